This design comes from an exercise in tuning for small area, a short achievable clock period and few clock cycles on the open sky130 flow, not from production work.
Where RTL was checked, it was by simulation tests only, not by an equivalence proof against the original.
Runs are listed by start time; runs that overlapped did not see each other's results, and the first one shown may already differ from the original design.
The series may have gaps, and a smaller design here may also do less where the tests do not look.
No functional check of the RTL was part of runs 12, 22, 23, 28, 31, 34 and 36.
No activity file was given, so power comes from the tool's default toggle rates.

**flow/run.sh**
```bash
#!/bin/bash
# synth_recipe.tcl (not shown) runs the flow's synth.tcl, then flattens the netlist and writes it again
# the make line also repeats each setting of config.mk as NAME=value (left out here)
make -C /OpenROAD-flow-scripts/flow DESIGN_CONFIG=/design/flow/config.mk WORK_HOME=/design/flow/orfs CLKGATE_MAP_FILE= SYNTH_SCRIPT=/design/flow/synth_recipe.tcl finish
```
**flow/config.mk**
```make
export PLATFORM = sky130hd
export DESIGN_NAME = alu
export DESIGN_NICKNAME = alu
export VERILOG_FILES = /design/flow/design.v
export SDC_FILE = /design/flow/constraint.sdc
export NUM_CORES = 4
export LEC_CHECK = 0
export CAP_MARGIN = 20
export CORE_MARGIN = 2
export CORE_UTILIZATION = 40
export PLACE_DENSITY = 0.6
export SLEW_MARGIN = 20
```
**flow/constraint.sdc**
```tcl
create_clock -name core_clock -period 11.0 [get_ports {clk}]
set_input_delay 2.2000 -clock core_clock [delete_from_list [all_inputs] [get_ports {clk}]]
set_output_delay 2.2000 -clock core_clock [all_outputs]
set_load 0.01 [all_outputs]
```
**flow/design.v**
```verilog
module alu(
    input logic clk,
    input logic rst,
    input logic in_alu,
    input logic[31:0] operand1,
    input logic[31:0] operand2,
    input logic [5:0]operation,
    input logic[5:0]op,
    input logic [4:0]shamt,
    output logic[31:0] result,
    output logic out_alu
);
logic [31:0]ii;
logic flag_shift;
logic flag_shift2;
logic [31:0]operand1_use;
logic signed [31:0]D;
always_ff @(posedge clk)
begin
if(rst==1'b1)
begin
    flag_shift <= 1'b0;
    flag_shift2 <= 1'b0;
    ii <= 32'd0;
    out_alu <= 1'b0;
end
else
begin
out_alu <= 1'b0;
if(in_alu==1'b1)
begin
    case(operation)
        6'b001101:
        begin
            result <= operand1+operand2;
            out_alu <= 1'b1;
        end
        6'b000001:
        begin
            result <= operand1-operand2;
            out_alu <= 1'b1;
        end
        6'b000010:
        begin
            if(flag_shift==1'b0)
            begin
                ii<=shamt;
            end
            flag_shift<=1'b1;
            operand1_use<=operand1;
            if(flag_shift==1'b1)
            begin
                operand1_use<={operand1_use[30:0],1'b0};
                ii<=ii-1;
                if(ii==0)
                begin
                    result<=operand1_use;
                    out_alu <= 1'b1;
                    flag_shift<=1'b0;
                end
            end
        end
        6'b000011:
        begin
            if(flag_shift==1'b0)
            begin
                ii<=shamt;
            end
            flag_shift<=1'b1;
            operand1_use<=operand1;
            if(flag_shift==1'b1)
            begin
                operand1_use<={1'b0,operand1_use[31:1]};
                ii<=ii-1;
                if(ii==0)
                begin
                    result<=operand1_use;
                    out_alu <= 1'b1;
                    flag_shift<=1'b0;
                end
            end
        end
        6'b000100:
        begin
            result<=operand1<operand2; 
            out_alu<=1'b1;
        end
        6'b000101:
        begin
            result<=operand1>operand2; 
            out_alu<=1'b1;
        end
        6'b000110:
        begin
            result<=(operand1==operand2); 
            out_alu<=1'b1;
        end
        6'b000111: 
        begin
            if(flag_shift==1'b0)
            begin
                ii<=shamt;
            end
            flag_shift<=1'b1;
            operand1_use<=operand1;
            if(flag_shift==1'b1)
            begin
                operand1_use<={operand1_use[31],operand1_use[31:1]};
                ii<=ii-1;
                if(ii==0)
                begin
                    result<=operand1_use;
                    out_alu <= 1'b1;
                    flag_shift<=1'b0;
                end
            end
        end
        6'b001000: 
        begin
            if(flag_shift==1'b0)
            begin
                ii<=shamt;
            end
            flag_shift<=1'b1;
            operand1_use<=operand1;
            if(flag_shift==1'b1)
            begin
                operand1_use<={operand1_use[30:0],operand1_use[31]};
                ii<=ii-1;
                if(ii==0)
                begin
                    result<=operand1_use;
                    out_alu <= 1'b1;
                    flag_shift<=1'b0;
                end
            end
        end
        6'b001001: 
        begin
            if(flag_shift==1'b0)
            begin
                ii<=shamt;
            end
            flag_shift<=1'b1;
            operand1_use<=operand1;
            if(flag_shift==1'b1)
            begin
                operand1_use<={operand1_use[0],operand1_use[31:1]};
                ii<=ii-1;
                if(ii==0)
                begin
                    result<=operand1_use;
                    out_alu <= 1'b1;
                    flag_shift<=1'b0;
                end
            end
        end
        6'b001010: 
        begin
            if(flag_shift==1'b0)
            begin
                ii<=shamt;
            end
            flag_shift<=1'b1;
            operand1_use<=operand1;
            if(flag_shift==1'b1)
            begin
                operand1_use<={operand1_use[30:0],operand1_use[31]};
                ii<=ii-1;
                if(ii==0)
                begin
                    result<=operand1_use;
                    out_alu <= 1'b1;
                    flag_shift<=1'b0;
                end
            end
        end
        6'b001011: 
        begin
            result<=operand1*operand2;
            out_alu<=1'b1;
        end
        6'b001100: 
        begin
            if(flag_shift2==1'b0)
            begin
                D<=(operand1-operand2);
                flag_shift2<=1'b1;
                ii<=0;
            end
            if(flag_shift2==1'b1)
            begin
                if(D>=0)
                begin
                    ii<=ii+1;
                    D<=D-operand2;
                end
                if(D<0)
                begin
                    result<=ii;
                    flag_shift2<=1'b0;
                    out_alu<=1'b1;
                end 
            end
        end
        default: ;
    endcase
end
end
end
endmodule
```
==> key figures, run 1 <==
Run status
  • Result of the run: no timing/DRC/antenna violations

Synth
  • Ys flop type: edfxtp_1
  • Mean Syn Cell Area: 8.51 um2
  • Mapped Area: 0.0282 mm2
  • Syn_nets: 4,028
  • Asr flop ratio synth: 0
  • Seq/Total Area, Yosys: 0.127
  • Ys Warns: 1
  • Number of flops mapped to enable cells by yosys: 96
  • Cell variety after synth: 94
  • #FFs+latches synth: 131
  • Cells after Synth: 3,313

CTS
  • Clk buf depth: 2
  • H-tree levels: 4
  • Post-cts sizing count: 0
  • Root buf cell: clkbuf_16
  • CTS Hold Bufs: 0
  • Post-CTS Setup Inserts: 0
  • Worst-Skew Late Latency: 460 ps
  • Worst-path clk slew: 60 ps
  • CTS tree: yes
  • Cts bufs inserted: 17
  • CTS Sinks: 131

Job
  • Max Cap Viol: 0

STA
  • Slew Viols, Final: 0
  • Post-Route Skew: 10.8 ps
  • Setup violators final: 0
  • Setup TNS: 0 ps
  • Fin. Hold Viols: 0
  • Highest Clock Rate: 100 MHz
  • Worst-Margin Slew: 1100 ps
  • Tcrit/Tclk final: 0.909
  • Slew HR: 0.264
  • Unrepaired setup endpoints after global routing: no
  • Fin crit period: 10,000 ps

Die
  • Top Ports: 117
  • Total die area: 0.0726 mm2
  • CORE AREA: 0.0699 mm2
  • Initial Utilization: 0.403
  • FP Rows: 97
  • Die Span X: 270 um
  • Die Ht: 270 um

Critical path
  • Required time of the critical path: 11,170 ps
  • Crit path DAT: 10,170 ps
  • Worst-case reg-to-reg path depth: 13
  • Critical Path Sink Type: flop
  • R2R setup slack: 7260 ps
  • Crit Path Max Fanout: 12
  • Startpoint class of the critical path: input pin
  • R2R Path Start: D[31]
  • Reg2Reg Capture Point: ii[31]
  • Setup CP Type: input pin to flop

Detailed routing
  • DR vias/cell: 5.62
  • Drt first pass iters: 8
  • DRC: 0
  • DR WL/cell: 22.7 um
  • Total Wirelength: 97,400 um
  • Initial DRC count: 2,426
  • Antenna-violating nets left: 0
  • Via count: 24,100

Cells and area
  • Proportion of layout cells with a drive suffix above 1: 0.0510
  • Fin nets: 4,054
  • N_diodes: 0
  • Post-route insts no fill: 4,292
  • P&R area growth vs syn: 10.5%

GRT
  • Initial antenna violation count: 11
  • Via count of the first global-routing pass: 24,000
  • First-pass GRT wire length: 149,000 um
  • Layer with the highest usage: met2
  • Met2 Use GR: 0.418
  • Remaining global-route overflow: 0
  • GRT Total Usage: 0.269
  • Met3 Use GR: 0.0477
  • Met1 Usage GRT: 0.387
  • Largest net degree at the start of global routing: 76

Place
  • Port bufs: 110
  • DP Cell Count: 4,259
  • Hpwl dp: 78,400 um
  • GP Congestion: 0.980

Worst hold path
  • Worst hold path type: flop to flop
  • Hold path start: D[20]
  • Hold EP: D[20]
  • Hold path cells: 2
## placed cells by master (no fill, tap or decap), types with 33 or more instances in the layout
master,instances
inv_1,466
fa_1,411
nand2_1,339
and2_1,260
nor2_1,227
ha_1,220
a21oi_1,210
o21ai_0,118
xnor2_1,113
clkdlybuf4s50_1,108
edfxtp_1,96
buf_4,91
nor3_1,47
xor2_1,44
mux2i_1,43
a21o_1,42
nand3_1,42
dfxtp_1,33
## Yosys cell counts, types with 10 or more instances
library cell    n  area (um2)
dfxtp_1        35         701
a21o_1         42         315
nor2b_1        14        87.6
a22oi_1        17         128
and2_1        260        1630
nand4_1        17         106
ha_1          220        2750
o21a_1         19         143
a211oi_1       23         173
edfxtp_1       96        2880
a21oi_1       210        1050
o21ai_0       118         591
nor3_1         47         235
xnor2_1       113         990
a221oi_1       24         210
or3_1          10        62.6
nand2b_1       23         144
xor2_1         44         385
nor2_1        231         867
clkbuf_1      185         694
o21bai_1       23         173
nand2_1       339        1270
a221o_1        15         150
mux2i_1        43         430
a31oi_1        15        93.8
fa_1          411        8230
and3_1         15        93.8
nand3_1        43         215
nor4_1         11        68.8
o31ai_1        10        75.1
inv_1         466        1750
o22ai_1        23         144
## through the flow
step	cell area, um2	util	hold WS, ps	setup WS, ps
2_1_floorplan	28200	-	517	2030
3_3_place_gp	30500	0.436	593	688
3_5_place_dp	30500	0.436	593	552
4_1_cts	31100	0.445	610	998
5_1_grt	31200	0.446	660	709
6_report	31200	0.446	615	997
## worst max path at each step
stage	from	to	slack, ps	cells after the start
2_1_floorplan	operand2[3]	result[27]	2030	25
3_3_place_gp	operand1[2]	result[27]	690	25
3_5_place_dp	operand1[2]	result[27]	550	25
4_1_cts	operand1[2]	result[27]	1000	25
5_1_grt	operand1[10]	result[27]	710	26
6_report	operand1[10]	result[27]	1000	26
## routing by layer
layer | share of wire | up-vias
met3 | 0.092 | 125
met4 | 0.027 | 16
met1 | 0.44 | 12000
li1 | - | 10900
met5 | 0.00097 | -
met2 | 0.44 | 1103
## final cells by class
type | count | area [um2]
well taps | 940 | 1180
multi-input cells | 2517 | 22200
repair buffers | 204 | 1840
flip-flops and latches | 131 | 3590
clock inverters | 9 | 113
clock buffers | 23 | 532
fillers | 6994 | 38700
inverters | 468 | 1760
## state kept, by name, summed over array words and instances, names as in the netlist
register and flops:
D 32, flag_shift 1, flag_shift2 1, ii 32, operand1_use 32, out_alu 1, result 32
## cells by family (layout without fill, tap and decap cells)
logic type / Yosys count / count (layout) / synth area share
buf+inv: 665 / 704 / 0.0890
flops: 131 / 131 / 0.127
simple gates: 1038 / 1038 / 0.178
fa+ha+maj: 631 / 631 / 0.389
compound gates: 644 / 644 / 0.151
xor+xnor: 157 / 157 / 0.0488
mux: 47 / 47 / 0.0169
## worst max-delay path, stage by stage
cell and delay (ps):
clkdlybuf4s50_1 840, buf_4 390, and2_1 170, fa_1 530
inv_1 50, fa_1 520, fa_1 450, fa_1 540
inv_1 40, ha_1 260, ha_1 300, fa_1 500
fa_1 410, ha_1 370, nand3_1 150, o21bai_1 190
a32oi_1 200, o41ai_1 100, buf_4 170, or3_1 340
a311oi_1 380, xnor2_1 280, a222oi_1 390, nand2_1 100
a221oi_1 210, a31oi_1 90
Testbench counts, summed over its fixed seeds: cycles 20,255.
Power of run 1 is left out: the tool's default activity adds up to more than one toggle a clock period on the data nets, which glitch-free logic cannot reach.
==> run 2: changes to the inputs <==
==> flow/design.v (replaced) <==
module alu(
    input logic clk,
    input logic rst,
    input logic in_alu,
    input logic[31:0] operand1,
    input logic[31:0] operand2,
    input logic [5:0]operation,
    input logic[5:0]op,
    input logic [4:0]shamt,
    output logic[31:0] result,
    output logic out_alu
);
localparam logic [1:0] ST_IDLE = 2'd0, ST_MUL = 2'd1, ST_DINIT = 2'd2, ST_DIV = 2'd3;
logic [1:0]  st;
logic [4:0]  cnt;
logic [30:0] rem;
wire [31:0] A = operand1;
wire [31:0] B = operand2;
wire op_add = (operation == 6'd13);
wire op_sub = (operation == 6'd1);
wire op_lt  = (operation == 6'd4);
wire op_gt  = (operation == 6'd5);
wire op_eq  = (operation == 6'd6);
wire op_sll = (operation == 6'd2);
wire op_srl = (operation == 6'd3);
wire op_sra = (operation == 6'd7);
wire op_rol = (operation == 6'd8) | (operation == 6'd10);
wire op_ror = (operation == 6'd9);
wire op_mul = (operation == 6'd11);
wire op_div = (operation == 6'd12);
wire op_cmp = op_lt | op_gt | op_eq;
wire op_shf = op_sll | op_srl | op_sra | op_rol | op_ror;
wire idle = (st == ST_IDLE);
wire [2:0] grp = idle ? 3'd7 : cnt[2:0];
wire [32:0] bext = {B, 1'b0};
wire [4:0] bd = bext[{grp, 2'b00} +: 5];    
function automatic [32:0] booth_pp(input [2:0] d, input [31:0] a);
    logic one, two, neg;
    logic [31:0] m;
    one = d[1] ^ d[0];
    two = (d[2] & ~d[1] & ~d[0]) | (~d[2] & d[1] & d[0]);
    neg = d[2];
    m = one ? a : (two ? {a[30:0], 1'b0} : 32'd0);
    booth_pp = {neg, m ^ {32{neg}}};
endfunction
wire [32:0] pplo = booth_pp(bd[2:0], A);
wire [32:0] pphi = booth_pp(bd[4:2], A);
wire [31:0] acc  = idle ? 32'd0 : result;
wire [31:0] mx = {acc[27:0], 1'b0, pphi[32], 1'b0, pplo[32]};
wire [31:0] my = pplo[31:0];
wire [31:0] mz = {pphi[29:0], 2'b00};
wire [31:0] csa_s = mx ^ my ^ mz;
wire [31:0] csa_c = {(mx[30:0] & my[30:0]) | (mx[30:0] & mz[30:0]) | (my[30:0] & mz[30:0]), 1'b0};
wire in_mul = (st == ST_MUL) | (idle & op_mul);
wire in_div = (st == ST_DIV);
wire do_sub = ~in_mul & (in_div | ~op_add);
wire [31:0] ax = in_mul ? csa_s : (in_div ? {rem, result[31]} : A);
wire [31:0] ay = in_mul ? csa_c : (B ^ {32{do_sub}});
wire [32:0] asum = {1'b0, ax} + {1'b0, ay} + {32'd0, do_sub};
wire borrow = ~asum[32];             
wire eq = (A == B);
wire lt = borrow;
wire gt = ~borrow & ~eq;
wire dinit = (st == ST_DINIT);
wire left = dinit | op_sll | op_rol;
wire [4:0] samt = dinit ? cnt : shamt;
wire [4:0] t = (left & ~dinit) ? ~samt : samt;
wire [62:0] fv = left ? {A, ((op_rol | dinit) ? A[31:1] : 31'd0)}
                      : {(op_ror ? A[30:0] : (op_sra ? {31{A[31]}} : 31'd0)), A};
wire [62:0] fsh = fv >> t;
wire [31:0] shv = fsh[31:0];
logic [31:0] dmask;
genvar gj;
generate for (gj = 0; gj < 32; gj++) begin : g_dmask
    assign dmask[gj] = (6'(gj) + {1'b0, cnt}) >= 6'd31;
end endgenerate
function automatic [5:0] bitlen(input [31:0] x);
    bitlen = 6'd0;
    for (int j = 0; j < 32; j++) if (x[j]) bitlen = j[5:0] + 6'd1;
endfunction
wire [5:0] sdiff = bitlen(A) - bitlen(B);
always_ff @(posedge clk)
begin
if (rst | ~in_alu) begin
    st <= ST_IDLE;
    out_alu <= 1'b0;
end else begin
    out_alu <= 1'b0;
    case (st)
    ST_IDLE: begin
        if (op_add | op_sub) begin
            result <= asum[31:0];
            out_alu <= 1'b1;
        end else if (op_cmp) begin
            result <= {31'd0, (op_lt & lt) | (op_gt & gt) | (op_eq & eq)};
            out_alu <= 1'b1;
        end else if (op_shf) begin
            result <= shv;
            out_alu <= 1'b1;
        end else if (op_mul) begin
            result <= asum[31:0];
            cnt <= 5'd6;
            st <= ST_MUL;
        end else if (op_div) begin
            if (lt) begin
                result <= 32'd0;
                out_alu <= 1'b1;
            end else begin
                cnt <= sdiff[4:0];
                st <= ST_DINIT;
            end
        end
    end
    ST_MUL: begin
        result <= asum[31:0];
        cnt <= cnt - 5'd1;
        if (cnt[2:0] == 3'd0) begin
            out_alu <= 1'b1;
            st <= ST_IDLE;
        end
    end
    ST_DINIT: begin
        result <= shv & dmask;
        rem <= shv[30:0] & ~dmask[30:0];
        st <= ST_DIV;
    end
    ST_DIV: begin
        result <= {result[30:0], ~borrow};
        rem <= borrow ? {rem[29:0], result[31]} : asum[30:0];
        cnt <= cnt - 5'd1;
        if (cnt == 5'd0) begin
            out_alu <= 1'b1;
            st <= ST_IDLE;
        end
    end
    endcase
end
end
endmodule
==> key figures, run 2 <==
Die
  • Total die area: 0.0432 mm2
  • Initial Utilization: 0.406
  • CORE AREA: 0.0409 mm2
  • Die Span X: 208 um
  • FP Rows: 74
  • Top Ports: 117
  • Die Ht: 208 um

Synth
  • Mux cell area share after synthesis: 0.151
  • Post-synth top area cell: edfxtp_1
  • Ys Warns: 1
  • Synth Area in XOR/XNOR: 0.0600
  • Top-count cell post-synth: nand2_1
  • Cells after Synth: 2,295
  • Post-synth top area share: 0.123
  • Seq/Total Area, Yosys: 0.126
  • Mapped Area: 0.0166 mm2
  • Asr flop ratio synth: 0
  • Post-synthesis compound-gate area fraction: 0.307
  • Mean Syn Cell Area: 7.25 um2
  • Syn_nets: 2,468
  • Cell variety after synth: 92
  • Ys flop type: edfxtp_1
  • Ranking of synthesized cells by area: edfxtp_1 (12%), mux2i_1 (9.4%), nand2_1 (6.7%)
  • Adder-cell share of the synthesized area: 0.0805
  • Post-Synth Simple-Gate Area: 0.205
  • Number of flops mapped to enable cells by yosys: 68
  • #FFs+latches synth: 71
  • Largest family of logic cells by synthesized area: compound AO/OA/AOI/OAI gates
  • Commonest cells in the netlist: nand2_1 (299), nor2_1 (284), clkbuf_1 (164)

Run status
  • Result of the run: no timing/DRC/antenna violations

Place
  • Port bufs: 110
  • GP Congestion: 1.00
  • Hpwl dp: 57,400 um

Critical path
  • Crit path DAT: 9150 ps
  • Required time of the critical path: 10,970 ps
  • Reg2Reg Capture Point: result[18]
  • Crit Path Max Fanout: 32
  • CP max stage delay: 760 ps
  • Top cell by count, worst path: nand2_1
  • R2R Path Start: st[0]
  • Startpoint class of the critical path: input pin
  • Critical Path Sink Type: flop
  • R2R setup slack: 2940 ps
  • Crit-path cells: clkdlybuf4s50_1 > mux4_2 > mux2_2 > nand2_1 > buf_4 > nor2_1 > a211oi_1 > nor2_1 > a221oi_1 > fa_1 > nand2_1 > o21ai_0 > ha_1 > or2_2 > a21o_1 > nor2b_1 > a21o_1 > a21oi_1 > o21a_1 > nand2_1 > a31oi_4 > buf_4
  • Setup CP Type: input pin to flop
  • Worst-case reg-to-reg path depth: 24
  • Worst path slowest cell: nand2_1

Worst hold path
  • Hold EP: st[1]
  • Worst hold path type: flop to flop
  • Hold path cells: 2
  • Hold path start: st[1]

GRT
  • GRT Total Usage: 0.339
  • Initial antenna violation count: 1
  • Largest net degree at the start of global routing: 69
  • First-pass GRT wire length: 112,000 um
  • Remaining global-route overflow: 0
  • Via count of the first global-routing pass: 16,800

Pwr
  • Cell Pwr Density: 91.3 mW/mm2
  • Peak VDD IR: 0.0786 mV
  • Clock share of power: 0.177
  • Comb power frac: 0.637
  • Net load switching power: 0.808 mW
  • Leak pwr: 6.77 nW
  • Internal Power: 0.869 mW
  • Sequential group share of total power: 0.186
  • Switching share of power: 0.482

Cells and area
  • P&R area growth vs syn: 10.4%
  • Final Core Density: 0.449
  • Commonest non-fill, non-tap cells in the layout: nand2_1 (299), nor2_1 (279), mux2i_1 (155)
  • Largest Register: result
  • Fin nets: 2,431
  • Proportion of layout cells with a drive suffix above 1: 0.0946
  • Commonest non-fill, non-tap cell in the layout: nand2_1
  • Max reg flops: 32
  • N_diodes: 0
  • Largest regs: result: 32 flops, rem: 31 flops, cnt: 5 flops

CTS
  • CTS Sinks: 71
  • Post-CTS Setup Inserts: 0
  • Clk buf depth: 2
  • H-tree levels: 3
  • CTS tree: yes
  • Worst-Skew Late Latency: 340 ps
  • Root buf cell: clkbuf_16
  • Post-cts sizing count: 0
  • Worst-path clk slew: 60 ps
  • CTS Hold Bufs: 0
  • Cts bufs inserted: 9

STA
  • Post-Route Skew: 9.79 ps
  • Slew Viols, Final: 0
  • Fin. Hold Viols: 0
  • Highest Clock Rate: 109 MHz
  • Setup violators final: 0
  • Tcrit/Tclk final: 0.834
  • Setup TNS: 0 ps
  • Worst-Margin Slew: 1140 ps
  • Fin crit period: 9180 ps
  • Slew HR: 0.237
  • Unrepaired setup endpoints after global routing: no

Detailed routing
  • DR vias/cell: 6.67
  • Met3 Wirelength: 9790 um
  • Total Wirelength: 76,600 um
  • Antenna-violating nets left: 0
  • Via count: 18,600
  • Initial DRC count: 2,996
  • M1 wire length: 32,300 um
  • DR WL/cell: 27.4 um
  • WL met2: 31,700 um
  • Drt first pass iters: 10
  • DRC: 0
  • Top Metal Used: met5

Job
  • Max Cap Viol: 0
==> run 2: cell count changes in the layout (fill, tap and decap cells not counted), sizes merged, moves of 32 or more <==
cell and delta:
fa -381, nor2 +54, and2 -250, ha -161
a21oi -58, nand2 -40, inv -427, dfxtp -32
a221oi +44, mux2i +114, mux2 +63, xnor2 -38
==> run 2: how the worst max path moves through the flow <==
stage                            start         end  slack, ps  depth (start not counted)
after detailed placement  operand2[17]  result[28]       1610                         22
after CTS                 operand2[17]  result[18]       1930                         22
after global placement    operand2[17]  result[23]       1660                         22
after global routing      operand2[17]  result[18]       1460                         21
after floorplan           operand2[25]   result[0]       1710                         23
final                     operand2[17]  result[18]       1820                         22
==> run 2: logic make-up after synthesis <==
| group | Yosys count |
|---|---|
| xor+xnor | 114 |
| mux | 232 |
| fa+ha+maj | 89 |
| buf+inv | 276 |
| compound gates | 732 |
| simple gates | 781 |
| flops | 71 |
==> run 2: per-layer routing <==
metal | GRT usage | vias up
li1 | - | 8386
met1 | 0.492 | 8912
met2 | 0.492 | 1227
met3 | 0.0755 | 116
met4 | 0.116 | 2
met5 | 0 | -
==> run 2: layout make-up <==
cell class / count / area (um2)
clock buffer: 10 / 229
clock inverter: 6 / 61.3
fill: 4181 / 22600
inverter: 44 / 165
multi-input combinational: 1948 / 13500
sequential: 71 / 2100
tap: 532 / 666
timing repair buffer: 184 / 1660
==> run 2: critical path, delay by kind of cell <==
family | cells | cell delay (ps)
AO/OA/AOI/OAI | 8 | 2070
AND/OR/NAND/NOR | 7 | 1560
buffers and inverters | 3 | 1360
multiplexers | 2 | 1020
adder cells (fa/ha/maj) | 2 | 860
==> run 2: power groups by stage <==
stage	clock, mW	sequential, mW	combinational (mW)
3_3_place_gp	0	0.318	1.02
6_report	0.297	0.312	1.07
5_1_grt	0.304	0.312	1.14
4_1_cts	0.295	0.312	1.03
3_5_place_dp	0	0.318	1.03
2_1_floorplan	0	0.317	0.702
==> run 2: through the flow <==
| step | instance area, um2 | hold slack (ps) | power [mW] | cells | setup slack (ps) |
|---|---|---|---|---|---|
| 3_3_place_gp | 18100 | 551 | 1.33 | 2779 | 1660 |
| 2_1_floorplan | 16600 | 487 | 1.02 | 2295 | 1710 |
| 6_report | 18400 | 570 | 1.68 | 2795 | 1820 |
| 5_1_grt | 18400 | 626 | 1.75 | 2795 | 1460 |
| 3_5_place_dp | 18100 | 570 | 1.34 | 2779 | 1610 |
| 4_1_cts | 18400 | 579 | 1.64 | 2795 | 1930 |
Testbench counts for the RTL of run 2, summed over its fixed seeds: cycles 5,792.
==> run 3: changes to the inputs <==
--- a/flow/config.mk
+++ b/flow/config.mk
@@ -5,8 +5,10 @@
 export SDC_FILE = /design/flow/constraint.sdc
 export NUM_CORES = 4
 export LEC_CHECK = 0
+export ABC_CLOCK_PERIOD_IN_PS = 4000
 export CAP_MARGIN = 20
 export CORE_MARGIN = 2
 export CORE_UTILIZATION = 40
 export PLACE_DENSITY = 0.6
+export SETUP_SLACK_MARGIN = 5
 export SLEW_MARGIN = 20
==> key figures, run 3 <==
Run status
  • Result of the run: no timing/DRC/antenna violations

Critical path
  • Crit path DAT: 7190 ps
  • Critical Path Sink Type: flop
  • Setup crit start: operand2[23]
  • R2R Path Start: cnt[0]
  • Crit Path Max Fanout: 7
  • Startpoint class of the critical path: input pin
  • Setup CP Type: input pin to flop
  • CP max stage delay: 450 ps
  • Worst path slowest cell: fa_1
  • Required time of the critical path: 11,070 ps

STA
  • Setup TNS: 0 ps
  • Slew Viols, Final: 0
  • Highest Clock Rate: 140 MHz
  • Unrepaired setup endpoints after global routing: yes
  • Tcrit/Tclk final: 0.647
  • Fin crit period: 7120 ps
  • Fin. Hold Viols: 0
  • Post-Route Skew: 9.32 ps
  • Worst-Margin Slew: 1210 ps
  • Setup violators final: 0
  • Slew HR: 0.196
  • Worst Hold Slack: 567 ps

Cells and area
  • Commonest non-fill, non-tap cell in the layout: nand2_1
  • Max reg flops: 32
  • Post-route insts no fill: 2,991
  • Proportion of layout cells with a drive suffix above 1: 0.274
  • Fillers: 3,769
  • Fin nets: 2,625
  • Largest regs: result: 32 flops, rem: 31 flops, cnt: 5 flops
  • Commonest non-fill, non-tap cells in the layout: nand2_1 (279), nor2_1 (266), buf_4 (186)
  • P&R area growth vs syn: 33.4%
  • Largest Register: result

GRT
  • Remaining global-route overflow: 0
  • GRT Total Usage: 0.382
  • First-pass GRT wire length: 125,000 um
  • Initial antenna violation count: 3
  • Largest net degree at the start of global routing: 61
  • Via count of the first global-routing pass: 18,400

Die
  • CORE AREA: 0.0409 mm2
  • Top Ports: 117
  • FP Rows: 74
  • Initial Utilization: 0.406
  • Die Span X: 208 um
  • Total die area: 0.0432 mm2
  • Die Ht: 208 um

Pwr
  • Internal Power: 1.14 mW
  • Peak VDD IR: 0.0658 mV
  • Cell Pwr Density: 95.8 mW/mm2
  • Leak pwr: 8.39 nW
  • Clock share of power: 0.162
  • Comb power frac: 0.691
  • Total power: 2.13 mW
  • Sequential group share of total power: 0.147
  • Net load switching power: 0.986 mW
  • Switching share of power: 0.464

Synth
  • Post-synth top area share: 0.123
  • Mean Syn Cell Area: 7.25 um2
  • Asr flop ratio synth: 0
  • Number of flops mapped to enable cells by yosys: 68
  • #FFs+latches synth: 71
  • Cells after Synth: 2,295
  • Cell variety after synth: 92
  • Commonest cells in the netlist: nand2_1 (299), nor2_1 (284), clkbuf_1 (164)
  • Mapped Area: 0.0166 mm2
  • Ys flop type: edfxtp_1
  • Ys Warns: 1
  • Top-count cell post-synth: nand2_1
  • Seq/Total Area, Yosys: 0.126
  • Post-synth top area cell: edfxtp_1
  • Syn_nets: 2,468
  • Ranking of synthesized cells by area: edfxtp_1 (12%), mux2i_1 (9.4%), nand2_1 (6.7%)

Worst hold path
  • Hold path start: st[1]
  • Worst hold path type: flop to flop

Detailed routing
  • DR vias/cell: 6.84
  • Initial DRC count: 2,938
  • Via count: 20,500
  • DRC: 0
  • Drt first pass iters: 6
  • Total Wirelength: 88,300 um
  • DR WL/cell: 29.5 um
  • Antenna-violating nets left: 0

CTS
  • CTS Hold Bufs: 0
  • Cts bufs inserted: 9
  • Clk buf depth: 2
  • H-tree levels: 3
  • Root buf cell: clkbuf_16
  • Worst-Skew Late Latency: 350 ps
  • Worst-path clk slew: 60 ps
  • CTS Sinks: 71
  • CTS tree: yes

Place
  • GP Congestion: 1.03
  • Hpwl dp: 59,500 um
  • DP Cell Count: 2,775
  • Port bufs: 110

Job
  • Max Cap Viol: 0
==> run 3: path summary, 6_finish.rpt <==
kind	cells after the start	slack, ps	end
setup / recovery	28	3880	result[0]
hold reg to reg	2	570	st[1]
setup reg to reg	25	4430	result[31]
hold / removal	2	570	st[1]
==> run 3: kinds of logic (layout without fill, tap and decap cells) <==
kind of cell | Yosys count | in the layout | synth area share
other | 0 | 2 | 0
XOR/XNOR | 114 | 114 | 0.0600
AO/OA/AOI/OAI | 732 | 732 | 0.307
flip-flops | 71 | 71 | 0.126
AND/OR/NAND/NOR | 781 | 791 | 0.205
multiplexers | 232 | 235 | 0.151
buffers and inverters | 276 | 425 | 0.0698
adder cells (fa/ha/maj) | 89 | 89 | 0.0805
==> run 3: final cells by class <==
cell class,instances,area [um2],area share
multi-input cells,1961,15200,0.685
repair buffers,365,3700,0.167
flip-flops and latches,71,2100,0.0947
well taps,532,666,0.0300
clock buffers,9,225,0.0102
inverters,44,176,0.00795
clock inverters,7,121,0.00547
diodes,2,5.00,0.000226
==> run 3: metrics by stage <==
stage          utilization  area [um2]  setup WS (ps)
4_1_cts              0.512       21000           4060
5_1_grt              0.542       22200           3760
6_report             0.542       22200           3880
3_3_place_gp         0.451       18500           1610
2_1_floorplan            -       17300           3710
3_5_place_dp         0.451       18500           1540
==> run 3: worst max-delay path: cells and delay by family <==
kind	cells	cell delay (ps)
AO/OA/AOI/OAI	10	2100
adder cells (fa/ha/maj)	2	780
AND/OR/NAND/NOR	9	1140
buffers and inverters	7	960
==> run 3: repair_timing <==
item | in CTS | in global routing
gates cloned | 18 | 4
buffers inserted | 118 | 58
pin swaps | 97 | 94
gates resized for setup | 398 | 165
endpoints found under the setup margin | 104 | 104
==> run 3: per-layer routing <==
metal  GRT usage  up-vias  wire length [um]
met5           0        -                43
met1       0.531     9825             35400
met2       0.548     1522             35800
met4       0.180        6              5500
met3       0.101      296             11600
li1            -     8821                 -
==> run 3: power groups by stage <==
stage	combinational, mW	clock [mW]	sequential (mW)
finish	1.47	0.344	0.313
global route	1.53	0.352	0.313
CTS	1.29	0.341	0.313
detailed placement	1.07	0	0.318
global placement	1.07	0	0.318
floorplan	0.765	0	0.316
==> run 4: changes to the inputs <==
==> flow/design.v (replaced) <==
module alu(
    input logic clk,
    input logic rst,
    input logic in_alu,
    input logic[31:0] operand1,
    input logic[31:0] operand2,
    input logic [5:0]operation,
    input logic[5:0]op,
    input logic [4:0]shamt,
    output logic[31:0] result,
    output logic out_alu
);
localparam logic [1:0] ST_IDLE = 2'd0, ST_MUL = 2'd1, ST_DINIT = 2'd2, ST_DIV = 2'd3;
logic [1:0]  st;
logic [4:0]  cnt;
logic [30:0] rem;
logic [4:0]  bdr;      
logic        swp;      
wire [31:0] A = operand1;
wire [31:0] B = operand2;
wire [3:0]  oc = operation[3:0];
wire op_add = (oc == 4'd13);
wire op_sub = (oc == 4'd1);
wire op_lt  = (oc == 4'd4);
wire op_gt  = (oc == 4'd5);
wire op_eq  = (oc == 4'd6);
wire op_sll = (oc == 4'd2);
wire op_srl = (oc == 4'd3);
wire op_sra = (oc == 4'd7);
wire op_rol = (oc == 4'd8) | (oc == 4'd10);
wire op_ror = (oc == 4'd9);
wire op_mul = (oc == 4'd11);
wire op_div = (oc == 4'd12);
wire op_cmp = op_lt | op_gt | op_eq;
wire idle    = (st == ST_IDLE);
wire s_mul   = (st == ST_MUL);
wire s_dinit = (st == ST_DINIT);
wire s_div   = (st == ST_DIV);
function automatic [2:0] tstar(input [31:0] x);
    logic [2:0] t;
    logic [31:0] d;
    d = x ^ {32{x[31]}};
    t = 3'd7;
    for (int g = 6; g >= 0; g--)
        if ((d >> (4*g+3)) == 32'd0) t = g[2:0];
    tstar = t;
endfunction
function automatic [4:0] group_bits(input [31:0] x, input [2:0] g);
    logic [32:0] xe;
    xe = {x, 1'b0};
    group_bits = xe[{g, 2'b00} +: 5];
endfunction
wire [2:0] ta = tstar(A);
wire [2:0] tb = tstar(B);
wire       swp_n = (ta < tb);
wire [2:0] t0 = swp_n ? ta : tb;
wire [31:0] dsrc0 = swp_n ? A : B;
wire [31:0] dsrc  = swp ? A : B;
wire [31:0] mcand = swp ? B : A;
function automatic [32:0] booth_pp(input [2:0] d, input [31:0] a);
    logic one, two, neg;
    logic [31:0] m;
    one = d[1] ^ d[0];
    two = (d[2] & ~d[1] & ~d[0]) | (~d[2] & d[1] & d[0]);
    neg = d[2];
    m = one ? a : (two ? {a[30:0], 1'b0} : 32'd0);
    booth_pp = {neg, m ^ {32{neg}}};
endfunction
wire [32:0] pplo = booth_pp(bdr[2:0], mcand);
wire [32:0] pphi = booth_pp(bdr[4:2], mcand);
wire [31:0] mx = {result[27:0], 1'b0, pphi[32], 1'b0, pplo[32]};
wire [31:0] my = pplo[31:0];
wire [31:0] mz = {pphi[29:0], 2'b00};
wire [31:0] csa_s = mx ^ my ^ mz;
wire [31:0] csa_c = {(mx[30:0] & my[30:0]) | (mx[30:0] & mz[30:0]) | (my[30:0] & mz[30:0]), 1'b0};
wire do_sub = ~s_mul & (s_div | ~op_add);
wire [31:0] ax = s_mul ? csa_s : (s_div ? {rem, result[31]} : A);
wire [31:0] ay = s_mul ? csa_c : (B ^ {32{do_sub}});
wire [32:0] asum = {1'b0, ax} + {1'b0, ay} + {32'd0, do_sub};
wire borrow = ~asum[32];             
wire eq = (A == B);
wire lt = borrow;
wire gt = ~borrow & ~eq;
wire cmp_bit = (op_lt & lt) | (op_gt & gt) | (op_eq & eq);
wire left = s_dinit | op_sll | op_rol;
wire [4:0] samt = s_dinit ? ~cnt : shamt;
wire [4:0] n = left ? (~samt + 5'd1) : samt;
wire [63:0] rr = {A, A} >> n;
wire [31:0] rot = rr[31:0];
logic [31:0] m;
genvar gj;
generate for (gj = 0; gj < 32; gj++) begin : g_mask
    assign m[gj] = left ? (5'(gj) >= samt) : ((6'(gj) + {1'b0, samt}) <= 6'd31);
end endgenerate
wire is_rot = op_rol | op_ror;
wire [31:0] shv = is_rot ? rot : ((rot & m) | (~m & {32{op_sra & A[31]}}));
function automatic [5:0] bitlen(input [31:0] x);
    bitlen = 6'd0;
    for (int j = 0; j < 32; j++) if (x[j]) bitlen = j[5:0] + 6'd1;
endfunction
wire [5:0] sdiff = bitlen(A) - bitlen(B);
logic [31:0] res_n;
logic        out_n;
logic [1:0]  st_n;
logic [4:0]  cnt_n;
always_comb begin
    res_n = asum[31:0];
    out_n = 1'b0;
    st_n  = st;
    cnt_n = cnt - 5'd1;
    case (st)
    ST_IDLE: begin
        out_n = 1'b1;
        if (op_cmp) res_n = {31'd0, cmp_bit};
        else if (op_mul) begin
            res_n = 32'd0;
            out_n = 1'b0;
            st_n = ST_MUL;
            cnt_n = {2'b00, t0};
        end else if (op_div) begin
            res_n = 32'd0;
            out_n = lt;
            st_n = lt ? ST_IDLE : ST_DINIT;
            cnt_n = sdiff[4:0];
        end else if (!(op_add | op_sub)) res_n = shv;
    end
    ST_MUL: begin
        if (cnt[2:0] == 3'd0) begin
            out_n = 1'b1;
            st_n = ST_IDLE;
        end
    end
    ST_DINIT: begin
        res_n = rot & m;
        cnt_n = cnt;
        st_n = ST_DIV;
    end
    default: begin
        res_n = {result[30:0], ~borrow};
        if (cnt == 5'd0) begin
            out_n = 1'b1;
            st_n = ST_IDLE;
        end
    end
    endcase
end
always_ff @(posedge clk) begin
    result <= res_n;
    cnt <= cnt_n;
    rem <= s_dinit ? (rot[30:0] & ~m[30:0]) : (borrow ? {rem[29:0], result[31]} : asum[30:0]);
    bdr <= idle ? group_bits(dsrc0, t0) : group_bits(dsrc, cnt[2:0] - 3'd1);
    swp <= idle ? swp_n : swp;
    if (rst | ~in_alu) begin
        st <= ST_IDLE;
        out_alu <= 1'b0;
    end else begin
        st <= st_n;
        out_alu <= out_n;
    end
end
endmodule
==> flow/config.mk (replaced) <==
export PLATFORM = sky130hd
export DESIGN_NAME = alu
export DESIGN_NICKNAME = alu
export VERILOG_FILES = /design/flow/design.v
export SDC_FILE = /design/flow/constraint.sdc
export NUM_CORES = 4
export LEC_CHECK = 0
export CAP_MARGIN = 20
export CORE_MARGIN = 2
export CORE_UTILIZATION = 40
export PLACE_DENSITY = 0.6
export SLEW_MARGIN = 20
==> key figures, run 4 <==
Pwr
  • Clock share of power: 0.135
  • Leak pwr: 7.21 nW
  • Comb power frac: 0.633
  • Switching share of power: 0.511
  • Sequential group share of total power: 0.232
  • Net load switching power: 1.24 mW
  • Cell Pwr Density: 130 mW/mm2
  • Peak VDD IR: 0.0947 mV
  • Internal Power: 1.19 mW

STA
  • Slew HR: 0.270
  • Tcrit/Tclk final: 0.746
  • Post-Route Skew: 17.0 ps
  • Setup TNS: 0 ps
  • Fin. Hold Viols: 0
  • Worst-Margin Slew: 1090 ps
  • Setup violators final: 0
  • Highest Clock Rate: 122 MHz
  • Setup slack after layout: 2800 ps
  • Unrepaired setup endpoints after global routing: no
  • Fin crit period: 8200 ps
  • Slew Viols, Final: 0

Synth
  • Cell variety after synth: 83
  • Mapped Area: 0.0170 mm2
  • Mean Syn Cell Area: 6.93 um2
  • Ys flop type: dfxtp_1
  • Asr flop ratio synth: 0
  • Commonest cells in the netlist: a21oi_1 (330), nand2_1 (277), mux2i_1 (238)
  • Cells after Synth: 2,455
  • Number of flops mapped to enable cells by yosys: 6
  • Post-Synth Simple-Gate Area: 0.173
  • #FFs+latches synth: 77
  • Synth Area in XOR/XNOR: 0.0375
  • Largest family of logic cells by synthesized area: compound AO/OA/AOI/OAI gates
  • Ys Warns: 1
  • Post-synth top area cell: mux2i_1
  • Post-synth top area share: 0.140
  • Adder-cell share of the synthesized area: 0.0903
  • Syn_nets: 2,619
  • Ranking of synthesized cells by area: mux2i_1 (14%), a21oi_1 (9.7%), dfxtp_1 (8.3%)
  • Seq/Total Area, Yosys: 0.0941
  • Top-count cell post-synth: a21oi_1
  • Mux cell area share after synthesis: 0.220
  • Post-synthesis compound-gate area fraction: 0.318

Cells and area
  • Largest regs: result: 32 flops, rem: 31 flops
  • Commonest non-fill, non-tap cells in the layout: a21oi_1 (327), nand2_1 (277), mux2i_1 (238)
  • Post-route insts no fill: 2,937
  • Largest Register: result
  • Max reg flops: 32
  • Final Core Density: 0.447
  • P&R area growth vs syn: 10.0%
  • Fin nets: 2,556
  • Commonest non-fill, non-tap cell in the layout: a21oi_1
  • Proportion of layout cells with a drive suffix above 1: 0.0872

Worst hold path
  • Worst hold path type: flop to flop

Detailed routing
  • Via count: 19,800
  • Antenna-violating nets left: 0
  • DR WL/cell: 26.7 um
  • DRC: 0
  • Drt first pass iters: 8
  • Total Wirelength: 78,400 um
  • Initial DRC count: 2,711
  • DR vias/cell: 6.74

CTS
  • CTS Hold Bufs: 0
  • Root buf cell: clkbuf_16
  • Post-cts sizing count: 0
  • Clk buf depth: 2
  • Worst-path clk slew: 70 ps
  • Worst-Skew Late Latency: 380 ps
  • CTS Sinks: 77
  • Cts bufs inserted: 9
  • Post-CTS Setup Inserts: 0
  • H-tree levels: 3
  • CTS tree: yes

Critical path
  • Top cell by count, worst path: buf_4
  • Required time of the critical path: 11,290 ps
  • Crit-path cells: clkdlybuf4s50_1 > nand2b_1 > or3_1 > buf_4 > and2_0 > buf_4 > inv_1 > mux2_2 > fa_1 > fa_1 > nor2b_1 > o31a_1 > o2bb2ai_1 > o21ai_0 > nand4_1 > a21oi_1 > o21ai_0 > o2bb2ai_4 > buf_4 > or4_1 > a21oi_1
  • Startpoint class of the critical path: input pin
  • Worst path slowest cell: o21ai_0
  • Setup CP Type: input pin to flop
  • Critical Path Sink Type: flop
  • Crit Path Max Fanout: 37
  • CP max stage delay: 730 ps
  • Crit path DAT: 8490 ps

Die
  • Total die area: 0.0442 mm2
  • Initial Utilization: 0.406
  • Die Span X: 210 um
  • CORE AREA: 0.0419 mm2
  • FP Rows: 75
  • Top Ports: 117
  • Die Ht: 210 um

Place
  • Port bufs: 108
  • Hpwl dp: 56,500 um
  • DP Cell Count: 2,920
  • GP Congestion: 1.03
  • Post-placement setup slack: 2510 ps

GRT
  • Largest net degree at the start of global routing: 109
  • Initial antenna violation count: 2
  • First-pass GRT wire length: 115,000 um
  • Remaining global-route overflow: 0
  • Via count of the first global-routing pass: 18,100
  • GRT Total Usage: 0.345

Job
  • Max Cap Viol: 0

Run status
  • Result of the run: no timing/DRC/antenna violations
==> run 4: cell count changes after synthesis, moves of 31 or more <==
cell / change
o21ai_0: +67
maj3_1: +31
mux2i_1: +82
edfxtp_1: -62
dfxtp_1: +68
nor2_1: -60
a21oi_1: +178
o22ai_1: +105
a221oi_1: -58
==> run 4: path summary, 6_finish.rpt <==
path / cells past startpoint / endpoint / slack (ps) / startpoint
setup reg to reg: 22 / st[1] / 3740 / swp
hold reg to reg: 2 / rem[6] / 520 / rem[5]
hold / removal: 2 / rem[6] / 520 / rem[5]
setup / recovery: 21 / st[1] / 2800 / operation[1]
==> run 4: logic make-up (layout without fill, tap and decap cells) <==
logic type / after synthesis / count (layout)
AO/OA/AOI/OAI: 903 / 903
XOR/XNOR: 72 / 72
adder cells (fa/ha/maj): 111 / 111
buffers and inverters: 295 / 237
flip-flops: 77 / 77
multiplexers: 321 / 321
other: 0 / 1
AND/OR/NAND/NOR: 676 / 676
==> run 4: critical path: cells and delay by family <==
family / cells / cell delay [ps]
and+or+nand+nor: 6 / 1420
adders and majority gates: 2 / 840
buffers and inverters: 5 / 1850
AOI/OAI and AO/OA: 7 / 1830
muxes: 1 / 290
==> run 4: cell type report <==
| type | count | area [um2] |
|---|---|---|
| diodes | 1 | 2.50 |
| well taps | 539 | 674 |
| fillers | 4264 | 23200 |
| clock buffers | 10 | 229 |
| multi-input cells | 2083 | 14400 |
| repair buffers | 180 | 1620 |
| clock inverters | 6 | 68.8 |
| flip-flops and latches | 77 | 1620 |
| inverters | 41 | 154 |
==> run 4: power by group through the flow <==
stage                     combinational (mW)  sequential [mW]  clock [mW]
after global routing                    1.66            0.566       0.338
after CTS                               1.49            0.551       0.328
after detailed placement                1.48            0.557           0
after global placement                  1.46            0.557           0
final                                   1.54            0.565       0.329
after floorplan                         1.05            0.456           0
==> run 4: metrics by stage <==
step | power (mW) | hold WS (ps) | instance area (um2)
after floorplan | 1.50 | 452 | 17000
after global routing | 2.56 | 545 | 18700
final | 2.44 | 524 | 18700
after CTS | 2.37 | 517 | 18700
after global placement | 2.02 | 510 | 18400
after detailed placement | 2.04 | 507 | 18400
==> run 4: metal layers <==
layer,track usage,up-vias,share of wire
li1,-,8918,-
met1,0.478,9342,0.41
met2,0.509,1310,0.41
met3,0.0743,234,0.12
met4,0.163,0,0.054
met5,0,-,0
Testbench counts for the RTL of run 4, summed over its fixed seeds: cycles 4,604.
==> run 5: changes to the inputs <==
--- a/flow/config.mk
+++ b/flow/config.mk
@@ -5,8 +5,10 @@
 export SDC_FILE = /design/flow/constraint.sdc
 export NUM_CORES = 4
 export LEC_CHECK = 0
+export ABC_CLOCK_PERIOD_IN_PS = 4000
 export CAP_MARGIN = 20
 export CORE_MARGIN = 2
 export CORE_UTILIZATION = 40
 export PLACE_DENSITY = 0.6
+export SETUP_SLACK_MARGIN = 5
 export SLEW_MARGIN = 20
==> key figures, run 5 <==
Pwr
  • Peak VDD IR: 0.0953 mV
  • Leak pwr: 8.65 nW
  • Cell Pwr Density: 126 mW/mm2

CTS
  • Clk buf depth: 2
  • Cts bufs inserted: 9
  • CTS tree: yes
  • Worst-Skew Late Latency: 370 ps
  • CTS Sinks: 77
  • H-tree levels: 3
  • Worst-path clk slew: 70 ps
  • Root buf cell: clkbuf_16
  • CTS Hold Bufs: 0

STA
  • Unrepaired setup endpoints after global routing: yes
  • Highest Clock Rate: 155 MHz
  • Setup TNS: 0 ps
  • Tcrit/Tclk final: 0.585
  • Slew Viols, Final: 0
  • Worst-Margin Slew: 1080 ps
  • Setup violators final: 0
  • Post-Route Skew: 15.1 ps
  • Fin crit period: 6440 ps
  • Slew HR: 0.279
  • Fin. Hold Viols: 0

Cells and area
  • Commonest non-fill, non-tap cell in the layout: a21oi_1
  • Proportion of layout cells with a drive suffix above 1: 0.249
  • Largest regs: result: 32 flops, rem: 31 flops
  • N_diodes: 0
  • FF+latch area: 0.00162 mm2
  • Commonest non-fill, non-tap cells in the layout: a21oi_1 (263), nand2_1 (257), mux2i_1 (229)
  • Multi-input gate area: 0.0155 mm2
  • Fillers: 4,021
  • Fin nets: 2,747
  • Post-route insts no fill: 3,126
  • Largest Register: result
  • P&R area growth vs syn: 27.6%
  • Max reg flops: 32

Detailed routing
  • DR WL/cell: 27.9 um
  • Initial DRC count: 2,811
  • Drt first pass iters: 6
  • Total Wirelength: 87,200 um
  • DRC: 0
  • DR vias/cell: 6.76
  • Via count: 21,100
  • Antenna-violating nets left: 0

Critical path
  • Startpoint class of the critical path: input pin
  • R2R Path Start: bdr[2]
  • Setup CP Type: input pin to flop
  • Worst path top cell family by delay: compound AO/OA/AOI/OAI gates
  • Worst path slowest cell: fa_1
  • Critical Path Sink Type: flop
  • Setup crit start: operand1[6]
  • WP buf/inv: 7
  • Crit path DAT: 6640 ps
  • Required time of the critical path: 11,210 ps
  • Reg2Reg Capture Point: st[1]
  • CP max stage delay: 490 ps
  • R2R setup slack: 4740 ps
  • Worst-case reg-to-reg path depth: 20
  • Crit Path Max Fanout: 5

GRT
  • Initial antenna violation count: 3
  • GRT Total Usage: 0.382
  • First-pass GRT wire length: 126,000 um
  • Largest net degree at the start of global routing: 148
  • Remaining global-route overflow: 0
  • Via count of the first global-routing pass: 19,200

Synth
  • Cells after Synth: 2,455
  • Number of flops mapped to enable cells by yosys: 6
  • Post-synth top area cell: mux2i_1
  • Ys Warns: 1
  • Mapped Area: 0.0170 mm2
  • Seq/Total Area, Yosys: 0.0941
  • Cell variety after synth: 83
  • #FFs+latches synth: 77
  • Mean Syn Cell Area: 6.93 um2
  • Post-synth top area share: 0.140
  • Commonest cells in the netlist: a21oi_1 (330), nand2_1 (277), mux2i_1 (238)
  • Top-count cell post-synth: a21oi_1
  • Ranking of synthesized cells by area: mux2i_1 (14%), a21oi_1 (9.7%), dfxtp_1 (8.3%)
  • Ys flop type: dfxtp_1
  • Syn_nets: 2,619
  • Asr flop ratio synth: 0

Die
  • CORE AREA: 0.0419 mm2
  • Top Ports: 117
  • Die Ht: 210 um
  • Total die area: 0.0442 mm2
  • FP Rows: 75
  • Die Span X: 210 um
  • Initial Utilization: 0.406

Place
  • DP Cell Count: 2,933
  • Port bufs: 108
  • GP Congestion: 1.03
  • Hpwl dp: 56,300 um

Run status
  • Result of the run: no timing/DRC/antenna violations

Worst hold path
  • Worst hold path type: flop to flop
  • Hold EP: result[30]
  • Hold path start: result[29]
  • Hold path cells: 2

Job
  • Max Cap Viol: 0
==> run 5: cell families (layout without fill, tap and decap cells) <==
logic type,after synthesis,in the layout,share of synthesized area
compound gates,903,903,0.318
simple gates,676,676,0.173
xor+xnor,72,72,0.0375
buf+inv,295,427,0.0680
flops,77,77,0.0941
fa+ha+maj,111,111,0.0903
mux,321,321,0.220
==> run 5: layout make-up <==
class                           count  share of cell area
Multi-Input combinational cell   2083               0.716
Timing Repair Buffer              371               0.158
Sequential cell                    77              0.0746
Tap cell                          539              0.0310
Clock buffer                       11              0.0112
Inverter                           41             0.00737
Clock inverter                      4             0.00225
==> run 5: worst max-delay path by stage <==
stage,end,slack (ps),cells past startpoint
3_3_place_gp,rem[9],3280,23
3_5_place_dp,rem[8],3140,23
5_1_grt,result[29],4410,23
4_1_cts,rem[21],4710,23
2_1_floorplan,result[22],4920,19
6_report,rem[8],4560,26
==> run 5: metrics by stage <==
| stage | cell area, um2 | hold slack [ps] | setup slack [ps] | util | power [mW] |
|---|---|---|---|---|---|
| after global placement | 18600 | 506 | 3280 | 0.444 | 2.01 |
| after global routing | 21700 | 551 | 4410 | 0.518 | 2.87 |
| after floorplan | 17200 | 452 | 4920 | - | 1.52 |
| after detailed placement | 18600 | 502 | 3140 | 0.444 | 2.03 |
| after CTS | 21200 | 513 | 4710 | 0.505 | 2.59 |
| final | 21700 | 509 | 4560 | 0.518 | 2.74 |
==> run 5: worst register-to-register path, delay by kind of cell (launching register included) <==
kind	cells	cell delay, ps
simple gates	4	1300
buf+inv	3	1220
flops	1	1030
compound gates	12	2280
fa+ha+maj	1	320
==> run 5: layer usage <==
| layer | global-route usage | up-vias | routed length (um) |
|---|---|---|---|
| li1 | - | 9322 | - |
| met1 | 0.485 | 9978 | 33200 |
| met2 | 0.551 | 1504 | 35300 |
| met3 | 0.109 | 326 | 11000 |
| met4 | 0.278 | 6 | 7700 |
| met5 | 0 | - | 39 |
==> run 5: timing repair <==
action	in CTS	in global routing
setup buffers	149	23
cloned	5	1
resized for setup	461	91
setup endpoints to repair	70	64
pin swaps	93	70
==> run 5: where the power goes <==
| group | internal, mW | switching (mW) | leakage [nW] |
|---|---|---|---|
| logic | 0.814 | 1.06 | 7.85 |
| registers | 0.385 | 0.165 | 0.662 |
| clock network | 0.181 | 0.136 | 0.145 |
| total | 1.38 | 1.36 | 8.65 |
==> run 6: changes to the inputs <==
--- a/flow/design.v
+++ b/flow/design.v
@@ -13,7 +13,7 @@
 localparam logic [1:0] ST_IDLE = 2'd0, ST_MUL = 2'd1, ST_DINIT = 2'd2, ST_DIV = 2'd3;
 logic [1:0]  st;
 logic [4:0]  cnt;
-logic [30:0] rem;
+logic [31:0] rem;      
 logic [4:0]  bdr;      
 logic        swp;      
 wire [31:0] A = operand1;
@@ -56,7 +56,7 @@
 wire [2:0] t0 = swp_n ? ta : tb;
 wire [31:0] dsrc0 = swp_n ? A : B;
 wire [31:0] dsrc  = swp ? A : B;
-wire [31:0] mcand = swp ? B : A;
+wire [31:0] mcand = rem;
 function automatic [32:0] booth_pp(input [2:0] d, input [31:0] a);
     logic one, two, neg;
     logic [31:0] m;
@@ -73,8 +73,8 @@
 wire [31:0] mz = {pphi[29:0], 2'b00};
 wire [31:0] csa_s = mx ^ my ^ mz;
 wire [31:0] csa_c = {(mx[30:0] & my[30:0]) | (mx[30:0] & mz[30:0]) | (my[30:0] & mz[30:0]), 1'b0};
-wire do_sub = ~s_mul & (s_div | ~op_add);
-wire [31:0] ax = s_mul ? csa_s : (s_div ? {rem, result[31]} : A);
+wire do_sub = s_div ? ~rem[31] : (~s_mul & ~op_add);
+wire [31:0] ax = s_mul ? csa_s : (s_div ? {rem[30:0], result[31]} : A);
 wire [31:0] ay = s_mul ? csa_c : (B ^ {32{do_sub}});
 wire [32:0] asum = {1'b0, ax} + {1'b0, ay} + {32'd0, do_sub};
 wire borrow = ~asum[32];             
@@ -136,7 +136,7 @@
         st_n = ST_DIV;
     end
     default: begin
-        res_n = {result[30:0], ~borrow};
+        res_n = {result[30:0], ~asum[31]};
         if (cnt == 5'd0) begin
             out_n = 1'b1;
             st_n = ST_IDLE;
@@ -147,7 +147,9 @@
 always_ff @(posedge clk) begin
     result <= res_n;
     cnt <= cnt_n;
-    rem <= s_dinit ? (rot[30:0] & ~m[30:0]) : (borrow ? {rem[29:0], result[31]} : asum[30:0]);
+    if (idle)         rem <= swp_n ? B : A;
+    else if (s_dinit) rem <= rot & ~m;
+    else if (s_div)   rem <= asum[31:0];
     bdr <= idle ? group_bits(dsrc0, t0) : group_bits(dsrc, cnt[2:0] - 3'd1);
     swp <= idle ? swp_n : swp;
     if (rst | ~in_alu) begin
==> key figures, run 6 <==
Critical path
  • Required time of the critical path: 11,110 ps
  • Critical Path Sink Type: flop
  • Startpoint class of the critical path: input pin
  • Worst path slowest cell: or4_1
  • Crit path DAT: 6040 ps
  • Crit Path Max Fanout: 15
  • Setup CP Type: input pin to flop
  • Worst path top cell family by delay: simple AND/OR/NAND/NOR gates
  • Crit-path cells: dlygate4sd2_1 > or4_1 > o22ai_1 > and2_1 > nand2_1 > ha_1 > a21oi_2 > inv_1 > a31oi_4 > buf_4 > buf_12 > mux2_1 > a221o_1
  • WP buf/inv: 4
  • R2R setup slack: 5220 ps
  • CP max stage delay: 720 ps

Cells and area
  • Commonest non-fill, non-tap cell in the layout: a21oi_1
  • N_diodes: 0
  • P&R area growth vs syn: 12.1%
  • Final instance area: 0.0196 mm2
  • Largest regs: rem: 32 flops, result: 32 flops
  • Proportion of layout cells with a drive suffix above 1: 0.105
  • Commonest non-fill, non-tap cells in the layout: a21oi_1 (275), nor2_1 (250), nand2_1 (244)
  • Fillers: 4,424
  • Fin nets: 2,562

Detailed routing
  • Antenna-violating nets left: 0
  • Drt first pass iters: 6
  • Via count: 19,600
  • Total Wirelength: 79,000 um
  • DR WL/cell: 26.4 um
  • Initial DRC count: 2,253
  • DR vias/cell: 6.55
  • DRC: 0

Place
  • Port bufs: 108
  • Post-placement cell area: 0.0188 mm2
  • Hpwl dp: 57,300 um
  • GP Congestion: 0.992

Synth
  • Mean Syn Cell Area: 7.11 um2
  • Mapped Area: 0.0175 mm2
  • Top-count cell post-synth: a21oi_1
  • #FFs+latches synth: 78
  • Cell variety after synth: 87
  • Asr flop ratio synth: 0
  • Syn_nets: 2,626
  • Seq/Total Area, Yosys: 0.111
  • Ys Warns: 1
  • Cells after Synth: 2,462
  • Commonest cells in the netlist: a21oi_1 (278), nor2_1 (252), nand2_1 (246)
  • Ranking of synthesized cells by area: mux2i_1 (12%), a21oi_1 (7.9%), edfxtp_1 (6.5%)
  • Number of flops mapped to enable cells by yosys: 38
  • Post-synth top area share: 0.119
  • Ys flop type: dfxtp_1
  • Post-synth top area cell: mux2i_1

GRT
  • GRT Total Usage: 0.338
  • Initial antenna violation count: 1
  • First-pass GRT wire length: 114,000 um
  • Via count of the first global-routing pass: 17,800
  • Largest net degree at the start of global routing: 86
  • Remaining global-route overflow: 0

Die
  • Die Span X: 213 um
  • FP Rows: 76
  • Total die area: 0.0455 mm2
  • Initial Utilization: 0.406
  • Top Ports: 117
  • Die Ht: 213 um
  • CORE AREA: 0.0432 mm2

STA
  • Worst-Margin Slew: 1130 ps
  • Slew HR: 0.244
  • Fin. Hold Viols: 0
  • Tcrit/Tclk final: 0.540
  • Unrepaired setup endpoints after global routing: yes
  • Setup TNS: 0 ps
  • Fin crit period: 5940 ps
  • Highest Clock Rate: 168 MHz
  • Setup violators final: 0
  • Post-Route Skew: 14.7 ps
  • Slew Viols, Final: 0

Pwr
  • Peak VDD IR: 0.0667 mV
  • Leak pwr: 7.37 nW
  • Cell Pwr Density: 144 mW/mm2

CTS
  • Cts bufs inserted: 9
  • H-tree levels: 3
  • CTS Sinks: 78
  • Clk buf depth: 2
  • Worst-Skew Late Latency: 370 ps
  • CTS tree: yes
  • Worst-path clk slew: 70 ps
  • Root buf cell: clkbuf_16

Job
  • Max Cap Viol: 0

Worst hold path
  • Worst hold path type: flop to flop

Run status
  • Result of the run: no timing/DRC/antenna violations
-- run 6: per-layer routing --
layer / track usage / wire (um) / up-vias
met2: 0.518 / 34100 / 1130
met1: 0.438 / 31800 / 9345
met3: 0.0525 / 7050 / 294
met5: 0 / 0 / -
li1: - / - / 8803
met4: 0.229 / 6000 / 0
-- run 6: final cells by class --
class	instances	area, um2	area share
clock inverters	7	51.3	0.00261
clock buffers	9	225	0.0115
flip-flops and latches	78	1960	0.100
inverters	50	195	0.00994
well taps	585	732	0.0373
repair buffers	204	1910	0.0974
multi-input cells	2055	14600	0.741
-- run 6: kinds of logic (layout without fill, tap and decap cells) --
group,after synthesis,count (layout),share of synthesized area
AO/OA/AOI/OAI,810,810,0.283
AND/OR/NAND/NOR,729,729,0.189
buffers and inverters,329,270,0.0762
multiplexers,272,272,0.185
adder cells (fa/ha/maj),136,136,0.102
XOR/XNOR,108,108,0.0544
flip-flops,78,78,0.111
-- run 6: path summary, 6_finish.rpt --
kind / to / depth (start not counted) / startpoint
min: result[30] / 2 / result[29]
max: rem[10] / 13 / operand1[15]
min reg2reg: result[30] / 2 / result[29]
max reg2reg: result[30] / 17 / st[1]
-- run 6: tightest hold or removal path, stage by stage (launching register included) --
cell and delay, ps:
dfxtp_1 320, inv_1 50, a311oi_1 70
-- run 6: stage by stage --
step | hold WS [ps] | util | power, mW | std cells | setup slack (ps)
2_1_floorplan | 506 | - | 1.80 | 2462 | 5010
3_3_place_gp | 483 | 0.435 | 2.39 | 2949 | 3140
3_5_place_dp | 482 | 0.435 | 2.42 | 2949 | 3100
4_1_cts | 495 | 0.448 | 2.77 | 2972 | 5000
5_1_grt | 510 | 0.455 | 3.01 | 2988 | 4940
6_report | 491 | 0.455 | 2.83 | 2988 | 5060
-- run 6: where the power goes --
part | internal, mW | switching [mW]
Clock | 0.156 | 0.154
Combinational | 0.804 | 1.14
Sequential | 0.382 | 0.191
Total | 1.34 | 1.49
-- run 6: repair_timing --
| item | CTS | global route |
|---|---|---|
| gates resized for setup | 61 | 43 |
| hold buffers | 0 | 0 |
| setup endpoints to repair | 70 | 53 |
| buffers inserted | 6 | 12 |
| cloned | 1 | 3 |
| pin swaps | 12 | 19 |
| hold endpoints to repair | 0 | 0 |
Testbench counts for the RTL of run 6, summed over its fixed seeds: cycles 4,604.
==> run 7: changes to the inputs <==
==> flow/config.mk (replaced) <==
export PLATFORM = sky130hd
export DESIGN_NAME = alu
export DESIGN_NICKNAME = alu
export VERILOG_FILES = /design/flow/design.v
export SDC_FILE = /design/flow/constraint.sdc
export NUM_CORES = 4
export LEC_CHECK = 0
export ABC_AREA = 1
export CAP_MARGIN = 20
export CORE_MARGIN = 2
export CORE_UTILIZATION = 60
export PLACE_DENSITY = 0.75
export SETUP_SLACK_MARGIN = 5
export SLEW_MARGIN = 20
==> key figures, run 7 <==
CTS
  • CTS Sinks: 78
  • Worst-Skew Late Latency: 380 ps
  • H-tree levels: 3
  • Clk buf depth: 2
  • Cts bufs inserted: 9
  • Worst-path clk slew: 70 ps
  • CTS tree: yes
  • Root buf cell: clkbuf_16

GRT
  • Initial antenna violation count: 2
  • Remaining global-route overflow: 0
  • Largest net degree at the start of global routing: 91
  • First-pass GRT wire length: 105,000 um
  • GRT Total Usage: 0.524
  • Via count of the first global-routing pass: 17,900

Synth
  • #FFs+latches synth: 78
  • Ys Warns: 1
  • Top-count cell post-synth: nand2_1
  • Ranking of synthesized cells by area: nand2_1 (16%), o21ai_0 (8.6%), inv_1 (7.6%)
  • Syn_nets: 2,742
  • Seq/Total Area, Yosys: 0.129
  • Cell variety after synth: 64
  • Commonest cells in the netlist: nand2_1 (657), inv_1 (305), o21ai_0 (258)
  • Mean Syn Cell Area: 5.84 um2
  • Post-synth top area share: 0.164
  • Mapped Area: 0.0151 mm2
  • Cells after Synth: 2,578
  • Asr flop ratio synth: 0
  • Number of flops mapped to enable cells by yosys: 38
  • Ys flop type: dfxtp_1
  • Post-synth top area cell: nand2_1

Cells and area
  • Commonest non-fill, non-tap cells in the layout: nand2_1 (652), inv_1 (297), o21ai_0 (248)
  • Fin nets: 2,770
  • Post-route insts no fill: 2,936
  • Proportion of layout cells with a drive suffix above 1: 0.0823
  • Commonest non-fill, non-tap cell in the layout: nand2_1
  • Largest regs: rem: 32 flops, result: 32 flops
  • P&R area growth vs syn: 13.7%

Critical path
  • Setup crit start: operation[0]
  • Reg2Reg Capture Point: rem[29]
  • Crit Path Max Fanout: 11
  • Setup CP Type: input pin to flop
  • Worst-case reg-to-reg path depth: 23
  • Crit path DAT: 6090 ps
  • CP max stage delay: 330 ps
  • Worst Setup EP: rem[29]
  • Required time of the critical path: 11,080 ps
  • Critical Path Sink Type: flop
  • Worst path slowest cell: a32oi_2
  • Startpoint class of the critical path: input pin
  • R2R setup slack: 5170 ps
  • R2R Path Start: bdr[2]

STA
  • Worst-Margin Slew: 1160 ps
  • Unrepaired setup endpoints after global routing: no
  • Setup TNS: 0 ps
  • Setup violators final: 0
  • Slew Viols, Final: 0
  • Post-Route Skew: 25.7 ps
  • Slew HR: 0.216
  • Fin. Hold Viols: 0
  • Highest Clock Rate: 166 MHz
  • Fin crit period: 6010 ps
  • Tcrit/Tclk final: 0.547

Die
  • Top Ports: 117
  • Total die area: 0.0264 mm2
  • CORE AREA: 0.0245 mm2
  • FP Rows: 57
  • Initial Utilization: 0.616
  • Die Ht: 162 um
  • Die Span X: 162 um

Pwr
  • Cell Pwr Density: 161 mW/mm2
  • Peak VDD IR: 0.159 mV
  • Leak pwr: 7.84 nW

Place
  • GP Congestion: 1.13
  • DP Cell Count: 2,876
  • Port bufs: 108
  • Hpwl dp: 52,500 um

Detailed routing
  • DR vias/cell: 6.78
  • Antenna-violating nets left: 0
  • Total Wirelength: 72,000 um
  • Drt first pass iters: 9
  • Via count: 19,900
  • DRC: 0
  • DR WL/cell: 24.5 um
  • Initial DRC count: 3,840

Job
  • Max Cap Viol: 0

Run status
  • Result of the run: no timing/DRC/antenna violations

Worst hold path
  • Worst hold path type: flop to flop
-- run 7: changes by cell type after synthesis, moves of 47 or more --
cell	previous run	this run
o21ai_0	181	258
o21ai_1	7	101
a21oi_1	278	162
nand2b_1	47	0
mux2i_1	208	5
nand3_1	23	119
inv_1	47	305
nand2_1	246	657
clkbuf_1	192	104
nor2_1	252	161
nor2b_1	58	0
maj3_1	56	0
-- run 7: cell families after synthesis --
logic type | after synthesis | share of synthesized area
buffers and inverters | 487 | 0.130
XOR/XNOR | 114 | 0.0668
AND/OR/NAND/NOR | 1013 | 0.276
adder cells (fa/ha/maj) | 80 | 0.0814
flip-flops | 78 | 0.129
multiplexers | 5 | 0.00332
AO/OA/AOI/OAI | 801 | 0.313
-- run 7: per-layer routing --
metal / GRT usage / wire (um) / up-vias
met2: 0.748 / 28000 / 1869
met4: 0.396 / 7220 / 4
li1: - / - / 8789
met5: 0 / 31 / -
met3: 0.193 / 12000 / 471
met1: 0.641 / 24700 / 8781
-- run 7: worst max-delay path, delay by kind of cell --
family	cells	cell delay (ps)
xor gates and xnor gates	1	210
AOI/OAI and AO/OA	12	2220
and+or+nand+nor	4	350
buffers and inverters	7	810
adders and majority gates	1	270
-- run 7: area by class of cell --
type                       instances  area (um2)
antenna                            1        2.50
clock buffer                       9         225
clock inverter                     7        61.3
fill                            2203        7340
inverter                         328        1260
multi-input combinational       2014       11500
sequential                        78        1950
tap                              324         405
timing repair buffer             174        1680
timing repair inverter             1        7.51
-- run 7: repair_timing --
item                       4_1_cts  5_1_grt
gates cloned                     2        2
hold buffers                     0        0
gates resized for setup         66       79
setup endpoints to repair       71       60
buffers inserted                16       23
pin swaps                       13       28
-- run 7: power by group --
| part | internal (mW) | switching, mW | leakage, nW | total, mW |
|---|---|---|---|---|
| clock | 0.158 | 0.157 | 0.135 | 0.315 |
| combinational | 0.681 | 1.26 | 6.96 | 1.95 |
| sequential | 0.385 | 0.111 | 0.738 | 0.496 |
-- run 7: worst min-delay path by stage --
stage	from	end	slack [ps]	depth (start not counted)
after detailed placement	result[28]	result[29]	480	2
after CTS	result[28]	result[29]	500	2
final	result[28]	result[29]	500	2
after global routing	result[28]	result[29]	530	2
after global placement	result[28]	result[29]	470	2
after floorplan	result[29]	result[30]	510	2
-- run 7: through the flow --
stage	cell area, um2	utilization	total power, mW	setup slack, ps	hold slack [ps]
final	17100	0.700	2.76	4990	504
after global routing	17100	0.700	2.90	4830	530
after CTS	16700	0.682	2.59	5010	501
after detailed placement	16100	0.656	2.24	2960	484
after global placement	16100	0.656	2.19	3210	470
after floorplan	15100	-	1.68	5040	506
==> run 8: changes to the inputs <==
--- a/flow/config.mk
+++ b/flow/config.mk
@@ -8,7 +8,7 @@
 export ABC_AREA = 1
 export CAP_MARGIN = 20
 export CORE_MARGIN = 2
-export CORE_UTILIZATION = 60
-export PLACE_DENSITY = 0.75
+export CORE_UTILIZATION = 40
+export PLACE_DENSITY = 0.6
 export SETUP_SLACK_MARGIN = 5
 export SLEW_MARGIN = 20
==> key figures, run 8 <==
Run status
  • Result of the run: no timing/DRC/antenna violations

GRT
  • Largest net degree at the start of global routing: 82
  • Remaining global-route overflow: 0
  • Via count of the first global-routing pass: 17,400
  • First-pass GRT wire length: 118,000 um
  • Initial antenna violation count: 2
  • GRT Total Usage: 0.414

STA
  • Post-Route Skew: 17.9 ps
  • Fin. Hold Viols: 0
  • Setup slack after layout: 5110 ps
  • Unrepaired setup endpoints after global routing: no
  • Worst-Margin Slew: 1150 ps
  • Highest Clock Rate: 170 MHz
  • Worst Hold Slack: 489 ps
  • Setup violators final: 0
  • Setup TNS: 0 ps
  • Slew HR: 0.234
  • Tcrit/Tclk final: 0.535
  • Fin crit period: 5890 ps
  • Slew Viols, Final: 0

Synth
  • Cell variety after synth: 64
  • #FFs+latches synth: 78
  • Post-synth top area share: 0.164
  • Cells after Synth: 2,578
  • Ys Warns: 1
  • Commonest cells in the netlist: nand2_1 (657), inv_1 (305), o21ai_0 (258)
  • Number of flops mapped to enable cells by yosys: 38
  • Post-synth top area cell: nand2_1
  • Syn_nets: 2,742
  • Seq/Total Area, Yosys: 0.129
  • Ys flop type: dfxtp_1
  • Ranking of synthesized cells by area: nand2_1 (16%), o21ai_0 (8.6%), inv_1 (7.6%)
  • Mean Syn Cell Area: 5.84 um2
  • Asr flop ratio synth: 0
  • Mapped Area: 0.0151 mm2
  • Top-count cell post-synth: nand2_1

CTS
  • H-tree levels: 3
  • CTS Hold Bufs: 0
  • Worst-Skew Late Latency: 390 ps
  • Cts bufs inserted: 9
  • CTS tree: yes
  • Root buf cell: clkbuf_16
  • Worst-path clk slew: 80 ps
  • Clk buf depth: 2
  • CTS Sinks: 78

Pwr
  • Cell Pwr Density: 163 mW/mm2
  • Leak pwr: 7.87 nW
  • Peak VDD IR: 0.0910 mV

Die
  • Die Span X: 198 um
  • CORE AREA: 0.0374 mm2
  • FP Rows: 71
  • Top Ports: 117
  • Die Ht: 198 um
  • Total die area: 0.0392 mm2
  • Initial Utilization: 0.403

Cells and area
  • Commonest non-fill, non-tap cells in the layout: nand2_1 (649), inv_1 (290), o21ai_0 (244)
  • Post-route insts no fill: 3,133
  • Commonest non-fill, non-tap cell in the layout: nand2_1
  • N_diodes: 0
  • Proportion of layout cells with a drive suffix above 1: 0.0908
  • Fin nets: 2,782
  • Multi-input gate area: 0.0116 mm2
  • FF+latch area: 0.00194 mm2
  • Fillers: 4,029
  • P&R area growth vs syn: 16.7%
  • Largest regs: rem: 32 flops, result: 32 flops
  • Final instance area: 0.0176 mm2

Place
  • DP Cell Count: 3,071
  • GP Congestion: 1.03
  • Post-placement cell area: 0.0164 mm2
  • Hpwl dp: 61,500 um
  • Post-placement setup slack: 3250 ps
  • Port bufs: 108

Critical path
  • R2R Path Start: bdr[2]
  • R2R setup slack: 5230 ps
  • Setup crit start: operand1[31]
  • Critical Path Sink Type: flop
  • Crit Path Max Fanout: 23
  • Crit path DAT: 6080 ps
  • Reg2Reg Capture Point: rem[31]
  • Worst-case reg-to-reg path depth: 24
  • Required time of the critical path: 11,200 ps
  • Setup CP Type: input pin to flop
  • Startpoint class of the critical path: input pin
  • Worst Setup EP: bdr[0]

Detailed routing
  • DR vias/cell: 6.24
  • Total Wirelength: 83,800 um
  • Via count: 19,600
  • Drt first pass iters: 6
  • DR WL/cell: 26.8 um
  • Initial DRC count: 2,817
  • DRC: 0
  • Antenna-violating nets left: 0

Worst hold path
  • Hold path cells: 2
  • Worst hold path type: flop to flop

Job
  • Max Cap Viol: 0
## run 8: worst min path at each step
stage                           from    endpoint
after floorplan           result[29]  result[30]
after CTS                 result[29]  result[30]
final                     result[29]  result[30]
after global routing      result[28]  result[29]
after global placement    result[29]  result[30]
after detailed placement  result[29]  result[30]
## run 8: critical path, stage by stage
cell	delay [ps]
clkdlybuf4s50_1	490
buf_8	240
nand2_1	130
o41ai_4	490
nand4_4	250
inv_2	140
nand3_2	80
inv_1	110
a31oi_4	70
ha_1	380
nand3_4	180
nand2_8	110
clkinv_1	70
buf_6	220
nand2_1	120
nand2_4	210
nand2_1	90
nand3_1	70
nand3_1	70
nand3_1	110
nand2_1	220
## run 8: metal layers
layer	GRT usage	wire length, um	share of wire
met2	0.585	33100	0.40
met4	0.256	6350	0.076
met5	0.00255	13	0.00016
met3	0.0949	10500	0.13
met1	0.567	33800	0.40
## run 8: through the flow
step | total power, mW | util
after floorplan | 1.68 | -
after global placement | 2.31 | 0.437
after detailed placement | 2.33 | 0.438
after CTS | 2.73 | 0.458
after global routing | 3.04 | 0.470
final | 2.86 | 0.470
## run 8: cell families (layout without fill, tap and decap cells)
kind of cell               after synthesis  after routing  synth area share
muxes                                    5              5           0.00332
adders and majority gates               80             80            0.0814
and+or+nand+nor                       1013           1016             0.276
buffers and inverters                  487            526             0.130
xor gates and xnor gates               114            114            0.0668
DFF                                     78             78             0.129
AOI/OAI and AO/OA                      801            803             0.313
## run 8: power breakdown
part / switching, mW / internal, mW / total [mW]
clock: 0.154 / 0.175 / 0.330
combinational: 1.35 / 0.696 / 2.04
sequential: 0.101 / 0.385 / 0.486
total: 1.60 / 1.26 / 2.86
## run 8: timing repair
| item | CTS | global route |
|---|---|---|
| resized for setup | 103 | 72 |
| cloned | 2 | 5 |
| pin swaps | 26 | 31 |
| setup buffers | 17 | 22 |
| setup endpoints to repair | 66 | 58 |
## run 8: layout make-up
class / instances / area share
Timing Repair Buffer: 183 / 0.102
Tap cell: 511 / 0.0364
Sequential cell: 78 / 0.111
Multi-Input combinational cell: 2018 / 0.663
Clock inverter: 5 / 0.00335
Clock buffer: 10 / 0.0130
Inverter: 328 / 0.0721
==> run 9: changes to the inputs <==
--- a/flow/design.v
+++ b/flow/design.v
@@ -36,25 +36,38 @@
 wire s_mul   = (st == ST_MUL);
 wire s_dinit = (st == ST_DINIT);
 wire s_div   = (st == ST_DIV);
-function automatic [2:0] tstar(input [31:0] x);
-    logic [2:0] t;
+function automatic [7:0] sign_groups(input [31:0] x);
     logic [31:0] d;
     d = x ^ {32{x[31]}};
-    t = 3'd7;
-    for (int g = 6; g >= 0; g--)
-        if ((d >> (4*g+3)) == 32'd0) t = g[2:0];
-    tstar = t;
+    for (int g = 0; g < 7; g++) sign_groups[g] = ((d >> (4*g+3)) == 32'd0);
+    sign_groups[7] = 1'b1;
 endfunction
 function automatic [4:0] group_bits(input [31:0] x, input [2:0] g);
     logic [32:0] xe;
     xe = {x, 1'b0};
     group_bits = xe[{g, 2'b00} +: 5];
 endfunction
-wire [2:0] ta = tstar(A);
-wire [2:0] tb = tstar(B);
-wire       swp_n = (ta < tb);
-wire [2:0] t0 = swp_n ? ta : tb;
-wire [31:0] dsrc0 = swp_n ? A : B;
+function automatic [7:0] top_group(input [31:0] x, input [7:0] sgn);
+    logic [32:0] xe;
+    logic [4:0] b;
+    logic [2:0] t;
+    xe = {x, 1'b0};
+    b = 5'd0;
+    t = 3'd0;
+    for (int g = 0; g < 8; g++)
+        if (sgn[g] & ((g == 0) | ~sgn[(g == 0) ? 0 : g-1])) begin
+            b = b | xe[4*g +: 5];
+            t = t | g[2:0];
+        end
+    top_group = {t, b};
+endfunction
+wire [7:0] sga = sign_groups(A);
+wire [7:0] sgb = sign_groups(B);
+wire [7:0] tga = top_group(A, sga);
+wire [7:0] tgb = top_group(B, sgb);
+wire       swp_n = |(sga & ~sgb);     
+wire [2:0] t0 = swp_n ? tga[7:5] : tgb[7:5];
+wire [4:0] bd0 = swp_n ? tga[4:0] : tgb[4:0];
 wire [31:0] dsrc  = swp ? A : B;
 wire [31:0] mcand = rem;
 function automatic [32:0] booth_pp(input [2:0] d, input [31:0] a);
@@ -76,9 +89,28 @@
 wire do_sub = s_div ? ~rem[31] : (~s_mul & ~op_add);
 wire [31:0] ax = s_mul ? csa_s : (s_div ? {rem[30:0], result[31]} : A);
 wire [31:0] ay = s_mul ? csa_c : (B ^ {32{do_sub}});
-wire [32:0] asum = {1'b0, ax} + {1'b0, ay} + {32'd0, do_sub};
+wire [31:0] pp = ax ^ ay;
+wire [31:0] gg = ax & ay;
+logic [31:0] pg [0:5];
+logic [31:0] gl [0:5];
+assign gl[0] = {gg[31:1], gg[0] | (pp[0] & do_sub)};
+assign pg[0] = {pp[31:1], 1'b0};
+genvar lv, bi;
+generate for (lv = 0; lv < 5; lv++) begin : g_lv
+    for (bi = 0; bi < 32; bi++) begin : g_bi
+        if (((bi >> lv) & 1) == 1) begin : g_op
+            localparam integer J = ((bi >> lv) << lv) - 1;
+            assign gl[lv+1][bi] = gl[lv][bi] | (pg[lv][bi] & gl[lv][J]);
+            assign pg[lv+1][bi] = pg[lv][bi] & pg[lv][J];
+        end else begin : g_pass
+            assign gl[lv+1][bi] = gl[lv][bi];
+            assign pg[lv+1][bi] = pg[lv][bi];
+        end
+    end
+end endgenerate
+wire [32:0] asum = {gl[5][31], pp ^ {gl[5][30:0], do_sub}};
 wire borrow = ~asum[32];             
-wire eq = (A == B);
+wire eq = &pp;                       
 wire lt = borrow;
 wire gt = ~borrow & ~eq;
 wire cmp_bit = (op_lt & lt) | (op_gt & gt) | (op_eq & eq);
@@ -131,7 +163,7 @@
         end
     end
     ST_DINIT: begin
-        res_n = rot & m;
+        res_n = shv;           
         cnt_n = cnt;
         st_n = ST_DIV;
     end
@@ -150,7 +182,7 @@
     if (idle)         rem <= swp_n ? B : A;
     else if (s_dinit) rem <= rot & ~m;
     else if (s_div)   rem <= asum[31:0];
-    bdr <= idle ? group_bits(dsrc0, t0) : group_bits(dsrc, cnt[2:0] - 3'd1);
+    bdr <= idle ? bd0 : group_bits(dsrc, cnt[2:0] - 3'd1);
     swp <= idle ? swp_n : swp;
     if (rst | ~in_alu) begin
         st <= ST_IDLE;
--- a/flow/config.mk
+++ b/flow/config.mk
@@ -8,7 +8,7 @@
 export ABC_AREA = 1
 export CAP_MARGIN = 20
 export CORE_MARGIN = 2
-export CORE_UTILIZATION = 40
-export PLACE_DENSITY = 0.6
+export CORE_UTILIZATION = 60
+export PLACE_DENSITY = 0.75
 export SETUP_SLACK_MARGIN = 5
 export SLEW_MARGIN = 20
==> key figures, run 9 <==
GRT
  • GRT Total Usage: 0.523
  • Largest net degree at the start of global routing: 68
  • First-pass GRT wire length: 96,400 um
  • Initial antenna violation count: 7
  • Remaining global-route overflow: 0
  • Via count of the first global-routing pass: 16,000

STA
  • Fin crit period: 6050 ps
  • Post-Route Skew: 19.4 ps
  • Slew Viols, Final: 0
  • Tcrit/Tclk final: 0.550
  • Fin. Hold Viols: 0
  • Setup TNS: 0 ps
  • Worst-Margin Slew: 1130 ps
  • Unrepaired setup endpoints after global routing: yes
  • Setup violators final: 0
  • Highest Clock Rate: 165 MHz
  • Slew HR: 0.242

Synth
  • Post-synth top area cell: nand2_1
  • Syn_nets: 2,604
  • Seq/Total Area, Yosys: 0.138
  • Mean Syn Cell Area: 5.79 um2
  • Ys Warns: 3
  • Mapped Area: 0.0141 mm2
  • #FFs+latches synth: 78
  • Commonest cells in the netlist: nand2_1 (518), inv_1 (356), o21ai_0 (240)
  • Asr flop ratio synth: 0
  • Top-count cell post-synth: nand2_1
  • Number of flops mapped to enable cells by yosys: 38
  • Post-synth top area share: 0.138
  • Cell variety after synth: 59
  • Ys flop type: dfxtp_1
  • Cells after Synth: 2,438
  • Ranking of synthesized cells by area: nand2_1 (14%), inv_1 (9.5%), o21ai_0 (8.5%)

Place
  • Hpwl dp: 50,900 um
  • Port bufs: 108
  • Post-placement cell area: 0.0153 mm2
  • GP Congestion: 1.14

CTS
  • Clk buf depth: 2
  • CTS tree: yes
  • Worst-Skew Late Latency: 370 ps
  • Cts bufs inserted: 9
  • H-tree levels: 3
  • CTS Hold Bufs: 0
  • Worst-path clk slew: 70 ps
  • CTS Sinks: 78
  • Root buf cell: clkbuf_16

Cells and area
  • Commonest non-fill, non-tap cell in the layout: nand2_1
  • P&R area growth vs syn: 14.7%
  • Final instance area: 0.0162 mm2
  • Largest regs: rem: 32 flops, result: 32 flops
  • Proportion of layout cells with a drive suffix above 1: 0.0697
  • Commonest non-fill, non-tap cells in the layout: nand2_1 (511), inv_1 (341), o21ai_0 (218)
  • Fin nets: 2,644

Critical path
  • Critical Path Sink Type: flop
  • Setup crit start: operation[1]
  • Crit Path Max Fanout: 9
  • Top cell by count, worst path: nand2_2
  • Crit path DAT: 6290 ps
  • CP max stage delay: 380 ps
  • Worst path slowest cell: fa_1
  • Startpoint class of the critical path: input pin
  • R2R Path Start: bdr[2]
  • Required time of the critical path: 11,240 ps
  • Setup CP Type: input pin to flop

Run status
  • Result of the run: no timing/DRC/antenna violations

Detailed routing
  • DR vias/cell: 6.74
  • Drt first pass iters: 13
  • Via count: 18,900
  • DRC: 0
  • Antenna-violating nets left: 0
  • Initial DRC count: 3,667
  • DR WL/cell: 24.3 um
  • Total Wirelength: 68,100 um

Die
  • Top Ports: 117
  • Total die area: 0.0248 mm2
  • Die Ht: 157 um
  • CORE AREA: 0.0233 mm2
  • FP Rows: 56
  • Initial Utilization: 0.607
  • Die Span X: 157 um

Pwr
  • Cell Pwr Density: 136 mW/mm2
  • Leak pwr: 7.42 nW
  • Peak VDD IR: 0.0922 mV

Worst hold path
  • Hold path start: result[28]
  • Worst hold path type: flop to flop

Job
  • Max Cap Viol: 0
run 9: path summary, 6_finish.rpt:
check,endpoint,cells after the start,slack [ps]
min reg2reg,result[29],2,500
max,result[17],30,4950
max reg2reg,result[17],28,5060
min,result[29],2,500
run 9: critical path, delay by kind of cell:
family	cells	cell delay (ps)
adders and majority gates	2	680
xor gates and xnor gates	1	170
AOI/OAI and AO/OA	10	1500
and+or+nand+nor	11	970
buffers and inverters	6	730
run 9: kinds of logic after synthesis:
group,after synthesis,share of synthesized area
AO/OA/AOI/OAI,754,0.301
flip-flops,78,0.138
multiplexers,1,0.000709
AND/OR/NAND/NOR,937,0.280
buffers and inverters,506,0.139
adder cells (fa/ha/maj),82,0.0908
XOR/XNOR,80,0.0502
run 9: final cells by class:
class                           instances  area, um2
Timing Repair inverter                  3       26.3
Clock inverter                          5       37.5
Tap cell                              319        399
Antenna cell                            5       12.5
Inverter                              376       1480
Sequential cell                        78       1940
Clock buffer                           11        233
Timing Repair Buffer                  155       1520
Multi-Input combinational cell       1855      10500
Fill cell                            2081       7080
run 9: timing repair:
action                                  in CTS  in global routing
cloned                                       3                  2
setup buffers                                9                 16
endpoints found under the setup margin      68                 67
gates resized for setup                     48                 85
pin swaps                                    6                 22
run 9: per-layer routing:
metal  global-route usage  wire length, um
met1                0.667            23400
met2                0.734            27000
met3                0.210            12100
met4                0.317             5620
met5                    0               16
run 9: metrics by stage:
| step | util | power [mW] | instances | setup slack, ps | hold WS, ps |
|---|---|---|---|---|---|
| final | 0.695 | 2.20 | 2807 | 4950 | 498 |
| after global routing | 0.695 | 2.30 | 2803 | 4890 | 545 |
| after CTS | 0.677 | 2.05 | 2783 | 5010 | 502 |
| after detailed placement | 0.656 | 1.73 | 2755 | 2950 | 485 |
| after global placement | 0.656 | 1.70 | 2755 | 3100 | 456 |
| after floorplan | - | 1.29 | 2438 | 4900 | 492 |
run 9: power by group:
group          internal, mW  switching, mW  leakage (nW)
combinational         0.510          0.955          6.56
clock                 0.154          0.147         0.126
sequential            0.366         0.0678         0.736
Testbench counts for the RTL of run 9, summed over its fixed seeds: cycles 4,604.
==> run 10: changes to the inputs <==
==> flow/flow/run.sh (new file) <==
#!/bin/bash
export SETUP_SLACK_MARGIN=6
bash standard.sh > standard.log 2>&1
==> flow/standard.sh (new file) <==
#!/bin/bash
# synth_recipe.tcl (not shown) runs the flow's synth.tcl, then flattens the netlist and writes it again
# the make line also repeats each setting of config.mk as NAME=value (left out here)
make -C /OpenROAD-flow-scripts/flow DESIGN_CONFIG=/design/flow/config.mk WORK_HOME=/design/flow/orfs CLKGATE_MAP_FILE= SYNTH_SCRIPT=/design/flow/synth_recipe.tcl "${@:-finish}"
--- a/flow/config.mk
+++ b/flow/config.mk
@@ -10,5 +10,4 @@
 export CORE_MARGIN = 2
 export CORE_UTILIZATION = 60
 export PLACE_DENSITY = 0.75
-export SETUP_SLACK_MARGIN = 5
 export SLEW_MARGIN = 20
removed: flow/run.sh
==> key figures, run 10 <==
Synth
  • Seq/Total Area, Yosys: 0.138
  • Cell variety after synth: 59
  • Post-synth top area cell: nand2_1
  • Asr flop ratio synth: 0
  • Ys Warns: 3
  • Post-synth top area share: 0.138
  • Commonest cells in the netlist: nand2_1 (518), inv_1 (356), o21ai_0 (240)
  • #FFs+latches synth: 78
  • Mean Syn Cell Area: 5.79 um2
  • Top-count cell post-synth: nand2_1
  • Syn_nets: 2,604
  • Number of flops mapped to enable cells by yosys: 38
  • Mapped Area: 0.0141 mm2
  • Ranking of synthesized cells by area: nand2_1 (14%), inv_1 (9.5%), o21ai_0 (8.5%)
  • Cells after Synth: 2,438
  • Ys flop type: dfxtp_1

CTS
  • Root buf cell: clkbuf_16
  • CTS Hold Bufs: 0
  • H-tree levels: 3
  • CTS Sinks: 78
  • Clk buf depth: 2
  • Cts bufs inserted: 9

STA
  • GRT worst endpoint: rem[12]$_DFFE_PP_/D
  • WEP type: register data pin

GRT
  • GRT Total Usage: 0.774
  • Largest net degree at the start of global routing: 89
  • Remaining global-route overflow: 6

Run status
  • Stopped at: global routing
  • Result of the run: did not finish
  • Err: [ERROR GRT-0232] Routing congestion too high. Check the congestion heatmap in the GUI.

Place
  • Post-placement setup slack: 3000 ps
  • Hpwl dp: 50,800 um
  • Port bufs: 108
  • GP Congestion: 1.10

Die
  • Die Ht: 157 um
  • FP Rows: 56
  • Initial Utilization: 0.607
  • Top Ports: 117
  • Die Span X: 157 um
-- run 10: cell families after synthesis --
group           Yosys count  synth area share
compound gates          754             0.301
simple gates            937             0.280
buf+inv                 506             0.139
mux                       1          0.000709
flops                    78             0.138
xor+xnor                 80            0.0502
fa+ha+maj                82            0.0908
-- run 10: timing repair --
action / CTS
setup endpoints to repair: 77
buffers inserted: 94
gates cloned: 17
resized for setup: 371
pin swaps: 54
-- run 10: per-stage QoR --
| step | hold slack [ps] | util | area [um2] | std cells |
|---|---|---|---|---|
| 3_3_place_gp | 450 | 0.656 | 15300 | 2755 |
| 3_5_place_dp | 474 | 0.656 | 15300 | 2755 |
| 2_1_floorplan | 492 | - | 14200 | 2438 |
| 4_1_cts | 492 | 0.748 | 17400 | 2882 |
-- run 10: worst max path at each step --
| stage | to | slack (ps) | cells past startpoint |
|---|---|---|---|
| 3_5_place_dp | result[16] | 3000 | 30 |
| 2_1_floorplan | result[16] | 4900 | 30 |
| 4_1_cts | rem[18] | 5300 | 29 |
| 3_3_place_gp | result[16] | 3120 | 30 |
-- run 10: per-layer routing --
layer,global-route usage,overflow
met1,0.784,0
met2,0.906,6
met3,0.655,0
met4,0.703,0
met5,0.559,0
==> run 11: changes to the inputs <==
==> flow/run.sh (new file) <==
#!/bin/bash
# synth_recipe.tcl (not shown) runs the flow's synth.tcl, then flattens the netlist and writes it again
# the make line also repeats each setting of config.mk as NAME=value (left out here)
make -C /OpenROAD-flow-scripts/flow DESIGN_CONFIG=/design/flow/config.mk WORK_HOME=/design/flow/orfs CLKGATE_MAP_FILE= SYNTH_SCRIPT=/design/flow/synth_recipe.tcl finish
--- a/flow/config.mk
+++ b/flow/config.mk
@@ -8,6 +8,7 @@
 export ABC_AREA = 1
 export CAP_MARGIN = 20
 export CORE_MARGIN = 2
-export CORE_UTILIZATION = 60
-export PLACE_DENSITY = 0.75
+export CORE_UTILIZATION = 40
+export PLACE_DENSITY = 0.6
+export SETUP_SLACK_MARGIN = 5
 export SLEW_MARGIN = 20
removed: flow/flow/run.sh
removed: flow/standard.sh
==> key figures, run 11 <==
Run status
  • Result of the run: no timing/DRC/antenna violations

Cells and area
  • Commonest non-fill, non-tap cell in the layout: nand2_1
  • Final Core Density: 0.475
  • Largest regs: rem: 32 flops, result: 32 flops
  • Proportion of layout cells with a drive suffix above 1: 0.0758
  • Post-route insts no fill: 2,951
  • Final instance area: 0.0165 mm2
  • Commonest non-fill, non-tap cells in the layout: nand2_1 (512), inv_1 (340), o21ai_0 (221)
  • Fillers: 3,746
  • Fin nets: 2,656
  • P&R area growth vs syn: 16.7%

Place
  • GP Congestion: 1.10
  • Port bufs: 108
  • Post-placement setup slack: 2930 ps
  • Post-placement cell area: 0.0155 mm2
  • Hpwl dp: 56,700 um
  • DP Cell Count: 2,904

Critical path
  • Crit Path Max Fanout: 50
  • Critical Path Sink Type: flop
  • Setup CP Type: input pin to flop
  • Crit path DAT: 6260 ps
  • Startpoint class of the critical path: input pin
  • Required time of the critical path: 11,100 ps
  • Worst-case reg-to-reg path depth: 26

GRT
  • Initial antenna violation count: 5
  • First-pass GRT wire length: 106,000 um
  • GRT Total Usage: 0.394
  • Largest net degree at the start of global routing: 71
  • Remaining global-route overflow: 0
  • Via count of the first global-routing pass: 16,200

CTS
  • CTS Sinks: 78
  • Clk buf depth: 2
  • Worst-Skew Late Latency: 390 ps
  • H-tree levels: 3
  • Cts bufs inserted: 9
  • CTS tree: yes
  • Root buf cell: clkbuf_16
  • Worst-path clk slew: 70 ps

STA
  • Post-Route Skew: 19.1 ps
  • Slew Viols, Final: 0
  • Setup violators final: 0
  • Setup TNS: 0 ps
  • Tcrit/Tclk final: 0.559
  • Highest Clock Rate: 162 MHz
  • Worst Hold Slack: 463 ps
  • Unrepaired setup endpoints after global routing: yes
  • Fin crit period: 6150 ps
  • Worst-Margin Slew: 1090 ps
  • Slew HR: 0.274
  • Setup slack after layout: 4850 ps
  • Fin. Hold Viols: 0

Die
  • Total die area: 0.0368 mm2
  • Die Ht: 192 um
  • CORE AREA: 0.0346 mm2
  • Die Span X: 192 um
  • Top Ports: 117
  • FP Rows: 68
  • Initial Utilization: 0.407

Synth
  • Seq/Total Area, Yosys: 0.138
  • Mean Syn Cell Area: 5.79 um2
  • Post-Synth Simple-Gate Area: 0.280
  • Commonest cells in the netlist: nand2_1 (518), inv_1 (356), o21ai_0 (240)
  • Largest family of logic cells by synthesized area: compound AO/OA/AOI/OAI gates
  • Syn_nets: 2,604
  • Cells after Synth: 2,438
  • Synth Area in XOR/XNOR: 0.0502
  • Ranking of synthesized cells by area: nand2_1 (14%), inv_1 (9.5%), o21ai_0 (8.5%)
  • Top-count cell post-synth: nand2_1
  • Post-synth top area cell: nand2_1
  • Asr flop ratio synth: 0
  • Ys Warns: 3
  • Post-synthesis compound-gate area fraction: 0.301
  • Post-synth top area share: 0.138
  • Mapped Area: 0.0141 mm2
  • Adder-cell share of the synthesized area: 0.0908
  • Mux cell area share after synthesis: 0.000709
  • Number of flops mapped to enable cells by yosys: 38
  • #FFs+latches synth: 78
  • Cell variety after synth: 59
  • Ys flop type: dfxtp_1

Detailed routing
  • Initial DRC count: 2,294
  • DR vias/cell: 6.11
  • DR WL/cell: 24.8 um
  • Drt first pass iters: 6
  • Via count: 18,000
  • Antenna-violating nets left: 0
  • DRC: 0
  • Total Wirelength: 73,200 um

Pwr
  • Switching share of power: 0.520
  • Leak pwr: 7.61 nW
  • Cell Pwr Density: 132 mW/mm2
  • Internal Power: 1.05 mW
  • Net load switching power: 1.13 mW
  • Peak VDD IR: 0.0951 mV
  • Total power: 2.18 mW
  • Clock share of power: 0.157
  • Comb power frac: 0.641
  • Sequential group share of total power: 0.202

Worst hold path
  • Worst hold path type: flop to flop
  • Hold path cells: 2

Job
  • Max Cap Viol: 0
-- run 11: critical path: stages --
cell,delay (ps)
clkdlybuf4s50_1,570
inv_1,440
nand4_1,360
o21ai_0,730
inv_1,90
nor2_1,160
nand2_1,170
o221ai_4,370
nand2_4,200
buf_12,250
o21ai_0,510
nand3b_1,170
-- run 11: what timing repair did --
item | in CTS | in global routing
setup endpoints to repair | 69 | 54
setup buffers | 14 | 12
gates cloned | 3 | 0
gates resized for setup | 36 | 101
hold buffers | 0 | 0
pin swaps | 8 | 22
-- run 11: cell type report --
| class | count | area [um2] | share of cell area |
|---|---|---|---|
| timing repair inverter | 1 | 8.76 | 0.000532 |
| inverter | 376 | 1450 | 0.0879 |
| clock buffer | 11 | 243 | 0.0147 |
| timing repair buffer | 169 | 1670 | 0.101 |
| tap | 455 | 569 | 0.0346 |
| sequential | 78 | 1940 | 0.118 |
| clock inverter | 5 | 57.6 | 0.00350 |
| antenna | 1 | 2.50 | 0.000152 |
| multi-input combinational | 1855 | 10500 | 0.639 |
-- run 11: power by group through the flow --
stage / clock network (mW) / logic, mW / registers [mW]
2_1_floorplan: 0 / 0.863 / 0.423
3_3_place_gp: 0 / 1.30 / 0.445
3_5_place_dp: 0 / 1.30 / 0.446
4_1_cts: 0.342 / 1.33 / 0.439
5_1_grt: 0.354 / 1.53 / 0.447
6_report: 0.342 / 1.40 / 0.440
-- run 11: cells by family (layout without fill, tap and decap cells) --
| kind of cell | Yosys count | after routing |
|---|---|---|
| XOR/XNOR | 80 | 80 |
| other | 0 | 1 |
| flip-flops | 78 | 78 |
| multiplexers | 1 | 1 |
| AND/OR/NAND/NOR | 937 | 938 |
| AO/OA/AOI/OAI | 754 | 754 |
| buffers and inverters | 506 | 562 |
| adder cells (fa/ha/maj) | 82 | 82 |
-- run 11: worst paths after layout --
check                             startpoint    endpoint  slack [ps]
worst max-delay path            operand1[10]      rem[8]        4850
worst max register to register         st[0]  result[31]        5290
worst min register to register    result[30]  result[31]         460
worst min-delay path              result[30]  result[31]         460
-- run 11: layer usage --
layer,global-route usage,vias up,wire length [um]
li1,-,8315,-
met2,0.611,1093,31600
met5,0,-,13
met4,0.195,2,4180
met1,0.526,8440,29100
met3,0.0700,176,8270
==> run 12: changes to the inputs <==
--- a/flow/design.v
+++ b/flow/design.v
@@ -10,7 +10,7 @@
     output logic[31:0] result,
     output logic out_alu
 );
-localparam logic [1:0] ST_IDLE = 2'd0, ST_MUL = 2'd1, ST_DINIT = 2'd2, ST_DIV = 2'd3;
+localparam logic [1:0] ST_IDLE = 2'd0, ST_MUL = 2'd1, ST_DIV1 = 2'd2, ST_DIV = 2'd3;
 logic [1:0]  st;
 logic [4:0]  cnt;
 logic [31:0] rem;      
@@ -34,13 +34,18 @@
 wire op_cmp = op_lt | op_gt | op_eq;
 wire idle    = (st == ST_IDLE);
 wire s_mul   = (st == ST_MUL);
-wire s_dinit = (st == ST_DINIT);
+wire s_div1  = (st == ST_DIV1);
 wire s_div   = (st == ST_DIV);
 function automatic [7:0] sign_groups(input [31:0] x);
-    logic [31:0] d;
-    d = x ^ {32{x[31]}};
-    for (int g = 0; g < 7; g++) sign_groups[g] = ((d >> (4*g+3)) == 32'd0);
+    logic z, o;
+    z = ~x[31];
+    o = x[31];
     sign_groups[7] = 1'b1;
+    for (int g = 6; g >= 0; g--) begin
+        z = z & ~(|x[4*g+3 +: 4]);
+        o = o & (&x[4*g+3 +: 4]);
+        sign_groups[g] = z | o;
+    end
 endfunction
 function automatic [4:0] group_bits(input [31:0] x, input [2:0] g);
     logic [32:0] xe;
@@ -87,7 +92,7 @@
 wire [31:0] csa_s = mx ^ my ^ mz;
 wire [31:0] csa_c = {(mx[30:0] & my[30:0]) | (mx[30:0] & mz[30:0]) | (my[30:0] & mz[30:0]), 1'b0};
 wire do_sub = s_div ? ~rem[31] : (~s_mul & ~op_add);
-wire [31:0] ax = s_mul ? csa_s : (s_div ? {rem[30:0], result[31]} : A);
+wire [31:0] ax = s_mul ? csa_s : (s_div ? {rem[30:0], result[31]} : (s_div1 ? shv : A));
 wire [31:0] ay = s_mul ? csa_c : (B ^ {32{do_sub}});
 wire [31:0] pp = ax ^ ay;
 wire [31:0] gg = ax & ay;
@@ -114,10 +119,11 @@
 wire lt = borrow;
 wire gt = ~borrow & ~eq;
 wire cmp_bit = (op_lt & lt) | (op_gt & gt) | (op_eq & eq);
-wire left = s_dinit | op_sll | op_rol;
-wire [4:0] samt = s_dinit ? ~cnt : shamt;
+wire [31:0] sa = s_div1 ? rem : A;
+wire left = op_sll | op_rol;
+wire [4:0] samt = s_div1 ? cnt : shamt;
 wire [4:0] n = left ? (~samt + 5'd1) : samt;
-wire [63:0] rr = {A, A} >> n;
+wire [63:0] rr = {sa, sa} >> n;
 wire [31:0] rot = rr[31:0];
 logic [31:0] m;
 genvar gj;
@@ -152,7 +158,7 @@
         end else if (op_div) begin
             res_n = 32'd0;
             out_n = lt;
-            st_n = lt ? ST_IDLE : ST_DINIT;
+            st_n = lt ? ST_IDLE : ST_DIV1;
             cnt_n = sdiff[4:0];
         end else if (!(op_add | op_sub)) res_n = shv;
     end
@@ -162,10 +168,12 @@
             st_n = ST_IDLE;
         end
     end
-    ST_DINIT: begin
-        res_n = shv;           
-        cnt_n = cnt;
-        st_n = ST_DIV;
+    ST_DIV1: begin
+        res_n = (rot & ~m) | {31'd0, ~asum[31]};
+        if (cnt == 5'd0) begin
+            out_n = 1'b1;
+            st_n = ST_IDLE;
+        end else st_n = ST_DIV;
     end
     default: begin
         res_n = {result[30:0], ~asum[31]};
@@ -179,9 +187,8 @@
 always_ff @(posedge clk) begin
     result <= res_n;
     cnt <= cnt_n;
-    if (idle)         rem <= swp_n ? B : A;
-    else if (s_dinit) rem <= rot & ~m;
-    else if (s_div)   rem <= asum[31:0];
+    if (idle)         rem <= (swp_n & op_mul) ? B : A;
+    else if (~s_mul)  rem <= asum[31:0];
     bdr <= idle ? bd0 : group_bits(dsrc, cnt[2:0] - 3'd1);
     swp <= idle ? swp_n : swp;
     if (rst | ~in_alu) begin
==> key figures, run 12 <==
Critical path
  • CP max stage delay: 370 ps
  • Setup CP Type: input pin to flop
  • Worst path slowest cell: fa_2
  • Critical Path Sink Type: flop
  • Startpoint class of the critical path: input pin
  • Top cell by count, worst path: o21ai_4
  • Crit path DAT: 7050 ps
  • Crit Path Max Fanout: 5
  • Required time of the critical path: 11,100 ps

Detailed routing
  • Top Metal Used: met4
  • WL met2: 31,000 um
  • M1 wire length: 29,200 um
  • Initial DRC count: 2,075
  • Antenna-violating nets left: 0
  • Via count: 18,600
  • DR vias/cell: 6.05
  • Total Wirelength: 71,700 um
  • DR WL/cell: 23.4 um
  • DRC: 0
  • Met3 Wirelength: 7490 um
  • Drt first pass iters: 8

Pwr
  • Internal Power: 1.19 mW
  • Comb power frac: 0.681
  • Sequential group share of total power: 0.182
  • Switching share of power: 0.507
  • Leak pwr: 8.44 nW
  • Peak VDD IR: 0.0765 mV
  • Cell Pwr Density: 129 mW/mm2
  • Net load switching power: 1.22 mW
  • Clock share of power: 0.137

Cells and area
  • P&R area growth vs syn: 30.4%
  • Largest regs: rem: 32 flops, result: 32 flops
  • Commonest non-fill, non-tap cell in the layout: nand2_1
  • N_diodes: 0
  • Fin nets: 2,769
  • Commonest non-fill, non-tap cells in the layout: nand2_1 (601), inv_1 (246), o21ai_0 (159)
  • Final instance area: 0.0187 mm2
  • Proportion of layout cells with a drive suffix above 1: 0.197

GRT
  • Largest net degree at the start of global routing: 118
  • Via count of the first global-routing pass: 16,700
  • First-pass GRT wire length: 104,000 um
  • Remaining global-route overflow: 0
  • Initial antenna violation count: 0
  • GRT Total Usage: 0.364

Synth
  • Cells after Synth: 2,438
  • Post-synth top area share: 0.167
  • Number of flops mapped to enable cells by yosys: 33
  • #FFs+latches synth: 78
  • Syn_nets: 2,604
  • Top-count cell post-synth: nand2_1
  • Ranking of synthesized cells by area: nand2_1 (17%), o21ai_0 (7.6%), inv_1 (7.4%)
  • Mapped Area: 0.0144 mm2
  • Mean Syn Cell Area: 5.89 um2
  • Ys Warns: 3
  • Cell variety after synth: 59
  • Asr flop ratio synth: 0
  • Post-synth top area cell: nand2_1
  • Ys flop type: dfxtp_1
  • Commonest cells in the netlist: nand2_1 (639), inv_1 (282), o21ai_0 (219)
  • Seq/Total Area, Yosys: 0.132

STA
  • Slew Viols, Final: 0
  • Fin crit period: 6950 ps
  • Tcrit/Tclk final: 0.632
  • Setup violators final: 0
  • Fin. Hold Viols: 0
  • Worst-Margin Slew: 1090 ps
  • Unrepaired setup endpoints after global routing: yes
  • Slew HR: 0.274
  • Post-Route Skew: 17.6 ps
  • Highest Clock Rate: 144 MHz
  • Setup slack after layout: 4050 ps
  • Setup TNS: 0 ps

Die
  • Die Ht: 194 um
  • FP Rows: 69
  • Total die area: 0.0374 mm2
  • Top Ports: 117
  • CORE AREA: 0.0355 mm2
  • Die Span X: 194 um
  • Initial Utilization: 0.405

Run status
  • Result of the run: no timing/DRC/antenna violations

CTS
  • CTS Hold Bufs: 0
  • H-tree levels: 3
  • CTS tree: yes
  • Worst-Skew Late Latency: 380 ps
  • Cts bufs inserted: 9
  • Clk buf depth: 2
  • Root buf cell: clkbuf_16
  • Worst-path clk slew: 70 ps
  • CTS Sinks: 78

Place
  • GP Congestion: 1.02
  • Port bufs: 108
  • Hpwl dp: 54,300 um
  • Post-placement setup slack: 1750 ps
  • Post-placement cell area: 0.0158 mm2

Job
  • Max Cap Viol: 0

Worst hold path
  • Worst hold path type: flop to flop
run 12: cells by family (layout without fill, tap and decap cells):
kind of cell,after synthesis,after routing,share of synthesized area
and+or+nand+nor,966,966,0.275
AOI/OAI and AO/OA,758,759,0.309
buffers and inverters,441,610,0.123
xor gates and xnor gates,88,88,0.0542
adders and majority gates,82,82,0.0892
DFF,78,78,0.132
muxes,25,25,0.0174
run 12: path summary, 6_finish.rpt:
| kind | from | to | slack [ps] | cells after the start |
|---|---|---|---|---|
| worst max-delay path | shamt[1] | rem[27] | 4050 | 38 |
| worst min-delay path | result[30] | result[31] | 490 | 2 |
| worst max register to register | st[1] | rem[27] | 4120 | 39 |
| worst min register to register | result[30] | result[31] | 490 | 2 |
run 12: cell type report:
class / count / area, um2
fillers: 3675 / 16800
multi-input cells: 1920 / 12000
repair buffers: 286 / 2660
flip-flops and latches: 78 / 1890
inverters: 306 / 1240
well taps: 461 / 577
clock buffers: 13 / 270
clock inverters: 3 / 42.5
repair inverters: 2 / 21.3
run 12: through the flow:
step           std cells  hold WS [ps]  total power, mW  utilization
3_3_place_gp        2904           468             1.71        0.446
3_5_place_dp        2904           480             1.72        0.446
6_report            3069           489             2.42        0.528
4_1_cts             3012           492             2.23        0.498
5_1_grt             3069           519             2.55        0.528
2_1_floorplan       2438           506             1.26            -
run 12: timing repair:
item,4_1_cts,5_1_grt
setup endpoints to repair,66,65
pin swaps,74,77
gates resized for setup,279,167
gates cloned,6,0
buffers inserted,86,57
run 12: layer usage:
metal | vias to the layer above | track usage
li1 | 8648 | -
met1 | 8701 | 0.489
met2 | 1052 | 0.563
met3 | 180 | 0.0659
met4 | 0 | 0.178
met5 | - | 0
run 12: critical path: cells and delay by family:
kind / cells / cell delay [ps]
AOI/OAI and AO/OA: 13 / 1700
and+or+nand+nor: 13 / 1110
adders and majority gates: 3 / 1080
buffers and inverters: 9 / 950
run 12: power groups by stage:
stage / combinational, mW / clock, mW / sequential (mW)
global placement: 1.27 / 0 / 0.439
detailed placement: 1.28 / 0 / 0.439
CTS: 1.46 / 0.332 / 0.435
global route: 1.77 / 0.340 / 0.443
finish: 1.65 / 0.331 / 0.439
floorplan: 0.852 / 0 / 0.413
==> run 13: changes to the inputs <==
--- a/flow/design.v
+++ b/flow/design.v
@@ -10,7 +10,7 @@
     output logic[31:0] result,
     output logic out_alu
 );
-localparam logic [1:0] ST_IDLE = 2'd0, ST_MUL = 2'd1, ST_DIV1 = 2'd2, ST_DIV = 2'd3;
+localparam logic [1:0] ST_IDLE = 2'd0, ST_MUL = 2'd1, ST_DINIT = 2'd2, ST_DIV = 2'd3;
 logic [1:0]  st;
 logic [4:0]  cnt;
 logic [31:0] rem;      
@@ -34,7 +34,7 @@
 wire op_cmp = op_lt | op_gt | op_eq;
 wire idle    = (st == ST_IDLE);
 wire s_mul   = (st == ST_MUL);
-wire s_div1  = (st == ST_DIV1);
+wire s_dinit = (st == ST_DINIT);
 wire s_div   = (st == ST_DIV);
 function automatic [7:0] sign_groups(input [31:0] x);
     logic z, o;
@@ -92,7 +92,7 @@
 wire [31:0] csa_s = mx ^ my ^ mz;
 wire [31:0] csa_c = {(mx[30:0] & my[30:0]) | (mx[30:0] & mz[30:0]) | (my[30:0] & mz[30:0]), 1'b0};
 wire do_sub = s_div ? ~rem[31] : (~s_mul & ~op_add);
-wire [31:0] ax = s_mul ? csa_s : (s_div ? {rem[30:0], result[31]} : (s_div1 ? shv : A));
+wire [31:0] ax = s_mul ? csa_s : (s_div ? {rem[30:0], result[31]} : A);
 wire [31:0] ay = s_mul ? csa_c : (B ^ {32{do_sub}});
 wire [31:0] pp = ax ^ ay;
 wire [31:0] gg = ax & ay;
@@ -119,11 +119,10 @@
 wire lt = borrow;
 wire gt = ~borrow & ~eq;
 wire cmp_bit = (op_lt & lt) | (op_gt & gt) | (op_eq & eq);
-wire [31:0] sa = s_div1 ? rem : A;
-wire left = op_sll | op_rol;
-wire [4:0] samt = s_div1 ? cnt : shamt;
+wire left = s_dinit | op_sll | op_rol;
+wire [4:0] samt = s_dinit ? ~cnt : shamt;
 wire [4:0] n = left ? (~samt + 5'd1) : samt;
-wire [63:0] rr = {sa, sa} >> n;
+wire [63:0] rr = {A, A} >> n;
 wire [31:0] rot = rr[31:0];
 logic [31:0] m;
 genvar gj;
@@ -158,7 +157,7 @@
         end else if (op_div) begin
             res_n = 32'd0;
             out_n = lt;
-            st_n = lt ? ST_IDLE : ST_DIV1;
+            st_n = lt ? ST_IDLE : ST_DINIT;
             cnt_n = sdiff[4:0];
         end else if (!(op_add | op_sub)) res_n = shv;
     end
@@ -168,12 +167,10 @@
             st_n = ST_IDLE;
         end
     end
-    ST_DIV1: begin
-        res_n = (rot & ~m) | {31'd0, ~asum[31]};
-        if (cnt == 5'd0) begin
-            out_n = 1'b1;
-            st_n = ST_IDLE;
-        end else st_n = ST_DIV;
+    ST_DINIT: begin
+        res_n = shv;           
+        cnt_n = cnt;
+        st_n = ST_DIV;
     end
     default: begin
         res_n = {result[30:0], ~asum[31]};
@@ -187,8 +184,9 @@
 always_ff @(posedge clk) begin
     result <= res_n;
     cnt <= cnt_n;
-    if (idle)         rem <= (swp_n & op_mul) ? B : A;
-    else if (~s_mul)  rem <= asum[31:0];
+    if (idle)         rem <= swp_n ? B : A;
+    else if (s_dinit) rem <= rot & ~m;
+    else if (s_div)   rem <= asum[31:0];
     bdr <= idle ? bd0 : group_bits(dsrc, cnt[2:0] - 3'd1);
     swp <= idle ? swp_n : swp;
     if (rst | ~in_alu) begin
--- a/flow/config.mk
+++ b/flow/config.mk
@@ -6,6 +6,7 @@
 export NUM_CORES = 4
 export LEC_CHECK = 0
 export ABC_AREA = 1
+export ABC_CLOCK_PERIOD_IN_PS = 6000
 export CAP_MARGIN = 20
 export CORE_MARGIN = 2
 export CORE_UTILIZATION = 40
==> key figures, run 13 <==
STA
  • Worst-Margin Slew: 1100 ps
  • Highest Clock Rate: 169 MHz
  • Slew Viols, Final: 0
  • Post-Route Skew: 10.4 ps
  • Slew HR: 0.266
  • Tcrit/Tclk final: 0.536
  • Fin crit period: 5900 ps
  • Worst Hold Slack: 498 ps
  • Unrepaired setup endpoints after global routing: yes
  • Setup TNS: 0 ps
  • Setup violators final: 0
  • Fin. Hold Viols: 0

Pwr
  • Peak VDD IR: 0.0910 mV
  • Cell Pwr Density: 135 mW/mm2
  • Leak pwr: 7.40 nW

Worst hold path
  • Hold path start: result[29]
  • Hold EP: result[30]
  • Worst hold path type: flop to flop
  • Hold path cells: 2

Critical path
  • R2R setup slack: 5190 ps
  • Required time of the critical path: 11,200 ps
  • Crit path DAT: 6100 ps
  • Reg2Reg Capture Point: rem[20]
  • Setup CP Type: input pin to flop
  • Crit Path Max Fanout: 52
  • R2R Path Start: st[0]
  • CP Depth: 18
  • Startpoint class of the critical path: input pin
  • Worst path slowest cell: clkdlybuf4s50_1
  • Worst path top cell family by delay: compound AO/OA/AOI/OAI gates
  • WP buf/inv: 5
  • Critical Path Sink Type: flop
  • Top cell by count, worst path: nand2_1
  • CP max stage delay: 450 ps
  • Crit-path cells: clkdlybuf4s50_1 > nand2_1 > o21ai_1 > inv_1 > ha_1 > inv_1 > nand2_1 > xor2_4 > inv_4 > o21ai_2 > nand2_1 > o21ai_2 > inv_2 > o21ai_1 > nand3_1 > o21ai_0 > nand2_1 > o21ai_1
  • Worst-case reg-to-reg path depth: 23

GRT
  • Via count of the first global-routing pass: 15,800
  • First-pass GRT wire length: 101,000 um
  • Largest net degree at the start of global routing: 74
  • Remaining global-route overflow: 0
  • Initial antenna violation count: 2
  • GRT Total Usage: 0.376

Detailed routing
  • DR vias/cell: 6.07
  • Initial DRC count: 2,370
  • Via count: 17,500
  • M1 wire length: 28,900 um
  • DR WL/cell: 24.3 um
  • Top Metal Used: met5
  • WL met2: 29,200 um
  • Met3 Wirelength: 7250 um
  • Total Wirelength: 69,900 um
  • Antenna-violating nets left: 0
  • Drt first pass iters: 6
  • DRC: 0

Synth
  • #FFs+latches synth: 78
  • Ranking of synthesized cells by area: nand2_1 (13%), inv_1 (8.9%), edfxtp_1 (8.2%)
  • Seq/Total Area, Yosys: 0.139
  • Mean Syn Cell Area: 5.89 um2
  • Syn_nets: 2,542
  • Cell variety after synth: 63
  • Post-synth top area share: 0.135
  • Ys Warns: 3
  • Ys flop type: dfxtp_1
  • Post-synth top area cell: nand2_1
  • Commonest cells in the netlist: nand2_1 (503), inv_1 (332), nor2_1 (183)
  • Asr flop ratio synth: 0
  • Top-count cell post-synth: nand2_1
  • Number of flops mapped to enable cells by yosys: 38
  • Mapped Area: 0.0140 mm2
  • Cells after Synth: 2,376

CTS
  • Worst-Skew Late Latency: 370 ps
  • Cts bufs inserted: 9
  • CTS Sinks: 78
  • Clk buf depth: 2
  • CTS Hold Bufs: 0
  • Worst-path clk slew: 70 ps
  • Root buf cell: clkbuf_16
  • CTS tree: yes
  • H-tree levels: 3

Cells and area
  • N_diodes: 0
  • Commonest non-fill, non-tap cells in the layout: nand2_1 (499), inv_1 (320), nor2_1 (178)
  • Largest regs: rem: 32 flops, result: 32 flops
  • Fin nets: 2,584
  • Commonest non-fill, non-tap cell in the layout: nand2_1
  • Proportion of layout cells with a drive suffix above 1: 0.0739
  • P&R area growth vs syn: 15.5%

Run status
  • Result of the run: no timing/DRC/antenna violations

Die
  • Die Span X: 191 um
  • Total die area: 0.0365 mm2
  • CORE AREA: 0.0345 mm2
  • Top Ports: 117
  • FP Rows: 68
  • Die Ht: 191 um
  • Initial Utilization: 0.406

Place
  • GP Congestion: 1.03
  • Port bufs: 108
  • Hpwl dp: 54,200 um

Job
  • Max Cap Viol: 0
## run 13: cell types whose count changed in the layout (fill, tap and decap cells not counted), sizes merged, moves of 19 or more
cell / delta
nand2: -137
buf: -132
o21ai: -81
a21oi: +66
inv: +52
nor2: +44
mux2i: -24
o2111ai: -24
nand3: +19
## run 13: cell type report
cell class	instances	area (um2)
fillers	3731	18300
multi-input cells	1813	10400
flip-flops and latches	78	1940
repair buffers	160	1570
inverters	355	1360
well taps	455	569
clock buffers	12	236
clock inverters	4	71.3
repair inverters	1	7.51
## run 13: metrics by stage
| step | worst slack, ps | std cells | util | area, um2 | total power, mW |
|---|---|---|---|---|---|
| detailed placement | 3440 | 2834 | 0.443 | 15300 | 1.73 |
| finish | 5100 | 2878 | 0.469 | 16200 | 2.18 |
| floorplan | 5180 | 2376 | - | 14000 | 1.28 |
| CTS | 4860 | 2867 | 0.462 | 15900 | 2.11 |
| global route | 4980 | 2878 | 0.469 | 16200 | 2.32 |
| global placement | 3480 | 2834 | 0.443 | 15300 | 1.72 |
## run 13: tightest hold or removal path, stage by stage, from the launching register on
cell	delay, ps
dfxtp_1	310
nor2_1	90
a21oi_1	50
## run 13: cell families after synthesis
group / Yosys count / share of synthesized area
xor+xnor: 90 / 0.0569
flops: 78 / 0.139
simple gates: 896 / 0.267
buf+inv: 485 / 0.137
fa+ha+maj: 82 / 0.0916
compound gates: 744 / 0.308
mux: 1 / 0.000715
## run 13: worst max-delay path by stage
stage,end,slack [ps],from
after floorplan,rem[22],5180,operation[0]
after global placement,result[0],3480,operation[0]
after detailed placement,result[0],3440,operation[0]
after CTS,rem[13],4860,operand2[15]
after global routing,result[17],4980,shamt[1]
final,rem[20],5100,shamt[1]
## run 13: timing repair
action                                  CTS  global route
endpoints found under the setup margin   63            67
pin swaps                                12            25
buffers inserted                         14            11
resized for setup                        57            89
cloned                                    3             0
## run 13: routing by layer
metal	global-route usage	vias up
met2	0.566	1079
met5	0	-
met4	0.201	4
met1	0.507	8113
met3	0.0690	184
li1	-	8082
## run 13: power breakdown
group | internal [mW] | total [mW] | leakage [nW] | switching (mW)
sequential | 0.366 | 0.445 | 0.736 | 0.0782
combinational | 0.497 | 1.39 | 6.52 | 0.896
clock | 0.199 | 0.340 | 0.144 | 0.142
Testbench counts for the RTL of run 13, summed over its fixed seeds: cycles 4,604.
==> run 14: changes to the inputs <==
--- a/flow/config.mk
+++ b/flow/config.mk
@@ -6,10 +6,9 @@
 export NUM_CORES = 4
 export LEC_CHECK = 0
 export ABC_AREA = 1
-export ABC_CLOCK_PERIOD_IN_PS = 6000
-export CAP_MARGIN = 20
+export CAP_MARGIN = 10
 export CORE_MARGIN = 2
 export CORE_UTILIZATION = 40
 export PLACE_DENSITY = 0.6
 export SETUP_SLACK_MARGIN = 5
-export SLEW_MARGIN = 20
+export SLEW_MARGIN = 10
==> key figures, run 14 <==
Run status
  • Result of the run: no timing/DRC/antenna violations

STA
  • Post-Route Skew: 10.4 ps
  • Fin crit period: 5900 ps
  • Fin. Hold Viols: 0
  • Tcrit/Tclk final: 0.536
  • Unrepaired setup endpoints after global routing: yes
  • Setup TNS: 0 ps
  • Highest Clock Rate: 169 MHz
  • Setup violators final: 0
  • Slew HR: 0.266
  • Slew Viols, Final: 0
  • Worst-Margin Slew: 1100 ps

Synth
  • #FFs+latches synth: 78
  • Post-synthesis compound-gate area fraction: 0.308
  • Largest family of logic cells by synthesized area: compound AO/OA/AOI/OAI gates
  • Ys Warns: 3
  • Asr flop ratio synth: 0
  • Top-count cell post-synth: nand2_1
  • Commonest cells in the netlist: nand2_1 (503), inv_1 (332), nor2_1 (183)
  • Ranking of synthesized cells by area: nand2_1 (13%), inv_1 (8.9%), edfxtp_1 (8.2%)
  • Number of flops mapped to enable cells by yosys: 38
  • Cell variety after synth: 63
  • Cells after Synth: 2,376
  • Synth Area in XOR/XNOR: 0.0569
  • Post-synth top area share: 0.135
  • Mapped Area: 0.0140 mm2
  • Mean Syn Cell Area: 5.89 um2
  • Seq/Total Area, Yosys: 0.139
  • Syn_nets: 2,542
  • Ys flop type: dfxtp_1
  • Post-synth top area cell: nand2_1
  • Post-Synth Simple-Gate Area: 0.267
  • Adder-cell share of the synthesized area: 0.0916
  • Mux cell area share after synthesis: 0.000715

Critical path
  • Crit path DAT: 6100 ps
  • Critical Path Sink Type: flop
  • Setup CP Type: input pin to flop
  • Required time of the critical path: 11,200 ps
  • Startpoint class of the critical path: input pin
  • Worst-case reg-to-reg path depth: 23
  • Crit Path Max Fanout: 52

Place
  • Hpwl dp: 54,200 um
  • Port bufs: 108
  • GP Congestion: 1.03

CTS
  • H-tree levels: 3
  • Cts bufs inserted: 9
  • CTS tree: yes
  • CTS Hold Bufs: 0
  • Worst-Skew Late Latency: 370 ps
  • CTS Sinks: 78
  • Clk buf depth: 2
  • Root buf cell: clkbuf_16
  • Worst-path clk slew: 70 ps

Die
  • FP Rows: 68
  • Total die area: 0.0365 mm2
  • Die Span X: 191 um
  • CORE AREA: 0.0345 mm2
  • Initial Utilization: 0.406
  • Top Ports: 117
  • Die Ht: 191 um

GRT
  • Met3 Use GR: 0.0690
  • GRT Total Usage: 0.376
  • Via count of the first global-routing pass: 15,800
  • Remaining global-route overflow: 0
  • Initial antenna violation count: 2
  • First-pass GRT wire length: 101,000 um
  • Met1 Usage GRT: 0.507
  • Largest net degree at the start of global routing: 74
  • Met2 Use GR: 0.566
  • Layer with the highest usage: met2

Detailed routing
  • Drt first pass iters: 6
  • DR WL/cell: 24.3 um
  • Antenna-violating nets left: 0
  • DR vias/cell: 6.07
  • Via count: 17,500
  • Total Wirelength: 69,900 um
  • DRC: 0
  • Initial DRC count: 2,370

Pwr
  • Sequential group share of total power: 0.204
  • Peak VDD IR: 0.0910 mV
  • Cell Pwr Density: 135 mW/mm2
  • Comb power frac: 0.639
  • Net load switching power: 1.12 mW
  • Leak pwr: 7.40 nW
  • Switching share of power: 0.512
  • Internal Power: 1.06 mW
  • Clock share of power: 0.156

Cells and area
  • P&R area growth vs syn: 15.5%
  • Final Core Density: 0.469
  • Commonest non-fill, non-tap cells in the layout: nand2_1 (499), inv_1 (320), nor2_1 (178)
  • N_diodes: 0
  • Proportion of layout cells with a drive suffix above 1: 0.0739
  • Fin nets: 2,584
  • Commonest non-fill, non-tap cell in the layout: nand2_1
  • Largest regs: rem: 32 flops, result: 32 flops

Job
  • Max Cap Viol: 0

Worst hold path
  • Hold path cells: 2
  • Worst hold path type: flop to flop
run 14: power by group through the flow:
stage | Sequential [mW] | Clock, mW | Combinational, mW
final | 0.445 | 0.340 | 1.39
after global routing | 0.450 | 0.350 | 1.52
after CTS | 0.443 | 0.339 | 1.33
after detailed placement | 0.449 | 0 | 1.29
after global placement | 0.448 | 0 | 1.28
after floorplan | 0.423 | 0 | 0.852
run 14: critical path, cell delays in order:
cell             delay (ps)
clkdlybuf4s50_1         450
nand2_1                  50
o21ai_1                 290
inv_1                   170
ha_1                    250
inv_1                   180
nand2_1                 180
xor2_4                  400
inv_4                   270
o21ai_2                 280
nand2_1                  90
o21ai_2                  80
inv_2                    50
o21ai_1                 410
nand3_1                 320
o21ai_0                 220
nand2_1                  90
o21ai_1                 120
run 14: metal layers:
| metal | up-vias | routed length, um |
|---|---|---|
| li1 | 8082 | - |
| met2 | 1079 | 29200 |
| met5 | - | 20 |
| met1 | 8113 | 28900 |
| met3 | 184 | 7250 |
| met4 | 4 | 4540 |
run 14: final cells by class:
class	count	area [um2]
well taps	455	569
repair buffers	160	1570
multi-input cells	1813	10400
clock inverters	4	71.3
fillers	3731	18300
flip-flops and latches	78	1940
repair inverters	1	7.51
inverters	355	1360
clock buffers	12	236
run 14: what timing repair did:
item                       in CTS  in global routing
pin swaps                      12                 25
cloned                          3                  0
setup endpoints to repair      63                 67
gates resized for setup        57                 89
setup buffers                  14                 11
run 14: worst paths after layout:
kind	start	end	slack [ps]
worst max-delay path	shamt[1]	rem[20]	5100
worst min-delay path	result[29]	result[30]	500
worst max register to register	st[0]	rem[20]	5190
worst min register to register	result[29]	result[30]	500
run 14: stage by stage:
stage	setup slack, ps	cell area, um2	hold slack, ps	cells	power [mW]
2_1_floorplan	5180	14000	508	2376	1.28
3_3_place_gp	3480	15300	490	2834	1.72
3_5_place_dp	3440	15300	491	2834	1.73
4_1_cts	4860	15900	503	2867	2.11
5_1_grt	4980	16200	540	2878	2.32
6_report	5100	16200	498	2878	2.18
run 14: cells by family (layout without fill, tap and decap cells):
kind of cell,Yosys count,in the layout
compound gates,744,744
xor+xnor,90,90
mux,1,1
buf+inv,485,532
simple gates,896,896
fa+ha+maj,82,82
flops,78,78
==> run 15: changes to the inputs <==
--- a/flow/config.mk
+++ b/flow/config.mk
@@ -6,9 +6,9 @@
 export NUM_CORES = 4
 export LEC_CHECK = 0
 export ABC_AREA = 1
-export CAP_MARGIN = 10
+export CAP_MARGIN = 20
 export CORE_MARGIN = 2
 export CORE_UTILIZATION = 40
 export PLACE_DENSITY = 0.6
 export SETUP_SLACK_MARGIN = 5
-export SLEW_MARGIN = 10
+export SLEW_MARGIN = 20
==> key figures, run 15 <==
Run status
  • Result of the run: no timing/DRC/antenna violations

CTS
  • CTS tree: yes
  • Clk buf depth: 2
  • Cts bufs inserted: 9
  • Worst-path clk slew: 70 ps
  • CTS Hold Bufs: 0
  • Worst-Skew Late Latency: 370 ps
  • H-tree levels: 3
  • CTS Sinks: 78
  • Root buf cell: clkbuf_16

STA
  • Slew HR: 0.266
  • Tcrit/Tclk final: 0.536
  • Fin crit period: 5900 ps
  • Unrepaired setup endpoints after global routing: yes
  • Post-Route Skew: 10.4 ps
  • Slew Viols, Final: 0
  • Worst Hold Slack: 498 ps
  • Setup violators final: 0
  • Worst-Margin Slew: 1100 ps
  • Setup TNS: 0 ps
  • Highest Clock Rate: 169 MHz
  • Fin. Hold Viols: 0

Synth
  • Post-synthesis compound-gate area fraction: 0.308
  • Top-count cell post-synth: nand2_1
  • Post-synth top area share: 0.135
  • Synth Area in XOR/XNOR: 0.0569
  • Number of flops mapped to enable cells by yosys: 38
  • Post-synth top area cell: nand2_1
  • Ranking of synthesized cells by area: nand2_1 (13%), inv_1 (8.9%), edfxtp_1 (8.2%)
  • Ys flop type: dfxtp_1
  • Syn_nets: 2,542
  • Cell variety after synth: 63
  • Mux cell area share after synthesis: 0.000715
  • Largest family of logic cells by synthesized area: compound AO/OA/AOI/OAI gates
  • Cells after Synth: 2,376
  • Post-Synth Simple-Gate Area: 0.267
  • Mean Syn Cell Area: 5.89 um2
  • Adder-cell share of the synthesized area: 0.0916
  • Seq/Total Area, Yosys: 0.139
  • Ys Warns: 3
  • #FFs+latches synth: 78
  • Asr flop ratio synth: 0
  • Commonest cells in the netlist: nand2_1 (503), inv_1 (332), nor2_1 (183)
  • Mapped Area: 0.0140 mm2

Die
  • Initial Utilization: 0.406
  • Top Ports: 117
  • CORE AREA: 0.0345 mm2
  • Total die area: 0.0365 mm2
  • FP Rows: 68
  • Die Span X: 191 um
  • Die Ht: 191 um

Cells and area
  • Fin nets: 2,584
  • Commonest non-fill, non-tap cell in the layout: nand2_1
  • Largest regs: rem: 32 flops, result: 32 flops
  • Commonest non-fill, non-tap cells in the layout: nand2_1 (499), inv_1 (320), nor2_1 (178)
  • Final instance area: 0.0162 mm2
  • FF+latch area: 0.00194 mm2
  • N_diodes: 0
  • Multi-input gate area: 0.0104 mm2
  • Proportion of layout cells with a drive suffix above 1: 0.0739
  • Fillers: 3,731
  • P&R area growth vs syn: 15.5%

Critical path
  • Critical Path Sink Type: flop
  • R2R setup slack: 5190 ps
  • R2R Path Start: st[0]
  • Crit Path Max Fanout: 52
  • Reg2Reg Capture Point: rem[20]
  • Top cell by count, worst path: nand2_1
  • Setup CP Type: input pin to flop
  • Required time of the critical path: 11,200 ps
  • Worst path slowest cell: clkdlybuf4s50_1
  • Setup crit start: shamt[1]
  • Crit-path cells: clkdlybuf4s50_1 > nand2_1 > o21ai_1 > inv_1 > ha_1 > inv_1 > nand2_1 > xor2_4 > inv_4 > o21ai_2 > nand2_1 > o21ai_2 > inv_2 > o21ai_1 > nand3_1 > o21ai_0 > nand2_1 > o21ai_1
  • Worst Setup EP: rem[20]
  • Crit path DAT: 6100 ps
  • CP max stage delay: 450 ps
  • Startpoint class of the critical path: input pin
  • Worst-case reg-to-reg path depth: 23

Detailed routing
  • DR vias/cell: 6.07
  • DRC: 0
  • Via count: 17,500
  • DR WL/cell: 24.3 um
  • Total Wirelength: 69,900 um
  • Initial DRC count: 2,370
  • Drt first pass iters: 6
  • Antenna-violating nets left: 0

Job
  • Max Cap Viol: 0

Worst hold path
  • Worst hold path type: flop to flop

GRT
  • Largest net degree at the start of global routing: 74
  • GRT Total Usage: 0.376
  • First-pass GRT wire length: 101,000 um
  • Via count of the first global-routing pass: 15,800
  • Initial antenna violation count: 2
  • Remaining global-route overflow: 0

Pwr
  • Cell Pwr Density: 135 mW/mm2
  • Total power: 2.18 mW
  • Leak pwr: 7.40 nW
  • Peak VDD IR: 0.0910 mV

Place
  • Port bufs: 108
  • Post-placement cell area: 0.0153 mm2
  • GP Congestion: 1.03
  • Hpwl dp: 54,200 um
[run 15: cell counts in the layout (fill, tap and decap cells not counted)]
Identical to the previous run, type by type.
[run 15: final cells by class]
type	instances	share of cell area
clock buffers	12	0.0146
well taps	455	0.0352
clock inverters	4	0.00441
inverters	355	0.0844
flip-flops and latches	78	0.120
repair inverters	1	0.000464
repair buffers	160	0.0969
multi-input cells	1813	0.644
[run 15: critical path: cells and delay by family]
| kind | cells | cell delay [ps] |
|---|---|---|
| AO/OA/AOI/OAI | 6 | 1400 |
| AND/OR/NAND/NOR | 5 | 730 |
| buffers and inverters | 5 | 1120 |
| XOR/XNOR | 1 | 400 |
| adder cells (fa/ha/maj) | 1 | 250 |
[run 15: logic make-up (layout without fill, tap and decap cells)]
kind of cell	after synthesis	in the layout
simple gates	896	896
buf+inv	485	532
mux	1	1
fa+ha+maj	82	82
compound gates	744	744
flops	78	78
xor+xnor	90	90
[run 15: worst min path at each step]
stage / from / endpoint / slack (ps) / depth (start not counted)
floorplan: result[28] / result[29] / 510 / 2
detailed placement: result[29] / result[30] / 490 / 2
finish: result[29] / result[30] / 500 / 2
CTS: result[29] / result[30] / 500 / 2
global placement: result[30] / result[31] / 490 / 2
global route: result[30] / result[31] / 540 / 2
[run 15: metrics by stage]
step            util  instances  worst slack (ps)
6_report       0.469       2878              5100
5_1_grt        0.469       2878              4980
4_1_cts        0.462       2867              4860
3_5_place_dp   0.443       2834              3440
3_3_place_gp   0.443       2834              3480
2_1_floorplan      -       2376              5180
[run 15: routing by layer]
| layer | vias up | routed length (um) | GRT usage |
|---|---|---|---|
| met5 | - | 20 | 0 |
| met4 | 4 | 4540 | 0.201 |
| met3 | 184 | 7250 | 0.0690 |
| met2 | 1079 | 29200 | 0.566 |
| met1 | 8113 | 28900 | 0.507 |
| li1 | 8082 | - | - |
[run 15: timing repair]
item                                   CTS  global route
cloned                                   3             0
endpoints found under the hold margin    0             0
setup endpoints to repair               63            67
pin swaps                               12            25
buffers inserted                        14            11
gates resized for setup                 57            89
[run 15: where the power goes]
part | switching [mW] | total (mW) | internal [mW]
clock | 0.142 | 0.340 | 0.199
combinational | 0.896 | 1.39 | 0.497
sequential | 0.0782 | 0.445 | 0.366
total | 1.12 | 2.18 | 1.06
==> run 16: changes to the inputs <==
--- a/flow/config.mk
+++ b/flow/config.mk
@@ -12,3 +12,4 @@
 export PLACE_DENSITY = 0.6
 export SETUP_SLACK_MARGIN = 5
 export SLEW_MARGIN = 20
+export TNS_END_PERCENT = 0
==> key figures, run 16 <==
Run status
  • Result of the run: no timing/DRC/antenna violations

GRT
  • GRT Total Usage: 0.375
  • Largest net degree at the start of global routing: 74
  • First-pass GRT wire length: 101,000 um
  • Remaining global-route overflow: 0
  • Via count of the first global-routing pass: 15,700
  • Initial antenna violation count: 1

Die
  • Initial Utilization: 0.406
  • Die Ht: 191 um
  • CORE AREA: 0.0345 mm2
  • FP Rows: 68
  • Total die area: 0.0365 mm2
  • Die Span X: 191 um
  • Top Ports: 117

Critical path
  • Required time of the critical path: 11,070 ps
  • Crit Path Max Fanout: 64
  • Startpoint class of the critical path: input pin
  • Critical Path Sink Type: flop
  • Setup CP Type: input pin to flop
  • Crit path DAT: 6280 ps

Detailed routing
  • Drt first pass iters: 6
  • Total Wirelength: 69,700 um
  • DR WL/cell: 24.3 um
  • Initial DRC count: 2,268
  • DR vias/cell: 6.07
  • Via count: 17,400
  • DRC: 0
  • Antenna-violating nets left: 0

STA
  • Slew Viols, Final: 0
  • Setup TNS: 0 ps
  • Slew HR: 0.261
  • Fin crit period: 6210 ps
  • Fin. Hold Viols: 0
  • Unrepaired setup endpoints after global routing: yes
  • Post-Route Skew: 10.6 ps
  • Worst Hold Slack: 497 ps
  • Setup violators final: 0
  • Setup slack after layout: 4790 ps
  • Worst-Margin Slew: 1110 ps
  • Tcrit/Tclk final: 0.565
  • Highest Clock Rate: 161 MHz

Synth
  • Cells after Synth: 2,376
  • Ys flop type: dfxtp_1
  • #FFs+latches synth: 78
  • Syn_nets: 2,542
  • Mapped Area: 0.0140 mm2
  • Ranking of synthesized cells by area: nand2_1 (13%), inv_1 (8.9%), edfxtp_1 (8.2%)
  • Asr flop ratio synth: 0
  • Ys Warns: 3
  • Top-count cell post-synth: nand2_1
  • Post-synth top area share: 0.135
  • Commonest cells in the netlist: nand2_1 (503), inv_1 (332), nor2_1 (183)
  • Mean Syn Cell Area: 5.89 um2
  • Post-synth top area cell: nand2_1
  • Number of flops mapped to enable cells by yosys: 38
  • Seq/Total Area, Yosys: 0.139
  • Cell variety after synth: 63

CTS
  • Worst-Skew Late Latency: 370 ps
  • Cts bufs inserted: 9
  • H-tree levels: 3
  • Root buf cell: clkbuf_16
  • CTS tree: yes
  • CTS Sinks: 78
  • Worst-path clk slew: 60 ps
  • Clk buf depth: 2
  • CTS Hold Bufs: 0

Cells and area
  • Largest regs: rem: 32 flops, result: 32 flops
  • Post-route insts no fill: 2,869
  • Commonest non-fill, non-tap cell in the layout: nand2_1
  • Final Core Density: 0.466
  • N_diodes: 0
  • Fin nets: 2,575
  • Proportion of layout cells with a drive suffix above 1: 0.0609
  • FF+latch area: 0.00194 mm2
  • Multi-input gate area: 0.0104 mm2
  • P&R area growth vs syn: 14.9%
  • Commonest non-fill, non-tap cells in the layout: nand2_1 (500), inv_1 (324), nor2_1 (180)
  • Fillers: 3,725
  • Final instance area: 0.0161 mm2

Pwr
  • Net load switching power: 1.11 mW
  • Internal Power: 1.06 mW
  • Clock share of power: 0.156
  • Cell Pwr Density: 135 mW/mm2
  • Peak VDD IR: 0.0905 mV
  • Leak pwr: 7.34 nW
  • Switching share of power: 0.513
  • Sequential group share of total power: 0.206
  • Total power: 2.17 mW
  • Comb power frac: 0.638

Place
  • Post-placement cell area: 0.0153 mm2
  • GP Congestion: 1.03
  • DP Cell Count: 2,834
  • Post-placement setup slack: 3440 ps
  • Port bufs: 108
  • Hpwl dp: 54,200 um

Worst hold path
  • Worst hold path type: flop to flop

Job
  • Max Cap Viol: 0
[run 16: layout make-up]
cell class,instances,area share
multi-input cells,1813,0.644
flip-flops and latches,78,0.121
repair buffers,151,0.0948
inverters,355,0.0850
well taps,455,0.0354
clock buffers,12,0.0147
clock inverters,4,0.00444
repair inverters,1,0.000467
[run 16: logic make-up after synthesis]
| kind of cell | Yosys count | share of synthesized area |
|---|---|---|
| AND/OR/NAND/NOR | 896 | 0.267 |
| AO/OA/AOI/OAI | 744 | 0.308 |
| buffers and inverters | 485 | 0.137 |
| XOR/XNOR | 90 | 0.0569 |
| adder cells (fa/ha/maj) | 82 | 0.0916 |
| flip-flops | 78 | 0.139 |
| multiplexers | 1 | 0.000715 |
[run 16: worst paths after layout]
| check | depth (start not counted) | slack (ps) | start | end |
|---|---|---|---|---|
| max | 13 | 4790 | operand2[15] | rem[13] |
| min | 2 | 500 | result[29] | result[30] |
| max reg2reg | 22 | 5100 | st[0] | result[17] |
| min reg2reg | 2 | 500 | result[29] | result[30] |
[run 16: power groups by stage]
| stage | Clock (mW) | Sequential, mW | Combinational, mW |
|---|---|---|---|
| 2_1_floorplan | 0 | 0.423 | 0.852 |
| 3_3_place_gp | 0 | 0.448 | 1.28 |
| 3_5_place_dp | 0 | 0.449 | 1.29 |
| 4_1_cts | 0.339 | 0.443 | 1.32 |
| 5_1_grt | 0.350 | 0.450 | 1.51 |
| 6_report | 0.339 | 0.445 | 1.38 |
[run 16: metal layers]
metal  share of wire  global-route usage  vias to the layer above
met4           0.069               0.213                        2
met5         0.00019                   0                        -
met1            0.42               0.501                     8121
met2            0.41               0.557                     1037
li1                -                   -                     8063
met3            0.10              0.0762                      184
[run 16: critical path, cell delays in order]
cell and delay [ps]:
clkdlybuf4s50_1 720, inv_1 220, nor4_1 520, nand3_1 180, nand3b_1 190, inv_1 110
nor2_1 70, a221oi_1 310, nand2_1 140, nor2_4 520, inv_8 240, o21ai_0 620
o211ai_1 190
[run 16: timing repair]
item / 4_1_cts / 5_1_grt
endpoints found under the setup margin: 63 / 71
buffers inserted: 6 / 10
pin swaps: 11 / 15
hold endpoints to repair: 0 / 0
gates resized for setup: 34 / 60
cloned: 2 / 1
==> run 17: changes to the inputs <==
==> flow/flow/run.sh (new file) <==
#!/bin/bash
export SETUP_SLACK_MARGIN=5.5
bash standard.sh > standard.log 2>&1
==> flow/standard.sh (new file) <==
#!/bin/bash
# synth_recipe.tcl (not shown) runs the flow's synth.tcl, then flattens the netlist and writes it again
# the make line also repeats each setting of config.mk as NAME=value (left out here)
make -C /OpenROAD-flow-scripts/flow DESIGN_CONFIG=/design/flow/config.mk WORK_HOME=/design/flow/orfs CLKGATE_MAP_FILE= SYNTH_SCRIPT=/design/flow/synth_recipe.tcl "${@:-finish}"
--- a/flow/config.mk
+++ b/flow/config.mk
@@ -10,6 +10,4 @@
 export CORE_MARGIN = 2
 export CORE_UTILIZATION = 40
 export PLACE_DENSITY = 0.6
-export SETUP_SLACK_MARGIN = 5
 export SLEW_MARGIN = 20
-export TNS_END_PERCENT = 0
removed: flow/run.sh
==> key figures, run 17 <==
Detailed routing
  • Initial DRC count: 2,208
  • Antenna-violating nets left: 0
  • Total Wirelength: 74,300 um
  • DRC: 0
  • Drt first pass iters: 8
  • DR WL/cell: 25.5 um
  • Via count: 17,800
  • DR vias/cell: 6.11

Die
  • Total die area: 0.0365 mm2
  • Die Span X: 191 um
  • CORE AREA: 0.0345 mm2
  • Die Ht: 191 um
  • FP Rows: 68
  • Top Ports: 117
  • Initial Utilization: 0.406

Pwr
  • Peak VDD IR: 0.101 mV
  • Switching share of power: 0.526
  • Leak pwr: 7.65 nW
  • Internal Power: 1.10 mW
  • Cell Pwr Density: 135 mW/mm2
  • Net load switching power: 1.21 mW
  • Clock share of power: 0.143
  • Sequential group share of total power: 0.193
  • Comb power frac: 0.664

Synth
  • Ys Warns: 3
  • Top-count cell post-synth: nand2_1
  • Post-synth top area cell: nand2_1
  • Ys flop type: dfxtp_1
  • #FFs+latches synth: 78
  • Number of flops mapped to enable cells by yosys: 38
  • Syn_nets: 2,542
  • Mean Syn Cell Area: 5.89 um2
  • Ranking of synthesized cells by area: nand2_1 (13%), inv_1 (8.9%), edfxtp_1 (8.2%)
  • Seq/Total Area, Yosys: 0.139
  • Commonest cells in the netlist: nand2_1 (503), inv_1 (332), nor2_1 (183)
  • Post-synth top area share: 0.135
  • Mapped Area: 0.0140 mm2
  • Cells after Synth: 2,376
  • Asr flop ratio synth: 0
  • Cell variety after synth: 63

Cells and area
  • Fin nets: 2,614
  • Largest regs: rem: 32 flops, result: 32 flops
  • N_diodes: 0
  • Commonest non-fill, non-tap cell in the layout: nand2_1
  • Fillers: 3,662
  • Multi-input gate area: 0.0110 mm2
  • Proportion of layout cells with a drive suffix above 1: 0.131
  • P&R area growth vs syn: 21.9%
  • FF+latch area: 0.00195 mm2
  • Final Core Density: 0.495
  • Commonest non-fill, non-tap cells in the layout: nand2_1 (488), inv_1 (304), nor2_1 (174)

Critical path
  • Required time of the critical path: 11,090 ps
  • WP buf/inv: 2
  • Setup CP Type: input pin to flop
  • Worst path slowest cell: clkdlybuf4s50_1
  • Worst path top cell family by delay: simple AND/OR/NAND/NOR gates
  • Crit Path Max Fanout: 6
  • Startpoint class of the critical path: input pin
  • CP max stage delay: 770 ps
  • Crit path DAT: 5610 ps
  • Critical Path Sink Type: flop
  • Top cell by count, worst path: nand2_1

CTS
  • CTS tree: yes
  • Root buf cell: clkbuf_16
  • CTS Sinks: 78
  • Clk buf depth: 2
  • Worst-Skew Late Latency: 390 ps
  • Cts bufs inserted: 9
  • H-tree levels: 3
  • CTS Hold Bufs: 0
  • Worst-path clk slew: 70 ps

GRT
  • First-pass GRT wire length: 104,000 um
  • GRT Total Usage: 0.394
  • Largest net degree at the start of global routing: 70
  • Via count of the first global-routing pass: 15,600
  • Initial antenna violation count: 1
  • Remaining global-route overflow: 0

Worst hold path
  • Worst hold path type: flop to flop

STA
  • Fin. Hold Viols: 0
  • Setup violators final: 0
  • Unrepaired setup endpoints after global routing: yes
  • Worst-Margin Slew: 1240 ps
  • Highest Clock Rate: 181 MHz
  • Setup TNS: 0 ps
  • Tcrit/Tclk final: 0.502
  • Post-Route Skew: 27.2 ps
  • Slew Viols, Final: 0
  • Fin crit period: 5520 ps
  • Slew HR: 0.168

Place
  • GP Congestion: 1.05
  • Hpwl dp: 56,200 um
  • Port bufs: 108

Job
  • Max Cap Viol: 0

Run status
  • Result of the run: no timing/DRC/antenna violations
## run 17: per-stage QoR
stage / setup slack (ps) / instances / hold slack [ps] / power [mW] / instance area (um2)
after floorplan: 5460 / 2376 / 508 / 1.28 / 14000
after global placement: 3530 / 2836 / 492 / 1.77 / 15300
after detailed placement: 3530 / 2836 / 484 / 1.78 / 15300
after CTS: 5470 / 2872 / 501 / 2.17 / 16200
after global routing: 5400 / 2908 / 554 / 2.44 / 17100
final: 5480 / 2908 / 500 / 2.31 / 17100
## run 17: what timing repair did
item / 4_1_cts / 5_1_grt
setup buffers: 17 / 31
pin swaps: 17 / 46
resized for setup: 189 / 205
cloned: 3 / 4
hold endpoints to repair: 0 / 0
endpoints found under the setup margin: 75 / 70
## run 17: final cells by class
type	count	area share
clock buffer	11	0.0136
clock inverter	5	0.00345
inverter	355	0.0846
multi-input combinational	1814	0.643
sequential	78	0.114
tap	455	0.0334
timing repair buffer	187	0.106
timing repair inverter	3	0.00161
## run 17: cell families after synthesis
family | share of synthesized area
AO/OA/AOI/OAI | 0.308
XOR/XNOR | 0.0569
adder cells (fa/ha/maj) | 0.0916
buffers and inverters | 0.137
flip-flops | 0.139
multiplexers | 0.000715
AND/OR/NAND/NOR | 0.267
## run 17: metal layers
layer | wire length, um | part of all wire | GRT usage | up-vias
li1 | - | - | - | 8144
met1 | 29500 | 0.40 | 0.525 | 8294
met2 | 31300 | 0.42 | 0.599 | 1106
met3 | 8470 | 0.11 | 0.0758 | 211
met4 | 5050 | 0.068 | 0.208 | 2
met5 | 16 | 0.00022 | 0 | -
## run 17: power by group through the flow
stage | registers, mW | clock network [mW] | logic [mW]
3_3_place_gp | 0.450 | 0 | 1.32
3_5_place_dp | 0.449 | 0 | 1.33
2_1_floorplan | 0.423 | 0 | 0.856
6_report | 0.445 | 0.330 | 1.53
5_1_grt | 0.450 | 0.338 | 1.65
4_1_cts | 0.443 | 0.328 | 1.40
## run 17: worst paths after layout
kind | start | depth (start not counted) | end | slack, ps
min | result[29] | 2 | result[30] | 500
min reg2reg | result[29] | 2 | result[30] | 500
max | operand1[15] | 27 | cnt[4] | 5480
max reg2reg | st[1] | 19 | result[0] | 5620
## run 17: worst min-delay path: cells and delay by family (launching register included)
kind / cells / cell delay [ps]
AO/OA/AOI/OAI: 1 / 50
flip-flops: 1 / 320
AND/OR/NAND/NOR: 1 / 90
==> run 18: changes to the inputs <==
==> flow/flow/run.sh (replaced) <==
#!/bin/bash
# The standard layout (standard.sh: unchanged synthesis, steps and
# constraints); only the cell used to buffer each input and output port is
# chosen here (a plain buffer instead of the default delay buffer).
export BUFFER_PORTS_ARGS="-buffer_cell sky130_fd_sc_hd__buf_1"
bash standard.sh > standard.log 2>&1
--- a/flow/config.mk
+++ b/flow/config.mk
@@ -10,4 +10,5 @@
 export CORE_MARGIN = 2
 export CORE_UTILIZATION = 40
 export PLACE_DENSITY = 0.6
+export SETUP_SLACK_MARGIN = 5
 export SLEW_MARGIN = 20
==> key figures, run 18 <==
Run status
  • Result of the run: no timing/DRC/antenna violations

Cells and area
  • Multi-input gate area: 0.0104 mm2
  • P&R area growth vs syn: 10.4%
  • N_diodes: 0
  • Proportion of layout cells with a drive suffix above 1: 0.0696
  • Final Core Density: 0.448
  • Largest regs: rem: 32 flops, result: 32 flops
  • Fin nets: 2,589
  • Commonest non-fill, non-tap cell in the layout: nand2_1
  • Commonest non-fill, non-tap cells in the layout: nand2_1 (501), inv_1 (325), nor2_1 (180)
  • Fillers: 3,752
  • FF+latch area: 0.00194 mm2

Critical path
  • CP max stage delay: 360 ps
  • Startpoint class of the critical path: input pin
  • Crit Path Max Fanout: 11
  • Setup crit start: operation[0]
  • CP Depth: 26
  • Top cell by count, worst path: inv_2
  • Worst-case reg-to-reg path depth: 20
  • Worst path top cell family by delay: compound AO/OA/AOI/OAI gates
  • R2R Path Start: st[0]
  • Crit path DAT: 6080 ps
  • Worst path slowest cell: nor2_2
  • Required time of the critical path: 11,240 ps
  • Setup CP Type: input pin to flop
  • WP buf/inv: 8
  • Critical Path Sink Type: flop

Synth
  • Syn_nets: 2,542
  • Commonest cells in the netlist: nand2_1 (503), inv_1 (332), nor2_1 (183)
  • Post-synth top area cell: nand2_1
  • Ys flop type: dfxtp_1
  • Mapped Area: 0.0140 mm2
  • Cells after Synth: 2,376
  • #FFs+latches synth: 78
  • Seq/Total Area, Yosys: 0.139
  • Mean Syn Cell Area: 5.89 um2
  • Asr flop ratio synth: 0
  • Number of flops mapped to enable cells by yosys: 38
  • Top-count cell post-synth: nand2_1
  • Post-synth top area share: 0.135
  • Ys Warns: 3
  • Cell variety after synth: 63
  • Ranking of synthesized cells by area: nand2_1 (13%), inv_1 (8.9%), edfxtp_1 (8.2%)

STA
  • Setup slack after layout: 5160 ps
  • Unrepaired setup endpoints after global routing: yes
  • Post-Route Skew: 9.78 ps
  • Worst-Margin Slew: 1140 ps
  • Slew Viols, Final: 0
  • Fin crit period: 5840 ps
  • Tcrit/Tclk final: 0.531
  • Setup TNS: 0 ps
  • Highest Clock Rate: 171 MHz
  • Setup violators final: 0
  • Slew HR: 0.240
  • Fin. Hold Viols: 0

Pwr
  • Total power: 2.12 mW
  • Leak pwr: 6.97 nW
  • Peak VDD IR: 0.0903 mV
  • Cell Pwr Density: 137 mW/mm2

Detailed routing
  • Total Wirelength: 70,100 um
  • Initial DRC count: 2,565
  • DR vias/cell: 6.11
  • Antenna-violating nets left: 0
  • DRC: 0
  • Drt first pass iters: 6
  • DR WL/cell: 24.3 um
  • Via count: 17,600

CTS
  • Worst-path clk slew: 70 ps
  • Root buf cell: clkbuf_16
  • Clk buf depth: 2
  • Cts bufs inserted: 9
  • Worst-Skew Late Latency: 360 ps
  • H-tree levels: 3
  • CTS tree: yes
  • CTS Sinks: 78

Die
  • Initial Utilization: 0.406
  • Die Ht: 191 um
  • FP Rows: 68
  • CORE AREA: 0.0345 mm2
  • Top Ports: 117
  • Die Span X: 191 um
  • Total die area: 0.0365 mm2

Worst hold path
  • Hold path cells: 2
  • Hold path start: result[30]
  • Worst hold path type: flop to flop

Place
  • Post-placement setup slack: 3430 ps
  • GP Congestion: 1.03
  • Port bufs: 108
  • Hpwl dp: 54,500 um

GRT
  • GRT Total Usage: 0.374
  • Initial antenna violation count: 1
  • Largest net degree at the start of global routing: 82
  • Remaining global-route overflow: 0
  • First-pass GRT wire length: 100,000 um
  • Via count of the first global-routing pass: 15,600

Job
  • Max Cap Viol: 0
==> run 18: cell type report <==
cell class                 count  share of cell area
timing repair inverter         2            0.000972
clock buffer                  11              0.0151
tap                          455              0.0369
multi-input combinational   1814               0.671
timing repair buffer         163              0.0573
inverter                     355              0.0876
clock inverter                 5             0.00478
sequential                    78               0.126
==> run 18: cells by family (layout without fill, tap and decap cells) <==
kind of cell    after synthesis  after routing  share of synthesized area
simple gates                896            896                      0.267
compound gates              744            745                      0.308
buf+inv                     485            536                      0.137
xor+xnor                     90             90                     0.0569
fa+ha+maj                    82             82                     0.0916
flops                        78             78                      0.139
mux                           1              1                   0.000715
==> run 18: timing repair <==
action                                  in CTS  in global routing
pin swaps                                    4                 14
endpoints found under the setup margin      61                 67
hold buffers                                 0                  0
buffers inserted                             5                 18
cloned                                       1                  3
resized for setup                           21                 61
==> run 18: per-stage QoR <==
| stage | hold WS, ps | std cells | instance area, um2 |
|---|---|---|---|
| after global placement | 486 | 2840 | 14600 |
| final | 505 | 2883 | 15400 |
| after CTS | 511 | 2862 | 15100 |
| after global routing | 543 | 2883 | 15400 |
| after floorplan | 508 | 2376 | 14000 |
| after detailed placement | 496 | 2840 | 14600 |
==> run 18: power by group <==
part / internal [mW] / switching [mW]
Clock: 0.198 / 0.137
Sequential: 0.367 / 0.0785
Combinational: 0.440 / 0.903
==> run 18: per-layer routing <==
layer | part of all wire | GRT usage | up-vias
met5 | 0.00019 | 0 | -
met4 | 0.062 | 0.207 | 2
met3 | 0.11 | 0.0830 | 189
met2 | 0.42 | 0.555 | 1070
met1 | 0.41 | 0.500 | 8245
li1 | - | - | 8102
==> run 18: worst min-delay path, stage by stage (launching register included) <==
cell     delay, ps
dfxtp_1        310
nor2_1         100
a21oi_1         50
==> run 18: final timing paths <==
kind              slack (ps)          to
hold reg to reg          510  result[31]
setup reg to reg        5190     rem[23]
hold / removal           510  result[31]
setup / recovery        5160   result[0]
==> run 19: changes to the inputs <==
==> flow/flow/run.sh (replaced) <==
#!/bin/bash
# The standard layout (standard.sh: unchanged synthesis, steps and
# constraints); only the cell used to buffer each input and output port is
# chosen here (a plain buffer instead of the default delay buffer).
export BUFFER_PORTS_ARGS="-buffer_cell sky130_fd_sc_hd__buf_2"
bash standard.sh > standard.log 2>&1
==> key figures, run 19 <==
STA
  • Tcrit/Tclk final: 0.537
  • Highest Clock Rate: 169 MHz
  • Setup TNS: 0 ps
  • Fin. Hold Viols: 0
  • Slew Viols, Final: 0
  • Fin crit period: 5910 ps
  • Setup slack after layout: 5090 ps
  • Unrepaired setup endpoints after global routing: yes
  • Setup violators final: 0
  • Worst Hold Slack: 502 ps
  • Worst-Margin Slew: 1160 ps
  • Post-Route Skew: 15.5 ps
  • Slew HR: 0.227

Place
  • Hpwl dp: 55,500 um
  • Port bufs: 108
  • GP Congestion: 1.01
  • Post-placement setup slack: 3400 ps

Synth
  • Ranking of synthesized cells by area: nand2_1 (13%), inv_1 (8.9%), edfxtp_1 (8.2%)
  • Cell variety after synth: 63
  • Post-synth top area cell: nand2_1
  • Ys flop type: dfxtp_1
  • Mean Syn Cell Area: 5.89 um2
  • Cells after Synth: 2,376
  • Asr flop ratio synth: 0
  • Mapped Area: 0.0140 mm2
  • Ys Warns: 3
  • Commonest cells in the netlist: nand2_1 (503), inv_1 (332), nor2_1 (183)
  • Top-count cell post-synth: nand2_1
  • Post-synth top area share: 0.135
  • Number of flops mapped to enable cells by yosys: 38
  • #FFs+latches synth: 78
  • Seq/Total Area, Yosys: 0.139
  • Syn_nets: 2,542

Pwr
  • Clock share of power: 0.144
  • Peak VDD IR: 0.0864 mV
  • Cell Pwr Density: 135 mW/mm2
  • Sequential group share of total power: 0.212
  • Leak pwr: 7.19 nW
  • Net load switching power: 1.12 mW
  • Comb power frac: 0.644
  • Total power: 2.09 mW
  • Switching share of power: 0.533
  • Internal Power: 0.978 mW

GRT
  • Via count of the first global-routing pass: 16,100
  • First-pass GRT wire length: 104,000 um
  • Largest net degree at the start of global routing: 74
  • Remaining global-route overflow: 0
  • Initial antenna violation count: 0
  • GRT Total Usage: 0.385

Die
  • Top Ports: 117
  • FP Rows: 68
  • Die Span X: 191 um
  • Initial Utilization: 0.406
  • Die Ht: 191 um
  • CORE AREA: 0.0345 mm2
  • Total die area: 0.0365 mm2

Cells and area
  • Proportion of layout cells with a drive suffix above 1: 0.108
  • P&R area growth vs syn: 10.4%
  • Fin nets: 2,578
  • Commonest non-fill, non-tap cells in the layout: nand2_1 (500), inv_1 (325), nor2_1 (179)
  • Largest regs: rem: 32 flops, result: 32 flops
  • Commonest non-fill, non-tap cell in the layout: nand2_1
  • N_diodes: 0

CTS
  • CTS Sinks: 78
  • H-tree levels: 3
  • Worst-path clk slew: 60 ps
  • Clk buf depth: 2
  • CTS tree: yes
  • Root buf cell: clkbuf_16
  • Cts bufs inserted: 9
  • Worst-Skew Late Latency: 370 ps

Detailed routing
  • Antenna-violating nets left: 0
  • DRC: 0
  • DR vias/cell: 6.09
  • Total Wirelength: 71,400 um
  • Via count: 17,500
  • Initial DRC count: 2,374
  • Drt first pass iters: 6
  • DR WL/cell: 24.9 um

Critical path
  • Setup CP Type: input pin to flop
  • Critical Path Sink Type: flop
  • Crit Path Max Fanout: 32
  • Required time of the critical path: 11,190 ps
  • Crit path DAT: 6100 ps
  • Startpoint class of the critical path: input pin

Worst hold path
  • Worst hold path type: flop to flop

Job
  • Max Cap Viol: 0

Run status
  • Result of the run: no timing/DRC/antenna violations
run 19: cell count changes in the layout (fill, tap and decap cells not counted), sizes merged:
cell,change
buf,-5
bufinv,-2
clkbuf,-1
clkinv,-2
clkinvlp,+2
inv,-2
o21ai,-1
run 19: cells by family after synthesis:
| group | Yosys count | synth area share |
|---|---|---|
| AND/OR/NAND/NOR | 896 | 0.267 |
| AO/OA/AOI/OAI | 744 | 0.308 |
| buffers and inverters | 485 | 0.137 |
| XOR/XNOR | 90 | 0.0569 |
| adder cells (fa/ha/maj) | 82 | 0.0916 |
| flip-flops | 78 | 0.139 |
| multiplexers | 1 | 0.000715 |
run 19: layer usage:
metal | GRT usage | routed length [um] | vias up
met2 | 0.578 | 30100 | 1038
met5 | 0 | 0 | -
met4 | 0.223 | 4530 | 0
met1 | 0.515 | 29400 | 8220
met3 | 0.0692 | 7340 | 173
li1 | - | - | 8063
run 19: power by group through the flow:
stage | clock network [mW] | logic [mW] | registers [mW]
after floorplan | 0 | 0.852 | 0.423
final | 0.301 | 1.35 | 0.445
after detailed placement | 0 | 1.26 | 0.447
after global placement | 0 | 1.25 | 0.447
after global routing | 0.311 | 1.47 | 0.448
after CTS | 0.301 | 1.28 | 0.441
run 19: layout make-up:
cell class | count | area, um2
multi-input cells | 1813 | 10300
fillers | 3816 | 19000
inverters | 355 | 1360
clock buffers | 15 | 268
well taps | 455 | 569
flip-flops and latches | 78 | 1940
clock inverters | 1 | 5.00
repair buffers | 153 | 938
repair inverters | 2 | 12.5
run 19: per-stage QoR:
stage	instances	utilization	area (um2)
after global routing	2872	0.448	15400
after floorplan	2376	-	14000
after detailed placement	2832	0.427	14700
after global placement	2832	0.427	14700
final	2872	0.448	15400
after CTS	2852	0.438	15100
run 19: worst paths after layout:
| kind | startpoint | endpoint | slack [ps] | depth (start not counted) |
|---|---|---|---|---|
| worst max register to register | bdr[2] | result[31] | 5260 | 22 |
| worst min-delay path | result[29] | result[30] | 500 | 2 |
| worst min register to register | result[29] | result[30] | 500 | 2 |
| worst max-delay path | shamt[3] | rem[12] | 5090 | 14 |
run 19: repair_timing:
| item | CTS | global route |
|---|---|---|
| hold buffers | 0 | 0 |
| setup endpoints to repair | 60 | 50 |
| resized for setup | 19 | 46 |
| buffers inserted | 3 | 17 |
| pin swaps | 3 | 13 |
| cloned | 1 | 3 |
run 19: critical path, stage by stage:
cell and delay, ps:
buf_2 120, or2_1 230, o21ai_2 210, inv_2 260, nor2_1 340, inv_1 110
nor2_1 300, ha_1 310, o21ai_2 180, buf_4 340, clkinvlp_2 560, o21ai_1 590
nand3_1 180, o211ai_1 150
==> run 20: changes to the inputs <==
==> flow/flow/run.sh (replaced) <==
#!/bin/bash
export BUFFER_PORTS_ARGS="-buffer_cell sky130_fd_sc_hd__buf_1"
export SETUP_SLACK_MARGIN=6
bash standard.sh > standard.log 2>&1
--- a/flow/config.mk
+++ b/flow/config.mk
@@ -10,5 +10,4 @@
 export CORE_MARGIN = 2
 export CORE_UTILIZATION = 40
 export PLACE_DENSITY = 0.6
-export SETUP_SLACK_MARGIN = 5
 export SLEW_MARGIN = 20
==> key figures, run 20 <==
Worst hold path
  • Worst hold path type: flop to flop

STA
  • Worst-Margin Slew: 991 ps
  • Post-Route Skew: 12.9 ps
  • Setup violators final: 0
  • Setup TNS: 0 ps
  • Slew Viols, Final: 0
  • Tcrit/Tclk final: 0.513
  • Fin. Hold Viols: 0
  • Unrepaired setup endpoints after global routing: yes
  • Fin crit period: 5650 ps
  • Slew HR: 0.339
  • Highest Clock Rate: 177 MHz
  • Setup slack after layout: 5350 ps

Cells and area
  • Fin nets: 2,652
  • Commonest non-fill, non-tap cell in the layout: nand2_1
  • Largest regs: rem: 32 flops, result: 32 flops
  • Proportion of layout cells with a drive suffix above 1: 0.174
  • Commonest non-fill, non-tap cells in the layout: nand2_1 (476), inv_1 (305), nor2_1 (165)
  • P&R area growth vs syn: 23.3%
  • Final Core Density: 0.501
  • Final instance area: 0.0173 mm2
  • N_diodes: 0

Place
  • Hpwl dp: 54,200 um
  • GP Congestion: 1.03
  • Post-placement cell area: 0.0147 mm2
  • Post-placement setup slack: 3800 ps
  • Port bufs: 108

Critical path
  • Critical Path Sink Type: flop
  • Startpoint class of the critical path: input pin
  • Crit Path Max Fanout: 6
  • Setup CP Type: input pin to flop
  • Required time of the critical path: 11,280 ps
  • Crit path DAT: 5930 ps

Die
  • Die Ht: 191 um
  • Initial Utilization: 0.406
  • Total die area: 0.0365 mm2
  • FP Rows: 68
  • Top Ports: 117
  • CORE AREA: 0.0345 mm2
  • Die Span X: 191 um

Detailed routing
  • Via count: 18,100
  • Antenna-violating nets left: 0
  • Initial DRC count: 2,828
  • DR vias/cell: 6.14
  • DRC: 0
  • Total Wirelength: 72,500 um
  • DR WL/cell: 24.6 um
  • Drt first pass iters: 5

Pwr
  • Internal Power: 1.17 mW
  • Sequential group share of total power: 0.188
  • Cell Pwr Density: 138 mW/mm2
  • Clock share of power: 0.161
  • Peak VDD IR: 0.0904 mV
  • Net load switching power: 1.21 mW
  • Switching share of power: 0.508
  • Comb power frac: 0.651
  • Leak pwr: 7.67 nW

CTS
  • CTS Sinks: 78
  • Root buf cell: clkbuf_16
  • Worst-Skew Late Latency: 360 ps
  • Cts bufs inserted: 9
  • H-tree levels: 3
  • Clk buf depth: 2
  • CTS tree: yes
  • Worst-path clk slew: 70 ps

Synth
  • Ys Warns: 3
  • Ys flop type: dfxtp_1
  • Top-count cell post-synth: nand2_1
  • Post-synth top area share: 0.135
  • Number of flops mapped to enable cells by yosys: 38
  • Seq/Total Area, Yosys: 0.139
  • Commonest cells in the netlist: nand2_1 (503), inv_1 (332), nor2_1 (183)
  • Syn_nets: 2,542
  • #FFs+latches synth: 78
  • Mapped Area: 0.0140 mm2
  • Asr flop ratio synth: 0
  • Post-synth top area cell: nand2_1
  • Cell variety after synth: 63
  • Ranking of synthesized cells by area: nand2_1 (13%), inv_1 (8.9%), edfxtp_1 (8.2%)
  • Cells after Synth: 2,376
  • Mean Syn Cell Area: 5.89 um2

GRT
  • Initial antenna violation count: 3
  • Via count of the first global-routing pass: 16,200
  • Largest net degree at the start of global routing: 74
  • Remaining global-route overflow: 0
  • GRT Total Usage: 0.382
  • First-pass GRT wire length: 103,000 um

Job
  • Max Cap Viol: 0

Run status
  • Result of the run: no timing/DRC/antenna violations
## run 20: cell counts after synthesis
Identical to the previous run, type by type.
## run 20: what timing repair did
action	4_1_cts	5_1_grt
hold buffers	0	0
setup buffers	41	41
pin swaps	51	86
gates cloned	5	2
resized for setup	221	179
setup endpoints to repair	77	72
## run 20: final timing paths
check | startpoint | end | slack [ps] | cells past startpoint
min | result[29] | result[30] | 520 | 2
max | operation[1] | result[17] | 5350 | 24
min reg2reg | result[29] | result[30] | 520 | 2
max reg2reg | bdr[2] | result[17] | 5410 | 22
## run 20: per-layer routing
layer / wire length (um) / global-route usage / up-vias
li1: - / - / 8222
met4: 5090 / 0.220 / 4
met2: 30600 / 0.581 / 1165
met3: 8390 / 0.0876 / 227
met1: 28400 / 0.495 / 8470
met5: 21 / 0 / -
## run 20: stage by stage
stage / cells / hold slack, ps / power, mW
floorplan: 2376 / 508 / 1.28
global placement: 2841 / 492 / 1.69
detailed placement: 2841 / 490 / 1.70
CTS: 2903 / 505 / 2.18
global route: 2946 / 549 / 2.51
finish: 2946 / 522 / 2.37
## run 20: area by class of cell
class | instances | area [um2]
Sequential cell | 78 | 1940
Inverter | 355 | 1440
Timing Repair inverter | 5 | 48.8
Timing Repair Buffer | 224 | 1560
Multi-Input combinational cell | 1813 | 11300
Clock buffer | 10 | 229
Tap cell | 455 | 569
Clock inverter | 6 | 134
Fill cell | 3580 | 17200
## run 20: critical path, stage by stage
cell and delay [ps]:
buf_8 100, nor2_4 110, inv_2 60, o21ai_4 200, o21ai_4 120, buf_12 140
buf_16 140, nor2_2 140, nor3_4 70, inv_2 60, fa_2 200, fa_2 200
inv_2 50, nand2_2 80, nand2_4 70, a211oi_4 330, o21a_4 240, inv_4 60
fa_2 350, xnor2_2 160, nor2_2 200, nor2_1 60, a311o_1 410, a21oi_1 180
## run 20: power groups by stage
stage,logic [mW],clock network (mW),registers [mW]
2_1_floorplan,0.860,0,0.424
3_3_place_gp,1.24,0,0.447
3_5_place_dp,1.25,0,0.448
4_1_cts,1.36,0.382,0.441
5_1_grt,1.67,0.390,0.448
6_report,1.55,0.382,0.445
## run 20: cells by family after synthesis
| group | after synthesis | synth area share |
|---|---|---|
| adder cells (fa/ha/maj) | 82 | 0.0916 |
| flip-flops | 78 | 0.139 |
| AND/OR/NAND/NOR | 896 | 0.267 |
| XOR/XNOR | 90 | 0.0569 |
| multiplexers | 1 | 0.000715 |
| AO/OA/AOI/OAI | 744 | 0.308 |
| buffers and inverters | 485 | 0.137 |
==> run 21: changes to the inputs <==
==> flow/flow/run.sh (replaced) <==
#!/bin/bash
export BUFFER_PORTS_ARGS="-buffer_cell sky130_fd_sc_hd__buf_1"
export SETUP_SLACK_MARGIN=5.5
bash standard.sh > standard.log 2>&1
==> key figures, run 21 <==
STA
  • Fin. Hold Viols: 0
  • Setup TNS: 0 ps
  • Fin crit period: 5510 ps
  • Unrepaired setup endpoints after global routing: yes
  • Post-Route Skew: 9.85 ps
  • Setup slack after layout: 5490 ps
  • Setup violators final: 0
  • Worst Hold Slack: 532 ps
  • Slew HR: 0.259
  • Tcrit/Tclk final: 0.501
  • Slew Viols, Final: 0
  • Worst-Margin Slew: 1110 ps
  • Highest Clock Rate: 181 MHz

Cells and area
  • Commonest non-fill, non-tap cells in the layout: nand2_1 (486), inv_1 (313), nor2_1 (176)
  • N_diodes: 0
  • Fin nets: 2,600
  • Final Core Density: 0.468
  • Proportion of layout cells with a drive suffix above 1: 0.112
  • Commonest non-fill, non-tap cell in the layout: nand2_1
  • P&R area growth vs syn: 15.2%
  • FF+latch area: 0.00194 mm2
  • Fillers: 3,703
  • Multi-input gate area: 0.0108 mm2
  • Largest regs: rem: 32 flops, result: 32 flops

Critical path
  • Crit Path Max Fanout: 5
  • R2R Path Start: bdr[4]
  • R2R setup slack: 5640 ps
  • Reg2Reg Capture Point: rem[27]
  • Critical Path Sink Type: flop
  • Setup CP Type: input pin to flop
  • Required time of the critical path: 11,080 ps
  • Crit path DAT: 5590 ps
  • Startpoint class of the critical path: input pin
  • Worst-case reg-to-reg path depth: 24
  • Top cell by count, worst path: nand2_1
  • Worst path slowest cell: buf_1
  • CP max stage delay: 340 ps

Synth
  • Ranking of synthesized cells by area: nand2_1 (13%), inv_1 (8.9%), edfxtp_1 (8.2%)
  • Ys flop type: dfxtp_1
  • Mapped Area: 0.0140 mm2
  • Number of flops mapped to enable cells by yosys: 38
  • Commonest cells in the netlist: nand2_1 (503), inv_1 (332), nor2_1 (183)
  • Post-synth top area cell: nand2_1
  • Top-count cell post-synth: nand2_1
  • #FFs+latches synth: 78
  • Cell variety after synth: 63
  • Mean Syn Cell Area: 5.89 um2
  • Ys Warns: 3
  • Seq/Total Area, Yosys: 0.139
  • Syn_nets: 2,542
  • Asr flop ratio synth: 0
  • Post-synth top area share: 0.135
  • Cells after Synth: 2,376

Detailed routing
  • DR vias/cell: 6.08
  • Drt first pass iters: 7
  • WL met2: 29,900 um
  • Antenna-violating nets left: 0
  • Via count: 17,600
  • Met3 Wirelength: 7520 um
  • Total Wirelength: 71,900 um
  • DR WL/cell: 24.8 um
  • DRC: 0
  • M1 wire length: 29,100 um
  • Initial DRC count: 2,249
  • Top Metal Used: met5

GRT
  • Largest net degree at the start of global routing: 92
  • Initial antenna violation count: 3
  • First-pass GRT wire length: 103,000 um
  • Via count of the first global-routing pass: 15,900
  • Remaining global-route overflow: 0
  • GRT Total Usage: 0.387

Place
  • Port bufs: 108
  • Post-placement setup slack: 3850 ps
  • Hpwl dp: 55,500 um
  • GP Congestion: 1.02

CTS
  • Clk buf depth: 2
  • CTS Sinks: 78
  • H-tree levels: 3
  • Cts bufs inserted: 9
  • Worst-path clk slew: 60 ps
  • Worst-Skew Late Latency: 360 ps
  • CTS tree: yes
  • Root buf cell: clkbuf_16

Pwr
  • Total power: 2.19 mW
  • Peak VDD IR: 0.0759 mV
  • Leak pwr: 7.22 nW
  • Cell Pwr Density: 136 mW/mm2

Die
  • FP Rows: 68
  • Total die area: 0.0365 mm2
  • Die Span X: 191 um
  • Die Ht: 191 um
  • CORE AREA: 0.0345 mm2
  • Top Ports: 117
  • Initial Utilization: 0.406

Worst hold path
  • Worst hold path type: flop to flop
  • Hold path start: result[29]
  • Hold EP: result[30]
  • Hold path cells: 2

Run status
  • Result of the run: no timing/DRC/antenna violations

Job
  • Max Cap Viol: 0
==> run 21: changes by cell type in the layout (fill, tap and decap cells not counted), sizes merged <==
cell	before	now
buf	221	168
bufinv	4	1
clkbuf	12	16
clkinv	8	5
clkinvlp	5	4
inv	349	352
o21ai	316	317
==> run 21: final cells by class <==
type                            count  share of cell area
Clock buffer                       12              0.0153
Clock inverter                      4             0.00341
Inverter                          355              0.0878
Multi-Input combinational cell   1814               0.669
Sequential cell                    78               0.121
Tap cell                          455              0.0353
Timing Repair Buffer              173              0.0664
Timing Repair inverter              3             0.00241
==> run 21: worst max-delay path by stage <==
stage	slack, ps	end	depth (start not counted)	start
floorplan	5460	rem[22]	22	operation[0]
global placement	3890	result[0]	27	operation[0]
detailed placement	3850	result[0]	27	operation[0]
CTS	5460	result[0]	23	operation[0]
global route	5230	cnt[4]	39	operand2[2]
finish	5490	cnt[4]	33	operand2[8]
==> run 21: kinds of logic after synthesis <==
| logic type | Yosys count | share of synthesized area |
|---|---|---|
| AND/OR/NAND/NOR | 896 | 0.267 |
| AO/OA/AOI/OAI | 744 | 0.308 |
| buffers and inverters | 485 | 0.137 |
| XOR/XNOR | 90 | 0.0569 |
| adder cells (fa/ha/maj) | 82 | 0.0916 |
| flip-flops | 78 | 0.139 |
| multiplexers | 1 | 0.000715 |
==> run 21: per-layer routing <==
metal | global-route usage | up-vias
li1 | - | 8120
met1 | 0.502 | 8249
met2 | 0.579 | 1005
met3 | 0.0837 | 207
met4 | 0.248 | 6
met5 | 0 | -
==> run 21: what timing repair did <==
| action | in CTS | in global routing |
|---|---|---|
| hold buffers | 0 | 0 |
| endpoints found under the setup margin | 71 | 67 |
| cloned | 5 | 1 |
| setup buffers | 8 | 24 |
| gates resized for setup | 96 | 147 |
| pin swaps | 15 | 56 |
==> run 21: critical path, delay by kind of cell <==
family | cells | cell delay, ps
AOI/OAI and AO/OA | 3 | 560
xor gates and xnor gates | 1 | 310
adders and majority gates | 2 | 420
buffers and inverters | 2 | 600
and+or+nand+nor | 25 | 1510
==> run 21: report_power, final <==
group / switching [mW] / internal (mW) / leakage (nW)
Clock: 0.143 / 0.184 / 0.143
Combinational: 0.932 / 0.478 / 6.34
Sequential: 0.0877 / 0.366 / 0.736
==> run 21: through the flow <==
| step | cells | cell area [um2] |
|---|---|---|
| final | 2894 | 16100 |
| after global routing | 2894 | 16100 |
| after CTS | 2869 | 15400 |
| after detailed placement | 2840 | 14700 |
| after global placement | 2840 | 14700 |
| after floorplan | 2376 | 14000 |
==> run 22: changes to the inputs <==
--- a/flow/design.v
+++ b/flow/design.v
@@ -91,7 +91,7 @@
 wire [31:0] mz = {pphi[29:0], 2'b00};
 wire [31:0] csa_s = mx ^ my ^ mz;
 wire [31:0] csa_c = {(mx[30:0] & my[30:0]) | (mx[30:0] & mz[30:0]) | (my[30:0] & mz[30:0]), 1'b0};
-wire do_sub = s_div ? ~rem[31] : (~s_mul & ~op_add);
+wire do_sub = s_div ? ~rem[31] : (~s_mul & ~(oc[3] & oc[0]));
 wire [31:0] ax = s_mul ? csa_s : (s_div ? {rem[30:0], result[31]} : A);
 wire [31:0] ay = s_mul ? csa_c : (B ^ {32{do_sub}});
 wire [31:0] pp = ax ^ ay;
==> key figures, run 22 <==
Run status
  • Result of the run: no timing/DRC/antenna violations

Synth
  • Post-Synth Simple-Gate Area: 0.264
  • Cell variety after synth: 58
  • Syn_nets: 2,530
  • Post-synthesis compound-gate area fraction: 0.306
  • Number of flops mapped to enable cells by yosys: 38
  • Seq/Total Area, Yosys: 0.139
  • Synth Area in XOR/XNOR: 0.0569
  • Mux cell area share after synthesis: 0.00143
  • Largest family of logic cells by synthesized area: compound AO/OA/AOI/OAI gates
  • Asr flop ratio synth: 0
  • Commonest cells in the netlist: nand2_1 (503), inv_1 (339), a21oi_1 (173)
  • Top-count cell post-synth: nand2_1
  • Cells after Synth: 2,364
  • Post-synth top area cell: nand2_1
  • Mean Syn Cell Area: 5.93 um2
  • Ys Warns: 3
  • #FFs+latches synth: 78
  • Adder-cell share of the synthesized area: 0.0915
  • Post-synth top area share: 0.135
  • Ys flop type: dfxtp_1
  • Ranking of synthesized cells by area: nand2_1 (13%), inv_1 (9.1%), edfxtp_1 (8.1%)
  • Mapped Area: 0.0140 mm2

STA
  • Worst-Margin Slew: 1040 ps
  • Fin. Hold Viols: 0
  • Highest Clock Rate: 181 MHz
  • Slew Viols, Final: 0
  • Setup violators final: 0
  • Tcrit/Tclk final: 0.504
  • Worst Hold Slack: 547 ps
  • Fin crit period: 5540 ps
  • Setup TNS: 0 ps
  • Unrepaired setup endpoints after global routing: yes
  • Post-Route Skew: 15.6 ps
  • Setup slack after layout: 5460 ps
  • Slew HR: 0.302

Die
  • Total die area: 0.0365 mm2
  • FP Rows: 68
  • Die Span X: 191 um
  • Top Ports: 117
  • CORE AREA: 0.0345 mm2
  • Initial Utilization: 0.406
  • Die Ht: 191 um

Critical path
  • R2R setup slack: 5520 ps
  • Worst path slowest cell: fa_2
  • WP buf/inv: 6
  • Required time of the critical path: 11,090 ps
  • Startpoint class of the critical path: input pin
  • Crit-path cells: buf_12 > inv_12 > o21ai_4 > nand2_8 > inv_16 > nor2_4 > nor3_2 > inv_1 > fa_2 > fa_2 > inv_2 > nand3_2 > nand2_2 > nand2_2 > o211ai_1 > a21boi_2 > o21ai_2 > inv_2 > o21bai_4 > a21oi_4 > o21ai_4 > a21oi_2 > xor2_2 > o21ai_1
  • Setup CP Type: input pin to flop
  • CP max stage delay: 360 ps
  • Critical Path Sink Type: flop
  • Crit path DAT: 5630 ps
  • Crit Path Max Fanout: 6
  • Worst path top cell family by delay: compound AO/OA/AOI/OAI gates

CTS
  • H-tree levels: 3
  • CTS tree: yes
  • Clk buf depth: 2
  • Worst-path clk slew: 70 ps
  • Worst-Skew Late Latency: 360 ps
  • Root buf cell: clkbuf_16
  • CTS Sinks: 78
  • Cts bufs inserted: 9

Detailed routing
  • Via count: 17,900
  • Drt first pass iters: 6
  • DR WL/cell: 25.9 um
  • DR vias/cell: 6.18
  • Antenna-violating nets left: 0
  • DRC: 0
  • Initial DRC count: 2,621
  • Total Wirelength: 75,200 um

Cells and area
  • Fin nets: 2,604
  • Proportion of layout cells with a drive suffix above 1: 0.107
  • P&R area growth vs syn: 14.6%
  • Largest regs: rem: 32 flops, result: 32 flops
  • Commonest non-fill, non-tap cells in the layout: nand2_1 (491), inv_1 (323), a21oi_1 (164)
  • Fillers: 3,807
  • Commonest non-fill, non-tap cell in the layout: nand2_1
  • Post-route insts no fill: 2,902

GRT
  • First-pass GRT wire length: 107,000 um
  • GRT Total Usage: 0.400
  • Initial antenna violation count: 3
  • Remaining global-route overflow: 0
  • Via count of the first global-routing pass: 15,600
  • Largest net degree at the start of global routing: 77

Place
  • Hpwl dp: 56,600 um
  • Port bufs: 108
  • DP Cell Count: 2,834
  • Post-placement setup slack: 3500 ps
  • GP Congestion: 1.04

Job
  • Max Cap Viol: 0

Pwr
  • Peak VDD IR: 0.125 mV
  • Cell Pwr Density: 140 mW/mm2
  • Leak pwr: 7.26 nW
  • Total power: 2.25 mW

Worst hold path
  • Worst hold path type: flop to flop
[run 22: per-layer routing]
layer	global-route usage	share of wire	up-vias
li1	-	-	8128
met1	0.565	0.41	8479
met2	0.586	0.42	1167
met3	0.0729	0.12	171
met4	0.189	0.054	0
met5	0	0	-
[run 22: through the flow]
stage	util	area [um2]
global placement	0.427	14700
floorplan	-	14100
finish	0.465	16100
global route	0.465	16100
CTS	0.449	15500
detailed placement	0.427	14700
[run 22: layout make-up]
class,instances,area [um2],share of cell area
diodes,4,10.0,0.000623
clock buffers,9,225,0.0140
clock inverters,7,97.6,0.00608
inverters,365,1440,0.0897
multi-input cells,1796,10600,0.658
flip-flops and latches,78,1940,0.121
well taps,455,569,0.0354
repair buffers,186,1190,0.0740
repair inverters,2,16.3,0.00101
[run 22: cell families (layout without fill, tap and decap cells)]
| logic type | after synthesis | count (layout) |
|---|---|---|
| adder cells (fa/ha/maj) | 82 | 82 |
| buffers and inverters | 492 | 569 |
| multiplexers | 2 | 2 |
| XOR/XNOR | 91 | 91 |
| AO/OA/AOI/OAI | 735 | 736 |
| flip-flops | 78 | 78 |
| other | 0 | 4 |
| AND/OR/NAND/NOR | 884 | 885 |
[run 22: where the power goes]
| group | switching, mW | leakage, nW | total (mW) | internal [mW] |
|---|---|---|---|---|
| Sequential | 0.0768 | 0.736 | 0.444 | 0.367 |
| Clock | 0.148 | 0.157 | 0.348 | 0.201 |
| Combinational | 0.970 | 6.37 | 1.46 | 0.492 |
[run 22: worst min-delay path: stages, from the launching register on]
cell     delay, ps
dfxtp_1        390
o21ai_1         90
inv_1           50
[run 22: path summary, 6_finish.rpt]
check               startpoint          to  depth (start not counted)
setup / recovery  operation[0]     rem[31]                         24
hold / removal      result[13]  result[14]                          2
setup reg to reg         st[0]     rem[31]                         26
hold reg to reg     result[13]  result[14]                          2
[run 22: repair_timing]
| action | in CTS | in global routing |
|---|---|---|
| pin swaps | 15 | 20 |
| gates cloned | 5 | 2 |
| hold buffers | 0 | 0 |
| setup endpoints to repair | 71 | 71 |
| buffers inserted | 22 | 19 |
| gates resized for setup | 64 | 104 |
| hold endpoints to repair | 0 | 0 |
==> run 23: changes to the inputs <==
--- a/flow/design.v
+++ b/flow/design.v
@@ -91,7 +91,7 @@
 wire [31:0] mz = {pphi[29:0], 2'b00};
 wire [31:0] csa_s = mx ^ my ^ mz;
 wire [31:0] csa_c = {(mx[30:0] & my[30:0]) | (mx[30:0] & mz[30:0]) | (my[30:0] & mz[30:0]), 1'b0};
-wire do_sub = s_div ? ~rem[31] : (~s_mul & ~(oc[3] & oc[0]));
+wire do_sub = s_div ? ~rem[31] : (~s_mul & ~op_add);
 wire [31:0] ax = s_mul ? csa_s : (s_div ? {rem[30:0], result[31]} : A);
 wire [31:0] ay = s_mul ? csa_c : (B ^ {32{do_sub}});
 wire [31:0] pp = ax ^ ay;
@@ -131,11 +131,30 @@
 end endgenerate
 wire is_rot = op_rol | op_ror;
 wire [31:0] shv = is_rot ? rot : ((rot & m) | (~m & {32{op_sra & A[31]}}));
-function automatic [5:0] bitlen(input [31:0] x);
-    bitlen = 6'd0;
-    for (int j = 0; j < 32; j++) if (x[j]) bitlen = j[5:0] + 6'd1;
-endfunction
-wire [5:0] sdiff = bitlen(A) - bitlen(B);
+function automatic [4:0] lead_pos(input [31:0] x);
+    logic [15:0] v1; logic [15:0] p1;
+    logic [7:0]  v2; logic [15:0] p2;
+    logic [3:0]  v3; logic [11:0] p3;
+    logic [1:0]  v4; logic [7:0]  p4;
+    for (int i = 0; i < 16; i++) begin
+        v1[i] = x[2*i+1] | x[2*i];
+        p1[i] = x[2*i+1];
+    end
+    for (int i = 0; i < 8; i++) begin
+        v2[i] = v1[2*i+1] | v1[2*i];
+        p2[2*i +: 2] = v1[2*i+1] ? {1'b1, p1[2*i+1]} : {1'b0, p1[2*i]};
+    end
+    for (int i = 0; i < 4; i++) begin
+        v3[i] = v2[2*i+1] | v2[2*i];
+        p3[3*i +: 3] = v2[2*i+1] ? {1'b1, p2[2*(2*i+1) +: 2]} : {1'b0, p2[2*(2*i) +: 2]};
+    end
+    for (int i = 0; i < 2; i++) begin
+        v4[i] = v3[2*i+1] | v3[2*i];
+        p4[4*i +: 4] = v3[2*i+1] ? {1'b1, p3[3*(2*i+1) +: 3]} : {1'b0, p3[3*(2*i) +: 3]};
+    end
+    lead_pos = v4[1] ? {1'b1, p4[7:4]} : {1'b0, p4[3:0]};
+endfunction
+wire [4:0] sdiff = lead_pos(A) - lead_pos(B);
 logic [31:0] res_n;
 logic        out_n;
 logic [1:0]  st_n;
==> key figures, run 23 <==
STA
  • Slew HR: 0.307
  • Highest Clock Rate: 181 MHz
  • Fin crit period: 5520 ps
  • Fin. Hold Viols: 0
  • Unrepaired setup endpoints after global routing: yes
  • Tcrit/Tclk final: 0.501
  • Setup slack after layout: 5480 ps
  • Slew Viols, Final: 0
  • Post-Route Skew: 16.8 ps
  • Worst-Margin Slew: 1040 ps
  • Setup TNS: 0 ps
  • Setup violators final: 0
  • Worst Hold Slack: 476 ps

Synth
  • Ys Warns: 3
  • Ranking of synthesized cells by area: nand2_1 (18%), nand3_1 (16%), edfxtp_1 (7.8%)
  • #FFs+latches synth: 78
  • Asr flop ratio synth: 0
  • Post-synth top area share: 0.176
  • Post-synth top area cell: nand2_1
  • Seq/Total Area, Yosys: 0.132
  • Mean Syn Cell Area: 5.70 um2
  • Ys flop type: dfxtp_1
  • Mapped Area: 0.0147 mm2
  • Cells after Synth: 2,581
  • Commonest cells in the netlist: nand2_1 (689), nand3_1 (473), inv_1 (279)
  • Top-count cell post-synth: nand2_1
  • Number of flops mapped to enable cells by yosys: 38
  • Syn_nets: 2,747
  • Cell variety after synth: 53

Critical path
  • Top cell by count, worst path: nor2_1
  • Setup crit start: operand1[26]
  • Crit-path cells: buf_1 > inv_1 > nor2_1 > nand3_1 > nor2_1 > nand4_1 > nand2_2 > nand3_2 > nand2_4 > a21oi_1 > o21ai_1 > nand2_1
  • CP max stage delay: 750 ps
  • Required time of the critical path: 11,110 ps
  • Crit path DAT: 5630 ps
  • Worst path slowest cell: buf_1
  • Startpoint class of the critical path: input pin
  • Setup CP Type: input pin to flop
  • R2R Path Start: st[0]
  • Crit Path Max Fanout: 45
  • Critical Path Sink Type: flop

GRT
  • Initial antenna violation count: 4
  • GRT Total Usage: 0.419
  • First-pass GRT wire length: 117,000 um
  • Remaining global-route overflow: 0
  • Largest net degree at the start of global routing: 76
  • Via count of the first global-routing pass: 17,100

Cells and area
  • Post-route insts no fill: 3,086
  • Final instance area: 0.0161 mm2
  • Commonest non-fill, non-tap cell in the layout: nand2_1
  • N_diodes: 0
  • Final Core Density: 0.442
  • Proportion of layout cells with a drive suffix above 1: 0.0665
  • Fin nets: 2,779
  • Fillers: 4,083
  • P&R area growth vs syn: 9.42%
  • Largest regs: rem: 32 flops, result: 32 flops
  • Commonest non-fill, non-tap cells in the layout: nand2_1 (680), nand3_1 (465), inv_1 (272)

Place
  • Post-placement setup slack: 4030 ps
  • Port bufs: 108
  • Post-placement cell area: 0.0152 mm2
  • DP Cell Count: 3,042
  • GP Congestion: 1.03
  • Hpwl dp: 63,400 um

CTS
  • Worst-Skew Late Latency: 380 ps
  • H-tree levels: 3
  • CTS Sinks: 78
  • CTS tree: yes
  • Clk buf depth: 2
  • Cts bufs inserted: 9
  • Root buf cell: clkbuf_16
  • CTS Hold Bufs: 0
  • Worst-path clk slew: 70 ps

Pwr
  • Peak VDD IR: 0.120 mV
  • Leak pwr: 7.73 nW
  • Total power: 2.62 mW
  • Cell Pwr Density: 163 mW/mm2

Run status
  • Result of the run: no timing/DRC/antenna violations

Detailed routing
  • Drt first pass iters: 8
  • Initial DRC count: 2,632
  • DR WL/cell: 26.5 um
  • WL met2: 33,900 um
  • Met3 Wirelength: 9350 um
  • Total Wirelength: 81,900 um
  • Top Metal Used: met5
  • DR vias/cell: 6.24
  • M1 wire length: 33,400 um
  • Antenna-violating nets left: 0
  • DRC: 0
  • Via count: 19,300

Die
  • FP Rows: 70
  • Initial Utilization: 0.404
  • CORE AREA: 0.0364 mm2
  • Die Ht: 196 um
  • Die Span X: 196 um
  • Top Ports: 117
  • Total die area: 0.0383 mm2

Worst hold path
  • Hold path start: result[28]
  • Worst hold path type: flop to flop

Job
  • Max Cap Viol: 0
[run 23: kinds of logic (layout without fill, tap and decap cells)]
family,count (synthesis),after routing,synth area share
AND/OR/NAND/NOR,1419,1419,0.421
AO/OA/AOI/OAI,491,491,0.191
XOR/XNOR,78,78,0.0465
flip-flops,78,78,0.132
buffers and inverters,433,470,0.122
adder cells (fa/ha/maj),82,82,0.0871
[run 23: cell type report]
type | instances | area [um2] | area share
clock buffer | 12 | 246 | 0.0153
sequential | 78 | 1940 | 0.121
multi-input combinational | 2070 | 11200 | 0.698
inverter | 296 | 1150 | 0.0712
timing repair inverter | 1 | 8.76 | 0.000544
timing repair buffer | 157 | 882 | 0.0548
tap | 468 | 586 | 0.0364
clock inverter | 4 | 53.8 | 0.00334
[run 23: power by group]
| part | leakage [nW] | switching, mW | internal [mW] |
|---|---|---|---|
| sequential | 0.739 | 0.100 | 0.385 |
| clock | 0.148 | 0.155 | 0.184 |
| combinational | 6.84 | 1.23 | 0.562 |
| total | 7.73 | 1.49 | 1.13 |
[run 23: final timing paths]
check | endpoint | slack (ps) | cells after the start
worst min register to register | result[29] | 480 | 2
worst min-delay path | result[29] | 480 | 2
worst max register to register | result[9] | 5630 | 20
worst max-delay path | rem[29] | 5480 | 12
[run 23: worst max-delay path, delay by kind of cell]
| family | cells | cell delay (ps) |
|---|---|---|
| AOI/OAI and AO/OA | 2 | 570 |
| buffers and inverters | 2 | 1060 |
| and+or+nand+nor | 8 | 1770 |
[run 23: layer usage]
metal	global-route usage	up-vias
li1	-	8728
met1	0.569	9036
met2	0.620	1272
met3	0.0830	213
met4	0.236	4
met5	0	-
[run 23: what timing repair did]
action,CTS,global route
gates resized for setup,20,50
endpoints found under the hold margin,0,0
pin swaps,4,15
gates cloned,1,2
buffers inserted,3,22
setup endpoints to repair,63,49
==> run 24: changes to the inputs <==
--- a/flow/design.v
+++ b/flow/design.v
@@ -131,30 +131,11 @@
 end endgenerate
 wire is_rot = op_rol | op_ror;
 wire [31:0] shv = is_rot ? rot : ((rot & m) | (~m & {32{op_sra & A[31]}}));
-function automatic [4:0] lead_pos(input [31:0] x);
-    logic [15:0] v1; logic [15:0] p1;
-    logic [7:0]  v2; logic [15:0] p2;
-    logic [3:0]  v3; logic [11:0] p3;
-    logic [1:0]  v4; logic [7:0]  p4;
-    for (int i = 0; i < 16; i++) begin
-        v1[i] = x[2*i+1] | x[2*i];
-        p1[i] = x[2*i+1];
-    end
-    for (int i = 0; i < 8; i++) begin
-        v2[i] = v1[2*i+1] | v1[2*i];
-        p2[2*i +: 2] = v1[2*i+1] ? {1'b1, p1[2*i+1]} : {1'b0, p1[2*i]};
-    end
-    for (int i = 0; i < 4; i++) begin
-        v3[i] = v2[2*i+1] | v2[2*i];
-        p3[3*i +: 3] = v2[2*i+1] ? {1'b1, p2[2*(2*i+1) +: 2]} : {1'b0, p2[2*(2*i) +: 2]};
-    end
-    for (int i = 0; i < 2; i++) begin
-        v4[i] = v3[2*i+1] | v3[2*i];
-        p4[4*i +: 4] = v3[2*i+1] ? {1'b1, p3[3*(2*i+1) +: 3]} : {1'b0, p3[3*(2*i) +: 3]};
-    end
-    lead_pos = v4[1] ? {1'b1, p4[7:4]} : {1'b0, p4[3:0]};
-endfunction
-wire [4:0] sdiff = lead_pos(A) - lead_pos(B);
+function automatic [5:0] bitlen(input [31:0] x);
+    bitlen = 6'd0;
+    for (int j = 0; j < 32; j++) if (x[j]) bitlen = j[5:0] + 6'd1;
+endfunction
+wire [5:0] sdiff = bitlen(A) - bitlen(B);
 logic [31:0] res_n;
 logic        out_n;
 logic [1:0]  st_n;
--- a/flow/config.mk
+++ b/flow/config.mk
@@ -9,5 +9,5 @@
 export CAP_MARGIN = 20
 export CORE_MARGIN = 2
 export CORE_UTILIZATION = 40
-export PLACE_DENSITY = 0.6
+export PLACE_DENSITY = 0.5
 export SLEW_MARGIN = 20
==> key figures, run 24 <==
Pwr
  • Net load switching power: 1.17 mW
  • Clock share of power: 0.157
  • Sequential group share of total power: 0.201
  • Switching share of power: 0.526
  • Internal Power: 1.05 mW
  • Total power: 2.22 mW
  • Leak pwr: 7.27 nW
  • Comb power frac: 0.642
  • Peak VDD IR: 0.0833 mV
  • Cell Pwr Density: 137 mW/mm2

Die
  • FP Rows: 68
  • Die Span X: 191 um
  • Top Ports: 117
  • Initial Utilization: 0.406
  • Die Ht: 191 um
  • CORE AREA: 0.0345 mm2
  • Total die area: 0.0365 mm2

Critical path
  • Crit Path Max Fanout: 6
  • Worst path slowest cell: xor2_2
  • Required time of the critical path: 11,080 ps
  • Startpoint class of the critical path: input pin
  • Crit path DAT: 5690 ps
  • Critical Path Sink Type: flop
  • Top cell by count, worst path: nand2_1
  • Setup CP Type: input pin to flop
  • CP max stage delay: 340 ps

Synth
  • Cell variety after synth: 63
  • #FFs+latches synth: 78
  • Number of flops mapped to enable cells by yosys: 38
  • Seq/Total Area, Yosys: 0.139
  • Mapped Area: 0.0140 mm2
  • Ranking of synthesized cells by area: nand2_1 (13%), inv_1 (8.9%), edfxtp_1 (8.2%)
  • Ys flop type: dfxtp_1
  • Asr flop ratio synth: 0
  • Syn_nets: 2,542
  • Post-synth top area share: 0.135
  • Cells after Synth: 2,376
  • Top-count cell post-synth: nand2_1
  • Mean Syn Cell Area: 5.89 um2
  • Post-synth top area cell: nand2_1
  • Commonest cells in the netlist: nand2_1 (503), inv_1 (332), nor2_1 (183)
  • Ys Warns: 3

Detailed routing
  • DR vias/cell: 6.05
  • Via count: 17,500
  • Drt first pass iters: 8
  • Initial DRC count: 2,111
  • DRC: 0
  • Antenna-violating nets left: 0
  • Total Wirelength: 73,700 um
  • DR WL/cell: 25.4 um

STA
  • Fin. Hold Viols: 0
  • Worst Hold Slack: 492 ps
  • Highest Clock Rate: 178 MHz
  • Unrepaired setup endpoints after global routing: yes
  • Slew Viols, Final: 0
  • Setup TNS: 0 ps
  • Tcrit/Tclk final: 0.510
  • Slew HR: 0.219
  • Post-Route Skew: 17.6 ps
  • Setup violators final: 0
  • Worst-Margin Slew: 1170 ps
  • Fin crit period: 5610 ps

Cells and area
  • N_diodes: 0
  • Proportion of layout cells with a drive suffix above 1: 0.116
  • Commonest non-fill, non-tap cell in the layout: nand2_1
  • Commonest non-fill, non-tap cells in the layout: nand2_1 (488), inv_1 (312), nor2_1 (173)
  • P&R area growth vs syn: 16.1%
  • Fin nets: 2,604
  • Largest regs: rem: 32 flops, result: 32 flops

GRT
  • Initial antenna violation count: 1
  • First-pass GRT wire length: 105,000 um
  • Remaining global-route overflow: 0
  • Largest net degree at the start of global routing: 73
  • Via count of the first global-routing pass: 15,600
  • GRT Total Usage: 0.394

Job
  • Max Cap Viol: 0

CTS
  • H-tree levels: 3
  • Worst-path clk slew: 70 ps
  • Root buf cell: clkbuf_16
  • CTS tree: yes
  • Worst-Skew Late Latency: 370 ps
  • CTS Sinks: 78
  • CTS Hold Bufs: 0
  • Cts bufs inserted: 9
  • Clk buf depth: 2

Worst hold path
  • Worst hold path type: flop to flop

Place
  • Hpwl dp: 56,700 um
  • Port bufs: 108
  • GP Congestion: 1.01

Run status
  • Result of the run: no timing/DRC/antenna violations
## run 24: cell count changes in the layout (fill, tap and decap cells not counted), sizes merged, moves of 13 or more
cell,delta
nand3,-345
nand2,-196
o21ai,+116
inv,+53
a21oi,+40
o211ai,+23
o22ai,+21
o21a,+19
buf,+14
a31oi,+13
## run 24: cell type report
class                   instances  area [um2]
clock buffers                  10         239
clock inverters                 6        85.1
fillers                      3786       18200
inverters                     355        1450
multi-input cells            1813       10700
flip-flops and latches         78        1940
well taps                     455         569
repair buffers                177        1170
repair inverters                4        36.3
## run 24: logic make-up (layout without fill, tap and decap cells)
logic type,Yosys count,in the layout,share of synthesized area
compound gates,744,744,0.308
xor+xnor,90,90,0.0569
fa+ha+maj,82,82,0.0916
buf+inv,485,552,0.137
flops,78,78,0.139
mux,1,1,0.000715
simple gates,896,896,0.267
## run 24: power by group through the flow
stage	clock, mW	combinational [mW]	sequential (mW)
2_1_floorplan	0	0.856	0.423
3_3_place_gp	0	1.27	0.449
3_5_place_dp	0	1.27	0.450
4_1_cts	0.349	1.32	0.444
5_1_grt	0.360	1.55	0.450
6_report	0.349	1.43	0.447
## run 24: worst max-delay path: cells and delay by family
kind                     cells  cell delay (ps)
adder cells (fa/ha/maj)      2              380
buffers and inverters        2              560
AO/OA/AOI/OAI                2              350
XOR/XNOR                     1              340
AND/OR/NAND/NOR             28             1860
## run 24: path summary, 6_finish.rpt
check | startpoint | end | slack (ps) | cells past startpoint
max | operand1[7] | cnt[4] | 5390 | 35
max reg2reg | bdr[2] | result[0] | 5560 | 25
min | result[29] | result[30] | 490 | 2
min reg2reg | result[29] | result[30] | 490 | 2
## run 24: through the flow
| step | instance area (um2) | worst slack (ps) | std cells | util |
|---|---|---|---|---|
| finish | 16200 | 5390 | 2898 | 0.471 |
| floorplan | 14000 | 5460 | 2376 | - |
| global placement | 14700 | 3970 | 2838 | 0.426 |
| detailed placement | 14700 | 3930 | 2838 | 0.426 |
| global route | 16200 | 5180 | 2898 | 0.471 |
| CTS | 15400 | 5470 | 2866 | 0.447 |
## run 24: metal layers
layer  part of all wire  vias up  GRT usage
met3               0.11      193     0.0936
met5            0.00020        -          0
met2               0.42     1039      0.599
met1               0.41     8180      0.520
met4              0.065        2      0.193
li1                   -     8131          -
## run 24: timing repair
action,4_1_cts,5_1_grt
gates resized for setup,92,168
setup endpoints to repair,69,70
buffers inserted,9,29
endpoints found under the hold margin,0,0
gates cloned,3,3
pin swaps,16,37
Testbench counts for the RTL of run 24, summed over its fixed seeds: cycles 4,604.
==> run 25: changes to the inputs <==
--- a/flow/config.mk
+++ b/flow/config.mk
@@ -9,5 +9,5 @@
 export CAP_MARGIN = 20
 export CORE_MARGIN = 2
 export CORE_UTILIZATION = 40
-export PLACE_DENSITY = 0.5
+export PLACE_DENSITY = 0.7
 export SLEW_MARGIN = 20
==> key figures, run 25 <==
Synth
  • Cell variety after synth: 63
  • Commonest cells in the netlist: nand2_1 (503), inv_1 (332), nor2_1 (183)
  • Seq/Total Area, Yosys: 0.139
  • Cells after Synth: 2,376
  • Post-synth top area cell: nand2_1
  • Top-count cell post-synth: nand2_1
  • Mapped Area: 0.0140 mm2
  • Mean Syn Cell Area: 5.89 um2
  • Ranking of synthesized cells by area: nand2_1 (13%), inv_1 (8.9%), edfxtp_1 (8.2%)
  • Ys flop type: dfxtp_1
  • #FFs+latches synth: 78
  • Number of flops mapped to enable cells by yosys: 38
  • Asr flop ratio synth: 0
  • Ys Warns: 3
  • Syn_nets: 2,542
  • Post-synth top area share: 0.135

GRT
  • GRT Total Usage: 0.368
  • Largest net degree at the start of global routing: 75
  • First-pass GRT wire length: 100,000 um
  • Via count of the first global-routing pass: 16,000
  • Remaining global-route overflow: 0
  • Initial antenna violation count: 2

Detailed routing
  • Via count: 18,100
  • Drt first pass iters: 6
  • DRC: 0
  • Antenna-violating nets left: 0
  • Total Wirelength: 69,400 um
  • DR vias/cell: 6.21
  • DR WL/cell: 23.8 um
  • Initial DRC count: 2,738

Cells and area
  • Proportion of layout cells with a drive suffix above 1: 0.126
  • Fin nets: 2,615
  • Final instance area: 0.0164 mm2
  • FF+latch area: 0.00194 mm2
  • Commonest non-fill, non-tap cell in the layout: nand2_1
  • P&R area growth vs syn: 17.3%
  • Multi-input gate area: 0.0109 mm2
  • Largest regs: rem: 32 flops, result: 32 flops
  • Fillers: 3,569
  • Commonest non-fill, non-tap cells in the layout: nand2_1 (485), inv_1 (312), nor2_1 (172)
  • Post-route insts no fill: 2,911

Worst hold path
  • Hold path cells: 2
  • Worst hold path type: flop to flop

Critical path
  • Crit path DAT: 5870 ps
  • Startpoint class of the critical path: input pin
  • WP buf/inv: 6
  • Worst-case reg-to-reg path depth: 21
  • Worst path slowest cell: a311o_1
  • CP Depth: 24
  • Worst path top cell family by delay: compound AO/OA/AOI/OAI gates
  • Crit-path cells: buf_12 > nor2_4 > inv_2 > o21ai_4 > o21ai_4 > buf_12 > inv_12 > nand2_1 > nand3_2 > o21ai_2 > inv_1 > ha_4 > a21o_1 > a21oi_2 > o21bai_1 > a21oi_2 > o21a_4 > inv_4 > fa_2 > xnor2_2 > nor2_2 > nor2_1 > a311o_1 > a21oi_1
  • Required time of the critical path: 11,310 ps
  • Critical Path Sink Type: flop
  • Crit Path Max Fanout: 7
  • Setup CP Type: input pin to flop
  • CP max stage delay: 400 ps

Job
  • Max Cap Viol: 0

CTS
  • Worst-path clk slew: 80 ps
  • Clk buf depth: 2
  • Cts bufs inserted: 9
  • CTS Hold Bufs: 0
  • Root buf cell: clkbuf_16
  • CTS tree: yes
  • Worst-Skew Late Latency: 370 ps
  • CTS Sinks: 78
  • H-tree levels: 3

Die
  • Top Ports: 117
  • Initial Utilization: 0.406
  • FP Rows: 68
  • Die Ht: 191 um
  • CORE AREA: 0.0345 mm2
  • Die Span X: 191 um
  • Total die area: 0.0365 mm2

Place
  • GP Congestion: 1.06
  • DP Cell Count: 2,835
  • Port bufs: 108
  • Hpwl dp: 52,500 um
  • Post-placement cell area: 0.0146 mm2

STA
  • Fin crit period: 5560 ps
  • Setup TNS: 0 ps
  • Post-Route Skew: 17.2 ps
  • Unrepaired setup endpoints after global routing: yes
  • Worst-Margin Slew: 1100 ps
  • Fin. Hold Viols: 0
  • Worst Hold Slack: 533 ps
  • Setup violators final: 0
  • Highest Clock Rate: 180 MHz
  • Tcrit/Tclk final: 0.506
  • Slew HR: 0.263
  • Slew Viols, Final: 0

Run status
  • Result of the run: no timing/DRC/antenna violations

Pwr
  • Switching share of power: 0.524
  • Total power: 2.23 mW
  • Net load switching power: 1.17 mW
  • Leak pwr: 7.35 nW
  • Clock share of power: 0.159
  • Peak VDD IR: 0.0864 mV
  • Sequential group share of total power: 0.204
  • Comb power frac: 0.637
  • Cell Pwr Density: 136 mW/mm2
  • Internal Power: 1.06 mW
==> run 25: power by group through the flow <==
stage / clock network (mW) / logic (mW) / registers [mW]
floorplan: 0 / 0.856 / 0.423
global placement: 0 / 1.21 / 0.457
detailed placement: 0 / 1.23 / 0.457
CTS: 0.352 / 1.28 / 0.451
global route: 0.361 / 1.53 / 0.458
finish: 0.356 / 1.42 / 0.455
==> run 25: tightest hold or removal path, stage by stage (launching register included) <==
cell and delay (ps):
dfxtp_1 350, nor2_1 60, a21oi_2 90
==> run 25: kinds of logic (layout without fill, tap and decap cells) <==
| kind of cell | Yosys count | in the layout | share of synthesized area |
|---|---|---|---|
| and+or+nand+nor | 896 | 896 | 0.267 |
| AOI/OAI and AO/OA | 744 | 745 | 0.308 |
| other | 0 | 2 | 0 |
| DFF | 78 | 78 | 0.139 |
| muxes | 1 | 1 | 0.000715 |
| buffers and inverters | 485 | 562 | 0.137 |
| adders and majority gates | 82 | 82 | 0.0916 |
| xor gates and xnor gates | 90 | 90 | 0.0569 |
==> run 25: timing repair <==
action	in CTS	in global routing
cloned	4	2
pin swaps	22	66
setup endpoints to repair	71	66
hold endpoints to repair	0	0
resized for setup	96	183
buffers inserted	15	37
==> run 25: stage by stage <==
stage,setup slack (ps),utilization
after floorplan,5460,-
after global placement,3910,0.425
after detailed placement,3830,0.425
after CTS,5500,0.449
after global routing,5310,0.476
final,5440,0.476
==> run 25: final timing paths <==
path | from | endpoint | slack (ps)
worst min-delay path | result[30] | result[31] | 530
worst max register to register | bdr[4] | result[17] | 5590
worst min register to register | result[30] | result[31] | 530
worst max-delay path | operation[1] | result[17] | 5440
==> run 25: final cells by class <==
| class | instances | share of cell area |
|---|---|---|
| Sequential cell | 78 | 0.118 |
| Clock buffer | 9 | 0.0137 |
| Inverter | 355 | 0.0872 |
| Multi-Input combinational cell | 1814 | 0.663 |
| Antenna cell | 2 | 0.000305 |
| Timing Repair inverter | 3 | 0.00198 |
| Tap cell | 455 | 0.0347 |
| Clock inverter | 7 | 0.00625 |
| Timing Repair Buffer | 188 | 0.0746 |
==> run 25: per-layer routing <==
layer | wire (um) | track usage
met4 | 5140 | 0.225
met3 | 9030 | 0.0918
met5 | 23 | 0
met2 | 29000 | 0.551
met1 | 26200 | 0.473
==> run 26: changes to the inputs <==
==> flow/flow/run.sh (replaced) <==
#!/bin/bash
export BUFFER_PORTS_ARGS="-buffer_cell sky130_fd_sc_hd__buf_1"
export SETUP_SLACK_MARGIN=5.25
bash standard.sh > standard.log 2>&1
--- a/flow/config.mk
+++ b/flow/config.mk
@@ -9,5 +9,5 @@
 export CAP_MARGIN = 20
 export CORE_MARGIN = 2
 export CORE_UTILIZATION = 40
-export PLACE_DENSITY = 0.7
+export PLACE_DENSITY = 0.6
 export SLEW_MARGIN = 20
==> key figures, run 26 <==
Run status
  • Result of the run: no timing/DRC/antenna violations

Synth
  • #FFs+latches synth: 78
  • Post-synth top area share: 0.135
  • Mean Syn Cell Area: 5.89 um2
  • Ys Warns: 3
  • Cell variety after synth: 63
  • Ys flop type: dfxtp_1
  • Syn_nets: 2,542
  • Number of flops mapped to enable cells by yosys: 38
  • Cells after Synth: 2,376
  • Mapped Area: 0.0140 mm2
  • Commonest cells in the netlist: nand2_1 (503), inv_1 (332), nor2_1 (183)
  • Top-count cell post-synth: nand2_1
  • Ranking of synthesized cells by area: nand2_1 (13%), inv_1 (8.9%), edfxtp_1 (8.2%)
  • Post-synth top area cell: nand2_1
  • Seq/Total Area, Yosys: 0.139
  • Asr flop ratio synth: 0

Pwr
  • Leak pwr: 7.23 nW
  • Cell Pwr Density: 135 mW/mm2
  • Peak VDD IR: 0.0873 mV

STA
  • Fin. Hold Viols: 0
  • Post-Route Skew: 15.0 ps
  • Setup violators final: 0
  • Slew Viols, Final: 0
  • Tcrit/Tclk final: 0.524
  • Fin crit period: 5760 ps
  • Highest Clock Rate: 174 MHz
  • Setup TNS: 0 ps
  • Unrepaired setup endpoints after global routing: yes
  • Worst-Margin Slew: 961 ps
  • Slew HR: 0.358

Cells and area
  • P&R area growth vs syn: 14.7%
  • Final instance area: 0.0161 mm2
  • Largest regs: rem: 32 flops, result: 32 flops
  • Commonest non-fill, non-tap cell in the layout: nand2_1
  • Final Core Density: 0.466
  • Fin nets: 2,618
  • Proportion of layout cells with a drive suffix above 1: 0.107
  • Fillers: 3,712
  • Commonest non-fill, non-tap cells in the layout: nand2_1 (494), inv_1 (314), nor2_1 (174)

CTS
  • Worst-path clk slew: 60 ps
  • H-tree levels: 3
  • Clk buf depth: 2
  • CTS tree: yes
  • Root buf cell: clkbuf_16
  • Worst-Skew Late Latency: 360 ps
  • CTS Sinks: 78
  • Cts bufs inserted: 9
  • CTS Hold Bufs: 0

GRT
  • Via count of the first global-routing pass: 15,800
  • Met2 Use GR: 0.567
  • Met1 Usage GRT: 0.488
  • Largest net degree at the start of global routing: 74
  • Met3 Use GR: 0.103
  • GRT Total Usage: 0.374
  • First-pass GRT wire length: 101,000 um
  • Layer with the highest usage: met2
  • Remaining global-route overflow: 0
  • Initial antenna violation count: 1

Place
  • Post-placement cell area: 0.0146 mm2
  • GP Congestion: 1.04
  • Hpwl dp: 53,900 um
  • Port bufs: 108

Detailed routing
  • Antenna-violating nets left: 0
  • Initial DRC count: 2,389
  • DR vias/cell: 6.07
  • DRC: 0
  • Via count: 17,700
  • Total Wirelength: 70,100 um
  • Drt first pass iters: 6
  • DR WL/cell: 24.1 um

Job
  • Max Cap Viol: 0

Die
  • Die Ht: 191 um
  • CORE AREA: 0.0345 mm2
  • Die Span X: 191 um
  • Initial Utilization: 0.406
  • Total die area: 0.0365 mm2
  • FP Rows: 68
  • Top Ports: 117

Critical path
  • WP buf/inv: 8
  • CP max stage delay: 420 ps
  • Required time of the critical path: 11,290 ps
  • Setup CP Type: input pin to flop
  • Crit path DAT: 6050 ps
  • Startpoint class of the critical path: input pin
  • Worst path top cell family by delay: compound AO/OA/AOI/OAI gates
  • Worst path slowest cell: a311o_1
  • Top cell by count, worst path: a21oi_2
  • Crit Path Max Fanout: 6
  • Critical Path Sink Type: flop

Worst hold path
  • Worst hold path type: flop to flop
run 26: cell counts after synthesis:
Identical to the previous run, type by type.
run 26: per-layer routing:
layer  vias up  wire [um]
met2      1096      29500
met4         0       3880
li1       8156          -
met5         -          0
met1      8261      28200
met3       175       8430
run 26: cells by family (layout without fill, tap and decap cells):
group / Yosys count / in the layout / share of synthesized area
flops: 78 / 78 / 0.139
mux: 1 / 1 / 0.000715
compound gates: 744 / 745 / 0.308
simple gates: 896 / 896 / 0.267
other cells: 0 / 1 / 0
fa+ha+maj: 82 / 82 / 0.0916
xor+xnor: 90 / 90 / 0.0569
buf+inv: 485 / 565 / 0.137
run 26: cell type report:
| type | count | area [um2] | share of cell area |
|---|---|---|---|
| multi-input combinational | 1814 | 10600 | 0.662 |
| sequential | 78 | 1940 | 0.121 |
| inverter | 355 | 1400 | 0.0870 |
| timing repair buffer | 191 | 1190 | 0.0744 |
| tap | 455 | 569 | 0.0355 |
| clock buffer | 13 | 260 | 0.0162 |
| clock inverter | 3 | 42.5 | 0.00265 |
| timing repair inverter | 3 | 22.5 | 0.00140 |
| antenna | 1 | 2.50 | 0.000156 |
run 26: power breakdown:
group	total, mW	internal (mW)	switching (mW)
Clock	0.324	0.189	0.135
Combinational	1.39	0.473	0.919
Sequential	0.447	0.367	0.0802
run 26: final timing paths:
kind	start	to	slack, ps	cells past startpoint
min	result[30]	result[31]	500	2
min reg2reg	result[30]	result[31]	500	2
max	operation[0]	result[17]	5240	26
max reg2reg	st[0]	result[17]	5290	20
run 26: what timing repair did:
action                                  4_1_cts  5_1_grt
pin swaps                                    12       47
gates resized for setup                      55      135
endpoints found under the setup margin       67       64
gates cloned                                  5        1
setup buffers                                11       41
run 26: worst min-delay path: stages, from the launching register on:
cell     delay (ps)
dfxtp_1         320
nor2_1          100
a21oi_1          40
run 26: per-stage QoR:
stage	worst slack (ps)	hold slack, ps	std cells	power [mW]
after global placement	3420	489	2838	1.68
after CTS	5260	495	2870	2.04
after global routing	5110	569	2912	2.29
after floorplan	5280	508	2376	1.28
after detailed placement	3430	485	2838	1.69
final	5240	499	2913	2.16
==> run 27: changes to the inputs <==
==> flow/flow/run.sh (replaced) <==
#!/bin/bash
export BUFFER_PORTS_ARGS="-buffer_cell sky130_fd_sc_hd__buf_1"
export SETUP_SLACK_MARGIN=5.75
bash standard.sh > standard.log 2>&1
==> key figures, run 27 <==
Critical path
  • Worst Setup EP: result[17]
  • Worst-case reg-to-reg path depth: 24
  • Required time of the critical path: 11,300 ps
  • Reg2Reg Capture Point: result[17]
  • Crit path DAT: 5930 ps
  • Setup CP Type: input pin to flop
  • R2R Path Start: bdr[2]
  • Critical Path Sink Type: flop
  • Setup crit start: operation[1]
  • Startpoint class of the critical path: input pin
  • Crit Path Max Fanout: 7
  • R2R setup slack: 5530 ps

Synth
  • Cells after Synth: 2,376
  • Ranking of synthesized cells by area: nand2_1 (13%), inv_1 (8.9%), edfxtp_1 (8.2%)
  • Mean Syn Cell Area: 5.89 um2
  • Commonest cells in the netlist: nand2_1 (503), inv_1 (332), nor2_1 (183)
  • Ys Warns: 3
  • Mapped Area: 0.0140 mm2
  • Post-synth top area share: 0.135
  • Ys flop type: dfxtp_1
  • Post-synth top area cell: nand2_1
  • #FFs+latches synth: 78
  • Number of flops mapped to enable cells by yosys: 38
  • Cell variety after synth: 63
  • Seq/Total Area, Yosys: 0.139
  • Top-count cell post-synth: nand2_1
  • Syn_nets: 2,542
  • Asr flop ratio synth: 0

Place
  • GP Congestion: 1.00
  • Hpwl dp: 56,300 um
  • DP Cell Count: 2,838
  • Post-placement cell area: 0.0147 mm2
  • Port bufs: 108
  • Post-placement setup slack: 3700 ps

STA
  • Setup TNS: 0 ps
  • Fin crit period: 5630 ps
  • Worst Hold Slack: 520 ps
  • Fin. Hold Viols: 0
  • Slew HR: 0.240
  • Worst-Margin Slew: 1140 ps
  • Highest Clock Rate: 178 MHz
  • Slew Viols, Final: 0
  • Unrepaired setup endpoints after global routing: yes
  • Post-Route Skew: 13.1 ps
  • Setup slack after layout: 5370 ps
  • Tcrit/Tclk final: 0.512
  • Setup violators final: 0

Cells and area
  • FF+latch area: 0.00195 mm2
  • N_diodes: 0
  • Commonest non-fill, non-tap cells in the layout: nand2_1 (478), inv_1 (307), nor2_1 (170)
  • Final instance area: 0.0169 mm2
  • Proportion of layout cells with a drive suffix above 1: 0.153
  • Largest regs: rem: 32 flops, result: 32 flops
  • Fillers: 3,632
  • P&R area growth vs syn: 20.8%
  • Final Core Density: 0.490
  • Post-route insts no fill: 2,918
  • Fin nets: 2,624
  • Commonest non-fill, non-tap cell in the layout: nand2_1
  • Multi-input gate area: 0.0113 mm2

Die
  • Initial Utilization: 0.406
  • CORE AREA: 0.0345 mm2
  • Total die area: 0.0365 mm2
  • Die Ht: 191 um
  • Die Span X: 191 um
  • Top Ports: 117
  • FP Rows: 68

Worst hold path
  • Worst hold path type: flop to flop

GRT
  • GRT Total Usage: 0.401
  • First-pass GRT wire length: 107,000 um
  • Remaining global-route overflow: 0
  • Largest net degree at the start of global routing: 84
  • Via count of the first global-routing pass: 16,200
  • Initial antenna violation count: 1

Pwr
  • Leak pwr: 7.48 nW
  • Total power: 2.34 mW
  • Peak VDD IR: 0.0871 mV
  • Cell Pwr Density: 138 mW/mm2

CTS
  • CTS Hold Bufs: 0
  • CTS Sinks: 78
  • Cts bufs inserted: 9
  • Worst-path clk slew: 70 ps
  • Worst-Skew Late Latency: 370 ps
  • Root buf cell: clkbuf_16
  • Clk buf depth: 2
  • CTS tree: yes
  • H-tree levels: 3

Detailed routing
  • Total Wirelength: 74,200 um
  • DR WL/cell: 25.4 um
  • Antenna-violating nets left: 0
  • Initial DRC count: 2,187
  • Via count: 17,800
  • DRC: 0
  • DR vias/cell: 6.11
  • Drt first pass iters: 6

Run status
  • Result of the run: no timing/DRC/antenna violations

Job
  • Max Cap Viol: 0
[run 27: changes by cell type in the layout (fill, tap and decap cells not counted), sizes merged]
| cell | before | now |
|---|---|---|
| buf | 179 | 194 |
| bufinv | 2 | 3 |
| clkbuf | 24 | 15 |
| clkinvlp | 8 | 5 |
| o21ai | 317 | 316 |
| clkinv | 3 | 7 |
| bufbuf | 1 | 0 |
| diode | 1 | 0 |
[run 27: logic make-up (layout without fill, tap and decap cells)]
logic type,Yosys count,after routing,synth area share
mux,1,1,0.000715
compound gates,744,744,0.308
simple gates,896,896,0.267
fa+ha+maj,82,82,0.0916
xor+xnor,90,90,0.0569
flops,78,78,0.139
buf+inv,485,572,0.137
[run 27: worst max-delay path, cell delays in order]
cell and delay, ps:
buf_8 100, nor2_4 100, inv_2 60, o21ai_4 180, o21ai_4 120, buf_12 170
inv_16 90, nand2_1 80, a32oi_2 360, ha_4 270, a21oi_2 170, nand2_4 80
a211oi_4 290, o21a_4 230, inv_4 60, fa_2 350, xnor2_2 160, nor2_2 190
nor2_1 60, a311o_1 410, a21oi_2 170
[run 27: power breakdown]
part / leakage, nW / total (mW) / internal (mW) / switching (mW)
clock network: 0.161 / 0.368 / 0.222 / 0.146
registers: 0.737 / 0.452 / 0.367 / 0.0855
logic: 6.58 / 1.52 / 0.536 / 0.980
[run 27: repair_timing]
action | 4_1_cts | 5_1_grt
buffers inserted | 36 | 21
setup endpoints to repair | 74 | 70
pin swaps | 58 | 51
resized for setup | 232 | 132
cloned | 6 | 0
[run 27: how the worst min path moves through the flow]
stage	start	endpoint	slack, ps	depth (start not counted)
6_report	result[29]	result[30]	520	2
5_1_grt	result[29]	result[30]	540	2
4_1_cts	result[30]	result[31]	500	2
3_5_place_dp	result[30]	result[31]	480	2
3_3_place_gp	result[30]	result[31]	490	2
2_1_floorplan	result[28]	result[29]	510	2
[run 27: layer usage]
layer,routed length (um),vias up,track usage
met5,0,-,0
met4,4320,0,0.203
met3,7790,181,0.0824
met2,31600,1050,0.609
met1,30500,8427,0.536
li1,-,8181,-
[run 27: cell type report]
type / instances / share of cell area
Tap cell: 455 / 0.0337
Timing Repair Buffer: 197 / 0.0785
Inverter: 355 / 0.0850
Clock inverter: 4 / 0.00563
Clock buffer: 12 / 0.0140
Sequential cell: 78 / 0.115
Timing Repair inverter: 4 / 0.00200
Multi-Input combinational cell: 1813 / 0.666
==> run 28: changes to the inputs <==
--- a/flow/design.v
+++ b/flow/design.v
@@ -91,7 +91,7 @@
 wire [31:0] mz = {pphi[29:0], 2'b00};
 wire [31:0] csa_s = mx ^ my ^ mz;
 wire [31:0] csa_c = {(mx[30:0] & my[30:0]) | (mx[30:0] & mz[30:0]) | (my[30:0] & mz[30:0]), 1'b0};
-wire do_sub = s_div ? ~rem[31] : (~s_mul & ~op_add);
+wire do_sub = s_div ? ~rem[31] : (~s_mul & ~(oc[3] & oc[0]));
 wire [31:0] ax = s_mul ? csa_s : (s_div ? {rem[30:0], result[31]} : A);
 wire [31:0] ay = s_mul ? csa_c : (B ^ {32{do_sub}});
 wire [31:0] pp = ax ^ ay;
@@ -131,11 +131,30 @@
 end endgenerate
 wire is_rot = op_rol | op_ror;
 wire [31:0] shv = is_rot ? rot : ((rot & m) | (~m & {32{op_sra & A[31]}}));
-function automatic [5:0] bitlen(input [31:0] x);
-    bitlen = 6'd0;
-    for (int j = 0; j < 32; j++) if (x[j]) bitlen = j[5:0] + 6'd1;
-endfunction
-wire [5:0] sdiff = bitlen(A) - bitlen(B);
+function automatic [4:0] lead_pos(input [31:0] x);
+    logic [15:0] v1; logic [15:0] p1;
+    logic [7:0]  v2; logic [15:0] p2;
+    logic [3:0]  v3; logic [11:0] p3;
+    logic [1:0]  v4; logic [7:0]  p4;
+    for (int i = 0; i < 16; i++) begin
+        v1[i] = x[2*i+1] | x[2*i];
+        p1[i] = x[2*i+1];
+    end
+    for (int i = 0; i < 8; i++) begin
+        v2[i] = v1[2*i+1] | v1[2*i];
+        p2[2*i +: 2] = v1[2*i+1] ? {1'b1, p1[2*i+1]} : {1'b0, p1[2*i]};
+    end
+    for (int i = 0; i < 4; i++) begin
+        v3[i] = v2[2*i+1] | v2[2*i];
+        p3[3*i +: 3] = v2[2*i+1] ? {1'b1, p2[2*(2*i+1) +: 2]} : {1'b0, p2[2*(2*i) +: 2]};
+    end
+    for (int i = 0; i < 2; i++) begin
+        v4[i] = v3[2*i+1] | v3[2*i];
+        p4[4*i +: 4] = v3[2*i+1] ? {1'b1, p3[3*(2*i+1) +: 3]} : {1'b0, p3[3*(2*i) +: 3]};
+    end
+    lead_pos = v4[1] ? {1'b1, p4[7:4]} : {1'b0, p4[3:0]};
+endfunction
+wire [4:0] sdiff = lead_pos(A) - lead_pos(B);
 logic [31:0] res_n;
 logic        out_n;
 logic [1:0]  st_n;
==> flow/flow/run.sh (replaced) <==
#!/bin/bash
export BUFFER_PORTS_ARGS="-buffer_cell sky130_fd_sc_hd__buf_1"
export SETUP_SLACK_MARGIN=5.5
bash standard.sh > standard.log 2>&1
==> key figures, run 28 <==
Run status
  • Result of the run: no timing/DRC/antenna violations

Detailed routing
  • Total Wirelength: 82,200 um
  • Antenna-violating nets left: 0
  • DRC: 0
  • DR WL/cell: 26.2 um
  • Drt first pass iters: 6
  • Initial DRC count: 3,035
  • Via count: 19,500
  • DR vias/cell: 6.23

Synth
  • Cells after Synth: 2,626
  • Ranking of synthesized cells by area: nand2_1 (18%), nand3_1 (17%), edfxtp_1 (7.7%)
  • Ys Warns: 3
  • Top-count cell post-synth: nand2_1
  • Mean Syn Cell Area: 5.66 um2
  • Seq/Total Area, Yosys: 0.131
  • Number of flops mapped to enable cells by yosys: 38
  • Cell variety after synth: 59
  • Post-synth top area cell: nand2_1
  • Largest family of logic cells by synthesized area: simple AND/OR/NAND/NOR gates
  • #FFs+latches synth: 78
  • Post-Synth Simple-Gate Area: 0.435
  • Mapped Area: 0.0149 mm2
  • Mux cell area share after synthesis: 0
  • Asr flop ratio synth: 0
  • Ys flop type: dfxtp_1
  • Post-synthesis compound-gate area fraction: 0.180
  • Commonest cells in the netlist: nand2_1 (700), nand3_1 (506), inv_1 (283)
  • Synth Area in XOR/XNOR: 0.0477
  • Post-synth top area share: 0.177
  • Adder-cell share of the synthesized area: 0.0863
  • Syn_nets: 2,792

Worst hold path
  • Worst hold path type: flop to flop

Critical path
  • Worst path slowest cell: buf_1
  • Crit-path cells: buf_1 > inv_1 > a221oi_1 > ha_1 > nand2_1 > inv_1 > nand3_1 > nor3_2 > nand2_1 > nor3b_2 > nor2_1 > nand2_1 > nand3_1 > a21oi_1 > a21oi_1
  • Setup CP Type: input pin to flop
  • Required time of the critical path: 11,240 ps
  • Crit Path Max Fanout: 6
  • CP max stage delay: 580 ps
  • Crit path DAT: 5820 ps
  • Worst path top cell family by delay: simple AND/OR/NAND/NOR gates
  • Startpoint class of the critical path: input pin
  • WP buf/inv: 3
  • Top cell by count, worst path: nand2_1
  • Critical Path Sink Type: flop

CTS
  • CTS Sinks: 78
  • CTS tree: yes
  • Worst-path clk slew: 60 ps
  • Worst-Skew Late Latency: 380 ps
  • H-tree levels: 3
  • Clk buf depth: 2
  • Cts bufs inserted: 9
  • Root buf cell: clkbuf_16

STA
  • Fin. Hold Viols: 0
  • Tcrit/Tclk final: 0.507
  • Fin crit period: 5580 ps
  • Highest Clock Rate: 179 MHz
  • Slew HR: 0.351
  • Setup TNS: 0 ps
  • Unrepaired setup endpoints after global routing: yes
  • Slew Viols, Final: 0
  • Post-Route Skew: 20.5 ps
  • Worst-Margin Slew: 973 ps
  • Setup violators final: 0
  • Worst Hold Slack: 496 ps

Cells and area
  • P&R area growth vs syn: 8.80%
  • Commonest non-fill, non-tap cell in the layout: nand2_1
  • Proportion of layout cells with a drive suffix above 1: 0.0634
  • Post-route insts no fill: 3,135
  • Fillers: 4,104
  • Fin nets: 2,828
  • Largest regs: rem: 32 flops, result: 32 flops
  • N_diodes: 0
  • Commonest non-fill, non-tap cells in the layout: nand2_1 (692), nand3_1 (506), inv_1 (279)

Place
  • Hpwl dp: 62,600 um
  • Port bufs: 108
  • DP Cell Count: 3,094
  • GP Congestion: 1.02

Die
  • Die Ht: 197 um
  • Top Ports: 117
  • CORE AREA: 0.0366 mm2
  • FP Rows: 70
  • Initial Utilization: 0.406
  • Die Span X: 197 um
  • Total die area: 0.0387 mm2

Pwr
  • Peak VDD IR: 0.0927 mV
  • Cell Pwr Density: 144 mW/mm2
  • Leak pwr: 7.88 nW

GRT
  • Initial antenna violation count: 5
  • Remaining global-route overflow: 0
  • GRT Total Usage: 0.417
  • Via count of the first global-routing pass: 17,500
  • First-pass GRT wire length: 117,000 um
  • Largest net degree at the start of global routing: 62

Job
  • Max Cap Viol: 0
-- run 28: cell count changes in the layout (fill, tap and decap cells not counted), moves of 16 or more --
cell / before / now
o21ai_1: 149 / 22
nand3_1: 116 / 506
a21oi_2: 24 / 0
ha_1: 32 / 48
nand2_1: 478 / 692
o211ai_1: 37 / 8
o22ai_1: 99 / 83
o21ai_0: 125 / 153
o21a_1: 17 / 1
buf_1: 86 / 104
buf_6: 20 / 3
o21ai_2: 31 / 4
inv_1: 307 / 279
-- run 28: worst min-delay path: stages, from the launching register on --
cell     delay [ps]
dfxtp_1         310
nor2_1          100
a21oi_1          40
-- run 28: worst paths after layout --
| kind | startpoint | to | slack, ps | cells past startpoint |
|---|---|---|---|---|
| worst max register to register | st[0] | result[0] | 5560 | 21 |
| worst min register to register | result[29] | result[30] | 500 | 2 |
| worst min-delay path | result[29] | result[30] | 500 | 2 |
| worst max-delay path | operand1[25] | result[0] | 5420 | 15 |
-- run 28: logic make-up (layout without fill, tap and decap cells) --
kind of cell	after synthesis	after routing
buffers and inverters	436	475
xor gates and xnor gates	80	80
DFF	78	78
AOI/OAI and AO/OA	475	476
adders and majority gates	82	82
and+or+nand+nor	1475	1476
-- run 28: final cells by class --
class / instances / area [um2] / share of cell area
Clock buffer: 9 / 225 / 0.0139
Clock inverter: 7 / 88.8 / 0.00550
Inverter: 298 / 1150 / 0.0709
Multi-Input combinational cell: 2114 / 11300 / 0.702
Sequential cell: 78 / 1940 / 0.120
Tap cell: 468 / 586 / 0.0362
Timing Repair Buffer: 160 / 825 / 0.0510
Timing Repair inverter: 1 / 8.76 / 0.000542
-- run 28: where the power goes --
group | internal, mW | switching, mW | total (mW)
clock network | 0.182 | 0.162 | 0.344
logic | 0.478 | 1.05 | 1.52
registers | 0.373 | 0.0926 | 0.466
total | 1.03 | 1.30 | 2.33
-- run 28: timing repair --
action                     in CTS  in global routing
pin swaps                       4                  9
setup endpoints to repair      67                 43
hold buffers                    0                  0
cloned                          3                  0
resized for setup              21                 28
buffers inserted                8                 14
-- run 28: routing by layer --
layer	global-route usage	up-vias	routed length, um
met4	0.232	8	5570
met2	0.629	1296	34600
met3	0.0780	252	9750
met5	0	-	48
li1	-	8870	-
met1	0.560	9096	32300
-- run 28: stage by stage --
step	util	power (mW)	setup WS, ps	cell area, um2
floorplan	-	1.42	5510	14900
global placement	0.422	1.89	3850	15500
detailed placement	0.422	1.90	3800	15500
CTS	0.436	2.26	5470	16000
global route	0.441	2.48	5300	16200
finish	0.441	2.33	5420	16200
==> run 29: changes to the inputs <==
--- a/flow/design.v
+++ b/flow/design.v
@@ -91,7 +91,7 @@
 wire [31:0] mz = {pphi[29:0], 2'b00};
 wire [31:0] csa_s = mx ^ my ^ mz;
 wire [31:0] csa_c = {(mx[30:0] & my[30:0]) | (mx[30:0] & mz[30:0]) | (my[30:0] & mz[30:0]), 1'b0};
-wire do_sub = s_div ? ~rem[31] : (~s_mul & ~(oc[3] & oc[0]));
+wire do_sub = s_div ? ~rem[31] : (~s_mul & ~op_add);
 wire [31:0] ax = s_mul ? csa_s : (s_div ? {rem[30:0], result[31]} : A);
 wire [31:0] ay = s_mul ? csa_c : (B ^ {32{do_sub}});
 wire [31:0] pp = ax ^ ay;
@@ -131,30 +131,11 @@
 end endgenerate
 wire is_rot = op_rol | op_ror;
 wire [31:0] shv = is_rot ? rot : ((rot & m) | (~m & {32{op_sra & A[31]}}));
-function automatic [4:0] lead_pos(input [31:0] x);
-    logic [15:0] v1; logic [15:0] p1;
-    logic [7:0]  v2; logic [15:0] p2;
-    logic [3:0]  v3; logic [11:0] p3;
-    logic [1:0]  v4; logic [7:0]  p4;
-    for (int i = 0; i < 16; i++) begin
-        v1[i] = x[2*i+1] | x[2*i];
-        p1[i] = x[2*i+1];
-    end
-    for (int i = 0; i < 8; i++) begin
-        v2[i] = v1[2*i+1] | v1[2*i];
-        p2[2*i +: 2] = v1[2*i+1] ? {1'b1, p1[2*i+1]} : {1'b0, p1[2*i]};
-    end
-    for (int i = 0; i < 4; i++) begin
-        v3[i] = v2[2*i+1] | v2[2*i];
-        p3[3*i +: 3] = v2[2*i+1] ? {1'b1, p2[2*(2*i+1) +: 2]} : {1'b0, p2[2*(2*i) +: 2]};
-    end
-    for (int i = 0; i < 2; i++) begin
-        v4[i] = v3[2*i+1] | v3[2*i];
-        p4[4*i +: 4] = v3[2*i+1] ? {1'b1, p3[3*(2*i+1) +: 3]} : {1'b0, p3[3*(2*i) +: 3]};
-    end
-    lead_pos = v4[1] ? {1'b1, p4[7:4]} : {1'b0, p4[3:0]};
-endfunction
-wire [4:0] sdiff = lead_pos(A) - lead_pos(B);
+function automatic [5:0] bitlen(input [31:0] x);
+    bitlen = 6'd0;
+    for (int j = 0; j < 32; j++) if (x[j]) bitlen = j[5:0] + 6'd1;
+endfunction
+wire [5:0] sdiff = bitlen(A) - bitlen(B);
 logic [31:0] res_n;
 logic        out_n;
 logic [1:0]  st_n;
--- a/flow/config.mk
+++ b/flow/config.mk
@@ -9,5 +9,7 @@
 export CAP_MARGIN = 20
 export CORE_MARGIN = 2
 export CORE_UTILIZATION = 40
+export CTS_CLUSTER_DIAMETER = 100
+export CTS_CLUSTER_SIZE = 40
 export PLACE_DENSITY = 0.6
 export SLEW_MARGIN = 20
==> key figures, run 29 <==
STA
  • Highest Clock Rate: 181 MHz
  • Slew Viols, Final: 0
  • Tcrit/Tclk final: 0.501
  • Unrepaired setup endpoints after global routing: yes
  • Setup slack after layout: 5490 ps
  • Worst-Margin Slew: 1110 ps
  • Post-Route Skew: 9.85 ps
  • Fin crit period: 5510 ps
  • Fin. Hold Viols: 0
  • Setup TNS: 0 ps
  • Slew HR: 0.259
  • Setup violators final: 0

GRT
  • GRT Total Usage: 0.387
  • Largest net degree at the start of global routing: 92
  • Remaining global-route overflow: 0
  • Via count of the first global-routing pass: 15,900
  • First-pass GRT wire length: 103,000 um
  • Initial antenna violation count: 3

Critical path
  • Critical Path Sink Type: flop
  • Startpoint class of the critical path: input pin
  • Required time of the critical path: 11,080 ps
  • CP max stage delay: 340 ps
  • Top cell by count, worst path: nand2_1
  • R2R Path Start: bdr[4]
  • Setup crit start: operand2[8]
  • Crit path DAT: 5590 ps
  • Setup CP Type: input pin to flop
  • Worst path slowest cell: buf_1
  • Crit Path Max Fanout: 5

Die
  • Top Ports: 117
  • FP Rows: 68
  • Die Ht: 191 um
  • Initial Utilization: 0.406
  • Total die area: 0.0365 mm2
  • CORE AREA: 0.0345 mm2
  • Die Span X: 191 um

Pwr
  • Peak VDD IR: 0.0759 mV
  • Leak pwr: 7.22 nW
  • Total power: 2.19 mW
  • Cell Pwr Density: 136 mW/mm2

Place
  • DP Cell Count: 2,840
  • Post-placement setup slack: 3850 ps
  • Hpwl dp: 55,500 um
  • GP Congestion: 1.02
  • Port bufs: 108

Detailed routing
  • Via count: 17,600
  • Drt first pass iters: 7
  • DRC: 0
  • Initial DRC count: 2,249
  • Total Wirelength: 71,900 um
  • Antenna-violating nets left: 0
  • DR vias/cell: 6.08
  • DR WL/cell: 24.8 um

CTS
  • Cts bufs inserted: 9
  • Worst-path clk slew: 60 ps
  • H-tree levels: 3
  • CTS tree: yes
  • Root buf cell: clkbuf_16
  • Clk buf depth: 2
  • CTS Sinks: 78
  • Worst-Skew Late Latency: 360 ps

Cells and area
  • P&R area growth vs syn: 15.2%
  • Commonest non-fill, non-tap cells in the layout: nand2_1 (486), inv_1 (313), nor2_1 (176)
  • Fin nets: 2,600
  • Commonest non-fill, non-tap cell in the layout: nand2_1
  • Post-route insts no fill: 2,894
  • Proportion of layout cells with a drive suffix above 1: 0.112
  • Final Core Density: 0.468
  • N_diodes: 0
  • Largest regs: rem: 32 flops, result: 32 flops

Synth
  • Cells after Synth: 2,376
  • Syn_nets: 2,542
  • Number of flops mapped to enable cells by yosys: 38
  • #FFs+latches synth: 78
  • Asr flop ratio synth: 0
  • Ys flop type: dfxtp_1
  • Cell variety after synth: 63
  • Mean Syn Cell Area: 5.89 um2
  • Ranking of synthesized cells by area: nand2_1 (13%), inv_1 (8.9%), edfxtp_1 (8.2%)
  • Top-count cell post-synth: nand2_1
  • Mapped Area: 0.0140 mm2
  • Post-synth top area cell: nand2_1
  • Ys Warns: 3
  • Commonest cells in the netlist: nand2_1 (503), inv_1 (332), nor2_1 (183)
  • Post-synth top area share: 0.135
  • Seq/Total Area, Yosys: 0.139

Worst hold path
  • Worst hold path type: flop to flop
  • Hold path start: result[29]

Run status
  • Result of the run: no timing/DRC/antenna violations

Job
  • Max Cap Viol: 0
[run 29: changes by cell type in the layout (fill, tap and decap cells not counted), sizes merged, moves of 19 or more]
cell	before	now
nand3	511	132
nand2	712	506
o21ai	184	317
inv	301	352
o211ai	8	37
a21oi	153	176
o21a	1	20
[run 29: routing by layer]
metal / share of wire / wire length [um] / vias to the layer above / track usage
met3: 0.10 / 7520 / 207 / 0.0837
met4: 0.074 / 5290 / 6 / 0.248
met1: 0.41 / 29100 / 8249 / 0.502
met2: 0.42 / 29900 / 1005 / 0.579
li1: - / - / 8120 / -
met5: 0.00049 / 35 / - / 0
[run 29: final cells by class]
class | instances | area [um2]
Timing Repair Buffer | 173 | 1070
Multi-Input combinational cell | 1814 | 10800
Timing Repair inverter | 3 | 38.8
Tap cell | 455 | 569
Clock inverter | 4 | 55.1
Sequential cell | 78 | 1940
Clock buffer | 12 | 246
Fill cell | 3703 | 18300
Inverter | 355 | 1420
[run 29: report_power, final]
part	switching, mW	internal (mW)	leakage, nW
registers	0.0877	0.366	0.736
logic	0.932	0.478	6.34
clock network	0.143	0.184	0.143
[run 29: path summary, 6_finish.rpt]
kind	endpoint	slack (ps)	depth (start not counted)
worst max-delay path	cnt[4]	5490	33
worst min-delay path	result[30]	530	2
worst max register to register	rem[27]	5640	24
worst min register to register	result[30]	530	2
[run 29: cell families after synthesis]
| logic type | count (synthesis) | synth area share |
|---|---|---|
| buffers and inverters | 485 | 0.137 |
| multiplexers | 1 | 0.000715 |
| AO/OA/AOI/OAI | 744 | 0.308 |
| AND/OR/NAND/NOR | 896 | 0.267 |
| adder cells (fa/ha/maj) | 82 | 0.0916 |
| flip-flops | 78 | 0.139 |
| XOR/XNOR | 90 | 0.0569 |
[run 29: through the flow]
step	cell area, um2	hold WS [ps]
3_5_place_dp	14700	508
6_report	16100	532
5_1_grt	16100	551
3_3_place_gp	14700	514
2_1_floorplan	14000	508
4_1_cts	15400	523
[run 29: repair_timing]
action | in CTS | in global routing
buffers inserted | 8 | 24
hold buffers | 0 | 0
setup endpoints to repair | 71 | 67
gates cloned | 5 | 1
gates resized for setup | 96 | 147
pin swaps | 15 | 56
[run 29: critical path, delay by kind of cell]
family	cells	cell delay [ps]
AOI/OAI and AO/OA	3	560
xor gates and xnor gates	1	310
buffers and inverters	2	600
adders and majority gates	2	420
and+or+nand+nor	25	1510
Testbench counts for the RTL of run 29, summed over its fixed seeds: cycles 4,604.
==> run 30: changes to the inputs <==
--- a/flow/config.mk
+++ b/flow/config.mk
@@ -8,8 +8,7 @@
 export ABC_AREA = 1
 export CAP_MARGIN = 20
 export CORE_MARGIN = 2
-export CORE_UTILIZATION = 40
-export CTS_CLUSTER_DIAMETER = 100
-export CTS_CLUSTER_SIZE = 40
+export CORE_UTILIZATION = 45
+export GPL_ROUTABILITY_DRIVEN = 0
 export PLACE_DENSITY = 0.6
 export SLEW_MARGIN = 20
==> key figures, run 30 <==
Pwr
  • Comb power frac: 0.640
  • Switching share of power: 0.523
  • Net load switching power: 1.15 mW
  • Peak VDD IR: 0.0962 mV
  • Cell Pwr Density: 137 mW/mm2
  • Sequential group share of total power: 0.203
  • Total power: 2.19 mW
  • Clock share of power: 0.157
  • Internal Power: 1.05 mW
  • Leak pwr: 7.22 nW

Synth
  • Synth Area in XOR/XNOR: 0.0569
  • Number of flops mapped to enable cells by yosys: 38
  • Adder-cell share of the synthesized area: 0.0916
  • Seq/Total Area, Yosys: 0.139
  • Mean Syn Cell Area: 5.89 um2
  • Top-count cell post-synth: nand2_1
  • Cells after Synth: 2,376
  • Mapped Area: 0.0140 mm2
  • Post-synthesis compound-gate area fraction: 0.308
  • Mux cell area share after synthesis: 0.000715
  • Ys flop type: dfxtp_1
  • Post-synth top area share: 0.135
  • Cell variety after synth: 63
  • Post-synth top area cell: nand2_1
  • Commonest cells in the netlist: nand2_1 (503), inv_1 (332), nor2_1 (183)
  • #FFs+latches synth: 78
  • Asr flop ratio synth: 0
  • Ys Warns: 3
  • Syn_nets: 2,542
  • Largest family of logic cells by synthesized area: compound AO/OA/AOI/OAI gates
  • Ranking of synthesized cells by area: nand2_1 (13%), inv_1 (8.9%), edfxtp_1 (8.2%)
  • Post-Synth Simple-Gate Area: 0.267

GRT
  • Via count of the first global-routing pass: 15,900
  • GRT Total Usage: 0.392
  • First-pass GRT wire length: 97,600 um
  • Remaining global-route overflow: 0
  • Initial antenna violation count: 0
  • Largest net degree at the start of global routing: 74

Detailed routing
  • Total Wirelength: 66,800 um
  • DR WL/cell: 23.5 um
  • DR vias/cell: 6.30
  • Drt first pass iters: 9
  • Initial DRC count: 3,030
  • DRC: 0
  • Via count: 17,900
  • Antenna-violating nets left: 0

Cells and area
  • Commonest non-fill, non-tap cells in the layout: nand2_1 (488), inv_1 (312), nor2_1 (175)
  • Final Core Density: 0.525
  • Commonest non-fill, non-tap cell in the layout: nand2_1
  • N_diodes: 0
  • Largest regs: rem: 32 flops, result: 32 flops
  • Fillers: 3,234
  • P&R area growth vs syn: 14.7%
  • Proportion of layout cells with a drive suffix above 1: 0.114
  • Multi-input gate area: 0.0107 mm2
  • FF+latch area: 0.00194 mm2
  • Fin nets: 2,602

CTS
  • Root buf cell: clkbuf_16
  • CTS tree: yes
  • Worst-Skew Late Latency: 360 ps
  • Clk buf depth: 2
  • H-tree levels: 3
  • CTS Hold Bufs: 0
  • Cts bufs inserted: 9
  • Worst-path clk slew: 70 ps
  • CTS Sinks: 78

Critical path
  • Worst path top cell family by delay: compound AO/OA/AOI/OAI gates
  • Worst path slowest cell: or2_2
  • WP buf/inv: 6
  • Setup CP Type: input pin to flop
  • Critical Path Sink Type: flop
  • Startpoint class of the critical path: input pin
  • CP max stage delay: 290 ps
  • Crit Path Max Fanout: 7
  • Crit path DAT: 5790 ps
  • Required time of the critical path: 11,300 ps
  • Crit-path cells: buf_12 > nor2_4 > inv_2 > o21ai_4 > o21ai_4 > buf_12 > buf_4 > inv_6 > nand2_1 > nand3_1 > o21ai_2 > inv_1 > ha_1 > a21oi_2 > o21bai_1 > a21oi_2 > o21ai_4 > a211oi_2 > o21ai_2 > a21o_1 > or2_2 > nand2_2 > o21ai_2 > a21oi_2

Job
  • Max Cap Viol: 0

Die
  • FP Rows: 64
  • Die Ht: 180 um
  • Top Ports: 117
  • Die Span X: 180 um
  • Initial Utilization: 0.457
  • Total die area: 0.0325 mm2
  • CORE AREA: 0.0306 mm2

STA
  • Unrepaired setup endpoints after global routing: yes
  • Highest Clock Rate: 182 MHz
  • Slew HR: 0.285
  • Fin. Hold Viols: 0
  • Tcrit/Tclk final: 0.499
  • Fin crit period: 5490 ps
  • Setup violators final: 0
  • Worst-Margin Slew: 1070 ps
  • Post-Route Skew: 8.78 ps
  • Setup TNS: 0 ps
  • Setup slack after layout: 5510 ps
  • Slew Viols, Final: 0

Worst hold path
  • Worst hold path type: flop to flop

Run status
  • Result of the run: no timing/DRC/antenna violations

Place
  • Post-placement setup slack: 4000 ps
  • Port bufs: 108
  • Hpwl dp: 50,700 um
run 30: through the flow:
| step | cell area, um2 | instances | hold slack (ps) |
|---|---|---|---|
| 6_report | 16000 | 2837 | 499 |
| 4_1_cts | 15200 | 2800 | 502 |
| 2_1_floorplan | 14000 | 2376 | 508 |
| 3_3_place_gp | 14500 | 2773 | 490 |
| 3_5_place_dp | 14500 | 2773 | 487 |
| 5_1_grt | 16000 | 2837 | 539 |
run 30: cells by family (layout without fill, tap and decap cells):
logic type               Yosys count  count (layout)
XOR/XNOR                          90              90
flip-flops                        78              78
adder cells (fa/ha/maj)           82              82
AND/OR/NAND/NOR                  896             896
AO/OA/AOI/OAI                    744             744
multiplexers                       1               1
buffers and inverters            485             550
run 30: power groups by stage:
stage          combinational (mW)  sequential, mW  clock, mW
6_report                     1.40           0.446      0.343
5_1_grt                      1.52           0.450      0.351
4_1_cts                      1.27           0.441      0.339
3_5_place_dp                 1.23           0.447          0
3_3_place_gp                 1.22           0.445          0
2_1_floorplan               0.856           0.423          0
run 30: layout make-up:
cell class | instances | area share
multi-input combinational | 1813 | 0.667
sequential | 78 | 0.121
inverter | 355 | 0.0890
timing repair buffer | 176 | 0.0697
tap | 396 | 0.0309
clock buffer | 11 | 0.0172
clock inverter | 5 | 0.00327
timing repair inverter | 3 | 0.00203
run 30: worst paths after layout:
| check | start | endpoint | slack (ps) | cells after the start |
|---|---|---|---|---|
| hold reg to reg | result[29] | result[30] | 500 | 2 |
| hold / removal | result[29] | result[30] | 500 | 2 |
| setup / recovery | operation[1] | result[31] | 5510 | 24 |
| setup reg to reg | bdr[2] | rem[27] | 5720 | 27 |
run 30: per-layer routing:
layer | track usage | vias to the layer above | wire (um)
met3 | 0.106 | 269 | 8980
met5 | 0.0133 | - | 0
met4 | 0.223 | 0 | 5030
met1 | 0.515 | 8208 | 25600
li1 | - | 8132 | -
met2 | 0.575 | 1272 | 27200
run 30: what timing repair did:
item | in CTS | in global routing
hold endpoints to repair | 0 | 0
resized for setup | 67 | 173
pin swaps | 13 | 52
cloned | 4 | 1
setup endpoints to repair | 69 | 67
buffers inserted | 7 | 36
run 30: worst reg2reg max path, cell delays in order, from the launching register on:
cell and delay (ps):
dfxtp_2 320, buf_6 380, nand2_1 150, inv_1 70
nor2_1 40, inv_1 340, buf_4 370, o22ai_1 140
xor2_1 180, fa_1 540, o22ai_1 90, a21oi_1 260
ha_4 260, a21o_1 190, a21oi_1 130, nor2_1 90
a211oi_4 210, o21a_4 260, inv_4 70, a21oi_4 210
nor2_4 60, o21ai_2 180, nand2_1 90, nand2_2 80
nand2_2 60, xor2_2 150, nand2_1 60, nand3_1 60
==> run 31: changes to the inputs <==
--- a/flow/design.v
+++ b/flow/design.v
@@ -73,6 +73,7 @@
 wire       swp_n = |(sga & ~sgb);     
 wire [2:0] t0 = swp_n ? tga[7:5] : tgb[7:5];
 wire [4:0] bd0 = swp_n ? tga[4:0] : tgb[4:0];
+wire       mul_zero = ~(|A) | ~(|B);
 wire [31:0] dsrc  = swp ? A : B;
 wire [31:0] mcand = rem;
 function automatic [32:0] booth_pp(input [2:0] d, input [31:0] a);
@@ -151,8 +152,8 @@
         if (op_cmp) res_n = {31'd0, cmp_bit};
         else if (op_mul) begin
             res_n = 32'd0;
-            out_n = 1'b0;
-            st_n = ST_MUL;
+            out_n = mul_zero;
+            st_n = mul_zero ? ST_IDLE : ST_MUL;
             cnt_n = {2'b00, t0};
         end else if (op_div) begin
             res_n = 32'd0;
--- a/flow/config.mk
+++ b/flow/config.mk
@@ -8,7 +8,6 @@
 export ABC_AREA = 1
 export CAP_MARGIN = 20
 export CORE_MARGIN = 2
-export CORE_UTILIZATION = 45
-export GPL_ROUTABILITY_DRIVEN = 0
+export CORE_UTILIZATION = 40
 export PLACE_DENSITY = 0.6
 export SLEW_MARGIN = 20
==> key figures, run 31 <==
Run status
  • Result of the run: no timing/DRC/antenna violations

Detailed routing
  • Drt first pass iters: 6
  • DRC: 0
  • DR vias/cell: 6.15
  • Antenna-violating nets left: 0
  • Via count: 18,100
  • DR WL/cell: 25.2 um
  • Total Wirelength: 74,200 um
  • Initial DRC count: 2,802

GRT
  • Via count of the first global-routing pass: 16,200
  • Largest net degree at the start of global routing: 71
  • Remaining global-route overflow: 0
  • GRT Total Usage: 0.399
  • Initial antenna violation count: 2
  • First-pass GRT wire length: 107,000 um

CTS
  • Cts bufs inserted: 9
  • CTS Sinks: 78
  • Worst-Skew Late Latency: 390 ps
  • H-tree levels: 3
  • CTS tree: yes
  • Worst-path clk slew: 70 ps
  • Root buf cell: clkbuf_16
  • CTS Hold Bufs: 0
  • Clk buf depth: 2

Die
  • Total die area: 0.0365 mm2
  • FP Rows: 68
  • Die Ht: 191 um
  • CORE AREA: 0.0345 mm2
  • Initial Utilization: 0.405
  • Top Ports: 117
  • Die Span X: 191 um

Critical path
  • CP max stage delay: 400 ps
  • Startpoint class of the critical path: input pin
  • Reg2Reg Capture Point: result[17]
  • Crit Path Max Fanout: 17
  • Crit-path cells: buf_8 > nor2_4 > inv_2 > o21ai_4 > o21ai_4 > buf_4 > bufbuf_16 > nand2_1 > a32oi_1 > ha_1 > a21oi_2 > nand2_2 > nand2_2 > o211ai_1 > a21boi_4 > o21ai_4 > buf_4 > fa_2 > xnor2_2 > nor2_1 > nor2_1 > a311o_1 > a21oi_2
  • Crit path DAT: 6020 ps
  • Critical Path Sink Type: flop
  • Required time of the critical path: 11,300 ps
  • Setup crit start: operation[1]
  • Setup CP Type: input pin to flop
  • Top cell by count, worst path: o21ai_4
  • R2R Path Start: bdr[2]
  • Worst path slowest cell: ha_1
  • Worst Setup EP: result[17]
  • R2R setup slack: 5380 ps
  • Worst-case reg-to-reg path depth: 23

Synth
  • #FFs+latches synth: 78
  • Asr flop ratio synth: 0
  • Post-synth top area cell: nand2_1
  • Mean Syn Cell Area: 5.84 um2
  • Seq/Total Area, Yosys: 0.139
  • Cells after Synth: 2,399
  • Cell variety after synth: 63
  • Ys flop type: dfxtp_1
  • Number of flops mapped to enable cells by yosys: 38
  • Mapped Area: 0.0140 mm2
  • Top-count cell post-synth: nand2_1
  • Post-synth top area share: 0.146
  • Commonest cells in the netlist: nand2_1 (546), inv_1 (331), nor2_1 (173)
  • Ranking of synthesized cells by area: nand2_1 (15%), inv_1 (8.9%), edfxtp_1 (8.2%)
  • Syn_nets: 2,565
  • Ys Warns: 3

Cells and area
  • P&R area growth vs syn: 16.0%
  • Post-route insts no fill: 2,947
  • Largest regs: rem: 32 flops, result: 32 flops
  • Fillers: 3,795
  • Commonest non-fill, non-tap cell in the layout: nand2_1
  • FF+latch area: 0.00194 mm2
  • Fin nets: 2,651
  • Commonest non-fill, non-tap cells in the layout: nand2_1 (524), inv_1 (315), o21ai_1 (183)
  • Proportion of layout cells with a drive suffix above 1: 0.127
  • Multi-input gate area: 0.0107 mm2

STA
  • Highest Clock Rate: 175 MHz
  • Worst-Margin Slew: 1090 ps
  • Unrepaired setup endpoints after global routing: yes
  • Fin. Hold Viols: 0
  • Tcrit/Tclk final: 0.520
  • Setup violators final: 0
  • Slew HR: 0.267
  • Fin crit period: 5720 ps
  • Worst Hold Slack: 485 ps
  • Slew Viols, Final: 0
  • Post-Route Skew: 16.0 ps
  • Setup slack after layout: 5280 ps
  • Setup TNS: 0 ps

Pwr
  • Internal Power: 0.940 mW
  • Comb power frac: 0.627
  • Net load switching power: 1.07 mW
  • Switching share of power: 0.532
  • Clock share of power: 0.158
  • Leak pwr: 7.34 nW
  • Total power: 2.01 mW
  • Sequential group share of total power: 0.215
  • Peak VDD IR: 0.126 mV
  • Cell Pwr Density: 124 mW/mm2

Place
  • Hpwl dp: 55,900 um
  • Post-placement setup slack: 3500 ps
  • GP Congestion: 1.05
  • DP Cell Count: 2,865
  • Port bufs: 108

Worst hold path
  • Hold path cells: 2
  • Worst hold path type: flop to flop

Job
  • Max Cap Viol: 0
-- run 31: changes by cell type after synthesis, moves of 5 or more --
cell / before / now
o31ai_1: 10 / 5
nor2_1: 183 / 173
o22ai_1: 99 / 94
a21oi_1: 176 / 168
nand3b_1: 16 / 11
o21ai_0: 180 / 147
or2_1: 8 / 1
o21a_1: 18 / 10
nand2_1: 503 / 546
inv_2: 17 / 45
o21ai_1: 129 / 172
-- run 31: worst min-delay path by stage --
stage / from / slack [ps] / end
after floorplan: result[28] / 510 / result[29]
after global placement: result[29] / 470 / result[30]
after detailed placement: result[29] / 480 / result[30]
after CTS: result[28] / 490 / result[29]
after global routing: result[28] / 530 / result[29]
final: result[28] / 480 / result[29]
-- run 31: area by class of cell --
class	count	area share
Tap cell	455	0.0351
Multi-Input combinational cell	1817	0.658
Inverter	379	0.0912
Sequential cell	78	0.120
Antenna cell	2	0.000308
Clock inverter	6	0.00285
Timing Repair Buffer	198	0.0767
Timing Repair inverter	2	0.00100
Clock buffer	10	0.0147
-- run 31: power groups by stage --
stage	sequential, mW	clock (mW)	combinational (mW)
2_1_floorplan	0.409	0	0.748
3_3_place_gp	0.435	0	1.11
3_5_place_dp	0.435	0	1.11
4_1_cts	0.428	0.314	1.16
5_1_grt	0.434	0.321	1.36
6_report	0.432	0.317	1.26
-- run 31: cells by family (layout without fill, tap and decap cells) --
| family | Yosys count | count (layout) | synth area share |
|---|---|---|---|
| AOI/OAI and AO/OA | 724 | 725 | 0.298 |
| xor gates and xnor gates | 87 | 87 | 0.0544 |
| adders and majority gates | 82 | 82 | 0.0915 |
| buffers and inverters | 507 | 595 | 0.143 |
| DFF | 78 | 78 | 0.139 |
| muxes | 1 | 1 | 0.000715 |
| other | 0 | 2 | 0 |
| and+or+nand+nor | 920 | 922 | 0.274 |
-- run 31: per-layer routing --
metal	global-route usage	wire length [um]
met1	0.547	30100
met2	0.590	30900
met3	0.0681	8340
met4	0.225	4920
met5	0	0
-- run 31: critical path: cells and delay by family --
kind / cells / cell delay (ps)
xor gates and xnor gates: 1 / 150
buffers and inverters: 5 / 760
and+or+nand+nor: 6 / 570
adders and majority gates: 2 / 750
AOI/OAI and AO/OA: 9 / 1590
-- run 31: stage by stage --
stage          utilization  cell area [um2]
2_1_floorplan            -            14100
4_1_cts              0.451            15600
3_5_place_dp         0.426            14700
6_report             0.470            16200
3_3_place_gp         0.426            14700
5_1_grt              0.470            16200
-- run 31: repair_timing --
item | in CTS | in global routing
setup buffers | 33 | 25
gates resized for setup | 72 | 120
pin swaps | 26 | 29
cloned | 3 | 3
setup endpoints to repair | 66 | 65
==> run 32: changes to the inputs <==
--- a/flow/design.v
+++ b/flow/design.v
@@ -132,11 +132,30 @@
 end endgenerate
 wire is_rot = op_rol | op_ror;
 wire [31:0] shv = is_rot ? rot : ((rot & m) | (~m & {32{op_sra & A[31]}}));
-function automatic [5:0] bitlen(input [31:0] x);
-    bitlen = 6'd0;
-    for (int j = 0; j < 32; j++) if (x[j]) bitlen = j[5:0] + 6'd1;
-endfunction
-wire [5:0] sdiff = bitlen(A) - bitlen(B);
+function automatic [4:0] lead_pos(input [31:0] x);
+    logic [15:0] v1; logic [15:0] p1;
+    logic [7:0]  v2; logic [15:0] p2;
+    logic [3:0]  v3; logic [11:0] p3;
+    logic [1:0]  v4; logic [7:0]  p4;
+    for (int i = 0; i < 16; i++) begin
+        v1[i] = x[2*i+1] | x[2*i];
+        p1[i] = x[2*i+1];
+    end
+    for (int i = 0; i < 8; i++) begin
+        v2[i] = v1[2*i+1] | v1[2*i];
+        p2[2*i +: 2] = v1[2*i+1] ? {1'b1, p1[2*i+1]} : {1'b0, p1[2*i]};
+    end
+    for (int i = 0; i < 4; i++) begin
+        v3[i] = v2[2*i+1] | v2[2*i];
+        p3[3*i +: 3] = v2[2*i+1] ? {1'b1, p2[2*(2*i+1) +: 2]} : {1'b0, p2[2*(2*i) +: 2]};
+    end
+    for (int i = 0; i < 2; i++) begin
+        v4[i] = v3[2*i+1] | v3[2*i];
+        p4[4*i +: 4] = v3[2*i+1] ? {1'b1, p3[3*(2*i+1) +: 3]} : {1'b0, p3[3*(2*i) +: 3]};
+    end
+    lead_pos = v4[1] ? {1'b1, p4[7:4]} : {1'b0, p4[3:0]};
+endfunction
+wire [4:0] sdiff = lead_pos(A) - lead_pos(B);
 logic [31:0] res_n;
 logic        out_n;
 logic [1:0]  st_n;
@@ -156,9 +175,9 @@
             st_n = mul_zero ? ST_IDLE : ST_MUL;
             cnt_n = {2'b00, t0};
         end else if (op_div) begin
-            res_n = 32'd0;
-            out_n = lt;
-            st_n = lt ? ST_IDLE : ST_DINIT;
+            res_n = {31'd0, ~lt};
+            out_n = lt | (sdiff == 5'd0);
+            st_n = out_n ? ST_IDLE : ST_DINIT;
             cnt_n = sdiff[4:0];
         end else if (!(op_add | op_sub)) res_n = shv;
     end
==> key figures, run 32 <==
Die
  • Total die area: 0.0382 mm2
  • Die Ht: 195 um
  • FP Rows: 70
  • CORE AREA: 0.0363 mm2
  • Top Ports: 117
  • Initial Utilization: 0.404
  • Die Span X: 195 um

Critical path
  • Crit path DAT: 5810 ps
  • Setup crit start: operation[1]
  • Required time of the critical path: 11,210 ps
  • Critical Path Sink Type: flop
  • Setup CP Type: input pin to flop
  • Crit Path Max Fanout: 17
  • R2R Path Start: st[0]
  • Startpoint class of the critical path: input pin

Pwr
  • Leak pwr: 7.76 nW
  • Total power: 2.29 mW
  • Peak VDD IR: 0.0805 mV
  • Cell Pwr Density: 141 mW/mm2

Job
  • Max Cap Viol: 0

Synth
  • Ranking of synthesized cells by area: nand2_1 (19%), nand3_1 (13%), edfxtp_1 (7.8%)
  • Top-count cell post-synth: nand2_1
  • Cells after Synth: 2,587
  • #FFs+latches synth: 78
  • Post-synth top area share: 0.186
  • Ys Warns: 3
  • Post-synth top area cell: nand2_1
  • Asr flop ratio synth: 0
  • Number of flops mapped to enable cells by yosys: 38
  • Syn_nets: 2,753
  • Mapped Area: 0.0147 mm2
  • Ys flop type: dfxtp_1
  • Commonest cells in the netlist: nand2_1 (728), nand3_1 (394), inv_1 (272)
  • Seq/Total Area, Yosys: 0.132
  • Mean Syn Cell Area: 5.67 um2
  • Cell variety after synth: 55

STA
  • Setup TNS: 0 ps
  • Unrepaired setup endpoints after global routing: yes
  • Highest Clock Rate: 179 MHz
  • Tcrit/Tclk final: 0.509
  • Setup violators final: 0
  • Fin. Hold Viols: 0
  • Worst Hold Slack: 530 ps
  • Fin crit period: 5600 ps
  • Worst-Margin Slew: 986 ps
  • Slew HR: 0.339
  • Post-Route Skew: 14.9 ps
  • Slew Viols, Final: 0

Detailed routing
  • Total Wirelength: 82,000 um
  • DR WL/cell: 26.4 um
  • Via count: 19,100
  • Initial DRC count: 2,622
  • Antenna-violating nets left: 0
  • Drt first pass iters: 6
  • DR vias/cell: 6.16
  • DRC: 0

GRT
  • First-pass GRT wire length: 117,000 um
  • GRT Total Usage: 0.421
  • Via count of the first global-routing pass: 17,300
  • Largest net degree at the start of global routing: 83
  • Remaining global-route overflow: 0
  • Initial antenna violation count: 2

CTS
  • Root buf cell: clkbuf_16
  • CTS tree: yes
  • Worst-path clk slew: 70 ps
  • Worst-Skew Late Latency: 370 ps
  • CTS Hold Bufs: 0
  • H-tree levels: 3
  • Clk buf depth: 2
  • Cts bufs inserted: 9
  • CTS Sinks: 78

Place
  • Post-placement cell area: 0.0153 mm2
  • Port bufs: 108
  • Hpwl dp: 64,300 um
  • GP Congestion: 1.04

Cells and area
  • Fin nets: 2,797
  • Final instance area: 0.0162 mm2
  • Final Core Density: 0.446
  • Commonest non-fill, non-tap cells in the layout: nand2_1 (715), nand3_1 (382), inv_1 (262)
  • Proportion of layout cells with a drive suffix above 1: 0.0770
  • P&R area growth vs syn: 10.6%
  • Largest regs: rem: 32 flops, result: 32 flops
  • Commonest non-fill, non-tap cell in the layout: nand2_1
  • Fillers: 4,042

Worst hold path
  • Worst hold path type: flop to flop
  • Hold path start: result[9]

Run status
  • Result of the run: no timing/DRC/antenna violations
-- run 32: metal layers --
layer | global-route usage | wire, um | up-vias
met4 | 0.268 | 6410 | 4
met5 | 0 | 26 | -
met2 | 0.618 | 33700 | 1252
li1 | - | - | 8752
met3 | 0.0843 | 9270 | 202
met1 | 0.562 | 32600 | 8913
-- run 32: path summary, 6_finish.rpt --
path	endpoint	slack (ps)	cells past startpoint
worst max-delay path	result[0]	5400	24
worst min-delay path	result[10]	530	2
worst max register to register	result[0]	5700	22
worst min register to register	result[10]	530	2
-- run 32: stage by stage --
step | setup slack (ps) | instances
after floorplan | 5490 | 2587
after global placement | 4130 | 3060
after detailed placement | 4050 | 3060
after CTS | 5520 | 3087
after global routing | 5330 | 3104
final | 5400 | 3105
-- run 32: final cells by class --
class                   count  area (um2)  share of cell area
well taps                 468         586              0.0361
flip-flops and latches     78        1940               0.120
multi-input cells        2089       11300               0.698
repair inverters            1        6.26            0.000386
clock buffers               9         225              0.0139
diodes                      1        2.50            0.000154
clock inverters             7        72.6             0.00447
inverters                 289        1120              0.0693
repair buffers            163         940              0.0579
-- run 32: critical path, cell delays in order --
cell and delay [ps]:
buf_8 110, nor2_4 110, inv_2 60, o21ai_4 280
o21ai_4 180, bufbuf_16 340, nand2_1 60, nand3_1 140
o21ai_0 150, inv_1 70, ha_1 340, a21o_1 220
nand3_1 120, nand3_4 130, nand2_2 100, nand2_4 90
buf_12 160, buf_4 130, nand3_1 70, nand2_1 60
nand2_1 130, nand2_1 70, nor2_1 340, a21oi_1 150
-- run 32: where the power goes --
part           internal, mW  switching, mW  leakage [nW]
logic                 0.478           1.02          6.88
clock network         0.177          0.157         0.143
registers             0.372         0.0861         0.738
total                  1.03           1.26          7.76
-- run 32: cell families after synthesis --
family,share of synthesized area
flip-flops,0.132
buffers and inverters,0.118
AO/OA/AOI/OAI,0.199
adder cells (fa/ha/maj),0.0874
AND/OR/NAND/NOR,0.413
XOR/XNOR,0.0508
-- run 32: timing repair --
action | in CTS | in global routing
gates cloned | 2 | 1
gates resized for setup | 33 | 57
setup buffers | 9 | 15
pin swaps | 6 | 18
setup endpoints to repair | 60 | 65
Testbench counts for the RTL of run 32, summed over its fixed seeds: cycles 4,436.
==> run 33: changes to the inputs <==
==> flow/flow/run.sh (replaced) <==
#!/bin/bash
# The standard layout (standard.sh: unchanged synthesis, steps and
# constraints); only the cell used to buffer each input and output port is
# chosen here (a plain buffer instead of the default delay buffer).
export BUFFER_PORTS_ARGS="-buffer_cell sky130_fd_sc_hd__buf_1"
bash standard.sh > standard.log 2>&1
--- a/flow/config.mk
+++ b/flow/config.mk
@@ -10,4 +10,5 @@
 export CORE_MARGIN = 2
 export CORE_UTILIZATION = 40
 export PLACE_DENSITY = 0.6
+export SETUP_SLACK_MARGIN = 5
 export SLEW_MARGIN = 20
==> key figures, run 33 <==
Pwr
  • Cell Pwr Density: 141 mW/mm2
  • Leak pwr: 7.61 nW
  • Peak VDD IR: 0.0849 mV
  • Clock share of power: 0.142
  • Switching share of power: 0.558
  • Internal Power: 0.988 mW
  • Comb power frac: 0.655
  • Sequential group share of total power: 0.203
  • Total power: 2.24 mW
  • Net load switching power: 1.25 mW

Die
  • Total die area: 0.0382 mm2
  • Initial Utilization: 0.404
  • Top Ports: 117
  • CORE AREA: 0.0363 mm2
  • Die Ht: 195 um
  • FP Rows: 70
  • Die Span X: 195 um

Synth
  • Mean Syn Cell Area: 5.67 um2
  • Ys Warns: 3
  • Cell variety after synth: 55
  • #FFs+latches synth: 78
  • Post-synth top area cell: nand2_1
  • Post-synthesis compound-gate area fraction: 0.199
  • Largest family of logic cells by synthesized area: simple AND/OR/NAND/NOR gates
  • Mux cell area share after synthesis: 0
  • Post-synth top area share: 0.186
  • Asr flop ratio synth: 0
  • Mapped Area: 0.0147 mm2
  • Top-count cell post-synth: nand2_1
  • Ys flop type: dfxtp_1
  • Synth Area in XOR/XNOR: 0.0508
  • Syn_nets: 2,753
  • Adder-cell share of the synthesized area: 0.0874
  • Seq/Total Area, Yosys: 0.132
  • Post-Synth Simple-Gate Area: 0.413
  • Ranking of synthesized cells by area: nand2_1 (19%), nand3_1 (13%), edfxtp_1 (7.8%)
  • Number of flops mapped to enable cells by yosys: 38
  • Cells after Synth: 2,587
  • Commonest cells in the netlist: nand2_1 (728), nand3_1 (394), inv_1 (272)

Critical path
  • WP buf/inv: 10
  • Critical Path Sink Type: flop
  • Crit Path Max Fanout: 16
  • Crit path DAT: 6110 ps
  • Top cell by count, worst path: inv_1
  • CP max stage delay: 380 ps
  • Worst path slowest cell: fa_2
  • Required time of the critical path: 11,260 ps
  • Worst path top cell family by delay: adder cells
  • Startpoint class of the critical path: input pin
  • Setup CP Type: input pin to flop

Place
  • DP Cell Count: 3,062
  • GP Congestion: 1.07
  • Post-placement setup slack: 3520 ps
  • Hpwl dp: 60,700 um
  • Port bufs: 108

Detailed routing
  • DRC: 0
  • DR vias/cell: 6.23
  • DR WL/cell: 25.3 um
  • Total Wirelength: 78,200 um
  • Via count: 19,300
  • Drt first pass iters: 6
  • Initial DRC count: 2,923
  • Antenna-violating nets left: 0

GRT
  • First-pass GRT wire length: 112,000 um
  • Remaining global-route overflow: 0
  • GRT Total Usage: 0.399
  • Initial antenna violation count: 9
  • Largest net degree at the start of global routing: 83
  • Via count of the first global-routing pass: 17,000

CTS
  • H-tree levels: 3
  • Worst-Skew Late Latency: 380 ps
  • CTS Hold Bufs: 0
  • CTS Sinks: 78
  • Root buf cell: clkbuf_16
  • Worst-path clk slew: 70 ps
  • CTS tree: yes
  • Cts bufs inserted: 9
  • Clk buf depth: 2

Cells and area
  • P&R area growth vs syn: 8.01%
  • Post-route insts no fill: 3,094
  • Fin nets: 2,786
  • Commonest non-fill, non-tap cell in the layout: nand2_1
  • Fillers: 4,061
  • Proportion of layout cells with a drive suffix above 1: 0.0541
  • Largest regs: rem: 32 flops, result: 32 flops
  • Commonest non-fill, non-tap cells in the layout: nand2_1 (723), nand3_1 (393), inv_1 (269)

Run status
  • Result of the run: no timing/DRC/antenna violations

STA
  • Worst-Margin Slew: 1210 ps
  • Tcrit/Tclk final: 0.532
  • Fin crit period: 5850 ps
  • Setup violators final: 0
  • Unrepaired setup endpoints after global routing: no
  • Slew HR: 0.187
  • Fin. Hold Viols: 0
  • Slew Viols, Final: 0
  • Setup TNS: 0 ps
  • Highest Clock Rate: 171 MHz
  • Setup slack after layout: 5150 ps
  • Post-Route Skew: 13.1 ps

Worst hold path
  • Worst hold path type: flop to flop

Job
  • Max Cap Viol: 0
[run 33: path summary, 6_finish.rpt]
path	start	end	slack [ps]	cells after the start
max	operation[0]	result[17]	5150	29
min	result[10]	result[11]	520	2
max reg2reg	st[0]	rem[9]	5400	21
min reg2reg	result[10]	result[11]	520	2
[run 33: worst register-to-register path, cell delays in order, from the launching register on]
cell and delay (ps):
dfxtp_2 480, buf_4 530, inv_4 110, buf_4 320, nand2_4 420, nand2_1 150, nand2_2 80, buf_4 570
ha_1 260, inv_1 100, nand2_1 100, nand2_1 70, nand2_2 530, inv_2 410, o21ai_0 540, nand2_1 150
nand3_1 140, nand2_1 70, nand2_1 70, nand2_1 50, nand2_1 110, nand2_1 80
[run 33: logic make-up after synthesis]
group                    Yosys count
AND/OR/NAND/NOR                 1407
AO/OA/AOI/OAI                    516
buffers and inverters            421
XOR/XNOR                          83
adder cells (fa/ha/maj)           82
flip-flops                        78
[run 33: through the flow]
step	utilization	hold WS (ps)	cell area [um2]
2_1_floorplan	-	508	14700
3_3_place_gp	0.420	500	15300
3_5_place_dp	0.420	507	15300
4_1_cts	0.431	520	15700
5_1_grt	0.436	541	15800
6_report	0.436	523	15800
[run 33: cell type report]
class	count	area, um2	share of cell area
well taps	468	586	0.0370
inverters	289	1090	0.0690
clock buffers	9	225	0.0142
flip-flops and latches	78	1940	0.123
diodes	1	2.50	0.000158
multi-input cells	2088	11100	0.700
repair buffers	154	841	0.0531
clock inverters	7	62.6	0.00395
[run 33: routing by layer]
layer  vias up  share of wire  GRT usage  routed length [um]
met3       245           0.13     0.0846                9940
met4        16          0.070      0.244                5490
met2      1397           0.41      0.584               32100
met5         -         0.0019     0.0115                 147
li1       8724              -          -                   -
met1      8885           0.39      0.535               30600
[run 33: power by group through the flow]
stage	clock, mW	combinational, mW	sequential [mW]
2_1_floorplan	0	0.943	0.430
3_3_place_gp	0	1.37	0.456
3_5_place_dp	0	1.38	0.456
4_1_cts	0.315	1.40	0.450
5_1_grt	0.323	1.59	0.456
6_report	0.318	1.47	0.453
[run 33: repair_timing]
| item | 4_1_cts | 5_1_grt |
|---|---|---|
| resized for setup | 16 | 12 |
| pin swaps | 3 | 4 |
| endpoints found under the setup margin | 54 | 34 |
| buffers inserted | 4 | 8 |
| cloned | 1 | 2 |
==> run 34: changes to the inputs <==
--- a/flow/design.v
+++ b/flow/design.v
@@ -97,24 +97,26 @@
 wire [31:0] ay = s_mul ? csa_c : (B ^ {32{do_sub}});
 wire [31:0] pp = ax ^ ay;
 wire [31:0] gg = ax & ay;
-logic [31:0] pg [0:5];
-logic [31:0] gl [0:5];
+logic [31:0] pg [0:9];
+logic [31:0] gl [0:9];
 assign gl[0] = {gg[31:1], gg[0] | (pp[0] & do_sub)};
 assign pg[0] = {pp[31:1], 1'b0};
 genvar lv, bi;
-generate for (lv = 0; lv < 5; lv++) begin : g_lv
+generate for (lv = 0; lv < 9; lv++) begin : g_lv
+    localparam integer D = (lv < 5) ? (1 << lv) : (1 << (8 - lv));
     for (bi = 0; bi < 32; bi++) begin : g_bi
-        if (((bi >> lv) & 1) == 1) begin : g_op
-            localparam integer J = ((bi >> lv) << lv) - 1;
-            assign gl[lv+1][bi] = gl[lv][bi] | (pg[lv][bi] & gl[lv][J]);
-            assign pg[lv+1][bi] = pg[lv][bi] & pg[lv][J];
+        localparam bit UP = (lv < 5) && (((bi + 1) % (2 * D)) == 0);
+        localparam bit DN = (lv >= 5) && (((bi + 1) % (2 * D)) == D) && (bi >= 2 * D);
+        if (UP || DN) begin : g_op
+            assign gl[lv+1][bi] = gl[lv][bi] | (pg[lv][bi] & gl[lv][bi-D]);
+            assign pg[lv+1][bi] = pg[lv][bi] & pg[lv][bi-D];
         end else begin : g_pass
             assign gl[lv+1][bi] = gl[lv][bi];
             assign pg[lv+1][bi] = pg[lv][bi];
         end
     end
 end endgenerate
-wire [32:0] asum = {gl[5][31], pp ^ {gl[5][30:0], do_sub}};
+wire [32:0] asum = {gl[9][31], pp ^ {gl[9][30:0], do_sub}};
 wire borrow = ~asum[32];             
 wire eq = &pp;                       
 wire lt = borrow;
==> flow/flow/run.sh (replaced) <==
#!/bin/bash
export BUFFER_PORTS_ARGS="-buffer_cell sky130_fd_sc_hd__buf_1"
export SETUP_SLACK_MARGIN=5.5
bash standard.sh > standard.log 2>&1
--- a/flow/config.mk
+++ b/flow/config.mk
@@ -10,5 +10,4 @@
 export CORE_MARGIN = 2
 export CORE_UTILIZATION = 40
 export PLACE_DENSITY = 0.6
-export SETUP_SLACK_MARGIN = 5
 export SLEW_MARGIN = 20
==> key figures, run 34 <==
Run status
  • Result of the run: no timing/DRC/antenna violations

STA
  • Worst Hold Slack: 471 ps
  • Highest Clock Rate: 164 MHz
  • Slew Viols, Final: 0
  • Fin crit period: 6090 ps
  • Setup slack after layout: 4910 ps
  • Fin. Hold Viols: 0
  • Setup TNS: 0 ps
  • Slew HR: 0.247
  • Setup violators final: 0
  • Post-Route Skew: 20.0 ps
  • Worst-Margin Slew: 1130 ps
  • Unrepaired setup endpoints after global routing: yes
  • Tcrit/Tclk final: 0.554

GRT
  • GRT Total Usage: 0.423
  • Remaining global-route overflow: 0
  • Initial antenna violation count: 1
  • Via count of the first global-routing pass: 18,700
  • First-pass GRT wire length: 123,000 um
  • Largest net degree at the start of global routing: 72

Pwr
  • Total power: 2.47 mW
  • Peak VDD IR: 0.0863 mV
  • Cell Pwr Density: 141 mW/mm2
  • Leak pwr: 8.56 nW

Worst hold path
  • Hold path start: result[29]
  • Worst hold path type: flop to flop

Critical path
  • Setup crit start: operation[0]
  • Worst path top cell family by delay: adder cells
  • Startpoint class of the critical path: input pin
  • R2R setup slack: 5280 ps
  • CP max stage delay: 440 ps
  • Top cell by count, worst path: inv_2
  • Crit Path Max Fanout: 5
  • Required time of the critical path: 11,250 ps
  • Worst path slowest cell: fa_2
  • Setup CP Type: input pin to flop
  • WP buf/inv: 11
  • Critical Path Sink Type: flop
  • R2R Path Start: bdr[4]
  • Crit path DAT: 6350 ps

Synth
  • Post-synth top area cell: nand3_1
  • Post-Synth Simple-Gate Area: 0.449
  • Ys Warns: 3
  • Synth Area in XOR/XNOR: 0.0474
  • Adder-cell share of the synthesized area: 0.0980
  • Largest family of logic cells by synthesized area: simple AND/OR/NAND/NOR gates
  • Number of flops mapped to enable cells by yosys: 38
  • Mean Syn Cell Area: 5.66 um2
  • #FFs+latches synth: 78
  • Cells after Synth: 2,707
  • Cell variety after synth: 54
  • Seq/Total Area, Yosys: 0.127
  • Top-count cell post-synth: nand2_1
  • Post-synth top area share: 0.200
  • Syn_nets: 2,884
  • Mux cell area share after synthesis: 0
  • Asr flop ratio synth: 0
  • Ys flop type: dfxtp_1
  • Commonest cells in the netlist: nand2_1 (706), nand3_1 (614), inv_1 (313)
  • Mapped Area: 0.0153 mm2
  • Ranking of synthesized cells by area: nand3_1 (20%), nand2_1 (17%), inv_1 (7.7%)
  • Post-synthesis compound-gate area fraction: 0.157

Die
  • Die Ht: 200 um
  • Die Span X: 200 um
  • Initial Utilization: 0.407
  • CORE AREA: 0.0377 mm2
  • Top Ports: 117
  • FP Rows: 71
  • Total die area: 0.0399 mm2

CTS
  • Cts bufs inserted: 9
  • Clk buf depth: 2
  • CTS tree: yes
  • Worst-path clk slew: 70 ps
  • CTS Sinks: 78
  • Worst-Skew Late Latency: 380 ps
  • Root buf cell: clkbuf_16
  • H-tree levels: 3

Job
  • Max Cap Viol: 0

Cells and area
  • Final Core Density: 0.463
  • N_diodes: 0
  • Largest regs: rem: 32 flops, result: 32 flops
  • P&R area growth vs syn: 13.8%
  • Commonest non-fill, non-tap cell in the layout: nand2_1
  • Proportion of layout cells with a drive suffix above 1: 0.104
  • Post-route insts no fill: 3,280
  • Fin nets: 2,941
  • Final instance area: 0.0174 mm2
  • Commonest non-fill, non-tap cells in the layout: nand2_1 (676), nand3_1 (594), inv_1 (289)

Detailed routing
  • Initial DRC count: 3,052
  • DR vias/cell: 6.27
  • Via count: 20,600
  • Total Wirelength: 85,300 um
  • DRC: 0
  • DR WL/cell: 26.0 um
  • Antenna-violating nets left: 0
  • Drt first pass iters: 7

Place
  • Post-placement setup slack: 3270 ps
  • Hpwl dp: 64,500 um
  • Post-placement cell area: 0.0161 mm2
  • GP Congestion: 1.04
  • Port bufs: 108
  • DP Cell Count: 3,214
[run 34: changes by cell type in the layout (fill, tap and decap cells not counted), sizes merged, moves of 8 or more]
cell    previous run  this run
nand2            743       717
a21oi            138       112
buf              151       186
o21ai            230       145
inv              290       327
fa                34        45
nand3b            12         1
nor2             190       178
o221ai            13         5
nand3            395       615
[run 34: logic make-up after synthesis]
group                      after synthesis
and+or+nand+nor                       1569
buffers and inverters                  470
AOI/OAI and AO/OA                      414
adders and majority gates               93
xor gates and xnor gates                83
DFF                                     78
[run 34: path summary, 6_finish.rpt]
check / endpoint / depth (start not counted)
setup / recovery: result[23] / 33
hold / removal: result[30] / 2
setup reg to reg: result[23] / 28
hold reg to reg: result[30] / 2
[run 34: report_power, final]
| group | switching, mW | internal, mW |
|---|---|---|
| Combinational | 1.12 | 0.552 |
| Clock | 0.163 | 0.158 |
| Sequential | 0.0972 | 0.371 |
[run 34: timing repair]
item,4_1_cts,5_1_grt
pin swaps,36,48
hold buffers,0,0
resized for setup,114,66
cloned,3,0
setup endpoints to repair,63,63
setup buffers,34,13
[run 34: worst reg2reg max path, delay by kind of cell, from the launching register on]
kind / cells / cell delay [ps]
AOI/OAI and AO/OA: 6 / 1330
DFF: 1 / 310
buffers and inverters: 7 / 1030
adders and majority gates: 3 / 1120
and+or+nand+nor: 10 / 1380
xor gates and xnor gates: 2 / 460
[run 34: metal layers]
layer	share of wire	wire, um	up-vias	track usage
met5	0.00013	11	-	0
met4	0.077	6550	2	0.266
met3	0.14	11800	314	0.132
met2	0.40	34100	1544	0.608
met1	0.38	32800	9546	0.550
li1	-	-	9172	-
[run 34: layout make-up]
class,count,area (um2)
fill,4167,20200
multi-input combinational,2159,12200
sequential,78,1940
inverter,324,1250
timing repair buffer,190,1140
tap,511,639
clock buffer,9,225
clock inverter,7,62.6
timing repair inverter,2,16.3
==> run 35: changes to the inputs <==
--- a/flow/design.v
+++ b/flow/design.v
@@ -97,26 +97,24 @@
 wire [31:0] ay = s_mul ? csa_c : (B ^ {32{do_sub}});
 wire [31:0] pp = ax ^ ay;
 wire [31:0] gg = ax & ay;
-logic [31:0] pg [0:9];
-logic [31:0] gl [0:9];
+logic [31:0] pg [0:5];
+logic [31:0] gl [0:5];
 assign gl[0] = {gg[31:1], gg[0] | (pp[0] & do_sub)};
 assign pg[0] = {pp[31:1], 1'b0};
 genvar lv, bi;
-generate for (lv = 0; lv < 9; lv++) begin : g_lv
-    localparam integer D = (lv < 5) ? (1 << lv) : (1 << (8 - lv));
+generate for (lv = 0; lv < 5; lv++) begin : g_lv
     for (bi = 0; bi < 32; bi++) begin : g_bi
-        localparam bit UP = (lv < 5) && (((bi + 1) % (2 * D)) == 0);
-        localparam bit DN = (lv >= 5) && (((bi + 1) % (2 * D)) == D) && (bi >= 2 * D);
-        if (UP || DN) begin : g_op
-            assign gl[lv+1][bi] = gl[lv][bi] | (pg[lv][bi] & gl[lv][bi-D]);
-            assign pg[lv+1][bi] = pg[lv][bi] & pg[lv][bi-D];
+        if (((bi >> lv) & 1) == 1) begin : g_op
+            localparam integer J = ((bi >> lv) << lv) - 1;
+            assign gl[lv+1][bi] = gl[lv][bi] | (pg[lv][bi] & gl[lv][J]);
+            assign pg[lv+1][bi] = pg[lv][bi] & pg[lv][J];
         end else begin : g_pass
             assign gl[lv+1][bi] = gl[lv][bi];
             assign pg[lv+1][bi] = pg[lv][bi];
         end
     end
 end endgenerate
-wire [32:0] asum = {gl[9][31], pp ^ {gl[9][30:0], do_sub}};
+wire [32:0] asum = {gl[5][31], pp ^ {gl[5][30:0], do_sub}};
 wire borrow = ~asum[32];             
 wire eq = &pp;                       
 wire lt = borrow;
--- a/flow/config.mk
+++ b/flow/config.mk
@@ -8,6 +8,7 @@
 export ABC_AREA = 1
 export CAP_MARGIN = 20
 export CORE_MARGIN = 2
-export CORE_UTILIZATION = 40
+export CORE_UTILIZATION = 45
+export GPL_ROUTABILITY_DRIVEN = 0
 export PLACE_DENSITY = 0.6
 export SLEW_MARGIN = 20
==> key figures, run 35 <==
Run status
  • Result of the run: no timing/DRC/antenna violations

CTS
  • H-tree levels: 3
  • Cts bufs inserted: 9
  • CTS Hold Bufs: 0
  • CTS tree: yes
  • CTS Sinks: 78
  • Clk buf depth: 2
  • Worst-Skew Late Latency: 390 ps
  • Worst-path clk slew: 80 ps
  • Root buf cell: clkbuf_16

Critical path
  • Required time of the critical path: 11,320 ps
  • Reg2Reg Capture Point: result[17]
  • Setup CP Type: input pin to flop
  • R2R setup slack: 5750 ps
  • Startpoint class of the critical path: input pin
  • Critical Path Sink Type: flop
  • R2R Path Start: st[0]
  • Crit path DAT: 5810 ps
  • Crit Path Max Fanout: 5
  • Worst-case reg-to-reg path depth: 25

Synth
  • Mean Syn Cell Area: 5.67 um2
  • Mapped Area: 0.0147 mm2
  • Post-synth top area cell: nand2_1
  • Post-synth top area share: 0.186
  • Ys flop type: dfxtp_1
  • Ranking of synthesized cells by area: nand2_1 (19%), nand3_1 (13%), edfxtp_1 (7.8%)
  • Syn_nets: 2,753
  • Seq/Total Area, Yosys: 0.132
  • Asr flop ratio synth: 0
  • Cell variety after synth: 55
  • Top-count cell post-synth: nand2_1
  • #FFs+latches synth: 78
  • Ys Warns: 3
  • Cells after Synth: 2,587
  • Number of flops mapped to enable cells by yosys: 38
  • Commonest cells in the netlist: nand2_1 (728), nand3_1 (394), inv_1 (272)

Cells and area
  • Fillers: 3,474
  • Multi-input gate area: 0.0112 mm2
  • Largest regs: rem: 32 flops, result: 32 flops
  • N_diodes: 0
  • Final instance area: 0.0160 mm2
  • Proportion of layout cells with a drive suffix above 1: 0.0651
  • Commonest non-fill, non-tap cell in the layout: nand2_1
  • FF+latch area: 0.00194 mm2
  • Fin nets: 2,786
  • Final Core Density: 0.494
  • Post-route insts no fill: 3,067
  • P&R area growth vs syn: 8.86%
  • Commonest non-fill, non-tap cells in the layout: nand2_1 (720), nand3_1 (390), inv_1 (263)

Place
  • DP Cell Count: 3,026
  • Port bufs: 108
  • Hpwl dp: 57,200 um
  • Post-placement cell area: 0.0152 mm2
  • Post-placement setup slack: 3900 ps

Die
  • Initial Utilization: 0.454
  • Die Ht: 185 um
  • Die Span X: 185 um
  • Total die area: 0.0341 mm2
  • FP Rows: 66
  • CORE AREA: 0.0323 mm2
  • Top Ports: 117

STA
  • Setup TNS: 0 ps
  • Worst-Margin Slew: 1020 ps
  • Tcrit/Tclk final: 0.500
  • Fin. Hold Viols: 0
  • Slew HR: 0.317
  • Setup slack after layout: 5500 ps
  • Setup violators final: 0
  • Fin crit period: 5500 ps
  • Slew Viols, Final: 0
  • Unrepaired setup endpoints after global routing: yes
  • Highest Clock Rate: 182 MHz
  • Post-Route Skew: 12.0 ps

Detailed routing
  • Via count: 19,600
  • DR WL/cell: 24.6 um
  • Total Wirelength: 75,500 um
  • DR vias/cell: 6.39
  • Antenna-violating nets left: 0
  • DRC: 0
  • Drt first pass iters: 8
  • Initial DRC count: 3,443

GRT
  • GRT Total Usage: 0.432
  • Remaining global-route overflow: 0
  • Largest net degree at the start of global routing: 98
  • First-pass GRT wire length: 108,000 um
  • Initial antenna violation count: 1
  • Via count of the first global-routing pass: 17,200

Pwr
  • Cell Pwr Density: 143 mW/mm2
  • Leak pwr: 7.65 nW
  • Peak VDD IR: 0.0880 mV

Worst hold path
  • Hold path cells: 2
  • Hold path start: result[22]
  • Hold EP: result[23]
  • Worst hold path type: flop to flop

Job
  • Max Cap Viol: 0
run 35: metal layers:
layer	up-vias	GRT usage	part of all wire
met3	343	0.166	0.17
met2	1647	0.598	0.39
met4	2	0.284	0.078
met1	8894	0.551	0.36
met5	-	0	0.00017
li1	8713	-	-
run 35: cell families after synthesis:
group	Yosys count	synth area share
adders and majority gates	82	0.0874
xor gates and xnor gates	83	0.0508
buffers and inverters	421	0.118
AOI/OAI and AO/OA	516	0.199
DFF	78	0.132
and+or+nand+nor	1407	0.413
run 35: final cells by class:
cell class                 count  area share
multi-input combinational   2089       0.702
sequential                    78       0.122
inverter                     289      0.0704
timing repair buffer         151      0.0524
tap                          442      0.0346
clock buffer                   9      0.0141
clock inverter                 7     0.00392
timing repair inverter         2     0.00110
run 35: how the worst max path moves through the flow:
stage	startpoint	end	slack, ps
after floorplan	operation[0]	rem[17]	5490
after global placement	operation[0]	result[17]	3980
after detailed placement	operation[0]	result[17]	3900
after CTS	operation[0]	result[0]	5510
after global routing	operation[0]	result[17]	5420
final	operation[0]	result[17]	5500
run 35: timing repair:
item	4_1_cts	5_1_grt
cloned	2	3
resized for setup	26	39
pin swaps	5	4
setup buffers	7	13
setup endpoints to repair	65	45
run 35: report_power, final:
group          switching, mW  internal [mW]  total, mW
Sequential            0.0865          0.372      0.459
Clock                  0.171          0.158      0.329
Combinational           1.02          0.465       1.49
run 35: critical path, stage by stage:
cell	delay, ps
buf_12	100
inv_12	30
nor2_4	100
inv_2	50
o21ai_4	180
o21ai_4	100
buf_12	190
inv_16	70
nor2_4	30
nor3_2	160
inv_1	100
fa_2	380
fa_2	350
inv_2	80
nand3_2	80
nand2_4	120
nand2_4	60
nand3_4	100
nand2_2	80
nand2_4	80
inv_2	40
fa_2	360
xor2_2	200
nor2_2	190
o22ai_1	110
inv_1	60
nand2_1	60
a21oi_1	110
run 35: metrics by stage:
| step | total power, mW | hold WS (ps) |
|---|---|---|
| 6_report | 2.28 | 512 |
| 3_5_place_dp | 1.83 | 495 |
| 4_1_cts | 2.17 | 511 |
| 3_3_place_gp | 1.81 | 493 |
| 2_1_floorplan | 1.38 | 508 |
| 5_1_grt | 2.39 | 530 |
Testbench counts for the RTL of run 35, summed over its fixed seeds: cycles 4,436.
==> run 36: changes to the inputs <==
--- a/flow/design.v
+++ b/flow/design.v
@@ -37,15 +37,9 @@
 wire s_dinit = (st == ST_DINIT);
 wire s_div   = (st == ST_DIV);
 function automatic [7:0] sign_groups(input [31:0] x);
-    logic z, o;
-    z = ~x[31];
-    o = x[31];
+    for (int g = 0; g < 7; g++)
+        sign_groups[g] = ((x >> (4*g+3)) == 32'd0) | ((~x >> (4*g+3)) == 32'd0);
     sign_groups[7] = 1'b1;
-    for (int g = 6; g >= 0; g--) begin
-        z = z & ~(|x[4*g+3 +: 4]);
-        o = o & (&x[4*g+3 +: 4]);
-        sign_groups[g] = z | o;
-    end
 endfunction
 function automatic [4:0] group_bits(input [31:0] x, input [2:0] g);
     logic [32:0] xe;
@@ -92,11 +86,13 @@
 wire [31:0] mz = {pphi[29:0], 2'b00};
 wire [31:0] csa_s = mx ^ my ^ mz;
 wire [31:0] csa_c = {(mx[30:0] & my[30:0]) | (mx[30:0] & mz[30:0]) | (my[30:0] & mz[30:0]), 1'b0};
-wire do_sub = s_div ? ~rem[31] : (~s_mul & ~op_add);
+wire do_sub = s_div ? ~rem[31] : (~s_mul & ~(oc[3] & oc[0]));
 wire [31:0] ax = s_mul ? csa_s : (s_div ? {rem[30:0], result[31]} : A);
-wire [31:0] ay = s_mul ? csa_c : (B ^ {32{do_sub}});
-wire [31:0] pp = ax ^ ay;
-wire [31:0] gg = ax & ay;
+wire [31:0] by = s_mul ? csa_c : B;
+wire        inv = do_sub & ~s_mul;   
+wire [31:0] pt = ax ^ by;
+wire [31:0] pp = pt ^ {32{inv}};
+wire [31:0] gg = inv ? (ax & ~by) : (ax & by);
 logic [31:0] pg [0:5];
 logic [31:0] gl [0:5];
 assign gl[0] = {gg[31:1], gg[0] | (pp[0] & do_sub)};
--- a/flow/config.mk
+++ b/flow/config.mk
@@ -8,7 +8,6 @@
 export ABC_AREA = 1
 export CAP_MARGIN = 20
 export CORE_MARGIN = 2
-export CORE_UTILIZATION = 45
-export GPL_ROUTABILITY_DRIVEN = 0
+export CORE_UTILIZATION = 40
 export PLACE_DENSITY = 0.6
 export SLEW_MARGIN = 20
==> key figures, run 36 <==
Run status
  • Result of the run: no timing/DRC/antenna violations

Die
  • Die Ht: 195 um
  • CORE AREA: 0.0363 mm2
  • Initial Utilization: 0.403
  • Total die area: 0.0381 mm2
  • Die Span X: 195 um
  • FP Rows: 70
  • Top Ports: 117

Synth
  • Syn_nets: 2,718
  • Commonest cells in the netlist: nand2_1 (717), inv_1 (310), o21ai_0 (231)
  • Ys Warns: 3
  • Top-count cell post-synth: nand2_1
  • Post-synth top area cell: nand2_1
  • #FFs+latches synth: 78
  • Number of flops mapped to enable cells by yosys: 38
  • Seq/Total Area, Yosys: 0.133
  • Ys flop type: dfxtp_1
  • Cells after Synth: 2,584
  • Mean Syn Cell Area: 5.66 um2
  • Post-synth top area share: 0.184
  • Asr flop ratio synth: 0
  • Ranking of synthesized cells by area: nand2_1 (18%), inv_1 (8.0%), o21ai_0 (7.9%)
  • Mapped Area: 0.0146 mm2
  • Cell variety after synth: 60

Cells and area
  • Fillers: 4,016
  • Commonest non-fill, non-tap cells in the layout: nand2_1 (713), inv_1 (305), o21ai_0 (218)
  • Fin nets: 2,762
  • Largest regs: rem: 32 flops, result: 32 flops
  • Proportion of layout cells with a drive suffix above 1: 0.0649
  • Final Core Density: 0.443
  • Post-route insts no fill: 3,103
  • Commonest non-fill, non-tap cell in the layout: nand2_1
  • P&R area growth vs syn: 9.76%

STA
  • Worst-Margin Slew: 1120 ps
  • Unrepaired setup endpoints after global routing: yes
  • Tcrit/Tclk final: 0.488
  • Setup TNS: 0 ps
  • Highest Clock Rate: 186 MHz
  • Fin. Hold Viols: 0
  • Setup violators final: 0
  • Slew Viols, Final: 0
  • Worst Hold Slack: 488 ps
  • Slew HR: 0.239
  • Post-Route Skew: 22.6 ps
  • Fin crit period: 5370 ps

Detailed routing
  • Initial DRC count: 2,485
  • DRC: 0
  • Antenna-violating nets left: 0
  • Total Wirelength: 76,300 um
  • DR WL/cell: 24.6 um
  • Via count: 19,100
  • DR vias/cell: 6.15
  • Drt first pass iters: 7

CTS
  • H-tree levels: 3
  • Worst-path clk slew: 70 ps
  • Clk buf depth: 2
  • CTS Sinks: 78
  • Cts bufs inserted: 9
  • Worst-Skew Late Latency: 380 ps
  • CTS tree: yes
  • Root buf cell: clkbuf_16

Place
  • DP Cell Count: 3,065
  • GP Congestion: 1.05
  • Port bufs: 108
  • Hpwl dp: 58,900 um

Pwr
  • Net load switching power: 1.26 mW
  • Sequential group share of total power: 0.201
  • Leak pwr: 7.27 nW
  • Comb power frac: 0.664
  • Total power: 2.24 mW
  • Cell Pwr Density: 140 mW/mm2
  • Clock share of power: 0.135
  • Internal Power: 0.985 mW
  • Switching share of power: 0.561
  • Peak VDD IR: 0.0860 mV

GRT
  • GRT Total Usage: 0.386
  • First-pass GRT wire length: 110,000 um
  • Largest net degree at the start of global routing: 89
  • Remaining global-route overflow: 0
  • Via count of the first global-routing pass: 17,000
  • Initial antenna violation count: 4

Worst hold path
  • Worst hold path type: flop to flop

Job
  • Max Cap Viol: 0

Critical path
  • Worst path top cell family by delay: compound AO/OA/AOI/OAI gates
  • Startpoint class of the critical path: input pin
  • Setup CP Type: input pin to flop
  • Required time of the critical path: 11,290 ps
  • Critical Path Sink Type: flop
  • Crit Path Max Fanout: 73
  • Crit path DAT: 5660 ps
  • Crit-path cells: buf_1 > o21a_2 > buf_12 > inv_2 > ha_1 > o21ai_4 > buf_12 > nand2_1 > o21ai_0 > inv_1 > o21ai_1 > o21ai_1 > o21ai_0 > mux2i_1 > nand2_1 > o211ai_1 > o2111ai_1
  • CP max stage delay: 600 ps
  • Worst path slowest cell: o21ai_0
  • WP buf/inv: 5
-- run 36: stage by stage --
step	worst slack, ps	area (um2)
2_1_floorplan	5840	14600
3_3_place_gp	4210	15300
3_5_place_dp	4120	15300
4_1_cts	5500	15800
5_1_grt	5490	16000
6_report	5630	16000
-- run 36: worst min-delay path: stages (launching register included) --
cell and delay [ps]:
dfxtp_1 330, nand2_1 60, nand4_1 70
-- run 36: worst paths after layout --
check	slack, ps	depth (start not counted)	from	end
setup / recovery	5630	17	shamt[0]	result[8]
hold / removal	490	2	result[28]	result[29]
setup reg to reg	5900	25	st[1]	rem[17]
hold reg to reg	490	2	result[28]	result[29]
-- run 36: repair_timing --
item,CTS,global route
hold buffers,0,0
endpoints found under the setup margin,69,69
gates resized for setup,34,51
gates cloned,1,2
pin swaps,4,4
setup buffers,3,13
-- run 36: cell type report --
class,count,area [um2],share of cell area
tap,468,586,0.0365
clock buffer,10,229,0.0143
clock inverter,6,38.8,0.00242
timing repair buffer,157,872,0.0543
multi-input combinational,2043,11100,0.691
inverter,339,1290,0.0804
antenna,2,5.00,0.000312
sequential,78,1950,0.121
-- run 36: cell families after synthesis --
kind of cell	share of synthesized area
DFF	0.133
AOI/OAI and AO/OA	0.272
adders and majority gates	0.0572
xor gates and xnor gates	0.0659
and+or+nand+nor	0.339
muxes	0.00685
buffers and inverters	0.127
-- run 36: power groups by stage --
stage	clock, mW	combinational, mW	sequential, mW
after floorplan	0	0.936	0.436
after global placement	0	1.37	0.453
after detailed placement	0	1.39	0.455
after CTS	0.296	1.42	0.449
after global routing	0.308	1.62	0.456
final	0.303	1.49	0.450
-- run 36: metal layers --
| layer | GRT usage | routed length [um] | vias up |
|---|---|---|---|
| li1 | - | - | 8742 |
| met1 | 0.531 | 30800 | 8854 |
| met2 | 0.575 | 31700 | 1255 |
| met5 | 0 | 0 | - |
| met4 | 0.162 | 3610 | 0 |
| met3 | 0.0953 | 10200 | 217 |
==> run 37: changes to the inputs <==
--- a/flow/design.v
+++ b/flow/design.v
@@ -37,9 +37,15 @@
 wire s_dinit = (st == ST_DINIT);
 wire s_div   = (st == ST_DIV);
 function automatic [7:0] sign_groups(input [31:0] x);
-    for (int g = 0; g < 7; g++)
-        sign_groups[g] = ((x >> (4*g+3)) == 32'd0) | ((~x >> (4*g+3)) == 32'd0);
+    logic z, o;
+    z = ~x[31];
+    o = x[31];
     sign_groups[7] = 1'b1;
+    for (int g = 6; g >= 0; g--) begin
+        z = z & ~(|x[4*g+3 +: 4]);
+        o = o & (&x[4*g+3 +: 4]);
+        sign_groups[g] = z | o;
+    end
 endfunction
 function automatic [4:0] group_bits(input [31:0] x, input [2:0] g);
     logic [32:0] xe;
==> key figures, run 37 <==
GRT
  • GRT Total Usage: 0.411
  • First-pass GRT wire length: 110,000 um
  • Initial antenna violation count: 5
  • Remaining global-route overflow: 0
  • Via count of the first global-routing pass: 16,200
  • Largest net degree at the start of global routing: 73

Worst hold path
  • Worst hold path type: flop to flop
  • Hold path start: result[29]
  • Hold EP: result[30]
  • Hold path cells: 2

Detailed routing
  • Total Wirelength: 78,300 um
  • Antenna-violating nets left: 0
  • Initial DRC count: 2,702
  • Drt first pass iters: 6
  • M1 wire length: 31,400 um
  • DRC: 0
  • DR WL/cell: 26.3 um
  • WL met2: 32,000 um
  • Top Metal Used: met5
  • DR vias/cell: 6.20
  • Met3 Wirelength: 10,900 um
  • Via count: 18,500

Critical path
  • R2R setup slack: 5810 ps
  • Critical Path Sink Type: flop
  • Reg2Reg Capture Point: result[17]
  • Crit path DAT: 5530 ps
  • CP max stage delay: 440 ps
  • Setup CP Type: input pin to flop
  • Crit Path Max Fanout: 51
  • Required time of the critical path: 11,060 ps
  • Startpoint class of the critical path: input pin
  • Crit-path cells: buf_1 > inv_1 > nor2_1 > nand3_1 > nor3_1 > nand4_1 > nor2_1 > nand3_1 > nand2_1 > inv_1 > nand2_1 > nand3_2 > buf_6 > o21ai_0 > o211ai_1
  • Worst path slowest cell: o21ai_0
  • Worst-case reg-to-reg path depth: 25
  • R2R Path Start: bdr[2]

STA
  • Post-Route Skew: 14.2 ps
  • Fin. Hold Viols: 0
  • Highest Clock Rate: 183 MHz
  • Worst Hold Slack: 501 ps
  • Tcrit/Tclk final: 0.497
  • Unrepaired setup endpoints after global routing: no
  • Worst-Margin Slew: 1050 ps
  • Fin crit period: 5470 ps
  • Slew HR: 0.297
  • Setup TNS: 0 ps
  • Setup violators final: 0
  • Slew Viols, Final: 0

Synth
  • Mapped Area: 0.0143 mm2
  • Ys Warns: 3
  • Ranking of synthesized cells by area: nand2_1 (16%), o21ai_0 (9.5%), inv_1 (8.1%)
  • Number of flops mapped to enable cells by yosys: 38
  • Commonest cells in the netlist: nand2_1 (608), inv_1 (308), o21ai_0 (271)
  • Post-synth top area cell: nand2_1
  • Mean Syn Cell Area: 5.76 um2
  • Asr flop ratio synth: 0
  • Seq/Total Area, Yosys: 0.136
  • #FFs+latches synth: 78
  • Syn_nets: 2,610
  • Post-synth top area share: 0.160
  • Ys flop type: dfxtp_1
  • Top-count cell post-synth: nand2_1
  • Cell variety after synth: 63
  • Cells after Synth: 2,476

Job
  • Max Cap Viol: 0

Cells and area
  • Largest regs: rem: 32 flops, result: 32 flops
  • Commonest non-fill, non-tap cells in the layout: nand2_1 (605), inv_1 (297), o21ai_0 (248)
  • Proportion of layout cells with a drive suffix above 1: 0.0719
  • Commonest non-fill, non-tap cell in the layout: nand2_1
  • P&R area growth vs syn: 9.51%
  • Fin nets: 2,648

CTS
  • CTS Hold Bufs: 0
  • CTS Sinks: 78
  • Cts bufs inserted: 9
  • H-tree levels: 3
  • Root buf cell: clkbuf_16
  • CTS tree: yes
  • Worst-path clk slew: 70 ps
  • Clk buf depth: 2
  • Worst-Skew Late Latency: 370 ps

Die
  • Die Ht: 193 um
  • Initial Utilization: 0.404
  • Top Ports: 117
  • Total die area: 0.0372 mm2
  • CORE AREA: 0.0353 mm2
  • Die Span X: 193 um
  • FP Rows: 69

Place
  • GP Congestion: 1.02
  • Hpwl dp: 60,000 um
  • Port bufs: 108

Run status
  • Result of the run: no timing/DRC/antenna violations

Pwr
  • Leak pwr: 6.96 nW
  • Peak VDD IR: 0.0700 mV
  • Cell Pwr Density: 131 mW/mm2
## run 37: cell count changes after synthesis, moves of 9 or more
cell,previous run,this run
buf_2,21,32
o21ai_1,96,63
o22ai_1,93,82
nand3_1,174,152
a21oi_1,129,162
inv_2,25,16
or2_2,12,21
o21ai_0,231,271
nand4_1,28,17
nand2_1,717,608
## run 37: critical path, delay by kind of cell
family | cells | cell delay, ps
AO/OA/AOI/OAI | 2 | 710
buffers and inverters | 4 | 1020
AND/OR/NAND/NOR | 9 | 1570
## run 37: repair_timing
action / 4_1_cts / 5_1_grt
gates resized for setup: 35 / 64
gates cloned: 1 / 1
hold endpoints to repair: 0 / 0
buffers inserted: 4 / 10
endpoints found under the setup margin: 74 / 74
pin swaps: 3 / 4
## run 37: final cells by class
class | instances | area (um2)
Clock buffer | 11 | 254
Antenna cell | 2 | 5.00
Tap cell | 461 | 577
Clock inverter | 5 | 32.5
Fill cell | 3975 | 19700
Timing Repair Buffer | 156 | 852
Sequential cell | 78 | 1950
Multi-Input combinational cell | 1941 | 10700
Inverter | 328 | 1260
## run 37: per-stage QoR
| step | total power [mW] | area (um2) | cells | setup slack [ps] | utilization |
|---|---|---|---|---|---|
| 5_1_grt | 2.15 | 15600 | 2980 | 5510 | 0.442 |
| 4_1_cts | 1.97 | 15300 | 2969 | 5520 | 0.435 |
| 2_1_floorplan | 1.22 | 14300 | 2476 | 5800 | - |
| 3_5_place_dp | 1.64 | 14900 | 2948 | 4540 | 0.423 |
| 3_3_place_gp | 1.63 | 14900 | 2948 | 4570 | 0.423 |
| 6_report | 2.04 | 15600 | 2982 | 5530 | 0.442 |
## run 37: how the worst max path moves through the flow
stage,start,to
global route,shamt[0],result[19]
floorplan,operation[0],result[17]
finish,operand2[27],rem[21]
global placement,shamt[0],result[20]
CTS,operation[3],result[17]
detailed placement,shamt[0],result[20]
## run 37: per-layer routing
metal | GRT usage | vias up
met5 | 0 | -
met4 | 0.182 | 6
met3 | 0.122 | 215
met2 | 0.593 | 1282
met1 | 0.560 | 8577
li1 | - | 8410
## run 37: logic make-up (layout without fill, tap and decap cells)
logic type	after synthesis	count (layout)	share of synthesized area
AND/OR/NAND/NOR	1047	1048	0.310
XOR/XNOR	109	109	0.0680
AO/OA/AOI/OAI	726	726	0.294
other	0	2	0
adder cells (fa/ha/maj)	50	50	0.0586
multiplexers	8	8	0.00562
flip-flops	78	78	0.136
buffers and inverters	458	500	0.128
## run 37: where the power goes
part	switching [mW]	total [mW]	internal, mW
registers	0.0804	0.443	0.363
clock network	0.148	0.315	0.167
logic	0.890	1.28	0.391
Testbench counts for the RTL of run 37, summed over its fixed seeds: cycles 4,436.
==> run 38: changes to the inputs <==
--- a/flow/config.mk
+++ b/flow/config.mk
@@ -8,6 +8,7 @@
 export ABC_AREA = 1
 export CAP_MARGIN = 20
 export CORE_MARGIN = 2
-export CORE_UTILIZATION = 40
+export CORE_UTILIZATION = 45
+export GPL_ROUTABILITY_DRIVEN = 0
 export PLACE_DENSITY = 0.6
 export SLEW_MARGIN = 20
==> key figures, run 38 <==
Worst hold path
  • Hold path cells: 2
  • Hold path start: result[28]
  • Hold EP: result[29]
  • Worst hold path type: flop to flop

STA
  • Setup slack after layout: 5570 ps
  • Post-Route Skew: 11.2 ps
  • Setup TNS: 0 ps
  • Setup violators final: 0
  • Fin. Hold Viols: 0
  • Worst-Margin Slew: 1150 ps
  • Slew Viols, Final: 0
  • Unrepaired setup endpoints after global routing: no
  • Highest Clock Rate: 184 MHz
  • Fin crit period: 5430 ps
  • Slew HR: 0.230
  • Tcrit/Tclk final: 0.494

CTS
  • Worst-Skew Late Latency: 360 ps
  • Root buf cell: clkbuf_16
  • Worst-path clk slew: 70 ps
  • CTS Hold Bufs: 0
  • CTS tree: yes
  • Clk buf depth: 2
  • Cts bufs inserted: 9
  • H-tree levels: 3
  • CTS Sinks: 78

Place
  • Hpwl dp: 52,300 um
  • Port bufs: 108
  • Post-placement setup slack: 4410 ps

Run status
  • Result of the run: no timing/DRC/antenna violations

Die
  • Die Span X: 182 um
  • Initial Utilization: 0.454
  • FP Rows: 65
  • Die Ht: 182 um
  • Top Ports: 117
  • Total die area: 0.0331 mm2
  • CORE AREA: 0.0314 mm2

Cells and area
  • Fin nets: 2,639
  • Commonest non-fill, non-tap cells in the layout: nand2_1 (607), inv_1 (302), o21ai_0 (248)
  • Largest regs: rem: 32 flops, result: 32 flops
  • Commonest non-fill, non-tap cell in the layout: nand2_1
  • P&R area growth vs syn: 8.25%
  • Proportion of layout cells with a drive suffix above 1: 0.0661

Pwr
  • Leak pwr: 6.90 nW
  • Total power: 2.02 mW
  • Cell Pwr Density: 131 mW/mm2
  • Peak VDD IR: 0.0596 mV

GRT
  • Initial antenna violation count: 5
  • Via count of the first global-routing pass: 16,200
  • GRT Total Usage: 0.402
  • Largest net degree at the start of global routing: 73
  • Remaining global-route overflow: 0
  • First-pass GRT wire length: 100,000 um

Critical path
  • Setup CP Type: input pin to flop
  • Reg2Reg Capture Point: result[0]
  • Worst-case reg-to-reg path depth: 26
  • R2R Path Start: bdr[2]
  • Startpoint class of the critical path: input pin
  • Crit path DAT: 5690 ps
  • R2R setup slack: 5690 ps
  • Crit Path Max Fanout: 8
  • Required time of the critical path: 11,260 ps
  • Critical Path Sink Type: flop

Detailed routing
  • DRC: 0
  • DR vias/cell: 6.35
  • Antenna-violating nets left: 0
  • Initial DRC count: 2,750
  • Via count: 18,500
  • Drt first pass iters: 11
  • DR WL/cell: 23.7 um
  • Total Wirelength: 69,100 um

Synth
  • Ys flop type: dfxtp_1
  • Number of flops mapped to enable cells by yosys: 38
  • Seq/Total Area, Yosys: 0.136
  • #FFs+latches synth: 78
  • Asr flop ratio synth: 0
  • Ys Warns: 3
  • Syn_nets: 2,610
  • Cell variety after synth: 63
  • Post-synth top area cell: nand2_1
  • Commonest cells in the netlist: nand2_1 (608), inv_1 (308), o21ai_0 (271)
  • Mapped Area: 0.0143 mm2
  • Cells after Synth: 2,476
  • Top-count cell post-synth: nand2_1
  • Post-synth top area share: 0.160
  • Mean Syn Cell Area: 5.76 um2
  • Ranking of synthesized cells by area: nand2_1 (16%), o21ai_0 (9.5%), inv_1 (8.1%)

Job
  • Max Cap Viol: 0
==> run 38: worst max-delay path, cell delays in order <==
cell and delay (ps):
buf_1 460, inv_1 450, o22ai_1 270, a21oi_1 80, or2_2 340, nand2_2 140
o21ai_0 90, a21oi_1 120, nand2_1 370, nand2_1 170, nand2_1 80, a21boi_1 260
nand2_1 260, a21oi_1 190, nand2_1 90, nand2_1 60, inv_1 40
==> run 38: where the power goes <==
part | internal, mW | total (mW) | leakage, nW | switching [mW]
registers | 0.363 | 0.442 | 0.738 | 0.0790
logic | 0.385 | 1.25 | 6.01 | 0.860
clock network | 0.184 | 0.329 | 0.146 | 0.146
total | 0.932 | 2.02 | 6.90 | 1.08
==> run 38: routing by layer <==
layer,part of all wire,wire (um),vias to the layer above,global-route usage
met5,0.00095,66,-,0
met4,0.081,5570,8,0.248
met3,0.15,10500,338,0.131
met2,0.38,26400,1483,0.559
met1,0.38,26600,8292,0.533
li1,-,-,8396,-
==> run 38: layout make-up <==
type | count | area [um2]
sequential | 78 | 1950
clock inverter | 6 | 66.3
inverter | 328 | 1240
antenna | 2 | 5.00
timing repair buffer | 143 | 724
fill | 3424 | 16000
multi-input combinational | 1944 | 10700
timing repair inverter | 1 | 7.51
clock buffer | 10 | 239
tap | 402 | 503
==> run 38: timing repair <==
action / CTS / global route
gates resized for setup: 29 / 55
pin swaps: 5 / 3
setup endpoints to repair: 73 / 68
setup buffers: 5 / 4
cloned: 4 / 1
==> run 38: how the worst max path moves through the flow <==
stage                     slack (ps)    startpoint         end
after floorplan                 5800  operation[0]  result[17]
after global placement          4480      shamt[3]      rem[6]
after detailed placement        4410      shamt[0]      rem[6]
after CTS                       5450      shamt[0]      rem[6]
after global routing            5500  operand2[19]     out_alu
final                           5570  operand1[23]   result[0]
==> run 38: through the flow <==
| stage | utilization | cells | hold WS [ps] | area (um2) |
|---|---|---|---|---|
| detailed placement | 0.471 | 2882 | 496 | 14800 |
| CTS | 0.485 | 2907 | 507 | 15200 |
| global placement | 0.471 | 2882 | 475 | 14800 |
| global route | 0.491 | 2912 | 527 | 15400 |
| floorplan | - | 2476 | 504 | 14300 |
| finish | 0.491 | 2914 | 506 | 15400 |
==> run 38: cells by family (layout without fill, tap and decap cells) <==
family                     after synthesis  after routing  synth area share
buffers and inverters                  458            488             0.128
other                                    0              2                 0
adders and majority gates               50             50            0.0586
DFF                                     78             78             0.136
and+or+nand+nor                       1047           1048             0.310
xor gates and xnor gates               109            109            0.0680
AOI/OAI and AO/OA                      726            729             0.294
muxes                                    8              8           0.00562

## separate check: timing with driven ports
The results above use ideal ports. As a check the final layouts listed here were re-extracted and re-timed, cells and wires unchanged.
Step 1 sets driving cells, clkbuf_16 on the clock port and buf_2 on the other inputs (assumed; they add their load-dependent delay and slew).
Step 2 moves the port delays by t, midway between the first and last clock arrival at a register: inputs arrive t later, outputs are due t later. That takes back most of the time a late clock gives input paths.
Slacks: ideal ports / drivers / drivers and shift; pairs: ideal ports / drivers.
run	shift t [ns]	slack for setup (ns)	clock arrival spread, ns
run 1	0.504	0.997 / 1.026 / 0.522	0.011 / 0.011
run 2	0.372	1.822 / 1.831 / 1.459	0.009 / 0.010
run 3	0.382	3.880 / 3.870 / 3.488	0.009 / 0.009
run 4	0.426	2.796 / 2.824 / 2.398	0.017 / 0.017
run 5	0.410	4.564 / 4.589 / 4.178	0.015 / 0.015
run 6	0.418	5.063 / 5.092 / 4.673	0.015 / 0.015
run 7	0.411	4.988 / 5.009 / 4.598	0.026 / 0.026
run 8	0.431	5.113 / 5.138 / 4.707	0.018 / 0.018
run 9	0.412	4.955 / 4.967 / 4.555	0.021 / 0.021
run 11	0.435	4.846 / 4.883 / 4.447	0.019 / 0.019
run 12	0.419	4.052 / 4.064 / 3.645	0.018 / 0.018
run 13	0.415	5.099 / 5.127 / 4.712	0.011 / 0.011
run 14	0.415	5.099 / 5.127 / 4.712	0.011 / 0.011
run 15	0.415	5.099 / 5.127 / 4.712	0.011 / 0.011
run 16	0.416	4.789 / 4.810 / 4.394	0.011 / 0.010
run 17	0.429	5.481 / 5.500 / 5.071	0.027 / 0.027
run 18	0.412	5.162 / 5.189 / 4.777	0.010 / 0.010
run 19	0.413	5.092 / 5.125 / 4.712	0.015 / 0.016
run 20	0.405	5.352 / 5.349 / 4.944	0.013 / 0.013
run 21	0.404	5.486 / 5.496 / 5.092	0.010 / 0.010
run 22	0.400	5.461 / 5.444 / 5.044	0.016 / 0.016
run 23	0.429	5.485 / 5.493 / 5.064	0.017 / 0.017
run 24	0.419	5.394 / 5.421 / 5.002	0.018 / 0.018
run 25	0.410	5.437 / 5.433 / 5.023	0.017 / 0.017
run 26	0.409	5.240 / 5.249 / 4.840	0.015 / 0.015
run 27	0.411	5.371 / 5.363 / 4.952	0.013 / 0.014
run 28	0.427	5.420 / 5.448 / 5.021	0.021 / 0.021
run 29	0.404	5.486 / 5.496 / 5.092	0.010 / 0.010
run 30	0.414	5.507 / 5.506 / 5.092	0.009 / 0.008
run 31	0.425	5.284 / 5.279 / 4.854	0.016 / 0.017
run 32	0.418	5.405 / 5.397 / 4.978	0.015 / 0.015
run 33	0.430	5.149 / 5.181 / 4.750	0.013 / 0.013
run 34	0.415	4.907 / 4.891 / 4.476	0.020 / 0.020
run 35	0.431	5.503 / 5.489 / 5.058	0.013 / 0.013
run 36	0.417	5.629 / 5.644 / 5.227	0.023 / 0.022
run 37	0.410	5.531 / 5.560 / 5.150	0.014 / 0.014
run 38	0.407	5.567 / 5.595 / 5.187	0.011 / 0.011
After both steps setup and hold are still met in every run listed. The setup slack of run 1, which loses most, moves by +0.029 ns with the drivers and by -0.475 ns with both steps.
